This design comes from an exercise in tuning for small area, a short achievable clock period and few clock cycles on the open sky130 flow, not from production work.
Where RTL was checked, it was by simulation tests only, not by an equivalence proof against the original.
The runs stand in the order in which they began. Some may have run side by side, so a run need not build on the results above it, and the first need not be the original design.
Some runs may be left out. An edit can pass the tests and still lose a function that they never use.
Function not checked in runs 7, 8 and 15 to 17: the RTL went through the layout flow alone.
Power figures rest on the tool's default switching activity, not on a simulated workload.

$ cat constraint.sdc
create_clock -name core_clock -period 8.0 [get_ports {clk}]
set_input_delay 1.6000 -clock core_clock [delete_from_list [all_inputs] [get_ports {clk}]]
set_output_delay 1.6000 -clock core_clock [all_outputs]
set_load 0.01 [all_outputs]
$ cat design.v
 module butterfly_ra2
 (
	rst_n,
	clk,
	bf_go,
	bf_done,
	wx,
	wy,
	x1,
	y1,
	x2,
	y2,
	bfx1,
	bfy1,
	bfx2,
	bfy2
 );
	input rst_n;
	input clk;
	input bf_go;
	output reg bf_done;
	input signed[7:0]wx;
	input signed[7:0]wy;
	input signed[7:0]x1;
	input signed[7:0]y1;
	input signed[7:0]x2;
	input signed[7:0]y2;
	output reg signed[8:0]bfx1;
	output reg signed[8:0]bfy1;
	output reg signed[8:0]bfx2;
	output reg signed[8:0]bfy2;
	reg [1:0]cnt;
	reg clc_en;
	reg signed [15:0]a;
	reg signed [15:0]b;
	reg signed [15:0]c;
	reg signed [15:0]d;
	reg signed[7:0]r_x1;
	reg signed[7:0]r_y1;
	reg signed[15:0]rel;
	reg signed[15:0]img;
	always@(posedge clk or negedge rst_n)
	if(!rst_n)
		clc_en <= 1'd0;
	else if(bf_go)
		clc_en <= 1'd1;
	else if(cnt == 2'b11)
		clc_en <= 1'd0;
	always@(posedge clk or negedge rst_n)
	if(!rst_n)begin
		r_x1 = 8'd0;
		r_y1 = 8'd0;
	end
	else if(bf_go)begin
		r_x1 <= x1;
		r_y1 <= y1;
		end
	always@(posedge clk or negedge rst_n)
	if(!rst_n)
		cnt <= 2'd0;
	else if(bf_go)
		cnt <= 2'd1;
	else if(clc_en)
		cnt <= cnt + 1'b1;
	always@(posedge clk or negedge rst_n)
	if(!rst_n)begin
		bfx1 <= 9'd0;
		bfy1 <= 9'd0;
	   bfx2 <= 9'd0;
      bfy2 <= 9'd0;
		rel <=15'd0;
		img <=15'd0;
	end else if(bf_go | clc_en )
		case(cnt)
			1: 
				begin 
					a <= x2*wx;
					b <= y2*wy;
					c <= y2*wx;
					d <= x2*wy;
				end
			2:
				begin
					rel <= (a - b);
					img <= (c + d);	
				end
			3:
				begin
					bfx1 <= {r_x1[7],r_x1} + rel[15:7];
					bfy1 <= {r_y1[7],r_y1} + img[15:7];
					bfx2 <= {r_x1[7],r_x1} - rel[15:7];
					bfy2 <= {r_y1[7],r_y1} - img[15:7];
				end
			default:;
		endcase
	always @(posedge clk or negedge rst_n)
	if(!rst_n)
		bf_done <= 1'b0;
	else if(cnt == 2'd3)
		bf_done <= 1'b1;
	else
		bf_done <= 1'b0;
 endmodule
 module butterfly_ra2_seri
 (
	rst_n,
	clk,
	bf_go,
	bf_done,  
	datax,
	datay,
	wx, 
	wy,
	wren, 
	bfx,
	bfy
 );
 	input rst_n;
	input clk;
	input bf_go;
	output reg bf_done;
	input[7:0]datax;
	input[7:0]datay;
	input[7:0]wx; 
	input[7:0]wy;
	output reg[7:0]bfx;
	output reg[7:0]bfy;
	output reg wren;
	reg signed[7:0]r_wx;
	reg signed[7:0]r_wy;
	reg signed[7:0]x1;
	reg signed[7:0]y1;
	reg signed[7:0]x2;
	reg signed[7:0]y2;
	wire signed[8:0]bfx1;
	wire signed[8:0]bfy1;
	wire signed[8:0]bfx2;
	wire signed[8:0]bfy2;
	wire bbf_done;
	reg r_bbf_go;
	reg[3:0]cnt;
	reg cnt_en;
	always@(posedge clk or negedge rst_n)
	if(!rst_n)
		cnt_en <= 1'd0;
	else if(bf_go)
		cnt_en <= 1'b1;
	else if(cnt >= 4'd7)
		cnt_en <= 1'd0;
	always@(posedge clk or negedge rst_n)
	if(!rst_n)
		cnt <= 'd0;
	else if(cnt_en)
		cnt <= cnt + 1'b1;
	else
		cnt <= 'd0;
	always@(posedge clk or negedge rst_n)
	if(!rst_n)begin
		r_bbf_go <= 1'b0;
		bf_done <= 1'b0;
		bfx <= 8'd0;
	   bfy <= 8'd0;
		wren <= 1'b0;
	end
	else  
		case(cnt)
			0:begin
				x1 <= datax;
				y1 <= datay;
				r_wx <= wx;
				r_wy <= wy;
				wren <= 1'b00;
				bf_done <= 1'b0;
			end
			1:begin
				x2 <= datax;
				y2 <= datay;
				r_bbf_go <= 1'd1;				
			end
			2:begin
				r_bbf_go <= 1'd0;
			end
			6:begin
				bfx <= bfx1[8:1];
				bfy <= bfy1[8:1];
				wren <= 1'b1;
			end
			7:begin
				bfx <= bfx2[8:1];
				bfy <= bfy2[8:1];			
				wren <= 1'b1;
				bf_done <= 1'b1;
			end
			8:begin
				wren <= 1'b00;
				bf_done <= 1'b0;
			end
			default:;
		endcase
	butterfly_ra2 bflab1(
		.rst_n(rst_n),
		.clk(clk),
		.bf_go(r_bbf_go),
		.bf_done(bbf_done),
		.wx(r_wx),
		.wy(r_wy),
		.x1(x1),
		.y1(y1),
		.x2(x2),
		.y2(y2),
		.bfx1(bfx1),
		.bfy1(bfy1),
		.bfx2(bfx2),
		.bfy2(bfy2)
	 );
 endmodule
module ram128 (
	address,
	clock,
	data,
	wren,
	q);
	input	[6:0]  address;
	input	  clock;
	input	[15:0]  data;
	input	  wren;
	output	[15:0]  q;
	reg [15:0] mem [0:127];
	reg [6:0] addr_r;
	always @(posedge clock) begin
		if (wren)
			mem[address] <= data;
		addr_r <= address;
	end
	assign q = mem[addr_r];
endmodule
module wnp (
	address,
	clock,
	q);
	input	[5:0]  address;
	input	  clock;
	output	reg [15:0]  q;
	reg [5:0] addr_r;
	always @(posedge clock)
		addr_r <= address;
	always @(*)
		case (addr_r)
			6'd0: q = 16'h7f00;
			6'd1: q = 16'h7ffa;
			6'd2: q = 16'h7ef4;
			6'd3: q = 16'h7eed;
			6'd4: q = 16'h7de7;
			6'd5: q = 16'h7be1;
			6'd6: q = 16'h7adb;
			6'd7: q = 16'h78d5;
			6'd8: q = 16'h75cf;
			6'd9: q = 16'h73ca;
			6'd10: q = 16'h70c4;
			6'd11: q = 16'h6dbf;
			6'd12: q = 16'h6ab9;
			6'd13: q = 16'h66b4;
			6'd14: q = 16'h62af;
			6'd15: q = 16'h5eab;
			6'd16: q = 16'h5aa6;
			6'd17: q = 16'h55a2;
			6'd18: q = 16'h519e;
			6'd19: q = 16'h4c9a;
			6'd20: q = 16'h4796;
			6'd21: q = 16'h4193;
			6'd22: q = 16'h3c90;
			6'd23: q = 16'h368d;
			6'd24: q = 16'h318b;
			6'd25: q = 16'h2b88;
			6'd26: q = 16'h2586;
			6'd27: q = 16'h1f85;
			6'd28: q = 16'h1983;
			6'd29: q = 16'h1382;
			6'd30: q = 16'h0c82;
			6'd31: q = 16'h0681;
			6'd32: q = 16'h0081;
			6'd33: q = 16'hfa81;
			6'd34: q = 16'hf482;
			6'd35: q = 16'hed82;
			6'd36: q = 16'he783;
			6'd37: q = 16'he185;
			6'd38: q = 16'hdb86;
			6'd39: q = 16'hd588;
			6'd40: q = 16'hcf8b;
			6'd41: q = 16'hca8d;
			6'd42: q = 16'hc490;
			6'd43: q = 16'hbf93;
			6'd44: q = 16'hb996;
			6'd45: q = 16'hb49a;
			6'd46: q = 16'haf9e;
			6'd47: q = 16'haba2;
			6'd48: q = 16'ha6a6;
			6'd49: q = 16'ha2ab;
			6'd50: q = 16'h9eaf;
			6'd51: q = 16'h9ab4;
			6'd52: q = 16'h96b9;
			6'd53: q = 16'h93bf;
			6'd54: q = 16'h90c4;
			6'd55: q = 16'h8dca;
			6'd56: q = 16'h8bcf;
			6'd57: q = 16'h88d5;
			6'd58: q = 16'h86db;
			6'd59: q = 16'h85e1;
			6'd60: q = 16'h83e7;
			6'd61: q = 16'h82ed;
			6'd62: q = 16'h82f4;
			6'd63: q = 16'h81fa;
			default: q = 16'h0000;
		endcase
endmodule
module fft(
	rst_n,
	clk,
	data1,
	fft_go,
	fft_done,
	fft_res
);
	input rst_n;
	input clk;
	input signed[7:0]data1;
	input fft_go;
	output reg fft_done;
	output [15:0]fft_res;	
	reg[7:0]current_state;
	reg[7:0]next_state;
	reg rad_data_en; 
	reg[6:0]rd_cnt;
	reg[6:0]ot_cnt;
	reg unsigned[6:0]rd_data_add; 
	reg r_wren;
	reg [3:0]lay_cnt;	 
	reg [6:0]r_lay_cnt; 
	reg [6:0]bf_cnt;	 
	wire bf_done;		 
	reg unsigned [6:0]bstep;
	reg[5:0]rom_wn;
	reg[3:0]bf_clc_cnt;
	reg bf_go;
	wire[15:0]ram_out;
	wire[15:0]ram_data_in;
	wire[15:0]bf_data_out;
	wire[15:0]w_wnp;
	wire[15:0]fft_data_out;
	reg[6:0]ram_add_prv;
	reg fft_done_pre;
	localparam[7:0]
		IDEL  = 8'b0000_0001,
		RADDAT= 8'b0000_0010,
		FBKSEQ= 8'b0000_0100,
		FFTCLC= 8'b0001_0000,
		FFTOUT= 8'b0100_0000;
	ram128 ram_rel(
		.address(rd_data_add),
		.clock(clk),
		.data(ram_data_in),
		.wren(r_wren & ~((current_state == FFTCLC) & (bf_cnt == 7'd0))),
		.q(ram_out));
	wnp wnp_tab(
		.address(rom_wn),
		.clock(clk),
		.q(w_wnp));
	always@(posedge clk or negedge rst_n )
	if(!rst_n)
		lay_cnt <= 4'b0;
	else if(current_state == IDEL)
		lay_cnt <= 4'b0;
	else if((current_state == FFTCLC)&(bf_cnt == 7'd64)&(bf_clc_cnt == 4'd9))
		lay_cnt <= lay_cnt + 1'd1;
	always@(posedge clk or negedge rst_n )
	if(!rst_n)
		r_lay_cnt <= 1'b0;
	else 
		r_lay_cnt <= 1'b1 << lay_cnt;			
	always@(posedge clk or negedge rst_n)
	if(!rst_n)
		bf_cnt <= 7'b0;
	else if(current_state == IDEL)
		bf_cnt <= 7'b0;
	else if((current_state == FFTCLC)&(bf_clc_cnt == 4'd0)&(r_wren == 1'b1))
		if(bf_cnt < 7'd64)
			bf_cnt <= bf_cnt + 1'd1;
		else
			bf_cnt <= 7'd1;
	always@(posedge clk or negedge rst_n)
	if(!rst_n)
		bstep <= 7'b0;
	else 
		bstep <= 7'b1<<(lay_cnt );
	always@(posedge clk or negedge rst_n)
	if(!rst_n)
		bf_clc_cnt <= 4'b0;
	else 
		if((current_state == FFTCLC)&(bf_clc_cnt < 4'd9))
			bf_clc_cnt <= bf_clc_cnt + 1'd1;
		else	
			bf_clc_cnt <= 4'd0;
	always@(posedge clk or negedge rst_n)
	if(!rst_n)begin
		rd_data_add <= 7'd0;
		r_wren <= 1'd0;
		bf_go <= 1'd0;
		ram_add_prv <='d0;
		rom_wn <= 6'd0;
	end 
	else case(current_state)
		RADDAT :begin
			r_wren <= 1'd1;
			rd_data_add <= {rd_cnt[0],rd_cnt[1],rd_cnt[2],rd_cnt[3],rd_cnt[4],rd_cnt[5],rd_cnt[6]}; 
		end
		FFTCLC :
			case(bf_clc_cnt)
				0:begin
					bf_go <= 1'd1; 
					r_wren <= 1'd0;
					rd_data_add[0] <= (r_lay_cnt[6]|r_lay_cnt[5]|r_lay_cnt[4]|r_lay_cnt[3]|r_lay_cnt[2]|r_lay_cnt[1])&(bf_cnt[0]) ;
					rd_data_add[1] <= (r_lay_cnt[6]|r_lay_cnt[5]|r_lay_cnt[4]|r_lay_cnt[3]|r_lay_cnt[2])&(bf_cnt[1])|(r_lay_cnt[0])&bf_cnt[0];
					rd_data_add[2] <= (r_lay_cnt[6]|r_lay_cnt[5]|r_lay_cnt[4]|r_lay_cnt[3])&(bf_cnt[2])|(r_lay_cnt[1]|r_lay_cnt[0])&bf_cnt[1];
					rd_data_add[3] <= (r_lay_cnt[6]|r_lay_cnt[5]|r_lay_cnt[4])&(bf_cnt[3])|(r_lay_cnt[2]|r_lay_cnt[1]|r_lay_cnt[0])&bf_cnt[2];
					rd_data_add[4] <= (r_lay_cnt[6]|r_lay_cnt[5])&(bf_cnt[4])|(r_lay_cnt[3]|r_lay_cnt[2]|r_lay_cnt[1]|r_lay_cnt[0])&bf_cnt[3];
					rd_data_add[5] <= (r_lay_cnt[6])&(bf_cnt[5])|(r_lay_cnt[4]|r_lay_cnt[3]|r_lay_cnt[2]|r_lay_cnt[1]|r_lay_cnt[0])&bf_cnt[4];
					rd_data_add[6] <= (r_lay_cnt[5]|r_lay_cnt[4]|r_lay_cnt[3]|r_lay_cnt[2]|r_lay_cnt[1]|r_lay_cnt[0])&bf_cnt[5];
					rom_wn <={r_lay_cnt[6],r_lay_cnt[6],r_lay_cnt[6],r_lay_cnt[6],r_lay_cnt[6],r_lay_cnt[6]}&{bf_cnt[5],bf_cnt[4],bf_cnt[3],bf_cnt[2],bf_cnt[1],bf_cnt[0]}|
								{r_lay_cnt[5],r_lay_cnt[5],r_lay_cnt[5],r_lay_cnt[5],r_lay_cnt[5],r_lay_cnt[5]}&{bf_cnt[4],bf_cnt[3],bf_cnt[2],bf_cnt[1],bf_cnt[0],1'b0}|
								{r_lay_cnt[4],r_lay_cnt[4],r_lay_cnt[4],r_lay_cnt[4],r_lay_cnt[4],r_lay_cnt[4]}&{bf_cnt[3],bf_cnt[2],bf_cnt[1],bf_cnt[0],1'b0,1'b0}|
								{r_lay_cnt[3],r_lay_cnt[3],r_lay_cnt[3],r_lay_cnt[3],r_lay_cnt[3],r_lay_cnt[3]}&{bf_cnt[2],bf_cnt[1],bf_cnt[0],1'b0,1'b0,1'b0}|
								{r_lay_cnt[2],r_lay_cnt[2],r_lay_cnt[2],r_lay_cnt[2],r_lay_cnt[2],r_lay_cnt[2]}&{bf_cnt[1],bf_cnt[0],1'b0,1'b0,1'b0,1'b0}|
								{r_lay_cnt[1],r_lay_cnt[1],r_lay_cnt[1],r_lay_cnt[1],r_lay_cnt[1],r_lay_cnt[1]}&{bf_cnt[0],1'b0,1'b0,1'b0,1'b0,1'b0}|
								{r_lay_cnt[0],r_lay_cnt[0],r_lay_cnt[0],r_lay_cnt[0],r_lay_cnt[0],r_lay_cnt[0]}&{1'b0,1'b0,1'b0,1'b0,1'b0,1'b0};					
				end
				1:begin
					bf_go <= 1'd0;
					ram_add_prv <= rd_data_add;
					rd_data_add <= rd_data_add + bstep;  
				end
				8:begin
					r_wren <= 1'd1;
					rd_data_add <= ram_add_prv;  
				end
				9:begin
					rd_data_add <= rd_data_add + bstep;
				end
				default:;
			endcase	
		FFTOUT:begin
			rd_data_add <= ot_cnt;
		end
		default:begin
			r_wren <= 1'b0;
		end
	endcase
	always@(posedge clk or negedge rst_n )
	if(!rst_n)
		rd_cnt <= 1'b0;
	else if(current_state == IDEL)
		rd_cnt <= 7'd0;
	else if(current_state == RADDAT)
		rd_cnt <= rd_cnt + 1'd1;
	always@(posedge clk or negedge rst_n)
	if(!rst_n)
		ot_cnt <= 7'd0;
	else if(current_state == FFTOUT)
		ot_cnt <= ot_cnt + 1'b1;
	else
		ot_cnt <= 7'd0;
	always@(posedge clk or negedge rst_n )
	if(!rst_n) begin
		fft_done_pre <= 1'b0;
		fft_done <= 1'b0;
	end
	else begin
		fft_done_pre <= (current_state == FFTOUT);
		fft_done <= fft_done_pre;
	end
	always@(posedge clk or negedge rst_n )
	if(!rst_n)
		current_state <= IDEL;
	else
		current_state <= next_state;
	always@(posedge clk or negedge rst_n )
	if(!rst_n)
		next_state <= IDEL;
	else case(current_state)
		IDEL	:begin
					if(fft_go)
						next_state <= RADDAT;
				end
		RADDAT:begin
						if(rd_cnt == 7'b111_1111)
							next_state <= FFTCLC;
				end
		FFTCLC:begin
						if((lay_cnt == 4'd7) &(bf_cnt == 7'b100_0000 ))
							next_state <= FFTOUT;
				end
		FFTOUT:begin
					if(ot_cnt == 7'b111_1110)
						next_state <= IDEL;
				end
		endcase
	butterfly_ra2_seri bfcalc(
		.rst_n(rst_n),
		.clk(clk),
		.bf_go(bf_go),
		.bf_done(bf_done),  
		.datax(ram_out[15:8]),  
		.datay(ram_out[7:0]),	 
		.wx(w_wnp[15:8]), 
		.wy(w_wnp[7:0]),
		.wren(), 
		.bfx(bf_data_out[15:8]),
		.bfy(bf_data_out[7:0]));
	assign fft_res = fft_done ? ram_out : 16'd0;
	assign ram_data_in = (current_state == FFTCLC) ? bf_data_out : {data1, 8'd0};
endmodule
$ cat run.sh
#!/bin/bash
# synth_recipe.tcl (not shown) runs the flow's synth.tcl, then flattens the netlist and writes it again
# the make line also repeats each setting of config.mk as NAME=value (left out here)
make -C /OpenROAD-flow-scripts/flow DESIGN_CONFIG=/design/flow/config.mk WORK_HOME=/design/flow/orfs CLKGATE_MAP_FILE= SYNTH_SCRIPT=/design/flow/synth_recipe.tcl finish
$ cat config.mk
export PLATFORM = sky130hd
export DESIGN_NAME = fft
export DESIGN_NICKNAME = fft
export VERILOG_FILES = /design/flow/design.v
export SDC_FILE = /design/flow/constraint.sdc
export NUM_CORES = 4
export LEC_CHECK = 0
export CAP_MARGIN = 20
export CORE_MARGIN = 2
export CORE_UTILIZATION = 40
export SLEW_MARGIN = 20
==> run summary, run 1 <==
final wirelength 259,600 um; Startpoint Class flip-flop; final setup fails 0; Post-CTS Resized 0; arrival time worst endpoint between 5 and 6 ns; unrepaired setup endpoints after global routing false; Leakage between 0.03 and 0.04 uW; nets@finish between 6,000 and 7,000; post-layout util 45.23%; Root Buffer Master clkbuf_16; CTS clk-pin slew, worst paths approximately 0.060 ns; CP peak stage delay 1.04 ns; initial antenna violation count 8; drt pass-1 iters 6; Final ANT Viol Nets 0; largest net degree at the start of global routing 99; H-Tree Depth 4; Via density around 5.5; Crit Path Class flip-flop to primary output; Hold Path Class flip-flop to flip-flop; fin worst setup slack 0.7853 ns; Post-Syn Area 103,300 sq um; Tmin final 7.215 ns; Final Hold Viols 0; residual DRC count 0; sequential share of the synthesized area between 60% and 70%; IO buf count 27; outcome finished clean; Layout area overhead 12.52%; switching power total 6141 uW; WP data required 6.40 ns; Die Area 262,300 sq um; insertion delay to the later sink of the worst-skew pair 0.90 ns; layout cells sized above 1 between 10% and 20%; first-pass GRT wire length 380,200 um; Int Power 20,740 uW; clock skew 0.07960 ns; Ports 28; Via Count between 50,000 and 60,000; syn_area_per_cell 16.86 sq um; cts hold-fix bufs 0; crit end category primary output; relative max-transition margin between 10% and 20%; Switching Share 22.84%; Slew @ Worst Pin 1.223 ns; # fillers approximately 22,000; clk sinks ~2,300; #FFs+latches synth around 2,300; fin crit share 90.18%; slowest stage cell, crit path a211oi_1; Comb power frac 8.6%; Clock Path Buffers 3; cts bufs inserted 231; Die X 512.2 um; power density over cell area between 200 and 250 nW/um^2; Seq pwr share around half; CTS tree yes; commonest non-fill, non-tap cells in the layout 2,160 x edfxtp_1, 412 x mux4_2, 411 x inv_1, 304 x mux2i_1, 271 x nand2_1; fin. max-slew vios 0; Synth warnings 5; Top cell by count, worst path buf_4; clock power share approximately 42%; number of enable flip-flop cells after synthesis about 2,200; Die Ht 512.2 um; row cnt 186; wire length per cell after detailed routing 26.21 um; core area 256,900 sq um; Global Route Usage Sum just under 20%; dpl ws 1.609 ns; commonest non-fill, non-tap cell in the layout edfxtp_1; Worst VDD drop around 0.22 mV; grt ovf 0; Unique masters post-synth 82; Critical Path, Cell by Cell buf_4, buf_4, mux4_2, mux2i_1, o21ai_0, a211oi_1, nor3_2, and2_1, clkdlybuf4s50_1; vias in the first global route 55,220; DP HPWL 161,500 um; FMAX 138.6 MHz; Syn Inst Count about 6,100; FFs w/ async S/R, synth a little under 7%; setup TNS 0 ns; initial cell density of the core 40.20%; Crit Path Max Fanout 40; Placer Congestion between 0.8 and 0.9; Max Cap Viol 0; post-CTS setup buffers 0; dominant synthesized flop cell edfxtp_1; initial DRC count 5,778
final cells by class:
class | count | area (sq um) | share of cell area, %
clock inverters | 154 | 1795 | 1.545
clock buffers | 282 | 6065 | 5.218
multi-input cells | 3085 | 31320 | 26.95
inverters | 413 | 1550 | 1.334
flip-flops and latches | 2332 | 69130 | 59.48
repair buffers | 249 | 2115 | 1.819
well taps | 3384 | 4234 | 3.643
diodes | 6 | 15.01 | 0.01292
power by group through the flow:
stage	clock network (uW)	registers [uW]	logic, uW
3_5_place_dp	0	13700	2350
5_1_grt	11800	13400	2680
6_report	11200	13400	2320
4_1_cts	11300	13400	2370
3_3_place_gp	0	13700	2310
2_1_floorplan	0	13700	1810
cells by family (layout without fill, tap and decap cells):
logic type,after synthesis,in the layout,share of synthesized area (%)
buf+inv,709,1098,2.944
mux,800,800,12.85
flops,2332,2332,66.90
fa+ha+maj,436,436,6.917
simple gates,1006,1006,4.820
xor+xnor,115,115,0.9752
other cells,0,6,0
compound gates,728,728,4.594
cell usage after synthesis, types with 79 or more instances:
cell type,number,share of area [%]
nor2b_1,83,0.50
ha_1,211,2.6
nand2_1,279,1.0
o21ai_0,148,0.72
a21oi_1,155,0.75
and2_1,196,1.2
a211oi_1,79,0.57
edfxtp_1,2160,63
mux4_2,412,9.0
xnor2_1,95,0.81
clkbuf_1,156,0.57
o22ai_1,96,0.58
mux2_2,84,0.92
fa_1,225,4.4
mux2i_1,304,2.9
dfrtp_1,157,3.8
nor2_1,262,0.95
inv_1,411,1.5
metrics by stage:
stage	area, sq um	hold slack (ns)	cells	power [uW]
floorplan	103300	0.3312	6126	15460
global placement	108300	0.3457	9460	15980
detailed placement	108300	0.3434	9462	16020
CTS	116200	0.3603	9898	27130
global route	116200	0.3655	9899	27910
finish	116200	0.3587	9905	26880
worst max-delay path, delay by kind of cell (launching register included):
family | cells | cell delay [ns]
AO/OA/AOI/OAI | 2 | 1.19
buffers and inverters | 3 | 1.54
flip-flops | 1 | 0.59
multiplexers | 2 | 0.67
AND/OR/NAND/NOR | 2 | 0.69
per-layer routing:
layer  up-vias  part of all wire, %  routed length [um]  global-route usage, %
li1      23720                    -                   -                      -
met1     28770                   43              111700                  27.72
met2      1865                   48              123800                  31.48
met3       387                  6.5               16770                  3.035
met4         2                  2.8                7345                  5.622
met5         -               0.0050                  13                      0
worst paths after layout:
path	from	endpoint	slack (ns)	cells after the start
setup / recovery	flip-flop	fft_res[10]	0.79	9
hold / removal	fft_done_pre$_DFF_PN0_	fft_done$_DFF_PN0_	0.36	0
setup reg to reg	bfcalc.r_wx[2]$_DFFE_PP_	bfcalc.bflab1.c[15]$_DFFE_PP_	2.86	17
hold reg to reg	fft_done_pre$_DFF_PN0_	fft_done$_DFF_PN0_	0.36	0
max in group asynchronous	rst_n	current_state[0]$_DFF_PN1_	5.51	3
min in group asynchronous	rst_n	bfcalc.bflab1.cnt[0]$_DFFE_PN0N_	0.73	1
flip-flops by register name, indices dropped and copies added, names as in the netlist, 8 cells and up, named ones only:
name,cells
bfcalc.bflab1.a,16
bfcalc.bflab1.d,16
bfcalc.bflab1.bfx2,8
bfcalc.bflab1.rel,9
bfcalc.bfy,8
ram_rel.mem,2048
bfcalc.y2,8
bfcalc.r_wx,8
bfcalc.x1,8
bfcalc.bflab1.img,9
bfcalc.x2,8
bfcalc.bfx,8
bfcalc.bflab1.c,16
bfcalc.bflab1.bfy2,8
bfcalc.bflab1.r_x1,8
bfcalc.bflab1.bfy1,8
bfcalc.r_wy,8
bfcalc.bflab1.r_y1,8
bfcalc.y1,8
bfcalc.bflab1.bfx1,8
bfcalc.bflab1.b,16
Testbench counts, summed over its fixed seeds: cycles 227,664.
==> inputs of run 2 (changes only) <==
==> design.v (replaced) <==
module butterfly_ra2 #(parameter S = 3) (
	input             clk,
	input      [6:0]  pos,
	input      [15:0] xin,
	output     [15:0] xout
);
	localparam D = 1 << S;
	localparam L = D + 2;
	reg  [16*L-1:0] sr;                  
	reg  [15:0]     x2r;
	reg  [15:0]     twr;
	reg  [8:0]      r9r, i9r;
	wire [6:0]      j = pos - 7'd2;
	wire [6:0]      q = pos - D - 7'd2;
	wire [5:0]      lo = pos[5:0] & (D - 1);
	wire [15:0]     tw;
	wnp twtab(.address(lo << (6 - S)), .q(tw));
	wire signed [7:0]  xr = x2r[15:8];
	wire signed [7:0]  xi = x2r[7:0];
	wire signed [7:0]  wr = twr[15:8];
	wire signed [7:0]  wi = twr[7:0];
	wire signed [15:0] rel;
	wire signed [15:0] img;
	generate
		if (S == 2) begin : g_const
			wire signed [15:0] sxr = xr;
			wire signed [15:0] sxi = xi;
			wire signed [15:0] s = sxr + sxi;
			wire signed [15:0] d = sxi - sxr;
			reg  signed [15:0] rl, im;
			always @(*)
				case (twr[1:0])
					2'd0: begin rl = sxr * 16'sd127; im = sxi * 16'sd127; end
					2'd1: begin rl = s * 16'sd90;    im = d * 16'sd90;    end
					2'd2: begin rl = sxi * 16'sd127; im = -(sxr * 16'sd127); end
					default: begin rl = d * 16'sd90; im = -(s * 16'sd90); end
				endcase
			assign rel = rl;
			assign img = im;
		end else begin : g_gen
			assign rel = xr * wr - xi * wi;
			assign img = xi * wr + xr * wi;
		end
	endgenerate
	wire [15:0] x1 = sr[16*(D+2)-1 -: 16];
	wire [8:0]  p = {x1[15], x1[15:8]} + r9r;
	wire [8:0]  u = {x1[15], x1[15:8]} - r9r;
	wire [8:0]  qq = {x1[7], x1[7:0]} + i9r;
	wire [8:0]  v = {x1[7], x1[7:0]} - i9r;
	wire [15:0] a = {p[8:1], qq[8:1]};
	wire [15:0] b = {u[8:1], v[8:1]};
	integer k;
	always @(posedge clk) begin
		sr[15:0] <= xin;
		sr[31:16] <= sr[15:0];
		sr[47:32] <= j[S] ? b : sr[31:16];
		for (k = 3; k < L; k = k + 1)
			sr[16*k +: 16] <= sr[16*(k-1) +: 16];
		x2r <= xin;
		twr <= (S == 2) ? {14'd0, lo[1:0]} : tw;
		r9r <= rel[15:7];
		i9r <= img[15:7];
	end
	assign xout = q[S] ? sr[16*L-1 -: 16] : a;
endmodule
module bf_s0 (
	input             clk,
	input      [6:0]  pos,       
	input      [7:0]  xin,
	output     [7:0]  xout
);
	reg  [7:0] r0, r1;           
	reg  [7:0] ar, br;           
	wire [6:0] j = pos - 7'd1;   
	wire [6:0] q = pos - 7'd2;   
	wire signed [7:0]  x1 = r0;
	wire signed [7:0]  x2 = xin;
	wire signed [15:0] rel = x2 * 16'sd127;
	wire        [8:0]  r9 = rel[15:7];
	wire        [8:0]  p = {x1[7], x1} + r9;
	wire        [8:0]  u = {x1[7], x1} - r9;
	always @(posedge clk) begin
		r0 <= xin;
		r1 <= j[0] ? br : r0;
		ar <= p[8:1];
		br <= u[8:1];
	end
	assign xout = q[0] ? r1 : ar;
endmodule
module bf_s1 (
	input             clk,
	input      [6:0]  pos,
	input      [7:0]  xin,
	output     [15:0] xout
);
	reg  [7:0]  r0;
	reg  [15:0] r1, r2;
	reg  [15:0] ar, br;
	wire [6:0]  j = pos - 7'd1;
	wire [6:0]  q = pos - 7'd3;
	wire signed [7:0]  x1 = r1[15:8];    
	wire signed [7:0]  x2 = xin;
	wire signed [15:0] m = x2 * 16'sd127;
	wire signed [15:0] mn = -m;
	wire        [8:0]  r9 = pos[0] ? 9'd0 : m[15:7];
	wire        [8:0]  i9 = pos[0] ? mn[15:7] : 9'd0;
	wire        [8:0]  p = {x1[7], x1} + r9;
	wire        [8:0]  u = {x1[7], x1} - r9;
	wire        [8:0]  v = 9'd0 - i9;
	always @(posedge clk) begin
		r0 <= xin;
		r1 <= j[1] ? br : {r0, 8'd0};
		r2 <= r1;
		ar <= {p[8:1], i9[8:1]};
		br <= {u[8:1], v[8:1]};
	end
	assign xout = q[1] ? r2 : ar;
endmodule
module ram128 #(parameter I = 0, parameter J = 6, parameter W = 8) (
	input              clk,
	input      [6:0]   pos,
	input      [W-1:0] din,
	output     [W-1:0] dout
);
	localparam L = (1 << J) - (1 << I);
	reg  [W*L-1:0] sr;           
	wire           byp = pos[J] & ~pos[I];
	wire [W-1:0]   last = sr[W*L-1 -: W];
	always @(posedge clk)
		sr <= {sr[W*(L-1)-1:0], byp ? last : din};
	assign dout = byp ? din : last;
endmodule
module wnp (
	input      [5:0]  address,
	output reg [15:0] q
);
	always @(*)
		case (address)
      6'd0: q = 16'h7f00;
      6'd1: q = 16'h7ffa;
      6'd2: q = 16'h7ef4;
      6'd3: q = 16'h7eed;
      6'd4: q = 16'h7de7;
      6'd5: q = 16'h7be1;
      6'd6: q = 16'h7adb;
      6'd7: q = 16'h78d5;
      6'd8: q = 16'h75cf;
      6'd9: q = 16'h73ca;
      6'd10: q = 16'h70c4;
      6'd11: q = 16'h6dbf;
      6'd12: q = 16'h6ab9;
      6'd13: q = 16'h66b4;
      6'd14: q = 16'h62af;
      6'd15: q = 16'h5eab;
      6'd16: q = 16'h5aa6;
      6'd17: q = 16'h55a2;
      6'd18: q = 16'h519e;
      6'd19: q = 16'h4c9a;
      6'd20: q = 16'h4796;
      6'd21: q = 16'h4193;
      6'd22: q = 16'h3c90;
      6'd23: q = 16'h368d;
      6'd24: q = 16'h318b;
      6'd25: q = 16'h2b88;
      6'd26: q = 16'h2586;
      6'd27: q = 16'h1f85;
      6'd28: q = 16'h1983;
      6'd29: q = 16'h1382;
      6'd30: q = 16'h0c82;
      6'd31: q = 16'h0681;
      6'd32: q = 16'h0081;
      6'd33: q = 16'hfa81;
      6'd34: q = 16'hf482;
      6'd35: q = 16'hed82;
      6'd36: q = 16'he783;
      6'd37: q = 16'he185;
      6'd38: q = 16'hdb86;
      6'd39: q = 16'hd588;
      6'd40: q = 16'hcf8b;
      6'd41: q = 16'hca8d;
      6'd42: q = 16'hc490;
      6'd43: q = 16'hbf93;
      6'd44: q = 16'hb996;
      6'd45: q = 16'hb49a;
      6'd46: q = 16'haf9e;
      6'd47: q = 16'haba2;
      6'd48: q = 16'ha6a6;
      6'd49: q = 16'ha2ab;
      6'd50: q = 16'h9eaf;
      6'd51: q = 16'h9ab4;
      6'd52: q = 16'h96b9;
      6'd53: q = 16'h93bf;
      6'd54: q = 16'h90c4;
      6'd55: q = 16'h8dca;
      6'd56: q = 16'h8bcf;
      6'd57: q = 16'h88d5;
      6'd58: q = 16'h86db;
      6'd59: q = 16'h85e1;
      6'd60: q = 16'h83e7;
      6'd61: q = 16'h82ed;
      6'd62: q = 16'h82f4;
      6'd63: q = 16'h81fa;
			default: q = 16'h0000;
		endcase
endmodule
module fft(
	rst_n,
	clk,
	data1,
	fft_go,
	fft_done,
	fft_res
);
	input rst_n;
	input clk;
	input signed [7:0] data1;
	input fft_go;
	output reg fft_done;
	output reg [15:0] fft_res;
	localparam [8:0] OUT0 = 9'd249;              
	localparam [8:0] LAST = OUT0 + 9'd127;       
	reg        run;
	reg  [8:0] cnt;
	always @(posedge clk or negedge rst_n)
		if (!rst_n) begin
			run <= 1'b0;
			cnt <= 9'd0;
		end else if (fft_go) begin
			run <= 1'b1;
			cnt <= 9'd1;
		end else if (run) begin
			cnt <= cnt + 9'd1;
			if (cnt == LAST)
				run <= 1'b0;
		end
	always @(posedge clk or negedge rst_n)
		if (!rst_n)
			fft_done <= 1'b0;
		else
			fft_done <= run & ~fft_go & (cnt >= OUT0 - 9'd1) & (cnt <= LAST - 9'd1);
	reg [7:0] din;
	always @(posedge clk)
		din <= data1;
	wire [7:0]  s_a, s_b, s_c, s_0;
	wire [15:0] s_1, s_2, s_3, s_4, s_5, s_6;
	ram128 #(.I(0), .J(6), .W(8)) swp_a(.clk(clk), .pos(cnt[6:0] - 7'd4),  .din(din), .dout(s_a));
	ram128 #(.I(1), .J(5), .W(8)) swp_b(.clk(clk), .pos(cnt[6:0] - 7'd67), .din(s_a), .dout(s_b));
	ram128 #(.I(2), .J(4), .W(8)) swp_c(.clk(clk), .pos(cnt[6:0] - 7'd97), .din(s_b), .dout(s_c));
	bf_s0 st0(.clk(clk), .pos(cnt[6:0] - 7'd109), .xin(s_c), .xout(s_0));
	bf_s1 st1(.clk(clk), .pos(cnt[6:0] - 7'd111), .xin(s_0), .xout(s_1));
	butterfly_ra2 #(.S(2)) st2(.clk(clk), .pos(cnt[6:0] - 7'd114), .xin(s_1), .xout(s_2));
	butterfly_ra2 #(.S(3)) st3(.clk(clk), .pos(cnt[6:0] - 7'd120), .xin(s_2), .xout(s_3));
	butterfly_ra2 #(.S(4)) st4(.clk(clk), .pos(cnt[6:0] - 7'd130), .xin(s_3), .xout(s_4));
	butterfly_ra2 #(.S(5)) st5(.clk(clk), .pos(cnt[6:0] - 7'd148), .xin(s_4), .xout(s_5));
	butterfly_ra2 #(.S(6)) st6(.clk(clk), .pos(cnt[6:0] - 7'd182), .xin(s_5), .xout(s_6));
	always @(posedge clk)
		fft_res <= s_6;
endmodule
==> run 2 against run 1 <==
Compared with the run above:
- non-clock buffer count down 96
- largest cell class unchanged
- fmax down 4.7%
- wire length down 6.0%
- synthesized cell count up 70%
- utilization up 0.20 points
==> run summary, run 2 <==
outcome finished clean; CP peak stage delay 0.52 ns (-0.52 ns); initial antenna violation count 17 (+9); initial DRC count 3,388 (-41%); residual DRC count 0 (unchanged); kind of cell adding the most delay to the critical path adder cells; R2R cell count 34 (+17); R2R Path End st0.br[6]$_DFF_P_; fin. max-slew vios 0 (unchanged); # fillers 28,440 (+29%); dominant synthesized flop cell dfxtp_1; Final Hold Viols 0 (unchanged); arrival time worst endpoint 8.34 ns (+2.73 ns); Via Count 68,190 (+25%); core area 317,300 sq um (+23%); CTS tree yes; Yosys top cell by area dfxtp_1; unrepaired setup endpoints after global routing true; Top cell by count, worst path ha_1; Layout area overhead 13.24%; IO buf count 27 (unchanged); Die Ht 568.2 um (+11%); Ports 28 (unchanged); Via density 4.513 (-18%); Hold Path Class flip-flop to flip-flop; Tmin final 7.569 ns (+0.3540 ns); R2R Setup Slk 0.43 ns (-2.43 ns); fin crit share 94.61% (+4.4 points); cell depth of the worst setup path 34 (+25); Crit Path Max Fanout 21 (-48%); relative max-transition margin 18.22% (+0.23 points); Startpoint Class flip-flop; row cnt 207 (+11%); grt ovf 0 (unchanged); Clock Path Buffers 4 (+1); Max Cap Viol 0 (unchanged); crit end category flip-flop; Yosys top cell area share 51.36% (-11 points); Largest Register st6.sr; drt pass-1 iters 7 (+1); final setup fails 0 (unchanged); WP data required 8.77 ns (+2.37 ns); FFs w/ async S/R, synth 0.3357% (-6.5 points); Final ANT Viol Nets 0 (unchanged); number of flip-flops in the largest register 1,056 (-48%); clk sinks 3,277 (+41%); most common cell in the synthesized netlist dfxtp_1; sequential share of the synthesized area 51.57% (-15 points); CTS clk-pin slew, worst paths 0.06 ns (about the same); top flop regs st6.sr (1056), st5.sr (544), swp_a.sr (504); crit path to st0.br[6]$_DFF_P_; largest net degree at the start of global routing 63 (-36%); clock skew 0.05809 ns (-0.02151 ns); setup TNS 0 ns (unchanged); Crit Path Class flip-flop to flip-flop; H-Tree Depth 5 (+1); number of enable flip-flop cells after synthesis 0 (-100%); Critical R2R Launch cnt[2]$_DFFE_PN0P_; Post-Syn Area 127,300 sq um (+23%); top post-synthesis cells by count 3,266 x dfxtp_1, 1,497 x inv_1, 1,208 x fa_1; final wirelength 244,100 um (-6.0%); Slew @ Worst Pin 1.214 ns (-0.008952 ns); nets@finish 12,680 (+88%); layout cells sized above 1 7.077% (-11 points); Synth warnings 15 (+10); Global Route Usage Sum 15.49% (-4.1 points); insertion delay to the later sink of the worst-skew pair 0.90 ns (about the same); first-pass GRT wire length 401,600 um (+5.6%); slowest stage cell, crit path fa_1; DP HPWL 174,300 um (+7.9%); vias in the first global route 74,010 (+34%); Syn Inst Count 10,410 (+70%); synth top area cells dfxtp_1 51%, fa_1 19%, ha_1 8.1%; commonest non-fill, non-tap cells in the layout 3,266 x dfxtp_1, 1,497 x inv_1, 1,208 x fa_1, 824 x ha_1, 596 x nand2_1; #FFs+latches synth 3,277 (+41%); wire length per cell after detailed routing 16.15 um (-38%); Unique masters post-synth 95 (+16%); critical path buffer and inverter count 6 (+3); FMAX 132.1 MHz (-4.7%); initial cell density of the core 40.13% (-0.074 points); cts bufs inserted 316 (+37%); crit path from cnt[2]$_DFFE_PN0P_; Placer Congestion 0.8783 (+1.1%); commonest non-fill, non-tap cell in the layout dfxtp_1; Die X 568.2 um (+11%); Die Area 322,800 sq um (+23%); syn_area_per_cell 12.23 sq um (-27%); Root Buffer Master clkbuf_16
## run 2: area by class of cell
type / count / area (sq um) / share of cell area (%)
sequential: 3277 / 65660 / 45.55
clock inverter: 138 / 1938 / 1.344
antenna: 34 / 85.08 / 0.05902
tap: 4180 / 5230 / 3.628
timing repair buffer: 153 / 1229 / 0.8523
clock buffer: 440 / 9163 / 6.356
inverter: 1506 / 5654 / 3.922
multi-input combinational: 5381 / 55210 / 38.29
## run 2: per-layer routing
metal	global-route usage (%)	vias up	share of wire [%]	wire length [um]
met1	20.11	33860	44	108000
li1	-	32680	-	-
met5	0	-	0	0
met2	26.15	1236	48	117300
met4	5.777	0	3.5	8647
met3	2.245	415	4.1	10130
## run 2: worst min path at each step
stage,from,endpoint,slack (ns),cells past startpoint
6_report,st2.sr[49]$_DFF_P_,st2.sr[65]$_DFF_P_,0.28,0
5_1_grt,st4.sr[225]$_DFF_P_,st4.sr[241]$_DFF_P_,0.27,0
4_1_cts,st4.sr[145]$_DFF_P_,st4.sr[161]$_DFF_P_,0.26,0
3_5_place_dp,st4.sr[205]$_DFF_P_,st4.sr[221]$_DFF_P_,0.31,0
3_3_place_gp,swp_c.sr[66]$_DFF_P_,swp_c.sr[74]$_DFF_P_,0.31,0
2_1_floorplan,st1.r1[0]$_SDFF_PP0_,st1.r2[0]$_DFF_P_,0.31,0
## run 2: per-stage QoR
step	hold slack (ns)	cell area [sq um]	cells	setup slack, ns	util (%)
after floorplan	0.3096	127300	10410	0.05340	-
after global placement	0.3098	132900	14490	0.02554	41.88
after detailed placement	0.3121	132900	14490	0.06764	41.88
after CTS	0.2624	144000	15070	0.04534	45.38
after global routing	0.2711	144100	15100	-0.04471	45.43
final	0.2771	144200	15110	0.4313	45.44
## run 2: kinds of logic after synthesis
group,share of synthesized area [%]
flops,51.57
fa+ha+maj,27.12
simple gates,7.215
buf+inv,5.179
compound gates,4.449
xor+xnor,3.476
mux,0.9887
## run 2: what timing repair did
| action | 4_1_cts | 5_1_grt |
|---|---|---|
| resized for setup | 0 | 5 |
| setup buffers | 0 | 9 |
| endpoints found under the setup margin | 0 | 7 |
| hold buffers | 0 | 0 |
Testbench counts for the RTL of run 2, summed over its fixed seeds: cycles 18,096.
Power of run 2 is not shown: default switching activity piles up to over one toggle a cycle in this logic, so the estimate is an artifact.
==> inputs of run 3 (changes only) <==
==> design.v (replaced) <==
module cmul (
	input             clk,
	input      [15:0] x,
	input      [15:0] w,
	output reg [8:0]  r9,
	output reg [8:0]  i9
);
	reg signed [7:0]  xr, xi, wr, wi;
	reg signed [15:0] prr, pii, pir, pri;
	wire signed [15:0] rel = prr - pii;
	wire signed [15:0] img = pir + pri;
	always @(posedge clk) begin
		xr <= x[15:8];
		xi <= x[7:0];
		wr <= w[15:8];
		wi <= w[7:0];
		prr <= xr * wr;
		pii <= xi * wi;
		pir <= xi * wr;
		pri <= xr * wi;
		r9 <= rel[15:7];
		i9 <= img[15:7];
	end
endmodule
module butterfly_ra2 #(parameter S = 3) (
	input             clk,
	input             inj,
	input             osel,
	input      [8:0]  r9,
	input      [8:0]  i9,
	input      [15:0] xin,
	output     [15:0] xout
);
	localparam D = 1 << S;
	localparam L = D + 3;
	reg  [16*L-1:0] sr;                  
	wire [15:0] x1 = sr[16*L-1 -: 16];
	wire [8:0]  p = {x1[15], x1[15:8]} + r9;
	wire [8:0]  u = {x1[15], x1[15:8]} - r9;
	wire [8:0]  q = {x1[7], x1[7:0]} + i9;
	wire [8:0]  v = {x1[7], x1[7:0]} - i9;
	integer k;
	always @(posedge clk) begin
		sr[15:0] <= xin;
		for (k = 1; k < L; k = k + 1)
			sr[16*k +: 16] <= (k == 3 && inj) ? {u[8:1], v[8:1]} : sr[16*(k-1) +: 16];
	end
	assign xout = osel ? x1 : {p[8:1], q[8:1]};
endmodule
module bf_s0 (
	input             clk,
	input             inj,
	input             osel,
	input      [7:0]  xin,
	output     [7:0]  xout
);
	function automatic [8:0] mul127(input [7:0] x);
		begin
			if (x == 8'h80)
				mul127 = 9'h181;                     
			else if (!x[7] && x != 8'd0)
				mul127 = {1'b0, x} - 9'd1;           
			else
				mul127 = {x[7], x};                  
		end
	endfunction
	function automatic [8:0] mul127n(input [7:0] x);
		begin
			if (x[7])
				mul127n = 9'd0 - {x[7], x} - 9'd1;   
			else
				mul127n = 9'd0 - {1'b0, x};          
		end
	endfunction
	reg  [7:0] r0, r1;           
	reg  [7:0] ar, br;           
	wire [8:0] r9 = mul127(xin);
	wire [8:0] p = {r0[7], r0} + r9;
	wire [8:0] u = {r0[7], r0} - r9;
	always @(posedge clk) begin
		r0 <= xin;
		r1 <= inj ? br : r0;
		ar <= p[8:1];
		br <= u[8:1];
	end
	assign xout = osel ? r1 : ar;
endmodule
module bf_s1 (
	input             clk,
	input             lo,
	input             inj,
	input             osel,
	input      [7:0]  xin,
	output     [15:0] xout
);
	function automatic [8:0] mul127(input [7:0] x);
		begin
			if (x == 8'h80)
				mul127 = 9'h181;                     
			else if (!x[7] && x != 8'd0)
				mul127 = {1'b0, x} - 9'd1;           
			else
				mul127 = {x[7], x};                  
		end
	endfunction
	function automatic [8:0] mul127n(input [7:0] x);
		begin
			if (x[7])
				mul127n = 9'd0 - {x[7], x} - 9'd1;   
			else
				mul127n = 9'd0 - {1'b0, x};          
		end
	endfunction
	reg  [7:0]  r0;
	reg  [15:0] r1, r2;
	reg  [15:0] ar, br;
	wire [7:0] x1 = r1[15:8];    
	wire [8:0] r9 = lo ? 9'd0 : mul127(xin);
	wire [8:0] i9 = lo ? mul127n(xin) : 9'd0;
	wire [8:0] p = {x1[7], x1} + r9;
	wire [8:0] u = {x1[7], x1} - r9;
	wire [8:0] v = 9'd0 - i9;
	always @(posedge clk) begin
		r0 <= xin;
		r1 <= inj ? br : {r0, 8'd0};
		r2 <= r1;
		ar <= {p[8:1], i9[8:1]};
		br <= {u[8:1], v[8:1]};
	end
	assign xout = osel ? r2 : ar;
endmodule
module bf_s2 (
	input             clk,
	input      [1:0]  lo,
	input             inj,
	input             osel,
	input      [15:0] xin,
	output     [15:0] xout
);
	localparam D = 4;
	localparam L = D + 2;
	reg  [16*L-1:0] sr;
	reg  [9:0]      ra, ia;          
	reg             k90;             
	reg  [8:0]      r9r, i9r;
	wire [8:0] xr = {xin[15], xin[15:8]};
	wire [8:0] xi = {xin[7], xin[7:0]};
	wire [8:0] s = xr + xi;      
	wire [8:0] d = xi - xr;
	reg  [9:0] ra_n, ia_n;
	always @(*)
		case (lo)
			2'd0: begin ra_n = {xr[8], xr}; ia_n = {xi[8], xi};          end
			2'd1: begin ra_n = {s[8], s};   ia_n = {d[8], d};            end
			2'd2: begin ra_n = {xi[8], xi}; ia_n = 10'd0 - {xr[8], xr};  end
			default: begin ra_n = {d[8], d}; ia_n = 10'd0 - {s[8], s};  end
		endcase
	wire signed [9:0]  ras = ra;
	wire signed [9:0]  ias = ia;
	wire signed [15:0] sra = ras;
	wire signed [15:0] sia = ias;
	wire signed [15:0] rel = k90 ? (sra <<< 6) + (sra <<< 4) + (sra <<< 3) + (sra <<< 1)
	                             : (sra <<< 7) - sra;
	wire signed [15:0] img = k90 ? (sia <<< 6) + (sia <<< 4) + (sia <<< 3) + (sia <<< 1)
	                             : (sia <<< 7) - sia;
	wire [15:0] x1 = sr[16*L-1 -: 16];
	wire [8:0]  p = {x1[15], x1[15:8]} + r9r;
	wire [8:0]  u = {x1[15], x1[15:8]} - r9r;
	wire [8:0]  q = {x1[7], x1[7:0]} + i9r;
	wire [8:0]  v = {x1[7], x1[7:0]} - i9r;
	integer k;
	always @(posedge clk) begin
		sr[15:0] <= xin;
		sr[31:16] <= sr[15:0];
		sr[47:32] <= inj ? {u[8:1], v[8:1]} : sr[31:16];
		for (k = 3; k < L; k = k + 1)
			sr[16*k +: 16] <= sr[16*(k-1) +: 16];
		ra <= ra_n;
		ia <= ia_n;
		k90 <= lo[0];
		r9r <= rel[15:7];
		i9r <= img[15:7];
	end
	assign xout = osel ? x1 : {p[8:1], q[8:1]};
endmodule
module ram128 (
	input             clk,
	input             modeA,
	input             modeB,
	input             modeC,
	input             bypA,
	input             bypB,
	input             bypC,
	input      [7:0]  din,           
	output     [7:0]  dout,          
	input             inj,
	input             osel,
	input      [8:0]  r9,
	input      [8:0]  i9,
	input      [15:0] xin,
	output     [15:0] xout
);
	localparam D = 64;
	localparam L = D + 3;
	reg  [8*L-1:0] re;               
	reg  [8*L-1:0] im;
	wire [7:0] a_last = re[8*62 +: 8];
	wire [7:0] b_last = im[8*39 +: 8];
	wire [7:0] c_last = im[8*51 +: 8];
	wire [7:0] s_a = bypA ? din : a_last;
	wire [7:0] s_b = bypB ? s_a : b_last;
	assign dout = bypC ? s_b : c_last;
	wire [7:0] x1r = re[8*L-1 -: 8];
	wire [7:0] x1i = im[8*L-1 -: 8];
	wire [8:0] p = {x1r[7], x1r} + r9;
	wire [8:0] u = {x1r[7], x1r} - r9;
	wire [8:0] q = {x1i[7], x1i} + i9;
	wire [8:0] v = {x1i[7], x1i} - i9;
	integer k;
	always @(posedge clk) begin
		re[7:0] <= modeA ? (bypA ? a_last : din) : xin[15:8];
		im[7:0] <= xin[7:0];
		for (k = 1; k < L; k = k + 1) begin
			if (k == 3 && inj) begin
				re[8*k +: 8] <= u[8:1];
				im[8*k +: 8] <= v[8:1];
			end else begin
				re[8*k +: 8] <= re[8*(k-1) +: 8];
				if (k == 10 && modeB)
					im[8*k +: 8] <= bypB ? b_last : s_a;
				else if (k == 40 && modeC)
					im[8*k +: 8] <= bypC ? c_last : s_b;
				else
					im[8*k +: 8] <= im[8*(k-1) +: 8];
			end
		end
	end
	assign xout = osel ? {x1r, x1i} : {p[8:1], q[8:1]};
endmodule
module wnp (
	input      [5:0]  address,
	output reg [15:0] q
);
	always @(*)
		case (address)
      6'd0: q = 16'h7f00;
      6'd1: q = 16'h7ffa;
      6'd2: q = 16'h7ef4;
      6'd3: q = 16'h7eed;
      6'd4: q = 16'h7de7;
      6'd5: q = 16'h7be1;
      6'd6: q = 16'h7adb;
      6'd7: q = 16'h78d5;
      6'd8: q = 16'h75cf;
      6'd9: q = 16'h73ca;
      6'd10: q = 16'h70c4;
      6'd11: q = 16'h6dbf;
      6'd12: q = 16'h6ab9;
      6'd13: q = 16'h66b4;
      6'd14: q = 16'h62af;
      6'd15: q = 16'h5eab;
      6'd16: q = 16'h5aa6;
      6'd17: q = 16'h55a2;
      6'd18: q = 16'h519e;
      6'd19: q = 16'h4c9a;
      6'd20: q = 16'h4796;
      6'd21: q = 16'h4193;
      6'd22: q = 16'h3c90;
      6'd23: q = 16'h368d;
      6'd24: q = 16'h318b;
      6'd25: q = 16'h2b88;
      6'd26: q = 16'h2586;
      6'd27: q = 16'h1f85;
      6'd28: q = 16'h1983;
      6'd29: q = 16'h1382;
      6'd30: q = 16'h0c82;
      6'd31: q = 16'h0681;
      6'd32: q = 16'h0081;
      6'd33: q = 16'hfa81;
      6'd34: q = 16'hf482;
      6'd35: q = 16'hed82;
      6'd36: q = 16'he783;
      6'd37: q = 16'he185;
      6'd38: q = 16'hdb86;
      6'd39: q = 16'hd588;
      6'd40: q = 16'hcf8b;
      6'd41: q = 16'hca8d;
      6'd42: q = 16'hc490;
      6'd43: q = 16'hbf93;
      6'd44: q = 16'hb996;
      6'd45: q = 16'hb49a;
      6'd46: q = 16'haf9e;
      6'd47: q = 16'haba2;
      6'd48: q = 16'ha6a6;
      6'd49: q = 16'ha2ab;
      6'd50: q = 16'h9eaf;
      6'd51: q = 16'h9ab4;
      6'd52: q = 16'h96b9;
      6'd53: q = 16'h93bf;
      6'd54: q = 16'h90c4;
      6'd55: q = 16'h8dca;
      6'd56: q = 16'h8bcf;
      6'd57: q = 16'h88d5;
      6'd58: q = 16'h86db;
      6'd59: q = 16'h85e1;
      6'd60: q = 16'h83e7;
      6'd61: q = 16'h82ed;
      6'd62: q = 16'h82f4;
      6'd63: q = 16'h81fa;
			default: q = 16'h0000;
		endcase
endmodule
module fft(
	rst_n,
	clk,
	data1,
	fft_go,
	fft_done,
	fft_res
);
	input rst_n;
	input clk;
	input signed [7:0] data1;
	input fft_go;
	output reg fft_done;
	output reg [15:0] fft_res;
	localparam [8:0] OUT0 = 9'd254;              
	localparam [8:0] LAST = OUT0 + 9'd127;       
	reg        run;
	reg  [8:0] cnt;
	always @(posedge clk or negedge rst_n)
		if (!rst_n) begin
			run <= 1'b0;
			cnt <= 9'd0;
		end else if (fft_go) begin
			run <= 1'b1;
			cnt <= 9'd1;
		end else if (run) begin
			cnt <= cnt + 9'd1;
			if (cnt == LAST)
				run <= 1'b0;
		end
	always @(posedge clk or negedge rst_n)
		if (!rst_n)
			fft_done <= 1'b0;
		else
			fft_done <= run & ~fft_go & (cnt >= OUT0 - 9'd1) & (cnt <= LAST - 9'd1);
	wire [8:0] cn = cnt + 9'd1;
	reg  bypA, bypB, bypC, modeA, modeB, modeC;
	reg  inj0, osel0, lo1, inj1, osel1, inj2, osel2;
	reg  [1:0] lo2;
	reg  inj3, osel3, inj4, osel4, inj5, osel5, inj6, osel6, sel6;
	reg  [5:0] tw3, tw4, tw5;
	wire [6:0] pA = cn[6:0] - 7'd4;
	wire [6:0] pB = cn[6:0] - 7'd67;
	wire [6:0] pC = cn[6:0] - 7'd97;
	wire [6:0] p0 = cn[6:0] - 7'd110;
	wire [6:0] p1 = cn[6:0] - 7'd112;
	wire [6:0] p2 = cn[6:0] - 7'd115;
	wire [6:0] p3 = cn[6:0] - 7'd121;
	wire [6:0] p4 = cn[6:0] - 7'd132;
	wire [6:0] p5 = cn[6:0] - 7'd151;
	wire [6:0] p6 = cn[6:0] - 7'd186;
	wire [6:0] j0 = p0 - 7'd1, q0 = p0 - 7'd2;
	wire [6:0] j1 = p1 - 7'd1, q1 = p1 - 7'd3;
	wire [6:0] j2 = p2 - 7'd2, q2 = p2 - 7'd6;
	wire [6:0] j3 = p3 - 7'd3, q3 = p3 - 7'd11;
	wire [6:0] j4 = p4 - 7'd3, q4 = p4 - 7'd19;
	wire [6:0] j5 = p5 - 7'd3, q5 = p5 - 7'd35;
	wire [6:0] j6 = p6 - 7'd3, q6 = p6 - 7'd67;
	always @(posedge clk) begin
		bypA <= pA[6] & ~pA[0];
		bypB <= pB[5] & ~pB[1];
		bypC <= pC[4] & ~pC[2];
		modeA <= cn <= 9'd131;
		modeB <= cn <= 9'd194;
		modeC <= cn <= 9'd224;
		inj0 <= j0[0];  osel0 <= q0[0];
		lo1 <= p1[0];   inj1 <= j1[1];  osel1 <= q1[1];
		lo2 <= p2[1:0]; inj2 <= j2[2];  osel2 <= q2[2];
		tw3 <= {p3[2:0], 3'd0}; inj3 <= j3[3]; osel3 <= q3[3];
		tw4 <= {p4[3:0], 2'd0}; inj4 <= j4[4]; osel4 <= q4[4];
		tw5 <= {p5[4:0], 1'd0}; inj5 <= j5[5]; osel5 <= q5[5];
		inj6 <= j6[6] & (cn >= 9'd250);
		osel6 <= q6[6];
		sel6 <= cn >= 9'd249;
	end
	reg  [7:0] din;
	reg  [7:0] sc;
	wire [7:0] sc_n;
	always @(posedge clk) begin
		din <= data1;
		sc <= sc_n;
	end
	wire [7:0]  s_0;
	wire [15:0] s_1, s_2, s_3, s_4, s_5, s_6;
	wire [15:0] w3, w4, w5;
	wire [8:0]  r9a, i9a, r9b, i9b, r9c, i9c;
	bf_s0 st0(.clk(clk), .inj(inj0), .osel(osel0), .xin(sc), .xout(s_0));
	bf_s1 st1(.clk(clk), .lo(lo1), .inj(inj1), .osel(osel1), .xin(s_0), .xout(s_1));
	bf_s2 st2(.clk(clk), .lo(lo2), .inj(inj2), .osel(osel2), .xin(s_1), .xout(s_2));
	reg [5:0] p6r;
	always @(posedge clk)
		p6r <= p6[5:0];
	wnp twa(.address(sel6 ? p6r : tw3), .q(w3));
	wnp twb(.address(tw4), .q(w4));
	wnp twc(.address(tw5), .q(w5));
	cmul mula(.clk(clk), .x(sel6 ? s_5 : s_2), .w(w3), .r9(r9a), .i9(i9a));
	cmul mulb(.clk(clk), .x(s_3), .w(w4), .r9(r9b), .i9(i9b));
	cmul mulc(.clk(clk), .x(s_4), .w(w5), .r9(r9c), .i9(i9c));
	butterfly_ra2 #(.S(3)) st3(.clk(clk), .inj(inj3), .osel(osel3), .r9(r9a), .i9(i9a), .xin(s_2), .xout(s_3));
	butterfly_ra2 #(.S(4)) st4(.clk(clk), .inj(inj4), .osel(osel4), .r9(r9b), .i9(i9b), .xin(s_3), .xout(s_4));
	butterfly_ra2 #(.S(5)) st5(.clk(clk), .inj(inj5), .osel(osel5), .r9(r9c), .i9(i9c), .xin(s_4), .xout(s_5));
	ram128 st6(.clk(clk), .modeA(modeA), .modeB(modeB), .modeC(modeC),
		.bypA(bypA), .bypB(bypB), .bypC(bypC), .din(din), .dout(sc_n),
		.inj(inj6), .osel(osel6), .r9(r9a), .i9(i9a), .xin(s_5), .xout(s_6));
	always @(posedge clk)
		fft_res <= s_6;
endmodule
==> run 3 against run 2 <==
Compared with the run above:
- worst setup slack gained 2.4 ns
- wire length down 12%
- cell area decreased by 16%
- sequential cell count down 541
- utilization is essentially flat
- hold slack lost 0.024 ns
- via count decreased by 9.7%
- non-clock buffer count fell by 91
- clock-buffer cell count decreased by 71
- critical path type unchanged
- critical endpoint is now mula.pri[15]$_DFF_P_
- largest cell class unchanged
==> run summary, run 3 <==
most common cell in the synthesized netlist dfxtp_1; post-CTS setup buffers 0 (unchanged); top post-synthesis cells by count 2,725 x dfxtp_1, 1,319 x inv_1, 715 x ha_1; Ports 28 (unchanged); insertion delay to the later sink of the worst-skew pair 0.94 ns (+0.04 ns); Placer Congestion 0.8551 (-2.6%); Die Area 271,700 sq um (-16%); Post-CTS Resized 0 (unchanged); Layout area overhead 12.79%; sequential share of the synthesized area 51.23% (-0.34 points); crit path from mula.xr[5]$_DFF_P_; number of flip-flops in the largest register 560 (-47%); Die Ht 521.2 um (-8.3%); relative max-transition margin 13.30% (-4.9 points); cts hold-fix bufs 0 (unchanged); Startpoint Class flip-flop; final setup fails 0 (unchanged); fin. max-slew vios 0 (unchanged); Post-Syn Area 107,000 sq um (-16%); R2R Setup Slk 2.87 ns (+2.44 ns); initial DRC count 3,180 (-6.1%); FFs w/ async S/R, synth 0.4020% (+0.066 points); largest net degree at the start of global routing 44 (-30%); Via Count 61,560 (-9.7%); setup TNS 0 ns (unchanged); Final ANT Viol Nets 0 (unchanged); nets@finish 10,940 (-14%); clock skew 0.1067 ns (+0.04861 ns); Die X 521.2 um (-8.3%); layout cells sized above 1 6.669% (-0.41 points); Yosys top cell area share 50.98% (-0.38 points); cts bufs inserted 282 (-11%); grt ovf 0 (unchanged); IO buf count 27 (unchanged); Yosys top cell by area dfxtp_1; Crit Path Max Fanout 16 (-24%); Clock Path Buffers 4 (unchanged); Syn Inst Count 9,382 (-9.9%); Final Hold Viols 0 (unchanged); Via density 4.648 (+3.0%); outcome finished clean; commonest non-fill, non-tap cells in the layout 2,723 x dfxtp_1, 1,319 x inv_1, 714 x ha_1, 713 x fa_1, 521 x and2_1; Crit Path Class flip-flop to flip-flop; Slew @ Worst Pin 1.296 ns (+0.08231 ns); final wirelength 214,100 um (-12%); Tmin final 5.130 ns (-2.439 ns); Hold Crit Start st6.im[112]$_DFF_P_; core area 265,600 sq um (-16%); initial cell density of the core 40.30% (+0.17 points); H-Tree Depth 5 (unchanged); Hold Path Class flip-flop to flip-flop; Critical R2R Launch mula.xr[5]$_DFF_P_; Max Cap Viol 0 (unchanged); Root Buffer Master clkbuf_16; crit end category flip-flop; #FFs+latches synth 2,736 (-17%); vias in the first global route 64,150 (-13%); number of enable flip-flop cells after synthesis 0 (unchanged); Synth warnings 13 (-2); wire length per cell after detailed routing 16.16 um (about the same); Global Route Usage Sum 15.94% (+0.45 points); DP HPWL 156,900 um (-10%); clk sinks 2,736 (-17%); unrepaired setup endpoints after global routing false; CTS clk-pin slew, worst paths 0.06 ns (about the same); drt pass-1 iters 8 (+1); residual DRC count 0 (unchanged); CTS tree yes; WP data required 8.77 ns (about the same); hold path depth 0 (unchanged); row cnt 189 (-8.7%); first-pass GRT wire length 346,800 um (-14%); Largest Register st5.sr; synth top area cells dfxtp_1 51%, fa_1 13%, ha_1 8.4%; fin crit share 64.13% (-30 points); arrival time worst endpoint 5.90 ns (-2.44 ns); top flop regs st5.sr (560), st6.im (536), st6.re (536); dominant synthesized flop cell dfxtp_1; initial antenna violation count 11 (-6); syn_area_per_cell 11.41 sq um (-6.7%); FMAX 194.9 MHz (+48%); post-layout util 45.45% (about the same); R2R cell count 13 (-62%); Unique masters post-synth 95 (unchanged); commonest non-fill, non-tap cell in the layout dfxtp_1
## run 3: layout make-up
type                    instances  area [sq um]
diodes                         10         25.02
clock buffers                 369          8030
clock inverters               116          1534
fillers                     23940        144900
inverters                    1323          4966
multi-input cells            5095         46360
flip-flops and latches       2736         54830
well taps                    3533          4420
repair buffers                 62         533.0
## run 3: cell families after synthesis
| family | after synthesis | synth area share [%] |
|---|---|---|
| buffers and inverters | 1551 | 5.460 |
| flip-flops | 2736 | 51.23 |
| adder cells (fa/ha/maj) | 1428 | 21.70 |
| AO/OA/AOI/OAI | 1198 | 7.214 |
| multiplexers | 164 | 1.692 |
| AND/OR/NAND/NOR | 1844 | 8.925 |
| XOR/XNOR | 461 | 3.780 |
## run 3: stage by stage
stage / hold slack, ns / worst slack, ns / cell area, sq um / cells
floorplan: 0.3096 / 3.544 / 107000 / 9382
global placement: 0.3099 / 3.033 / 111100 / 12750
detailed placement: 0.3121 / 2.900 / 111100 / 12750
CTS: 0.2443 / 2.897 / 120700 / 13230
global route: 0.2476 / 2.598 / 120700 / 13240
finish: 0.2528 / 2.870 / 120700 / 13240
## run 3: per-layer routing
layer  vias up  share of wire [%]  track usage [%]
met2      1118                 46            25.70
li1      30090                  -                -
met3       359                4.6            2.762
met5         -             0.0061                0
met4         2                2.5            4.803
met1     29990                 47            21.86
## run 3: path summary, 6_finish.rpt
check	end
setup / recovery	mula.pri[15]$_DFF_P_
hold / removal	st6.im[120]$_DFF_P_
setup reg to reg	mula.pri[15]$_DFF_P_
hold reg to reg	st6.im[120]$_DFF_P_
max in group asynchronous	cnt[8]$_DFFE_PN0P_
min in group asynchronous	cnt[7]$_DFFE_PN0P_
## run 3: worst max-delay path: stages, from the launching register on
cell	delay (ns)
dfxtp_1	0.77
nand2_1	0.18
fa_1	0.52
fa_1	0.57
fa_1	0.43
fa_1	0.50
inv_1	0.04
ha_1	0.32
or3_1	0.31
o21ai_0	0.14
nor4b_1	0.10
a2111oi_0	0.77
a21oi_1	0.19
xnor2_1	0.17
Testbench counts for the RTL of run 3, summed over its fixed seeds: cycles 18,336.
Power of run 3 is left out for the same reason.
==> inputs of run 4 (changes only) <==
--- a/design.v
+++ b/design.v
@@ -1,80 +1,542 @@
 module cmul (
 	input             clk,
 	input      [15:0] x,
-	input      [15:0] w,
-	output reg [8:0]  r9,
-	output reg [8:0]  i9
+	input      [5:0]  idx,
+	output reg [15:0] rs,
+	output reg [15:0] rc,
+	output reg [15:0] is,
+	output reg [15:0] ic
 );
-	reg signed [7:0]  xr, xi, wr, wi;
-	reg signed [15:0] prr, pii, pir, pri;
-	wire signed [15:0] rel = prr - pii;
-	wire signed [15:0] img = pir + pri;
+	reg  [7:0] xr, xi;
+	reg  [3:0] wr_neg, wr_one, wr_two, wi_neg, wi_one, wi_two, wn_neg;
+	wire [3:0] wn_one = wi_one;
+	wire [3:0] wn_two = wi_two;
+	reg  [7:0] kr_k, ki_k;
+	reg  [43:0] rom;
+	always @(*)
+		case (idx)
+			6'd0: rom = 44'b00010001100000000000000000000000000100000001;    
+			6'd1: rom = 44'b00010001100000110010000100000000000100000110;    
+			6'd2: rom = 44'b00010000100101000110000000100000010100010001;    
+			6'd3: rom = 44'b00010000100101100111000000010000001000010101;    
+			6'd4: rom = 44'b00100011100001010001011000100000100000010101;    
+			6'd5: rom = 44'b00110011100001000001010000010000011000010101;    
+			6'd6: rom = 44'b00110010100110111011010001000001010101001010;    
+			6'd7: rom = 44'b00100000101010001111000001110001100101000100;    
+			6'd8: rom = 44'b01000111100010011101000001000010000001010001;    
+			6'd9: rom = 44'b01010111100010111110000101000010000101010110;    
+			6'd10: rom = 44'b01000100100010001010000000100001010001010000;    
+			6'd11: rom = 44'b01100111100010011001000000000001010001010101;    
+			6'd12: rom = 44'b01110110100110101001001000010001011001011001;    
+			6'd13: rom = 44'b01010000111111001110000000100001010101100001;    
+			6'd14: rom = 44'b01010010110111011101000000000001000101100010;    
+			6'd15: rom = 44'b00011000010111111111000000000000000101010110;    
+			6'd16: rom = 44'b00111010010111011000011100100000100101010110;    
+			6'd17: rom = 44'b00001111000011011010010100100000010001010001;    
+			6'd18: rom = 44'b00001101000010010000110101000001000001000001;    
+			6'd19: rom = 44'b00101110000010110010110101000001010001001001;    
+			6'd20: rom = 44'b00011001001010010100101101100001010101000010;    
+			6'd21: rom = 44'b00001001000010010111100001100001010001000001;    
+			6'd22: rom = 44'b00101010000010000100100001000001010001000100;    
+			6'd23: rom = 44'b01011100001110100111100001010010001001010101;    
+			6'd24: rom = 44'b01001101000010110111100001000010000001010101;    
+			6'd25: rom = 44'b01111111000010100100101001000010010101011001;    
+			6'd26: rom = 44'b01001011010010010000101100100001010001010001;    
+			6'd27: rom = 44'b00010001010010000011100000110000011001000001;    
+			6'd28: rom = 44'b00100001011010010011100000100000100001000101;    
+			6'd29: rom = 44'b00010111000010010010100100100000010101000010;    
+			6'd30: rom = 44'b00100110000010010010100100100000100001000101;    
+			6'd31: rom = 44'b00010000001110000001100000010000001001000001;    
+			6'd32: rom = 44'b00000000000010000001100000010000000101000000;    
+			6'd33: rom = 44'b00110010000110000001100000010000011001000101;    
+			6'd34: rom = 44'b01000110000010010010100100100001010001010001;    
+			6'd35: rom = 44'b01100111000010010010100100100001100001010101;    
+			6'd36: rom = 44'b01010001011010010011100000100001010101010010;    
+			6'd37: rom = 44'b01000001010010000011100000110001010101010000;    
+			6'd38: rom = 44'b10111011010010010000101100100100100110000110;    
+			6'd39: rom = 44'b10001111000010100100101001000101000010000100;    
+			6'd40: rom = 44'b10011101000010110111100001000101000110000110;    
+			6'd41: rom = 44'b10111110000110100111100001010101011010001001;    
+			6'd42: rom = 44'b10001010000010000100100001000101000010000000;    
+			6'd43: rom = 44'b10011001000010010111100001100101010110000010;    
+			6'd44: rom = 44'b10101001001010010100101101100101100010000101;    
+			6'd45: rom = 44'b11001110000010110010110101000110000010010101;    
+			6'd46: rom = 44'b11011101000010010000110101000110000110010010;    
+			6'd47: rom = 44'b11111111000011011010010100100101100110100110;    
+			6'd48: rom = 44'b11011000011111011000011100100101010110100010;    
+			6'd49: rom = 44'b11011010010111111111000000000101000110100110;    
+			6'd50: rom = 44'b10010000110111011101000000000100000110010010;    
+			6'd51: rom = 44'b10110010110111001110000000100100100110010101;    
+			6'd52: rom = 44'b10010100101110101001001000010100001010000101;    
+			6'd53: rom = 44'b10010111100010011001000000000100000110000010;    
+			6'd54: rom = 44'b10000100100010001010000000100100010010000000;    
+			6'd55: rom = 44'b10100111100010111110000101000101010010001001;    
+			6'd56: rom = 44'b10110111100010011101000001000101010110000110;    
+			6'd57: rom = 44'b10100100101010001111000001110101100110000100;    
+			6'd58: rom = 44'b10010000101110111011010001000101000110000110;    
+			6'd59: rom = 44'b10000011100001000001010000010100000101010000;    
+			6'd60: rom = 44'b10010011100001010001011000100100010101010010;    
+			6'd61: rom = 44'b10010010100101100111000000010100001001010101;    
+			6'd62: rom = 44'b10010010100101000110000000100100010101010001;    
+			6'd63: rom = 44'b10000001100000110010000100000100000001000101;    
+			default: rom = 44'd0;
+		endcase
 	always @(posedge clk) begin
 		xr <= x[15:8];
 		xi <= x[7:0];
-		wr <= w[15:8];
-		wi <= w[7:0];
-		prr <= xr * wr;
-		pii <= xi * wi;
-		pir <= xi * wr;
-		pri <= xr * wi;
-		r9 <= rel[15:7];
-		i9 <= img[15:7];
+		{wr_neg, wr_one, wr_two, wi_neg, wi_one, wi_two, wn_neg, kr_k, ki_k} <= rom;
+	end
+	wire t1 = ((wr_one[0] & xr[0]) ^ wr_neg[0]);
+	wire t2 = (((wr_one[0] & xr[1]) | (wr_two[0] & xr[0])) ^ wr_neg[0]);
+	wire t3 = (((wr_one[0] & xr[2]) | (wr_two[0] & xr[1])) ^ wr_neg[0]);
+	wire t4 = (((wr_one[0] & xr[3]) | (wr_two[0] & xr[2])) ^ wr_neg[0]);
+	wire t5 = (((wr_one[0] & xr[4]) | (wr_two[0] & xr[3])) ^ wr_neg[0]);
+	wire t6 = (((wr_one[0] & xr[5]) | (wr_two[0] & xr[4])) ^ wr_neg[0]);
+	wire t7 = (((wr_one[0] & xr[6]) | (wr_two[0] & xr[5])) ^ wr_neg[0]);
+	wire t8 = (((wr_one[0] & xr[7]) | (wr_two[0] & xr[6])) ^ wr_neg[0]);
+	wire t9 = ~(((wr_one[0] & xr[7]) | (wr_two[0] & xr[7])) ^ wr_neg[0]);
+	wire t10 = ((wr_one[1] & xr[0]) ^ wr_neg[1]);
+	wire t11 = (((wr_one[1] & xr[1]) | (wr_two[1] & xr[0])) ^ wr_neg[1]);
+	wire t12 = (((wr_one[1] & xr[2]) | (wr_two[1] & xr[1])) ^ wr_neg[1]);
+	wire t13 = (((wr_one[1] & xr[3]) | (wr_two[1] & xr[2])) ^ wr_neg[1]);
+	wire t14 = (((wr_one[1] & xr[4]) | (wr_two[1] & xr[3])) ^ wr_neg[1]);
+	wire t15 = (((wr_one[1] & xr[5]) | (wr_two[1] & xr[4])) ^ wr_neg[1]);
+	wire t16 = (((wr_one[1] & xr[6]) | (wr_two[1] & xr[5])) ^ wr_neg[1]);
+	wire t17 = (((wr_one[1] & xr[7]) | (wr_two[1] & xr[6])) ^ wr_neg[1]);
+	wire t18 = ~(((wr_one[1] & xr[7]) | (wr_two[1] & xr[7])) ^ wr_neg[1]);
+	wire t19 = ((wr_one[2] & xr[0]) ^ wr_neg[2]);
+	wire t20 = (((wr_one[2] & xr[1]) | (wr_two[2] & xr[0])) ^ wr_neg[2]);
+	wire t21 = (((wr_one[2] & xr[2]) | (wr_two[2] & xr[1])) ^ wr_neg[2]);
+	wire t22 = (((wr_one[2] & xr[3]) | (wr_two[2] & xr[2])) ^ wr_neg[2]);
+	wire t23 = (((wr_one[2] & xr[4]) | (wr_two[2] & xr[3])) ^ wr_neg[2]);
+	wire t24 = (((wr_one[2] & xr[5]) | (wr_two[2] & xr[4])) ^ wr_neg[2]);
+	wire t25 = (((wr_one[2] & xr[6]) | (wr_two[2] & xr[5])) ^ wr_neg[2]);
+	wire t26 = (((wr_one[2] & xr[7]) | (wr_two[2] & xr[6])) ^ wr_neg[2]);
+	wire t27 = ~(((wr_one[2] & xr[7]) | (wr_two[2] & xr[7])) ^ wr_neg[2]);
+	wire t28 = ((wr_one[3] & xr[0]) ^ wr_neg[3]);
+	wire t29 = (((wr_one[3] & xr[1]) | (wr_two[3] & xr[0])) ^ wr_neg[3]);
+	wire t30 = (((wr_one[3] & xr[2]) | (wr_two[3] & xr[1])) ^ wr_neg[3]);
+	wire t31 = (((wr_one[3] & xr[3]) | (wr_two[3] & xr[2])) ^ wr_neg[3]);
+	wire t32 = (((wr_one[3] & xr[4]) | (wr_two[3] & xr[3])) ^ wr_neg[3]);
+	wire t33 = (((wr_one[3] & xr[5]) | (wr_two[3] & xr[4])) ^ wr_neg[3]);
+	wire t34 = (((wr_one[3] & xr[6]) | (wr_two[3] & xr[5])) ^ wr_neg[3]);
+	wire t35 = (((wr_one[3] & xr[7]) | (wr_two[3] & xr[6])) ^ wr_neg[3]);
+	wire t36 = ~(((wr_one[3] & xr[7]) | (wr_two[3] & xr[7])) ^ wr_neg[3]);
+	wire t37 = ((wn_one[0] & xi[0]) ^ wn_neg[0]);
+	wire t38 = (((wn_one[0] & xi[1]) | (wn_two[0] & xi[0])) ^ wn_neg[0]);
+	wire t39 = (((wn_one[0] & xi[2]) | (wn_two[0] & xi[1])) ^ wn_neg[0]);
+	wire t40 = (((wn_one[0] & xi[3]) | (wn_two[0] & xi[2])) ^ wn_neg[0]);
+	wire t41 = (((wn_one[0] & xi[4]) | (wn_two[0] & xi[3])) ^ wn_neg[0]);
+	wire t42 = (((wn_one[0] & xi[5]) | (wn_two[0] & xi[4])) ^ wn_neg[0]);
+	wire t43 = (((wn_one[0] & xi[6]) | (wn_two[0] & xi[5])) ^ wn_neg[0]);
+	wire t44 = (((wn_one[0] & xi[7]) | (wn_two[0] & xi[6])) ^ wn_neg[0]);
+	wire t45 = ~(((wn_one[0] & xi[7]) | (wn_two[0] & xi[7])) ^ wn_neg[0]);
+	wire t46 = ((wn_one[1] & xi[0]) ^ wn_neg[1]);
+	wire t47 = (((wn_one[1] & xi[1]) | (wn_two[1] & xi[0])) ^ wn_neg[1]);
+	wire t48 = (((wn_one[1] & xi[2]) | (wn_two[1] & xi[1])) ^ wn_neg[1]);
+	wire t49 = (((wn_one[1] & xi[3]) | (wn_two[1] & xi[2])) ^ wn_neg[1]);
+	wire t50 = (((wn_one[1] & xi[4]) | (wn_two[1] & xi[3])) ^ wn_neg[1]);
+	wire t51 = (((wn_one[1] & xi[5]) | (wn_two[1] & xi[4])) ^ wn_neg[1]);
+	wire t52 = (((wn_one[1] & xi[6]) | (wn_two[1] & xi[5])) ^ wn_neg[1]);
+	wire t53 = (((wn_one[1] & xi[7]) | (wn_two[1] & xi[6])) ^ wn_neg[1]);
+	wire t54 = ~(((wn_one[1] & xi[7]) | (wn_two[1] & xi[7])) ^ wn_neg[1]);
+	wire t55 = ((wn_one[2] & xi[0]) ^ wn_neg[2]);
+	wire t56 = (((wn_one[2] & xi[1]) | (wn_two[2] & xi[0])) ^ wn_neg[2]);
+	wire t57 = (((wn_one[2] & xi[2]) | (wn_two[2] & xi[1])) ^ wn_neg[2]);
+	wire t58 = (((wn_one[2] & xi[3]) | (wn_two[2] & xi[2])) ^ wn_neg[2]);
+	wire t59 = (((wn_one[2] & xi[4]) | (wn_two[2] & xi[3])) ^ wn_neg[2]);
+	wire t60 = (((wn_one[2] & xi[5]) | (wn_two[2] & xi[4])) ^ wn_neg[2]);
+	wire t61 = (((wn_one[2] & xi[6]) | (wn_two[2] & xi[5])) ^ wn_neg[2]);
+	wire t62 = (((wn_one[2] & xi[7]) | (wn_two[2] & xi[6])) ^ wn_neg[2]);
+	wire t63 = ~(((wn_one[2] & xi[7]) | (wn_two[2] & xi[7])) ^ wn_neg[2]);
+	wire t64 = ((wn_one[3] & xi[0]) ^ wn_neg[3]);
+	wire t65 = (((wn_one[3] & xi[1]) | (wn_two[3] & xi[0])) ^ wn_neg[3]);
+	wire t66 = (((wn_one[3] & xi[2]) | (wn_two[3] & xi[1])) ^ wn_neg[3]);
+	wire t67 = (((wn_one[3] & xi[3]) | (wn_two[3] & xi[2])) ^ wn_neg[3]);
+	wire t68 = (((wn_one[3] & xi[4]) | (wn_two[3] & xi[3])) ^ wn_neg[3]);
+	wire t69 = (((wn_one[3] & xi[5]) | (wn_two[3] & xi[4])) ^ wn_neg[3]);
+	wire t70 = (((wn_one[3] & xi[6]) | (wn_two[3] & xi[5])) ^ wn_neg[3]);
+	wire t71 = (((wn_one[3] & xi[7]) | (wn_two[3] & xi[6])) ^ wn_neg[3]);
+	wire t72 = ~(((wn_one[3] & xi[7]) | (wn_two[3] & xi[7])) ^ wn_neg[3]);
+	wire t73 = t5 ^ t12;
+	wire t74 = t5 & t12;
+	wire t75 = t6 ^ t13 ^ t20;
+	wire t76 = (t6 & t13) | (t6 & t20) | (t13 & t20);
+	wire t77 = t7 ^ t14 ^ t21;
+	wire t78 = (t7 & t14) | (t7 & t21) | (t14 & t21);
+	wire t79 = t28 ^ t43 ^ t50;
+	wire t80 = (t28 & t43) | (t28 & t50) | (t43 & t50);
+	wire t81 = t8 ^ t15 ^ t22;
+	wire t82 = (t8 & t15) | (t8 & t22) | (t15 & t22);
+	wire t83 = t29 ^ t44 ^ t51;
+	wire t84 = (t29 & t44) | (t29 & t51) | (t44 & t51);
+	wire t85 = t58 ^ t65;
+	wire t86 = t58 & t65;
+	wire t87 = t9 ^ t16 ^ t23;
+	wire t88 = (t9 & t16) | (t9 & t23) | (t16 & t23);
+	wire t89 = t30 ^ t45 ^ t52;
+	wire t90 = (t30 & t45) | (t30 & t52) | (t45 & t52);
+	wire t91 = t59 ^ t66;
+	wire t92 = t59 & t66;
+	wire t93 = t17 ^ t24 ^ t31;
+	wire t94 = (t17 & t24) | (t17 & t31) | (t24 & t31);
+	wire t95 = t53 ^ t60 ^ t67;
+	wire t96 = (t53 & t60) | (t53 & t67) | (t60 & t67);
+	wire t97 = t18 ^ t25 ^ t32;
+	wire t98 = (t18 & t25) | (t18 & t32) | (t25 & t32);
+	wire t99 = t54 ^ t61;
+	wire t100 = t54 & t61;
+	wire t101 = t3 ^ t10;
+	wire t102 = t3 & t10;
+	wire t103 = t4 ^ t11 ^ t40;
+	wire t104 = (t4 & t11) | (t4 & t40) | (t11 & t40);
+	wire t105 = t73 ^ t19 ^ t41;
+	wire t106 = (t73 & t19) | (t73 & t41) | (t19 & t41);
+	wire t107 = t48 ^ t55;
+	wire t108 = t48 & t55;
+	wire t109 = t75 ^ t42 ^ t49;
+	wire t110 = (t75 & t42) | (t75 & t49) | (t42 & t49);
+	wire t111 = t56 ^ kr_k[5] ^ t74;
+	wire t112 = (t56 & kr_k[5]) | (t56 & t74) | (kr_k[5] & t74);
+	wire t113 = t77 ^ t79 ^ t57;
+	wire t114 = (t77 & t79) | (t77 & t57) | (t79 & t57);
+	wire t115 = t64 ^ kr_k[6] ^ t76;
+	wire t116 = (t64 & kr_k[6]) | (t64 & t76) | (kr_k[6] & t76);
+	wire t117 = t81 ^ t83 ^ t85;
+	wire t118 = (t81 & t83) | (t81 & t85) | (t83 & t85);
+	wire t119 = kr_k[7] ^ t78 ^ t80;
+	wire t120 = (kr_k[7] & t78) | (kr_k[7] & t80) | (t78 & t80);
+	wire t121 = t87 ^ t89 ^ t91;
+	wire t122 = (t87 & t89) | (t87 & t91) | (t89 & t91);
+	wire t123 = t82 ^ t84 ^ t86;
+	wire t124 = (t82 & t84) | (t82 & t86) | (t84 & t86);
+	wire t125 = t93 ^ t95 ^ 1'b1;
+	wire t126 = (t93 & t95) | (t93 & 1'b1) | (t95 & 1'b1);
+	wire t127 = t88 ^ t90 ^ t92;
+	wire t128 = (t88 & t90) | (t88 & t92) | (t90 & t92);
+	wire t129 = t97 ^ t99 ^ t68;
+	wire t130 = (t97 & t99) | (t97 & t68) | (t99 & t68);
+	wire t131 = 1'b1 ^ t94 ^ t96;
+	wire t132 = (1'b1 & t94) | (1'b1 & t96) | (t94 & t96);
+	wire t133 = t26 ^ t33 ^ t62;
+	wire t134 = (t26 & t33) | (t26 & t62) | (t33 & t62);
+	wire t135 = t69 ^ t98 ^ t100;
+	wire t136 = (t69 & t98) | (t69 & t100) | (t98 & t100);
+	wire t137 = t27 ^ t34 ^ t63;
+	wire t138 = (t27 & t34) | (t27 & t63) | (t34 & t63);
+	wire t139 = t70 ^ 1'b1;
+	wire t140 = t70 & 1'b1;
+	wire t141 = t101 ^ t39;
+	wire t142 = t101 & t39;
+	wire t143 = t103 ^ t47 ^ kr_k[3];
+	wire t144 = (t103 & t47) | (t103 & kr_k[3]) | (t47 & kr_k[3]);
+	wire t145 = t105 ^ t107 ^ kr_k[4];
+	wire t146 = (t105 & t107) | (t105 & kr_k[4]) | (t107 & kr_k[4]);
+	wire t147 = t109 ^ t111 ^ t106;
+	wire t148 = (t109 & t111) | (t109 & t106) | (t111 & t106);
+	wire t149 = t113 ^ t115 ^ t110;
+	wire t150 = (t113 & t115) | (t113 & t110) | (t115 & t110);
+	wire t151 = t117 ^ t119 ^ t114;
+	wire t152 = (t117 & t119) | (t117 & t114) | (t119 & t114);
+	wire t153 = t121 ^ t123 ^ t118;
+	wire t154 = (t121 & t123) | (t121 & t118) | (t123 & t118);
+	wire t155 = t125 ^ t127 ^ t122;
+	wire t156 = (t125 & t127) | (t125 & t122) | (t127 & t122);
+	wire t157 = t129 ^ t131 ^ t126;
+	wire t158 = (t129 & t131) | (t129 & t126) | (t131 & t126);
+	wire t159 = t133 ^ t135 ^ t130;
+	wire t160 = (t133 & t135) | (t133 & t130) | (t135 & t130);
+	wire t161 = t137 ^ t139 ^ t134;
+	wire t162 = (t137 & t139) | (t137 & t134) | (t139 & t134);
+	wire t163 = t35 ^ t71 ^ t138;
+	wire t164 = (t35 & t71) | (t35 & t138) | (t71 & t138);
+	wire t165 = t36 ^ t72;
+	wire t166 = t36 & t72;
+	wire t167 = t1 ^ t37;
+	wire t168 = t1 & t37;
+	wire t169 = t2 ^ t38 ^ kr_k[1];
+	wire t170 = (t2 & t38) | (t2 & kr_k[1]) | (t38 & kr_k[1]);
+	wire t171 = t141 ^ t46 ^ kr_k[2];
+	wire t172 = (t141 & t46) | (t141 & kr_k[2]) | (t46 & kr_k[2]);
+	wire t173 = t143 ^ t102 ^ t142;
+	wire t174 = (t143 & t102) | (t143 & t142) | (t102 & t142);
+	wire t175 = t145 ^ t104 ^ t144;
+	wire t176 = (t145 & t104) | (t145 & t144) | (t104 & t144);
+	wire t177 = t147 ^ t108 ^ t146;
+	wire t178 = (t147 & t108) | (t147 & t146) | (t108 & t146);
+	wire t179 = t149 ^ t112 ^ t148;
+	wire t180 = (t149 & t112) | (t149 & t148) | (t112 & t148);
+	wire t181 = t151 ^ t116 ^ t150;
+	wire t182 = (t151 & t116) | (t151 & t150) | (t116 & t150);
+	wire t183 = t153 ^ t120 ^ t152;
+	wire t184 = (t153 & t120) | (t153 & t152) | (t120 & t152);
+	wire t185 = t155 ^ t124 ^ t154;
+	wire t186 = (t155 & t124) | (t155 & t154) | (t124 & t154);
+	wire t187 = t157 ^ t128 ^ t156;
+	wire t188 = (t157 & t128) | (t157 & t156) | (t128 & t156);
+	wire t189 = t159 ^ t132 ^ t158;
+	wire t190 = (t159 & t132) | (t159 & t158) | (t132 & t158);
+	wire t191 = t161 ^ t136 ^ t160;
+	wire t192 = (t161 & t136) | (t161 & t160) | (t136 & t160);
+	wire t193 = t163 ^ t140 ^ t162;
+	wire t194 = (t163 & t140) | (t163 & t162) | (t140 & t162);
+	wire t195 = t165 ^ 1'b1 ^ t164;
+	wire t196 = (t165 & 1'b1) | (t165 & t164) | (1'b1 & t164);
+	wire t197 = ((wr_one[0] & xi[0]) ^ wr_neg[0]);
+	wire t198 = (((wr_one[0] & xi[1]) | (wr_two[0] & xi[0])) ^ wr_neg[0]);
+	wire t199 = (((wr_one[0] & xi[2]) | (wr_two[0] & xi[1])) ^ wr_neg[0]);
+	wire t200 = (((wr_one[0] & xi[3]) | (wr_two[0] & xi[2])) ^ wr_neg[0]);
+	wire t201 = (((wr_one[0] & xi[4]) | (wr_two[0] & xi[3])) ^ wr_neg[0]);
+	wire t202 = (((wr_one[0] & xi[5]) | (wr_two[0] & xi[4])) ^ wr_neg[0]);
+	wire t203 = (((wr_one[0] & xi[6]) | (wr_two[0] & xi[5])) ^ wr_neg[0]);
+	wire t204 = (((wr_one[0] & xi[7]) | (wr_two[0] & xi[6])) ^ wr_neg[0]);
+	wire t205 = ~(((wr_one[0] & xi[7]) | (wr_two[0] & xi[7])) ^ wr_neg[0]);
+	wire t206 = ((wr_one[1] & xi[0]) ^ wr_neg[1]);
+	wire t207 = (((wr_one[1] & xi[1]) | (wr_two[1] & xi[0])) ^ wr_neg[1]);
+	wire t208 = (((wr_one[1] & xi[2]) | (wr_two[1] & xi[1])) ^ wr_neg[1]);
+	wire t209 = (((wr_one[1] & xi[3]) | (wr_two[1] & xi[2])) ^ wr_neg[1]);
+	wire t210 = (((wr_one[1] & xi[4]) | (wr_two[1] & xi[3])) ^ wr_neg[1]);
+	wire t211 = (((wr_one[1] & xi[5]) | (wr_two[1] & xi[4])) ^ wr_neg[1]);
+	wire t212 = (((wr_one[1] & xi[6]) | (wr_two[1] & xi[5])) ^ wr_neg[1]);
+	wire t213 = (((wr_one[1] & xi[7]) | (wr_two[1] & xi[6])) ^ wr_neg[1]);
+	wire t214 = ~(((wr_one[1] & xi[7]) | (wr_two[1] & xi[7])) ^ wr_neg[1]);
+	wire t215 = ((wr_one[2] & xi[0]) ^ wr_neg[2]);
+	wire t216 = (((wr_one[2] & xi[1]) | (wr_two[2] & xi[0])) ^ wr_neg[2]);
+	wire t217 = (((wr_one[2] & xi[2]) | (wr_two[2] & xi[1])) ^ wr_neg[2]);
+	wire t218 = (((wr_one[2] & xi[3]) | (wr_two[2] & xi[2])) ^ wr_neg[2]);
+	wire t219 = (((wr_one[2] & xi[4]) | (wr_two[2] & xi[3])) ^ wr_neg[2]);
+	wire t220 = (((wr_one[2] & xi[5]) | (wr_two[2] & xi[4])) ^ wr_neg[2]);
+	wire t221 = (((wr_one[2] & xi[6]) | (wr_two[2] & xi[5])) ^ wr_neg[2]);
+	wire t222 = (((wr_one[2] & xi[7]) | (wr_two[2] & xi[6])) ^ wr_neg[2]);
+	wire t223 = ~(((wr_one[2] & xi[7]) | (wr_two[2] & xi[7])) ^ wr_neg[2]);
+	wire t224 = ((wr_one[3] & xi[0]) ^ wr_neg[3]);
+	wire t225 = (((wr_one[3] & xi[1]) | (wr_two[3] & xi[0])) ^ wr_neg[3]);
+	wire t226 = (((wr_one[3] & xi[2]) | (wr_two[3] & xi[1])) ^ wr_neg[3]);
+	wire t227 = (((wr_one[3] & xi[3]) | (wr_two[3] & xi[2])) ^ wr_neg[3]);
+	wire t228 = (((wr_one[3] & xi[4]) | (wr_two[3] & xi[3])) ^ wr_neg[3]);
+	wire t229 = (((wr_one[3] & xi[5]) | (wr_two[3] & xi[4])) ^ wr_neg[3]);
+	wire t230 = (((wr_one[3] & xi[6]) | (wr_two[3] & xi[5])) ^ wr_neg[3]);
+	wire t231 = (((wr_one[3] & xi[7]) | (wr_two[3] & xi[6])) ^ wr_neg[3]);
+	wire t232 = ~(((wr_one[3] & xi[7]) | (wr_two[3] & xi[7])) ^ wr_neg[3]);
+	wire t233 = ((wi_one[0] & xr[0]) ^ wi_neg[0]);
+	wire t234 = (((wi_one[0] & xr[1]) | (wi_two[0] & xr[0])) ^ wi_neg[0]);
+	wire t235 = (((wi_one[0] & xr[2]) | (wi_two[0] & xr[1])) ^ wi_neg[0]);
+	wire t236 = (((wi_one[0] & xr[3]) | (wi_two[0] & xr[2])) ^ wi_neg[0]);
+	wire t237 = (((wi_one[0] & xr[4]) | (wi_two[0] & xr[3])) ^ wi_neg[0]);
+	wire t238 = (((wi_one[0] & xr[5]) | (wi_two[0] & xr[4])) ^ wi_neg[0]);
+	wire t239 = (((wi_one[0] & xr[6]) | (wi_two[0] & xr[5])) ^ wi_neg[0]);
+	wire t240 = (((wi_one[0] & xr[7]) | (wi_two[0] & xr[6])) ^ wi_neg[0]);
+	wire t241 = ~(((wi_one[0] & xr[7]) | (wi_two[0] & xr[7])) ^ wi_neg[0]);
+	wire t242 = ((wi_one[1] & xr[0]) ^ wi_neg[1]);
+	wire t243 = (((wi_one[1] & xr[1]) | (wi_two[1] & xr[0])) ^ wi_neg[1]);
+	wire t244 = (((wi_one[1] & xr[2]) | (wi_two[1] & xr[1])) ^ wi_neg[1]);
+	wire t245 = (((wi_one[1] & xr[3]) | (wi_two[1] & xr[2])) ^ wi_neg[1]);
+	wire t246 = (((wi_one[1] & xr[4]) | (wi_two[1] & xr[3])) ^ wi_neg[1]);
+	wire t247 = (((wi_one[1] & xr[5]) | (wi_two[1] & xr[4])) ^ wi_neg[1]);
+	wire t248 = (((wi_one[1] & xr[6]) | (wi_two[1] & xr[5])) ^ wi_neg[1]);
+	wire t249 = (((wi_one[1] & xr[7]) | (wi_two[1] & xr[6])) ^ wi_neg[1]);
+	wire t250 = ~(((wi_one[1] & xr[7]) | (wi_two[1] & xr[7])) ^ wi_neg[1]);
+	wire t251 = ((wi_one[2] & xr[0]) ^ wi_neg[2]);
+	wire t252 = (((wi_one[2] & xr[1]) | (wi_two[2] & xr[0])) ^ wi_neg[2]);
+	wire t253 = (((wi_one[2] & xr[2]) | (wi_two[2] & xr[1])) ^ wi_neg[2]);
+	wire t254 = (((wi_one[2] & xr[3]) | (wi_two[2] & xr[2])) ^ wi_neg[2]);
+	wire t255 = (((wi_one[2] & xr[4]) | (wi_two[2] & xr[3])) ^ wi_neg[2]);
+	wire t256 = (((wi_one[2] & xr[5]) | (wi_two[2] & xr[4])) ^ wi_neg[2]);
+	wire t257 = (((wi_one[2] & xr[6]) | (wi_two[2] & xr[5])) ^ wi_neg[2]);
+	wire t258 = (((wi_one[2] & xr[7]) | (wi_two[2] & xr[6])) ^ wi_neg[2]);
+	wire t259 = ~(((wi_one[2] & xr[7]) | (wi_two[2] & xr[7])) ^ wi_neg[2]);
+	wire t260 = ((wi_one[3] & xr[0]) ^ wi_neg[3]);
+	wire t261 = (((wi_one[3] & xr[1]) | (wi_two[3] & xr[0])) ^ wi_neg[3]);
+	wire t262 = (((wi_one[3] & xr[2]) | (wi_two[3] & xr[1])) ^ wi_neg[3]);
+	wire t263 = (((wi_one[3] & xr[3]) | (wi_two[3] & xr[2])) ^ wi_neg[3]);
+	wire t264 = (((wi_one[3] & xr[4]) | (wi_two[3] & xr[3])) ^ wi_neg[3]);
+	wire t265 = (((wi_one[3] & xr[5]) | (wi_two[3] & xr[4])) ^ wi_neg[3]);
+	wire t266 = (((wi_one[3] & xr[6]) | (wi_two[3] & xr[5])) ^ wi_neg[3]);
+	wire t267 = (((wi_one[3] & xr[7]) | (wi_two[3] & xr[6])) ^ wi_neg[3]);
+	wire t268 = ~(((wi_one[3] & xr[7]) | (wi_two[3] & xr[7])) ^ wi_neg[3]);
+	wire t269 = t201 ^ t208;
+	wire t270 = t201 & t208;
+	wire t271 = t202 ^ t209 ^ t216;
+	wire t272 = (t202 & t209) | (t202 & t216) | (t209 & t216);
+	wire t273 = t203 ^ t210 ^ t217;
+	wire t274 = (t203 & t210) | (t203 & t217) | (t210 & t217);
+	wire t275 = t224 ^ t239 ^ t246;
+	wire t276 = (t224 & t239) | (t224 & t246) | (t239 & t246);
+	wire t277 = t204 ^ t211 ^ t218;
+	wire t278 = (t204 & t211) | (t204 & t218) | (t211 & t218);
+	wire t279 = t225 ^ t240 ^ t247;
+	wire t280 = (t225 & t240) | (t225 & t247) | (t240 & t247);
+	wire t281 = t254 ^ t261;
+	wire t282 = t254 & t261;
+	wire t283 = t205 ^ t212 ^ t219;
+	wire t284 = (t205 & t212) | (t205 & t219) | (t212 & t219);
+	wire t285 = t226 ^ t241 ^ t248;
+	wire t286 = (t226 & t241) | (t226 & t248) | (t241 & t248);
+	wire t287 = t255 ^ t262;
+	wire t288 = t255 & t262;
+	wire t289 = t213 ^ t220 ^ t227;
+	wire t290 = (t213 & t220) | (t213 & t227) | (t220 & t227);
+	wire t291 = t249 ^ t256 ^ t263;
+	wire t292 = (t249 & t256) | (t249 & t263) | (t256 & t263);
+	wire t293 = t214 ^ t221 ^ t228;
+	wire t294 = (t214 & t221) | (t214 & t228) | (t221 & t228);
+	wire t295 = t250 ^ t257;
+	wire t296 = t250 & t257;
+	wire t297 = t199 ^ t206;
+	wire t298 = t199 & t206;
+	wire t299 = t200 ^ t207 ^ t236;
+	wire t300 = (t200 & t207) | (t200 & t236) | (t207 & t236);
+	wire t301 = t269 ^ t215 ^ t237;
+	wire t302 = (t269 & t215) | (t269 & t237) | (t215 & t237);
+	wire t303 = t244 ^ t251;
+	wire t304 = t244 & t251;
+	wire t305 = t271 ^ t238 ^ t245;
+	wire t306 = (t271 & t238) | (t271 & t245) | (t238 & t245);
+	wire t307 = t252 ^ ki_k[5] ^ t270;
+	wire t308 = (t252 & ki_k[5]) | (t252 & t270) | (ki_k[5] & t270);
+	wire t309 = t273 ^ t275 ^ t253;
+	wire t310 = (t273 & t275) | (t273 & t253) | (t275 & t253);
+	wire t311 = t260 ^ ki_k[6] ^ t272;
+	wire t312 = (t260 & ki_k[6]) | (t260 & t272) | (ki_k[6] & t272);
+	wire t313 = t277 ^ t279 ^ t281;
+	wire t314 = (t277 & t279) | (t277 & t281) | (t279 & t281);
+	wire t315 = ki_k[7] ^ t274 ^ t276;
+	wire t316 = (ki_k[7] & t274) | (ki_k[7] & t276) | (t274 & t276);
+	wire t317 = t283 ^ t285 ^ t287;
+	wire t318 = (t283 & t285) | (t283 & t287) | (t285 & t287);
+	wire t319 = t278 ^ t280 ^ t282;
+	wire t320 = (t278 & t280) | (t278 & t282) | (t280 & t282);
+	wire t321 = t289 ^ t291 ^ 1'b1;
+	wire t322 = (t289 & t291) | (t289 & 1'b1) | (t291 & 1'b1);
+	wire t323 = t284 ^ t286 ^ t288;
+	wire t324 = (t284 & t286) | (t284 & t288) | (t286 & t288);
+	wire t325 = t293 ^ t295 ^ t264;
+	wire t326 = (t293 & t295) | (t293 & t264) | (t295 & t264);
+	wire t327 = 1'b1 ^ t290 ^ t292;
+	wire t328 = (1'b1 & t290) | (1'b1 & t292) | (t290 & t292);
+	wire t329 = t222 ^ t229 ^ t258;
+	wire t330 = (t222 & t229) | (t222 & t258) | (t229 & t258);
+	wire t331 = t265 ^ t294 ^ t296;
+	wire t332 = (t265 & t294) | (t265 & t296) | (t294 & t296);
+	wire t333 = t223 ^ t230 ^ t259;
+	wire t334 = (t223 & t230) | (t223 & t259) | (t230 & t259);
+	wire t335 = t266 ^ 1'b1;
+	wire t336 = t266 & 1'b1;
+	wire t337 = t297 ^ t235;
+	wire t338 = t297 & t235;
+	wire t339 = t299 ^ t243 ^ ki_k[3];
+	wire t340 = (t299 & t243) | (t299 & ki_k[3]) | (t243 & ki_k[3]);
+	wire t341 = t301 ^ t303 ^ ki_k[4];
+	wire t342 = (t301 & t303) | (t301 & ki_k[4]) | (t303 & ki_k[4]);
+	wire t343 = t305 ^ t307 ^ t302;
+	wire t344 = (t305 & t307) | (t305 & t302) | (t307 & t302);
+	wire t345 = t309 ^ t311 ^ t306;
+	wire t346 = (t309 & t311) | (t309 & t306) | (t311 & t306);
+	wire t347 = t313 ^ t315 ^ t310;
+	wire t348 = (t313 & t315) | (t313 & t310) | (t315 & t310);
+	wire t349 = t317 ^ t319 ^ t314;
+	wire t350 = (t317 & t319) | (t317 & t314) | (t319 & t314);
+	wire t351 = t321 ^ t323 ^ t318;
+	wire t352 = (t321 & t323) | (t321 & t318) | (t323 & t318);
+	wire t353 = t325 ^ t327 ^ t322;
+	wire t354 = (t325 & t327) | (t325 & t322) | (t327 & t322);
+	wire t355 = t329 ^ t331 ^ t326;
+	wire t356 = (t329 & t331) | (t329 & t326) | (t331 & t326);
+	wire t357 = t333 ^ t335 ^ t330;
+	wire t358 = (t333 & t335) | (t333 & t330) | (t335 & t330);
+	wire t359 = t231 ^ t267 ^ t334;
+	wire t360 = (t231 & t267) | (t231 & t334) | (t267 & t334);
+	wire t361 = t232 ^ t268;
+	wire t362 = t232 & t268;
+	wire t363 = t197 ^ t233;
+	wire t364 = t197 & t233;
+	wire t365 = t198 ^ t234 ^ ki_k[1];
+	wire t366 = (t198 & t234) | (t198 & ki_k[1]) | (t234 & ki_k[1]);
+	wire t367 = t337 ^ t242 ^ ki_k[2];
+	wire t368 = (t337 & t242) | (t337 & ki_k[2]) | (t242 & ki_k[2]);
+	wire t369 = t339 ^ t298 ^ t338;
+	wire t370 = (t339 & t298) | (t339 & t338) | (t298 & t338);
+	wire t371 = t341 ^ t300 ^ t340;
+	wire t372 = (t341 & t300) | (t341 & t340) | (t300 & t340);
+	wire t373 = t343 ^ t304 ^ t342;
+	wire t374 = (t343 & t304) | (t343 & t342) | (t304 & t342);
+	wire t375 = t345 ^ t308 ^ t344;
+	wire t376 = (t345 & t308) | (t345 & t344) | (t308 & t344);
+	wire t377 = t347 ^ t312 ^ t346;
+	wire t378 = (t347 & t312) | (t347 & t346) | (t312 & t346);
+	wire t379 = t349 ^ t316 ^ t348;
+	wire t380 = (t349 & t316) | (t349 & t348) | (t316 & t348);
+	wire t381 = t351 ^ t320 ^ t350;
+	wire t382 = (t351 & t320) | (t351 & t350) | (t320 & t350);
+	wire t383 = t353 ^ t324 ^ t352;
+	wire t384 = (t353 & t324) | (t353 & t352) | (t324 & t352);
+	wire t385 = t355 ^ t328 ^ t354;
+	wire t386 = (t355 & t328) | (t355 & t354) | (t328 & t354);
+	wire t387 = t357 ^ t332 ^ t356;
+	wire t388 = (t357 & t332) | (t357 & t356) | (t332 & t356);
+	wire t389 = t359 ^ t336 ^ t358;
+	wire t390 = (t359 & t336) | (t359 & t358) | (t336 & t358);
+	wire t391 = t361 ^ 1'b1 ^ t360;
+	wire t392 = (t361 & 1'b1) | (t361 & t360) | (1'b1 & t360);
+	always @(posedge clk) begin
+		rs <= {t166, t195, t193, t191, t189, t187, t185, t183, t181, t179, t177, t175, t173, t171, t169, t167};
+		rc <= {t196, t194, t192, t190, t188, t186, t184, t182, t180, t178, t176, t174, t172, t170, t168, kr_k[0]};
+		is <= {t362, t391, t389, t387, t385, t383, t381, t379, t377, t375, t373, t371, t369, t367, t365, t363};
+		ic <= {t392, t390, t388, t386, t384, t382, t380, t378, t376, t374, t372, t370, t368, t366, t364, ki_k[0]};
 	end
 endmodule
 module butterfly_ra2 #(parameter S = 3) (
 	input             clk,
 	input             inj,
 	input             osel,
-	input      [8:0]  r9,
-	input      [8:0]  i9,
+	input      [15:0] rs,
+	input      [15:0] rc,
+	input      [15:0] is,
+	input      [15:0] ic,
 	input      [15:0] xin,
 	output     [15:0] xout
 );
 	localparam D = 1 << S;
-	localparam L = D + 3;
+	localparam L = D + 2;
 	reg  [16*L-1:0] sr;                  
 	wire [15:0] x1 = sr[16*L-1 -: 16];
-	wire [8:0]  p = {x1[15], x1[15:8]} + r9;
-	wire [8:0]  u = {x1[15], x1[15:8]} - r9;
-	wire [8:0]  q = {x1[7], x1[7:0]} + i9;
-	wire [8:0]  v = {x1[7], x1[7:0]} - i9;
+	wire [15:0] xr7 = {x1[15], x1[15:8], 7'd0};
+	wire [15:0] xi7 = {x1[7], x1[7:0], 7'd0};
+	wire [15:0] nrs = ~rs, nrc = ~rc, nis = ~is, nic = ~ic;
+	wire [15:0] ps1 = rs ^ rc ^ xr7;
+	wire [15:0] pc1 = {((rs & rc) | (rs & xr7) | (rc & xr7)), 1'b0};
+	wire [15:0] us1 = nrs ^ nrc ^ xr7;
+	wire [15:0] uc1 = {((nrs & nrc) | (nrs & xr7) | (nrc & xr7)), 1'b1};
+	wire [15:0] us2 = us1 ^ uc1 ^ 16'h0080;
+	wire [15:0] uc2 = {((us1 & uc1) | ((us1 | uc1) & 16'h0080)), 1'b0};
+	wire [15:0] qs1 = is ^ ic ^ xi7;
+	wire [15:0] qc1 = {((is & ic) | (is & xi7) | (ic & xi7)), 1'b0};
+	wire [15:0] vs1 = nis ^ nic ^ xi7;
+	wire [15:0] vc1 = {((nis & nic) | (nis & xi7) | (nic & xi7)), 1'b1};
+	wire [15:0] vs2 = vs1 ^ vc1 ^ 16'h0080;
+	wire [15:0] vc2 = {((vs1 & vc1) | ((vs1 | vc1) & 16'h0080)), 1'b0};
+	wire [15:0] p = ps1 + pc1;
+	wire [15:0] u = us2 + uc2;
+	wire [15:0] q = qs1 + qc1;
+	wire [15:0] v = vs2 + vc2;
 	integer k;
 	always @(posedge clk) begin
 		sr[15:0] <= xin;
 		for (k = 1; k < L; k = k + 1)
-			sr[16*k +: 16] <= (k == 3 && inj) ? {u[8:1], v[8:1]} : sr[16*(k-1) +: 16];
+			sr[16*k +: 16] <= (k == 2 && inj) ? {u[15:8], v[15:8]} : sr[16*(k-1) +: 16];
 	end
-	assign xout = osel ? x1 : {p[8:1], q[8:1]};
+	assign xout = osel ? x1 : {p[15:8], q[15:8]};
 endmodule
 module bf_s0 (
 	input             clk,
 	input             inj,
 	input             osel,
 	input      [7:0]  xin,
+	input      [8:0]  r9,
 	output     [7:0]  xout
 );
-	function automatic [8:0] mul127(input [7:0] x);
-		begin
-			if (x == 8'h80)
-				mul127 = 9'h181;                     
-			else if (!x[7] && x != 8'd0)
-				mul127 = {1'b0, x} - 9'd1;           
-			else
-				mul127 = {x[7], x};                  
-		end
-	endfunction
-	function automatic [8:0] mul127n(input [7:0] x);
-		begin
-			if (x[7])
-				mul127n = 9'd0 - {x[7], x} - 9'd1;   
-			else
-				mul127n = 9'd0 - {1'b0, x};          
-		end
-	endfunction
 	reg  [7:0] r0, r1;           
 	reg  [7:0] ar, br;           
-	wire [8:0] r9 = mul127(xin);
 	wire [8:0] p = {r0[7], r0} + r9;
 	wire [8:0] u = {r0[7], r0} - r9;
 	always @(posedge clk) begin
@@ -111,23 +573,25 @@
 				mul127n = 9'd0 - {1'b0, x};          
 		end
 	endfunction
-	reg  [7:0]  r0;
-	reg  [15:0] r1, r2;
+	reg  [7:0]  r0, r1;
+	reg  [15:0] r2, r3;
+	reg  [8:0]  r9r, i9r;
 	reg  [15:0] ar, br;
-	wire [7:0] x1 = r1[15:8];    
-	wire [8:0] r9 = lo ? 9'd0 : mul127(xin);
-	wire [8:0] i9 = lo ? mul127n(xin) : 9'd0;
-	wire [8:0] p = {x1[7], x1} + r9;
-	wire [8:0] u = {x1[7], x1} - r9;
-	wire [8:0] v = 9'd0 - i9;
+	wire [7:0] x1 = r2[15:8];    
+	wire [8:0] p = {x1[7], x1} + r9r;
+	wire [8:0] u = {x1[7], x1} - r9r;
+	wire [8:0] v = 9'd0 - i9r;
 	always @(posedge clk) begin
 		r0 <= xin;
-		r1 <= inj ? br : {r0, 8'd0};
-		r2 <= r1;
-		ar <= {p[8:1], i9[8:1]};
+		r1 <= r0;
+		r2 <= inj ? br : {r1, 8'd0};
+		r3 <= r2;
+		r9r <= lo ? 9'd0 : mul127(xin);
+		i9r <= lo ? mul127n(xin) : 9'd0;
+		ar <= {p[8:1], i9r[8:1]};
 		br <= {u[8:1], v[8:1]};
 	end
-	assign xout = osel ? r2 : ar;
+	assign xout = osel ? r3 : ar;
 endmodule
 module bf_s2 (
 	input             clk,
@@ -145,15 +609,19 @@
 	reg  [8:0]      r9r, i9r;
 	wire [8:0] xr = {xin[15], xin[15:8]};
 	wire [8:0] xi = {xin[7], xin[7:0]};
-	wire [8:0] s = xr + xi;      
-	wire [8:0] d = xi - xr;
+	wire [9:0] xr10 = {xr[8], xr};
+	wire [9:0] xi10 = {xi[8], xi};
+	wire [9:0] s = xr10 + xi10;
+	wire [9:0] d = xi10 - xr10;
+	wire [9:0] nx = ~xr10 + 10'd1;               
+	wire [9:0] ns = ~xr10 + ~xi10 + 10'd2;       
 	reg  [9:0] ra_n, ia_n;
 	always @(*)
 		case (lo)
-			2'd0: begin ra_n = {xr[8], xr}; ia_n = {xi[8], xi};          end
-			2'd1: begin ra_n = {s[8], s};   ia_n = {d[8], d};            end
-			2'd2: begin ra_n = {xi[8], xi}; ia_n = 10'd0 - {xr[8], xr};  end
-			default: begin ra_n = {d[8], d}; ia_n = 10'd0 - {s[8], s};  end
+			2'd0: begin ra_n = xr10; ia_n = xi10; end
+			2'd1: begin ra_n = s;    ia_n = d;    end
+			2'd2: begin ra_n = xi10; ia_n = nx;   end
+			default: begin ra_n = d; ia_n = ns;   end
 		endcase
 	wire signed [9:0]  ras = ra;
 	wire signed [9:0]  ias = ia;
@@ -195,13 +663,15 @@
 	output     [7:0]  dout,          
 	input             inj,
 	input             osel,
-	input      [8:0]  r9,
-	input      [8:0]  i9,
+	input      [15:0] rs,            
+	input      [15:0] rc,
+	input      [15:0] is,
+	input      [15:0] ic,
 	input      [15:0] xin,
 	output     [15:0] xout
 );
 	localparam D = 64;
-	localparam L = D + 3;
+	localparam L = D + 2;
 	reg  [8*L-1:0] re;               
 	reg  [8*L-1:0] im;
 	wire [7:0] a_last = re[8*62 +: 8];
@@ -212,18 +682,33 @@
 	assign dout = bypC ? s_b : c_last;
 	wire [7:0] x1r = re[8*L-1 -: 8];
 	wire [7:0] x1i = im[8*L-1 -: 8];
-	wire [8:0] p = {x1r[7], x1r} + r9;
-	wire [8:0] u = {x1r[7], x1r} - r9;
-	wire [8:0] q = {x1i[7], x1i} + i9;
-	wire [8:0] v = {x1i[7], x1i} - i9;
+	wire [15:0] xr7 = {x1r[7], x1r, 7'd0};
+	wire [15:0] xi7 = {x1i[7], x1i, 7'd0};
+	wire [15:0] nrs = ~rs, nrc = ~rc, nis = ~is, nic = ~ic;
+	wire [15:0] ps1 = rs ^ rc ^ xr7;
+	wire [15:0] pc1 = {((rs & rc) | (rs & xr7) | (rc & xr7)), 1'b0};
+	wire [15:0] us1 = nrs ^ nrc ^ xr7;
+	wire [15:0] uc1 = {((nrs & nrc) | (nrs & xr7) | (nrc & xr7)), 1'b1};
+	wire [15:0] us2 = us1 ^ uc1 ^ 16'h0080;
+	wire [15:0] uc2 = {((us1 & uc1) | ((us1 | uc1) & 16'h0080)), 1'b0};
+	wire [15:0] qs1 = is ^ ic ^ xi7;
+	wire [15:0] qc1 = {((is & ic) | (is & xi7) | (ic & xi7)), 1'b0};
+	wire [15:0] vs1 = nis ^ nic ^ xi7;
+	wire [15:0] vc1 = {((nis & nic) | (nis & xi7) | (nic & xi7)), 1'b1};
+	wire [15:0] vs2 = vs1 ^ vc1 ^ 16'h0080;
+	wire [15:0] vc2 = {((vs1 & vc1) | ((vs1 | vc1) & 16'h0080)), 1'b0};
+	wire [15:0] p = ps1 + pc1;
+	wire [15:0] u = us2 + uc2;
+	wire [15:0] q = qs1 + qc1;
+	wire [15:0] v = vs2 + vc2;
 	integer k;
 	always @(posedge clk) begin
 		re[7:0] <= modeA ? (bypA ? a_last : din) : xin[15:8];
 		im[7:0] <= xin[7:0];
 		for (k = 1; k < L; k = k + 1) begin
-			if (k == 3 && inj) begin
-				re[8*k +: 8] <= u[8:1];
-				im[8*k +: 8] <= v[8:1];
+			if (k == 2 && inj) begin
+				re[8*k +: 8] <= u[15:8];
+				im[8*k +: 8] <= v[15:8];
 			end else begin
 				re[8*k +: 8] <= re[8*(k-1) +: 8];
 				if (k == 10 && modeB)
@@ -235,7 +720,7 @@
 			end
 		end
 	end
-	assign xout = osel ? {x1r, x1i} : {p[8:1], q[8:1]};
+	assign xout = osel ? {x1r, x1i} : {p[15:8], q[15:8]};
 endmodule
 module wnp (
 	input      [5:0]  address,
@@ -324,7 +809,7 @@
 	input fft_go;
 	output reg fft_done;
 	output reg [15:0] fft_res;
-	localparam [8:0] OUT0 = 9'd254;              
+	localparam [8:0] OUT0 = 9'd253;              
 	localparam [8:0] LAST = OUT0 + 9'd127;       
 	reg        run;
 	reg  [8:0] cnt;
@@ -350,24 +835,24 @@
 	reg  inj0, osel0, lo1, inj1, osel1, inj2, osel2;
 	reg  [1:0] lo2;
 	reg  inj3, osel3, inj4, osel4, inj5, osel5, inj6, osel6, sel6;
-	reg  [5:0] tw3, tw4, tw5;
+	reg  [5:0] tw3, tw4, tw5, tw6;
 	wire [6:0] pA = cn[6:0] - 7'd4;
 	wire [6:0] pB = cn[6:0] - 7'd67;
 	wire [6:0] pC = cn[6:0] - 7'd97;
 	wire [6:0] p0 = cn[6:0] - 7'd110;
 	wire [6:0] p1 = cn[6:0] - 7'd112;
-	wire [6:0] p2 = cn[6:0] - 7'd115;
-	wire [6:0] p3 = cn[6:0] - 7'd121;
+	wire [6:0] p2 = cn[6:0] - 7'd116;
+	wire [6:0] p3 = cn[6:0] - 7'd122;
 	wire [6:0] p4 = cn[6:0] - 7'd132;
-	wire [6:0] p5 = cn[6:0] - 7'd151;
+	wire [6:0] p5 = cn[6:0] - 7'd150;
 	wire [6:0] p6 = cn[6:0] - 7'd186;
 	wire [6:0] j0 = p0 - 7'd1, q0 = p0 - 7'd2;
-	wire [6:0] j1 = p1 - 7'd1, q1 = p1 - 7'd3;
+	wire [6:0] j1 = p1 - 7'd2, q1 = p1 - 7'd4;
 	wire [6:0] j2 = p2 - 7'd2, q2 = p2 - 7'd6;
-	wire [6:0] j3 = p3 - 7'd3, q3 = p3 - 7'd11;
-	wire [6:0] j4 = p4 - 7'd3, q4 = p4 - 7'd19;
-	wire [6:0] j5 = p5 - 7'd3, q5 = p5 - 7'd35;
-	wire [6:0] j6 = p6 - 7'd3, q6 = p6 - 7'd67;
+	wire [6:0] j3 = p3 - 7'd2, q3 = p3 - 7'd10;
+	wire [6:0] j4 = p4 - 7'd2, q4 = p4 - 7'd18;
+	wire [6:0] j5 = p5 - 7'd2, q5 = p5 - 7'd34;
+	wire [6:0] j6 = p6 - 7'd2, q6 = p6 - 7'd66;
 	always @(posedge clk) begin
 		bypA <= pA[6] & ~pA[0];
 		bypB <= pB[5] & ~pB[1];
@@ -381,39 +866,50 @@
 		tw3 <= {p3[2:0], 3'd0}; inj3 <= j3[3]; osel3 <= q3[3];
 		tw4 <= {p4[3:0], 2'd0}; inj4 <= j4[4]; osel4 <= q4[4];
 		tw5 <= {p5[4:0], 1'd0}; inj5 <= j5[5]; osel5 <= q5[5];
+		tw6 <= p6[5:0];
 		inj6 <= j6[6] & (cn >= 9'd250);
 		osel6 <= q6[6];
-		sel6 <= cn >= 9'd249;
+		sel6 <= cn >= 9'd250;
 	end
+	function automatic [8:0] mul127(input [7:0] x);
+		begin
+			if (x == 8'h80)
+				mul127 = 9'h181;                     
+			else if (!x[7] && x != 8'd0)
+				mul127 = {1'b0, x} - 9'd1;           
+			else
+				mul127 = {x[7], x};                  
+		end
+	endfunction
 	reg  [7:0] din;
 	reg  [7:0] sc;
+	reg  [8:0] sc9;                  
 	wire [7:0] sc_n;
 	always @(posedge clk) begin
 		din <= data1;
 		sc <= sc_n;
+		sc9 <= mul127(sc_n);
 	end
 	wire [7:0]  s_0;
 	wire [15:0] s_1, s_2, s_3, s_4, s_5, s_6;
-	wire [15:0] w3, w4, w5;
-	wire [8:0]  r9a, i9a, r9b, i9b, r9c, i9c;
-	bf_s0 st0(.clk(clk), .inj(inj0), .osel(osel0), .xin(sc), .xout(s_0));
+	wire [15:0] rsa, rca, isa, ica, rsb, rcb, isb, icb, rsc, rcc, isc, icc;
+	reg  [15:0] s_5a, s_5d;
+	bf_s0 st0(.clk(clk), .inj(inj0), .osel(osel0), .xin(sc), .r9(sc9), .xout(s_0));
 	bf_s1 st1(.clk(clk), .lo(lo1), .inj(inj1), .osel(osel1), .xin(s_0), .xout(s_1));
 	bf_s2 st2(.clk(clk), .lo(lo2), .inj(inj2), .osel(osel2), .xin(s_1), .xout(s_2));
-	reg [5:0] p6r;
-	always @(posedge clk)
-		p6r <= p6[5:0];
-	wnp twa(.address(sel6 ? p6r : tw3), .q(w3));
-	wnp twb(.address(tw4), .q(w4));
-	wnp twc(.address(tw5), .q(w5));
-	cmul mula(.clk(clk), .x(sel6 ? s_5 : s_2), .w(w3), .r9(r9a), .i9(i9a));
-	cmul mulb(.clk(clk), .x(s_3), .w(w4), .r9(r9b), .i9(i9b));
-	cmul mulc(.clk(clk), .x(s_4), .w(w5), .r9(r9c), .i9(i9c));
-	butterfly_ra2 #(.S(3)) st3(.clk(clk), .inj(inj3), .osel(osel3), .r9(r9a), .i9(i9a), .xin(s_2), .xout(s_3));
-	butterfly_ra2 #(.S(4)) st4(.clk(clk), .inj(inj4), .osel(osel4), .r9(r9b), .i9(i9b), .xin(s_3), .xout(s_4));
-	butterfly_ra2 #(.S(5)) st5(.clk(clk), .inj(inj5), .osel(osel5), .r9(r9c), .i9(i9c), .xin(s_4), .xout(s_5));
+	cmul mula(.clk(clk), .x(sel6 ? s_5d : s_2), .idx(sel6 ? tw6 : tw3), .rs(rsa), .rc(rca), .is(isa), .ic(ica));
+	cmul mulb(.clk(clk), .x(s_3), .idx(tw4), .rs(rsb), .rc(rcb), .is(isb), .ic(icb));
+	cmul mulc(.clk(clk), .x(s_4), .idx(tw5), .rs(rsc), .rc(rcc), .is(isc), .ic(icc));
+	butterfly_ra2 #(.S(3)) st3(.clk(clk), .inj(inj3), .osel(osel3), .rs(rsa), .rc(rca), .is(isa), .ic(ica), .xin(s_2), .xout(s_3));
+	butterfly_ra2 #(.S(4)) st4(.clk(clk), .inj(inj4), .osel(osel4), .rs(rsb), .rc(rcb), .is(isb), .ic(icb), .xin(s_3), .xout(s_4));
+	butterfly_ra2 #(.S(5)) st5(.clk(clk), .inj(inj5), .osel(osel5), .rs(rsc), .rc(rcc), .is(isc), .ic(icc), .xin(s_4), .xout(s_5));
+	always @(posedge clk) begin
+		s_5a <= s_5;
+		s_5d <= s_5a;
+	end
 	ram128 st6(.clk(clk), .modeA(modeA), .modeB(modeB), .modeC(modeC),
 		.bypA(bypA), .bypB(bypB), .bypC(bypC), .din(din), .dout(sc_n),
-		.inj(inj6), .osel(osel6), .r9(r9a), .i9(i9a), .xin(s_5), .xout(s_6));
+		.inj(inj6), .osel(osel6), .rs(rsa), .rc(rca), .is(isa), .ic(ica), .xin(s_5d), .xout(s_6));
 	always @(posedge clk)
 		fft_res <= s_6;
 endmodule
==> run 4 against run 3 <==
Compared with the run above:
- sequential cell count rose by 16
- via count decreased by 9.3%
- synthesized cell count is 12% lower
- still clean
- worst setup slack better by 1.2 ns
- synthesized area shrank 8.3%
- first-iteration DRC count up 12%
==> run summary, run 4 <==
drt pass-1 iters 6 (-2); clock skew 0.1094 ns (+0.002673 ns); Synth Area in Simple Gates 4.705% (-4.2 points); Crit Path Class flip-flop to flip-flop; Root Buffer Master clkbuf_16; Routed met3 length 9518 um (-3.2%); FMAX 256.4 MHz (+32%); unrepaired setup endpoints after global routing false; Die X 499.2 um (-4.2%); outcome finished clean; Die Ht 499.2 um (-4.2%); post-CTS setup buffers 0 (unchanged); Largest Register st5.sr; Final Hold Viols 0 (unchanged); Post-CTS Resized 0 (unchanged); arrival time worst endpoint 4.68 ns (-1.22 ns); Slew @ Worst Pin 1.078 ns (-0.2181 ns); number of flip-flops in the largest register 544 (-2.9%); Via density 4.783 (+2.9%); Placer Congestion 0.8619 (+0.80%); largest family of logic cells by synthesized area adder cells; Ports 28 (unchanged); Critical Path, Cell by Cell inv_1, fa_1, inv_1, fa_1, ha_1, a41oi_1, o21bai_1, a21oi_1, o21ai_0, o41ai_1, o21ba_2, xor2_1, mux2i_1; wire length per cell after detailed routing 18.16 um (+12%); # fillers 22,070 (-7.8%); Yosys top cell area share 55.94% (+5.0 points); final setup fails 0 (unchanged); row cnt 181 (-4.2%); Max Cap Viol 0 (unchanged); clk sinks 2,752 (+0.58%); IO buf count 27 (unchanged); sequential share of the synthesized area 56.22% (+5.0 points); largest net degree at the start of global routing 73 (+66%); grt ovf 0 (unchanged); Max Used Layer met4; CTS tree yes; insertion delay to the later sink of the worst-skew pair 0.95 ns (about the same); slowest stage cell, crit path fa_1; Unique masters post-synth 88 (-7.4%); Global Route Usage Sum 17.09% (+1.1 points); number of enable flip-flop cells after synthesis 0 (unchanged); met1 wire length 98,420 um (-2.9%); commonest non-fill, non-tap cells in the layout 2,728 x dfxtp_1, 863 x inv_1, 635 x ha_1, 457 x fa_1, 444 x xnor2_1; Via Count 55,840 (-9.3%); commonest non-fill, non-tap cell in the layout dfxtp_1; dpl ws 4.098 ns (+1.198 ns); R2R Setup Slk 4.10 ns (+1.23 ns); Multi-input gate area 38,230 sq um (-18%); Tmin final 3.901 ns (-1.230 ns); Clock Path Buffers 4 (unchanged); CTS clk-pin slew, worst paths 0.06 ns (about the same); initial cell density of the core 40.30% (about the same); syn_area_per_cell 11.82 sq um (+3.6%); crit end category flip-flop; initial DRC count 3,563 (+12%); cts bufs inserted 286 (+1.4%); H-Tree Depth 5 (unchanged); R2R cell count 13 (unchanged); Layout area overhead 12.65%; dominant synthesized flop cell dfxtp_1; relative max-transition margin 28.03% (+15 points); Die Area 249,200 sq um (-8.3%); Final Instance Area 110,500 sq um (-8.4%); Post-Syn Area 98,100 sq um (-8.3%); most common cell in the synthesized netlist dfxtp_1; #FFs+latches synth 2,752 (+0.58%); DP HPWL 148,200 um (-5.6%); first-pass GRT wire length 335,400 um (-3.3%); vias in the first global route 58,330 (-9.1%); WP data required 8.78 ns (about the same); Post-Place Cell Area 101,200 sq um (-8.9%); top flop regs st5.sr (544), st6.im (528), st6.re (528); hold path depth 0 (unchanged); Synth warnings 12 (-1); mux contribution to synthesized area 1.909% (+0.22 points); CP peak stage delay 0.56 ns (-0.21 ns); area fraction in compound gates after synthesis 8.914% (+1.7 points); Hold Path Class flip-flop to flip-flop; layout cells sized above 1 7.663% (+0.99 points); top post-synthesis cells by count 2,741 x dfxtp_1, 864 x inv_1, 635 x ha_1; residual DRC count 0 (unchanged); Reg area 55,170 sq um (+0.61%); Yosys top cell by area dfxtp_1; initial antenna violation count 10 (-1); Startpoint Class flip-flop; final wirelength 212,000 um (-0.97%); nets@finish 9,374 (-14%); FFs w/ async S/R, synth 0.3997% (-0.0023 points); cts hold-fix bufs 0 (unchanged); setup TNS 0 ns (unchanged); Syn Inst Count 8,300 (-12%); Post-Synth Adder-Cell Area 17.43% (-4.3 points); XOR/XNOR share of the synthesized area 5.982% (+2.2 points); fin crit share 48.76% (-15 points); fin. max-slew vios 0 (unchanged); Crit Path Max Fanout 4 (-12); Hold Slack 0.2592 ns (+0.006390 ns); synth top area cells dfxtp_1 56%, fa_1 9.3%, ha_1 8.1%; Final ANT Viol Nets 0 (unchanged); core area 243,500 sq um (-8.3%); met2 wire length 97,440 um (about the same); fin worst setup slack 4.099 ns (+1.230 ns)
[run 4: final timing paths]
path	start	to
max in group asynchronous	rst_n	cnt[0]$_DFFE_PN0P_
worst max register to register	st2.ia[0]$_DFF_P_	st2.i9r[8]$_DFF_P_
worst max-delay path	st2.ia[0]$_DFF_P_	st2.i9r[8]$_DFF_P_
worst min register to register	st6.re[320]$_DFF_P_	st6.re[328]$_DFF_P_
min in group asynchronous	rst_n	fft_done$_DFF_PN0_
worst min-delay path	st6.re[320]$_DFF_P_	st6.re[328]$_DFF_P_
[run 4: cell type report]
type	instances	area share (%)
Sequential cell	2752	49.92
Multi-Input combinational cell	4296	34.60
Clock buffer	374	7.251
Tap cell	3202	3.625
Inverter	872	2.962
Clock inverter	112	1.147
Timing Repair Buffer	63	0.4891
Antenna cell	4	0.009058
[run 4: critical path, delay by kind of cell (launching register included)]
| kind | cells | cell delay (ns) |
|---|---|---|
| compound gates | 6 | 1.63 |
| fa+ha+maj | 3 | 1.28 |
| flops | 1 | 0.42 |
| buf+inv | 2 | 0.20 |
| xor+xnor | 1 | 0.14 |
| mux | 1 | 0.09 |
[run 4: kinds of logic after synthesis]
group | after synthesis
AND/OR/NAND/NOR | 1017
flip-flops | 2752
multiplexers | 173
AO/OA/AOI/OAI | 1347
adder cells (fa/ha/maj) | 1092
buffers and inverters | 1252
XOR/XNOR | 667
[run 4: through the flow]
step,std cells,utilization [%]
after floorplan,8300,-
after global placement,11190,41.57
after CTS,11670,45.38
after global routing,11670,45.39
after detailed placement,11190,41.57
final,11680,45.39
[run 4: routing by layer]
layer	up-vias	GRT usage, %
met5	-	0
met4	0	6.032
met3	393	2.499
met2	1303	27.73
met1	27150	23.23
li1	26990	-
Testbench counts for the RTL of run 4, summed over its fixed seeds: cycles 18,288.
Power of run 4 is left out for the same reason.
==> inputs of run 5 (changes only) <==
--- a/config.mk
+++ b/config.mk
@@ -8,4 +8,6 @@
 export CAP_MARGIN = 20
 export CORE_MARGIN = 2
 export CORE_UTILIZATION = 40
+export CTS_CLUSTER_DIAMETER = 60
+export CTS_CLUSTER_SIZE = 30
 export SLEW_MARGIN = 20
==> run 5 against run 4 <==
Compared with the run above:
- still clean on timing, DRC and antenna
- utilization down 1.3 points
- clock skew down 0.075 ns
- cell count down 1.8%
- register-to-register slack better by 0.04 ns
- die area unchanged
- global-route usage down 0.37 points
- clock-buffer cell count down 209
- hold slack better by 0.047 ns
- cell area down 2.9%
- via count down 1.8%
- sequential share of layout area up 1.5 points
- worst setup slack better by 0.039 ns
==> run summary, run 5 <==
cts bufs inserted 162 (-43%); largest net degree at the start of global routing 73 (unchanged); Yosys top cell by area dfxtp_1; Die Ht 499.2 um (unchanged); Hold Crit Start st5.sr[324]$_DFF_P_; Synth warnings 12 (unchanged); R2R Path End st2.i9r[8]$_DFF_P_; final setup fails 0 (unchanged); met2 wire length 95,470 um (-2.0%); Syn Inst Count 8,300 (unchanged); sequential share of the synthesized area 56.22% (unchanged); Via density 4.781 (about the same); final wirelength 207,400 um (-2.2%); Placer Congestion 0.8619 (unchanged); WHS Endpoint st5.sr[340]$_DFF_P_; Clock Path Buffers 3 (-1); fin. max-slew vios 0 (unchanged); Crit Path Class flip-flop to flip-flop; top post-synthesis cells by count 2,741 x dfxtp_1, 864 x inv_1, 635 x ha_1; core area 243,500 sq um (unchanged); Post-CTS Resized 0 (unchanged); DP HPWL 148,200 um (unchanged); IO buf count 27 (unchanged); dominant synthesized flop cell dfxtp_1; Ports 28 (unchanged); Hold Path Class flip-flop to flip-flop; Routed met3 length 9024 um (-5.2%); Layout area overhead 9.430%; drt pass-1 iters 6 (unchanged); initial antenna violation count 12 (+2); Max Cap Viol 0 (unchanged); wire length per cell after detailed routing 18.09 um (-0.40%); CTS clk-pin slew, worst paths 0.10 ns (+0.04 ns); setup TNS 0 ns (unchanged); Die X 499.2 um (unchanged); fin crit share 48.27% (-0.48 points); row cnt 181 (unchanged); vias in the first global route 56,900 (-2.4%); hold path depth 0 (unchanged); Max Used Layer met5; first-pass GRT wire length 328,400 um (-2.1%); layout cells sized above 1 5.820% (-1.8 points); number of flip-flops in the largest register 544 (unchanged); relative max-transition margin 22.67% (-5.4 points); FMAX 258.9 MHz (+1.0%); met1 wire length 97,200 um (-1.2%); nets@finish 9,250 (-1.3%); commonest non-fill, non-tap cells in the layout 2,730 x dfxtp_1, 863 x inv_1, 635 x ha_1, 457 x fa_1, 444 x xnor2_1; grt ovf 0 (unchanged); Root Buffer Master clkbuf_16; top flop regs st5.sr (544), st6.im (528), st6.re (528); Global Route Usage Sum 16.72% (-0.37 points); R2R Setup Slk 4.14 ns (+0.04 ns); Final Hold Viols 0 (unchanged); Tmin final 3.862 ns (-0.03867 ns); syn_area_per_cell 11.82 sq um (unchanged); number of enable flip-flop cells after synthesis 0 (unchanged); initial DRC count 3,395 (-4.7%); Yosys top cell area share 55.94% (unchanged); residual DRC count 0 (unchanged); clk sinks 2,752 (unchanged); commonest non-fill, non-tap cell in the layout dfxtp_1; Die Area 249,200 sq um (unchanged); outcome finished clean; Via Count 54,840 (-1.8%); unrepaired setup endpoints after global routing false; CTS tree yes; R2R cell count 13 (unchanged); Critical R2R Launch st2.ia[0]$_DFF_P_; insertion delay to the later sink of the worst-skew pair 0.84 ns (-0.11 ns); #FFs+latches synth 2,752 (unchanged); Unique masters post-synth 88 (unchanged); FFs w/ async S/R, synth 0.3997% (unchanged); Largest Register st5.sr; most common cell in the synthesized netlist dfxtp_1; WP data required 8.71 ns (-0.07 ns); clock skew 0.03430 ns (-0.07508 ns); initial cell density of the core 40.30% (unchanged); H-Tree Depth 4 (-1); post-CTS setup buffers 0 (unchanged); Crit Path Max Fanout 4 (unchanged); synth top area cells dfxtp_1 56%, fa_1 9.3%, ha_1 8.1%; cts hold-fix bufs 0 (unchanged); crit end category flip-flop; Startpoint Class flip-flop; Final ANT Viol Nets 0 (unchanged); Post-Syn Area 98,100 sq um (unchanged); arrival time worst endpoint 4.57 ns (-0.11 ns); Slew @ Worst Pin 1.148 ns (+0.06981 ns)
## run 5: worst max-delay path by stage
| stage | end | startpoint | depth (start not counted) |
|---|---|---|---|
| after detailed placement | st2.i9r[8]$_DFF_P_ | st2.ia[0]$_DFF_P_ | 13 |
| after global routing | st2.i9r[8]$_DFF_P_ | st2.ia[0]$_DFF_P_ | 13 |
| after global placement | mulb.is[6]$_DFF_P_ | st4.sr[5]$_DFF_P_ | 9 |
| after floorplan | st2.ia[9]$_DFF_P_ | tw4[3]$_DFF_P_ | 16 |
| final | st2.i9r[8]$_DFF_P_ | st2.ia[0]$_DFF_P_ | 13 |
| after CTS | st2.i9r[8]$_DFF_P_ | st2.ia[0]$_DFF_P_ | 13 |
## run 5: kinds of logic (layout without fill, tap and decap cells)
| kind of cell | after synthesis | after routing | share of synthesized area (%) |
|---|---|---|---|
| xor+xnor | 667 | 667 | 5.982 |
| simple gates | 1017 | 1017 | 4.705 |
| flops | 2752 | 2752 | 56.22 |
| fa+ha+maj | 1092 | 1092 | 17.43 |
| buf+inv | 1252 | 1217 | 4.848 |
| mux | 173 | 173 | 1.909 |
| compound gates | 1347 | 1347 | 8.914 |
| other cells | 0 | 2 | 0 |
## run 5: cell type report
cell class,count,area (sq um)
Clock buffer,165,4075
Sequential cell,2752,55160
Tap cell,3202,4006
Multi-Input combinational cell,4296,38230
Antenna cell,2,5.005
Inverter,872,3273
Clock inverter,117,2056
Fill cell,22320,136100
Timing Repair Buffer,63,540.5
## run 5: per-layer routing
| layer | up-vias | global-route usage, % |
|---|---|---|
| met5 | - | 0 |
| li1 | 26620 | - |
| met2 | 1211 | 27.31 |
| met4 | 2 | 5.013 |
| met1 | 26670 | 22.99 |
| met3 | 326 | 2.363 |
## run 5: per-stage QoR
step | cells | util (%) | instance area, sq um | setup slack (ns) | hold slack [ns]
5_1_grt | 11470 | 44.09 | 107300 | 3.891 | 0.3080
6_report | 11470 | 44.10 | 107400 | 4.138 | 0.3061
2_1_floorplan | 8300 | - | 98100 | 4.368 | 0.3096
4_1_cts | 11470 | 44.09 | 107300 | 4.125 | 0.3069
3_3_place_gp | 11190 | 41.57 | 101200 | 4.188 | 0.3096
3_5_place_dp | 11190 | 41.57 | 101200 | 4.098 | 0.3121
## run 5: worst max-delay path, cell delays in order (launching register included)
cell and delay (ns):
dfxtp_1 0.42, inv_1 0.14, fa_1 0.56, inv_1 0.06, fa_1 0.43, ha_1 0.29, a41oi_1 0.28, o21bai_1 0.15
a21oi_1 0.29, o21ai_0 0.23, o41ai_1 0.48, o21ba_2 0.20, xor2_1 0.14, mux2i_1 0.09
Power of run 5 is left out for the same reason.
==> inputs of run 6 (changes only) <==
--- a/config.mk
+++ b/config.mk
@@ -8,6 +8,5 @@
 export CAP_MARGIN = 20
 export CORE_MARGIN = 2
 export CORE_UTILIZATION = 40
-export CTS_CLUSTER_DIAMETER = 60
-export CTS_CLUSTER_SIZE = 30
+export SETUP_SLACK_MARGIN = 4.8
 export SLEW_MARGIN = 20
==> run 6 against run 5 <==
Compared with the run above:
- synthesized cell count unchanged
- hold slack worse by 0.056 ns
- worst setup slack improved by 0.61 ns
- cell count rose by 4.4%
- still clean on timing, DRC and antenna
==> run summary, run 6 <==
vias in the first global route 59,030 (+3.7%); Die Area 249,200 sq um (unchanged); Placer Congestion 0.8475 (-1.7%); Yosys top cell area share 55.94% (unchanged); Post-Place Cell Area 101,300 sq um (about the same); number of enable flip-flop cells after synthesis 0 (unchanged); cell depth of the worst setup path 13 (unchanged); sequential share of the synthesized area 56.22% (unchanged); Critical Path, Cell by Cell inv_4, fa_1, inv_1, fa_2, ha_4, a41oi_4, o21bai_2, a21oi_2, o21ai_2, o41ai_4, o21ba_2, xor2_1, mux2i_1; R2R Setup Slk 4.75 ns (+0.61 ns); Max Used Layer met4; Slew @ Worst Pin 1.116 ns (-0.03214 ns); DP HPWL 149,400 um (+0.82%); Post-Synth Adder-Cell Area 17.43% (unchanged); CTS tree yes; relative max-transition margin 24.84% (+2.2 points); met1 wire length 102,200 um (+5.1%); syn_area_per_cell 11.82 sq um (unchanged); clock skew 0.09620 ns (+0.06190 ns); commonest non-fill, non-tap cells in the layout 2,574 x dfxtp_1, 840 x inv_1, 614 x ha_1, 451 x fa_1, 432 x xnor2_1; Root Buffer Master clkbuf_16; Ports 28 (unchanged); Via Count 57,590 (+5.0%); WP data required 8.78 ns (+0.07 ns); final wirelength 222,600 um (+7.3%); R2R Path End st2.i9r[8]$_DFF_P_; Critical R2R Launch st2.ia[3]$_DFF_P_; crit path to st2.i9r[8]$_DFF_P_; Largest Register st5.sr; Post-Syn Area 98,100 sq um (unchanged); IO buf count 27 (unchanged); row cnt 181 (unchanged); nets@finish 9,665 (+4.5%); FFs w/ async S/R, synth 0.3997% (unchanged); mux contribution to synthesized area 1.909% (unchanged); Crit Path Max Fanout 2 (-2); largest net degree at the start of global routing 73 (unchanged); final setup fails 0 (unchanged); dominant synthesized flop cell dfxtp_1; CP peak stage delay 0.57 ns (about the same); cts bufs inserted 283 (+75%); initial cell density of the core 40.30% (unchanged); Via density 4.812 (+0.65%); slowest stage cell, crit path fa_2; Global Route Usage Sum 17.44% (+0.72 points); Final Hold Viols 0 (unchanged); largest family of logic cells by synthesized area adder cells; Final Instance Area 115,100 sq um (+7.2%); Routed met3 length 10,160 um (+13%); R2R cell count 13 (unchanged); Die X 499.2 um (unchanged); Synth Area in Simple Gates 4.705% (unchanged); residual DRC count 0 (unchanged); commonest non-fill, non-tap cell in the layout dfxtp_1; Die Ht 499.2 um (unchanged); initial antenna violation count 6 (-6); number of flip-flops in the largest register 544 (unchanged); clk sinks 2,752 (unchanged); H-Tree Depth 5 (+1); layout cells sized above 1 15.05% (+9.2 points); most common cell in the synthesized netlist dfxtp_1; FMAX 307.7 MHz (+19%); Hold Path Class flip-flop to flip-flop; fin crit share 40.62% (-7.7 points); setup TNS 0 ns (unchanged); arrival time worst endpoint 4.03 ns (-0.54 ns); Layout area overhead 17.35%; Yosys top cell by area dfxtp_1; Startpoint Class flip-flop; Clock Path Buffers 4 (+1); #FFs+latches synth 2,752 (unchanged); met2 wire length 102,900 um (+7.8%); initial DRC count 3,576 (+5.3%); Synth warnings 12 (unchanged); first-pass GRT wire length 341,400 um (+3.9%); Final ANT Viol Nets 0 (unchanged); unrepaired setup endpoints after global routing true; wire length per cell after detailed routing 18.60 um (+2.8%); drt pass-1 iters 5 (-1); crit path from st2.ia[3]$_DFF_P_; area fraction in compound gates after synthesis 8.914% (unchanged); grt ovf 0 (unchanged); fin. max-slew vios 0 (unchanged); synth top area cells dfxtp_1 56%, fa_1 9.3%, ha_1 8.1%; CTS clk-pin slew, worst paths 0.06 ns (-0.04 ns); hold path depth 0 (unchanged); insertion delay to the later sink of the worst-skew pair 0.97 ns (+0.13 ns); # fillers 21,550 (-3.4%); Unique masters post-synth 88 (unchanged); Max Cap Viol 0 (unchanged); outcome finished clean; critical path buffer and inverter count 2 (unchanged); core area 243,500 sq um (unchanged); crit end category flip-flop; XOR/XNOR share of the synthesized area 5.982% (unchanged); top flop regs st5.sr (544), st6.im (528), st6.re (528); Crit Path Class flip-flop to flip-flop; cts hold-fix bufs 0 (unchanged); Syn Inst Count 8,300 (unchanged); kind of cell adding the most delay to the critical path adder cells; top post-synthesis cells by count 2,741 x dfxtp_1, 864 x inv_1, 635 x ha_1; Tmin final 3.249 ns (-0.6124 ns)
==> run 6: cell counts after synthesis <==
Identical to the previous run, type by type.
==> run 6: cell type report <==
type	instances	area [sq um]	area share, %
flip-flops and latches	2752	55630	48.32
clock inverters	131	1832	1.591
diodes	2	5.005	0.004347
clock buffers	356	7809	6.783
well taps	3202	4006	3.480
repair buffers	356	3108	2.700
inverters	872	3306	2.871
multi-input cells	4297	39430	34.25
==> run 6: cells by family (layout without fill, tap and decap cells) <==
logic type                 Yosys count  count (layout)
DFF                               2752            2752
buffers and inverters             1252            1715
and+or+nand+nor                   1017            1017
xor gates and xnor gates           667             667
muxes                              173             173
AOI/OAI and AO/OA                 1347            1348
adders and majority gates         1092            1092
other                                0               2
==> run 6: repair_timing <==
| action | CTS | global route |
|---|---|---|
| buffers inserted | 91 | 197 |
| pin swaps | 28 | 109 |
| cloned | 1 | 1 |
| setup endpoints to repair | 231 | 145 |
| resized for setup | 353 | 269 |
==> run 6: worst reg2reg max path, cell delays in order (launching register included) <==
cell and delay, ns:
dfxtp_4 0.36, inv_4 0.04, fa_1 0.53, inv_1 0.05, fa_2 0.57, ha_4 0.21, a41oi_4 0.22, o21bai_2 0.10
a21oi_2 0.19, o21ai_2 0.11, o41ai_4 0.33, o21ba_2 0.18, xor2_1 0.13, mux2i_1 0.09
==> run 6: how the worst min path moves through the flow <==
stage,start,end
after detailed placement,st4.sr[247]$_DFF_P_,st4.sr[263]$_DFF_P_
final,st5.sr[376]$_DFF_P_,st5.sr[392]$_DFF_P_
after global placement,st6.im[491]$_DFF_P_,st6.im[499]$_DFF_P_
after CTS,st5.sr[376]$_DFF_P_,st5.sr[392]$_DFF_P_
after floorplan,mula.ki_k[0]$_DFF_P_,mula.ic[0]$_DFF_P_
after global routing,st5.sr[376]$_DFF_P_,st5.sr[392]$_DFF_P_
==> run 6: per-layer routing <==
metal | GRT usage, % | vias to the layer above
met5 | 0 | -
met4 | 5.998 | 0
li1 | - | 27590
met2 | 28.47 | 1348
met1 | 23.48 | 28210
met3 | 2.776 | 440
==> run 6: per-stage QoR <==
step / worst slack, ns / hold slack [ns] / instances / util [%]
floorplan: 4.786 / 0.3096 / 8300 / -
global placement: 4.087 / 0.3095 / 11190 / 41.59
detailed placement: 4.080 / 0.3121 / 11190 / 41.60
CTS: 4.687 / 0.2437 / 11770 / 46.17
global route: 4.628 / 0.2411 / 11970 / 47.29
finish: 4.751 / 0.2503 / 11970 / 47.29
Power of run 6 is left out for the same reason.
==> inputs of run 7 (changes only) <==
--- a/design.v
+++ b/design.v
@@ -9,6 +9,7 @@
 );
 	reg  [7:0] xr, xi;
 	reg  [3:0] wr_neg, wr_one, wr_two, wi_neg, wi_one, wi_two, wn_neg;
+	reg  [3:0] wq_neg, wq_one, wq_two;
 	wire [3:0] wn_one = wi_one;
 	wire [3:0] wn_two = wi_two;
 	reg  [7:0] kr_k, ki_k;
@@ -85,6 +86,7 @@
 		xr <= x[15:8];
 		xi <= x[7:0];
 		{wr_neg, wr_one, wr_two, wi_neg, wi_one, wi_two, wn_neg, kr_k, ki_k} <= rom;
+		{wq_neg, wq_one, wq_two} <= ~rom[43:32];
 	end
 	wire t1 = ((wr_one[0] & xr[0]) ^ wr_neg[0]);
 	wire t2 = (((wr_one[0] & xr[1]) | (wr_two[0] & xr[0])) ^ wr_neg[0]);
@@ -282,42 +284,42 @@
 	wire t194 = (t163 & t140) | (t163 & t162) | (t140 & t162);
 	wire t195 = t165 ^ 1'b1 ^ t164;
 	wire t196 = (t165 & 1'b1) | (t165 & t164) | (1'b1 & t164);
-	wire t197 = ((wr_one[0] & xi[0]) ^ wr_neg[0]);
-	wire t198 = (((wr_one[0] & xi[1]) | (wr_two[0] & xi[0])) ^ wr_neg[0]);
-	wire t199 = (((wr_one[0] & xi[2]) | (wr_two[0] & xi[1])) ^ wr_neg[0]);
-	wire t200 = (((wr_one[0] & xi[3]) | (wr_two[0] & xi[2])) ^ wr_neg[0]);
-	wire t201 = (((wr_one[0] & xi[4]) | (wr_two[0] & xi[3])) ^ wr_neg[0]);
-	wire t202 = (((wr_one[0] & xi[5]) | (wr_two[0] & xi[4])) ^ wr_neg[0]);
-	wire t203 = (((wr_one[0] & xi[6]) | (wr_two[0] & xi[5])) ^ wr_neg[0]);
-	wire t204 = (((wr_one[0] & xi[7]) | (wr_two[0] & xi[6])) ^ wr_neg[0]);
-	wire t205 = ~(((wr_one[0] & xi[7]) | (wr_two[0] & xi[7])) ^ wr_neg[0]);
-	wire t206 = ((wr_one[1] & xi[0]) ^ wr_neg[1]);
-	wire t207 = (((wr_one[1] & xi[1]) | (wr_two[1] & xi[0])) ^ wr_neg[1]);
-	wire t208 = (((wr_one[1] & xi[2]) | (wr_two[1] & xi[1])) ^ wr_neg[1]);
-	wire t209 = (((wr_one[1] & xi[3]) | (wr_two[1] & xi[2])) ^ wr_neg[1]);
-	wire t210 = (((wr_one[1] & xi[4]) | (wr_two[1] & xi[3])) ^ wr_neg[1]);
-	wire t211 = (((wr_one[1] & xi[5]) | (wr_two[1] & xi[4])) ^ wr_neg[1]);
-	wire t212 = (((wr_one[1] & xi[6]) | (wr_two[1] & xi[5])) ^ wr_neg[1]);
-	wire t213 = (((wr_one[1] & xi[7]) | (wr_two[1] & xi[6])) ^ wr_neg[1]);
-	wire t214 = ~(((wr_one[1] & xi[7]) | (wr_two[1] & xi[7])) ^ wr_neg[1]);
-	wire t215 = ((wr_one[2] & xi[0]) ^ wr_neg[2]);
-	wire t216 = (((wr_one[2] & xi[1]) | (wr_two[2] & xi[0])) ^ wr_neg[2]);
-	wire t217 = (((wr_one[2] & xi[2]) | (wr_two[2] & xi[1])) ^ wr_neg[2]);
-	wire t218 = (((wr_one[2] & xi[3]) | (wr_two[2] & xi[2])) ^ wr_neg[2]);
-	wire t219 = (((wr_one[2] & xi[4]) | (wr_two[2] & xi[3])) ^ wr_neg[2]);
-	wire t220 = (((wr_one[2] & xi[5]) | (wr_two[2] & xi[4])) ^ wr_neg[2]);
-	wire t221 = (((wr_one[2] & xi[6]) | (wr_two[2] & xi[5])) ^ wr_neg[2]);
-	wire t222 = (((wr_one[2] & xi[7]) | (wr_two[2] & xi[6])) ^ wr_neg[2]);
-	wire t223 = ~(((wr_one[2] & xi[7]) | (wr_two[2] & xi[7])) ^ wr_neg[2]);
-	wire t224 = ((wr_one[3] & xi[0]) ^ wr_neg[3]);
-	wire t225 = (((wr_one[3] & xi[1]) | (wr_two[3] & xi[0])) ^ wr_neg[3]);
-	wire t226 = (((wr_one[3] & xi[2]) | (wr_two[3] & xi[1])) ^ wr_neg[3]);
-	wire t227 = (((wr_one[3] & xi[3]) | (wr_two[3] & xi[2])) ^ wr_neg[3]);
-	wire t228 = (((wr_one[3] & xi[4]) | (wr_two[3] & xi[3])) ^ wr_neg[3]);
-	wire t229 = (((wr_one[3] & xi[5]) | (wr_two[3] & xi[4])) ^ wr_neg[3]);
-	wire t230 = (((wr_one[3] & xi[6]) | (wr_two[3] & xi[5])) ^ wr_neg[3]);
-	wire t231 = (((wr_one[3] & xi[7]) | (wr_two[3] & xi[6])) ^ wr_neg[3]);
-	wire t232 = ~(((wr_one[3] & xi[7]) | (wr_two[3] & xi[7])) ^ wr_neg[3]);
+	wire t197 = ((~wq_one[0] & xi[0]) ^ ~wq_neg[0]);
+	wire t198 = (((~wq_one[0] & xi[1]) | (~wq_two[0] & xi[0])) ^ ~wq_neg[0]);
+	wire t199 = (((~wq_one[0] & xi[2]) | (~wq_two[0] & xi[1])) ^ ~wq_neg[0]);
+	wire t200 = (((~wq_one[0] & xi[3]) | (~wq_two[0] & xi[2])) ^ ~wq_neg[0]);
+	wire t201 = (((~wq_one[0] & xi[4]) | (~wq_two[0] & xi[3])) ^ ~wq_neg[0]);
+	wire t202 = (((~wq_one[0] & xi[5]) | (~wq_two[0] & xi[4])) ^ ~wq_neg[0]);
+	wire t203 = (((~wq_one[0] & xi[6]) | (~wq_two[0] & xi[5])) ^ ~wq_neg[0]);
+	wire t204 = (((~wq_one[0] & xi[7]) | (~wq_two[0] & xi[6])) ^ ~wq_neg[0]);
+	wire t205 = ~(((~wq_one[0] & xi[7]) | (~wq_two[0] & xi[7])) ^ ~wq_neg[0]);
+	wire t206 = ((~wq_one[1] & xi[0]) ^ ~wq_neg[1]);
+	wire t207 = (((~wq_one[1] & xi[1]) | (~wq_two[1] & xi[0])) ^ ~wq_neg[1]);
+	wire t208 = (((~wq_one[1] & xi[2]) | (~wq_two[1] & xi[1])) ^ ~wq_neg[1]);
+	wire t209 = (((~wq_one[1] & xi[3]) | (~wq_two[1] & xi[2])) ^ ~wq_neg[1]);
+	wire t210 = (((~wq_one[1] & xi[4]) | (~wq_two[1] & xi[3])) ^ ~wq_neg[1]);
+	wire t211 = (((~wq_one[1] & xi[5]) | (~wq_two[1] & xi[4])) ^ ~wq_neg[1]);
+	wire t212 = (((~wq_one[1] & xi[6]) | (~wq_two[1] & xi[5])) ^ ~wq_neg[1]);
+	wire t213 = (((~wq_one[1] & xi[7]) | (~wq_two[1] & xi[6])) ^ ~wq_neg[1]);
+	wire t214 = ~(((~wq_one[1] & xi[7]) | (~wq_two[1] & xi[7])) ^ ~wq_neg[1]);
+	wire t215 = ((~wq_one[2] & xi[0]) ^ ~wq_neg[2]);
+	wire t216 = (((~wq_one[2] & xi[1]) | (~wq_two[2] & xi[0])) ^ ~wq_neg[2]);
+	wire t217 = (((~wq_one[2] & xi[2]) | (~wq_two[2] & xi[1])) ^ ~wq_neg[2]);
+	wire t218 = (((~wq_one[2] & xi[3]) | (~wq_two[2] & xi[2])) ^ ~wq_neg[2]);
+	wire t219 = (((~wq_one[2] & xi[4]) | (~wq_two[2] & xi[3])) ^ ~wq_neg[2]);
+	wire t220 = (((~wq_one[2] & xi[5]) | (~wq_two[2] & xi[4])) ^ ~wq_neg[2]);
+	wire t221 = (((~wq_one[2] & xi[6]) | (~wq_two[2] & xi[5])) ^ ~wq_neg[2]);
+	wire t222 = (((~wq_one[2] & xi[7]) | (~wq_two[2] & xi[6])) ^ ~wq_neg[2]);
+	wire t223 = ~(((~wq_one[2] & xi[7]) | (~wq_two[2] & xi[7])) ^ ~wq_neg[2]);
+	wire t224 = ((~wq_one[3] & xi[0]) ^ ~wq_neg[3]);
+	wire t225 = (((~wq_one[3] & xi[1]) | (~wq_two[3] & xi[0])) ^ ~wq_neg[3]);
+	wire t226 = (((~wq_one[3] & xi[2]) | (~wq_two[3] & xi[1])) ^ ~wq_neg[3]);
+	wire t227 = (((~wq_one[3] & xi[3]) | (~wq_two[3] & xi[2])) ^ ~wq_neg[3]);
+	wire t228 = (((~wq_one[3] & xi[4]) | (~wq_two[3] & xi[3])) ^ ~wq_neg[3]);
+	wire t229 = (((~wq_one[3] & xi[5]) | (~wq_two[3] & xi[4])) ^ ~wq_neg[3]);
+	wire t230 = (((~wq_one[3] & xi[6]) | (~wq_two[3] & xi[5])) ^ ~wq_neg[3]);
+	wire t231 = (((~wq_one[3] & xi[7]) | (~wq_two[3] & xi[6])) ^ ~wq_neg[3]);
+	wire t232 = ~(((~wq_one[3] & xi[7]) | (~wq_two[3] & xi[7])) ^ ~wq_neg[3]);
 	wire t233 = ((wi_one[0] & xr[0]) ^ wi_neg[0]);
 	wire t234 = (((wi_one[0] & xr[1]) | (wi_two[0] & xr[0])) ^ wi_neg[0]);
 	wire t235 = (((wi_one[0] & xr[2]) | (wi_two[0] & xr[1])) ^ wi_neg[0]);
@@ -493,13 +495,15 @@
 	input      [15:0] rc,
 	input      [15:0] is,
 	input      [15:0] ic,
+	input             ineg,
 	input      [15:0] xin,
 	output     [15:0] xout
 );
 	localparam D = 1 << S;
-	localparam L = D + 2;
+	localparam L = D + 3;
 	reg  [16*L-1:0] sr;                  
-	wire [15:0] x1 = sr[16*L-1 -: 16];
+	reg  [15:0]     ar, br;
+	wire [15:0] x1 = sr[16*(D+1) +: 16];
 	wire [15:0] xr7 = {x1[15], x1[15:8], 7'd0};
 	wire [15:0] xi7 = {x1[7], x1[7:0], 7'd0};
 	wire [15:0] nrs = ~rs, nrc = ~rc, nis = ~is, nic = ~ic;
@@ -509,12 +513,14 @@
 	wire [15:0] uc1 = {((nrs & nrc) | (nrs & xr7) | (nrc & xr7)), 1'b1};
 	wire [15:0] us2 = us1 ^ uc1 ^ 16'h0080;
 	wire [15:0] uc2 = {((us1 & uc1) | ((us1 | uc1) & 16'h0080)), 1'b0};
-	wire [15:0] qs1 = is ^ ic ^ xi7;
-	wire [15:0] qc1 = {((is & ic) | (is & xi7) | (ic & xi7)), 1'b0};
+	wire [15:0] xq7 = {x1[7], x1[7:0], {7{ineg}}};
+	wire [15:0] qs1 = is ^ ic ^ xq7;
+	wire [15:0] qc1 = {((is & ic) | (is & xq7) | (ic & xq7)), 1'b0};
 	wire [15:0] vs1 = nis ^ nic ^ xi7;
 	wire [15:0] vc1 = {((nis & nic) | (nis & xi7) | (nic & xi7)), 1'b1};
-	wire [15:0] vs2 = vs1 ^ vc1 ^ 16'h0080;
-	wire [15:0] vc2 = {((vs1 & vc1) | ((vs1 | vc1) & 16'h0080)), 1'b0};
+	wire [15:0] vk = ineg ? 16'h0001 : 16'h0080;
+	wire [15:0] vs2 = vs1 ^ vc1 ^ vk;
+	wire [15:0] vc2 = {((vs1 & vc1) | ((vs1 | vc1) & vk)), 1'b0};
 	wire [15:0] p = ps1 + pc1;
 	wire [15:0] u = us2 + uc2;
 	wire [15:0] q = qs1 + qc1;
@@ -523,9 +529,11 @@
 	always @(posedge clk) begin
 		sr[15:0] <= xin;
 		for (k = 1; k < L; k = k + 1)
-			sr[16*k +: 16] <= (k == 2 && inj) ? {u[15:8], v[15:8]} : sr[16*(k-1) +: 16];
+			sr[16*k +: 16] <= (k == 3 && inj) ? br : sr[16*(k-1) +: 16];
+		ar <= {p[15:8], ineg ? v[15:8] : q[15:8]};
+		br <= {u[15:8], ineg ? q[15:8] : v[15:8]};
 	end
-	assign xout = osel ? x1 : {p[15:8], q[15:8]};
+	assign xout = osel ? sr[16*L-1 -: 16] : ar;
 endmodule
 module bf_s0 (
 	input             clk,
@@ -593,63 +601,56 @@
 	end
 	assign xout = osel ? r3 : ar;
 endmodule
-module bf_s2 (
+module cmul2 (
 	input             clk,
+	input      [15:0] x,
 	input      [1:0]  lo,
-	input             inj,
-	input             osel,
-	input      [15:0] xin,
-	output     [15:0] xout
+	output reg [15:0] rs,
+	output reg [15:0] rc,
+	output reg [15:0] is,
+	output reg [15:0] ic,
+	output reg        ineg
 );
-	localparam D = 4;
-	localparam L = D + 2;
-	reg  [16*L-1:0] sr;
-	reg  [9:0]      ra, ia;          
-	reg             k90;             
-	reg  [8:0]      r9r, i9r;
-	wire [8:0] xr = {xin[15], xin[15:8]};
-	wire [8:0] xi = {xin[7], xin[7:0]};
-	wire [9:0] xr10 = {xr[8], xr};
-	wire [9:0] xi10 = {xi[8], xi};
+	reg  [9:0] ra, ia;           
+	reg        k90;              
+	reg        ineg0;
+	wire [9:0] xr10 = {{2{x[15]}}, x[15:8]};
+	wire [9:0] xi10 = {{2{x[7]}}, x[7:0]};
 	wire [9:0] s = xr10 + xi10;
 	wire [9:0] d = xi10 - xr10;
-	wire [9:0] nx = ~xr10 + 10'd1;               
-	wire [9:0] ns = ~xr10 + ~xi10 + 10'd2;       
 	reg  [9:0] ra_n, ia_n;
 	always @(*)
 		case (lo)
 			2'd0: begin ra_n = xr10; ia_n = xi10; end
 			2'd1: begin ra_n = s;    ia_n = d;    end
-			2'd2: begin ra_n = xi10; ia_n = nx;   end
-			default: begin ra_n = d; ia_n = ns;   end
+			2'd2: begin ra_n = xi10; ia_n = xr10; end
+			default: begin ra_n = d; ia_n = s;    end
 		endcase
-	wire signed [9:0]  ras = ra;
-	wire signed [9:0]  ias = ia;
-	wire signed [15:0] sra = ras;
-	wire signed [15:0] sia = ias;
-	wire signed [15:0] rel = k90 ? (sra <<< 6) + (sra <<< 4) + (sra <<< 3) + (sra <<< 1)
-	                             : (sra <<< 7) - sra;
-	wire signed [15:0] img = k90 ? (sia <<< 6) + (sia <<< 4) + (sia <<< 3) + (sia <<< 1)
-	                             : (sia <<< 7) - sia;
-	wire [15:0] x1 = sr[16*L-1 -: 16];
-	wire [8:0]  p = {x1[15], x1[15:8]} + r9r;
-	wire [8:0]  u = {x1[15], x1[15:8]} - r9r;
-	wire [8:0]  q = {x1[7], x1[7:0]} + i9r;
-	wire [8:0]  v = {x1[7], x1[7:0]} - i9r;
-	integer k;
+	wire [15:0] ar = {{6{ra[9]}}, ra};
+	wire [15:0] ai = {{6{ia[9]}}, ia};
+	wire [15:0] r1 = k90 ? ar << 6 : ar << 7;
+	wire [15:0] r2 = k90 ? ar << 4 : ~ar;
+	wire [15:0] r3 = k90 ? ar << 3 : 16'd0;
+	wire [15:0] r4 = k90 ? ar << 1 : 16'd0;
+	wire [15:0] i1 = k90 ? ai << 6 : ai << 7;
+	wire [15:0] i2 = k90 ? ai << 4 : ~ai;
+	wire [15:0] i3 = k90 ? ai << 3 : 16'd0;
+	wire [15:0] i4 = k90 ? ai << 1 : 16'd0;
+	wire [15:0] rs1 = r1 ^ r2 ^ r3;
+	wire [15:0] rc1 = {((r1 & r2) | (r1 & r3) | (r2 & r3)), ~k90};
+	wire [15:0] is1 = i1 ^ i2 ^ i3;
+	wire [15:0] ic1 = {((i1 & i2) | (i1 & i3) | (i2 & i3)), ~k90};
 	always @(posedge clk) begin
-		sr[15:0] <= xin;
-		sr[31:16] <= sr[15:0];
-		sr[47:32] <= inj ? {u[8:1], v[8:1]} : sr[31:16];
-		for (k = 3; k < L; k = k + 1)
-			sr[16*k +: 16] <= sr[16*(k-1) +: 16];
 		ra <= ra_n;
 		ia <= ia_n;
 		k90 <= lo[0];
-		r9r <= rel[15:7];
-		i9r <= img[15:7];
+		ineg0 <= lo[1];
+		rs <= rs1 ^ rc1 ^ r4;
+		rc <= {((rs1 & rc1) | (rs1 & r4) | (rc1 & r4)), 1'b0};
+		is <= is1 ^ ic1 ^ i4;
+		ic <= {((is1 & ic1) | (is1 & i4) | (ic1 & i4)), 1'b0};
+		ineg <= ineg0;
 	end
-	assign xout = osel ? x1 : {p[8:1], q[8:1]};
 endmodule
 module ram128 (
 	input             clk,
@@ -671,7 +672,7 @@
 	output     [15:0] xout
 );
 	localparam D = 64;
-	localparam L = D + 2;
+	localparam L = D + 3;
 	reg  [8*L-1:0] re;               
 	reg  [8*L-1:0] im;
 	wire [7:0] a_last = re[8*62 +: 8];
@@ -680,8 +681,9 @@
 	wire [7:0] s_a = bypA ? din : a_last;
 	wire [7:0] s_b = bypB ? s_a : b_last;
 	assign dout = bypC ? s_b : c_last;
-	wire [7:0] x1r = re[8*L-1 -: 8];
-	wire [7:0] x1i = im[8*L-1 -: 8];
+	reg  [15:0] ar, br;              
+	wire [7:0] x1r = re[8*(D+1) +: 8];
+	wire [7:0] x1i = im[8*(D+1) +: 8];
 	wire [15:0] xr7 = {x1r[7], x1r, 7'd0};
 	wire [15:0] xi7 = {x1i[7], x1i, 7'd0};
 	wire [15:0] nrs = ~rs, nrc = ~rc, nis = ~is, nic = ~ic;
@@ -706,9 +708,9 @@
 		re[7:0] <= modeA ? (bypA ? a_last : din) : xin[15:8];
 		im[7:0] <= xin[7:0];
 		for (k = 1; k < L; k = k + 1) begin
-			if (k == 2 && inj) begin
-				re[8*k +: 8] <= u[15:8];
-				im[8*k +: 8] <= v[15:8];
+			if (k == 3 && inj) begin
+				re[8*k +: 8] <= br[15:8];
+				im[8*k +: 8] <= br[7:0];
 			end else begin
 				re[8*k +: 8] <= re[8*(k-1) +: 8];
 				if (k == 10 && modeB)
@@ -720,7 +722,11 @@
 			end
 		end
 	end
-	assign xout = osel ? {x1r, x1i} : {p[15:8], q[15:8]};
+	always @(posedge clk) begin
+		ar <= {p[15:8], q[15:8]};
+		br <= {u[15:8], v[15:8]};
+	end
+	assign xout = osel ? {re[8*L-1 -: 8], im[8*L-1 -: 8]} : ar;
 endmodule
 module wnp (
 	input      [5:0]  address,
@@ -809,7 +815,7 @@
 	input fft_go;
 	output reg fft_done;
 	output reg [15:0] fft_res;
-	localparam [8:0] OUT0 = 9'd253;              
+	localparam [8:0] OUT0 = 9'd256;              
 	localparam [8:0] LAST = OUT0 + 9'd127;       
 	reg        run;
 	reg  [8:0] cnt;
@@ -830,36 +836,29 @@
 			fft_done <= 1'b0;
 		else
 			fft_done <= run & ~fft_go & (cnt >= OUT0 - 9'd1) & (cnt <= LAST - 9'd1);
-	wire [8:0] cn = cnt + 9'd1;
 	reg  bypA, bypB, bypC, modeA, modeB, modeC;
 	reg  inj0, osel0, lo1, inj1, osel1, inj2, osel2;
 	reg  [1:0] lo2;
 	reg  inj3, osel3, inj4, osel4, inj5, osel5, inj6, osel6, sel6;
 	reg  [5:0] tw3, tw4, tw5, tw6;
-	wire [6:0] pA = cn[6:0] - 7'd4;
-	wire [6:0] pB = cn[6:0] - 7'd67;
-	wire [6:0] pC = cn[6:0] - 7'd97;
-	wire [6:0] p0 = cn[6:0] - 7'd110;
-	wire [6:0] p1 = cn[6:0] - 7'd112;
-	wire [6:0] p2 = cn[6:0] - 7'd116;
-	wire [6:0] p3 = cn[6:0] - 7'd122;
-	wire [6:0] p4 = cn[6:0] - 7'd132;
-	wire [6:0] p5 = cn[6:0] - 7'd150;
-	wire [6:0] p6 = cn[6:0] - 7'd186;
-	wire [6:0] j0 = p0 - 7'd1, q0 = p0 - 7'd2;
-	wire [6:0] j1 = p1 - 7'd2, q1 = p1 - 7'd4;
-	wire [6:0] j2 = p2 - 7'd2, q2 = p2 - 7'd6;
-	wire [6:0] j3 = p3 - 7'd2, q3 = p3 - 7'd10;
-	wire [6:0] j4 = p4 - 7'd2, q4 = p4 - 7'd18;
-	wire [6:0] j5 = p5 - 7'd2, q5 = p5 - 7'd34;
-	wire [6:0] j6 = p6 - 7'd2, q6 = p6 - 7'd66;
+	wire [6:0] c7 = cnt[6:0];
+	wire [6:0] pA = c7 - 7'd3;       
+	wire [6:0] pB = c7 - 7'd66;
+	wire [6:0] pC = c7 - 7'd96;
+	wire [6:0] j0 = c7 - 7'd110, q0 = c7 - 7'd111;      
+	wire [6:0] p1 = c7 - 7'd111, j1 = c7 - 7'd113, q1 = c7 - 7'd115;
+	wire [6:0] p2 = c7 - 7'd115, j2 = c7 - 7'd118, q2 = c7 - 7'd122;
+	wire [6:0] p3 = c7 - 7'd122, j3 = c7 - 7'd125, q3 = c7 - 7'd133;
+	wire [6:0] p4 = c7 - 7'd133, j4 = c7 - 7'd136, q4 = c7 - 7'd152;
+	wire [6:0] p5 = c7 - 7'd152, j5 = c7 - 7'd155, q5 = c7 - 7'd187;
+	wire [6:0] p6 = c7 - 7'd187, j6 = c7 - 7'd190, q6 = c7 - 7'd254;
 	always @(posedge clk) begin
 		bypA <= pA[6] & ~pA[0];
 		bypB <= pB[5] & ~pB[1];
 		bypC <= pC[4] & ~pC[2];
-		modeA <= cn <= 9'd131;
-		modeB <= cn <= 9'd194;
-		modeC <= cn <= 9'd224;
+		modeA <= cnt <= 9'd130;
+		modeB <= cnt <= 9'd193;
+		modeC <= cnt <= 9'd223;
 		inj0 <= j0[0];  osel0 <= q0[0];
 		lo1 <= p1[0];   inj1 <= j1[1];  osel1 <= q1[1];
 		lo2 <= p2[1:0]; inj2 <= j2[2];  osel2 <= q2[2];
@@ -867,9 +866,9 @@
 		tw4 <= {p4[3:0], 2'd0}; inj4 <= j4[4]; osel4 <= q4[4];
 		tw5 <= {p5[4:0], 1'd0}; inj5 <= j5[5]; osel5 <= q5[5];
 		tw6 <= p6[5:0];
-		inj6 <= j6[6] & (cn >= 9'd250);
+		inj6 <= j6[6] & (cnt >= 9'd251);
 		osel6 <= q6[6];
-		sel6 <= cn >= 9'd250;
+		sel6 <= cnt >= 9'd250;
 	end
 	function automatic [8:0] mul127(input [7:0] x);
 		begin
@@ -893,23 +892,21 @@
 	wire [7:0]  s_0;
 	wire [15:0] s_1, s_2, s_3, s_4, s_5, s_6;
 	wire [15:0] rsa, rca, isa, ica, rsb, rcb, isb, icb, rsc, rcc, isc, icc;
-	reg  [15:0] s_5a, s_5d;
+	wire [15:0] rs2, rc2, is2, ic2;
+	wire        ineg2;
 	bf_s0 st0(.clk(clk), .inj(inj0), .osel(osel0), .xin(sc), .r9(sc9), .xout(s_0));
 	bf_s1 st1(.clk(clk), .lo(lo1), .inj(inj1), .osel(osel1), .xin(s_0), .xout(s_1));
-	bf_s2 st2(.clk(clk), .lo(lo2), .inj(inj2), .osel(osel2), .xin(s_1), .xout(s_2));
-	cmul mula(.clk(clk), .x(sel6 ? s_5d : s_2), .idx(sel6 ? tw6 : tw3), .rs(rsa), .rc(rca), .is(isa), .ic(ica));
+	cmul2 mul2(.clk(clk), .x(s_1), .lo(lo2), .rs(rs2), .rc(rc2), .is(is2), .ic(ic2), .ineg(ineg2));
+	butterfly_ra2 #(.S(2)) st2(.clk(clk), .inj(inj2), .osel(osel2), .rs(rs2), .rc(rc2), .is(is2), .ic(ic2), .ineg(ineg2), .xin(s_1), .xout(s_2));
+	cmul mula(.clk(clk), .x(sel6 ? s_5 : s_2), .idx(sel6 ? tw6 : tw3), .rs(rsa), .rc(rca), .is(isa), .ic(ica));
 	cmul mulb(.clk(clk), .x(s_3), .idx(tw4), .rs(rsb), .rc(rcb), .is(isb), .ic(icb));
 	cmul mulc(.clk(clk), .x(s_4), .idx(tw5), .rs(rsc), .rc(rcc), .is(isc), .ic(icc));
-	butterfly_ra2 #(.S(3)) st3(.clk(clk), .inj(inj3), .osel(osel3), .rs(rsa), .rc(rca), .is(isa), .ic(ica), .xin(s_2), .xout(s_3));
-	butterfly_ra2 #(.S(4)) st4(.clk(clk), .inj(inj4), .osel(osel4), .rs(rsb), .rc(rcb), .is(isb), .ic(icb), .xin(s_3), .xout(s_4));
-	butterfly_ra2 #(.S(5)) st5(.clk(clk), .inj(inj5), .osel(osel5), .rs(rsc), .rc(rcc), .is(isc), .ic(icc), .xin(s_4), .xout(s_5));
-	always @(posedge clk) begin
-		s_5a <= s_5;
-		s_5d <= s_5a;
-	end
+	butterfly_ra2 #(.S(3)) st3(.clk(clk), .inj(inj3), .osel(osel3), .rs(rsa), .rc(rca), .is(isa), .ic(ica), .ineg(1'b0), .xin(s_2), .xout(s_3));
+	butterfly_ra2 #(.S(4)) st4(.clk(clk), .inj(inj4), .osel(osel4), .rs(rsb), .rc(rcb), .is(isb), .ic(icb), .ineg(1'b0), .xin(s_3), .xout(s_4));
+	butterfly_ra2 #(.S(5)) st5(.clk(clk), .inj(inj5), .osel(osel5), .rs(rsc), .rc(rcc), .is(isc), .ic(icc), .ineg(1'b0), .xin(s_4), .xout(s_5));
 	ram128 st6(.clk(clk), .modeA(modeA), .modeB(modeB), .modeC(modeC),
 		.bypA(bypA), .bypB(bypB), .bypC(bypC), .din(din), .dout(sc_n),
-		.inj(inj6), .osel(osel6), .rs(rsa), .rc(rca), .is(isa), .ic(ica), .xin(s_5d), .xout(s_6));
+		.inj(inj6), .osel(osel6), .rs(rsa), .rc(rca), .is(isa), .ic(ica), .xin(s_5), .xout(s_6));
 	always @(posedge clk)
 		fft_res <= s_6;
 endmodule
--- a/config.mk
+++ b/config.mk
@@ -8,5 +8,7 @@
 export CAP_MARGIN = 20
 export CORE_MARGIN = 2
 export CORE_UTILIZATION = 40
-export SETUP_SLACK_MARGIN = 4.8
+export CTS_CLUSTER_DIAMETER = 60
+export CTS_CLUSTER_SIZE = 30
+export SETUP_SLACK_MARGIN = 5.0
 export SLEW_MARGIN = 20
==> run 7 against run 6 <==
Compared with the run above:
- still clean on timing, DRC and antenna
- wire length increased by 0.24%
- global-route usage decreased by 1.1 points
- register-to-register slack got worse by 0.03 ns
- sequential share of layout area up 3.8 points
- fmax is 1.1% lower
- sequential cell count rose by 367
- via count shrank 0.27%
- synthesized cell count rose by 2.7%
==> run summary, run 7 <==
synth top area cells dfxtp_1 59%, fa_1 9.3%, ha_1 7.7%; Syn Inst Count 8,526 (+2.7%); Layout area overhead 14.40%; CTS clk-pin slew, worst paths 0.10 ns (+0.04 ns); initial DRC count 3,387 (-5.3%); Clock Path Buffers 4 (unchanged); top post-synthesis cells by count 3,108 x dfxtp_1, 850 x inv_1, 651 x ha_1; nets@finish 9,811 (+1.5%); first-pass GRT wire length 345,100 um (+1.1%); DP HPWL 157,300 um (+5.3%); fin crit share 41.06% (+0.44 points); Ports 28 (unchanged); Startpoint Class flip-flop; grt ovf 0 (unchanged); Yosys top cell by area dfxtp_1; Global Route Usage Sum 16.36% (-1.1 points); Largest Register st5.sr; IO buf count 27 (unchanged); # fillers 23,730 (+10%); syn_area_per_cell 12.41 sq um (+5.0%); relative max-transition margin 27.14% (+2.3 points); largest net degree at the start of global routing 69 (-5.5%); setup TNS 0 ns (unchanged); row cnt 188 (+3.9%); Reg area 63,040 sq um (+13%); Final ANT Viol Nets 0 (unchanged); top flop regs st5.sr (560), st6.im (536), st6.re (536); FFs w/ async S/R, synth 0.3527% (-0.047 points); residual DRC count 0 (unchanged); commonest non-fill, non-tap cells in the layout 2,891 x dfxtp_1, 782 x inv_1, 622 x ha_1, 433 x fa_1, 394 x xnor2_1; Via density 4.665 (-3.1%); Final Instance Area 121,100 sq um (+5.2%); Tmin final 3.284 ns (+0.03495 ns); most common cell in the synthesized netlist dfxtp_1; Placer Congestion 0.8749 (+3.2%); final setup fails 0 (unchanged); H-Tree Depth 4 (-1); clk sinks 3,119 (+13%); Unique masters post-synth 76 (-14%); Via Count 57,430 (-0.27%); Max Cap Viol 0 (unchanged); clock skew 0.09068 ns (-0.005525 ns); Yosys top cell area share 58.80% (+2.9 points); layout cells sized above 1 16.77% (+1.7 points); unrepaired setup endpoints after global routing true; fin. max-slew vios 0 (unchanged); Die X 518.3 um (+3.8%); dominant synthesized flop cell dfxtp_1; wire length per cell after detailed routing 18.12 um (-2.6%); Post-Place Cell Area 109,700 sq um (+8.4%); Die Area 268,700 sq um (+7.8%); Hold Slack 0.2677 ns (+0.01740 ns); Multi-input gate area 40,680 sq um (+3.2%); FMAX 304.5 MHz (-1.1%); Slew @ Worst Pin 1.063 ns (-0.05314 ns); Post-Syn Area 105,800 sq um (+7.9%); initial antenna violation count 13 (+7); drt pass-1 iters 8 (+3); Synth warnings 20 (+8); CTS tree yes; crit end category flip-flop; final wirelength 223,100 um (+0.24%); Hold Path Class flip-flop to flip-flop; Crit Path Max Fanout 2 (unchanged); number of flip-flops in the largest register 560 (+2.9%); Die Ht 518.3 um (+3.8%); #FFs+latches synth 3,119 (+13%); number of enable flip-flop cells after synthesis 0 (unchanged); initial cell density of the core 40.27% (about the same); commonest non-fill, non-tap cell in the layout dfxtp_1; WP data required 8.79 ns (about the same); arrival time worst endpoint 4.08 ns (+0.05 ns); cts hold-fix bufs 0 (unchanged); outcome finished clean; vias in the first global route 59,100 (+0.12%); core area 262,700 sq um (+7.9%); Final Hold Viols 0 (unchanged); insertion delay to the later sink of the worst-skew pair 0.92 ns (-0.05 ns); Root Buffer Master clkbuf_16; Crit Path Class flip-flop to flip-flop; cts bufs inserted 186 (-34%); sequential share of the synthesized area 59.06% (+2.8 points)
==> run 7: cell types whose count changed in the layout (fill, tap and decap cells not counted), sizes merged, moves of 35 or more <==
cell,change
dfxtp,+367
clkbuf,-166
mux2,+107
o22ai,+80
a22oi,-79
o21ai,-70
nand2,-66
buf,-38
a21oi,-35
==> run 7: what timing repair did <==
item                                   in CTS  in global routing
setup buffers                             178                 61
endpoints found under the hold margin       0                  0
cloned                                      3                  0
resized for setup                         541                322
setup endpoints to repair                 317                233
pin swaps                                 134                191
==> run 7: cell families after synthesis <==
group	synth area share [%]
AND/OR/NAND/NOR	4.087
other	0.007098
buffers and inverters	4.344
multiplexers	3.364
XOR/XNOR	5.306
flip-flops	59.06
AO/OA/AOI/OAI	6.880
adder cells (fa/ha/maj)	16.95
==> run 7: critical path, stage by stage (launching register included) <==
cell,delay (ns)
dfxtp_2,0.34
fa_1,0.57
inv_1,0.05
ha_1,0.28
inv_2,0.04
ha_4,0.23
a21o_1,0.15
a21o_1,0.18
a21o_1,0.19
o21a_1,0.20
o31a_1,0.30
or3_4,0.36
a31oi_4,0.19
xnor2_1,0.13
==> run 7: layer usage <==
| metal | vias to the layer above | global-route usage (%) | share of wire [%] |
|---|---|---|---|
| met2 | 1199 | 26.91 | 47 |
| met3 | 367 | 2.051 | 3.9 |
| met1 | 28110 | 22.05 | 46 |
| met5 | - | 0 | 0 |
| met4 | 0 | 6.012 | 3.6 |
| li1 | 27760 | - | - |
==> run 7: worst paths after layout <==
check                                    start             endpoint  slack, ns  cells past startpoint
setup / recovery            mulb.ic[7]$_DFF_P_    st4.br[7]$_DFF_P_       4.72                     13
hold / removal             st5.sr[391]$_DFF_P_  st5.sr[407]$_DFF_P_       0.27                      0
setup reg to reg            mulb.ic[7]$_DFF_P_    st4.br[7]$_DFF_P_       4.72                     13
hold reg to reg            st5.sr[391]$_DFF_P_  st5.sr[407]$_DFF_P_       0.27                      0
max in group asynchronous                rst_n   cnt[1]$_DFFE_PN0P_       6.13                      1
min in group asynchronous                rst_n   cnt[4]$_DFFE_PN0P_       1.21                      1
==> run 7: through the flow <==
stage | util, % | std cells | setup slack (ns)
2_1_floorplan | - | 8530 | 4.844
3_3_place_gp | 41.76 | 11750 | 4.115
3_5_place_dp | 41.76 | 11750 | 4.077
4_1_cts | 45.39 | 12240 | 4.647
5_1_grt | 46.07 | 12310 | 4.577
6_report | 46.07 | 12310 | 4.716
==> run 7: area by class of cell <==
class	count	area share [%]
Sequential cell	3119	52.07
Clock inverter	117	1.748
Multi-Input combinational cell	4190	33.60
Timing Repair Buffer	298	2.178
Clock buffer	194	3.921
Antenna cell	14	0.02894
Timing Repair inverter	2	0.01034
Tap cell	3515	3.633
Inverter	863	2.804
Power of run 7 is left out for the same reason.
==> inputs of run 8 (changes only) <==
--- a/design.v
+++ b/design.v
@@ -500,10 +500,9 @@
 	output     [15:0] xout
 );
 	localparam D = 1 << S;
-	localparam L = D + 3;
+	localparam L = D + 2;
 	reg  [16*L-1:0] sr;                  
-	reg  [15:0]     ar, br;
-	wire [15:0] x1 = sr[16*(D+1) +: 16];
+	wire [15:0] x1 = sr[16*L-1 -: 16];
 	wire [15:0] xr7 = {x1[15], x1[15:8], 7'd0};
 	wire [15:0] xi7 = {x1[7], x1[7:0], 7'd0};
 	wire [15:0] nrs = ~rs, nrc = ~rc, nis = ~is, nic = ~ic;
@@ -525,15 +524,15 @@
 	wire [15:0] u = us2 + uc2;
 	wire [15:0] q = qs1 + qc1;
 	wire [15:0] v = vs2 + vc2;
+	wire [15:0] a = {p[15:8], ineg ? v[15:8] : q[15:8]};
+	wire [15:0] b = {u[15:8], ineg ? q[15:8] : v[15:8]};
 	integer k;
 	always @(posedge clk) begin
 		sr[15:0] <= xin;
 		for (k = 1; k < L; k = k + 1)
-			sr[16*k +: 16] <= (k == 3 && inj) ? br : sr[16*(k-1) +: 16];
-		ar <= {p[15:8], ineg ? v[15:8] : q[15:8]};
-		br <= {u[15:8], ineg ? q[15:8] : v[15:8]};
+			sr[16*k +: 16] <= (k == 2 && inj) ? b : sr[16*(k-1) +: 16];
 	end
-	assign xout = osel ? sr[16*L-1 -: 16] : ar;
+	assign xout = osel ? x1 : a;
 endmodule
 module bf_s0 (
 	input             clk,
@@ -672,7 +671,7 @@
 	output     [15:0] xout
 );
 	localparam D = 64;
-	localparam L = D + 3;
+	localparam L = D + 2;
 	reg  [8*L-1:0] re;               
 	reg  [8*L-1:0] im;
 	wire [7:0] a_last = re[8*62 +: 8];
@@ -681,9 +680,8 @@
 	wire [7:0] s_a = bypA ? din : a_last;
 	wire [7:0] s_b = bypB ? s_a : b_last;
 	assign dout = bypC ? s_b : c_last;
-	reg  [15:0] ar, br;              
-	wire [7:0] x1r = re[8*(D+1) +: 8];
-	wire [7:0] x1i = im[8*(D+1) +: 8];
+	wire [7:0] x1r = re[8*L-1 -: 8];
+	wire [7:0] x1i = im[8*L-1 -: 8];
 	wire [15:0] xr7 = {x1r[7], x1r, 7'd0};
 	wire [15:0] xi7 = {x1i[7], x1i, 7'd0};
 	wire [15:0] nrs = ~rs, nrc = ~rc, nis = ~is, nic = ~ic;
@@ -708,9 +706,9 @@
 		re[7:0] <= modeA ? (bypA ? a_last : din) : xin[15:8];
 		im[7:0] <= xin[7:0];
 		for (k = 1; k < L; k = k + 1) begin
-			if (k == 3 && inj) begin
-				re[8*k +: 8] <= br[15:8];
-				im[8*k +: 8] <= br[7:0];
+			if (k == 2 && inj) begin
+				re[8*k +: 8] <= u[15:8];
+				im[8*k +: 8] <= v[15:8];
 			end else begin
 				re[8*k +: 8] <= re[8*(k-1) +: 8];
 				if (k == 10 && modeB)
@@ -722,11 +720,7 @@
 			end
 		end
 	end
-	always @(posedge clk) begin
-		ar <= {p[15:8], q[15:8]};
-		br <= {u[15:8], v[15:8]};
-	end
-	assign xout = osel ? {re[8*L-1 -: 8], im[8*L-1 -: 8]} : ar;
+	assign xout = osel ? {x1r, x1i} : {p[15:8], q[15:8]};
 endmodule
 module wnp (
 	input      [5:0]  address,
@@ -815,7 +809,7 @@
 	input fft_go;
 	output reg fft_done;
 	output reg [15:0] fft_res;
-	localparam [8:0] OUT0 = 9'd256;              
+	localparam [8:0] OUT0 = 9'd253;              
 	localparam [8:0] LAST = OUT0 + 9'd127;       
 	reg        run;
 	reg  [8:0] cnt;
@@ -847,11 +841,11 @@
 	wire [6:0] pC = c7 - 7'd96;
 	wire [6:0] j0 = c7 - 7'd110, q0 = c7 - 7'd111;      
 	wire [6:0] p1 = c7 - 7'd111, j1 = c7 - 7'd113, q1 = c7 - 7'd115;
-	wire [6:0] p2 = c7 - 7'd115, j2 = c7 - 7'd118, q2 = c7 - 7'd122;
-	wire [6:0] p3 = c7 - 7'd122, j3 = c7 - 7'd125, q3 = c7 - 7'd133;
-	wire [6:0] p4 = c7 - 7'd133, j4 = c7 - 7'd136, q4 = c7 - 7'd152;
-	wire [6:0] p5 = c7 - 7'd152, j5 = c7 - 7'd155, q5 = c7 - 7'd187;
-	wire [6:0] p6 = c7 - 7'd187, j6 = c7 - 7'd190, q6 = c7 - 7'd254;
+	wire [6:0] p2 = c7 - 7'd115, j2 = c7 - 7'd117, q2 = c7 - 7'd121;
+	wire [6:0] p3 = c7 - 7'd121, j3 = c7 - 7'd123, q3 = c7 - 7'd131;
+	wire [6:0] p4 = c7 - 7'd131, j4 = c7 - 7'd133, q4 = c7 - 7'd149;
+	wire [6:0] p5 = c7 - 7'd149, j5 = c7 - 7'd151, q5 = c7 - 7'd183;
+	wire [6:0] p6 = c7 - 7'd185, j6 = c7 - 7'd187, q6 = c7 - 7'd251;
 	always @(posedge clk) begin
 		bypA <= pA[6] & ~pA[0];
 		bypB <= pB[5] & ~pB[1];
@@ -866,9 +860,9 @@
 		tw4 <= {p4[3:0], 2'd0}; inj4 <= j4[4]; osel4 <= q4[4];
 		tw5 <= {p5[4:0], 1'd0}; inj5 <= j5[5]; osel5 <= q5[5];
 		tw6 <= p6[5:0];
-		inj6 <= j6[6] & (cnt >= 9'd251);
+		inj6 <= j6[6] & (cnt >= 9'd249);
 		osel6 <= q6[6];
-		sel6 <= cnt >= 9'd250;
+		sel6 <= cnt >= 9'd249;
 	end
 	function automatic [8:0] mul127(input [7:0] x);
 		begin
@@ -894,19 +888,24 @@
 	wire [15:0] rsa, rca, isa, ica, rsb, rcb, isb, icb, rsc, rcc, isc, icc;
 	wire [15:0] rs2, rc2, is2, ic2;
 	wire        ineg2;
+	reg  [15:0] s_5a, s_5d;
 	bf_s0 st0(.clk(clk), .inj(inj0), .osel(osel0), .xin(sc), .r9(sc9), .xout(s_0));
 	bf_s1 st1(.clk(clk), .lo(lo1), .inj(inj1), .osel(osel1), .xin(s_0), .xout(s_1));
 	cmul2 mul2(.clk(clk), .x(s_1), .lo(lo2), .rs(rs2), .rc(rc2), .is(is2), .ic(ic2), .ineg(ineg2));
 	butterfly_ra2 #(.S(2)) st2(.clk(clk), .inj(inj2), .osel(osel2), .rs(rs2), .rc(rc2), .is(is2), .ic(ic2), .ineg(ineg2), .xin(s_1), .xout(s_2));
-	cmul mula(.clk(clk), .x(sel6 ? s_5 : s_2), .idx(sel6 ? tw6 : tw3), .rs(rsa), .rc(rca), .is(isa), .ic(ica));
+	cmul mula(.clk(clk), .x(sel6 ? s_5d : s_2), .idx(sel6 ? tw6 : tw3), .rs(rsa), .rc(rca), .is(isa), .ic(ica));
 	cmul mulb(.clk(clk), .x(s_3), .idx(tw4), .rs(rsb), .rc(rcb), .is(isb), .ic(icb));
 	cmul mulc(.clk(clk), .x(s_4), .idx(tw5), .rs(rsc), .rc(rcc), .is(isc), .ic(icc));
 	butterfly_ra2 #(.S(3)) st3(.clk(clk), .inj(inj3), .osel(osel3), .rs(rsa), .rc(rca), .is(isa), .ic(ica), .ineg(1'b0), .xin(s_2), .xout(s_3));
 	butterfly_ra2 #(.S(4)) st4(.clk(clk), .inj(inj4), .osel(osel4), .rs(rsb), .rc(rcb), .is(isb), .ic(icb), .ineg(1'b0), .xin(s_3), .xout(s_4));
 	butterfly_ra2 #(.S(5)) st5(.clk(clk), .inj(inj5), .osel(osel5), .rs(rsc), .rc(rcc), .is(isc), .ic(icc), .ineg(1'b0), .xin(s_4), .xout(s_5));
+	always @(posedge clk) begin
+		s_5a <= s_5;
+		s_5d <= s_5a;
+	end
 	ram128 st6(.clk(clk), .modeA(modeA), .modeB(modeB), .modeC(modeC),
 		.bypA(bypA), .bypB(bypB), .bypC(bypC), .din(din), .dout(sc_n),
-		.inj(inj6), .osel(osel6), .rs(rsa), .rc(rca), .is(isa), .ic(ica), .xin(s_5), .xout(s_6));
+		.inj(inj6), .osel(osel6), .rs(rsa), .rc(rca), .is(isa), .ic(ica), .xin(s_5d), .xout(s_6));
 	always @(posedge clk)
 		fft_res <= s_6;
 endmodule
==> run 8 against run 7 <==
Compared with the run above:
- highest routed layer unchanged
- critical path depth fell by 2
- utilization rose by 0.66 points
- synthesized area fell by 3.6%
- critical endpoint is now mula.xi[6]$_DFF_P_
- clock-buffer cell count fell by 21
==> run summary, run 8 <==
outcome finished clean; mux contribution to synthesized area 2.224% (-1.1 points); setup TNS 0 ns (unchanged); final setup fails 0 (unchanged); Post-Syn Area 102,000 sq um (-3.6%); vias in the first global route 58,740 (-0.61%); Crit Path Max Fanout 6 (+4); fin. max-slew vios 0 (unchanged); commonest non-fill, non-tap cell in the layout dfxtp_1; Post-Synth Adder-Cell Area 17.55% (+0.61 points); WP data required 8.79 ns (about the same); area fraction in compound gates after synthesis 8.027% (+1.1 points); Crit Path Class flip-flop to flip-flop; dominant synthesized flop cell dfxtp_1; Yosys top cell by area dfxtp_1; grt ovf 0 (unchanged); cts bufs inserted 169 (-9.1%); wire length per cell after detailed routing 18.82 um (+3.8%); initial DRC count 3,879 (+15%); commonest non-fill, non-tap cells in the layout 2,658 x dfxtp_1, 795 x inv_1, 582 x ha_1, 430 x fa_1, 428 x xnor2_1; arrival time worst endpoint 4.33 ns (+0.25 ns); IO buf count 27 (unchanged); largest net degree at the start of global routing 54 (-22%); Largest Register st5.sr; Final Hold Viols 0 (unchanged); relative max-transition margin 26.37% (-0.77 points); nets@finish 9,870 (+0.60%); drt pass-1 iters 6 (-2); Tmin final 3.543 ns (+0.2582 ns); synth top area cells dfxtp_1 57%, fa_1 9.6%, ha_1 7.9%; FFs w/ async S/R, synth 0.3780% (+0.025 points); Die Area 259,100 sq um (-3.6%); final wirelength 230,000 um (+3.1%); top flop regs st5.sr (544), st6.im (528), st6.re (528); core area 253,900 sq um (-3.4%); clock skew 0.07511 ns (-0.01557 ns); Syn Inst Count 8,519 (-0.082%); largest family of logic cells by synthesized area adder cells; crit end category flip-flop; H-Tree Depth 4 (unchanged); Root Buffer Master clkbuf_16; Hold Path Class flip-flop to flip-flop; layout cells sized above 1 18.85% (+2.1 points); Layout area overhead 16.33%; sequential share of the synthesized area 57.16% (-1.9 points); Max Cap Viol 0 (unchanged); Via density 4.763 (+2.1%); dpl ws 4.170 ns (+0.09274 ns); Ports 28 (unchanged); top post-synthesis cells by count 2,899 x dfxtp_1, 909 x inv_1, 644 x ha_1; row cnt 185 (-1.6%); CTS tree yes; initial cell density of the core 40.17% (-0.099 points); Global Route Usage Sum 17.62% (+1.3 points); fin worst setup slack 4.457 ns (-0.2582 ns); Yosys top cell area share 56.89% (-1.9 points); # fillers 22,520 (-5.1%); syn_area_per_cell 11.97 sq um (-3.5%); unrepaired setup endpoints after global routing true; Die X 509.0 um (-1.8%); first-pass GRT wire length 351,900 um (+2.0%); residual DRC count 0 (unchanged); #FFs+latches synth 2,910 (-6.7%); insertion delay to the later sink of the worst-skew pair 0.87 ns (-0.05 ns); Via Count 58,210 (+1.4%); XOR/XNOR share of the synthesized area 5.718% (+0.41 points); number of enable flip-flop cells after synthesis 0 (unchanged); FMAX 282.3 MHz (-7.3%); Synth Area in Simple Gates 4.536% (+0.45 points); Die Ht 509.0 um (-1.8%); Startpoint Class flip-flop; DP HPWL 161,100 um (+2.4%); fin crit share 44.28% (+3.2 points); Clock Path Buffers 3 (-1); initial antenna violation count 19 (+6); most common cell in the synthesized netlist dfxtp_1; Synth warnings 20 (unchanged); clk sinks 2,910 (-6.7%); Slew @ Worst Pin 1.103 ns (+0.04038 ns); Final ANT Viol Nets 0 (unchanged); Unique masters post-synth 87 (+14%); CTS clk-pin slew, worst paths 0.10 ns (about the same); number of flip-flops in the largest register 544 (-2.9%); Placer Congestion 0.9073 (+3.7%)
==> run 8: worst max-delay path, cell delays in order (launching register included) <==
cell and delay, ns:
dfxtp_1 0.39, fa_1 0.48, fa_1 0.39, ha_2 0.41
nand3_1 0.12, a21oi_1 0.36, nor4_4 0.11, o41ai_2 0.37
xor2_1 0.26, mux2i_1 0.12, o21ai_2 0.24, mux2_4 0.20
==> run 8: final timing paths <==
kind	startpoint	to	slack (ns)	depth (start not counted)
setup / recovery	st2.sr[80]$_DFF_P_	mula.xi[6]$_DFF_P_	4.46	11
max in group asynchronous	rst_n	cnt[1]$_DFFE_PN0P_	6.47	1
hold reg to reg	st5.sr[448]$_DFF_P_	st5.sr[464]$_DFF_P_	0.28	0
hold / removal	st5.sr[448]$_DFF_P_	st5.sr[464]$_DFF_P_	0.28	0
min in group asynchronous	rst_n	cnt[6]$_DFFE_PN0P_	1.09	1
setup reg to reg	st2.sr[80]$_DFF_P_	mula.xi[6]$_DFF_P_	4.46	11
==> run 8: layout make-up <==
class,count,area (sq um),area share (%)
sequential,2910,58880,49.62
multi-input combinational,4319,41910,35.32
clock buffer,173,4274,3.602
tap,3366,4212,3.549
inverter,925,3671,3.093
timing repair buffer,399,3600,3.033
clock inverter,113,2078,1.751
antenna,15,37.54,0.03163
timing repair inverter,1,5.005,0.004217
==> run 8: repair_timing <==
action,4_1_cts,5_1_grt
buffers inserted,246,85
hold buffers,0,0
resized for setup,730,413
gates cloned,3,0
pin swaps,181,200
hold endpoints to repair,0,0
setup endpoints to repair,343,258
==> run 8: metrics by stage <==
stage	area (sq um)	util, %	cells	hold slack (ns)
6_report	118700	46.73	12220	0.2821
5_1_grt	118700	46.73	12220	0.2733
4_1_cts	116400	45.86	12120	0.2737
3_5_place_dp	106000	41.73	11590	0.3121
3_3_place_gp	106000	41.73	11590	0.3096
2_1_floorplan	103200	-	8523	0.3089
==> run 8: cell families after synthesis <==
kind of cell    Yosys count
fa+ha+maj              1138
compound gates         1283
buf+inv                1295
simple gates           1027
other cells               2
flops                  2910
xor+xnor                666
mux                     198
==> run 8: layer usage <==
layer	global-route usage, %	vias to the layer above	part of all wire, %
li1	-	27930	-
met1	24.60	28580	46
met2	27.69	1304	45
met3	2.541	398	4.4
met4	6.494	0	3.9
met5	0	-	0
Power of run 8 is left out for the same reason.
==> inputs of run 9 (changes only) <==
--- a/design.v
+++ b/design.v
@@ -12,81 +12,90 @@
 	reg  [3:0] wq_neg, wq_one, wq_two;
 	wire [3:0] wn_one = wi_one;
 	wire [3:0] wn_two = wi_two;
-	reg  [7:0] kr_k, ki_k;
-	reg  [43:0] rom;
+	wire [7:0] kr_k, ki_k;
+	genvar gk;
+	generate
+		for (gk = 0; gk < 4; gk = gk + 1) begin : g_k
+			assign kr_k[2*gk]   = wr_neg[gk] ^ wn_neg[gk];
+			assign kr_k[2*gk+1] = wr_neg[gk] & wn_neg[gk];
+			assign ki_k[2*gk]   = ~wq_neg[gk] ^ wi_neg[gk];
+			assign ki_k[2*gk+1] = ~wq_neg[gk] & wi_neg[gk];
+		end
+	endgenerate
+	reg  [27:0] rom;
 	always @(*)
 		case (idx)
-			6'd0: rom = 44'b00010001100000000000000000000000000100000001;    
-			6'd1: rom = 44'b00010001100000110010000100000000000100000110;    
-			6'd2: rom = 44'b00010000100101000110000000100000010100010001;    
-			6'd3: rom = 44'b00010000100101100111000000010000001000010101;    
-			6'd4: rom = 44'b00100011100001010001011000100000100000010101;    
-			6'd5: rom = 44'b00110011100001000001010000010000011000010101;    
-			6'd6: rom = 44'b00110010100110111011010001000001010101001010;    
-			6'd7: rom = 44'b00100000101010001111000001110001100101000100;    
-			6'd8: rom = 44'b01000111100010011101000001000010000001010001;    
-			6'd9: rom = 44'b01010111100010111110000101000010000101010110;    
-			6'd10: rom = 44'b01000100100010001010000000100001010001010000;    
-			6'd11: rom = 44'b01100111100010011001000000000001010001010101;    
-			6'd12: rom = 44'b01110110100110101001001000010001011001011001;    
-			6'd13: rom = 44'b01010000111111001110000000100001010101100001;    
-			6'd14: rom = 44'b01010010110111011101000000000001000101100010;    
-			6'd15: rom = 44'b00011000010111111111000000000000000101010110;    
-			6'd16: rom = 44'b00111010010111011000011100100000100101010110;    
-			6'd17: rom = 44'b00001111000011011010010100100000010001010001;    
-			6'd18: rom = 44'b00001101000010010000110101000001000001000001;    
-			6'd19: rom = 44'b00101110000010110010110101000001010001001001;    
-			6'd20: rom = 44'b00011001001010010100101101100001010101000010;    
-			6'd21: rom = 44'b00001001000010010111100001100001010001000001;    
-			6'd22: rom = 44'b00101010000010000100100001000001010001000100;    
-			6'd23: rom = 44'b01011100001110100111100001010010001001010101;    
-			6'd24: rom = 44'b01001101000010110111100001000010000001010101;    
-			6'd25: rom = 44'b01111111000010100100101001000010010101011001;    
-			6'd26: rom = 44'b01001011010010010000101100100001010001010001;    
-			6'd27: rom = 44'b00010001010010000011100000110000011001000001;    
-			6'd28: rom = 44'b00100001011010010011100000100000100001000101;    
-			6'd29: rom = 44'b00010111000010010010100100100000010101000010;    
-			6'd30: rom = 44'b00100110000010010010100100100000100001000101;    
-			6'd31: rom = 44'b00010000001110000001100000010000001001000001;    
-			6'd32: rom = 44'b00000000000010000001100000010000000101000000;    
-			6'd33: rom = 44'b00110010000110000001100000010000011001000101;    
-			6'd34: rom = 44'b01000110000010010010100100100001010001010001;    
-			6'd35: rom = 44'b01100111000010010010100100100001100001010101;    
-			6'd36: rom = 44'b01010001011010010011100000100001010101010010;    
-			6'd37: rom = 44'b01000001010010000011100000110001010101010000;    
-			6'd38: rom = 44'b10111011010010010000101100100100100110000110;    
-			6'd39: rom = 44'b10001111000010100100101001000101000010000100;    
-			6'd40: rom = 44'b10011101000010110111100001000101000110000110;    
-			6'd41: rom = 44'b10111110000110100111100001010101011010001001;    
-			6'd42: rom = 44'b10001010000010000100100001000101000010000000;    
-			6'd43: rom = 44'b10011001000010010111100001100101010110000010;    
-			6'd44: rom = 44'b10101001001010010100101101100101100010000101;    
-			6'd45: rom = 44'b11001110000010110010110101000110000010010101;    
-			6'd46: rom = 44'b11011101000010010000110101000110000110010010;    
-			6'd47: rom = 44'b11111111000011011010010100100101100110100110;    
-			6'd48: rom = 44'b11011000011111011000011100100101010110100010;    
-			6'd49: rom = 44'b11011010010111111111000000000101000110100110;    
-			6'd50: rom = 44'b10010000110111011101000000000100000110010010;    
-			6'd51: rom = 44'b10110010110111001110000000100100100110010101;    
-			6'd52: rom = 44'b10010100101110101001001000010100001010000101;    
-			6'd53: rom = 44'b10010111100010011001000000000100000110000010;    
-			6'd54: rom = 44'b10000100100010001010000000100100010010000000;    
-			6'd55: rom = 44'b10100111100010111110000101000101010010001001;    
-			6'd56: rom = 44'b10110111100010011101000001000101010110000110;    
-			6'd57: rom = 44'b10100100101010001111000001110101100110000100;    
-			6'd58: rom = 44'b10010000101110111011010001000101000110000110;    
-			6'd59: rom = 44'b10000011100001000001010000010100000101010000;    
-			6'd60: rom = 44'b10010011100001010001011000100100010101010010;    
-			6'd61: rom = 44'b10010010100101100111000000010100001001010101;    
-			6'd62: rom = 44'b10010010100101000110000000100100010101010001;    
-			6'd63: rom = 44'b10000001100000110010000100000100000001000101;    
-			default: rom = 44'd0;
+			6'd0: rom = 28'b0001000110000000000000000000;    
+			6'd1: rom = 28'b0001000110000011001000010000;    
+			6'd2: rom = 28'b0001000010010100011000000010;    
+			6'd3: rom = 28'b0001000010010110011100000001;    
+			6'd4: rom = 28'b0010001110000101000101100010;    
+			6'd5: rom = 28'b0011001110000100000101000001;    
+			6'd6: rom = 28'b0011001010011011101101000100;    
+			6'd7: rom = 28'b0010000010101000111100000111;    
+			6'd8: rom = 28'b0100011110001001110100000100;    
+			6'd9: rom = 28'b0101011110001011111000010100;    
+			6'd10: rom = 28'b0100010010001000101000000010;    
+			6'd11: rom = 28'b0110011110001001100100000000;    
+			6'd12: rom = 28'b0111011010011010100100100001;    
+			6'd13: rom = 28'b0101000011111100111000000010;    
+			6'd14: rom = 28'b0101001011011101110100000000;    
+			6'd15: rom = 28'b0001100001011111111100000000;    
+			6'd16: rom = 28'b0011101001011101100001110010;    
+			6'd17: rom = 28'b0000111100001101101001010010;    
+			6'd18: rom = 28'b0000110100001001000011010100;    
+			6'd19: rom = 28'b0010111000001011001011010100;    
+			6'd20: rom = 28'b0001100100101001010010110110;    
+			6'd21: rom = 28'b0000100100001001011110000110;    
+			6'd22: rom = 28'b0010101000001000010010000100;    
+			6'd23: rom = 28'b0101110000111010011110000101;    
+			6'd24: rom = 28'b0100110100001011011110000100;    
+			6'd25: rom = 28'b0111111100001010010010100100;    
+			6'd26: rom = 28'b0100101101001001000010110010;    
+			6'd27: rom = 28'b0001000101001000001110000011;    
+			6'd28: rom = 28'b0010000101101001001110000010;    
+			6'd29: rom = 28'b0001011100001001001010010010;    
+			6'd30: rom = 28'b0010011000001001001010010010;    
+			6'd31: rom = 28'b0001000000111000000110000001;    
+			6'd32: rom = 28'b0000000000001000000110000001;    
+			6'd33: rom = 28'b0011001000011000000110000001;    
+			6'd34: rom = 28'b0100011000001001001010010010;    
+			6'd35: rom = 28'b0110011100001001001010010010;    
+			6'd36: rom = 28'b0101000101101001001110000010;    
+			6'd37: rom = 28'b0100000101001000001110000011;    
+			6'd38: rom = 28'b1011101101001001000010110010;    
+			6'd39: rom = 28'b1000111100001010010010100100;    
+			6'd40: rom = 28'b1001110100001011011110000100;    
+			6'd41: rom = 28'b1011111000011010011110000101;    
+			6'd42: rom = 28'b1000101000001000010010000100;    
+			6'd43: rom = 28'b1001100100001001011110000110;    
+			6'd44: rom = 28'b1010100100101001010010110110;    
+			6'd45: rom = 28'b1100111000001011001011010100;    
+			6'd46: rom = 28'b1101110100001001000011010100;    
+			6'd47: rom = 28'b1111111100001101101001010010;    
+			6'd48: rom = 28'b1101100001111101100001110010;    
+			6'd49: rom = 28'b1101101001011111111100000000;    
+			6'd50: rom = 28'b1001000011011101110100000000;    
+			6'd51: rom = 28'b1011001011011100111000000010;    
+			6'd52: rom = 28'b1001010010111010100100100001;    
+			6'd53: rom = 28'b1001011110001001100100000000;    
+			6'd54: rom = 28'b1000010010001000101000000010;    
+			6'd55: rom = 28'b1010011110001011111000010100;    
+			6'd56: rom = 28'b1011011110001001110100000100;    
+			6'd57: rom = 28'b1010010010101000111100000111;    
+			6'd58: rom = 28'b1001000010111011101101000100;    
+			6'd59: rom = 28'b1000001110000100000101000001;    
+			6'd60: rom = 28'b1001001110000101000101100010;    
+			6'd61: rom = 28'b1001001010010110011100000001;    
+			6'd62: rom = 28'b1001001010010100011000000010;    
+			6'd63: rom = 28'b1000000110000011001000010000;    
+			default: rom = 28'd0;
 		endcase
 	always @(posedge clk) begin
 		xr <= x[15:8];
 		xi <= x[7:0];
-		{wr_neg, wr_one, wr_two, wi_neg, wi_one, wi_two, wn_neg, kr_k, ki_k} <= rom;
-		{wq_neg, wq_one, wq_two} <= ~rom[43:32];
+		{wr_neg, wr_one, wr_two, wi_neg, wi_one, wi_two, wn_neg} <= rom;
+		{wq_neg, wq_one, wq_two} <= ~rom[27:16];
 	end
 	wire t1 = ((wr_one[0] & xr[0]) ^ wr_neg[0]);
 	wire t2 = (((wr_one[0] & xr[1]) | (wr_two[0] & xr[0])) ^ wr_neg[0]);
@@ -495,44 +504,29 @@
 	input      [15:0] rc,
 	input      [15:0] is,
 	input      [15:0] ic,
-	input             ineg,
 	input      [15:0] xin,
 	output     [15:0] xout
 );
 	localparam D = 1 << S;
-	localparam L = D + 2;
+	localparam L = D + 3;
 	reg  [16*L-1:0] sr;                  
+	reg  [8:0]      r9, i9;
+	wire [15:0] rel = rs + rc;
+	wire [15:0] img = is + ic;
 	wire [15:0] x1 = sr[16*L-1 -: 16];
-	wire [15:0] xr7 = {x1[15], x1[15:8], 7'd0};
-	wire [15:0] xi7 = {x1[7], x1[7:0], 7'd0};
-	wire [15:0] nrs = ~rs, nrc = ~rc, nis = ~is, nic = ~ic;
-	wire [15:0] ps1 = rs ^ rc ^ xr7;
-	wire [15:0] pc1 = {((rs & rc) | (rs & xr7) | (rc & xr7)), 1'b0};
-	wire [15:0] us1 = nrs ^ nrc ^ xr7;
-	wire [15:0] uc1 = {((nrs & nrc) | (nrs & xr7) | (nrc & xr7)), 1'b1};
-	wire [15:0] us2 = us1 ^ uc1 ^ 16'h0080;
-	wire [15:0] uc2 = {((us1 & uc1) | ((us1 | uc1) & 16'h0080)), 1'b0};
-	wire [15:0] xq7 = {x1[7], x1[7:0], {7{ineg}}};
-	wire [15:0] qs1 = is ^ ic ^ xq7;
-	wire [15:0] qc1 = {((is & ic) | (is & xq7) | (ic & xq7)), 1'b0};
-	wire [15:0] vs1 = nis ^ nic ^ xi7;
-	wire [15:0] vc1 = {((nis & nic) | (nis & xi7) | (nic & xi7)), 1'b1};
-	wire [15:0] vk = ineg ? 16'h0001 : 16'h0080;
-	wire [15:0] vs2 = vs1 ^ vc1 ^ vk;
-	wire [15:0] vc2 = {((vs1 & vc1) | ((vs1 | vc1) & vk)), 1'b0};
-	wire [15:0] p = ps1 + pc1;
-	wire [15:0] u = us2 + uc2;
-	wire [15:0] q = qs1 + qc1;
-	wire [15:0] v = vs2 + vc2;
-	wire [15:0] a = {p[15:8], ineg ? v[15:8] : q[15:8]};
-	wire [15:0] b = {u[15:8], ineg ? q[15:8] : v[15:8]};
+	wire [8:0]  p = {x1[15], x1[15:8]} + r9;
+	wire [8:0]  u = {x1[15], x1[15:8]} - r9;
+	wire [8:0]  q = {x1[7], x1[7:0]} + i9;
+	wire [8:0]  v = {x1[7], x1[7:0]} - i9;
 	integer k;
 	always @(posedge clk) begin
+		r9 <= rel[15:7];
+		i9 <= img[15:7];
 		sr[15:0] <= xin;
 		for (k = 1; k < L; k = k + 1)
-			sr[16*k +: 16] <= (k == 2 && inj) ? b : sr[16*(k-1) +: 16];
+			sr[16*k +: 16] <= (k == 3 && inj) ? {u[8:1], v[8:1]} : sr[16*(k-1) +: 16];
 	end
-	assign xout = osel ? x1 : a;
+	assign xout = osel ? x1 : {p[8:1], q[8:1]};
 endmodule
 module bf_s0 (
 	input             clk,
@@ -607,24 +601,23 @@
 	output reg [15:0] rs,
 	output reg [15:0] rc,
 	output reg [15:0] is,
-	output reg [15:0] ic,
-	output reg        ineg
+	output reg [15:0] ic
 );
-	reg  [9:0] ra, ia;           
-	reg        k90;              
-	reg        ineg0;
+	reg  [9:0] ra, ib;           
+	reg        k90, ineg;        
 	wire [9:0] xr10 = {{2{x[15]}}, x[15:8]};
 	wire [9:0] xi10 = {{2{x[7]}}, x[7:0]};
 	wire [9:0] s = xr10 + xi10;
 	wire [9:0] d = xi10 - xr10;
-	reg  [9:0] ra_n, ia_n;
+	reg  [9:0] ra_n, ib_n;
 	always @(*)
 		case (lo)
-			2'd0: begin ra_n = xr10; ia_n = xi10; end
-			2'd1: begin ra_n = s;    ia_n = d;    end
-			2'd2: begin ra_n = xi10; ia_n = xr10; end
-			default: begin ra_n = d; ia_n = s;    end
+			2'd0: begin ra_n = xr10; ib_n = xi10; end
+			2'd1: begin ra_n = s;    ib_n = d;    end
+			2'd2: begin ra_n = xi10; ib_n = xr10; end
+			default: begin ra_n = d; ib_n = s;    end
 		endcase
+	wire [9:0]  ia = (ib ^ {10{ineg}}) + {9'd0, ineg};
 	wire [15:0] ar = {{6{ra[9]}}, ra};
 	wire [15:0] ai = {{6{ia[9]}}, ia};
 	wire [15:0] r1 = k90 ? ar << 6 : ar << 7;
@@ -641,14 +634,13 @@
 	wire [15:0] ic1 = {((i1 & i2) | (i1 & i3) | (i2 & i3)), ~k90};
 	always @(posedge clk) begin
 		ra <= ra_n;
-		ia <= ia_n;
+		ib <= ib_n;
 		k90 <= lo[0];
-		ineg0 <= lo[1];
+		ineg <= lo[1];
 		rs <= rs1 ^ rc1 ^ r4;
 		rc <= {((rs1 & rc1) | (rs1 & r4) | (rc1 & r4)), 1'b0};
 		is <= is1 ^ ic1 ^ i4;
 		ic <= {((is1 & ic1) | (is1 & i4) | (ic1 & i4)), 1'b0};
-		ineg <= ineg0;
 	end
 endmodule
 module ram128 (
@@ -671,7 +663,7 @@
 	output     [15:0] xout
 );
 	localparam D = 64;
-	localparam L = D + 2;
+	localparam L = D + 3;
 	reg  [8*L-1:0] re;               
 	reg  [8*L-1:0] im;
 	wire [7:0] a_last = re[8*62 +: 8];
@@ -680,35 +672,23 @@
 	wire [7:0] s_a = bypA ? din : a_last;
 	wire [7:0] s_b = bypB ? s_a : b_last;
 	assign dout = bypC ? s_b : c_last;
+	reg  [8:0]  r9, i9;
+	wire [15:0] rel = rs + rc;
+	wire [15:0] img = is + ic;
 	wire [7:0] x1r = re[8*L-1 -: 8];
 	wire [7:0] x1i = im[8*L-1 -: 8];
-	wire [15:0] xr7 = {x1r[7], x1r, 7'd0};
-	wire [15:0] xi7 = {x1i[7], x1i, 7'd0};
-	wire [15:0] nrs = ~rs, nrc = ~rc, nis = ~is, nic = ~ic;
-	wire [15:0] ps1 = rs ^ rc ^ xr7;
-	wire [15:0] pc1 = {((rs & rc) | (rs & xr7) | (rc & xr7)), 1'b0};
-	wire [15:0] us1 = nrs ^ nrc ^ xr7;
-	wire [15:0] uc1 = {((nrs & nrc) | (nrs & xr7) | (nrc & xr7)), 1'b1};
-	wire [15:0] us2 = us1 ^ uc1 ^ 16'h0080;
-	wire [15:0] uc2 = {((us1 & uc1) | ((us1 | uc1) & 16'h0080)), 1'b0};
-	wire [15:0] qs1 = is ^ ic ^ xi7;
-	wire [15:0] qc1 = {((is & ic) | (is & xi7) | (ic & xi7)), 1'b0};
-	wire [15:0] vs1 = nis ^ nic ^ xi7;
-	wire [15:0] vc1 = {((nis & nic) | (nis & xi7) | (nic & xi7)), 1'b1};
-	wire [15:0] vs2 = vs1 ^ vc1 ^ 16'h0080;
-	wire [15:0] vc2 = {((vs1 & vc1) | ((vs1 | vc1) & 16'h0080)), 1'b0};
-	wire [15:0] p = ps1 + pc1;
-	wire [15:0] u = us2 + uc2;
-	wire [15:0] q = qs1 + qc1;
-	wire [15:0] v = vs2 + vc2;
+	wire [8:0] p = {x1r[7], x1r} + r9;
+	wire [8:0] u = {x1r[7], x1r} - r9;
+	wire [8:0] q = {x1i[7], x1i} + i9;
+	wire [8:0] v = {x1i[7], x1i} - i9;
 	integer k;
 	always @(posedge clk) begin
 		re[7:0] <= modeA ? (bypA ? a_last : din) : xin[15:8];
 		im[7:0] <= xin[7:0];
 		for (k = 1; k < L; k = k + 1) begin
-			if (k == 2 && inj) begin
-				re[8*k +: 8] <= u[15:8];
-				im[8*k +: 8] <= v[15:8];
+			if (k == 3 && inj) begin
+				re[8*k +: 8] <= u[8:1];
+				im[8*k +: 8] <= v[8:1];
 			end else begin
 				re[8*k +: 8] <= re[8*(k-1) +: 8];
 				if (k == 10 && modeB)
@@ -720,7 +700,11 @@
 			end
 		end
 	end
-	assign xout = osel ? {x1r, x1i} : {p[15:8], q[15:8]};
+	always @(posedge clk) begin
+		r9 <= rel[15:7];
+		i9 <= img[15:7];
+	end
+	assign xout = osel ? {x1r, x1i} : {p[8:1], q[8:1]};
 endmodule
 module wnp (
 	input      [5:0]  address,
@@ -809,7 +793,7 @@
 	input fft_go;
 	output reg fft_done;
 	output reg [15:0] fft_res;
-	localparam [8:0] OUT0 = 9'd253;              
+	localparam [8:0] OUT0 = 9'd255;              
 	localparam [8:0] LAST = OUT0 + 9'd127;       
 	reg        run;
 	reg  [8:0] cnt;
@@ -836,23 +820,23 @@
 	reg  inj3, osel3, inj4, osel4, inj5, osel5, inj6, osel6, sel6;
 	reg  [5:0] tw3, tw4, tw5, tw6;
 	wire [6:0] c7 = cnt[6:0];
-	wire [6:0] pA = c7 - 7'd3;       
-	wire [6:0] pB = c7 - 7'd66;
-	wire [6:0] pC = c7 - 7'd96;
-	wire [6:0] j0 = c7 - 7'd110, q0 = c7 - 7'd111;      
-	wire [6:0] p1 = c7 - 7'd111, j1 = c7 - 7'd113, q1 = c7 - 7'd115;
-	wire [6:0] p2 = c7 - 7'd115, j2 = c7 - 7'd117, q2 = c7 - 7'd121;
-	wire [6:0] p3 = c7 - 7'd121, j3 = c7 - 7'd123, q3 = c7 - 7'd131;
-	wire [6:0] p4 = c7 - 7'd131, j4 = c7 - 7'd133, q4 = c7 - 7'd149;
-	wire [6:0] p5 = c7 - 7'd149, j5 = c7 - 7'd151, q5 = c7 - 7'd183;
-	wire [6:0] p6 = c7 - 7'd185, j6 = c7 - 7'd187, q6 = c7 - 7'd251;
+	wire [6:0] pA = c7 - 7'd2;       
+	wire [6:0] pB = c7 - 7'd65;
+	wire [6:0] pC = c7 - 7'd95;
+	wire [6:0] j0 = c7 - 7'd109, q0 = c7 - 7'd110;      
+	wire [6:0] p1 = c7 - 7'd110, j1 = c7 - 7'd112, q1 = c7 - 7'd114;
+	wire [6:0] p2 = c7 - 7'd114, j2 = c7 - 7'd117, q2 = c7 - 7'd121;
+	wire [6:0] p3 = c7 - 7'd121, j3 = c7 - 7'd124, q3 = c7 - 7'd132;
+	wire [6:0] p4 = c7 - 7'd132, j4 = c7 - 7'd135, q4 = c7 - 7'd151;
+	wire [6:0] p5 = c7 - 7'd151, j5 = c7 - 7'd154, q5 = c7 - 7'd186;
+	wire [6:0] p6 = c7 - 7'd186, j6 = c7 - 7'd189, q6 = c7 - 7'd253;
 	always @(posedge clk) begin
 		bypA <= pA[6] & ~pA[0];
 		bypB <= pB[5] & ~pB[1];
 		bypC <= pC[4] & ~pC[2];
-		modeA <= cnt <= 9'd130;
-		modeB <= cnt <= 9'd193;
-		modeC <= cnt <= 9'd223;
+		modeA <= cnt <= 9'd129;
+		modeB <= cnt <= 9'd192;
+		modeC <= cnt <= 9'd222;
 		inj0 <= j0[0];  osel0 <= q0[0];
 		lo1 <= p1[0];   inj1 <= j1[1];  osel1 <= q1[1];
 		lo2 <= p2[1:0]; inj2 <= j2[2];  osel2 <= q2[2];
@@ -860,7 +844,7 @@
 		tw4 <= {p4[3:0], 2'd0}; inj4 <= j4[4]; osel4 <= q4[4];
 		tw5 <= {p5[4:0], 1'd0}; inj5 <= j5[5]; osel5 <= q5[5];
 		tw6 <= p6[5:0];
-		inj6 <= j6[6] & (cnt >= 9'd249);
+		inj6 <= j6[6] & (cnt >= 9'd250);
 		osel6 <= q6[6];
 		sel6 <= cnt >= 9'd249;
 	end
@@ -874,12 +858,10 @@
 				mul127 = {x[7], x};                  
 		end
 	endfunction
-	reg  [7:0] din;
 	reg  [7:0] sc;
 	reg  [8:0] sc9;                  
 	wire [7:0] sc_n;
 	always @(posedge clk) begin
-		din <= data1;
 		sc <= sc_n;
 		sc9 <= mul127(sc_n);
 	end
@@ -887,25 +869,19 @@
 	wire [15:0] s_1, s_2, s_3, s_4, s_5, s_6;
 	wire [15:0] rsa, rca, isa, ica, rsb, rcb, isb, icb, rsc, rcc, isc, icc;
 	wire [15:0] rs2, rc2, is2, ic2;
-	wire        ineg2;
-	reg  [15:0] s_5a, s_5d;
 	bf_s0 st0(.clk(clk), .inj(inj0), .osel(osel0), .xin(sc), .r9(sc9), .xout(s_0));
 	bf_s1 st1(.clk(clk), .lo(lo1), .inj(inj1), .osel(osel1), .xin(s_0), .xout(s_1));
-	cmul2 mul2(.clk(clk), .x(s_1), .lo(lo2), .rs(rs2), .rc(rc2), .is(is2), .ic(ic2), .ineg(ineg2));
-	butterfly_ra2 #(.S(2)) st2(.clk(clk), .inj(inj2), .osel(osel2), .rs(rs2), .rc(rc2), .is(is2), .ic(ic2), .ineg(ineg2), .xin(s_1), .xout(s_2));
-	cmul mula(.clk(clk), .x(sel6 ? s_5d : s_2), .idx(sel6 ? tw6 : tw3), .rs(rsa), .rc(rca), .is(isa), .ic(ica));
+	cmul2 mul2(.clk(clk), .x(s_1), .lo(lo2), .rs(rs2), .rc(rc2), .is(is2), .ic(ic2));
+	butterfly_ra2 #(.S(2)) st2(.clk(clk), .inj(inj2), .osel(osel2), .rs(rs2), .rc(rc2), .is(is2), .ic(ic2), .xin(s_1), .xout(s_2));
+	cmul mula(.clk(clk), .x(sel6 ? s_5 : s_2), .idx(sel6 ? tw6 : tw3), .rs(rsa), .rc(rca), .is(isa), .ic(ica));
 	cmul mulb(.clk(clk), .x(s_3), .idx(tw4), .rs(rsb), .rc(rcb), .is(isb), .ic(icb));
 	cmul mulc(.clk(clk), .x(s_4), .idx(tw5), .rs(rsc), .rc(rcc), .is(isc), .ic(icc));
-	butterfly_ra2 #(.S(3)) st3(.clk(clk), .inj(inj3), .osel(osel3), .rs(rsa), .rc(rca), .is(isa), .ic(ica), .ineg(1'b0), .xin(s_2), .xout(s_3));
-	butterfly_ra2 #(.S(4)) st4(.clk(clk), .inj(inj4), .osel(osel4), .rs(rsb), .rc(rcb), .is(isb), .ic(icb), .ineg(1'b0), .xin(s_3), .xout(s_4));
-	butterfly_ra2 #(.S(5)) st5(.clk(clk), .inj(inj5), .osel(osel5), .rs(rsc), .rc(rcc), .is(isc), .ic(icc), .ineg(1'b0), .xin(s_4), .xout(s_5));
-	always @(posedge clk) begin
-		s_5a <= s_5;
-		s_5d <= s_5a;
-	end
+	butterfly_ra2 #(.S(3)) st3(.clk(clk), .inj(inj3), .osel(osel3), .rs(rsa), .rc(rca), .is(isa), .ic(ica), .xin(s_2), .xout(s_3));
+	butterfly_ra2 #(.S(4)) st4(.clk(clk), .inj(inj4), .osel(osel4), .rs(rsb), .rc(rcb), .is(isb), .ic(icb), .xin(s_3), .xout(s_4));
+	butterfly_ra2 #(.S(5)) st5(.clk(clk), .inj(inj5), .osel(osel5), .rs(rsc), .rc(rcc), .is(isc), .ic(icc), .xin(s_4), .xout(s_5));
 	ram128 st6(.clk(clk), .modeA(modeA), .modeB(modeB), .modeC(modeC),
-		.bypA(bypA), .bypB(bypB), .bypC(bypC), .din(din), .dout(sc_n),
-		.inj(inj6), .osel(osel6), .rs(rsa), .rc(rca), .is(isa), .ic(ica), .xin(s_5d), .xout(s_6));
+		.bypA(bypA), .bypB(bypB), .bypC(bypC), .din(data1), .dout(sc_n),
+		.inj(inj6), .osel(osel6), .rs(rsa), .rc(rca), .is(isa), .ic(ica), .xin(s_5), .xout(s_6));
 	always @(posedge clk)
 		fft_res <= s_6;
 endmodule
--- a/config.mk
+++ b/config.mk
@@ -7,8 +7,9 @@
 export LEC_CHECK = 0
 export CAP_MARGIN = 20
 export CORE_MARGIN = 2
-export CORE_UTILIZATION = 40
+export CORE_UTILIZATION = 55
 export CTS_CLUSTER_DIAMETER = 60
 export CTS_CLUSTER_SIZE = 30
+export PLACE_DENSITY = 0.65
 export SETUP_SLACK_MARGIN = 5.0
 export SLEW_MARGIN = 20
==> run 9 against run 8 <==
Compared with the run above:
- the layout now fails its checks (antenna rules)
- die area fell by 31%
- fmax is 14% higher
- synthesized cell count shrank 8.4%
- clock skew fell by 0.013 ns
==> run summary, run 9 <==
GR Util met1 30.11% (+5.5 points); Final Hold Viols 0 (unchanged); relative max-transition margin 27.31% (+0.94 points); H-Tree Depth 4 (unchanged); Clock Path Buffers 3 (unchanged); dpl ws 4.226 ns (+0.05598 ns); fin crit share 38.92% (-5.4 points); #FFs+latches synth 2,950 (+1.4%); arrival time worst endpoint 3.91 ns (-0.42 ns); initial antenna violation count 5 (-14); Layout area overhead 12.51%; Tmin final 3.114 ns (-0.4290 ns); met3 usage 2.837% (+0.30 points); final wirelength 191,700 um (-17%); R2R Setup Slk 4.89 ns (+0.43 ns); number of flip-flops in the largest register 560 (+2.9%); initial cell density of the core 55.33% (+15 points); commonest non-fill, non-tap cells in the layout 2,770 x dfxtp_1, 610 x inv_1, 441 x ha_1, 439 x xnor2_1, 314 x fa_1; Die Ht 422.2 um (-17%); Startpoint Class flip-flop; residual DRC count 0 (unchanged); R2R Path End mul2.is[9]$_DFF_P_; row cnt 153 (-17%); unrepaired setup endpoints after global routing true; final setup fails 0 (unchanged); R2R cell count 12 (+1); DP HPWL 131,700 um (-18%); largest net degree at the start of global routing 45 (-17%); FFs w/ async S/R, synth 0.3729% (-0.0051 points); top post-synthesis cells by count 2,939 x dfxtp_1, 651 x inv_1, 469 x xnor2_1; cts bufs inserted 163 (-3.6%); Syn Inst Count 7,802 (-8.4%); number of enable flip-flop cells after synthesis 0 (unchanged); Unique masters post-synth 78 (-10%); Placer Congestion 0.8734 (-3.7%); Ports 28 (unchanged); drt pass-1 iters 6 (unchanged); Crit Path Class flip-flop to flip-flop; FMAX 321.2 MHz (+14%); insertion delay to the later sink of the worst-skew pair 0.86 ns (about the same); vias in the first global route 51,530 (-12%); clk sinks 2,950 (+1.4%); setup TNS 0 ns (unchanged); Die Area 178,200 sq um (-31%); initial DRC count 3,384 (-13%); Yosys top cell area share 61.17% (+4.3 points); Post-Syn Area 96,180 sq um (-5.7%); met2 GRT Util 33.78% (+6.1 points); clock skew 0.06165 ns (-0.01346 ns); GRT Max-Usage Layer met2; dominant synthesized flop cell dfxtp_1; crit path from mul2.ib[2]$_DFF_P_; fin. max-slew vios 0 (unchanged); Via density 5.064 (+6.3%); Global Route Usage Sum 21.10% (+3.5 points); Die X 422.2 um (-17%); first-pass GRT wire length 293,600 um (-17%); Root Buffer Master clkbuf_16; cts hold-fix bufs 0 (unchanged); top flop regs st5.sr (560), st6.im (536), st6.re (536); crit end category flip-flop; Final ANT Viol Nets 1 (+1); Crit Path Max Fanout 4 (-2); Critical R2R Launch mul2.ib[2]$_DFF_P_; Hold Path Class flip-flop to flip-flop; wire length per cell after detailed routing 18.58 um (-1.3%); WP data required 8.79 ns (about the same); Max Cap Viol 0 (unchanged); most common cell in the synthesized netlist dfxtp_1; IO buf count 27 (unchanged); commonest non-fill, non-tap cell in the layout dfxtp_1; outcome finished with violations; Synth warnings 20 (unchanged); Slew @ Worst Pin 1.060 ns (-0.04289 ns); CTS clk-pin slew, worst paths 0.10 ns (about the same); core area 173,800 sq um (-32%); grt ovf 0 (unchanged); Yosys top cell by area dfxtp_1; nets@finish 8,686 (-12%); # fillers 13,540 (-40%); layout cells sized above 1 14.61% (-4.2 points); syn_area_per_cell 12.33 sq um (+3.0%); synth top area cells dfxtp_1 61%, fa_1 7.2%, ha_1 5.9%; sequential share of the synthesized area 61.46% (+4.3 points); crit path to mul2.is[9]$_DFF_P_; Via Count 52,250 (-10%); Largest Register st5.sr; CTS tree yes; Layout Check Fails antenna rules; fin worst setup slack 4.886 ns (+0.4290 ns)
-- run 9: cell count changes after synthesis, sizes merged, moves of 21 or more --
cell    delta
a21o      +31
dfxtp     +40
fa       -146
ha       -187
inv      -261
nand2     -76
nor2      -33
nor2b     +21
nor3      -46
o21ai     -61
o21bai    +46
-- run 9: kinds of logic (layout without fill, tap and decap cells) --
kind of cell,Yosys count,count (layout),synth area share [%]
other,2,13,0.007808
muxes,201,201,2.489
DFF,2950,2950,61.46
adders and majority gates,801,801,13.11
AOI/OAI and AO/OA,1234,1234,8.268
and+or+nand+nor,909,909,4.505
xor gates and xnor gates,674,674,6.138
buffers and inverters,1031,1211,4.029
-- run 9: critical path, cell delays in order, from the launching register on --
cell and delay, ns:
dfxtp_4 0.36, or4b_4 0.57, mux2i_4 0.18, nand2_2 0.08, buf_4 0.14, nor4_4 0.15, nor3_2 0.08, a31o_4 0.22
inv_2 0.06, ha_4 0.14, nand2b_4 0.12, fa_1 0.43, fa_2 0.53
-- run 9: what timing repair did --
action / CTS / global route
gates resized for setup: 435 / 308
setup endpoints to repair: 274 / 168
gates cloned: 3 / 0
setup buffers: 103 / 93
pin swaps: 67 / 206
-- run 9: worst min path at each step --
stage          slack [ns]                     end  cells past startpoint            startpoint
2_1_floorplan        0.31  mulb.wi_neg[0]$_DFF_P_                      0  mulb.rom[12]$_DFF_P_
3_3_place_gp         0.31     st4.sr[165]$_DFF_P_                      0   st4.sr[149]$_DFF_P_
3_5_place_dp         0.31     st4.sr[142]$_DFF_P_                      0   st4.sr[126]$_DFF_P_
4_1_cts              0.27     st5.sr[310]$_DFF_P_                      0   st5.sr[294]$_DFF_P_
5_1_grt              0.28     st5.sr[436]$_DFF_P_                      0   st5.sr[420]$_DFF_P_
6_report             0.27     st5.sr[436]$_DFF_P_                      0   st5.sr[420]$_DFF_P_
-- run 9: layout make-up --
class / instances / area (sq um) / share of cell area [%]
Antenna cell: 8 / 20.02 / 0.01850
Clock buffer: 177 / 4223 / 3.902
Clock inverter: 99 / 1703 / 1.574
Inverter: 669 / 2675 / 2.472
Multi-Input combinational cell: 3824 / 34740 / 32.10
Sequential cell: 2950 / 59550 / 55.03
Tap cell: 2325 / 2909 / 2.688
Timing Repair Buffer: 265 / 2385 / 2.204
Timing Repair inverter: 1 / 7.507 / 0.006938
-- run 9: metrics by stage --
step,util (%),cells,instance area (sq um),hold slack [ns]
2_1_floorplan,-,7805,96850,0.3096
3_3_place_gp,56.67,9835,98510,0.3095
3_5_place_dp,56.67,9835,98510,0.3121
4_1_cts,61.08,10220,106200,0.2670
5_1_grt,62.24,10310,108200,0.2760
6_report,62.25,10320,108200,0.2750
-- run 9: per-layer routing --
metal / share of wire (%) / wire [um]
met2: 46 / 88070
met4: 2.3 / 4325
met5: 0 / 0
met1: 47 / 90900
met3: 4.4 / 8414
Testbench counts for the RTL of run 9, summed over its fixed seeds: cycles 18,384.
Power of run 9 is left out for the same reason.
==> inputs of run 10 (changes only) <==
--- a/design.v
+++ b/design.v
@@ -793,7 +793,7 @@
 	input fft_go;
 	output reg fft_done;
 	output reg [15:0] fft_res;
-	localparam [8:0] OUT0 = 9'd255;              
+	localparam [8:0] OUT0 = 9'd256;              
 	localparam [8:0] LAST = OUT0 + 9'd127;       
 	reg        run;
 	reg  [8:0] cnt;
@@ -820,23 +820,23 @@
 	reg  inj3, osel3, inj4, osel4, inj5, osel5, inj6, osel6, sel6;
 	reg  [5:0] tw3, tw4, tw5, tw6;
 	wire [6:0] c7 = cnt[6:0];
-	wire [6:0] pA = c7 - 7'd2;       
-	wire [6:0] pB = c7 - 7'd65;
-	wire [6:0] pC = c7 - 7'd95;
-	wire [6:0] j0 = c7 - 7'd109, q0 = c7 - 7'd110;      
-	wire [6:0] p1 = c7 - 7'd110, j1 = c7 - 7'd112, q1 = c7 - 7'd114;
-	wire [6:0] p2 = c7 - 7'd114, j2 = c7 - 7'd117, q2 = c7 - 7'd121;
-	wire [6:0] p3 = c7 - 7'd121, j3 = c7 - 7'd124, q3 = c7 - 7'd132;
-	wire [6:0] p4 = c7 - 7'd132, j4 = c7 - 7'd135, q4 = c7 - 7'd151;
-	wire [6:0] p5 = c7 - 7'd151, j5 = c7 - 7'd154, q5 = c7 - 7'd186;
-	wire [6:0] p6 = c7 - 7'd186, j6 = c7 - 7'd189, q6 = c7 - 7'd253;
+	wire [6:0] pA = c7 - 7'd3;       
+	wire [6:0] pB = c7 - 7'd66;
+	wire [6:0] pC = c7 - 7'd96;
+	wire [6:0] j0 = c7 - 7'd110, q0 = c7 - 7'd111;      
+	wire [6:0] p1 = c7 - 7'd111, j1 = c7 - 7'd113, q1 = c7 - 7'd115;
+	wire [6:0] p2 = c7 - 7'd115, j2 = c7 - 7'd118, q2 = c7 - 7'd122;
+	wire [6:0] p3 = c7 - 7'd122, j3 = c7 - 7'd125, q3 = c7 - 7'd133;
+	wire [6:0] p4 = c7 - 7'd133, j4 = c7 - 7'd136, q4 = c7 - 7'd152;
+	wire [6:0] p5 = c7 - 7'd152, j5 = c7 - 7'd155, q5 = c7 - 7'd187;
+	wire [6:0] p6 = c7 - 7'd187, j6 = c7 - 7'd190, q6 = c7 - 7'd254;
 	always @(posedge clk) begin
 		bypA <= pA[6] & ~pA[0];
 		bypB <= pB[5] & ~pB[1];
 		bypC <= pC[4] & ~pC[2];
-		modeA <= cnt <= 9'd129;
-		modeB <= cnt <= 9'd192;
-		modeC <= cnt <= 9'd222;
+		modeA <= cnt <= 9'd130;
+		modeB <= cnt <= 9'd193;
+		modeC <= cnt <= 9'd223;
 		inj0 <= j0[0];  osel0 <= q0[0];
 		lo1 <= p1[0];   inj1 <= j1[1];  osel1 <= q1[1];
 		lo2 <= p2[1:0]; inj2 <= j2[2];  osel2 <= q2[2];
@@ -844,9 +844,9 @@
 		tw4 <= {p4[3:0], 2'd0}; inj4 <= j4[4]; osel4 <= q4[4];
 		tw5 <= {p5[4:0], 1'd0}; inj5 <= j5[5]; osel5 <= q5[5];
 		tw6 <= p6[5:0];
-		inj6 <= j6[6] & (cnt >= 9'd250);
+		inj6 <= j6[6] & (cnt >= 9'd251);
 		osel6 <= q6[6];
-		sel6 <= cnt >= 9'd249;
+		sel6 <= cnt >= 9'd250;
 	end
 	function automatic [8:0] mul127(input [7:0] x);
 		begin
@@ -858,10 +858,12 @@
 				mul127 = {x[7], x};                  
 		end
 	endfunction
+	reg  [7:0] din;
 	reg  [7:0] sc;
 	reg  [8:0] sc9;                  
 	wire [7:0] sc_n;
 	always @(posedge clk) begin
+		din <= data1;
 		sc <= sc_n;
 		sc9 <= mul127(sc_n);
 	end
@@ -880,7 +882,7 @@
 	butterfly_ra2 #(.S(4)) st4(.clk(clk), .inj(inj4), .osel(osel4), .rs(rsb), .rc(rcb), .is(isb), .ic(icb), .xin(s_3), .xout(s_4));
 	butterfly_ra2 #(.S(5)) st5(.clk(clk), .inj(inj5), .osel(osel5), .rs(rsc), .rc(rcc), .is(isc), .ic(icc), .xin(s_4), .xout(s_5));
 	ram128 st6(.clk(clk), .modeA(modeA), .modeB(modeB), .modeC(modeC),
-		.bypA(bypA), .bypB(bypB), .bypC(bypC), .din(data1), .dout(sc_n),
+		.bypA(bypA), .bypB(bypB), .bypC(bypC), .din(din), .dout(sc_n),
 		.inj(inj6), .osel(osel6), .rs(rsa), .rc(rca), .is(isa), .ic(ica), .xin(s_5), .xout(s_6));
 	always @(posedge clk)
 		fft_res <= s_6;
--- a/config.mk
+++ b/config.mk
@@ -7,9 +7,8 @@
 export LEC_CHECK = 0
 export CAP_MARGIN = 20
 export CORE_MARGIN = 2
-export CORE_UTILIZATION = 55
+export CORE_UTILIZATION = 40
 export CTS_CLUSTER_DIAMETER = 60
 export CTS_CLUSTER_SIZE = 30
-export PLACE_DENSITY = 0.65
 export SETUP_SLACK_MARGIN = 5.0
 export SLEW_MARGIN = 20
==> run 10 against run 9 <==
Compared with the run above:
- the run now finishes clean
- critical path type unchanged
- utilization fell by 16 points
- non-clock buffer count rose by 21
- first-iteration DRC count fell by 13%
- sequential cell count rose by 8
- via count rose by 0.54%
==> run summary, run 10 <==
Die Area 244,600 sq um (+37%); cts bufs inserted 171 (+4.9%); Clock Path Buffers 3 (unchanged); FMAX 321.4 MHz (about the same); number of flip-flops in the largest register 560 (unchanged); Startpoint Class flip-flop; residual DRC count 0 (unchanged); Via density 4.682 (-7.5%); Syn Inst Count 7,797 (-0.064%); Layout area overhead 14.38%; WP data required 8.77 ns (-0.02 ns); Synth warnings 20 (unchanged); final setup fails 0 (unchanged); initial DRC count 2,938 (-13%); number of enable flip-flop cells after synthesis 0 (unchanged); Crit Path Max Fanout 4 (unchanged); clk sinks 2,958 (+0.27%); FFs w/ async S/R, synth 0.3719% (-0.0010 points); grt ovf 0 (unchanged); Via Count 52,530 (+0.54%); Yosys top cell by area dfxtp_1; Crit Path Class flip-flop to flip-flop; initial antenna violation count 13 (+8); Largest Register st5.sr; H-Tree Depth 4 (unchanged); DP HPWL 139,100 um (+5.6%); wire length per cell after detailed routing 17.79 um (-4.3%); Placer Congestion 0.8620 (-1.3%); fin crit share 38.89% (about the same); row cnt 180 (+18%); top flop regs st5.sr (560), st6.im (536), st6.re (536); Unique masters post-synth 99 (+27%); arrival time worst endpoint 3.88 ns (-0.03 ns); Post-Syn Area 96,250 sq um (about the same); outcome finished clean; core area 239,900 sq um (+38%); fin. max-slew vios 0 (unchanged); Die X 494.5 um (+17%); Max Cap Viol 0 (unchanged); Die Ht 494.5 um (+17%); Slew @ Worst Pin 0.9869 ns (-0.07311 ns); unrepaired setup endpoints after global routing true; vias in the first global route 52,560 (+2.0%); clock skew 0.07084 ns (+0.009189 ns); Yosys top cell area share 61.29% (+0.12 points); #FFs+latches synth 2,958 (+0.27%); Ports 28 (unchanged); CTS tree yes; synth top area cells dfxtp_1 61%, fa_1 7.1%, ha_1 5.8%; drt pass-1 iters 6 (unchanged); initial cell density of the core 40.13% (-15 points); Multi-input gate area 34,700 sq um (-0.12%); Hold Path Class flip-flop to flip-flop; Global Route Usage Sum 16.03% (-5.1 points); # fillers 21,550 (+59%); first-pass GRT wire length 305,200 um (+4.0%); setup TNS 0 ns (unchanged); commonest non-fill, non-tap cells in the layout 2,767 x dfxtp_1, 596 x inv_1, 439 x xnor2_1, 439 x ha_1, 317 x fa_1; nets@finish 8,708 (+0.25%); IO buf count 27 (unchanged); dominant synthesized flop cell dfxtp_1; syn_area_per_cell 12.34 sq um (+0.14%); largest net degree at the start of global routing 57 (+27%); Reg area 59,800 sq um (+0.41%); commonest non-fill, non-tap cell in the layout dfxtp_1; insertion delay to the later sink of the worst-skew pair 0.86 ns (about the same); layout cells sized above 1 15.52% (+0.91 points); CTS clk-pin slew, worst paths 0.08 ns (-0.02 ns); relative max-transition margin 33.51% (+6.2 points); crit end category flip-flop; cts hold-fix bufs 0 (unchanged); most common cell in the synthesized netlist dfxtp_1; sequential share of the synthesized area 61.58% (+0.12 points); Root Buffer Master clkbuf_16; Hold Slack 0.2655 ns (-0.009460 ns); Tmin final 3.111 ns (-0.002160 ns); top post-synthesis cells by count 2,947 x dfxtp_1, 645 x inv_1, 478 x xnor2_1; Final Hold Viols 0 (unchanged); Final ANT Viol Nets 0 (-1); final wirelength 199,600 um (+4.1%)
==> run 10: cells by family after synthesis <==
kind of cell             count (synthesis)  synth area share (%)
AO/OA/AOI/OAI                         1214                 8.226
XOR/XNOR                               677                 6.168
adder cells (fa/ha/maj)                793                 12.98
buffers and inverters                 1023                 4.034
flip-flops                            2958                 61.58
multiplexers                           193                 2.307
other                                    2              0.007802
AND/OR/NAND/NOR                        937                 4.694
==> run 10: cell type report <==
cell class	instances	area share, %
flip-flops and latches	2958	54.31
clock buffers	185	4.046
inverters	667	2.450
well taps	3185	3.620
repair inverters	1	0.004546
multi-input cells	3819	31.51
repair buffers	286	2.191
clock inverters	112	1.845
diodes	7	0.01591
==> run 10: critical path: stages (launching register included) <==
cell and delay, ns:
dfxtp_4 0.35, or4b_4 0.57, mux2i_4 0.18, nand2_2 0.12
nor4_2 0.15, nor3_1 0.09, a31o_1 0.25, inv_2 0.08
ha_4 0.15, nand2b_4 0.13, fa_1 0.43, fa_2 0.53
==> run 10: what timing repair did <==
item,CTS,global route
gates resized for setup,446,323
setup endpoints to repair,251,143
pin swaps,61,204
cloned,1,2
setup buffers,123,109
==> run 10: path summary, 6_finish.rpt <==
check,from,endpoint,slack (ns),depth (start not counted)
max,mul2.ib[3]$_DFF_P_,mul2.is[9]$_DFF_P_,4.89,11
min,st5.sr[403]$_DFF_P_,st5.sr[419]$_DFF_P_,0.27,0
max reg2reg,mul2.ib[3]$_DFF_P_,mul2.is[9]$_DFF_P_,4.89,11
min reg2reg,st5.sr[403]$_DFF_P_,st5.sr[419]$_DFF_P_,0.27,0
max in group asynchronous,rst_n,cnt[0]$_DFFE_PN0P_,6.27,1
min in group asynchronous,rst_n,fft_done$_DFF_PN0_,1.16,1
==> run 10: metrics by stage <==
step / cell area (sq um) / util, % / std cells / worst slack, ns
2_1_floorplan: 96810 / - / 7800 / 4.957
3_3_place_gp: 99460 / 41.47 / 10680 / 4.006
3_5_place_dp: 99470 / 41.47 / 10680 / 4.024
4_1_cts: 107800 / 44.94 / 11100 / 4.875
5_1_grt: 110100 / 45.89 / 11210 / 4.779
6_report: 110100 / 45.90 / 11220 / 4.889
==> run 10: per-layer routing <==
metal	GRT usage [%]	routed length, um	vias to the layer above
met5	0	0	-
met4	5.046	5473	0
met3	2.267	7930	349
met2	26.59	94130	1070
met1	21.58	92020	25560
li1	-	-	25560
Testbench counts for the RTL of run 10, summed over its fixed seeds: cycles 18,432.
Power of run 10 is left out for the same reason.
==> inputs of run 11 (changes only) <==
==> design.v: back to that of run 9 <==
==> run 11 against run 10 <==
Compared with the run above:
- via count down 0.44%
- sequential share of layout area increased by 0.30 points
- hold slack gained 0.044 ns
- cell count is 0.58% lower
- utilization decreased by 0.42 points
- largest cell class unchanged
- critical path depth is 2 lower
==> run summary, run 11 <==
Clock Path Buffers 3 (unchanged); initial DRC count 2,996 (+2.0%); WHS Endpoint st6.re[97]$_DFF_P_; initial antenna violation count 10 (-3); Syn Inst Count 7,802 (+0.064%); Synth warnings 20 (unchanged); Tmin final 3.101 ns (-0.01083 ns); initial cell density of the core 40.10% (about the same); clk sinks 2,950 (-0.27%); wire length per cell after detailed routing 17.77 um (about the same); Yosys top cell by area dfxtp_1; slowest stage cell, crit path fa_1; R2R cell count 9 (-2); layout cells sized above 1 14.60% (-0.92 points); kind of cell adding the most delay to the critical path adder cells; most common cell in the synthesized netlist dfxtp_1; Die Area 244,400 sq um (about the same); Critical Path, Cell by Cell buf_12, buf_12, a22oi_2, xor2_1, fa_1, inv_2, fa_1, fa_1, fa_1; unrepaired setup endpoints after global routing true; CP peak stage delay 0.56 ns (about the same); number of enable flip-flop cells after synthesis 0 (unchanged); vias in the first global route 52,680 (+0.24%); Via density 4.688 (+0.14%); hold path depth 0 (unchanged); first-pass GRT wire length 304,800 um (-0.14%); crit end category flip-flop; Crit Path Max Fanout 3 (-1); clock skew 0.04954 ns (-0.02130 ns); number of flip-flops in the largest register 560 (unchanged); Root Buffer Master clkbuf_16; FFs w/ async S/R, synth 0.3729% (+0.0010 points); GR Util met1 21.61% (+0.028 points); Max Cap Viol 0 (unchanged); Final Hold Viols 0 (unchanged); H-Tree Depth 4 (unchanged); met2 GRT Util 25.85% (-0.73 points); outcome finished clean; Hold Path Class flip-flop to flip-flop; commonest non-fill, non-tap cells in the layout 2,760 x dfxtp_1, 605 x inv_1, 442 x xnor2_1, 437 x ha_1, 326 x fa_1; commonest non-fill, non-tap cell in the layout dfxtp_1; Top cell by count, worst path fa_1; cts bufs inserted 158 (-7.6%); relative max-transition margin 32.85% (-0.66 points); cts hold-fix bufs 0 (unchanged); setup TNS 0 ns (unchanged); Critical R2R Launch st5.sr[3]$_DFF_P_; IO buf count 27 (unchanged); met3 usage 2.391% (+0.12 points); dpl cells 10,700 (+0.16%); final setup fails 0 (unchanged); WP data required 8.70 ns (-0.07 ns); final wirelength 198,300 um (-0.65%); Die Ht 494.4 um (about the same); #FFs+latches synth 2,950 (-0.27%); nets@finish 8,664 (-0.51%); Ports 28 (unchanged); Via Count 52,300 (-0.44%); residual DRC count 0 (unchanged); fin crit share 38.76% (-0.14 points); Placer Congestion 0.8731 (+1.3%); Hold Crit Start st6.re[89]$_DFF_P_; drt pass-1 iters 6 (unchanged); dominant synthesized flop cell dfxtp_1; largest net degree at the start of global routing 45 (-21%); Unique masters post-synth 78 (-21%); CTS clk-pin slew, worst paths 0.10 ns (+0.02 ns); Finished Layout Cells 11,160 (-0.58%); arrival time worst endpoint 3.80 ns (-0.08 ns); FMAX 322.5 MHz (+0.35%); insertion delay to the later sink of the worst-skew pair 0.85 ns (about the same); R2R Path End mulc.rs[6]$_DFF_P_; syn_area_per_cell 12.33 sq um (-0.14%); row cnt 180 (unchanged); core area 239,900 sq um (unchanged); CTS tree yes; GRT Max-Usage Layer met2; top flop regs st5.sr (560), st6.im (536), st6.re (536); Die X 494.4 um (about the same); Startpoint Class flip-flop; post-layout util 45.48% (-0.42 points); Post-Syn Area 96,180 sq um (about the same); synth top area cells dfxtp_1 61%, fa_1 7.2%, ha_1 5.9%; Slew @ Worst Pin 1.006 ns (+0.01891 ns); Final ANT Viol Nets 0 (unchanged); Largest Register st5.sr; Layout area overhead 13.41%; Yosys top cell area share 61.17% (-0.12 points); Global Route Usage Sum 16.01% (-0.026 points); top post-synthesis cells by count 2,939 x dfxtp_1, 651 x inv_1, 469 x xnor2_1; critical path buffer and inverter count 3 (+2); fin. max-slew vios 0 (unchanged); grt ovf 0 (unchanged); DP HPWL 138,300 um (-0.59%); sequential share of the synthesized area 61.46% (-0.12 points); Crit Path Class flip-flop to flip-flop; R2R Setup Slk 4.90 ns (about the same)
[run 11: cell count changes after synthesis, moves of 9 or more]
cell / previous run / this run
o21ai_0: 227 / 246
a21oi_1: 289 / 272
nand4_1: 22 / 7
nand2_1: 304 / 290
a31oi_1: 31 / 42
a21o_1: 75 / 85
clkbuf_1: 323 / 333
buf_1: 16 / 25
buf_2: 13 / 4
o21bai_1: 65 / 74
xnor2_1: 478 / 469
[run 11: cells by family (layout without fill, tap and decap cells)]
logic type,count (synthesis),after routing,share of synthesized area (%)
adders and majority gates,801,801,13.11
DFF,2950,2950,61.46
and+or+nand+nor,909,909,4.505
xor gates and xnor gates,674,674,6.138
buffers and inverters,1031,1190,4.029
other,2,11,0.007808
AOI/OAI and AO/OA,1234,1234,8.268
muxes,201,201,2.489
[run 11: cell type report]
cell class                      count  area [sq um]
Clock inverter                     99          1563
Multi-Input combinational cell   3824         34820
Timing Repair inverter              3         17.52
Sequential cell                  2950         59580
Inverter                          669          2680
Fill cell                       21470        130800
Tap cell                         3185          3985
Timing Repair Buffer              246          2337
Clock buffer                      173          4083
Antenna cell                        6         15.01
[run 11: routing by layer]
layer	vias to the layer above	share of wire, %
met4	2	3.9
met3	361	4.1
met5	-	0.0061
met1	25390	46
li1	25450	-
met2	1094	46
[run 11: worst max path at each step]
stage | startpoint | end | cells after the start
after floorplan | mula.xr[2]$_DFF_P_ | mula.rs[8]$_DFF_P_ | 9
after global placement | cnt[2]$_DFFE_PN0P_ | mulc.rom[21]$_DFF_P_ | 8
after detailed placement | cnt[2]$_DFFE_PN0P_ | mulc.rom[21]$_DFF_P_ | 8
after CTS | st5.sr[11]$_DFF_P_ | mulc.rs[6]$_DFF_P_ | 8
after global routing | st5.sr[3]$_DFF_P_ | mulc.rs[6]$_DFF_P_ | 9
final | st5.sr[3]$_DFF_P_ | mulc.rs[6]$_DFF_P_ | 9
[run 11: worst register-to-register path: cells and delay by family (launching register included)]
family          cells  cell delay [ns]
compound gates      1             0.17
buf+inv             3             0.37
fa+ha+maj           4             1.87
flops               1             0.34
xor+xnor            1             0.22
[run 11: per-stage QoR]
stage | setup slack, ns | cell area (sq um) | hold WS, ns
final | 4.899 | 109100 | 0.3091
after global routing | 4.801 | 109100 | 0.3072
after CTS | 4.921 | 107500 | 0.3126
after detailed placement | 4.022 | 99610 | 0.3121
after global placement | 4.082 | 99600 | 0.3095
after floorplan | 4.989 | 96850 | 0.3096
[run 11: what timing repair did]
action | 4_1_cts | 5_1_grt
setup endpoints to repair | 275 | 167
resized for setup | 486 | 269
pin swaps | 96 | 177
buffers inserted | 123 | 49
cloned | 5 | 2
Testbench counts for the RTL of run 11, summed over its fixed seeds: cycles 18,384.
Power of run 11 is left out for the same reason.
==> inputs of run 12 (changes only) <==
--- a/design.v
+++ b/design.v
@@ -574,25 +574,23 @@
 				mul127n = 9'd0 - {1'b0, x};          
 		end
 	endfunction
-	reg  [7:0]  r0, r1;
-	reg  [15:0] r2, r3;
-	reg  [8:0]  r9r, i9r;
+	reg  [7:0]  r0;
+	reg  [15:0] r1, r2;
 	reg  [15:0] ar, br;
-	wire [7:0] x1 = r2[15:8];    
-	wire [8:0] p = {x1[7], x1} + r9r;
-	wire [8:0] u = {x1[7], x1} - r9r;
-	wire [8:0] v = 9'd0 - i9r;
+	wire [7:0] x1 = r1[15:8];    
+	wire [8:0] r9 = lo ? 9'd0 : mul127(xin);
+	wire [8:0] i9 = lo ? mul127n(xin) : 9'd0;
+	wire [8:0] p = {x1[7], x1} + r9;
+	wire [8:0] u = {x1[7], x1} - r9;
+	wire [8:0] v = 9'd0 - i9;
 	always @(posedge clk) begin
 		r0 <= xin;
-		r1 <= r0;
-		r2 <= inj ? br : {r1, 8'd0};
-		r3 <= r2;
-		r9r <= lo ? 9'd0 : mul127(xin);
-		i9r <= lo ? mul127n(xin) : 9'd0;
-		ar <= {p[8:1], i9r[8:1]};
+		r1 <= inj ? br : {r0, 8'd0};
+		r2 <= r1;
+		ar <= {p[8:1], i9[8:1]};
 		br <= {u[8:1], v[8:1]};
 	end
-	assign xout = osel ? r3 : ar;
+	assign xout = osel ? r2 : ar;
 endmodule
 module cmul2 (
 	input             clk,
@@ -793,7 +791,7 @@
 	input fft_go;
 	output reg fft_done;
 	output reg [15:0] fft_res;
-	localparam [8:0] OUT0 = 9'd255;              
+	localparam [8:0] OUT0 = 9'd254;              
 	localparam [8:0] LAST = OUT0 + 9'd127;       
 	reg        run;
 	reg  [8:0] cnt;
@@ -824,12 +822,12 @@
 	wire [6:0] pB = c7 - 7'd65;
 	wire [6:0] pC = c7 - 7'd95;
 	wire [6:0] j0 = c7 - 7'd109, q0 = c7 - 7'd110;      
-	wire [6:0] p1 = c7 - 7'd110, j1 = c7 - 7'd112, q1 = c7 - 7'd114;
-	wire [6:0] p2 = c7 - 7'd114, j2 = c7 - 7'd117, q2 = c7 - 7'd121;
-	wire [6:0] p3 = c7 - 7'd121, j3 = c7 - 7'd124, q3 = c7 - 7'd132;
-	wire [6:0] p4 = c7 - 7'd132, j4 = c7 - 7'd135, q4 = c7 - 7'd151;
-	wire [6:0] p5 = c7 - 7'd151, j5 = c7 - 7'd154, q5 = c7 - 7'd186;
-	wire [6:0] p6 = c7 - 7'd186, j6 = c7 - 7'd189, q6 = c7 - 7'd253;
+	wire [6:0] p1 = c7 - 7'd110, j1 = c7 - 7'd111, q1 = c7 - 7'd113;
+	wire [6:0] p2 = c7 - 7'd113, j2 = c7 - 7'd116, q2 = c7 - 7'd120;
+	wire [6:0] p3 = c7 - 7'd120, j3 = c7 - 7'd123, q3 = c7 - 7'd131;
+	wire [6:0] p4 = c7 - 7'd131, j4 = c7 - 7'd134, q4 = c7 - 7'd150;
+	wire [6:0] p5 = c7 - 7'd150, j5 = c7 - 7'd153, q5 = c7 - 7'd185;
+	wire [6:0] p6 = c7 - 7'd185, j6 = c7 - 7'd188, q6 = c7 - 7'd252;
 	always @(posedge clk) begin
 		bypA <= pA[6] & ~pA[0];
 		bypB <= pB[5] & ~pB[1];
@@ -844,9 +842,9 @@
 		tw4 <= {p4[3:0], 2'd0}; inj4 <= j4[4]; osel4 <= q4[4];
 		tw5 <= {p5[4:0], 1'd0}; inj5 <= j5[5]; osel5 <= q5[5];
 		tw6 <= p6[5:0];
-		inj6 <= j6[6] & (cnt >= 9'd250);
+		inj6 <= j6[6] & (cnt >= 9'd249);
 		osel6 <= q6[6];
-		sel6 <= cnt >= 9'd249;
+		sel6 <= cnt >= 9'd248;
 	end
 	function automatic [8:0] mul127(input [7:0] x);
 		begin
==> run 12 against run 11 <==
Compared with the run above:
- non-clock buffer count increased by 76
- first-iteration DRC count increased by 11%
- utilization increased by 0.83 points
- hold slack got worse by 0.043 ns
- still clean on timing, DRC and antenna
==> run summary, run 12 <==
Max Cap Viol 0 (unchanged); Final ANT Viol Nets 0 (unchanged); cts hold-fix bufs 0 (unchanged); commonest non-fill, non-tap cells in the layout 2,730 x dfxtp_1, 711 x inv_1, 424 x xnor2_1, 423 x ha_1, 366 x nand2_1; residual DRC count 0 (unchanged); Via Count 54,910 (+5.0%); Yosys top cell area share 60.18% (-0.99 points); Slew @ Worst Pin 1.175 ns (+0.1692 ns); top flop regs st5.sr (560), st6.im (536), st6.re (536); number of flip-flops in the largest register 560 (unchanged); initial antenna violation count 9 (-1); final setup fails 0 (unchanged); Root Buffer Master clkbuf_16; Die X 496.2 um (+0.37%); clock skew 0.07822 ns (+0.02868 ns); dominant synthesized flop cell dfxtp_1; WP data required 8.78 ns (+0.08 ns); initial DRC count 3,332 (+11%); Post-Syn Area 96,900 sq um (+0.75%); Crit Path Max Fanout 6 (+3); fin crit share 39.25% (+0.49 points); nets@finish 9,054 (+4.5%); #FFs+latches synth 2,924 (-0.88%); Synth warnings 20 (unchanged); commonest non-fill, non-tap cell in the layout dfxtp_1; Unique masters post-synth 90 (+15%); CTS tree yes; Tmin final 3.140 ns (+0.03907 ns); outcome finished clean; core area 240,800 sq um (+0.38%); Die Area 246,200 sq um (+0.74%); unrepaired setup endpoints after global routing true; CTS clk-pin slew, worst paths 0.10 ns (about the same); first-pass GRT wire length 321,000 um (+5.3%); most common cell in the synthesized netlist dfxtp_1; row cnt 180 (unchanged); Largest Register st5.sr; Final Hold Viols 0 (unchanged); number of enable flip-flop cells after synthesis 0 (unchanged); # fillers 21,380 (-0.40%); Placer Congestion 0.8804 (+0.84%); Clock Path Buffers 3 (unchanged); Via density 4.750 (+1.3%); FFs w/ async S/R, synth 0.3762% (+0.0033 points); Layout area overhead 15.06%; initial cell density of the core 40.25% (+0.15 points); arrival time worst endpoint 3.92 ns (+0.12 ns); IO buf count 27 (unchanged); relative max-transition margin 21.67% (-11 points); crit end category flip-flop; synth top area cells dfxtp_1 60%, fa_1 7.1%, ha_1 5.7%; layout cells sized above 1 16.21% (+1.6 points); cts bufs inserted 162 (+2.5%); Crit Path Class flip-flop to flip-flop; Syn Inst Count 8,130 (+4.2%); top post-synthesis cells by count 2,913 x dfxtp_1, 781 x inv_1, 482 x xnor2_1; Die Ht 496.2 um (+0.37%); Multi-input gate area 36,180 sq um (+3.9%); clk sinks 2,924 (-0.88%); Startpoint Class flip-flop; Hold Path Class flip-flop to flip-flop; final wirelength 209,400 um (+5.6%); setup TNS 0 ns (unchanged); wire length per cell after detailed routing 18.11 um (+1.9%); H-Tree Depth 4 (unchanged); fin. max-slew vios 0 (unchanged); FMAX 318.5 MHz (-1.2%); insertion delay to the later sink of the worst-skew pair 0.87 ns (+0.02 ns); Global Route Usage Sum 16.82% (+0.81 points); grt ovf 0 (unchanged); sequential share of the synthesized area 60.47% (-0.99 points); vias in the first global route 54,740 (+3.9%); drt pass-1 iters 5 (-1); Reg area 59,150 sq um (-0.71%); DP HPWL 147,200 um (+6.5%); largest net degree at the start of global routing 51 (+13%); syn_area_per_cell 11.92 sq um (-3.3%); Ports 28 (unchanged); Yosys top cell by area dfxtp_1
[run 12: logic make-up (layout without fill, tap and decap cells)]
family,Yosys count,count (layout),synth area share [%]
flops,2924,2924,60.47
compound gates,1365,1365,9.216
buf+inv,1165,1403,4.547
simple gates,1069,1069,5.068
fa+ha+maj,789,789,12.85
xor+xnor,640,640,5.785
mux,176,176,2.057
other cells,2,9,0.007750
[run 12: area by class of cell]
cell class / instances / share of cell area [%]
multi-input cells: 4044 / 32.45
clock buffers: 167 / 3.680
diodes: 4 / 0.008978
flip-flops and latches: 2924 / 53.06
clock inverters: 111 / 1.737
inverters: 802 / 2.891
repair inverters: 1 / 0.01010
repair buffers: 322 / 2.585
well taps: 3185 / 3.575
[run 12: final timing paths]
kind / cells after the start / to / from / slack, ns
worst max register to register: 11 / mulb.is[10]$_DFF_P_ / st4.sr[5]$_DFF_P_ / 4.86
worst max-delay path: 11 / mulb.is[10]$_DFF_P_ / st4.sr[5]$_DFF_P_ / 4.86
worst min register to register: 0 / st2.sr[99]$_DFF_P_ / st2.sr[83]$_DFF_P_ / 0.27
max in group asynchronous: 1 / cnt[2]$_DFFE_PN0P_ / rst_n / 6.13
min in group asynchronous: 1 / cnt[1]$_DFFE_PN0P_ / rst_n / 1.24
worst min-delay path: 0 / st2.sr[99]$_DFF_P_ / st2.sr[83]$_DFF_P_ / 0.27
[run 12: metal layers]
layer / vias up / share of wire [%] / track usage, %
li1: 26730 / - / -
met1: 26710 / 47 / 23.11
met2: 1117 / 45 / 26.84
met3: 357 / 4.0 / 2.361
met4: 2 / 3.8 / 6.435
met5: - / 0.0062 / 0
[run 12: what timing repair did]
action	in CTS	in global routing
resized for setup	550	253
pin swaps	136	166
setup buffers	196	67
setup endpoints to repair	251	142
cloned	3	1
[run 12: per-stage QoR]
stage          utilization [%]  area [sq um]  std cells  setup WS (ns)  hold slack (ns)
4_1_cts                  45.65        109900      11490          4.889           0.2599
5_1_grt                  46.30        111500      11560          4.797           0.2727
2_1_floorplan                -         98750       8133          4.758           0.3096
6_report                 46.31        111500      11560          4.860           0.2659
3_3_place_gp             41.87        100800      11010          4.254           0.3096
3_5_place_dp             41.87        100800      11010          4.185           0.3121
[run 12: critical path, cell delays in order, from the launching register on]
cell,delay [ns]
dfxtp_4,0.46
inv_8,0.06
buf_12,0.14
o22ai_4,0.11
xnor2_2,0.10
fa_2,0.55
inv_2,0.04
fa_2,0.52
inv_1,0.05
fa_2,0.51
inv_1,0.05
fa_2,0.51
Testbench counts for the RTL of run 12, summed over its fixed seeds: cycles 18,336.
Power of run 12 is left out for the same reason.
==> inputs of run 13 (changes only) <==
--- a/design.v
+++ b/design.v
@@ -2,10 +2,12 @@
 	input             clk,
 	input      [15:0] x,
 	input      [5:0]  idx,
-	output reg [15:0] rs,
-	output reg [15:0] rc,
-	output reg [15:0] is,
-	output reg [15:0] ic
+	output reg [15:0] r0,
+	output reg [15:0] r1,
+	output reg [15:0] r2,
+	output reg [15:0] i0,
+	output reg [15:0] i1,
+	output reg [15:0] i2
 );
 	reg  [7:0] xr, xi;
 	reg  [3:0] wr_neg, wr_one, wr_two, wi_neg, wi_one, wi_two, wn_neg;
@@ -263,247 +265,191 @@
 	wire t164 = (t35 & t71) | (t35 & t138) | (t71 & t138);
 	wire t165 = t36 ^ t72;
 	wire t166 = t36 & t72;
-	wire t167 = t1 ^ t37;
-	wire t168 = t1 & t37;
-	wire t169 = t2 ^ t38 ^ kr_k[1];
-	wire t170 = (t2 & t38) | (t2 & kr_k[1]) | (t38 & kr_k[1]);
-	wire t171 = t141 ^ t46 ^ kr_k[2];
-	wire t172 = (t141 & t46) | (t141 & kr_k[2]) | (t46 & kr_k[2]);
-	wire t173 = t143 ^ t102 ^ t142;
-	wire t174 = (t143 & t102) | (t143 & t142) | (t102 & t142);
-	wire t175 = t145 ^ t104 ^ t144;
-	wire t176 = (t145 & t104) | (t145 & t144) | (t104 & t144);
-	wire t177 = t147 ^ t108 ^ t146;
-	wire t178 = (t147 & t108) | (t147 & t146) | (t108 & t146);
-	wire t179 = t149 ^ t112 ^ t148;
-	wire t180 = (t149 & t112) | (t149 & t148) | (t112 & t148);
-	wire t181 = t151 ^ t116 ^ t150;
-	wire t182 = (t151 & t116) | (t151 & t150) | (t116 & t150);
-	wire t183 = t153 ^ t120 ^ t152;
-	wire t184 = (t153 & t120) | (t153 & t152) | (t120 & t152);
-	wire t185 = t155 ^ t124 ^ t154;
-	wire t186 = (t155 & t124) | (t155 & t154) | (t124 & t154);
-	wire t187 = t157 ^ t128 ^ t156;
-	wire t188 = (t157 & t128) | (t157 & t156) | (t128 & t156);
-	wire t189 = t159 ^ t132 ^ t158;
-	wire t190 = (t159 & t132) | (t159 & t158) | (t132 & t158);
-	wire t191 = t161 ^ t136 ^ t160;
-	wire t192 = (t161 & t136) | (t161 & t160) | (t136 & t160);
-	wire t193 = t163 ^ t140 ^ t162;
-	wire t194 = (t163 & t140) | (t163 & t162) | (t140 & t162);
-	wire t195 = t165 ^ 1'b1 ^ t164;
-	wire t196 = (t165 & 1'b1) | (t165 & t164) | (1'b1 & t164);
-	wire t197 = ((~wq_one[0] & xi[0]) ^ ~wq_neg[0]);
-	wire t198 = (((~wq_one[0] & xi[1]) | (~wq_two[0] & xi[0])) ^ ~wq_neg[0]);
-	wire t199 = (((~wq_one[0] & xi[2]) | (~wq_two[0] & xi[1])) ^ ~wq_neg[0]);
-	wire t200 = (((~wq_one[0] & xi[3]) | (~wq_two[0] & xi[2])) ^ ~wq_neg[0]);
-	wire t201 = (((~wq_one[0] & xi[4]) | (~wq_two[0] & xi[3])) ^ ~wq_neg[0]);
-	wire t202 = (((~wq_one[0] & xi[5]) | (~wq_two[0] & xi[4])) ^ ~wq_neg[0]);
-	wire t203 = (((~wq_one[0] & xi[6]) | (~wq_two[0] & xi[5])) ^ ~wq_neg[0]);
-	wire t204 = (((~wq_one[0] & xi[7]) | (~wq_two[0] & xi[6])) ^ ~wq_neg[0]);
-	wire t205 = ~(((~wq_one[0] & xi[7]) | (~wq_two[0] & xi[7])) ^ ~wq_neg[0]);
-	wire t206 = ((~wq_one[1] & xi[0]) ^ ~wq_neg[1]);
-	wire t207 = (((~wq_one[1] & xi[1]) | (~wq_two[1] & xi[0])) ^ ~wq_neg[1]);
-	wire t208 = (((~wq_one[1] & xi[2]) | (~wq_two[1] & xi[1])) ^ ~wq_neg[1]);
-	wire t209 = (((~wq_one[1] & xi[3]) | (~wq_two[1] & xi[2])) ^ ~wq_neg[1]);
-	wire t210 = (((~wq_one[1] & xi[4]) | (~wq_two[1] & xi[3])) ^ ~wq_neg[1]);
-	wire t211 = (((~wq_one[1] & xi[5]) | (~wq_two[1] & xi[4])) ^ ~wq_neg[1]);
-	wire t212 = (((~wq_one[1] & xi[6]) | (~wq_two[1] & xi[5])) ^ ~wq_neg[1]);
-	wire t213 = (((~wq_one[1] & xi[7]) | (~wq_two[1] & xi[6])) ^ ~wq_neg[1]);
-	wire t214 = ~(((~wq_one[1] & xi[7]) | (~wq_two[1] & xi[7])) ^ ~wq_neg[1]);
-	wire t215 = ((~wq_one[2] & xi[0]) ^ ~wq_neg[2]);
-	wire t216 = (((~wq_one[2] & xi[1]) | (~wq_two[2] & xi[0])) ^ ~wq_neg[2]);
-	wire t217 = (((~wq_one[2] & xi[2]) | (~wq_two[2] & xi[1])) ^ ~wq_neg[2]);
-	wire t218 = (((~wq_one[2] & xi[3]) | (~wq_two[2] & xi[2])) ^ ~wq_neg[2]);
-	wire t219 = (((~wq_one[2] & xi[4]) | (~wq_two[2] & xi[3])) ^ ~wq_neg[2]);
-	wire t220 = (((~wq_one[2] & xi[5]) | (~wq_two[2] & xi[4])) ^ ~wq_neg[2]);
-	wire t221 = (((~wq_one[2] & xi[6]) | (~wq_two[2] & xi[5])) ^ ~wq_neg[2]);
-	wire t222 = (((~wq_one[2] & xi[7]) | (~wq_two[2] & xi[6])) ^ ~wq_neg[2]);
-	wire t223 = ~(((~wq_one[2] & xi[7]) | (~wq_two[2] & xi[7])) ^ ~wq_neg[2]);
-	wire t224 = ((~wq_one[3] & xi[0]) ^ ~wq_neg[3]);
-	wire t225 = (((~wq_one[3] & xi[1]) | (~wq_two[3] & xi[0])) ^ ~wq_neg[3]);
-	wire t226 = (((~wq_one[3] & xi[2]) | (~wq_two[3] & xi[1])) ^ ~wq_neg[3]);
-	wire t227 = (((~wq_one[3] & xi[3]) | (~wq_two[3] & xi[2])) ^ ~wq_neg[3]);
-	wire t228 = (((~wq_one[3] & xi[4]) | (~wq_two[3] & xi[3])) ^ ~wq_neg[3]);
-	wire t229 = (((~wq_one[3] & xi[5]) | (~wq_two[3] & xi[4])) ^ ~wq_neg[3]);
-	wire t230 = (((~wq_one[3] & xi[6]) | (~wq_two[3] & xi[5])) ^ ~wq_neg[3]);
-	wire t231 = (((~wq_one[3] & xi[7]) | (~wq_two[3] & xi[6])) ^ ~wq_neg[3]);
-	wire t232 = ~(((~wq_one[3] & xi[7]) | (~wq_two[3] & xi[7])) ^ ~wq_neg[3]);
-	wire t233 = ((wi_one[0] & xr[0]) ^ wi_neg[0]);
-	wire t234 = (((wi_one[0] & xr[1]) | (wi_two[0] & xr[0])) ^ wi_neg[0]);
-	wire t235 = (((wi_one[0] & xr[2]) | (wi_two[0] & xr[1])) ^ wi_neg[0]);
-	wire t236 = (((wi_one[0] & xr[3]) | (wi_two[0] & xr[2])) ^ wi_neg[0]);
-	wire t237 = (((wi_one[0] & xr[4]) | (wi_two[0] & xr[3])) ^ wi_neg[0]);
-	wire t238 = (((wi_one[0] & xr[5]) | (wi_two[0] & xr[4])) ^ wi_neg[0]);
-	wire t239 = (((wi_one[0] & xr[6]) | (wi_two[0] & xr[5])) ^ wi_neg[0]);
-	wire t240 = (((wi_one[0] & xr[7]) | (wi_two[0] & xr[6])) ^ wi_neg[0]);
-	wire t241 = ~(((wi_one[0] & xr[7]) | (wi_two[0] & xr[7])) ^ wi_neg[0]);
-	wire t242 = ((wi_one[1] & xr[0]) ^ wi_neg[1]);
-	wire t243 = (((wi_one[1] & xr[1]) | (wi_two[1] & xr[0])) ^ wi_neg[1]);
-	wire t244 = (((wi_one[1] & xr[2]) | (wi_two[1] & xr[1])) ^ wi_neg[1]);
-	wire t245 = (((wi_one[1] & xr[3]) | (wi_two[1] & xr[2])) ^ wi_neg[1]);
-	wire t246 = (((wi_one[1] & xr[4]) | (wi_two[1] & xr[3])) ^ wi_neg[1]);
-	wire t247 = (((wi_one[1] & xr[5]) | (wi_two[1] & xr[4])) ^ wi_neg[1]);
-	wire t248 = (((wi_one[1] & xr[6]) | (wi_two[1] & xr[5])) ^ wi_neg[1]);
-	wire t249 = (((wi_one[1] & xr[7]) | (wi_two[1] & xr[6])) ^ wi_neg[1]);
-	wire t250 = ~(((wi_one[1] & xr[7]) | (wi_two[1] & xr[7])) ^ wi_neg[1]);
-	wire t251 = ((wi_one[2] & xr[0]) ^ wi_neg[2]);
-	wire t252 = (((wi_one[2] & xr[1]) | (wi_two[2] & xr[0])) ^ wi_neg[2]);
-	wire t253 = (((wi_one[2] & xr[2]) | (wi_two[2] & xr[1])) ^ wi_neg[2]);
-	wire t254 = (((wi_one[2] & xr[3]) | (wi_two[2] & xr[2])) ^ wi_neg[2]);
-	wire t255 = (((wi_one[2] & xr[4]) | (wi_two[2] & xr[3])) ^ wi_neg[2]);
-	wire t256 = (((wi_one[2] & xr[5]) | (wi_two[2] & xr[4])) ^ wi_neg[2]);
-	wire t257 = (((wi_one[2] & xr[6]) | (wi_two[2] & xr[5])) ^ wi_neg[2]);
-	wire t258 = (((wi_one[2] & xr[7]) | (wi_two[2] & xr[6])) ^ wi_neg[2]);
-	wire t259 = ~(((wi_one[2] & xr[7]) | (wi_two[2] & xr[7])) ^ wi_neg[2]);
-	wire t260 = ((wi_one[3] & xr[0]) ^ wi_neg[3]);
-	wire t261 = (((wi_one[3] & xr[1]) | (wi_two[3] & xr[0])) ^ wi_neg[3]);
-	wire t262 = (((wi_one[3] & xr[2]) | (wi_two[3] & xr[1])) ^ wi_neg[3]);
-	wire t263 = (((wi_one[3] & xr[3]) | (wi_two[3] & xr[2])) ^ wi_neg[3]);
-	wire t264 = (((wi_one[3] & xr[4]) | (wi_two[3] & xr[3])) ^ wi_neg[3]);
-	wire t265 = (((wi_one[3] & xr[5]) | (wi_two[3] & xr[4])) ^ wi_neg[3]);
-	wire t266 = (((wi_one[3] & xr[6]) | (wi_two[3] & xr[5])) ^ wi_neg[3]);
-	wire t267 = (((wi_one[3] & xr[7]) | (wi_two[3] & xr[6])) ^ wi_neg[3]);
-	wire t268 = ~(((wi_one[3] & xr[7]) | (wi_two[3] & xr[7])) ^ wi_neg[3]);
-	wire t269 = t201 ^ t208;
-	wire t270 = t201 & t208;
-	wire t271 = t202 ^ t209 ^ t216;
-	wire t272 = (t202 & t209) | (t202 & t216) | (t209 & t216);
-	wire t273 = t203 ^ t210 ^ t217;
-	wire t274 = (t203 & t210) | (t203 & t217) | (t210 & t217);
-	wire t275 = t224 ^ t239 ^ t246;
-	wire t276 = (t224 & t239) | (t224 & t246) | (t239 & t246);
-	wire t277 = t204 ^ t211 ^ t218;
-	wire t278 = (t204 & t211) | (t204 & t218) | (t211 & t218);
-	wire t279 = t225 ^ t240 ^ t247;
-	wire t280 = (t225 & t240) | (t225 & t247) | (t240 & t247);
-	wire t281 = t254 ^ t261;
-	wire t282 = t254 & t261;
-	wire t283 = t205 ^ t212 ^ t219;
-	wire t284 = (t205 & t212) | (t205 & t219) | (t212 & t219);
-	wire t285 = t226 ^ t241 ^ t248;
-	wire t286 = (t226 & t241) | (t226 & t248) | (t241 & t248);
-	wire t287 = t255 ^ t262;
-	wire t288 = t255 & t262;
-	wire t289 = t213 ^ t220 ^ t227;
-	wire t290 = (t213 & t220) | (t213 & t227) | (t220 & t227);
-	wire t291 = t249 ^ t256 ^ t263;
-	wire t292 = (t249 & t256) | (t249 & t263) | (t256 & t263);
-	wire t293 = t214 ^ t221 ^ t228;
-	wire t294 = (t214 & t221) | (t214 & t228) | (t221 & t228);
-	wire t295 = t250 ^ t257;
-	wire t296 = t250 & t257;
-	wire t297 = t199 ^ t206;
-	wire t298 = t199 & t206;
-	wire t299 = t200 ^ t207 ^ t236;
-	wire t300 = (t200 & t207) | (t200 & t236) | (t207 & t236);
-	wire t301 = t269 ^ t215 ^ t237;
-	wire t302 = (t269 & t215) | (t269 & t237) | (t215 & t237);
-	wire t303 = t244 ^ t251;
-	wire t304 = t244 & t251;
-	wire t305 = t271 ^ t238 ^ t245;
-	wire t306 = (t271 & t238) | (t271 & t245) | (t238 & t245);
-	wire t307 = t252 ^ ki_k[5] ^ t270;
-	wire t308 = (t252 & ki_k[5]) | (t252 & t270) | (ki_k[5] & t270);
-	wire t309 = t273 ^ t275 ^ t253;
-	wire t310 = (t273 & t275) | (t273 & t253) | (t275 & t253);
-	wire t311 = t260 ^ ki_k[6] ^ t272;
-	wire t312 = (t260 & ki_k[6]) | (t260 & t272) | (ki_k[6] & t272);
-	wire t313 = t277 ^ t279 ^ t281;
-	wire t314 = (t277 & t279) | (t277 & t281) | (t279 & t281);
-	wire t315 = ki_k[7] ^ t274 ^ t276;
-	wire t316 = (ki_k[7] & t274) | (ki_k[7] & t276) | (t274 & t276);
-	wire t317 = t283 ^ t285 ^ t287;
-	wire t318 = (t283 & t285) | (t283 & t287) | (t285 & t287);
-	wire t319 = t278 ^ t280 ^ t282;
-	wire t320 = (t278 & t280) | (t278 & t282) | (t280 & t282);
-	wire t321 = t289 ^ t291 ^ 1'b1;
-	wire t322 = (t289 & t291) | (t289 & 1'b1) | (t291 & 1'b1);
-	wire t323 = t284 ^ t286 ^ t288;
-	wire t324 = (t284 & t286) | (t284 & t288) | (t286 & t288);
-	wire t325 = t293 ^ t295 ^ t264;
-	wire t326 = (t293 & t295) | (t293 & t264) | (t295 & t264);
-	wire t327 = 1'b1 ^ t290 ^ t292;
-	wire t328 = (1'b1 & t290) | (1'b1 & t292) | (t290 & t292);
-	wire t329 = t222 ^ t229 ^ t258;
-	wire t330 = (t222 & t229) | (t222 & t258) | (t229 & t258);
-	wire t331 = t265 ^ t294 ^ t296;
-	wire t332 = (t265 & t294) | (t265 & t296) | (t294 & t296);
-	wire t333 = t223 ^ t230 ^ t259;
-	wire t334 = (t223 & t230) | (t223 & t259) | (t230 & t259);
-	wire t335 = t266 ^ 1'b1;
-	wire t336 = t266 & 1'b1;
-	wire t337 = t297 ^ t235;
-	wire t338 = t297 & t235;
-	wire t339 = t299 ^ t243 ^ ki_k[3];
-	wire t340 = (t299 & t243) | (t299 & ki_k[3]) | (t243 & ki_k[3]);
-	wire t341 = t301 ^ t303 ^ ki_k[4];
-	wire t342 = (t301 & t303) | (t301 & ki_k[4]) | (t303 & ki_k[4]);
-	wire t343 = t305 ^ t307 ^ t302;
-	wire t344 = (t305 & t307) | (t305 & t302) | (t307 & t302);
-	wire t345 = t309 ^ t311 ^ t306;
-	wire t346 = (t309 & t311) | (t309 & t306) | (t311 & t306);
-	wire t347 = t313 ^ t315 ^ t310;
-	wire t348 = (t313 & t315) | (t313 & t310) | (t315 & t310);
-	wire t349 = t317 ^ t319 ^ t314;
-	wire t350 = (t317 & t319) | (t317 & t314) | (t319 & t314);
-	wire t351 = t321 ^ t323 ^ t318;
-	wire t352 = (t321 & t323) | (t321 & t318) | (t323 & t318);
-	wire t353 = t325 ^ t327 ^ t322;
-	wire t354 = (t325 & t327) | (t325 & t322) | (t327 & t322);
-	wire t355 = t329 ^ t331 ^ t326;
-	wire t356 = (t329 & t331) | (t329 & t326) | (t331 & t326);
-	wire t357 = t333 ^ t335 ^ t330;
-	wire t358 = (t333 & t335) | (t333 & t330) | (t335 & t330);
-	wire t359 = t231 ^ t267 ^ t334;
-	wire t360 = (t231 & t267) | (t231 & t334) | (t267 & t334);
-	wire t361 = t232 ^ t268;
-	wire t362 = t232 & t268;
-	wire t363 = t197 ^ t233;
-	wire t364 = t197 & t233;
-	wire t365 = t198 ^ t234 ^ ki_k[1];
-	wire t366 = (t198 & t234) | (t198 & ki_k[1]) | (t234 & ki_k[1]);
-	wire t367 = t337 ^ t242 ^ ki_k[2];
-	wire t368 = (t337 & t242) | (t337 & ki_k[2]) | (t242 & ki_k[2]);
-	wire t369 = t339 ^ t298 ^ t338;
-	wire t370 = (t339 & t298) | (t339 & t338) | (t298 & t338);
-	wire t371 = t341 ^ t300 ^ t340;
-	wire t372 = (t341 & t300) | (t341 & t340) | (t300 & t340);
-	wire t373 = t343 ^ t304 ^ t342;
-	wire t374 = (t343 & t304) | (t343 & t342) | (t304 & t342);
-	wire t375 = t345 ^ t308 ^ t344;
-	wire t376 = (t345 & t308) | (t345 & t344) | (t308 & t344);
-	wire t377 = t347 ^ t312 ^ t346;
-	wire t378 = (t347 & t312) | (t347 & t346) | (t312 & t346);
-	wire t379 = t349 ^ t316 ^ t348;
-	wire t380 = (t349 & t316) | (t349 & t348) | (t316 & t348);
-	wire t381 = t351 ^ t320 ^ t350;
-	wire t382 = (t351 & t320) | (t351 & t350) | (t320 & t350);
-	wire t383 = t353 ^ t324 ^ t352;
-	wire t384 = (t353 & t324) | (t353 & t352) | (t324 & t352);
-	wire t385 = t355 ^ t328 ^ t354;
-	wire t386 = (t355 & t328) | (t355 & t354) | (t328 & t354);
-	wire t387 = t357 ^ t332 ^ t356;
-	wire t388 = (t357 & t332) | (t357 & t356) | (t332 & t356);
-	wire t389 = t359 ^ t336 ^ t358;
-	wire t390 = (t359 & t336) | (t359 & t358) | (t336 & t358);
-	wire t391 = t361 ^ 1'b1 ^ t360;
-	wire t392 = (t361 & 1'b1) | (t361 & t360) | (1'b1 & t360);
+	wire t167 = ((~wq_one[0] & xi[0]) ^ ~wq_neg[0]);
+	wire t168 = (((~wq_one[0] & xi[1]) | (~wq_two[0] & xi[0])) ^ ~wq_neg[0]);
+	wire t169 = (((~wq_one[0] & xi[2]) | (~wq_two[0] & xi[1])) ^ ~wq_neg[0]);
+	wire t170 = (((~wq_one[0] & xi[3]) | (~wq_two[0] & xi[2])) ^ ~wq_neg[0]);
+	wire t171 = (((~wq_one[0] & xi[4]) | (~wq_two[0] & xi[3])) ^ ~wq_neg[0]);
+	wire t172 = (((~wq_one[0] & xi[5]) | (~wq_two[0] & xi[4])) ^ ~wq_neg[0]);
+	wire t173 = (((~wq_one[0] & xi[6]) | (~wq_two[0] & xi[5])) ^ ~wq_neg[0]);
+	wire t174 = (((~wq_one[0] & xi[7]) | (~wq_two[0] & xi[6])) ^ ~wq_neg[0]);
+	wire t175 = ~(((~wq_one[0] & xi[7]) | (~wq_two[0] & xi[7])) ^ ~wq_neg[0]);
+	wire t176 = ((~wq_one[1] & xi[0]) ^ ~wq_neg[1]);
+	wire t177 = (((~wq_one[1] & xi[1]) | (~wq_two[1] & xi[0])) ^ ~wq_neg[1]);
+	wire t178 = (((~wq_one[1] & xi[2]) | (~wq_two[1] & xi[1])) ^ ~wq_neg[1]);
+	wire t179 = (((~wq_one[1] & xi[3]) | (~wq_two[1] & xi[2])) ^ ~wq_neg[1]);
+	wire t180 = (((~wq_one[1] & xi[4]) | (~wq_two[1] & xi[3])) ^ ~wq_neg[1]);
+	wire t181 = (((~wq_one[1] & xi[5]) | (~wq_two[1] & xi[4])) ^ ~wq_neg[1]);
+	wire t182 = (((~wq_one[1] & xi[6]) | (~wq_two[1] & xi[5])) ^ ~wq_neg[1]);
+	wire t183 = (((~wq_one[1] & xi[7]) | (~wq_two[1] & xi[6])) ^ ~wq_neg[1]);
+	wire t184 = ~(((~wq_one[1] & xi[7]) | (~wq_two[1] & xi[7])) ^ ~wq_neg[1]);
+	wire t185 = ((~wq_one[2] & xi[0]) ^ ~wq_neg[2]);
+	wire t186 = (((~wq_one[2] & xi[1]) | (~wq_two[2] & xi[0])) ^ ~wq_neg[2]);
+	wire t187 = (((~wq_one[2] & xi[2]) | (~wq_two[2] & xi[1])) ^ ~wq_neg[2]);
+	wire t188 = (((~wq_one[2] & xi[3]) | (~wq_two[2] & xi[2])) ^ ~wq_neg[2]);
+	wire t189 = (((~wq_one[2] & xi[4]) | (~wq_two[2] & xi[3])) ^ ~wq_neg[2]);
+	wire t190 = (((~wq_one[2] & xi[5]) | (~wq_two[2] & xi[4])) ^ ~wq_neg[2]);
+	wire t191 = (((~wq_one[2] & xi[6]) | (~wq_two[2] & xi[5])) ^ ~wq_neg[2]);
+	wire t192 = (((~wq_one[2] & xi[7]) | (~wq_two[2] & xi[6])) ^ ~wq_neg[2]);
+	wire t193 = ~(((~wq_one[2] & xi[7]) | (~wq_two[2] & xi[7])) ^ ~wq_neg[2]);
+	wire t194 = ((~wq_one[3] & xi[0]) ^ ~wq_neg[3]);
+	wire t195 = (((~wq_one[3] & xi[1]) | (~wq_two[3] & xi[0])) ^ ~wq_neg[3]);
+	wire t196 = (((~wq_one[3] & xi[2]) | (~wq_two[3] & xi[1])) ^ ~wq_neg[3]);
+	wire t197 = (((~wq_one[3] & xi[3]) | (~wq_two[3] & xi[2])) ^ ~wq_neg[3]);
+	wire t198 = (((~wq_one[3] & xi[4]) | (~wq_two[3] & xi[3])) ^ ~wq_neg[3]);
+	wire t199 = (((~wq_one[3] & xi[5]) | (~wq_two[3] & xi[4])) ^ ~wq_neg[3]);
+	wire t200 = (((~wq_one[3] & xi[6]) | (~wq_two[3] & xi[5])) ^ ~wq_neg[3]);
+	wire t201 = (((~wq_one[3] & xi[7]) | (~wq_two[3] & xi[6])) ^ ~wq_neg[3]);
+	wire t202 = ~(((~wq_one[3] & xi[7]) | (~wq_two[3] & xi[7])) ^ ~wq_neg[3]);
+	wire t203 = ((wi_one[0] & xr[0]) ^ wi_neg[0]);
+	wire t204 = (((wi_one[0] & xr[1]) | (wi_two[0] & xr[0])) ^ wi_neg[0]);
+	wire t205 = (((wi_one[0] & xr[2]) | (wi_two[0] & xr[1])) ^ wi_neg[0]);
+	wire t206 = (((wi_one[0] & xr[3]) | (wi_two[0] & xr[2])) ^ wi_neg[0]);
+	wire t207 = (((wi_one[0] & xr[4]) | (wi_two[0] & xr[3])) ^ wi_neg[0]);
+	wire t208 = (((wi_one[0] & xr[5]) | (wi_two[0] & xr[4])) ^ wi_neg[0]);
+	wire t209 = (((wi_one[0] & xr[6]) | (wi_two[0] & xr[5])) ^ wi_neg[0]);
+	wire t210 = (((wi_one[0] & xr[7]) | (wi_two[0] & xr[6])) ^ wi_neg[0]);
+	wire t211 = ~(((wi_one[0] & xr[7]) | (wi_two[0] & xr[7])) ^ wi_neg[0]);
+	wire t212 = ((wi_one[1] & xr[0]) ^ wi_neg[1]);
+	wire t213 = (((wi_one[1] & xr[1]) | (wi_two[1] & xr[0])) ^ wi_neg[1]);
+	wire t214 = (((wi_one[1] & xr[2]) | (wi_two[1] & xr[1])) ^ wi_neg[1]);
+	wire t215 = (((wi_one[1] & xr[3]) | (wi_two[1] & xr[2])) ^ wi_neg[1]);
+	wire t216 = (((wi_one[1] & xr[4]) | (wi_two[1] & xr[3])) ^ wi_neg[1]);
+	wire t217 = (((wi_one[1] & xr[5]) | (wi_two[1] & xr[4])) ^ wi_neg[1]);
+	wire t218 = (((wi_one[1] & xr[6]) | (wi_two[1] & xr[5])) ^ wi_neg[1]);
+	wire t219 = (((wi_one[1] & xr[7]) | (wi_two[1] & xr[6])) ^ wi_neg[1]);
+	wire t220 = ~(((wi_one[1] & xr[7]) | (wi_two[1] & xr[7])) ^ wi_neg[1]);
+	wire t221 = ((wi_one[2] & xr[0]) ^ wi_neg[2]);
+	wire t222 = (((wi_one[2] & xr[1]) | (wi_two[2] & xr[0])) ^ wi_neg[2]);
+	wire t223 = (((wi_one[2] & xr[2]) | (wi_two[2] & xr[1])) ^ wi_neg[2]);
+	wire t224 = (((wi_one[2] & xr[3]) | (wi_two[2] & xr[2])) ^ wi_neg[2]);
+	wire t225 = (((wi_one[2] & xr[4]) | (wi_two[2] & xr[3])) ^ wi_neg[2]);
+	wire t226 = (((wi_one[2] & xr[5]) | (wi_two[2] & xr[4])) ^ wi_neg[2]);
+	wire t227 = (((wi_one[2] & xr[6]) | (wi_two[2] & xr[5])) ^ wi_neg[2]);
+	wire t228 = (((wi_one[2] & xr[7]) | (wi_two[2] & xr[6])) ^ wi_neg[2]);
+	wire t229 = ~(((wi_one[2] & xr[7]) | (wi_two[2] & xr[7])) ^ wi_neg[2]);
+	wire t230 = ((wi_one[3] & xr[0]) ^ wi_neg[3]);
+	wire t231 = (((wi_one[3] & xr[1]) | (wi_two[3] & xr[0])) ^ wi_neg[3]);
+	wire t232 = (((wi_one[3] & xr[2]) | (wi_two[3] & xr[1])) ^ wi_neg[3]);
+	wire t233 = (((wi_one[3] & xr[3]) | (wi_two[3] & xr[2])) ^ wi_neg[3]);
+	wire t234 = (((wi_one[3] & xr[4]) | (wi_two[3] & xr[3])) ^ wi_neg[3]);
+	wire t235 = (((wi_one[3] & xr[5]) | (wi_two[3] & xr[4])) ^ wi_neg[3]);
+	wire t236 = (((wi_one[3] & xr[6]) | (wi_two[3] & xr[5])) ^ wi_neg[3]);
+	wire t237 = (((wi_one[3] & xr[7]) | (wi_two[3] & xr[6])) ^ wi_neg[3]);
+	wire t238 = ~(((wi_one[3] & xr[7]) | (wi_two[3] & xr[7])) ^ wi_neg[3]);
+	wire t239 = t171 ^ t178;
+	wire t240 = t171 & t178;
+	wire t241 = t172 ^ t179 ^ t186;
+	wire t242 = (t172 & t179) | (t172 & t186) | (t179 & t186);
+	wire t243 = t173 ^ t180 ^ t187;
+	wire t244 = (t173 & t180) | (t173 & t187) | (t180 & t187);
+	wire t245 = t194 ^ t209 ^ t216;
+	wire t246 = (t194 & t209) | (t194 & t216) | (t209 & t216);
+	wire t247 = t174 ^ t181 ^ t188;
+	wire t248 = (t174 & t181) | (t174 & t188) | (t181 & t188);
+	wire t249 = t195 ^ t210 ^ t217;
+	wire t250 = (t195 & t210) | (t195 & t217) | (t210 & t217);
+	wire t251 = t224 ^ t231;
+	wire t252 = t224 & t231;
+	wire t253 = t175 ^ t182 ^ t189;
+	wire t254 = (t175 & t182) | (t175 & t189) | (t182 & t189);
+	wire t255 = t196 ^ t211 ^ t218;
+	wire t256 = (t196 & t211) | (t196 & t218) | (t211 & t218);
+	wire t257 = t225 ^ t232;
+	wire t258 = t225 & t232;
+	wire t259 = t183 ^ t190 ^ t197;
+	wire t260 = (t183 & t190) | (t183 & t197) | (t190 & t197);
+	wire t261 = t219 ^ t226 ^ t233;
+	wire t262 = (t219 & t226) | (t219 & t233) | (t226 & t233);
+	wire t263 = t184 ^ t191 ^ t198;
+	wire t264 = (t184 & t191) | (t184 & t198) | (t191 & t198);
+	wire t265 = t220 ^ t227;
+	wire t266 = t220 & t227;
+	wire t267 = t169 ^ t176;
+	wire t268 = t169 & t176;
+	wire t269 = t170 ^ t177 ^ t206;
+	wire t270 = (t170 & t177) | (t170 & t206) | (t177 & t206);
+	wire t271 = t239 ^ t185 ^ t207;
+	wire t272 = (t239 & t185) | (t239 & t207) | (t185 & t207);
+	wire t273 = t214 ^ t221;
+	wire t274 = t214 & t221;
+	wire t275 = t241 ^ t208 ^ t215;
+	wire t276 = (t241 & t208) | (t241 & t215) | (t208 & t215);
+	wire t277 = t222 ^ ki_k[5] ^ t240;
+	wire t278 = (t222 & ki_k[5]) | (t222 & t240) | (ki_k[5] & t240);
+	wire t279 = t243 ^ t245 ^ t223;
+	wire t280 = (t243 & t245) | (t243 & t223) | (t245 & t223);
+	wire t281 = t230 ^ ki_k[6] ^ t242;
+	wire t282 = (t230 & ki_k[6]) | (t230 & t242) | (ki_k[6] & t242);
+	wire t283 = t247 ^ t249 ^ t251;
+	wire t284 = (t247 & t249) | (t247 & t251) | (t249 & t251);
+	wire t285 = ki_k[7] ^ t244 ^ t246;
+	wire t286 = (ki_k[7] & t244) | (ki_k[7] & t246) | (t244 & t246);
+	wire t287 = t253 ^ t255 ^ t257;
+	wire t288 = (t253 & t255) | (t253 & t257) | (t255 & t257);
+	wire t289 = t248 ^ t250 ^ t252;
+	wire t290 = (t248 & t250) | (t248 & t252) | (t250 & t252);
+	wire t291 = t259 ^ t261 ^ 1'b1;
+	wire t292 = (t259 & t261) | (t259 & 1'b1) | (t261 & 1'b1);
+	wire t293 = t254 ^ t256 ^ t258;
+	wire t294 = (t254 & t256) | (t254 & t258) | (t256 & t258);
+	wire t295 = t263 ^ t265 ^ t234;
+	wire t296 = (t263 & t265) | (t263 & t234) | (t265 & t234);
+	wire t297 = 1'b1 ^ t260 ^ t262;
+	wire t298 = (1'b1 & t260) | (1'b1 & t262) | (t260 & t262);
+	wire t299 = t192 ^ t199 ^ t228;
+	wire t300 = (t192 & t199) | (t192 & t228) | (t199 & t228);
+	wire t301 = t235 ^ t264 ^ t266;
+	wire t302 = (t235 & t264) | (t235 & t266) | (t264 & t266);
+	wire t303 = t193 ^ t200 ^ t229;
+	wire t304 = (t193 & t200) | (t193 & t229) | (t200 & t229);
+	wire t305 = t236 ^ 1'b1;
+	wire t306 = t236 & 1'b1;
+	wire t307 = t267 ^ t205;
+	wire t308 = t267 & t205;
+	wire t309 = t269 ^ t213 ^ ki_k[3];
+	wire t310 = (t269 & t213) | (t269 & ki_k[3]) | (t213 & ki_k[3]);
+	wire t311 = t271 ^ t273 ^ ki_k[4];
+	wire t312 = (t271 & t273) | (t271 & ki_k[4]) | (t273 & ki_k[4]);
+	wire t313 = t275 ^ t277 ^ t272;
+	wire t314 = (t275 & t277) | (t275 & t272) | (t277 & t272);
+	wire t315 = t279 ^ t281 ^ t276;
+	wire t316 = (t279 & t281) | (t279 & t276) | (t281 & t276);
+	wire t317 = t283 ^ t285 ^ t280;
+	wire t318 = (t283 & t285) | (t283 & t280) | (t285 & t280);
+	wire t319 = t287 ^ t289 ^ t284;
+	wire t320 = (t287 & t289) | (t287 & t284) | (t289 & t284);
+	wire t321 = t291 ^ t293 ^ t288;
+	wire t322 = (t291 & t293) | (t291 & t288) | (t293 & t288);
+	wire t323 = t295 ^ t297 ^ t292;
+	wire t324 = (t295 & t297) | (t295 & t292) | (t297 & t292);
+	wire t325 = t299 ^ t301 ^ t296;
+	wire t326 = (t299 & t301) | (t299 & t296) | (t301 & t296);
+	wire t327 = t303 ^ t305 ^ t300;
+	wire t328 = (t303 & t305) | (t303 & t300) | (t305 & t300);
+	wire t329 = t201 ^ t237 ^ t304;
+	wire t330 = (t201 & t237) | (t201 & t304) | (t237 & t304);
+	wire t331 = t202 ^ t238;
+	wire t332 = t202 & t238;
 	always @(posedge clk) begin
-		rs <= {t166, t195, t193, t191, t189, t187, t185, t183, t181, t179, t177, t175, t173, t171, t169, t167};
-		rc <= {t196, t194, t192, t190, t188, t186, t184, t182, t180, t178, t176, t174, t172, t170, t168, kr_k[0]};
-		is <= {t362, t391, t389, t387, t385, t383, t381, t379, t377, t375, t373, t371, t369, t367, t365, t363};
-		ic <= {t392, t390, t388, t386, t384, t382, t380, t378, t376, t374, t372, t370, t368, t366, t364, ki_k[0]};
+		r0 <= {t166, t165, t163, t161, t159, t157, t155, t153, t151, t149, t147, t145, t143, t141, t2, t1};
+		r1 <= {1'b0, 1'b1, t140, t136, t132, t128, t124, t120, t116, t112, t108, t104, t102, t46, t38, t37};
+		r2 <= {1'b0, t164, t162, t160, t158, t156, t154, t152, t150, t148, t146, t144, t142, kr_k[2], kr_k[1], kr_k[0]};
+		i0 <= {t332, t331, t329, t327, t325, t323, t321, t319, t317, t315, t313, t311, t309, t307, t168, t167};
+		i1 <= {1'b0, 1'b1, t306, t302, t298, t294, t290, t286, t282, t278, t274, t270, t268, t212, t204, t203};
+		i2 <= {1'b0, t330, t328, t326, t324, t322, t320, t318, t316, t314, t312, t310, t308, ki_k[2], ki_k[1], ki_k[0]};
 	end
 endmodule
 module butterfly_ra2 #(parameter S = 3) (
 	input             clk,
 	input             inj,
 	input             osel,
-	input      [15:0] rs,
-	input      [15:0] rc,
-	input      [15:0] is,
-	input      [15:0] ic,
+	input      [15:0] r0,
+	input      [15:0] r1,
+	input      [15:0] r2,
+	input      [15:0] i0,
+	input      [15:0] i1,
+	input      [15:0] i2,
 	input      [15:0] xin,
 	output     [15:0] xout
 );
@@ -511,6 +457,10 @@
 	localparam L = D + 3;
 	reg  [16*L-1:0] sr;                  
 	reg  [8:0]      r9, i9;
+	wire [15:0] rs = r0 ^ r1 ^ r2;
+	wire [15:0] rc = {((r0 & r1) | (r0 & r2) | (r1 & r2)), 1'b0};
+	wire [15:0] is = i0 ^ i1 ^ i2;
+	wire [15:0] ic = {((i0 & i1) | (i0 & i2) | (i1 & i2)), 1'b0};
 	wire [15:0] rel = rs + rc;
 	wire [15:0] img = is + ic;
 	wire [15:0] x1 = sr[16*L-1 -: 16];
@@ -574,35 +524,39 @@
 				mul127n = 9'd0 - {1'b0, x};          
 		end
 	endfunction
-	reg  [7:0]  r0;
-	reg  [15:0] r1, r2;
+	reg  [7:0]  r0, r1;
+	reg  [15:0] r2, r3;
+	reg  [8:0]  r9r, i9r;
 	reg  [15:0] ar, br;
-	wire [7:0] x1 = r1[15:8];    
-	wire [8:0] r9 = lo ? 9'd0 : mul127(xin);
-	wire [8:0] i9 = lo ? mul127n(xin) : 9'd0;
-	wire [8:0] p = {x1[7], x1} + r9;
-	wire [8:0] u = {x1[7], x1} - r9;
-	wire [8:0] v = 9'd0 - i9;
+	wire [7:0] x1 = r2[15:8];    
+	wire [8:0] p = {x1[7], x1} + r9r;
+	wire [8:0] u = {x1[7], x1} - r9r;
+	wire [8:0] v = 9'd0 - i9r;
 	always @(posedge clk) begin
 		r0 <= xin;
-		r1 <= inj ? br : {r0, 8'd0};
-		r2 <= r1;
-		ar <= {p[8:1], i9[8:1]};
+		r1 <= r0;
+		r2 <= inj ? br : {r1, 8'd0};
+		r3 <= r2;
+		r9r <= lo ? 9'd0 : mul127(xin);
+		i9r <= lo ? mul127n(xin) : 9'd0;
+		ar <= {p[8:1], i9r[8:1]};
 		br <= {u[8:1], v[8:1]};
 	end
-	assign xout = osel ? r2 : ar;
+	assign xout = osel ? r3 : ar;
 endmodule
 module cmul2 (
 	input             clk,
 	input      [15:0] x,
 	input      [1:0]  lo,
-	output reg [15:0] rs,
-	output reg [15:0] rc,
-	output reg [15:0] is,
-	output reg [15:0] ic
+	output reg [15:0] r0,
+	output reg [15:0] r1,
+	output     [15:0] r2,
+	output reg [15:0] i0,
+	output reg [15:0] i1,
+	output     [15:0] i2
 );
 	reg  [9:0] ra, ib;           
-	reg        k90, ineg;        
+	reg  [1:0] lr;
 	wire [9:0] xr10 = {{2{x[15]}}, x[15:8]};
 	wire [9:0] xi10 = {{2{x[7]}}, x[7:0]};
 	wire [9:0] s = xr10 + xi10;
@@ -615,31 +569,36 @@
 			2'd2: begin ra_n = xi10; ib_n = xr10; end
 			default: begin ra_n = d; ib_n = s;    end
 		endcase
-	wire [9:0]  ia = (ib ^ {10{ineg}}) + {9'd0, ineg};
-	wire [15:0] ar = {{6{ra[9]}}, ra};
-	wire [15:0] ai = {{6{ia[9]}}, ia};
-	wire [15:0] r1 = k90 ? ar << 6 : ar << 7;
-	wire [15:0] r2 = k90 ? ar << 4 : ~ar;
-	wire [15:0] r3 = k90 ? ar << 3 : 16'd0;
-	wire [15:0] r4 = k90 ? ar << 1 : 16'd0;
-	wire [15:0] i1 = k90 ? ai << 6 : ai << 7;
-	wire [15:0] i2 = k90 ? ai << 4 : ~ai;
-	wire [15:0] i3 = k90 ? ai << 3 : 16'd0;
-	wire [15:0] i4 = k90 ? ai << 1 : 16'd0;
-	wire [15:0] rs1 = r1 ^ r2 ^ r3;
-	wire [15:0] rc1 = {((r1 & r2) | (r1 & r3) | (r2 & r3)), ~k90};
-	wire [15:0] is1 = i1 ^ i2 ^ i3;
-	wire [15:0] ic1 = {((i1 & i2) | (i1 & i3) | (i2 & i3)), ~k90};
+	wire [15:0] a = {{6{ra[9]}}, ra};
+	wire [15:0] b = {{6{ib[9]}}, ib};
+	wire        k90 = lr[0];
+	wire [15:0] ra1 = k90 ? a << 6 : a << 7;
+	wire [15:0] ra2 = k90 ? a << 4 : ~a;
+	wire [15:0] ra3 = k90 ? a << 3 : 16'd0;
+	wire [15:0] ra4 = k90 ? a << 1 : 16'd0;
+	reg  [15:0] ib1, ib2, ib3, ib4;
+	always @(*)
+		case (lr)
+			2'd0: begin ib1 = b << 7;    ib2 = ~b;     ib3 = 16'd0;  ib4 = 16'd0;      end
+			2'd1: begin ib1 = b << 6;    ib2 = b << 4; ib3 = b << 3; ib4 = b << 1;     end
+			2'd2: begin ib1 = ~(b << 7); ib2 = b;      ib3 = 16'd0;  ib4 = 16'd0;      end
+			default: begin ib1 = ~(b << 7); ib2 = b << 5; ib3 = b << 3; ib4 = ~(b << 1); end
+		endcase
+	wire [15:0] rs1 = ra1 ^ ra2 ^ ra3;
+	wire [15:0] rc1 = {((ra1 & ra2) | (ra1 & ra3) | (ra2 & ra3)), ~k90};
+	wire [15:0] is1 = ib1 ^ ib2 ^ ib3;
+	wire [15:0] ic1 = {((ib1 & ib2) | (ib1 & ib3) | (ib2 & ib3)), lr != 2'd1};
 	always @(posedge clk) begin
 		ra <= ra_n;
 		ib <= ib_n;
-		k90 <= lo[0];
-		ineg <= lo[1];
-		rs <= rs1 ^ rc1 ^ r4;
-		rc <= {((rs1 & rc1) | (rs1 & r4) | (rc1 & r4)), 1'b0};
-		is <= is1 ^ ic1 ^ i4;
-		ic <= {((is1 & ic1) | (is1 & i4) | (ic1 & i4)), 1'b0};
+		lr <= lo;
+		r0 <= rs1 ^ rc1 ^ ra4;
+		r1 <= {((rs1 & rc1) | (rs1 & ra4) | (rc1 & ra4)), 1'b0};
+		i0 <= is1 ^ ic1 ^ ib4;
+		i1 <= {((is1 & ic1) | (is1 & ib4) | (ic1 & ib4)), lr == 2'd3};
 	end
+	assign r2 = 16'd0;
+	assign i2 = 16'd0;
 endmodule
 module ram128 (
 	input             clk,
@@ -653,10 +612,12 @@
 	output     [7:0]  dout,          
 	input             inj,
 	input             osel,
-	input      [15:0] rs,            
-	input      [15:0] rc,
-	input      [15:0] is,
-	input      [15:0] ic,
+	input      [15:0] r0,            
+	input      [15:0] r1,
+	input      [15:0] r2,
+	input      [15:0] i0,            
+	input      [15:0] i1,
+	input      [15:0] i2,
 	input      [15:0] xin,
 	output     [15:0] xout
 );
@@ -671,6 +632,10 @@
 	wire [7:0] s_b = bypB ? s_a : b_last;
 	assign dout = bypC ? s_b : c_last;
 	reg  [8:0]  r9, i9;
+	wire [15:0] rs = r0 ^ r1 ^ r2;
+	wire [15:0] rc = {((r0 & r1) | (r0 & r2) | (r1 & r2)), 1'b0};
+	wire [15:0] is = i0 ^ i1 ^ i2;
+	wire [15:0] ic = {((i0 & i1) | (i0 & i2) | (i1 & i2)), 1'b0};
 	wire [15:0] rel = rs + rc;
 	wire [15:0] img = is + ic;
 	wire [7:0] x1r = re[8*L-1 -: 8];
@@ -791,7 +756,7 @@
 	input fft_go;
 	output reg fft_done;
 	output reg [15:0] fft_res;
-	localparam [8:0] OUT0 = 9'd254;              
+	localparam [8:0] OUT0 = 9'd255;              
 	localparam [8:0] LAST = OUT0 + 9'd127;       
 	reg        run;
 	reg  [8:0] cnt;
@@ -822,12 +787,12 @@
 	wire [6:0] pB = c7 - 7'd65;
 	wire [6:0] pC = c7 - 7'd95;
 	wire [6:0] j0 = c7 - 7'd109, q0 = c7 - 7'd110;      
-	wire [6:0] p1 = c7 - 7'd110, j1 = c7 - 7'd111, q1 = c7 - 7'd113;
-	wire [6:0] p2 = c7 - 7'd113, j2 = c7 - 7'd116, q2 = c7 - 7'd120;
-	wire [6:0] p3 = c7 - 7'd120, j3 = c7 - 7'd123, q3 = c7 - 7'd131;
-	wire [6:0] p4 = c7 - 7'd131, j4 = c7 - 7'd134, q4 = c7 - 7'd150;
-	wire [6:0] p5 = c7 - 7'd150, j5 = c7 - 7'd153, q5 = c7 - 7'd185;
-	wire [6:0] p6 = c7 - 7'd185, j6 = c7 - 7'd188, q6 = c7 - 7'd252;
+	wire [6:0] p1 = c7 - 7'd110, j1 = c7 - 7'd112, q1 = c7 - 7'd114;
+	wire [6:0] p2 = c7 - 7'd114, j2 = c7 - 7'd117, q2 = c7 - 7'd121;
+	wire [6:0] p3 = c7 - 7'd121, j3 = c7 - 7'd124, q3 = c7 - 7'd132;
+	wire [6:0] p4 = c7 - 7'd132, j4 = c7 - 7'd135, q4 = c7 - 7'd151;
+	wire [6:0] p5 = c7 - 7'd151, j5 = c7 - 7'd154, q5 = c7 - 7'd186;
+	wire [6:0] p6 = c7 - 7'd186, j6 = c7 - 7'd189, q6 = c7 - 7'd253;
 	always @(posedge clk) begin
 		bypA <= pA[6] & ~pA[0];
 		bypB <= pB[5] & ~pB[1];
@@ -842,9 +807,9 @@
 		tw4 <= {p4[3:0], 2'd0}; inj4 <= j4[4]; osel4 <= q4[4];
 		tw5 <= {p5[4:0], 1'd0}; inj5 <= j5[5]; osel5 <= q5[5];
 		tw6 <= p6[5:0];
-		inj6 <= j6[6] & (cnt >= 9'd249);
+		inj6 <= j6[6] & (cnt >= 9'd250);
 		osel6 <= q6[6];
-		sel6 <= cnt >= 9'd248;
+		sel6 <= cnt >= 9'd249;
 	end
 	function automatic [8:0] mul127(input [7:0] x);
 		begin
@@ -865,21 +830,22 @@
 	end
 	wire [7:0]  s_0;
 	wire [15:0] s_1, s_2, s_3, s_4, s_5, s_6;
-	wire [15:0] rsa, rca, isa, ica, rsb, rcb, isb, icb, rsc, rcc, isc, icc;
-	wire [15:0] rs2, rc2, is2, ic2;
+	wire [15:0] r0a, r1a, r2a, i0a, i1a, i2a, r0b, r1b, r2b, i0b, i1b, i2b;
+	wire [15:0] r0c, r1c, r2c, i0c, i1c, i2c;
+	wire [15:0] r02, r12, r22, i02, i12, i22;
 	bf_s0 st0(.clk(clk), .inj(inj0), .osel(osel0), .xin(sc), .r9(sc9), .xout(s_0));
 	bf_s1 st1(.clk(clk), .lo(lo1), .inj(inj1), .osel(osel1), .xin(s_0), .xout(s_1));
-	cmul2 mul2(.clk(clk), .x(s_1), .lo(lo2), .rs(rs2), .rc(rc2), .is(is2), .ic(ic2));
-	butterfly_ra2 #(.S(2)) st2(.clk(clk), .inj(inj2), .osel(osel2), .rs(rs2), .rc(rc2), .is(is2), .ic(ic2), .xin(s_1), .xout(s_2));
-	cmul mula(.clk(clk), .x(sel6 ? s_5 : s_2), .idx(sel6 ? tw6 : tw3), .rs(rsa), .rc(rca), .is(isa), .ic(ica));
-	cmul mulb(.clk(clk), .x(s_3), .idx(tw4), .rs(rsb), .rc(rcb), .is(isb), .ic(icb));
-	cmul mulc(.clk(clk), .x(s_4), .idx(tw5), .rs(rsc), .rc(rcc), .is(isc), .ic(icc));
-	butterfly_ra2 #(.S(3)) st3(.clk(clk), .inj(inj3), .osel(osel3), .rs(rsa), .rc(rca), .is(isa), .ic(ica), .xin(s_2), .xout(s_3));
-	butterfly_ra2 #(.S(4)) st4(.clk(clk), .inj(inj4), .osel(osel4), .rs(rsb), .rc(rcb), .is(isb), .ic(icb), .xin(s_3), .xout(s_4));
-	butterfly_ra2 #(.S(5)) st5(.clk(clk), .inj(inj5), .osel(osel5), .rs(rsc), .rc(rcc), .is(isc), .ic(icc), .xin(s_4), .xout(s_5));
+	cmul2 mul2(.clk(clk), .x(s_1), .lo(lo2), .r0(r02), .r1(r12), .r2(r22), .i0(i02), .i1(i12), .i2(i22));
+	butterfly_ra2 #(.S(2)) st2(.clk(clk), .inj(inj2), .osel(osel2), .r0(r02), .r1(r12), .r2(r22), .i0(i02), .i1(i12), .i2(i22), .xin(s_1), .xout(s_2));
+	cmul mula(.clk(clk), .x(sel6 ? s_5 : s_2), .idx(sel6 ? tw6 : tw3), .r0(r0a), .r1(r1a), .r2(r2a), .i0(i0a), .i1(i1a), .i2(i2a));
+	cmul mulb(.clk(clk), .x(s_3), .idx(tw4), .r0(r0b), .r1(r1b), .r2(r2b), .i0(i0b), .i1(i1b), .i2(i2b));
+	cmul mulc(.clk(clk), .x(s_4), .idx(tw5), .r0(r0c), .r1(r1c), .r2(r2c), .i0(i0c), .i1(i1c), .i2(i2c));
+	butterfly_ra2 #(.S(3)) st3(.clk(clk), .inj(inj3), .osel(osel3), .r0(r0a), .r1(r1a), .r2(r2a), .i0(i0a), .i1(i1a), .i2(i2a), .xin(s_2), .xout(s_3));
+	butterfly_ra2 #(.S(4)) st4(.clk(clk), .inj(inj4), .osel(osel4), .r0(r0b), .r1(r1b), .r2(r2b), .i0(i0b), .i1(i1b), .i2(i2b), .xin(s_3), .xout(s_4));
+	butterfly_ra2 #(.S(5)) st5(.clk(clk), .inj(inj5), .osel(osel5), .r0(r0c), .r1(r1c), .r2(r2c), .i0(i0c), .i1(i1c), .i2(i2c), .xin(s_4), .xout(s_5));
 	ram128 st6(.clk(clk), .modeA(modeA), .modeB(modeB), .modeC(modeC),
 		.bypA(bypA), .bypB(bypB), .bypC(bypC), .din(data1), .dout(sc_n),
-		.inj(inj6), .osel(osel6), .rs(rsa), .rc(rca), .is(isa), .ic(ica), .xin(s_5), .xout(s_6));
+		.inj(inj6), .osel(osel6), .r0(r0a), .r1(r1a), .r2(r2a), .i0(i0a), .i1(i1a), .i2(i2a), .xin(s_5), .xout(s_6));
 	always @(posedge clk)
 		fft_res <= s_6;
 endmodule
--- a/config.mk
+++ b/config.mk
@@ -8,7 +8,7 @@
 export CAP_MARGIN = 20
 export CORE_MARGIN = 2
 export CORE_UTILIZATION = 40
-export CTS_CLUSTER_DIAMETER = 60
-export CTS_CLUSTER_SIZE = 30
+export CTS_CLUSTER_DIAMETER = 70
+export CTS_CLUSTER_SIZE = 35
 export SETUP_SLACK_MARGIN = 5.0
 export SLEW_MARGIN = 20
==> run 13 against run 12 <==
Compared with the run above:
- still clean
- synthesized cell count down 3.0%
- wire length down 8.7%
- non-clock buffer count down 227
- synthesized area up 0.99%
- utilization down 2.2 points
- via count down 5.2%
- cell count down 4.2%
- critical path depth down 10
- cell area down 3.9%
- global-route usage down 1.7 points
==> run summary, run 13 <==
arrival time worst endpoint 1.52 ns (-2.40 ns); initial antenna violation count 10 (+1); clk sinks 3,030 (+3.6%); insertion delay to the later sink of the worst-skew pair 0.86 ns (about the same); Via density 4.703 (-1.0%); Crit Path Class flip-flop to primary output; drt pass-1 iters 6 (+1); Critical Path, Cell by Cell buf_6; relative max-transition margin 23.98% (+2.3 points); outcome finished clean; Die X 498.6 um (+0.49%); slowest stage cell, crit path dfrtp_2; Post-Syn Area 97,860 sq um (+0.99%); unrepaired setup endpoints after global routing true; Slew @ Worst Pin 1.128 ns (-0.04665 ns); clock skew 0.07796 ns (-0.0002599 ns); most common cell in the synthesized netlist dfxtp_1; FFs w/ async S/R, synth 0.3630% (-0.013 points); layout cells sized above 1 7.738% (-8.5 points); Largest Register st5.sr; setup TNS 0 ns (unchanged); Syn Inst Count 7,884 (-3.0%); vias in the first global route 51,580 (-5.8%); crit end category primary output; wire length per cell after detailed routing 17.26 um (-4.7%); Global Route Usage Sum 15.16% (-1.7 points); commonest non-fill, non-tap cell in the layout dfxtp_1; residual DRC count 0 (unchanged); fin crit share 38.95% (-0.30 points); sequential share of the synthesized area 62.04% (+1.6 points); Final Hold Viols 0 (unchanged); fin. max-slew vios 0 (unchanged); Ports 28 (unchanged); top flop regs st5.sr (560), st6.im (536), st6.re (536); Final ANT Viol Nets 0 (unchanged); WP data required 6.40 ns (-2.38 ns); largest net degree at the start of global routing 79 (+55%); CP peak stage delay 0.50 ns (-0.05 ns); Root Buffer Master clkbuf_16; number of flip-flops in the largest register 560 (unchanged); Placer Congestion 0.8705 (-1.1%); kind of cell adding the most delay to the critical path flip-flops; Die Ht 498.6 um (+0.49%); H-Tree Depth 4 (unchanged); DP HPWL 135,900 um (-7.7%); commonest non-fill, non-tap cells in the layout 2,953 x dfxtp_1, 614 x inv_1, 467 x xnor2_1, 451 x ha_1, 354 x fa_1; dpl cells 10,810 (-1.9%); Startpoint Class flip-flop; row cnt 181 (+0.56%); CTS tree yes; initial cell density of the core 40.23% (about the same); critical path buffer and inverter count 1 (-4); Synth warnings 20 (unchanged); Finished Layout Cells 11,080 (-4.2%); FMAX 321.0 MHz (+0.77%); synth top area cells dfxtp_1 62%, fa_1 7.2%, ha_1 5.9%; final wirelength 191,200 um (-8.7%); Die Area 248,600 sq um (+0.98%); first-pass GRT wire length 297,700 um (-7.3%); Yosys top cell by area dfxtp_1; Tmin final 3.116 ns (-0.02405 ns); Unique masters post-synth 83 (-7.8%); initial DRC count 3,729 (+12%); grt ovf 0 (unchanged); final setup fails 0 (unchanged); Crit Path Max Fanout 1 (-5); Yosys top cell area share 61.76% (+1.6 points); #FFs+latches synth 3,030 (+3.6%); Hold Path Class flip-flop to flip-flop; number of enable flip-flop cells after synthesis 0 (unchanged); Layout area overhead 9.532%; IO buf count 27 (unchanged); Max Cap Viol 0 (unchanged); Clock Path Buffers 3 (unchanged); Via Count 52,090 (-5.2%); nets@finish 8,599 (-5.0%); syn_area_per_cell 12.41 sq um (+4.1%); cts bufs inserted 142 (-12%); top post-synthesis cells by count 3,019 x dfxtp_1, 620 x inv_1, 471 x xnor2_1; dominant synthesized flop cell dfxtp_1; CTS clk-pin slew, worst paths 0.12 ns (+0.02 ns); core area 243,200 sq um (+1.0%)
-- run 13: per-stage QoR --
step	instance area [sq um]	setup WS [ns]	hold slack, ns	util [%]
after floorplan	97880	4.833	0.3096	-
after global placement	101100	4.069	0.3096	41.59
after detailed placement	101200	4.125	0.3121	41.59
after CTS	106700	4.811	0.2594	43.87
after global routing	107200	4.836	0.2803	44.06
final	107200	4.884	0.2650	44.07
-- run 13: logic make-up (layout without fill, tap and decap cells) --
kind of cell,Yosys count,count (layout),synth area share [%]
other,2,7,0.007674
AND/OR/NAND/NOR,929,929,4.533
multiplexers,195,195,2.204
flip-flops,3030,3030,62.04
XOR/XNOR,672,673,6.015
AO/OA/AOI/OAI,1257,1257,8.266
adder cells (fa/ha/maj),816,816,13.14
buffers and inverters,983,967,3.788
-- run 13: area by class of cell --
| cell class | count | area [sq um] |
|---|---|---|
| Fill cell | 22170 | 136000 |
| Inverter | 633 | 2410 |
| Clock inverter | 86 | 1745 |
| Multi-Input combinational cell | 3873 | 33720 |
| Tap cell | 3202 | 4006 |
| Timing Repair Buffer | 95 | 813.3 |
| Sequential cell | 3030 | 60850 |
| Antenna cell | 4 | 10.01 |
| Clock buffer | 153 | 3635 |
-- run 13: worst paths after layout --
check | endpoint | slack [ns] | from | cells after the start
worst min-delay path | st2.sr[90]$_DFF_P_ | 0.26 | st2.sr[74]$_DFF_P_ | 0
worst max register to register | st5.r9[1]$_DFF_P_ | 5.04 | mulc.r0[2]$_DFF_P_ | 9
worst min register to register | st2.sr[90]$_DFF_P_ | 0.26 | st2.sr[74]$_DFF_P_ | 0
min in group asynchronous | cnt[8]$_DFFE_PN0P_ | 1.20 | rst_n | 1
max in group asynchronous | cnt[0]$_DFFE_PN0P_ | 6.19 | rst_n | 1
worst max-delay path | fft_done | 4.88 | fft_done$_DFF_PN0_ | 1
-- run 13: timing repair --
| item | 4_1_cts | 5_1_grt |
|---|---|---|
| gates cloned | 1 | 2 |
| hold buffers | 0 | 0 |
| pin swaps | 9 | 20 |
| resized for setup | 163 | 67 |
| setup endpoints to repair | 180 | 98 |
| setup buffers | 0 | 25 |
-- run 13: layer usage --
layer / up-vias / part of all wire [%] / wire length, um / GRT usage, %
met4: 0 / 2.9 / 5564 / 4.705
met1: 25220 / 48 / 91500 / 21.26
met2: 1138 / 45 / 85940 / 24.23
li1: 25420 / - / - / -
met5: - / 0 / 0 / 0
met3: 309 / 4.3 / 8145 / 2.092
Testbench counts for the RTL of run 13, summed over its fixed seeds: cycles 18,384.
Power of run 13 is left out for the same reason.
==> inputs of run 14 (changes only) <==
--- a/config.mk
+++ b/config.mk
@@ -8,7 +8,7 @@
 export CAP_MARGIN = 20
 export CORE_MARGIN = 2
 export CORE_UTILIZATION = 40
-export CTS_CLUSTER_DIAMETER = 70
-export CTS_CLUSTER_SIZE = 35
+export CTS_CLUSTER_DIAMETER = 60
+export CTS_CLUSTER_SIZE = 30
 export SETUP_SLACK_MARGIN = 5.0
 export SLEW_MARGIN = 20
==> run 14 against run 13 <==
Compared with the run above:
- wire length is 0.13% higher
- global-route usage is 0.053 points higher
- fmax is 0.93% higher
- die area stayed put
- hold slack better by 0.025 ns
- cell area is 0.61% higher
- synthesized area stayed put
- first-iteration DRC count is 6.3% lower
- clock-buffer cell count is 17 higher
- utilization is 0.27 points higher
- register-to-register slack better by 0.04 ns
- sequential share of layout area is 0.35 points lower
- critical path type unchanged
- largest cell class unchanged
==> run summary, run 14 <==
fin worst setup slack 4.913 ns (+0.02884 ns); DP HPWL 135,900 um (unchanged); initial antenna violation count 9 (-1); commonest non-fill, non-tap cells in the layout 2,955 x dfxtp_1, 613 x inv_1, 467 x xnor2_1, 451 x ha_1, 354 x fa_1; setup TNS 0 ns (unchanged); CTS tree yes; IO buf count 27 (unchanged); Final Instance Area 107,800 sq um (+0.61%); final wirelength 191,400 um (+0.13%); first-pass GRT wire length 298,700 um (+0.34%); Crit Path Max Fanout 1 (unchanged); Syn Inst Count 7,884 (unchanged); R2R cell count 9 (unchanged); Crit Path Class flip-flop to primary output; nets@finish 8,618 (+0.22%); FMAX 324.0 MHz (+0.93%); Ports 28 (unchanged); Tmin final 3.087 ns (-0.02884 ns); critical path buffer and inverter count 1 (unchanged); H-Tree Depth 4 (unchanged); #FFs+latches synth 3,030 (unchanged); # fillers 22,110 (-0.25%); commonest non-fill, non-tap cell in the layout dfxtp_1; outcome finished clean; Clock Path Buffers 3 (unchanged); largest net degree at the start of global routing 79 (unchanged); insertion delay to the later sink of the worst-skew pair 0.86 ns (about the same); hold path depth 0 (unchanged); most common cell in the synthesized netlist dfxtp_1; top post-synthesis cells by count 3,019 x dfxtp_1, 620 x inv_1, 471 x xnor2_1; Yosys top cell by area dfxtp_1; Largest Register st5.sr; relative max-transition margin 26.36% (+2.4 points); Post-Syn Area 97,860 sq um (unchanged); final setup fails 0 (unchanged); Via Count 52,320 (+0.45%); Die Ht 498.6 um (unchanged); core area 243,200 sq um (unchanged); unrepaired setup endpoints after global routing true; initial DRC count 3,495 (-6.3%); Die Area 248,600 sq um (unchanged); row cnt 181 (unchanged); Finished Layout Cells 11,110 (+0.26%); Post-Place Cell Area 101,200 sq um (unchanged); Max Cap Viol 0 (unchanged); Global Route Usage Sum 15.21% (+0.053 points); wire length per cell after detailed routing 17.23 um (-0.13%); Final Hold Viols 0 (unchanged); initial cell density of the core 40.23% (unchanged); dominant synthesized flop cell dfxtp_1; FFs w/ async S/R, synth 0.3630% (unchanged); clk sinks 3,030 (unchanged); WP data required 6.40 ns (about the same); number of flip-flops in the largest register 560 (unchanged); synth top area cells dfxtp_1 62%, fa_1 7.2%, ha_1 5.9%; syn_area_per_cell 12.41 sq um (unchanged); crit end category primary output; Slew @ Worst Pin 1.093 ns (-0.03529 ns); number of enable flip-flop cells after synthesis 0 (unchanged); clock skew 0.07890 ns (+0.0009382 ns); arrival time worst endpoint 1.49 ns (-0.03 ns); Startpoint Class flip-flop; Die X 498.6 um (unchanged); dpl cells 10,810 (unchanged); top flop regs st5.sr (560), st6.im (536), st6.re (536); dpl ws 4.125 ns (unchanged); cell depth of the worst setup path 1 (unchanged); sequential share of the synthesized area 62.04% (unchanged); Layout area overhead 10.20%; layout cells sized above 1 8.125% (+0.39 points); cts bufs inserted 162 (+14%); fin crit share 38.59% (-0.36 points); Critical Path, Cell by Cell buf_6; Final ANT Viol Nets 0 (unchanged); Synth warnings 20 (unchanged); Yosys top cell area share 61.76% (unchanged); Unique masters post-synth 83 (unchanged); drt pass-1 iters 8 (+2); fin. max-slew vios 0 (unchanged); slowest stage cell, crit path dfrtp_2; CTS clk-pin slew, worst paths 0.09 ns (-0.03 ns); vias in the first global route 51,980 (+0.78%); Placer Congestion 0.8705 (unchanged); CP peak stage delay 0.49 ns (about the same); Hold Path Class flip-flop to flip-flop; kind of cell adding the most delay to the critical path flip-flops; grt ovf 0 (unchanged); Via density 4.711 (+0.19%); residual DRC count 0 (unchanged); Root Buffer Master clkbuf_16
## run 14: metal layers
metal | routed length (um) | track usage, % | up-vias
met3 | 8573 | 2.182 | 326
met4 | 5705 | 4.743 | 0
li1 | - | - | 25480
met1 | 90820 | 21.16 | 25360
met5 | 0 | 0 | -
met2 | 86300 | 24.44 | 1154
## run 14: area by class of cell
class	instances	area, sq um	area share [%]
inverters	633	2409	2.233
well taps	3202	4006	3.715
multi-input cells	3872	33680	31.23
clock buffers	170	4165	3.862
flip-flops and latches	3030	60840	56.42
diodes	1	2.502	0.002321
repair buffers	95	814.5	0.7553
clock inverters	102	1914	1.775
## run 14: timing repair
item | in CTS | in global routing
pin swaps | 9 | 19
resized for setup | 159 | 64
endpoints found under the setup margin | 178 | 102
endpoints found under the hold margin | 0 | 0
gates cloned | 2 | 0
buffers inserted | 0 | 25
hold buffers | 0 | 0
## run 14: path summary, 6_finish.rpt
path | from | endpoint | slack (ns)
worst min register to register | st2.sr[74]$_DFF_P_ | st2.sr[90]$_DFF_P_ | 0.29
worst max-delay path | fft_done$_DFF_PN0_ | fft_done | 4.91
max in group asynchronous | rst_n | cnt[0]$_DFFE_PN0P_ | 6.19
worst max register to register | mulc.r0[2]$_DFF_P_ | st5.r9[1]$_DFF_P_ | 5.08
min in group asynchronous | rst_n | cnt[0]$_DFFE_PN0P_ | 1.22
worst min-delay path | st2.sr[74]$_DFF_P_ | st2.sr[90]$_DFF_P_ | 0.29
## run 14: kinds of logic (layout without fill, tap and decap cells)
| family | Yosys count | after routing | share of synthesized area, % |
|---|---|---|---|
| DFF | 3030 | 3030 | 62.04 |
| xor gates and xnor gates | 672 | 672 | 6.015 |
| buffers and inverters | 983 | 1000 | 3.788 |
| adders and majority gates | 816 | 816 | 13.14 |
| AOI/OAI and AO/OA | 1257 | 1257 | 8.266 |
| other | 2 | 4 | 0.007674 |
| and+or+nand+nor | 929 | 929 | 4.533 |
| muxes | 195 | 195 | 2.204 |
## run 14: through the flow
stage	hold WS (ns)	utilization (%)
finish	0.2901	44.34
global route	0.2928	44.34
CTS	0.2776	44.17
detailed placement	0.3121	41.59
global placement	0.3096	41.59
floorplan	0.3096	-
Power of run 14 is left out for the same reason.
==> inputs of run 15 (changes only) <==
--- a/design.v
+++ b/design.v
@@ -483,11 +483,21 @@
 	input             inj,
 	input             osel,
 	input      [7:0]  xin,
-	input      [8:0]  r9,
 	output     [7:0]  xout
 );
+	function automatic [8:0] mul127(input [7:0] x);
+		begin
+			if (x == 8'h80)
+				mul127 = 9'h181;                     
+			else if (!x[7] && x != 8'd0)
+				mul127 = {1'b0, x} - 9'd1;           
+			else
+				mul127 = {x[7], x};                  
+		end
+	endfunction
 	reg  [7:0] r0, r1;           
 	reg  [7:0] ar, br;           
+	wire [8:0] r9 = mul127(xin);
 	wire [8:0] p = {r0[7], r0} + r9;
 	wire [8:0] u = {r0[7], r0} - r9;
 	always @(posedge clk) begin
@@ -811,29 +821,17 @@
 		osel6 <= q6[6];
 		sel6 <= cnt >= 9'd249;
 	end
-	function automatic [8:0] mul127(input [7:0] x);
-		begin
-			if (x == 8'h80)
-				mul127 = 9'h181;                     
-			else if (!x[7] && x != 8'd0)
-				mul127 = {1'b0, x} - 9'd1;           
-			else
-				mul127 = {x[7], x};                  
-		end
-	endfunction
 	reg  [7:0] sc;
-	reg  [8:0] sc9;                  
 	wire [7:0] sc_n;
 	always @(posedge clk) begin
 		sc <= sc_n;
-		sc9 <= mul127(sc_n);
 	end
 	wire [7:0]  s_0;
 	wire [15:0] s_1, s_2, s_3, s_4, s_5, s_6;
 	wire [15:0] r0a, r1a, r2a, i0a, i1a, i2a, r0b, r1b, r2b, i0b, i1b, i2b;
 	wire [15:0] r0c, r1c, r2c, i0c, i1c, i2c;
 	wire [15:0] r02, r12, r22, i02, i12, i22;
-	bf_s0 st0(.clk(clk), .inj(inj0), .osel(osel0), .xin(sc), .r9(sc9), .xout(s_0));
+	bf_s0 st0(.clk(clk), .inj(inj0), .osel(osel0), .xin(sc), .xout(s_0));
 	bf_s1 st1(.clk(clk), .lo(lo1), .inj(inj1), .osel(osel1), .xin(s_0), .xout(s_1));
 	cmul2 mul2(.clk(clk), .x(s_1), .lo(lo2), .r0(r02), .r1(r12), .r2(r22), .i0(i02), .i1(i12), .i2(i22));
 	butterfly_ra2 #(.S(2)) st2(.clk(clk), .inj(inj2), .osel(osel2), .r0(r02), .r1(r12), .r2(r22), .i0(i02), .i1(i12), .i2(i22), .xin(s_1), .xout(s_2));
==> run 15 against run 14 <==
Compared with the run above:
- still clean on timing, DRC and antenna
- cell area grew 0.18%
- first-iteration DRC count decreased by 10%
- wire length down 0.64%
- clock-buffer cell count up 4
- fmax hardly changed
- die area barely moved
- synthesized area barely moved
==> run summary, run 15 <==
outcome finished clean; core area 243,200 sq um (unchanged); Startpoint Class flip-flop; Critical Path, Cell by Cell buf_6; initial antenna violation count 18 (+9); cts bufs inserted 161 (-0.62%); commonest non-fill, non-tap cells in the layout 2,940 x dfxtp_1, 616 x inv_1, 495 x xnor2_1, 451 x ha_1, 353 x fa_1; clk sinks 3,021 (-0.30%); dominant synthesized flop cell dfxtp_1; CTS tree yes; Post-Synth Adder-Cell Area 13.20% (+0.056 points); XOR/XNOR share of the synthesized area 6.029% (+0.015 points); Root Buffer Master clkbuf_16; layout cells sized above 1 8.652% (+0.53 points); Final Hold Viols 0 (unchanged); number of flip-flops in the largest register 560 (unchanged); Post-Syn Area 97,910 sq um (about the same); largest net degree at the start of global routing 53 (-33%); nets@finish 8,619 (+0.012%); final wirelength 190,200 um (-0.64%); Final ANT Viol Nets 0 (unchanged); most common cell in the synthesized netlist dfxtp_1; area fraction in compound gates after synthesis 8.455% (+0.19 points); R2R cell count 16 (+7); Tmin final 3.084 ns (-0.002630 ns); R2R Path End st0.ar[7]$_DFF_P_; Clock Path Buffers 3 (unchanged); top flop regs st5.sr (560), st6.im (536), st6.re (536); Unique masters post-synth 89 (+7.2%); residual DRC count 0 (unchanged); Hold Slack 0.2985 ns (+0.008375 ns); Syn Inst Count 7,891 (+0.089%); fin crit share 38.55% (about the same); Slew @ Worst Pin 1.022 ns (-0.07092 ns); Synth warnings 20 (unchanged); slowest stage cell, crit path dfrtp_2; largest family of logic cells by synthesized area adder cells; Crit Path Class flip-flop to primary output; top post-synthesis cells by count 3,010 x dfxtp_1, 625 x inv_1, 500 x xnor2_1; Hold Crit Start st6.im[376]$_DFF_P_; first-pass GRT wire length 297,600 um (-0.37%); crit path to fft_done; setup TNS 0 ns (unchanged); CP peak stage delay 0.49 ns (about the same); Ports 28 (unchanged); FFs w/ async S/R, synth 0.3641% (+0.0011 points); #FFs+latches synth 3,021 (-0.30%); Crit Path Max Fanout 1 (unchanged); wire length per cell after detailed routing 17.11 um (-0.71%); drt pass-1 iters 8 (unchanged); Layout area overhead 10.34%; IO buf count 27 (unchanged); mux contribution to synthesized area 2.169% (-0.036 points); Die X 498.7 um (about the same); Hold Path Class flip-flop to flip-flop; Die Ht 498.7 um (about the same); post-layout util 44.42% (+0.080 points); arrival time worst endpoint 1.48 ns (about the same); fin. max-slew vios 0 (unchanged); Yosys top cell by area dfxtp_1; clock skew 0.04932 ns (-0.02957 ns); kind of cell adding the most delay to the critical path flip-flops; CTS clk-pin slew, worst paths 0.11 ns (+0.02 ns); grt ovf 0 (unchanged); crit end category primary output; row cnt 181 (unchanged); FMAX 324.2 MHz (about the same); Via Count 51,800 (-1.0%); Yosys top cell area share 61.54% (-0.22 points); WP data required 6.40 ns (about the same); insertion delay to the later sink of the worst-skew pair 0.84 ns (-0.02 ns); vias in the first global route 51,910 (-0.13%); cts hold-fix bufs 0 (unchanged); H-Tree Depth 4 (unchanged); Via density 4.661 (-1.1%); Reg area 60,670 sq um (-0.29%); Placer Congestion 0.8920 (+2.5%); initial DRC count 3,129 (-10%); Largest Register st5.sr; initial cell density of the core 40.25% (about the same); number of enable flip-flop cells after synthesis 0 (unchanged); Synth Area in Simple Gates 4.402% (-0.13 points); commonest non-fill, non-tap cell in the layout dfxtp_1; final setup fails 0 (unchanged); synth top area cells dfxtp_1 62%, fa_1 7.2%, ha_1 5.9%; sequential share of the synthesized area 61.83% (-0.22 points); R2R Setup Slk 5.03 ns (-0.05 ns); Max Cap Viol 0 (unchanged); cell depth of the worst setup path 1 (unchanged); syn_area_per_cell 12.41 sq um (about the same); Critical R2R Launch sc[1]$_DFF_P_; critical path buffer and inverter count 1 (unchanged); relative max-transition margin 31.76% (+5.4 points); Multi-input gate area 33,990 sq um (+0.93%); DP HPWL 134,200 um (-1.3%); crit path from fft_done$_DFF_PN0_; # fillers 22,050 (-0.27%); Die Area 248,700 sq um (about the same); Global Route Usage Sum 15.20% (-0.016 points); unrepaired setup endpoints after global routing true
## run 15: cell types whose count changed after synthesis, moves of 11 or more
cell	previous run	this run
a21o_1	63	75
xnor2_1	471	500
clkbuf_1	315	333
nor3_1	51	40
a21oi_1	273	257
o21ai_1	0	27
o21bai_1	56	70
nor2_1	272	255
o21ai_0	277	255
xor2_1	201	174
## run 15: what timing repair did
action,CTS,global route
setup endpoints to repair,215,93
pin swaps,8,23
buffers inserted,7,27
cloned,3,0
resized for setup,169,88
## run 15: final cells by class
class / instances / share of cell area [%]
diodes: 4 / 0.009265
well taps: 3202 / 3.708
repair inverters: 1 / 0.004633
flip-flops and latches: 3021 / 56.16
repair buffers: 103 / 0.7852
clock buffers: 174 / 3.879
clock inverters: 104 / 1.721
multi-input cells: 3861 / 31.47
inverters: 642 / 2.268
## run 15: worst min-delay path by stage
| stage | depth (start not counted) | slack [ns] | to |
|---|---|---|---|
| after detailed placement | 0 | 0.31 | st4.sr[300]$_DFF_P_ |
| final | 0 | 0.30 | st6.im[384]$_DFF_P_ |
| after global placement | 0 | 0.31 | st2.sr[102]$_DFF_P_ |
| after floorplan | 0 | 0.31 | mulb.wi_neg[0]$_DFF_P_ |
| after global routing | 0 | 0.31 | st6.im[384]$_DFF_P_ |
| after CTS | 0 | 0.31 | st5.sr[78]$_DFF_P_ |
## run 15: logic make-up (layout without fill, tap and decap cells)
family | Yosys count | in the layout
other cells | 2 | 7
simple gates | 901 | 901
fa+ha+maj | 821 | 821
compound gates | 1269 | 1269
mux | 193 | 193
flops | 3021 | 3021
buf+inv | 1010 | 1024
xor+xnor | 674 | 674
## run 15: metrics by stage
stage                     worst slack, ns  instances  instance area, sq um
final                               4.916      11110                108000
after floorplan                     5.011       7892                 97940
after global placement              3.740      10790                101100
after global routing                4.853      11110                108000
after CTS                           4.820      11080                107500
after detailed placement            3.692      10790                101100
## run 15: per-layer routing
| metal | GRT usage [%] | part of all wire [%] | wire length, um |
|---|---|---|---|
| met5 | 0 | 0.0042 | 8 |
| met2 | 24.14 | 45 | 85130 |
| met3 | 2.318 | 4.3 | 8231 |
| met1 | 20.88 | 47 | 89400 |
| met4 | 5.767 | 3.9 | 7395 |
## run 15: worst reg2reg max path, stage by stage, from the launching register on
cell and delay, ns:
dfxtp_4 0.36, inv_1 0.09, ha_2 0.20, nor2b_4 0.18, and2_4 0.23, xnor2_1 0.13
o21ai_1 0.10, and2_1 0.22, fa_1 0.43, nand2b_1 0.10, a21oi_1 0.09, nor2_2 0.15
o21bai_1 0.09, a21oi_2 0.18, o21bai_1 0.08, a21oi_1 0.17, xnor2_1 0.12
Power of run 15 is left out for the same reason.
==> inputs of run 16 (changes only) <==
--- a/design.v
+++ b/design.v
@@ -11,7 +11,6 @@
 );
 	reg  [7:0] xr, xi;
 	reg  [3:0] wr_neg, wr_one, wr_two, wi_neg, wi_one, wi_two, wn_neg;
-	reg  [3:0] wq_neg, wq_one, wq_two;
 	wire [3:0] wn_one = wi_one;
 	wire [3:0] wn_two = wi_two;
 	wire [7:0] kr_k, ki_k;
@@ -20,8 +19,8 @@
 		for (gk = 0; gk < 4; gk = gk + 1) begin : g_k
 			assign kr_k[2*gk]   = wr_neg[gk] ^ wn_neg[gk];
 			assign kr_k[2*gk+1] = wr_neg[gk] & wn_neg[gk];
-			assign ki_k[2*gk]   = ~wq_neg[gk] ^ wi_neg[gk];
-			assign ki_k[2*gk+1] = ~wq_neg[gk] & wi_neg[gk];
+			assign ki_k[2*gk]   = wr_neg[gk] ^ wi_neg[gk];
+			assign ki_k[2*gk+1] = wr_neg[gk] & wi_neg[gk];
 		end
 	endgenerate
 	reg  [27:0] rom;
@@ -97,7 +96,6 @@
 		xr <= x[15:8];
 		xi <= x[7:0];
 		{wr_neg, wr_one, wr_two, wi_neg, wi_one, wi_two, wn_neg} <= rom;
-		{wq_neg, wq_one, wq_two} <= ~rom[27:16];
 	end
 	wire t1 = ((wr_one[0] & xr[0]) ^ wr_neg[0]);
 	wire t2 = (((wr_one[0] & xr[1]) | (wr_two[0] & xr[0])) ^ wr_neg[0]);
@@ -265,42 +263,42 @@
 	wire t164 = (t35 & t71) | (t35 & t138) | (t71 & t138);
 	wire t165 = t36 ^ t72;
 	wire t166 = t36 & t72;
-	wire t167 = ((~wq_one[0] & xi[0]) ^ ~wq_neg[0]);
-	wire t168 = (((~wq_one[0] & xi[1]) | (~wq_two[0] & xi[0])) ^ ~wq_neg[0]);
-	wire t169 = (((~wq_one[0] & xi[2]) | (~wq_two[0] & xi[1])) ^ ~wq_neg[0]);
-	wire t170 = (((~wq_one[0] & xi[3]) | (~wq_two[0] & xi[2])) ^ ~wq_neg[0]);
-	wire t171 = (((~wq_one[0] & xi[4]) | (~wq_two[0] & xi[3])) ^ ~wq_neg[0]);
-	wire t172 = (((~wq_one[0] & xi[5]) | (~wq_two[0] & xi[4])) ^ ~wq_neg[0]);
-	wire t173 = (((~wq_one[0] & xi[6]) | (~wq_two[0] & xi[5])) ^ ~wq_neg[0]);
-	wire t174 = (((~wq_one[0] & xi[7]) | (~wq_two[0] & xi[6])) ^ ~wq_neg[0]);
-	wire t175 = ~(((~wq_one[0] & xi[7]) | (~wq_two[0] & xi[7])) ^ ~wq_neg[0]);
-	wire t176 = ((~wq_one[1] & xi[0]) ^ ~wq_neg[1]);
-	wire t177 = (((~wq_one[1] & xi[1]) | (~wq_two[1] & xi[0])) ^ ~wq_neg[1]);
-	wire t178 = (((~wq_one[1] & xi[2]) | (~wq_two[1] & xi[1])) ^ ~wq_neg[1]);
-	wire t179 = (((~wq_one[1] & xi[3]) | (~wq_two[1] & xi[2])) ^ ~wq_neg[1]);
-	wire t180 = (((~wq_one[1] & xi[4]) | (~wq_two[1] & xi[3])) ^ ~wq_neg[1]);
-	wire t181 = (((~wq_one[1] & xi[5]) | (~wq_two[1] & xi[4])) ^ ~wq_neg[1]);
-	wire t182 = (((~wq_one[1] & xi[6]) | (~wq_two[1] & xi[5])) ^ ~wq_neg[1]);
-	wire t183 = (((~wq_one[1] & xi[7]) | (~wq_two[1] & xi[6])) ^ ~wq_neg[1]);
-	wire t184 = ~(((~wq_one[1] & xi[7]) | (~wq_two[1] & xi[7])) ^ ~wq_neg[1]);
-	wire t185 = ((~wq_one[2] & xi[0]) ^ ~wq_neg[2]);
-	wire t186 = (((~wq_one[2] & xi[1]) | (~wq_two[2] & xi[0])) ^ ~wq_neg[2]);
-	wire t187 = (((~wq_one[2] & xi[2]) | (~wq_two[2] & xi[1])) ^ ~wq_neg[2]);
-	wire t188 = (((~wq_one[2] & xi[3]) | (~wq_two[2] & xi[2])) ^ ~wq_neg[2]);
-	wire t189 = (((~wq_one[2] & xi[4]) | (~wq_two[2] & xi[3])) ^ ~wq_neg[2]);
-	wire t190 = (((~wq_one[2] & xi[5]) | (~wq_two[2] & xi[4])) ^ ~wq_neg[2]);
-	wire t191 = (((~wq_one[2] & xi[6]) | (~wq_two[2] & xi[5])) ^ ~wq_neg[2]);
-	wire t192 = (((~wq_one[2] & xi[7]) | (~wq_two[2] & xi[6])) ^ ~wq_neg[2]);
-	wire t193 = ~(((~wq_one[2] & xi[7]) | (~wq_two[2] & xi[7])) ^ ~wq_neg[2]);
-	wire t194 = ((~wq_one[3] & xi[0]) ^ ~wq_neg[3]);
-	wire t195 = (((~wq_one[3] & xi[1]) | (~wq_two[3] & xi[0])) ^ ~wq_neg[3]);
-	wire t196 = (((~wq_one[3] & xi[2]) | (~wq_two[3] & xi[1])) ^ ~wq_neg[3]);
-	wire t197 = (((~wq_one[3] & xi[3]) | (~wq_two[3] & xi[2])) ^ ~wq_neg[3]);
-	wire t198 = (((~wq_one[3] & xi[4]) | (~wq_two[3] & xi[3])) ^ ~wq_neg[3]);
-	wire t199 = (((~wq_one[3] & xi[5]) | (~wq_two[3] & xi[4])) ^ ~wq_neg[3]);
-	wire t200 = (((~wq_one[3] & xi[6]) | (~wq_two[3] & xi[5])) ^ ~wq_neg[3]);
-	wire t201 = (((~wq_one[3] & xi[7]) | (~wq_two[3] & xi[6])) ^ ~wq_neg[3]);
-	wire t202 = ~(((~wq_one[3] & xi[7]) | (~wq_two[3] & xi[7])) ^ ~wq_neg[3]);
+	wire t167 = ((wr_one[0] & xi[0]) ^ wr_neg[0]);
+	wire t168 = (((wr_one[0] & xi[1]) | (wr_two[0] & xi[0])) ^ wr_neg[0]);
+	wire t169 = (((wr_one[0] & xi[2]) | (wr_two[0] & xi[1])) ^ wr_neg[0]);
+	wire t170 = (((wr_one[0] & xi[3]) | (wr_two[0] & xi[2])) ^ wr_neg[0]);
+	wire t171 = (((wr_one[0] & xi[4]) | (wr_two[0] & xi[3])) ^ wr_neg[0]);
+	wire t172 = (((wr_one[0] & xi[5]) | (wr_two[0] & xi[4])) ^ wr_neg[0]);
+	wire t173 = (((wr_one[0] & xi[6]) | (wr_two[0] & xi[5])) ^ wr_neg[0]);
+	wire t174 = (((wr_one[0] & xi[7]) | (wr_two[0] & xi[6])) ^ wr_neg[0]);
+	wire t175 = ~(((wr_one[0] & xi[7]) | (wr_two[0] & xi[7])) ^ wr_neg[0]);
+	wire t176 = ((wr_one[1] & xi[0]) ^ wr_neg[1]);
+	wire t177 = (((wr_one[1] & xi[1]) | (wr_two[1] & xi[0])) ^ wr_neg[1]);
+	wire t178 = (((wr_one[1] & xi[2]) | (wr_two[1] & xi[1])) ^ wr_neg[1]);
+	wire t179 = (((wr_one[1] & xi[3]) | (wr_two[1] & xi[2])) ^ wr_neg[1]);
+	wire t180 = (((wr_one[1] & xi[4]) | (wr_two[1] & xi[3])) ^ wr_neg[1]);
+	wire t181 = (((wr_one[1] & xi[5]) | (wr_two[1] & xi[4])) ^ wr_neg[1]);
+	wire t182 = (((wr_one[1] & xi[6]) | (wr_two[1] & xi[5])) ^ wr_neg[1]);
+	wire t183 = (((wr_one[1] & xi[7]) | (wr_two[1] & xi[6])) ^ wr_neg[1]);
+	wire t184 = ~(((wr_one[1] & xi[7]) | (wr_two[1] & xi[7])) ^ wr_neg[1]);
+	wire t185 = ((wr_one[2] & xi[0]) ^ wr_neg[2]);
+	wire t186 = (((wr_one[2] & xi[1]) | (wr_two[2] & xi[0])) ^ wr_neg[2]);
+	wire t187 = (((wr_one[2] & xi[2]) | (wr_two[2] & xi[1])) ^ wr_neg[2]);
+	wire t188 = (((wr_one[2] & xi[3]) | (wr_two[2] & xi[2])) ^ wr_neg[2]);
+	wire t189 = (((wr_one[2] & xi[4]) | (wr_two[2] & xi[3])) ^ wr_neg[2]);
+	wire t190 = (((wr_one[2] & xi[5]) | (wr_two[2] & xi[4])) ^ wr_neg[2]);
+	wire t191 = (((wr_one[2] & xi[6]) | (wr_two[2] & xi[5])) ^ wr_neg[2]);
+	wire t192 = (((wr_one[2] & xi[7]) | (wr_two[2] & xi[6])) ^ wr_neg[2]);
+	wire t193 = ~(((wr_one[2] & xi[7]) | (wr_two[2] & xi[7])) ^ wr_neg[2]);
+	wire t194 = ((wr_one[3] & xi[0]) ^ wr_neg[3]);
+	wire t195 = (((wr_one[3] & xi[1]) | (wr_two[3] & xi[0])) ^ wr_neg[3]);
+	wire t196 = (((wr_one[3] & xi[2]) | (wr_two[3] & xi[1])) ^ wr_neg[3]);
+	wire t197 = (((wr_one[3] & xi[3]) | (wr_two[3] & xi[2])) ^ wr_neg[3]);
+	wire t198 = (((wr_one[3] & xi[4]) | (wr_two[3] & xi[3])) ^ wr_neg[3]);
+	wire t199 = (((wr_one[3] & xi[5]) | (wr_two[3] & xi[4])) ^ wr_neg[3]);
+	wire t200 = (((wr_one[3] & xi[6]) | (wr_two[3] & xi[5])) ^ wr_neg[3]);
+	wire t201 = (((wr_one[3] & xi[7]) | (wr_two[3] & xi[6])) ^ wr_neg[3]);
+	wire t202 = ~(((wr_one[3] & xi[7]) | (wr_two[3] & xi[7])) ^ wr_neg[3]);
 	wire t203 = ((wi_one[0] & xr[0]) ^ wi_neg[0]);
 	wire t204 = (((wi_one[0] & xr[1]) | (wi_two[0] & xr[0])) ^ wi_neg[0]);
 	wire t205 = (((wi_one[0] & xr[2]) | (wi_two[0] & xr[1])) ^ wi_neg[0]);
@@ -782,11 +780,8 @@
 			if (cnt == LAST)
 				run <= 1'b0;
 		end
-	always @(posedge clk or negedge rst_n)
-		if (!rst_n)
-			fft_done <= 1'b0;
-		else
-			fft_done <= run & ~fft_go & (cnt >= OUT0 - 9'd1) & (cnt <= LAST - 9'd1);
+	always @(posedge clk)
+		fft_done <= run & ~fft_go & (cnt >= OUT0 - 9'd1) & (cnt <= LAST - 9'd1);
 	reg  bypA, bypB, bypC, modeA, modeB, modeC;
 	reg  inj0, osel0, lo1, inj1, osel1, inj2, osel2;
 	reg  [1:0] lo2;
==> run 16 against run 15 <==
Compared with the run above:
- non-clock buffer count increased by 3
- wire length increased by 0.46%
- global-route usage increased by 0.36 points
- critical endpoint is now fft_res[12]$_DFF_P_
- critical path type is now flip-flop to flip-flop
==> run summary, run 16 <==
insertion delay to the later sink of the worst-skew pair 0.85 ns (about the same); IO buf count 27 (unchanged); Final Instance Area 106,200 sq um (-1.7%); Crit Path Max Fanout 5 (+4); synth top area cells dfxtp_1 61%, fa_1 7.4%, ha_1 6.1%; cts hold-fix bufs 0 (unchanged); Post-Place Cell Area 99,260 sq um (-1.8%); relative max-transition margin 9.287% (-22 points); Slew @ Worst Pin 1.346 ns (+0.3243 ns); most common cell in the synthesized netlist dfxtp_1; DP HPWL 131,500 um (-2.0%); FMAX 314.0 MHz (-3.2%); layout cells sized above 1 8.985% (+0.33 points); number of enable flip-flop cells after synthesis 0 (unchanged); clk sinks 2,937 (-2.8%); Syn Inst Count 7,730 (-2.0%); residual DRC count 0 (unchanged); commonest non-fill, non-tap cell in the layout dfxtp_1; Largest Register st5.sr; arrival time worst endpoint 3.81 ns (+2.33 ns); outcome finished clean; first-pass GRT wire length 298,800 um (+0.40%); CTS tree yes; row cnt 179 (-1.1%); setup TNS 0 ns (unchanged); H-Tree Depth 4 (unchanged); cts bufs inserted 160 (-0.62%); Tmin final 3.185 ns (+0.1007 ns); Final ANT Viol Nets 0 (unchanged); vias in the first global route 52,170 (+0.49%); FFs w/ async S/R, synth 0.3405% (-0.024 points); Post-Syn Area 95,970 sq um (-2.0%); Root Buffer Master clkbuf_16; fin worst setup slack 4.815 ns (-0.1007 ns); drt pass-1 iters 6 (-2); nets@finish 8,455 (-1.9%); Ports 28 (unchanged); grt ovf 0 (unchanged); dominant synthesized flop cell dfxtp_1; Yosys top cell area share 61.06% (-0.49 points); CTS clk-pin slew, worst paths 0.09 ns (-0.02 ns); core area 238,300 sq um (-2.0%); Synth warnings 20 (unchanged); Clock Path Buffers 3 (unchanged); Via density 4.703 (+0.90%); Hold Path Class flip-flop to flip-flop; initial cell density of the core 40.27% (about the same); number of flip-flops in the largest register 560 (unchanged); Unique masters post-synth 77 (-13%); clock skew 0.05478 ns (+0.005455 ns); Die Area 243,900 sq um (-2.0%); top post-synthesis cells by count 2,927 x dfxtp_1, 548 x inv_1, 466 x ha_1; Die X 493.8 um (-0.99%); fin crit share 39.81% (+1.3 points); syn_area_per_cell 12.41 sq um (about the same); final setup fails 0 (unchanged); dpl ws 4.546 ns (+0.8540 ns); largest net degree at the start of global routing 79 (+49%); wire length per cell after detailed routing 17.51 um (+2.3%); Finished Layout Cells 10,910 (-1.8%); dpl cells 10,610 (-1.7%); initial antenna violation count 11 (-7); fin. max-slew vios 0 (unchanged); Max Cap Viol 0 (unchanged); initial DRC count 3,237 (+3.5%); top flop regs st5.sr (560), st6.im (536), st6.re (536); Placer Congestion 0.8618 (-3.4%); Global Route Usage Sum 15.55% (+0.36 points); unrepaired setup endpoints after global routing true; Via Count 51,300 (-0.96%); Die Ht 493.8 um (-0.99%); crit end category flip-flop; Yosys top cell by area dfxtp_1; sequential share of the synthesized area 61.32% (-0.51 points); Startpoint Class flip-flop; final wirelength 191,000 um (+0.46%); Final Hold Viols 0 (unchanged); Crit Path Class flip-flop to flip-flop; Layout area overhead 10.61%; WP data required 8.62 ns (+2.22 ns); commonest non-fill, non-tap cells in the layout 2,832 x dfxtp_1, 543 x inv_1, 462 x xnor2_1, 457 x ha_1, 351 x fa_1; #FFs+latches synth 2,937 (-2.8%)
## run 16: cell types whose count changed in the layout (fill, tap and decap cells not counted), moves of 38 or more
cell	before	now
dfxtp_1	2940	2832
inv_1	616	543
o22ai_1	100	8
o21ai_0	250	291
a22oi_1	233	312
xor2_1	170	208
## run 16: layout make-up
type | count | area (sq um)
well taps | 3167 | 3963
inverters | 553 | 2085
clock buffers | 168 | 4064
diodes | 5 | 12.51
flip-flops and latches | 2937 | 58990
clock inverters | 104 | 2049
fillers | 21550 | 132100
repair buffers | 106 | 888.4
multi-input cells | 3867 | 34100
## run 16: repair_timing
action	CTS	global route
gates cloned	2	0
resized for setup	189	84
setup endpoints to repair	128	99
setup buffers	8	12
pin swaps	13	38
## run 16: worst max-delay path, stage by stage (launching register included)
cell	delay, ns
dfxtp_1	0.57
inv_1	0.25
ha_1	0.36
o21bai_1	0.07
a21oi_1	0.26
o21bai_1	0.10
a21oi_1	0.26
xnor2_1	0.10
o21ai_0	1.03
## run 16: stage by stage
stage / hold WS [ns] / util (%)
after floorplan: 0.3096 / -
after global placement: 0.3096 / 41.65
after detailed placement: 0.3121 / 41.65
after CTS: 0.2896 / 44.35
after global routing: 0.2858 / 44.54
final: 0.2901 / 44.55
## run 16: path summary, 6_finish.rpt
check	from	endpoint	slack (ns)	cells after the start
max	st3.r9[1]$_DFF_P_	fft_res[12]$_DFF_P_	4.82	8
min	st4.sr[66]$_DFF_P_	st4.sr[82]$_DFF_P_	0.29	0
max reg2reg	st3.r9[1]$_DFF_P_	fft_res[12]$_DFF_P_	4.82	8
min reg2reg	st4.sr[66]$_DFF_P_	st4.sr[82]$_DFF_P_	0.29	0
max in group asynchronous	rst_n	cnt[4]$_DFFE_PN0P_	6.53	1
min in group asynchronous	rst_n	cnt[0]$_DFFE_PN0P_	1.08	1
## run 16: kinds of logic (layout without fill, tap and decap cells)
logic type / Yosys count / count (layout) / synth area share [%]
XOR/XNOR: 674 / 674 / 6.151
other: 2 / 8 / 0.007826
flip-flops: 2937 / 2937 / 61.32
AO/OA/AOI/OAI: 1260 / 1260 / 8.467
AND/OR/NAND/NOR: 889 / 889 / 4.432
multiplexers: 216 / 216 / 2.494
adder cells (fa/ha/maj): 825 / 825 / 13.50
buffers and inverters: 927 / 931 / 3.627
## run 16: layer usage
metal	share of wire [%]	up-vias	track usage [%]
met5	0	-	0
met4	3.4	0	5.352
met3	4.8	337	2.665
met2	45	1081	24.92
met1	47	24850	21.23
li1	-	25030	-
Power of run 16 is left out for the same reason.
==> inputs of run 17 (changes only) <==
--- a/config.mk
+++ b/config.mk
@@ -7,8 +7,9 @@
 export LEC_CHECK = 0
 export CAP_MARGIN = 20
 export CORE_MARGIN = 2
-export CORE_UTILIZATION = 40
+export CORE_UTILIZATION = 48
 export CTS_CLUSTER_DIAMETER = 60
 export CTS_CLUSTER_SIZE = 30
+export PLACE_DENSITY = 0.62
 export SETUP_SLACK_MARGIN = 5.0
 export SLEW_MARGIN = 20
==> run 17 against run 16 <==
Compared with the run above:
- sequential cell count stayed put
- synthesized cell count is the same
- cell area shrank 0.74%
- still clean on timing, DRC and antenna
==> run summary, run 17 <==
dominant synthesized flop cell dfxtp_1; initial cell density of the core 48.17% (+7.9 points); commonest non-fill, non-tap cells in the layout 2,833 x dfxtp_1, 545 x inv_1, 462 x xnor2_1, 460 x ha_1, 351 x fa_1; fin crit share 38.42% (-1.4 points); first-pass GRT wire length 293,200 um (-1.9%); Die X 451.1 um (-8.6%); number of flip-flops in the largest register 560 (unchanged); Startpoint Class flip-flop; Hold Slack 0.3044 ns (+0.01433 ns); core area 199,200 sq um (-16%); synth top area cells dfxtp_1 61%, fa_1 7.4%, ha_1 6.1%; Largest Register st5.sr; residual DRC count 0 (unchanged); Hold Crit Start st2.sr[25]$_DFF_P_; Finished Layout Cells 10,410 (-4.5%); clk sinks 2,937 (unchanged); Global Route Usage Sum 18.26% (+2.7 points); unrepaired setup endpoints after global routing true; final setup fails 0 (unchanged); R2R cell count 13 (+5); Placer Congestion 0.8679 (+0.71%); Die Ht 451.1 um (-8.6%); Critical R2R Launch sc[4]$_DFF_P_; Layout area overhead 9.797%; Via Count 51,280 (-0.029%); vias in the first global route 51,880 (-0.55%); clock skew 0.04814 ns (-0.006641 ns); Slew @ Worst Pin 1.062 ns (-0.2848 ns); nets@finish 8,457 (+0.024%); most common cell in the synthesized netlist dfxtp_1; Die Area 203,500 sq um (-17%); Yosys top cell area share 61.06% (unchanged); dpl ws 4.655 ns (+0.1093 ns); Syn Inst Count 7,730 (unchanged); Final Hold Viols 0 (unchanged); fin. max-slew vios 0 (unchanged); DP HPWL 126,500 um (-3.8%); Crit Path Max Fanout 3 (-2); cts bufs inserted 163 (+1.9%); Clock Path Buffers 3 (unchanged); Yosys top cell by area dfxtp_1; Max Cap Viol 0 (unchanged); Final ANT Viol Nets 0 (unchanged); WP data required 8.71 ns (+0.09 ns); sequential share of the synthesized area 61.32% (unchanged); row cnt 164 (-8.4%); crit path from sc[4]$_DFF_P_; IO buf count 27 (unchanged); CTS clk-pin slew, worst paths 0.10 ns (about the same); largest net degree at the start of global routing 79 (unchanged); top flop regs st5.sr (560), st6.im (536), st6.re (536); initial antenna violation count 10 (-1); arrival time worst endpoint 3.79 ns (-0.02 ns); Post-Syn Area 95,970 sq um (unchanged); setup TNS 0 ns (unchanged); Via density 4.925 (+4.7%); outcome finished clean; FFs w/ async S/R, synth 0.3405% (unchanged); top post-synthesis cells by count 2,927 x dfxtp_1, 548 x inv_1, 466 x ha_1; layout cells sized above 1 9.083% (+0.098 points); Unique masters post-synth 77 (unchanged); Ports 28 (unchanged); final wirelength 186,500 um (-2.4%); Hold Path Class flip-flop to flip-flop; H-Tree Depth 4 (unchanged); Root Buffer Master clkbuf_16; grt ovf 0 (unchanged); insertion delay to the later sink of the worst-skew pair 0.84 ns (about the same); number of enable flip-flop cells after synthesis 0 (unchanged); Tmin final 3.074 ns (-0.1114 ns); Synth warnings 20 (unchanged); initial DRC count 3,237 (unchanged); relative max-transition margin 29.12% (+20 points); FMAX 325.4 MHz (+3.6%); Crit Path Class flip-flop to flip-flop; CTS tree yes; #FFs+latches synth 2,937 (unchanged); drt pass-1 iters 6 (unchanged); hold path depth 0 (unchanged); syn_area_per_cell 12.41 sq um (unchanged); commonest non-fill, non-tap cell in the layout dfxtp_1; crit end category flip-flop; dpl cells 10,090 (-4.8%); wire length per cell after detailed routing 17.91 um (+2.2%); fin worst setup slack 4.926 ns (+0.1114 ns)
## run 17: path summary, 6_finish.rpt
path / end / slack, ns
worst min-delay path: st2.sr[41]$_DFF_P_ / 0.30
worst min register to register: st2.sr[41]$_DFF_P_ / 0.30
worst max register to register: st0.ar[7]$_DFF_P_ / 4.93
max in group asynchronous: cnt[2]$_DFFE_PN0P_ / 6.48
worst max-delay path: st0.ar[7]$_DFF_P_ / 4.93
min in group asynchronous: run$_DFF_PN0_ / 1.14
## run 17: layer usage
layer  track usage (%)  share of wire (%)  up-vias
met5                 0              0.014        -
met4             6.266                3.2        4
met3             2.898                4.6      299
met2             29.96                 47     1115
met1             24.52                 46    24790
li1                  -                  -    25080
## run 17: worst max-delay path, stage by stage (launching register included)
cell and delay (ns):
dfxtp_2 0.34, or4_4 0.56, nor2_4 0.12, mux2_4 0.30, o22a_1 0.23, buf_6 0.14
fa_2 0.34, o21bai_1 0.18, a21oi_2 0.09, o21bai_1 0.21, a21oi_2 0.09, o21bai_1 0.14
a21oi_1 0.10, xnor2_1 0.14
## run 17: timing repair
| action | CTS | global route |
|---|---|---|
| hold buffers | 0 | 0 |
| gates resized for setup | 182 | 76 |
| pin swaps | 19 | 34 |
| buffers inserted | 13 | 9 |
| gates cloned | 1 | 1 |
| endpoints found under the setup margin | 132 | 99 |
## run 17: kinds of logic (layout without fill, tap and decap cells)
family / after synthesis / in the layout / synth area share, %
muxes: 216 / 216 / 2.494
other: 2 / 10 / 0.007826
AOI/OAI and AO/OA: 1260 / 1260 / 8.467
DFF: 2937 / 2937 / 61.32
buffers and inverters: 927 / 947 / 3.627
xor gates and xnor gates: 674 / 674 / 6.151
and+or+nand+nor: 889 / 889 / 4.432
adders and majority gates: 825 / 825 / 13.50
## run 17: area by class of cell
class / instances / area (sq um)
sequential: 2937 / 58980
antenna: 7 / 17.52
inverter: 553 / 2086
fill: 16900 / 93880
tap: 2656 / 3323
clock inverter: 115 / 1901
clock buffer: 174 / 4182
multi-input combinational: 3867 / 34010
timing repair buffer: 105 / 865.8
## run 17: per-stage QoR
step                util (%)  instance area (sq um)
finish                 52.88                 105400
global route           52.88                 105400
CTS                    52.70                 105000
detailed placement     49.48                  98590
global placement       49.48                  98590
floorplan                  -                  96000
Power of run 17 is left out for the same reason.
==> inputs of run 18 (changes only) <==
--- a/design.v
+++ b/design.v
@@ -11,6 +11,7 @@
 );
 	reg  [7:0] xr, xi;
 	reg  [3:0] wr_neg, wr_one, wr_two, wi_neg, wi_one, wi_two, wn_neg;
+	reg  [3:0] wq_neg, wq_one, wq_two;
 	wire [3:0] wn_one = wi_one;
 	wire [3:0] wn_two = wi_two;
 	wire [7:0] kr_k, ki_k;
@@ -19,8 +20,8 @@
 		for (gk = 0; gk < 4; gk = gk + 1) begin : g_k
 			assign kr_k[2*gk]   = wr_neg[gk] ^ wn_neg[gk];
 			assign kr_k[2*gk+1] = wr_neg[gk] & wn_neg[gk];
-			assign ki_k[2*gk]   = wr_neg[gk] ^ wi_neg[gk];
-			assign ki_k[2*gk+1] = wr_neg[gk] & wi_neg[gk];
+			assign ki_k[2*gk]   = ~wq_neg[gk] ^ wi_neg[gk];
+			assign ki_k[2*gk+1] = ~wq_neg[gk] & wi_neg[gk];
 		end
 	endgenerate
 	reg  [27:0] rom;
@@ -96,6 +97,7 @@
 		xr <= x[15:8];
 		xi <= x[7:0];
 		{wr_neg, wr_one, wr_two, wi_neg, wi_one, wi_two, wn_neg} <= rom;
+		{wq_neg, wq_one, wq_two} <= ~rom[27:16];
 	end
 	wire t1 = ((wr_one[0] & xr[0]) ^ wr_neg[0]);
 	wire t2 = (((wr_one[0] & xr[1]) | (wr_two[0] & xr[0])) ^ wr_neg[0]);
@@ -263,42 +265,42 @@
 	wire t164 = (t35 & t71) | (t35 & t138) | (t71 & t138);
 	wire t165 = t36 ^ t72;
 	wire t166 = t36 & t72;
-	wire t167 = ((wr_one[0] & xi[0]) ^ wr_neg[0]);
-	wire t168 = (((wr_one[0] & xi[1]) | (wr_two[0] & xi[0])) ^ wr_neg[0]);
-	wire t169 = (((wr_one[0] & xi[2]) | (wr_two[0] & xi[1])) ^ wr_neg[0]);
-	wire t170 = (((wr_one[0] & xi[3]) | (wr_two[0] & xi[2])) ^ wr_neg[0]);
-	wire t171 = (((wr_one[0] & xi[4]) | (wr_two[0] & xi[3])) ^ wr_neg[0]);
-	wire t172 = (((wr_one[0] & xi[5]) | (wr_two[0] & xi[4])) ^ wr_neg[0]);
-	wire t173 = (((wr_one[0] & xi[6]) | (wr_two[0] & xi[5])) ^ wr_neg[0]);
-	wire t174 = (((wr_one[0] & xi[7]) | (wr_two[0] & xi[6])) ^ wr_neg[0]);
-	wire t175 = ~(((wr_one[0] & xi[7]) | (wr_two[0] & xi[7])) ^ wr_neg[0]);
-	wire t176 = ((wr_one[1] & xi[0]) ^ wr_neg[1]);
-	wire t177 = (((wr_one[1] & xi[1]) | (wr_two[1] & xi[0])) ^ wr_neg[1]);
-	wire t178 = (((wr_one[1] & xi[2]) | (wr_two[1] & xi[1])) ^ wr_neg[1]);
-	wire t179 = (((wr_one[1] & xi[3]) | (wr_two[1] & xi[2])) ^ wr_neg[1]);
-	wire t180 = (((wr_one[1] & xi[4]) | (wr_two[1] & xi[3])) ^ wr_neg[1]);
-	wire t181 = (((wr_one[1] & xi[5]) | (wr_two[1] & xi[4])) ^ wr_neg[1]);
-	wire t182 = (((wr_one[1] & xi[6]) | (wr_two[1] & xi[5])) ^ wr_neg[1]);
-	wire t183 = (((wr_one[1] & xi[7]) | (wr_two[1] & xi[6])) ^ wr_neg[1]);
-	wire t184 = ~(((wr_one[1] & xi[7]) | (wr_two[1] & xi[7])) ^ wr_neg[1]);
-	wire t185 = ((wr_one[2] & xi[0]) ^ wr_neg[2]);
-	wire t186 = (((wr_one[2] & xi[1]) | (wr_two[2] & xi[0])) ^ wr_neg[2]);
-	wire t187 = (((wr_one[2] & xi[2]) | (wr_two[2] & xi[1])) ^ wr_neg[2]);
-	wire t188 = (((wr_one[2] & xi[3]) | (wr_two[2] & xi[2])) ^ wr_neg[2]);
-	wire t189 = (((wr_one[2] & xi[4]) | (wr_two[2] & xi[3])) ^ wr_neg[2]);
-	wire t190 = (((wr_one[2] & xi[5]) | (wr_two[2] & xi[4])) ^ wr_neg[2]);
-	wire t191 = (((wr_one[2] & xi[6]) | (wr_two[2] & xi[5])) ^ wr_neg[2]);
-	wire t192 = (((wr_one[2] & xi[7]) | (wr_two[2] & xi[6])) ^ wr_neg[2]);
-	wire t193 = ~(((wr_one[2] & xi[7]) | (wr_two[2] & xi[7])) ^ wr_neg[2]);
-	wire t194 = ((wr_one[3] & xi[0]) ^ wr_neg[3]);
-	wire t195 = (((wr_one[3] & xi[1]) | (wr_two[3] & xi[0])) ^ wr_neg[3]);
-	wire t196 = (((wr_one[3] & xi[2]) | (wr_two[3] & xi[1])) ^ wr_neg[3]);
-	wire t197 = (((wr_one[3] & xi[3]) | (wr_two[3] & xi[2])) ^ wr_neg[3]);
-	wire t198 = (((wr_one[3] & xi[4]) | (wr_two[3] & xi[3])) ^ wr_neg[3]);
-	wire t199 = (((wr_one[3] & xi[5]) | (wr_two[3] & xi[4])) ^ wr_neg[3]);
-	wire t200 = (((wr_one[3] & xi[6]) | (wr_two[3] & xi[5])) ^ wr_neg[3]);
-	wire t201 = (((wr_one[3] & xi[7]) | (wr_two[3] & xi[6])) ^ wr_neg[3]);
-	wire t202 = ~(((wr_one[3] & xi[7]) | (wr_two[3] & xi[7])) ^ wr_neg[3]);
+	wire t167 = ((~wq_one[0] & xi[0]) ^ ~wq_neg[0]);
+	wire t168 = (((~wq_one[0] & xi[1]) | (~wq_two[0] & xi[0])) ^ ~wq_neg[0]);
+	wire t169 = (((~wq_one[0] & xi[2]) | (~wq_two[0] & xi[1])) ^ ~wq_neg[0]);
+	wire t170 = (((~wq_one[0] & xi[3]) | (~wq_two[0] & xi[2])) ^ ~wq_neg[0]);
+	wire t171 = (((~wq_one[0] & xi[4]) | (~wq_two[0] & xi[3])) ^ ~wq_neg[0]);
+	wire t172 = (((~wq_one[0] & xi[5]) | (~wq_two[0] & xi[4])) ^ ~wq_neg[0]);
+	wire t173 = (((~wq_one[0] & xi[6]) | (~wq_two[0] & xi[5])) ^ ~wq_neg[0]);
+	wire t174 = (((~wq_one[0] & xi[7]) | (~wq_two[0] & xi[6])) ^ ~wq_neg[0]);
+	wire t175 = ~(((~wq_one[0] & xi[7]) | (~wq_two[0] & xi[7])) ^ ~wq_neg[0]);
+	wire t176 = ((~wq_one[1] & xi[0]) ^ ~wq_neg[1]);
+	wire t177 = (((~wq_one[1] & xi[1]) | (~wq_two[1] & xi[0])) ^ ~wq_neg[1]);
+	wire t178 = (((~wq_one[1] & xi[2]) | (~wq_two[1] & xi[1])) ^ ~wq_neg[1]);
+	wire t179 = (((~wq_one[1] & xi[3]) | (~wq_two[1] & xi[2])) ^ ~wq_neg[1]);
+	wire t180 = (((~wq_one[1] & xi[4]) | (~wq_two[1] & xi[3])) ^ ~wq_neg[1]);
+	wire t181 = (((~wq_one[1] & xi[5]) | (~wq_two[1] & xi[4])) ^ ~wq_neg[1]);
+	wire t182 = (((~wq_one[1] & xi[6]) | (~wq_two[1] & xi[5])) ^ ~wq_neg[1]);
+	wire t183 = (((~wq_one[1] & xi[7]) | (~wq_two[1] & xi[6])) ^ ~wq_neg[1]);
+	wire t184 = ~(((~wq_one[1] & xi[7]) | (~wq_two[1] & xi[7])) ^ ~wq_neg[1]);
+	wire t185 = ((~wq_one[2] & xi[0]) ^ ~wq_neg[2]);
+	wire t186 = (((~wq_one[2] & xi[1]) | (~wq_two[2] & xi[0])) ^ ~wq_neg[2]);
+	wire t187 = (((~wq_one[2] & xi[2]) | (~wq_two[2] & xi[1])) ^ ~wq_neg[2]);
+	wire t188 = (((~wq_one[2] & xi[3]) | (~wq_two[2] & xi[2])) ^ ~wq_neg[2]);
+	wire t189 = (((~wq_one[2] & xi[4]) | (~wq_two[2] & xi[3])) ^ ~wq_neg[2]);
+	wire t190 = (((~wq_one[2] & xi[5]) | (~wq_two[2] & xi[4])) ^ ~wq_neg[2]);
+	wire t191 = (((~wq_one[2] & xi[6]) | (~wq_two[2] & xi[5])) ^ ~wq_neg[2]);
+	wire t192 = (((~wq_one[2] & xi[7]) | (~wq_two[2] & xi[6])) ^ ~wq_neg[2]);
+	wire t193 = ~(((~wq_one[2] & xi[7]) | (~wq_two[2] & xi[7])) ^ ~wq_neg[2]);
+	wire t194 = ((~wq_one[3] & xi[0]) ^ ~wq_neg[3]);
+	wire t195 = (((~wq_one[3] & xi[1]) | (~wq_two[3] & xi[0])) ^ ~wq_neg[3]);
+	wire t196 = (((~wq_one[3] & xi[2]) | (~wq_two[3] & xi[1])) ^ ~wq_neg[3]);
+	wire t197 = (((~wq_one[3] & xi[3]) | (~wq_two[3] & xi[2])) ^ ~wq_neg[3]);
+	wire t198 = (((~wq_one[3] & xi[4]) | (~wq_two[3] & xi[3])) ^ ~wq_neg[3]);
+	wire t199 = (((~wq_one[3] & xi[5]) | (~wq_two[3] & xi[4])) ^ ~wq_neg[3]);
+	wire t200 = (((~wq_one[3] & xi[6]) | (~wq_two[3] & xi[5])) ^ ~wq_neg[3]);
+	wire t201 = (((~wq_one[3] & xi[7]) | (~wq_two[3] & xi[6])) ^ ~wq_neg[3]);
+	wire t202 = ~(((~wq_one[3] & xi[7]) | (~wq_two[3] & xi[7])) ^ ~wq_neg[3]);
 	wire t203 = ((wi_one[0] & xr[0]) ^ wi_neg[0]);
 	wire t204 = (((wi_one[0] & xr[1]) | (wi_two[0] & xr[0])) ^ wi_neg[0]);
 	wire t205 = (((wi_one[0] & xr[2]) | (wi_two[0] & xr[1])) ^ wi_neg[0]);
@@ -481,21 +483,11 @@
 	input             inj,
 	input             osel,
 	input      [7:0]  xin,
+	input      [8:0]  r9,
 	output     [7:0]  xout
 );
-	function automatic [8:0] mul127(input [7:0] x);
-		begin
-			if (x == 8'h80)
-				mul127 = 9'h181;                     
-			else if (!x[7] && x != 8'd0)
-				mul127 = {1'b0, x} - 9'd1;           
-			else
-				mul127 = {x[7], x};                  
-		end
-	endfunction
 	reg  [7:0] r0, r1;           
 	reg  [7:0] ar, br;           
-	wire [8:0] r9 = mul127(xin);
 	wire [8:0] p = {r0[7], r0} + r9;
 	wire [8:0] u = {r0[7], r0} - r9;
 	always @(posedge clk) begin
@@ -816,17 +808,29 @@
 		osel6 <= q6[6];
 		sel6 <= cnt >= 9'd249;
 	end
+	function automatic [8:0] mul127(input [7:0] x);
+		begin
+			if (x == 8'h80)
+				mul127 = 9'h181;                     
+			else if (!x[7] && x != 8'd0)
+				mul127 = {1'b0, x} - 9'd1;           
+			else
+				mul127 = {x[7], x};                  
+		end
+	endfunction
 	reg  [7:0] sc;
+	reg  [8:0] sc9;                  
 	wire [7:0] sc_n;
 	always @(posedge clk) begin
 		sc <= sc_n;
+		sc9 <= mul127(sc_n);
 	end
 	wire [7:0]  s_0;
 	wire [15:0] s_1, s_2, s_3, s_4, s_5, s_6;
 	wire [15:0] r0a, r1a, r2a, i0a, i1a, i2a, r0b, r1b, r2b, i0b, i1b, i2b;
 	wire [15:0] r0c, r1c, r2c, i0c, i1c, i2c;
 	wire [15:0] r02, r12, r22, i02, i12, i22;
-	bf_s0 st0(.clk(clk), .inj(inj0), .osel(osel0), .xin(sc), .xout(s_0));
+	bf_s0 st0(.clk(clk), .inj(inj0), .osel(osel0), .xin(sc), .r9(sc9), .xout(s_0));
 	bf_s1 st1(.clk(clk), .lo(lo1), .inj(inj1), .osel(osel1), .xin(s_0), .xout(s_1));
 	cmul2 mul2(.clk(clk), .x(s_1), .lo(lo2), .r0(r02), .r1(r12), .r2(r22), .i0(i02), .i1(i12), .i2(i22));
 	butterfly_ra2 #(.S(2)) st2(.clk(clk), .inj(inj2), .osel(osel2), .r0(r02), .r1(r12), .r2(r22), .i0(i02), .i1(i12), .i2(i22), .xin(s_1), .xout(s_2));
==> run 18 against run 17 <==
Compared with the run above:
- synthesized area increased by 2.8%
- hold slack hardly changed
- via count is 4.4% higher
- register-to-register slack improved by 0.12 ns
- clock skew is 0.016 ns lower
- critical path depth shrank 12
- sequential share of layout area is 0.21 points higher
- cell count rose by 3.6%
- synthesized cell count grew 4.3%
- fmax is 2.7% higher
- wire length is 5.5% higher
- utilization rose by 0.073 points
- critical path type is now flip-flop to primary output
- highest routed layer unchanged
==> run summary, run 18 <==
arrival time worst endpoint 1.39 ns (-2.40 ns); FFs w/ async S/R, synth 0.3300% (-0.010 points); DP HPWL 140,500 um (+11%); Final Hold Viols 0 (unchanged); CTS clk-pin slew, worst paths 0.10 ns (about the same); relative max-transition margin 30.52% (+1.4 points); Via density 4.964 (+0.81%); insertion delay to the later sink of the worst-skew pair 0.85 ns (about the same); Post-Place Cell Area 101,300 sq um (+2.7%); cts bufs inserted 171 (+4.9%); synth top area cells dfxtp_1 61%, fa_1 7.2%, ha_1 5.8%; Synth warnings 20 (unchanged); final wirelength 196,800 um (+5.5%); syn_area_per_cell 12.23 sq um (-1.5%); hold path depth 0 (unchanged); dpl cells 10,460 (+3.6%); Critical Path, Cell by Cell buf_6; top flop regs st5.sr (560), st6.im (536), st6.re (536); Die X 457.3 um (+1.4%); first-pass GRT wire length 306,800 um (+4.6%); final setup fails 0 (unchanged); crit end category primary output; initial DRC count 3,321 (+2.6%); CTS tree yes; Die Ht 457.3 um (+1.4%); nets@finish 8,794 (+4.0%); fin crit share 37.42% (-0.99 points); H-Tree Depth 4 (unchanged); Crit Path Max Fanout 1 (-2); row cnt 166 (+1.2%); Placer Congestion 0.8826 (+1.7%); Finished Layout Cells 10,790 (+3.6%); top post-synthesis cells by count 3,020 x dfxtp_1, 650 x inv_1, 459 x ha_1; #FFs+latches synth 3,030 (+3.2%); number of enable flip-flop cells after synthesis 0 (unchanged); Unique masters post-synth 91 (+18%); FMAX 334.0 MHz (+2.7%); initial cell density of the core 48.26% (+0.092 points); clk sinks 3,030 (+3.2%); cts hold-fix bufs 0 (unchanged); slowest stage cell, crit path dfxtp_4; Root Buffer Master clkbuf_16; Tmin final 2.994 ns (-0.07960 ns); CP peak stage delay 0.44 ns (-0.12 ns); core area 204,400 sq um (+2.6%); Post-Syn Area 98,630 sq um (+2.8%); Startpoint Class flip-flop; wire length per cell after detailed routing 18.24 um (+1.8%); Hold Path Class flip-flop to flip-flop; dominant synthesized flop cell dfxtp_1; cell depth of the worst setup path 1 (-12); sequential share of the synthesized area 61.55% (+0.23 points); layout cells sized above 1 8.066% (-1.0 points); Slew @ Worst Pin 1.031 ns (-0.03034 ns); most common cell in the synthesized netlist dfxtp_1; setup TNS 0 ns (unchanged); Largest Register st5.sr; Die Area 209,100 sq um (+2.7%); Crit Path Class flip-flop to primary output; Global Route Usage Sum 18.75% (+0.49 points); number of flip-flops in the largest register 560 (unchanged); outcome finished clean; Syn Inst Count 8,062 (+4.3%); kind of cell adding the most delay to the critical path flip-flops; IO buf count 27 (unchanged); Max Cap Viol 0 (unchanged); vias in the first global route 52,990 (+2.1%); Clock Path Buffers 3 (unchanged); Ports 28 (unchanged); WP data required 6.40 ns (-2.31 ns); residual DRC count 0 (unchanged); grt ovf 0 (unchanged); Layout area overhead 9.738% (about the same); critical path buffer and inverter count 1 (unchanged); commonest non-fill, non-tap cell in the layout dfxtp_1; drt pass-1 iters 5 (-1); # fillers 17,650 (+4.4%); R2R cell count 12 (-1); Yosys top cell area share 61.30% (+0.24 points); clock skew 0.03188 ns (-0.01626 ns); Final ANT Viol Nets 0 (unchanged); unrepaired setup endpoints after global routing true; initial antenna violation count 15 (+5); Final Instance Area 108,200 sq um (+2.7%); largest net degree at the start of global routing 60 (-24%); fin. max-slew vios 0 (unchanged); Yosys top cell by area dfxtp_1; commonest non-fill, non-tap cells in the layout 2,960 x dfxtp_1, 645 x inv_1, 453 x xnor2_1, 451 x ha_1, 354 x fa_1; Via Count 53,570 (+4.4%)
==> run 18: final timing paths <==
check                                       to  slack (ns)           startpoint
max                                fft_res[13]        5.01  fft_res[13]$_DFF_P_
min                        st5.sr[207]$_DFF_P_        0.30  st5.sr[191]$_DFF_P_
max reg2reg                  st3.r9[8]$_DFF_P_        5.05   mula.r0[2]$_DFF_P_
min reg2reg                st5.sr[207]$_DFF_P_        0.30  st5.sr[191]$_DFF_P_
max in group asynchronous   cnt[2]$_DFFE_PN0P_        6.52                rst_n
min in group asynchronous   cnt[3]$_DFFE_PN0P_        1.09                rst_n
==> run 18: timing repair <==
action | CTS | global route
setup endpoints to repair | 200 | 110
setup buffers | 8 | 17
pin swaps | 7 | 23
gates cloned | 2 | 0
gates resized for setup | 154 | 84
==> run 18: area by class of cell <==
cell class / instances / area (sq um) / share of cell area (%)
timing repair buffer: 95 / 812.0 / 0.7503
inverter: 665 / 2529 / 2.336
multi-input combinational: 4007 / 34440 / 31.82
antenna: 6 / 15.01 / 0.01387
clock buffer: 186 / 4491 / 4.149
clock inverter: 113 / 1770 / 1.636
tap: 2688 / 3363 / 3.107
sequential: 3030 / 60810 / 56.19
==> run 18: worst register-to-register path, cell delays in order, from the launching register on <==
cell,delay [ns]
dfxtp_2,0.33
inv_2,0.04
fa_1,0.54
inv_1,0.05
ha_1,0.27
and3_4,0.16
a221oi_4,0.35
nor3_4,0.07
o41ai_2,0.20
buf_4,0.18
a21oi_4,0.08
or4_1,0.55
nand3_1,0.09
==> run 18: layer usage <==
metal / routed length [um] / GRT usage (%) / share of wire [%] / vias up
met3: 9022 / 2.749 / 4.6 / 302
li1: - / - / - / 26170
met5: 27 / 0 / 0.014 / -
met1: 95190 / 26.94 / 48 / 25910
met2: 86140 / 28.88 / 44 / 1183
met4: 6386 / 6.536 / 3.2 / 4
==> run 18: cell families after synthesis <==
| group | Yosys count | share of synthesized area (%) |
|---|---|---|
| other | 2 | 0.007615 |
| xor gates and xnor gates | 641 | 5.692 |
| buffers and inverters | 1026 | 3.930 |
| DFF | 3030 | 61.55 |
| adders and majority gates | 819 | 13.07 |
| AOI/OAI and AO/OA | 1363 | 8.973 |
| muxes | 178 | 2.026 |
| and+or+nand+nor | 1003 | 4.745 |
==> run 18: per-stage QoR <==
stage          hold slack [ns]  utilization, %  worst slack [ns]
3_3_place_gp            0.3098           49.55             3.836
4_1_cts                 0.3050           52.76             4.770
3_5_place_dp            0.3121           49.55             3.869
6_report                0.3043           52.96             5.006
2_1_floorplan           0.3096               -             4.930
5_1_grt                 0.3030           52.95             4.919
Testbench counts for the RTL of run 18, summed over its fixed seeds: cycles 18,384.
Power of run 18 is left out for the same reason.
==> inputs of run 19 (changes only) <==
--- a/config.mk
+++ b/config.mk
@@ -7,9 +7,8 @@
 export LEC_CHECK = 0
 export CAP_MARGIN = 20
 export CORE_MARGIN = 2
-export CORE_UTILIZATION = 48
+export CORE_UTILIZATION = 40
 export CTS_CLUSTER_DIAMETER = 60
 export CTS_CLUSTER_SIZE = 30
-export PLACE_DENSITY = 0.62
 export SETUP_SLACK_MARGIN = 5.0
 export SLEW_MARGIN = 20
==> run 19 against run 18 <==
Compared with the run above:
- synthesized cell count unchanged
- via count up 0.16%
- fmax up 1.2%
- highest routed layer is now met4
- cell count up 4.8%
==> run summary, run 19 <==
FMAX 337.9 MHz (+1.2%); Finished Layout Cells 11,310 (+4.8%); met3 usage 2.254% (-0.50 points); most common cell in the synthesized netlist dfxtp_1; crit end category primary output; number of enable flip-flop cells after synthesis 0 (unchanged); Largest Register st5.sr; Startpoint Class flip-flop; largest net degree at the start of global routing 60 (unchanged); synth top area cells dfxtp_1 61%, fa_1 7.2%, ha_1 5.8%; Die Ht 500.6 um (+9.5%); Ports 28 (unchanged); fin crit share 37.00% (-0.43 points); top flop regs st5.sr (560), st6.im (536), st6.re (536); #FFs+latches synth 3,030 (unchanged); first-pass GRT wire length 303,700 um (-1.0%); CTS tree yes; Clock Path Buffers 3 (unchanged); fin worst setup slack 5.040 ns (+0.03418 ns); R2R Setup Slk 5.10 ns (+0.05 ns); Yosys top cell area share 61.30% (unchanged); Global Route Usage Sum 15.43% (-3.3 points); Post-Syn Area 98,630 sq um (unchanged); H-Tree Depth 4 (unchanged); commonest non-fill, non-tap cells in the layout 2,951 x dfxtp_1, 645 x inv_1, 456 x xnor2_1, 454 x ha_1, 354 x fa_1; Synth warnings 20 (unchanged); final setup fails 0 (unchanged); Via density 4.745 (-4.4%); initial cell density of the core 40.18% (-8.1 points); CP peak stage delay 0.40 ns (-0.04 ns); Tmin final 2.960 ns (-0.03418 ns); GRT Max-Usage Layer met2; setup TNS 0 ns (unchanged); core area 245,500 sq um (+20%); syn_area_per_cell 12.23 sq um (unchanged); dpl ws 3.834 ns (-0.03537 ns); Critical Path, Cell by Cell buf_6; unrepaired setup endpoints after global routing true; IO buf count 27 (unchanged); kind of cell adding the most delay to the critical path flip-flops; final wirelength 196,000 um (-0.41%); Layout area overhead 9.997%; WP data required 6.40 ns (about the same); Die X 500.6 um (+9.5%); outcome finished clean; layout cells sized above 1 7.688% (-0.38 points); arrival time worst endpoint 1.36 ns (-0.03 ns); GR Util met1 22.19% (-4.7 points); top post-synthesis cells by count 3,020 x dfxtp_1, 650 x inv_1, 459 x ha_1; insertion delay to the later sink of the worst-skew pair 0.85 ns (about the same); number of flip-flops in the largest register 560 (unchanged); residual DRC count 0 (unchanged); row cnt 182 (+9.6%); Max Cap Viol 0 (unchanged); dominant synthesized flop cell dfxtp_1; Syn Inst Count 8,062 (unchanged); cts bufs inserted 168 (-1.8%); sequential share of the synthesized area 61.55% (unchanged); Crit Path Max Fanout 1 (unchanged); initial DRC count 3,611 (+8.7%); Hold Path Class flip-flop to flip-flop; Yosys top cell by area dfxtp_1; Placer Congestion 0.8598 (-2.6%); Final ANT Viol Nets 0 (unchanged); vias in the first global route 52,710 (-0.51%); Unique masters post-synth 91 (unchanged); Slew @ Worst Pin 0.9315 ns (-0.09982 ns); initial antenna violation count 15 (unchanged); critical path buffer and inverter count 1 (unchanged); DP HPWL 140,200 um (-0.27%); clk sinks 3,030 (unchanged); nets@finish 8,779 (-0.17%); commonest non-fill, non-tap cell in the layout dfxtp_1; FFs w/ async S/R, synth 0.3300% (unchanged); drt pass-1 iters 5 (unchanged); Final Hold Viols 0 (unchanged); Root Buffer Master clkbuf_16; slowest stage cell, crit path dfxtp_4; wire length per cell after detailed routing 17.33 um (-5.0%); CTS clk-pin slew, worst paths 0.10 ns (about the same); dpl cells 10,990 (+5.0%); grt ovf 0 (unchanged); fin. max-slew vios 0 (unchanged); Crit Path Class flip-flop to primary output; Via Count 53,650 (+0.16%); met2 GRT Util 24.00% (-4.9 points); post-layout util 44.19% (-8.8 points); relative max-transition margin 37.24% (+6.7 points); Die Area 250,600 sq um (+20%); clock skew 0.06722 ns (+0.03534 ns)
-- run 19: cell counts after synthesis --
Identical to the previous run, type by type.
-- run 19: area by class of cell --
class | instances | area, sq um
Fill cell | 22260 | 137000
Sequential cell | 3030 | 60830
Multi-Input combinational cell | 4007 | 34250
Clock buffer | 178 | 4333
Tap cell | 3220 | 4029
Inverter | 665 | 2525
Clock inverter | 115 | 1783
Timing Repair Buffer | 83 | 715.7
Antenna cell | 10 | 25.02
-- run 19: what timing repair did --
action | 4_1_cts | 5_1_grt
hold buffers | 0 | 0
buffers inserted | 3 | 15
pin swaps | 9 | 8
endpoints found under the hold margin | 0 | 0
cloned | 0 | 2
setup endpoints to repair | 160 | 100
resized for setup | 171 | 44
-- run 19: through the flow --
stage / area (sq um) / hold slack, ns
2_1_floorplan: 98670 / 0.3096
3_3_place_gp: 101900 / 0.3096
3_5_place_dp: 101900 / 0.3121
4_1_cts: 108200 / 0.3106
5_1_grt: 108500 / 0.3039
6_report: 108500 / 0.3052
-- run 19: logic make-up after synthesis --
| family | share of synthesized area [%] |
|---|---|
| muxes | 2.026 |
| and+or+nand+nor | 4.745 |
| adders and majority gates | 13.07 |
| xor gates and xnor gates | 5.692 |
| AOI/OAI and AO/OA | 8.973 |
| buffers and inverters | 3.930 |
| DFF | 61.55 |
| other | 0.007615 |
-- run 19: per-layer routing --
metal	vias up	share of wire [%]
li1	26170	-
met1	26030	49
met2	1191	44
met3	268	4.7
met4	0	2.7
met5	-	0
-- run 19: worst paths after layout --
path | startpoint | endpoint | cells past startpoint
max in group asynchronous | rst_n | cnt[2]$_DFFE_PN0P_ | 1
worst min register to register | st6.re[227]$_DFF_P_ | st6.re[235]$_DFF_P_ | 0
worst max-delay path | fft_res[1]$_DFF_P_ | fft_res[1] | 1
worst max register to register | mula.xi[5]$_DFF_P_ | mula.i0[6]$_DFF_P_ | 8
min in group asynchronous | rst_n | cnt[0]$_DFFE_PN0P_ | 1
worst min-delay path | st6.re[227]$_DFF_P_ | st6.re[235]$_DFF_P_ | 0
Power of run 19 is left out for the same reason.
==> inputs of run 20 (changes only) <==
--- a/config.mk
+++ b/config.mk
@@ -8,7 +8,7 @@
 export CAP_MARGIN = 20
 export CORE_MARGIN = 2
 export CORE_UTILIZATION = 40
-export CTS_CLUSTER_DIAMETER = 60
-export CTS_CLUSTER_SIZE = 30
+export CTS_CLUSTER_DIAMETER = 70
+export CTS_CLUSTER_SIZE = 35
 export SETUP_SLACK_MARGIN = 5.0
 export SLEW_MARGIN = 20
==> run 20 against run 19 <==
Compared with the run above:
- die area unchanged
- first-iteration DRC count rose by 7.7%
- clock skew down 0.0032 ns
- utilization decreased by 0.35 points
- global-route usage barely moved
- sequential share of layout area rose by 0.45 points
- via count is 0.60% lower
- wire length down 0.31%
- largest cell class unchanged
- highest routed layer is now met5
==> run summary, run 20 <==
outcome finished clean; Hold Crit Start st3.sr[79]$_DFF_P_; CTS tree yes; Via Count 53,330 (-0.60%); R2R Setup Slk 5.07 ns (-0.03 ns); cts hold-fix bufs 0 (unchanged); residual DRC count 0 (unchanged); syn_area_per_cell 12.23 sq um (unchanged); Post-Place Cell Area 101,900 sq um (unchanged); Post-Syn Area 98,630 sq um (unchanged); Final Hold Viols 0 (unchanged); top flop regs st5.sr (560), st6.im (536), st6.re (536); wire length per cell after detailed routing 17.36 um (+0.15%); Max Cap Viol 0 (unchanged); post-layout util 43.85% (-0.35 points); R2R Path End st3.r9[8]$_DFF_P_; drt pass-1 iters 6 (+1); DP HPWL 140,200 um (unchanged); Critical R2R Launch mula.r0[2]$_DFF_P_; Die Area 250,600 sq um (unchanged); clock skew 0.06397 ns (-0.003246 ns); met2 GRT Util 23.35% (-0.66 points); Largest Register st5.sr; sequential share of the synthesized area 61.55% (unchanged); layout cells sized above 1 7.138% (-0.55 points); number of flip-flops in the largest register 560 (unchanged); crit end category primary output; IO buf count 27 (unchanged); fin crit share 36.99% (about the same); initial DRC count 3,888 (+7.7%); Final ANT Viol Nets 0 (unchanged); Layout area overhead 9.138%; setup TNS 0 ns (unchanged); final setup fails 0 (unchanged); Crit Path Class flip-flop to primary output; met3 usage 2.369% (+0.12 points); most common cell in the synthesized netlist dfxtp_1; GR Util met1 22.13% (-0.059 points); Placer Congestion 0.8598 (unchanged); synth top area cells dfxtp_1 61%, fa_1 7.2%, ha_1 5.8%; fin worst setup slack 5.040 ns (+0.0002500 ns); CTS clk-pin slew, worst paths 0.11 ns (about the same); FFs w/ async S/R, synth 0.3300% (unchanged); grt ovf 0 (unchanged); Global Route Usage Sum 15.39% (-0.032 points); H-Tree Depth 4 (unchanged); Die X 500.6 um (unchanged); Crit Path Max Fanout 1 (unchanged); relative max-transition margin 23.87% (-13 points); Startpoint Class flip-flop; nets@finish 8,758 (-0.24%); hold path depth 0 (unchanged); Root Buffer Master clkbuf_16; Yosys top cell area share 61.30% (unchanged); dominant synthesized flop cell dfxtp_1; slowest stage cell, crit path dfxtp_4; unrepaired setup endpoints after global routing true; first-pass GRT wire length 302,200 um (-0.50%); core area 245,500 sq um (unchanged); final wirelength 195,400 um (-0.31%); vias in the first global route 52,300 (-0.79%); initial antenna violation count 16 (+1); cts bufs inserted 144 (-14%); Critical Path, Cell by Cell buf_6; Hold Path Class flip-flop to flip-flop; Die Ht 500.6 um (unchanged); Ports 28 (unchanged); clk sinks 3,030 (unchanged); Via density 4.738 (-0.14%); top post-synthesis cells by count 3,020 x dfxtp_1, 650 x inv_1, 459 x ha_1; Yosys top cell by area dfxtp_1; commonest non-fill, non-tap cells in the layout 2,948 x dfxtp_1, 644 x inv_1, 456 x xnor2_1, 454 x ha_1, 354 x fa_1; GRT Max-Usage Layer met2; CP peak stage delay 0.41 ns (about the same); Tmin final 2.960 ns (-0.0002500 ns); WHS Endpoint st3.sr[95]$_DFF_P_; row cnt 182 (unchanged); dpl ws 3.834 ns (unchanged); fin. max-slew vios 0 (unchanged); R2R cell count 12 (+4); initial cell density of the core 40.18% (unchanged); kind of cell adding the most delay to the critical path flip-flops; Final Instance Area 107,600 sq um (-0.78%); WP data required 6.40 ns (about the same); Clock Path Buffers 3 (unchanged); Syn Inst Count 8,062 (unchanged); insertion delay to the later sink of the worst-skew pair 0.84 ns (about the same); number of enable flip-flop cells after synthesis 0 (unchanged); Slew @ Worst Pin 1.130 ns (+0.1984 ns); #FFs+latches synth 3,030 (unchanged); Synth warnings 20 (unchanged); critical path buffer and inverter count 1 (unchanged); Unique masters post-synth 91 (unchanged); largest net degree at the start of global routing 60 (unchanged); arrival time worst endpoint 1.36 ns (about the same); commonest non-fill, non-tap cell in the layout dfxtp_1; FMAX 337.9 MHz (about the same)
run 20: cell counts after synthesis:
No cell type changed its count.
run 20: worst max-delay path by stage:
stage	start	endpoint	slack [ns]	cells past startpoint
final	fft_res[1]$_DFF_P_	fft_res[1]	5.04	1
after global routing	mula.r0[2]$_DFF_P_	st3.r9[8]$_DFF_P_	4.94	12
after CTS	cnt[0]$_DFFE_PN0P_	mulc.rom[21]$_DFF_P_	4.90	10
after detailed placement	cnt[1]$_DFFE_PN0P_	mulc.rom[21]$_DFF_P_	3.83	9
after global placement	cnt[1]$_DFFE_PN0P_	mulc.rom[21]$_DFF_P_	3.82	9
after floorplan	data1[5]	sc9[5]$_SDFF_PN0_	4.93	7
run 20: layout make-up:
type                       instances  area [sq um]
tap                             3220          4029
sequential                      3030         60840
clock buffer                     156          3795
antenna                            8         20.02
timing repair buffer              86         747.0
multi-input combinational       4007         34250
fill                           22320        137800
inverter                         665          2531
clock inverter                    84          1431
run 20: timing repair:
action | CTS | global route
pin swaps | 4 | 13
gates resized for setup | 168 | 56
setup endpoints to repair | 158 | 94
buffers inserted | 2 | 19
gates cloned | 0 | 2
run 20: per-stage QoR:
step	cells	hold WS (ns)
after floorplan	8063	0.3096
after global placement	10990	0.3096
after detailed placement	10990	0.3121
after CTS	11230	0.2859
after global routing	11250	0.2874
final	11260	0.2928
run 20: cell families (layout without fill, tap and decap cells):
logic type | after synthesis | count (layout) | synth area share [%]
mux | 178 | 178 | 2.026
simple gates | 1003 | 1003 | 4.745
flops | 3030 | 3030 | 61.55
other cells | 2 | 11 | 0.007615
compound gates | 1363 | 1363 | 8.973
fa+ha+maj | 819 | 819 | 13.07
buf+inv | 1026 | 991 | 3.930
xor+xnor | 641 | 641 | 5.692
run 20: worst reg2reg max path: stages (launching register included):
cell	delay, ns
dfxtp_2	0.34
inv_2	0.03
fa_1	0.52
inv_1	0.04
ha_1	0.26
and3_4	0.16
a221oi_4	0.33
nor3_4	0.08
o41ai_2	0.21
buf_4	0.19
a21oi_4	0.06
or4_4	0.54
nand3_2	0.09
run 20: layer usage:
metal | up-vias | share of wire [%]
li1 | 26070 | -
met1 | 25800 | 48
met2 | 1177 | 43
met3 | 280 | 5.0
met4 | 2 | 3.6
met5 | - | 0.0072
Power of run 20 is left out for the same reason.
==> inputs of run 21 (changes only) <==
--- a/config.mk
+++ b/config.mk
@@ -7,8 +7,9 @@
 export LEC_CHECK = 0
 export CAP_MARGIN = 20
 export CORE_MARGIN = 2
-export CORE_UTILIZATION = 40
+export CORE_UTILIZATION = 46
 export CTS_CLUSTER_DIAMETER = 70
 export CTS_CLUSTER_SIZE = 35
+export PLACE_DENSITY = 0.62
 export SETUP_SLACK_MARGIN = 5.0
 export SLEW_MARGIN = 20
==> run 21 against run 20 <==
Compared with the run above:
- critical path depth did not move
- first-iteration DRC count fell by 6.0%
- worst setup slack improved by 0.0060 ns
- non-clock buffer count rose by 10
- largest cell class unchanged
==> run summary, run 21 <==
post-layout util 50.57% (+6.7 points); CTS tree yes; Post-Syn Area 98,630 sq um (unchanged); Largest Register st5.sr; largest net degree at the start of global routing 59 (-1.7%); area fraction in compound gates after synthesis 8.973% (unchanged); dpl ws 4.177 ns (+0.3429 ns); Clock Path Buffers 3 (unchanged); final wirelength 192,800 um (-1.3%); crit path to fft_res[14]; Yosys top cell area share 61.30% (unchanged); Startpoint Class flip-flop; initial DRC count 3,653 (-6.0%); Global Route Usage Sum 17.65% (+2.3 points); WP data required 6.40 ns (about the same); Via density 4.903 (+3.5%); CTS clk-pin slew, worst paths 0.11 ns (about the same); Yosys top cell by area dfxtp_1; mux contribution to synthesized area 2.026% (unchanged); kind of cell adding the most delay to the critical path flip-flops; Slew @ Worst Pin 0.9297 ns (-0.2003 ns); number of flip-flops in the largest register 560 (unchanged); top post-synthesis cells by count 3,020 x dfxtp_1, 650 x inv_1, 459 x ha_1; R2R cell count 8 (-4); final setup fails 0 (unchanged); Max Cap Viol 0 (unchanged); XOR/XNOR share of the synthesized area 5.692% (unchanged); relative max-transition margin 37.94% (+14 points); Via Count 53,310 (-0.043%); drt pass-1 iters 6 (unchanged); Placer Congestion 0.8861 (+3.1%); unrepaired setup endpoints after global routing true; outcome finished clean; critical path buffer and inverter count 1 (unchanged); first-pass GRT wire length 301,200 um (-0.34%); Synth warnings 20 (unchanged); synth top area cells dfxtp_1 61%, fa_1 7.2%, ha_1 5.8%; initial antenna violation count 13 (-3); commonest non-fill, non-tap cell in the layout dfxtp_1; most common cell in the synthesized netlist dfxtp_1; Critical R2R Launch st4.sr[3]$_DFF_P_; R2R Setup Slk 5.10 ns (+0.03 ns); arrival time worst endpoint 1.35 ns (about the same); Crit Path Max Fanout 1 (unchanged); Tmin final 2.954 ns (-0.005950 ns); number of enable flip-flop cells after synthesis 0 (unchanged); Final Hold Viols 0 (unchanged); #FFs+latches synth 3,030 (unchanged); row cnt 169 (-7.1%); Hold Path Class flip-flop to flip-flop; Synth Area in Simple Gates 4.745% (unchanged); FFs w/ async S/R, synth 0.3300% (unchanged); vias in the first global route 52,720 (+0.79%); Die Ht 467.0 um (-6.7%); cell depth of the worst setup path 1 (unchanged); DP HPWL 137,700 um (-1.8%); Unique masters post-synth 91 (unchanged); sequential share of the synthesized area 61.55% (unchanged); slowest stage cell, crit path dfxtp_4; grt ovf 0 (unchanged); Die X 467.0 um (-6.7%); commonest non-fill, non-tap cells in the layout 2,951 x dfxtp_1, 644 x inv_1, 455 x xnor2_1, 452 x ha_1, 354 x fa_1; nets@finish 8,767 (+0.10%); insertion delay to the later sink of the worst-skew pair 0.85 ns (about the same); Critical Path, Cell by Cell buf_6; Layout area overhead 8.966%; crit end category primary output; fin crit share 36.92% (-0.074 points); fin. max-slew vios 0 (unchanged); residual DRC count 0 (unchanged); Final ANT Viol Nets 0 (unchanged); crit path from fft_res[14]$_DFF_P_; initial cell density of the core 46.41% (+6.2 points); wire length per cell after detailed routing 17.73 um (+2.2%); Ports 28 (unchanged); Die Area 218,100 sq um (-13%); Syn Inst Count 8,062 (unchanged); clock skew 0.05203 ns (-0.01194 ns); top flop regs st5.sr (560), st6.im (536), st6.re (536); Root Buffer Master clkbuf_16; clk sinks 3,030 (unchanged); layout cells sized above 1 7.311% (+0.17 points); setup TNS 0 ns (unchanged); Crit Path Class flip-flop to primary output; core area 212,500 sq um (-13%); R2R Path End mulb.i0[7]$_DFF_P_; largest family of logic cells by synthesized area adder cells; FMAX 338.6 MHz (+0.20%); cts bufs inserted 143 (-0.69%); dominant synthesized flop cell dfxtp_1; CP peak stage delay 0.41 ns (about the same); IO buf count 27 (unchanged); syn_area_per_cell 12.23 sq um (unchanged); fin worst setup slack 5.046 ns (+0.005950 ns); Post-Synth Adder-Cell Area 13.07% (unchanged); H-Tree Depth 4 (unchanged)
## run 21: changes by cell type in the layout (fill, tap and decap cells not counted), moves of 3 or more
| cell | before | now |
|---|---|---|
| buf_4 | 56 | 65 |
| dfxtp_4 | 13 | 19 |
| dfxtp_2 | 59 | 50 |
| clkbuf_8 | 5 | 8 |
| clkbuf_16 | 151 | 147 |
| dfxtp_1 | 2948 | 2951 |
| clkinv_16 | 16 | 23 |
| a21oi_2 | 7 | 4 |
| inv_8 | 7 | 2 |
| inv_16 | 16 | 19 |
## run 21: timing repair
item | 4_1_cts | 5_1_grt
endpoints found under the hold margin | 0 | 0
pin swaps | 7 | 19
endpoints found under the setup margin | 185 | 85
setup buffers | 5 | 26
gates resized for setup | 156 | 74
hold buffers | 0 | 0
## run 21: layer usage
layer  wire length [um]  vias up  global-route usage (%)
met5                  0        -                       0
met2              84240     1150                   27.00
li1                   -    26070                       -
met4               6048        0                   6.178
met1              94220    25810                   25.45
met3               8332      281                   2.590
## run 21: how the worst min path moves through the flow
stage / cells past startpoint / slack, ns / end / start
after global placement: 0 / 0.31 / st6.im[516]$_DFF_P_ / st6.im[508]$_DFF_P_
after global routing: 0 / 0.29 / st1.r3[3]$_DFF_P_ / st1.r2[3]$_SDFF_PN0_
after detailed placement: 0 / 0.31 / st4.sr[117]$_DFF_P_ / st4.sr[101]$_DFF_P_
after floorplan: 0 / 0.31 / mulb.wi_neg[0]$_DFF_P_ / mulb.rom[12]$_DFF_P_
after CTS: 0 / 0.29 / st5.sr[182]$_DFF_P_ / st5.sr[166]$_DFF_P_
final: 0 / 0.29 / st5.sr[182]$_DFF_P_ / st5.sr[166]$_DFF_P_
## run 21: area by class of cell
| cell class | instances | area [sq um] |
|---|---|---|
| diodes | 10 | 25.02 |
| multi-input cells | 4007 | 34330 |
| flip-flops and latches | 3030 | 60850 |
| repair buffers | 96 | 797.0 |
| well taps | 2821 | 3530 |
| fillers | 18390 | 105000 |
| inverters | 665 | 2529 |
| clock buffers | 159 | 3794 |
| clock inverters | 86 | 1618 |
## run 21: cells by family after synthesis
kind of cell | after synthesis
muxes | 178
other | 2
and+or+nand+nor | 1003
AOI/OAI and AO/OA | 1363
adders and majority gates | 819
DFF | 3030
xor gates and xnor gates | 641
buffers and inverters | 1026
## run 21: per-stage QoR
| stage | instances | instance area [sq um] | hold slack, ns |
|---|---|---|---|
| final | 10870 | 107500 | 0.2873 |
| after global routing | 10870 | 107500 | 0.2907 |
| after CTS | 10840 | 107000 | 0.2891 |
| after detailed placement | 10590 | 101400 | 0.3121 |
| after global placement | 10590 | 101400 | 0.3096 |
| after floorplan | 8063 | 98670 | 0.3096 |
Power of run 21 is left out for the same reason.
==> inputs of run 22 (changes only) <==
--- a/config.mk
+++ b/config.mk
@@ -7,9 +7,8 @@
 export LEC_CHECK = 0
 export CAP_MARGIN = 20
 export CORE_MARGIN = 2
-export CORE_UTILIZATION = 46
-export CTS_CLUSTER_DIAMETER = 70
-export CTS_CLUSTER_SIZE = 35
-export PLACE_DENSITY = 0.62
+export CORE_UTILIZATION = 40
+export CTS_CLUSTER_DIAMETER = 80
+export CTS_CLUSTER_SIZE = 32
 export SETUP_SLACK_MARGIN = 5.0
 export SLEW_MARGIN = 20
==> run 22 against run 21 <==
Compared with the run above:
- largest cell class unchanged
- clock-buffer cell count decreased by 17
- synthesized area unchanged
- synthesized cell count unchanged
- via count decreased by 0.23%
==> run summary, run 22 <==
top post-synthesis cells by count 3,020 x dfxtp_1, 650 x inv_1, 459 x ha_1; wire length per cell after detailed routing 17.40 um (-1.9%); outcome finished clean; Clock Path Buffers 3 (unchanged); crit end category primary output; fin. max-slew vios 0 (unchanged); FFs w/ async S/R, synth 0.3300% (unchanged); CTS tree yes; Final Instance Area 107,000 sq um (-0.47%); Global Route Usage Sum 15.37% (-2.3 points); Synth warnings 20 (unchanged); fin worst setup slack 5.066 ns (+0.01925 ns); initial DRC count 3,940 (+7.9%); first-pass GRT wire length 302,500 um (+0.45%); Unique masters post-synth 91 (unchanged); Ports 28 (unchanged); Die Area 250,600 sq um (+15%); Placer Congestion 0.8598 (-3.0%); most common cell in the synthesized netlist dfxtp_1; residual DRC count 0 (unchanged); #FFs+latches synth 3,030 (unchanged); Die Ht 500.6 um (+7.2%); insertion delay to the later sink of the worst-skew pair 0.82 ns (-0.03 ns); unrepaired setup endpoints after global routing true; nets@finish 8,748 (-0.22%); drt pass-1 iters 5 (-1); row cnt 182 (+7.7%); Post-Syn Area 98,630 sq um (unchanged); FMAX 340.8 MHz (+0.66%); layout cells sized above 1 6.753% (-0.56 points); Layout area overhead 8.459%; DP HPWL 140,200 um (+1.8%); relative max-transition margin 35.37% (-2.6 points); fin crit share 36.68% (-0.24 points); arrival time worst endpoint 1.33 ns (-0.02 ns); commonest non-fill, non-tap cell in the layout dfxtp_1; Yosys top cell by area dfxtp_1; clk sinks 3,030 (unchanged); top flop regs st5.sr (560), st6.im (536), st6.re (536); H-Tree Depth 4 (unchanged); synth top area cells dfxtp_1 61%, fa_1 7.2%, ha_1 5.8%; Die X 500.6 um (+7.2%); Crit Path Class flip-flop to primary output; initial antenna violation count 17 (+4); setup TNS 0 ns (unchanged); Slew @ Worst Pin 0.9594 ns (+0.02973 ns); final wirelength 195,300 um (+1.3%); Hold Slack 0.3133 ns (+0.02607 ns); Crit Path Max Fanout 1 (unchanged); cts hold-fix bufs 0 (unchanged); number of flip-flops in the largest register 560 (unchanged); CP peak stage delay 0.40 ns (about the same); Post-Place Cell Area 101,900 sq um (+0.48%); Via Count 53,190 (-0.23%); number of enable flip-flop cells after synthesis 0 (unchanged); Root Buffer Master clkbuf_16; dpl ws 3.834 ns (-0.3429 ns); kind of cell adding the most delay to the critical path flip-flops; largest net degree at the start of global routing 60 (+1.7%); sequential share of the synthesized area 61.55% (unchanged); syn_area_per_cell 12.23 sq um (unchanged); vias in the first global route 52,310 (-0.78%); cts bufs inserted 136 (-4.9%); commonest non-fill, non-tap cells in the layout 2,951 x dfxtp_1, 644 x inv_1, 456 x xnor2_1, 454 x ha_1, 354 x fa_1; Via density 4.739 (-3.3%); CTS clk-pin slew, worst paths 0.11 ns (about the same); Yosys top cell area share 61.30% (unchanged); Final Hold Viols 0 (unchanged); Final ANT Viol Nets 0 (unchanged); slowest stage cell, crit path dfxtp_4; initial cell density of the core 40.18% (-6.2 points); Largest Register st5.sr; Max Cap Viol 0 (unchanged); final setup fails 0 (unchanged); dominant synthesized flop cell dfxtp_1; clock skew 0.03324 ns (-0.01879 ns); grt ovf 0 (unchanged); critical path buffer and inverter count 1 (unchanged); WP data required 6.40 ns (about the same); Tmin final 2.934 ns (-0.01925 ns); core area 245,500 sq um (+16%); Syn Inst Count 8,062 (unchanged); Startpoint Class flip-flop; Critical Path, Cell by Cell buf_6; IO buf count 27 (unchanged); # fillers 22,360 (+22%); Hold Path Class flip-flop to flip-flop
run 22: per-stage QoR:
step,util (%),cells
final,43.58,11220
after CTS,43.43,11200
after detailed placement,41.50,10990
after global routing,43.57,11220
after global placement,41.50,10990
after floorplan,-,8063
run 22: worst paths after layout:
check / start / to / cells past startpoint / slack [ns]
hold reg to reg: st6.im[275]$_DFF_P_ / st6.im[283]$_DFF_P_ / 0 / 0.31
hold / removal: st6.im[275]$_DFF_P_ / st6.im[283]$_DFF_P_ / 0 / 0.31
setup / recovery: fft_res[2]$_DFF_P_ / fft_res[2] / 1 / 5.07
max in group asynchronous: rst_n / cnt[2]$_DFFE_PN0P_ / 1 / 6.49
setup reg to reg: mula.wq_neg[3]$_DFF_P_ / mula.i0[6]$_DFF_P_ / 6 / 5.10
min in group asynchronous: rst_n / cnt[3]$_DFFE_PN0P_ / 1 / 1.13
run 22: metal layers:
| layer | vias up | GRT usage [%] | share of wire [%] |
|---|---|---|---|
| met5 | - | 0 | 0 |
| met1 | 25740 | 22.31 | 49 |
| met4 | 0 | 4.327 | 2.6 |
| met2 | 1153 | 23.95 | 44 |
| li1 | 26030 | - | - |
| met3 | 265 | 2.018 | 4.7 |
run 22: what timing repair did:
item                                   in CTS  in global routing
setup endpoints to repair                 155                 88
pin swaps                                   9                 10
endpoints found under the hold margin       0                  0
gates resized for setup                   168                 52
buffers inserted                            3                 16
gates cloned                                0                  2
run 22: cell families after synthesis:
family                     share of synthesized area (%)
buffers and inverters                              3.930
xor gates and xnor gates                           5.692
muxes                                              2.026
AOI/OAI and AO/OA                                  8.973
other                                           0.007615
adders and majority gates                          13.07
and+or+nand+nor                                    4.745
DFF                                                61.55
run 22: area by class of cell:
type	count	area, sq um	area share (%)
repair buffers	84	724.4	0.6772
clock buffers	142	3467	3.241
inverters	665	2532	2.367
well taps	3220	4029	3.766
flip-flops and latches	3030	60830	56.87
clock inverters	68	1097	1.026
multi-input cells	4007	34270	32.03
diodes	8	20.02	0.01871
Power of run 22 is left out for the same reason.
==> inputs of run 23 (changes only) <==
--- a/config.mk
+++ b/config.mk
@@ -5,10 +5,10 @@
 export SDC_FILE = /design/flow/constraint.sdc
 export NUM_CORES = 4
 export LEC_CHECK = 0
-export CAP_MARGIN = 20
+export CAP_MARGIN = 10
 export CORE_MARGIN = 2
 export CORE_UTILIZATION = 40
 export CTS_CLUSTER_DIAMETER = 80
 export CTS_CLUSTER_SIZE = 32
 export SETUP_SLACK_MARGIN = 5.0
-export SLEW_MARGIN = 20
+export SLEW_MARGIN = 10
==> run 23 against run 22 <==
Compared with the run above:
- still clean on timing, DRC and antenna
- critical path type unchanged
- clock-buffer cell count is 1 lower
- clock skew increased by 0.011 ns
- worst setup slack lost 0.013 ns
- sequential share of layout area about the same
- cell count about the same
- first-iteration DRC count decreased by 5.9%
- critical path depth stayed put
- non-clock buffer count down 2
- via count is essentially flat
- synthesized cell count did not move
==> run summary, run 23 <==
crit end category primary output; dpl ws 3.871 ns (+0.03737 ns); fin. max-slew vios 0 (unchanged); Slew @ Worst Pin 1.214 ns (+0.2545 ns); #FFs+latches synth 3,030 (unchanged); clk sinks 3,030 (unchanged); H-Tree Depth 4 (unchanged); arrival time worst endpoint 1.35 ns (+0.02 ns); sequential share of the synthesized area 61.55% (unchanged); initial antenna violation count 13 (-4); initial cell density of the core 40.18% (unchanged); CP peak stage delay 0.42 ns (+0.02 ns); Reg area 60,830 sq um (about the same); vias in the first global route 52,310 (+0.015%); Largest Register st5.sr; number of flip-flops in the largest register 560 (unchanged); Die X 500.6 um (unchanged); nets@finish 8,746 (-0.023%); fin worst setup slack 5.052 ns (-0.01337 ns); Critical R2R Launch st4.sr[5]$_DFF_P_; synth top area cells dfxtp_1 61%, fa_1 7.2%, ha_1 5.8%; Syn Inst Count 8,062 (unchanged); grt ovf 0 (unchanged); Clock Path Buffers 3 (unchanged); insertion delay to the later sink of the worst-skew pair 0.82 ns (about the same); setup TNS 0 ns (unchanged); Synth warnings 20 (unchanged); slowest stage cell, crit path dfxtp_4; Tmin final 2.948 ns (+0.01337 ns); WP data required 6.40 ns (about the same); crit path from fft_done$_DFF_P_; first-pass GRT wire length 302,600 um (about the same); Final ANT Viol Nets 0 (unchanged); fin crit share 36.85% (+0.17 points); Die Ht 500.6 um (unchanged); top flop regs st5.sr (560), st6.im (536), st6.re (536); commonest non-fill, non-tap cells in the layout 2,949 x dfxtp_1, 647 x inv_1, 455 x xnor2_1, 454 x ha_1, 354 x fa_1; Max Cap Viol 0 (unchanged); R2R cell count 8 (+2); DP HPWL 140,100 um (about the same); Layout area overhead 8.399% (about the same); Multi-input gate area 34,270 sq um (about the same); Global Route Usage Sum 15.37% (about the same); most common cell in the synthesized netlist dfxtp_1; Root Buffer Master clkbuf_16; cts bufs inserted 136 (unchanged); relative max-transition margin 19.07% (-16 points); Via Count 53,220 (+0.053%); R2R Path End mulb.i0[7]$_DFF_P_; CTS clk-pin slew, worst paths 0.11 ns (about the same); number of enable flip-flop cells after synthesis 0 (unchanged); GR Util met1 22.18% (-0.13 points); Hold Path Class flip-flop to flip-flop; wire length per cell after detailed routing 17.41 um (about the same); residual DRC count 0 (unchanged); R2R Setup Slk 5.11 ns (about the same); kind of cell adding the most delay to the critical path flip-flops; final wirelength 195,500 um (about the same); largest net degree at the start of global routing 60 (unchanged); Post-Syn Area 98,630 sq um (unchanged); critical path buffer and inverter count 1 (unchanged); Unique masters post-synth 91 (unchanged); Hold Crit Start st5.sr[289]$_DFF_P_; row cnt 182 (unchanged); drt pass-1 iters 6 (+1); GRT Max-Usage Layer met2; Ports 28 (unchanged); commonest non-fill, non-tap cell in the layout dfxtp_1; Yosys top cell area share 61.30% (unchanged); FFs w/ async S/R, synth 0.3300% (unchanged); core area 245,500 sq um (unchanged); dominant synthesized flop cell dfxtp_1; CTS tree yes; layout cells sized above 1 6.729% (-0.024 points); Via density 4.741 (about the same); Yosys top cell by area dfxtp_1; initial DRC count 3,708 (-5.9%); syn_area_per_cell 12.23 sq um (unchanged); Die Area 250,600 sq um (unchanged); unrepaired setup endpoints after global routing true; Critical Path, Cell by Cell buf_6; outcome finished clean; clock skew 0.04472 ns (+0.01149 ns); Placer Congestion 0.8598 (unchanged); final setup fails 0 (unchanged); met2 GRT Util 23.83% (-0.12 points); Crit Path Max Fanout 1 (unchanged); top post-synthesis cells by count 3,020 x dfxtp_1, 650 x inv_1, 459 x ha_1; met3 usage 2.318% (+0.30 points); IO buf count 27 (unchanged); hold path depth 0 (unchanged); # fillers 22,420 (+0.25%); WHS Endpoint st5.sr[305]$_DFF_P_; FMAX 339.2 MHz (-0.45%); Startpoint Class flip-flop; Final Hold Viols 0 (unchanged); cts hold-fix bufs 0 (unchanged); Crit Path Class flip-flop to primary output
## run 23: layout make-up
class / instances / area share (%)
sequential: 3030 / 56.90
multi-input combinational: 4007 / 32.05
tap: 3220 / 3.768
antenna: 10 / 0.02341
clock buffer: 141 / 3.221
inverter: 665 / 2.357
timing repair buffer: 82 / 0.6741
clock inverter: 70 / 1.002
## run 23: kinds of logic after synthesis
| logic type | share of synthesized area, % |
|---|---|
| multiplexers | 2.026 |
| AO/OA/AOI/OAI | 8.973 |
| adder cells (fa/ha/maj) | 13.07 |
| other | 0.007615 |
| flip-flops | 61.55 |
| AND/OR/NAND/NOR | 4.745 |
| buffers and inverters | 3.930 |
| XOR/XNOR | 5.692 |
## run 23: metrics by stage
stage          std cells  area, sq um  hold WS (ns)  util, %
2_1_floorplan       8063        98670        0.3096        -
3_3_place_gp       10990       101900        0.3096    41.50
3_5_place_dp       10990       101900        0.3121    41.50
4_1_cts            11200       106600        0.3180    43.42
5_1_grt            11220       106900        0.3073    43.54
6_report           11230       106900        0.3159    43.55
## run 23: worst max path at each step
| stage | cells past startpoint | to | slack, ns |
|---|---|---|---|
| after floorplan | 7 | sc9[5]$_SDFF_PN0_ | 4.93 |
| after global placement | 9 | mulc.rom[21]$_DFF_P_ | 3.82 |
| after detailed placement | 8 | mulc.rom[21]$_DFF_P_ | 3.87 |
| after CTS | 10 | mulc.rom[21]$_DFF_P_ | 4.93 |
| after global routing | 1 | fft_res[15] | 4.98 |
| final | 1 | fft_done | 5.05 |
## run 23: routing by layer
metal | wire (um) | vias up
met5 | 0 | -
met4 | 5159 | 0
met3 | 9533 | 256
met2 | 86090 | 1179
met1 | 94700 | 25740
li1 | - | 26040
## run 23: repair_timing
| item | in CTS | in global routing |
|---|---|---|
| buffers inserted | 5 | 12 |
| gates cloned | 0 | 2 |
| hold endpoints to repair | 0 | 0 |
| pin swaps | 9 | 13 |
| gates resized for setup | 169 | 52 |
| setup endpoints to repair | 162 | 113 |
Power of run 23 is left out for the same reason.
==> inputs of run 24 (changes only) <==
==> config.mk (replaced) <==
export PLATFORM = sky130hd
export DESIGN_NAME = fft
export DESIGN_NICKNAME = fft
export VERILOG_FILES = /design/flow/design.v
export SDC_FILE = /design/flow/constraint.sdc
export NUM_CORES = 4
export LEC_CHECK = 0
export CAP_MARGIN = 20
export CORE_MARGIN = 2
export CORE_UTILIZATION = 42
export CTS_CLUSTER_DIAMETER = 90
export CTS_CLUSTER_SIZE = 32
export SETUP_SLACK_MARGIN = 5.0
export SLEW_MARGIN = 20
==> run 24 against run 23 <==
Compared with the run above:
- sequential cell count is the same
- cell area shrank 0.10%
- fmax shrank 0.93%
- global-route usage grew 1.1 points
- synthesized area is the same
- clock-buffer cell count shrank 2
- first-iteration DRC count shrank 4.7%
- wire length grew 0.87%
- register-to-register slack is essentially flat
- critical path depth is the same
- via count is essentially flat
==> run summary, run 24 <==
Root Buffer Master clkbuf_16; Die Area 238,700 sq um (-4.7%); initial DRC count 3,532 (-4.7%); CTS clk-pin slew, worst paths 0.11 ns (about the same); Layout area overhead 8.288%; arrival time worst endpoint 1.38 ns (+0.03 ns); FMAX 336.1 MHz (-0.93%); crit end category primary output; final setup fails 0 (unchanged); dpl cells 10,900 (-0.76%); Slew @ Worst Pin 0.9877 ns (-0.2262 ns); sequential share of the synthesized area 61.55% (unchanged); number of flip-flops in the largest register 560 (unchanged); most common cell in the synthesized netlist dfxtp_1; grt ovf 0 (unchanged); Tmin final 2.975 ns (+0.02771 ns); unrepaired setup endpoints after global routing true; core area 233,000 sq um (-5.1%); IO buf count 27 (unchanged); clock skew 0.03481 ns (-0.009915 ns); Synth warnings 20 (unchanged); Largest Register st5.sr; Via density 4.783 (+0.88%); Final ANT Viol Nets 0 (unchanged); top flop regs st5.sr (560), st6.im (536), st6.re (536); Startpoint Class flip-flop; nets@finish 8,752 (+0.069%); drt pass-1 iters 5 (-1); crit path from fft_res[15]$_DFF_P_; outcome finished clean; Yosys top cell area share 61.30% (unchanged); Critical R2R Launch st3.i9[0]$_DFF_P_; kind of cell adding the most delay to the critical path flip-flops; wire length per cell after detailed routing 17.72 um (+1.8%); dominant synthesized flop cell dfxtp_1; Crit Path Max Fanout 1 (unchanged); residual DRC count 0 (unchanged); Ports 28 (unchanged); slowest stage cell, crit path dfxtp_4; WP data required 6.40 ns (about the same); setup TNS 0 ns (unchanged); Crit Path Class flip-flop to primary output; Clock Path Buffers 3 (unchanged); # fillers 21,080 (-6.0%); first-pass GRT wire length 306,900 um (+1.4%); Max Cap Viol 0 (unchanged); final wirelength 197,200 um (+0.87%); R2R cell count 10 (+2); FFs w/ async S/R, synth 0.3300% (unchanged); vias in the first global route 52,900 (+1.1%); clk sinks 3,030 (unchanged); Die X 488.6 um (-2.4%); synth top area cells dfxtp_1 61%, fa_1 7.2%, ha_1 5.8%; Global Route Usage Sum 16.51% (+1.1 points); R2R Setup Slk 5.10 ns (about the same); Placer Congestion 0.8501 (-1.1%); Unique masters post-synth 91 (unchanged); cell depth of the worst setup path 1 (unchanged); relative max-transition margin 33.46% (+14 points); layout cells sized above 1 6.759% (+0.030 points); R2R Path End st4.sr[7]$_DFF_P_; Die Ht 488.6 um (-2.4%); syn_area_per_cell 12.23 sq um (unchanged); cts hold-fix bufs 0 (unchanged); largest net degree at the start of global routing 50 (-17%); critical path buffer and inverter count 1 (unchanged); CP peak stage delay 0.42 ns (about the same); fin. max-slew vios 0 (unchanged); Hold Path Class flip-flop to flip-flop; Via Count 53,210 (-0.017%); cts bufs inserted 130 (-4.4%); Syn Inst Count 8,062 (unchanged); CTS tree yes; crit path to fft_res[15]; initial cell density of the core 42.33% (+2.2 points); Final Hold Viols 0 (unchanged); Yosys top cell by area dfxtp_1; fin crit share 37.19% (+0.35 points); Critical Path, Cell by Cell buf_6; #FFs+latches synth 3,030 (unchanged); initial antenna violation count 18 (+5); row cnt 177 (-2.7%); Post-Syn Area 98,630 sq um (unchanged); top post-synthesis cells by count 3,020 x dfxtp_1, 650 x inv_1, 459 x ha_1; commonest non-fill, non-tap cells in the layout 2,944 x dfxtp_1, 645 x inv_1, 457 x xnor2_1, 452 x ha_1, 354 x fa_1; commonest non-fill, non-tap cell in the layout dfxtp_1; number of enable flip-flop cells after synthesis 0 (unchanged); H-Tree Depth 4 (unchanged); insertion delay to the later sink of the worst-skew pair 0.85 ns (+0.03 ns); DP HPWL 141,500 um (+0.96%); Finished Layout Cells 11,130 (-0.89%)
[run 24: kinds of logic (layout without fill, tap and decap cells)]
group,count (synthesis),in the layout,share of synthesized area [%]
other,2,7,0.007615
xor gates and xnor gates,641,641,5.692
muxes,178,178,2.026
buffers and inverters,1026,952,3.930
adders and majority gates,819,819,13.07
AOI/OAI and AO/OA,1363,1363,8.973
DFF,3030,3030,61.55
and+or+nand+nor,1003,1003,4.745
[run 24: cell type report]
cell class	count	area [sq um]	area share (%)
multi-input combinational	4007	34280	32.10
clock buffer	139	3379	3.164
tap	3132	3919	3.669
timing repair inverter	1	5.005	0.004686
inverter	665	2535	2.374
antenna	4	10.01	0.009372
timing repair buffer	93	845.8	0.7920
sequential	3030	60860	56.98
clock inverter	54	965.9	0.9044
[run 24: metal layers]
layer  vias to the layer above  part of all wire, %  global-route usage (%)
met5                         -                0.010                       0
met1                     25820                   49                   23.96
met2                      1090                   44                   25.51
li1                      26040                    -                       -
met3                       255                  4.2                   2.226
met4                         2                  2.8                   5.052
[run 24: worst min-delay path by stage]
| stage | end | slack [ns] | start | cells past startpoint |
|---|---|---|---|---|
| floorplan | mulb.wi_neg[0]$_DFF_P_ | 0.31 | mulb.rom[12]$_DFF_P_ | 0 |
| global placement | st6.im[450]$_DFF_P_ | 0.31 | st6.im[442]$_DFF_P_ | 0 |
| detailed placement | st4.sr[233]$_DFF_P_ | 0.31 | st4.sr[217]$_DFF_P_ | 0 |
| CTS | st5.sr[385]$_DFF_P_ | 0.31 | st5.sr[369]$_DFF_P_ | 0 |
| global route | st5.sr[385]$_DFF_P_ | 0.31 | st5.sr[369]$_DFF_P_ | 0 |
| finish | st6.im[40]$_DFF_P_ | 0.31 | st6.im[32]$_DFF_P_ | 0 |
[run 24: metrics by stage]
stage | cell area [sq um] | setup slack [ns] | util (%) | hold slack (ns)
2_1_floorplan | 98670 | 4.930 | - | 0.3096
3_3_place_gp | 101800 | 4.131 | 43.70 | 0.3096
3_5_place_dp | 101800 | 4.180 | 43.70 | 0.3121
4_1_cts | 106400 | 4.860 | 45.66 | 0.3084
5_1_grt | 106800 | 4.942 | 45.84 | 0.3073
6_report | 106800 | 5.025 | 45.84 | 0.3089
[run 24: timing repair]
action | CTS | global route
pin swaps | 4 | 18
resized for setup | 163 | 72
endpoints found under the setup margin | 176 | 108
cloned | 1 | 2
buffers inserted | 4 | 19
Power of run 24 is left out for the same reason.

[re-timing with driven ports]
How much do the figures lean on ideal ports? The routed layouts below were timed once more, with nothing changed but the port constraints. Step 1, drivers: a clkbuf_16 drives clk and a buf_2 each remaining input, both assumed. Step 2 moves the port delays by t, midway between the first and last clock arrival at a register: inputs arrive t later, outputs are due t later. That takes back most of the time a late clock gives input paths. a / b / c = no drivers / after step 1 / after step 2; a / b = the first two.
run	t, ns	setup WS [ns]	worst hold slack (ns)	worst setup path after step 2
run 1	0.950	0.785 / 0.690 / 1.640	0.359 / 0.359 / 0.359	register to output
run 2	0.966	0.431 / 0.431 / 0.431	0.277 / 0.277 / 0.277	register to register
run 3	0.970	2.870 / 2.870 / 2.870	0.253 / 0.253 / 0.253	register to register
run 4	0.989	4.099 / 4.099 / 4.099	0.259 / 0.259 / 0.259	register to register
run 5	0.913	4.138 / 4.138 / 4.138	0.306 / 0.306 / 0.306	register to register
run 6	0.994	4.751 / 4.751 / 4.751	0.250 / 0.250 / 0.250	register to register
run 7	0.967	4.716 / 4.716 / 4.716	0.268 / 0.268 / 0.268	register to register
run 8	0.924	4.457 / 4.457 / 4.457	0.282 / 0.282 / 0.282	register to register
run 9	0.924	4.886 / 4.886 / 4.299	0.275 / 0.275 / 0.275	input to register
run 10	0.909	4.889 / 4.889 / 4.889	0.265 / 0.265 / 0.265	register to register
run 11	0.907	4.899 / 4.899 / 4.400	0.309 / 0.309 / 0.309	input to register
run 12	0.921	4.860 / 4.860 / 4.227	0.266 / 0.266 / 0.266	input to register
run 13	0.914	4.884 / 4.791 / 4.177	0.265 / 0.265 / 0.265	input to register
run 14	0.923	4.913 / 4.820 / 4.166	0.290 / 0.290 / 0.290	input to register
run 15	0.909	4.916 / 4.831 / 4.887	0.299 / 0.299 / 0.299	input to register
run 16	0.920	4.815 / 4.815 / 4.815	0.290 / 0.290 / 0.290	register to register
run 17	0.903	4.926 / 4.926 / 4.630	0.304 / 0.304 / 0.304	input to register
run 18	0.912	5.006 / 4.919 / 4.165	0.304 / 0.304 / 0.304	input to register
run 19	0.911	5.040 / 4.946 / 4.215	0.305 / 0.305 / 0.305	input to register
run 20	0.897	5.040 / 4.957 / 4.238	0.293 / 0.293 / 0.293	input to register
run 21	0.908	5.046 / 4.962 / 4.242	0.287 / 0.287 / 0.287	input to register
run 22	0.888	5.066 / 4.980 / 4.237	0.313 / 0.313 / 0.313	input to register
run 23	0.887	5.052 / 4.968 / 4.230	0.316 / 0.316 / 0.316	input to register
run 24	0.913	5.025 / 4.938 / 4.200	0.309 / 0.309 / 0.309	input to register
For run 18, which loses most, drivers alone change the setup slack by -0.087 ns; drivers and shift together by -0.841 ns.
